What follows belongs to an exercise in optimizing a design on an open flow for small area; a production flow would make more cautious choices.
RTL that was checked went through simulation tests only; none was proved equivalent to the original.
Order is by start time. A run may have started before the one above it ended, and the first run may already hold edits.
The series may have gaps, and a smaller design here may also do less where the tests do not look.
The RTL of runs 4 and 19 was laid out without a check of its function.

===== design/flow/design.v =====
module P2SUM(input [15:0] r0, input [15:0] r1, input [15:0] r2, input [15:0] r3,
             input [3:0] c, output [15:0] y);
wire z1, z2;
assign z1 = r0[0] ^ c[0] ^ r1[0];
assign z2 = (r0[0] & c[0]) | (r0[0] & r1[0]) | (c[0] & r1[0]);
wire z3, z4;
assign z3 = c[1] ^ r2[0] ^ c[2];
assign z4 = (c[1] & r2[0]) | (c[1] & c[2]) | (r2[0] & c[2]);
wire z5, z6;
assign z5 = r0[1] ^ r1[1] ^ r2[1];
assign z6 = (r0[1] & r1[1]) | (r0[1] & r2[1]) | (r1[1] & r2[1]);
wire z7, z8;
assign z7 = r0[2] ^ r1[2];
assign z8 = r0[2] & r1[2];
wire z9, z10;
assign z9 = r0[3] ^ r1[3];
assign z10 = r0[3] & r1[3];
wire z11, z12;
assign z11 = r0[4] ^ r1[4];
assign z12 = r0[4] & r1[4];
wire z13, z14;
assign z13 = r0[5] ^ r1[5];
assign z14 = r0[5] & r1[5];
wire z15, z16;
assign z15 = r0[6] ^ r1[6];
assign z16 = r0[6] & r1[6];
wire z17, z18;
assign z17 = r0[7] ^ r1[7];
assign z18 = r0[7] & r1[7];
wire z19, z20;
assign z19 = r0[8] ^ r1[8];
assign z20 = r0[8] & r1[8];
wire z21, z22;
assign z21 = r0[9] ^ r1[9];
assign z22 = r0[9] & r1[9];
wire z23, z24;
assign z23 = r0[10] ^ r1[10];
assign z24 = r0[10] & r1[10];
wire z25, z26;
assign z25 = r0[11] ^ r1[11];
assign z26 = r0[11] & r1[11];
wire z27, z28;
assign z27 = r0[12] ^ r1[12];
assign z28 = r0[12] & r1[12];
wire z29, z30;
assign z29 = r0[13] ^ r1[13];
assign z30 = r0[13] & r1[13];
wire z31, z32;
assign z31 = r0[14] ^ r1[14];
assign z32 = r0[14] & r1[14];
wire z33, z34;
assign z33 = r0[15] ^ r1[15];
assign z34 = r0[15] & r1[15];
wire z35, z36;
assign z35 = r3[0] ^ c[3];
assign z36 = r3[0] & c[3];
wire z37, z38;
assign z37 = r3[1] ^ z2 ^ z4;
assign z38 = (r3[1] & z2) | (r3[1] & z4) | (z2 & z4);
wire z39, z40;
assign z39 = r2[2] ^ r3[2] ^ z6;
assign z40 = (r2[2] & r3[2]) | (r2[2] & z6) | (r3[2] & z6);
wire z41, z42;
assign z41 = r2[3] ^ r3[3] ^ z8;
assign z42 = (r2[3] & r3[3]) | (r2[3] & z8) | (r3[3] & z8);
wire z43, z44;
assign z43 = r2[4] ^ r3[4] ^ z10;
assign z44 = (r2[4] & r3[4]) | (r2[4] & z10) | (r3[4] & z10);
wire z45, z46;
assign z45 = r2[5] ^ r3[5] ^ z12;
assign z46 = (r2[5] & r3[5]) | (r2[5] & z12) | (r3[5] & z12);
wire z47, z48;
assign z47 = r2[6] ^ r3[6] ^ z14;
assign z48 = (r2[6] & r3[6]) | (r2[6] & z14) | (r3[6] & z14);
wire z49, z50;
assign z49 = r2[7] ^ r3[7] ^ z16;
assign z50 = (r2[7] & r3[7]) | (r2[7] & z16) | (r3[7] & z16);
wire z51, z52;
assign z51 = r2[8] ^ r3[8] ^ z18;
assign z52 = (r2[8] & r3[8]) | (r2[8] & z18) | (r3[8] & z18);
wire z53, z54;
assign z53 = r2[9] ^ r3[9] ^ z20;
assign z54 = (r2[9] & r3[9]) | (r2[9] & z20) | (r3[9] & z20);
wire z55, z56;
assign z55 = r2[10] ^ r3[10] ^ z22;
assign z56 = (r2[10] & r3[10]) | (r2[10] & z22) | (r3[10] & z22);
wire z57, z58;
assign z57 = r2[11] ^ r3[11] ^ z24;
assign z58 = (r2[11] & r3[11]) | (r2[11] & z24) | (r3[11] & z24);
wire z59, z60;
assign z59 = r2[12] ^ r3[12] ^ z26;
assign z60 = (r2[12] & r3[12]) | (r2[12] & z26) | (r3[12] & z26);
wire z61, z62;
assign z61 = r2[13] ^ r3[13] ^ z28;
assign z62 = (r2[13] & r3[13]) | (r2[13] & z28) | (r3[13] & z28);
wire z63, z64;
assign z63 = r2[14] ^ r3[14] ^ z30;
assign z64 = (r2[14] & r3[14]) | (r2[14] & z30) | (r3[14] & z30);
wire z65, z66;
assign z65 = r2[15] ^ r3[15] ^ z32;
assign z66 = (r2[15] & r3[15]) | (r2[15] & z32) | (r3[15] & z32);
wire z67, z68;
assign z67 = z1 ^ z3;
assign z68 = z1 & z3;
wire z69, z70;
assign z69 = z5 ^ z36 ^ z37;
assign z70 = (z5 & z36) | (z5 & z37) | (z36 & z37);
wire z71, z72;
assign z71 = z7 ^ z38 ^ z39;
assign z72 = (z7 & z38) | (z7 & z39) | (z38 & z39);
wire z73, z74;
assign z73 = z9 ^ z40 ^ z41;
assign z74 = (z9 & z40) | (z9 & z41) | (z40 & z41);
wire z75, z76;
assign z75 = z11 ^ z42 ^ z43;
assign z76 = (z11 & z42) | (z11 & z43) | (z42 & z43);
wire z77, z78;
assign z77 = z13 ^ z44 ^ z45;
assign z78 = (z13 & z44) | (z13 & z45) | (z44 & z45);
wire z79, z80;
assign z79 = z15 ^ z46 ^ z47;
assign z80 = (z15 & z46) | (z15 & z47) | (z46 & z47);
wire z81, z82;
assign z81 = z17 ^ z48 ^ z49;
assign z82 = (z17 & z48) | (z17 & z49) | (z48 & z49);
wire z83, z84;
assign z83 = z19 ^ z50 ^ z51;
assign z84 = (z19 & z50) | (z19 & z51) | (z50 & z51);
wire z85, z86;
assign z85 = z21 ^ z52 ^ z53;
assign z86 = (z21 & z52) | (z21 & z53) | (z52 & z53);
wire z87, z88;
assign z87 = z23 ^ z54 ^ z55;
assign z88 = (z23 & z54) | (z23 & z55) | (z54 & z55);
wire z89, z90;
assign z89 = z25 ^ z56 ^ z57;
assign z90 = (z25 & z56) | (z25 & z57) | (z56 & z57);
wire z91, z92;
assign z91 = z27 ^ z58 ^ z59;
assign z92 = (z27 & z58) | (z27 & z59) | (z58 & z59);
wire z93, z94;
assign z93 = z29 ^ z60 ^ z61;
assign z94 = (z29 & z60) | (z29 & z61) | (z60 & z61);
wire z95, z96;
assign z95 = z31 ^ z62 ^ z63;
assign z96 = (z31 & z62) | (z31 & z63) | (z62 & z63);
wire z97, z98;
assign z97 = z33 ^ z64 ^ z65;
assign z98 = (z33 & z64) | (z33 & z65) | (z64 & z65);
wire z99, z100;
assign z99 = z35 ^ z67;
assign z100 = z35 & z67;
wire z101, z102;
assign z101 = z68 ^ z69 ^ z100;
assign z102 = (z68 & z69) | (z68 & z100) | (z69 & z100);
wire z103, z104;
assign z103 = z70 ^ z71 ^ z102;
assign z104 = (z70 & z71) | (z70 & z102) | (z71 & z102);
wire z105, z106;
assign z105 = z72 ^ z73 ^ z104;
assign z106 = (z72 & z73) | (z72 & z104) | (z73 & z104);
wire z107, z108;
assign z107 = z74 ^ z75 ^ z106;
assign z108 = (z74 & z75) | (z74 & z106) | (z75 & z106);
wire z109, z110;
assign z109 = z76 ^ z77 ^ z108;
assign z110 = (z76 & z77) | (z76 & z108) | (z77 & z108);
wire z111, z112;
assign z111 = z78 ^ z79 ^ z110;
assign z112 = (z78 & z79) | (z78 & z110) | (z79 & z110);
wire z113, z114;
assign z113 = z80 ^ z81 ^ z112;
assign z114 = (z80 & z81) | (z80 & z112) | (z81 & z112);
wire z115, z116;
assign z115 = z82 ^ z83 ^ z114;
assign z116 = (z82 & z83) | (z82 & z114) | (z83 & z114);
wire z117, z118;
assign z117 = z84 ^ z85 ^ z116;
assign z118 = (z84 & z85) | (z84 & z116) | (z85 & z116);
wire z119, z120;
assign z119 = z86 ^ z87 ^ z118;
assign z120 = (z86 & z87) | (z86 & z118) | (z87 & z118);
wire z121, z122;
assign z121 = z88 ^ z89 ^ z120;
assign z122 = (z88 & z89) | (z88 & z120) | (z89 & z120);
wire z123, z124;
assign z123 = z90 ^ z91 ^ z122;
assign z124 = (z90 & z91) | (z90 & z122) | (z91 & z122);
wire z125, z126;
assign z125 = z92 ^ z93 ^ z124;
assign z126 = (z92 & z93) | (z92 & z124) | (z93 & z124);
wire z127, z128;
assign z127 = z94 ^ z95 ^ z126;
assign z128 = (z94 & z95) | (z94 & z126) | (z95 & z126);
wire z129, z130;
assign z129 = z96 ^ z97 ^ z128;
assign z130 = (z96 & z97) | (z96 & z128) | (z97 & z128);
assign y[0] = z99;
assign y[1] = z101;
assign y[2] = z103;
assign y[3] = z105;
assign y[4] = z107;
assign y[5] = z109;
assign y[6] = z111;
assign y[7] = z113;
assign y[8] = z115;
assign y[9] = z117;
assign y[10] = z119;
assign y[11] = z121;
assign y[12] = z123;
assign y[13] = z125;
assign y[14] = z127;
assign y[15] = z129;
endmodule
module RCA #(parameter W = 16) (
    input  [W-1:0] a,
    input  [W-1:0] b,
    input          ci,
    output [W-1:0] y
);
wire [W:0] c;
assign c[0] = ci;
genvar i;
generate
    for (i = 0; i < W; i = i + 1) begin : bit_
        assign y[i]   = a[i] ^ b[i] ^ c[i];
        assign c[i+1] = (a[i] & b[i]) | (a[i] & c[i]) | (b[i] & c[i]);
    end
endgenerate
endmodule
module DPA(input [15:0] p, input [15:0] q, input n1, input n2,
           output [15:0] d1, output [15:0] d2);
wire [15:0] p1 = p ^ {16{n1}}, q1 = q ^ {16{n1}};
wire [15:0] p2 = p ^ {16{n2}}, q2 = q ^ {16{n2}};
wire x1, x2;
assign x1 = p1[14] ^ p1[9];
assign x2 = p1[14] & p1[9];
wire x3, x4;
assign x3 = ~p1[15] ^ p1[10] ^ ~p1[7];
assign x4 = (~p1[15] & p1[10]) | (~p1[15] & ~p1[7]) | (p1[10] & ~p1[7]);
wire x5, x6;
assign x5 = p1[10] ^ p1[5];
assign x6 = p1[10] & p1[5];
wire x7, x8;
assign x7 = p1[11] ^ p1[6] ^ ~p1[3];
assign x8 = (p1[11] & p1[6]) | (p1[11] & ~p1[3]) | (p1[6] & ~p1[3]);
wire x9, x10;
assign x9 = ~p1[1] ^ ~q1[10];
assign x10 = ~p1[1] & ~q1[10];
wire x11, x12;
assign x11 = p1[12] ^ p1[7] ^ ~p1[4];
assign x12 = (p1[12] & p1[7]) | (p1[12] & ~p1[4]) | (p1[7] & ~p1[4]);
wire x13, x14;
assign x13 = ~p1[2] ^ ~q1[11];
assign x14 = ~p1[2] & ~q1[11];
wire x15, x16;
assign x15 = p1[13] ^ p1[8] ^ ~p1[5];
assign x16 = (p1[13] & p1[8]) | (p1[13] & ~p1[5]) | (p1[8] & ~p1[5]);
wire x17, x18;
assign x17 = ~p1[3] ^ ~q1[12] ^ q1[6];
assign x18 = (~p1[3] & ~q1[12]) | (~p1[3] & q1[6]) | (~q1[12] & q1[6]);
wire x19, x20;
assign x19 = ~q1[2] ^ q1[0];
assign x20 = ~q1[2] & q1[0];
wire x21, x22;
assign x21 = ~p1[6] ^ ~p1[4] ^ p1[0];
assign x22 = (~p1[6] & ~p1[4]) | (~p1[6] & p1[0]) | (~p1[4] & p1[0]);
wire x23, x24;
assign x23 = n1 ^ ~q1[13] ^ q1[7];
assign x24 = (n1 & ~q1[13]) | (n1 & q1[7]) | (~q1[13] & q1[7]);
wire x25, x26;
assign x25 = ~q1[3] ^ q1[1] ^ x1;
assign x26 = (~q1[3] & q1[1]) | (~q1[3] & x1) | (q1[1] & x1);
wire x27, x28;
assign x27 = ~p1[5] ^ p1[1] ^ ~q1[14];
assign x28 = (~p1[5] & p1[1]) | (~p1[5] & ~q1[14]) | (p1[1] & ~q1[14]);
wire x29, x30;
assign x29 = q1[8] ^ ~q1[4] ^ q1[2];
assign x30 = (q1[8] & ~q1[4]) | (q1[8] & q1[2]) | (~q1[4] & q1[2]);
wire x31, x32;
assign x31 = 1'b1 ^ x2 ^ x3;
assign x32 = (1'b1 & x2) | (1'b1 & x3) | (x2 & x3);
wire x33, x34;
assign x33 = p1[11] ^ ~p1[8] ^ ~p1[6];
assign x34 = (p1[11] & ~p1[8]) | (p1[11] & ~p1[6]) | (~p1[8] & ~p1[6]);
wire x35, x36;
assign x35 = p1[2] ^ q1[15] ^ q1[9];
assign x36 = (p1[2] & q1[15]) | (p1[2] & q1[9]) | (q1[15] & q1[9]);
wire x37, x38;
assign x37 = ~q1[5] ^ q1[3] ^ x4;
assign x38 = (~q1[5] & q1[3]) | (~q1[5] & x4) | (q1[3] & x4);
wire x39, x40;
assign x39 = p1[12] ^ ~p1[9] ^ ~p1[7];
assign x40 = (p1[12] & ~p1[9]) | (p1[12] & ~p1[7]) | (~p1[9] & ~p1[7]);
wire x41, x42;
assign x41 = p1[3] ^ q1[10] ^ ~q1[6];
assign x42 = (p1[3] & q1[10]) | (p1[3] & ~q1[6]) | (q1[10] & ~q1[6]);
wire x43, x44;
assign x43 = q1[4] ^ 1'b1;
assign x44 = q1[4] & 1'b1;
wire x45, x46;
assign x45 = p1[13] ^ ~p1[10] ^ ~p1[8];
assign x46 = (p1[13] & ~p1[10]) | (p1[13] & ~p1[8]) | (~p1[10] & ~p1[8]);
wire x47, x48;
assign x47 = p1[4] ^ q1[11] ^ ~q1[7];
assign x48 = (p1[4] & q1[11]) | (p1[4] & ~q1[7]) | (q1[11] & ~q1[7]);
wire x49, x50;
assign x49 = q1[5] ^ 1'b1;
assign x50 = q1[5] & 1'b1;
wire x51, x52;
assign x51 = p1[14] ^ ~p1[11] ^ ~p1[9];
assign x52 = (p1[14] & ~p1[11]) | (p1[14] & ~p1[9]) | (~p1[11] & ~p1[9]);
wire x53, x54;
assign x53 = p1[5] ^ q1[12] ^ ~q1[8];
assign x54 = (p1[5] & q1[12]) | (p1[5] & ~q1[8]) | (q1[12] & ~q1[8]);
wire x55, x56;
assign x55 = q1[6] ^ 1'b1;
assign x56 = q1[6] & 1'b1;
wire x57, x58;
assign x57 = ~p1[15] ^ ~p1[12] ^ ~p1[10];
assign x58 = (~p1[15] & ~p1[12]) | (~p1[15] & ~p1[10]) | (~p1[12] & ~p1[10]);
wire x59, x60;
assign x59 = p1[6] ^ q1[13] ^ ~q1[9];
assign x60 = (p1[6] & q1[13]) | (p1[6] & ~q1[9]) | (q1[13] & ~q1[9]);
wire x61, x62;
assign x61 = ~p1[13] ^ ~p1[11] ^ p1[7];
assign x62 = (~p1[13] & ~p1[11]) | (~p1[13] & p1[7]) | (~p1[11] & p1[7]);
wire x63, x64;
assign x63 = q1[14] ^ ~q1[10];
assign x64 = q1[14] & ~q1[10];
wire x65, x66;
assign x65 = ~p1[14] ^ ~p1[12] ^ p1[8];
assign x66 = (~p1[14] & ~p1[12]) | (~p1[14] & p1[8]) | (~p1[12] & p1[8]);
wire x67, x68;
assign x67 = p1[7] ^ p1[2];
assign x68 = p1[7] & p1[2];
wire x69, x70;
assign x69 = p1[8] ^ p1[3] ^ ~p1[0];
assign x70 = (p1[8] & p1[3]) | (p1[8] & ~p1[0]) | (p1[3] & ~p1[0]);
wire x71, x72;
assign x71 = ~n1 ^ ~q1[7];
assign x72 = ~n1 & ~q1[7];
wire x73, x74;
assign x73 = p1[9] ^ p1[4] ^ ~p1[1];
assign x74 = (p1[9] & p1[4]) | (p1[9] & ~p1[1]) | (p1[4] & ~p1[1]);
wire x75, x76;
assign x75 = ~q1[8] ^ q1[2];
assign x76 = ~q1[8] & q1[2];
wire x77, x78;
assign x77 = ~p1[2] ^ ~p1[0] ^ ~n1;
assign x78 = (~p1[2] & ~p1[0]) | (~p1[2] & ~n1) | (~p1[0] & ~n1);
wire x79, x80;
assign x79 = ~q1[9] ^ q1[3] ^ x5;
assign x80 = (~q1[9] & q1[3]) | (~q1[9] & x5) | (q1[3] & x5);
wire x81, x82;
assign x81 = q1[4] ^ ~q1[0] ^ ~n1;
assign x82 = (q1[4] & ~q1[0]) | (q1[4] & ~n1) | (~q1[0] & ~n1);
wire x83, x84;
assign x83 = x6 ^ x7 ^ x9;
assign x84 = (x6 & x7) | (x6 & x9) | (x7 & x9);
wire x85, x86;
assign x85 = q1[5] ^ ~q1[1] ^ x8;
assign x86 = (q1[5] & ~q1[1]) | (q1[5] & x8) | (~q1[1] & x8);
wire x87, x88;
assign x87 = x10 ^ x11 ^ x13;
assign x88 = (x10 & x11) | (x10 & x13) | (x11 & x13);
wire x89, x90;
assign x89 = n1 ^ x12 ^ x14;
assign x90 = (n1 & x12) | (n1 & x14) | (x12 & x14);
wire x91, x92;
assign x91 = x15 ^ x17 ^ x19;
assign x92 = (x15 & x17) | (x15 & x19) | (x17 & x19);
wire x93, x94;
assign x93 = x16 ^ x18 ^ x20;
assign x94 = (x16 & x18) | (x16 & x20) | (x18 & x20);
wire x95, x96;
assign x95 = x21 ^ x23 ^ x25;
assign x96 = (x21 & x23) | (x21 & x25) | (x23 & x25);
wire x97, x98;
assign x97 = x22 ^ x24 ^ x26;
assign x98 = (x22 & x24) | (x22 & x26) | (x24 & x26);
wire x99, x100;
assign x99 = x27 ^ x29 ^ x31;
assign x100 = (x27 & x29) | (x27 & x31) | (x29 & x31);
wire x101, x102;
assign x101 = x28 ^ x30 ^ x32;
assign x102 = (x28 & x30) | (x28 & x32) | (x30 & x32);
wire x103, x104;
assign x103 = x33 ^ x35 ^ x37;
assign x104 = (x33 & x35) | (x33 & x37) | (x35 & x37);
wire x105, x106;
assign x105 = x34 ^ x36 ^ x38;
assign x106 = (x34 & x36) | (x34 & x38) | (x36 & x38);
wire x107, x108;
assign x107 = x39 ^ x41 ^ x43;
assign x108 = (x39 & x41) | (x39 & x43) | (x41 & x43);
wire x109, x110;
assign x109 = x40 ^ x42 ^ x44;
assign x110 = (x40 & x42) | (x40 & x44) | (x42 & x44);
wire x111, x112;
assign x111 = x45 ^ x47 ^ x49;
assign x112 = (x45 & x47) | (x45 & x49) | (x47 & x49);
wire x113, x114;
assign x113 = x46 ^ x48 ^ x50;
assign x114 = (x46 & x48) | (x46 & x50) | (x48 & x50);
wire x115, x116;
assign x115 = x51 ^ x53 ^ x55;
assign x116 = (x51 & x53) | (x51 & x55) | (x53 & x55);
wire x117, x118;
assign x117 = q1[7] ^ x52 ^ x54;
assign x118 = (q1[7] & x52) | (q1[7] & x54) | (x52 & x54);
wire x119, x120;
assign x119 = x56 ^ x57 ^ x59;
assign x120 = (x56 & x57) | (x56 & x59) | (x57 & x59);
wire x121, x122;
assign x121 = q1[8] ^ 1'b1 ^ x58;
assign x122 = (q1[8] & 1'b1) | (q1[8] & x58) | (1'b1 & x58);
wire x123, x124;
assign x123 = x60 ^ x61 ^ x63;
assign x124 = (x60 & x61) | (x60 & x63) | (x61 & x63);
wire x125, x126;
assign x125 = ~q1[15] ^ ~q1[11] ^ q1[9];
assign x126 = (~q1[15] & ~q1[11]) | (~q1[15] & q1[9]) | (~q1[11] & q1[9]);
wire x127, x128;
assign x127 = x62 ^ x64 ^ x65;
assign x128 = (x62 & x64) | (x62 & x65) | (x64 & x65);
wire x129, x130;
assign x129 = p1[15] ^ ~p1[13] ^ p1[9];
assign x130 = (p1[15] & ~p1[13]) | (p1[15] & p1[9]) | (~p1[13] & p1[9]);
wire x131, x132;
assign x131 = ~q1[12] ^ q1[10] ^ x66;
assign x132 = (~q1[12] & q1[10]) | (~q1[12] & x66) | (q1[10] & x66);
wire x133, x134;
assign x133 = ~p1[14] ^ p1[10] ^ ~q1[13];
assign x134 = (~p1[14] & p1[10]) | (~p1[14] & ~q1[13]) | (p1[10] & ~q1[13]);
wire x135, x136;
assign x135 = q1[11] ^ 1'b1;
assign x136 = q1[11] & 1'b1;
wire x137, x138;
assign x137 = p1[15] ^ p1[11] ^ ~q1[14];
assign x138 = (p1[15] & p1[11]) | (p1[15] & ~q1[14]) | (p1[11] & ~q1[14]);
wire x139, x140;
assign x139 = p1[5] ^ p1[0];
assign x140 = p1[5] & p1[0];
wire x141, x142;
assign x141 = p1[6] ^ p1[1];
assign x142 = p1[6] & p1[1];
wire x143, x144;
assign x143 = ~q1[6] ^ q1[0] ^ n1;
assign x144 = (~q1[6] & q1[0]) | (~q1[6] & n1) | (q1[0] & n1);
wire x145, x146;
assign x145 = q1[1] ^ x68 ^ x69;
assign x146 = (q1[1] & x68) | (q1[1] & x69) | (x68 & x69);
wire x147, x148;
assign x147 = x70 ^ x72 ^ x73;
assign x148 = (x70 & x72) | (x70 & x73) | (x72 & x73);
wire x149, x150;
assign x149 = x74 ^ x76 ^ x77;
assign x150 = (x74 & x76) | (x74 & x77) | (x76 & x77);
wire x151, x152;
assign x151 = x78 ^ x80 ^ x81;
assign x152 = (x78 & x80) | (x78 & x81) | (x80 & x81);
wire x153, x154;
assign x153 = x82 ^ x84 ^ x85;
assign x154 = (x82 & x84) | (x82 & x85) | (x84 & x85);
wire x155, x156;
assign x155 = x86 ^ x88 ^ x89;
assign x156 = (x86 & x88) | (x86 & x89) | (x88 & x89);
wire x157, x158;
assign x157 = x90 ^ x92 ^ x93;
assign x158 = (x90 & x92) | (x90 & x93) | (x92 & x93);
wire x159, x160;
assign x159 = x94 ^ x96 ^ x97;
assign x160 = (x94 & x96) | (x94 & x97) | (x96 & x97);
wire x161, x162;
assign x161 = x98 ^ x100 ^ x101;
assign x162 = (x98 & x100) | (x98 & x101) | (x100 & x101);
wire x163, x164;
assign x163 = x102 ^ x104 ^ x105;
assign x164 = (x102 & x104) | (x102 & x105) | (x104 & x105);
wire x165, x166;
assign x165 = x106 ^ x108 ^ x109;
assign x166 = (x106 & x108) | (x106 & x109) | (x108 & x109);
wire x167, x168;
assign x167 = x110 ^ x112 ^ x113;
assign x168 = (x110 & x112) | (x110 & x113) | (x112 & x113);
wire x169, x170;
assign x169 = x114 ^ x116 ^ x117;
assign x170 = (x114 & x116) | (x114 & x117) | (x116 & x117);
wire x171, x172;
assign x171 = x118 ^ x120 ^ x121;
assign x172 = (x118 & x120) | (x118 & x121) | (x120 & x121);
wire x173, x174;
assign x173 = x122 ^ x124 ^ x125;
assign x174 = (x122 & x124) | (x122 & x125) | (x124 & x125);
wire x175, x176;
assign x175 = x126 ^ x128 ^ x129;
assign x176 = (x126 & x128) | (x126 & x129) | (x128 & x129);
wire x177, x178;
assign x177 = x130 ^ x132 ^ x133;
assign x178 = (x130 & x132) | (x130 & x133) | (x132 & x133);
wire x179, x180;
assign x179 = q1[12] ^ x134 ^ x136;
assign x180 = (q1[12] & x134) | (q1[12] & x136) | (x134 & x136);
wire x181, x182;
assign x181 = p1[12] ^ q1[15] ^ q1[13];
assign x182 = (p1[12] & q1[15]) | (p1[12] & q1[13]) | (q1[15] & q1[13]);
wire x183, x184;
assign x183 = p1[13] ^ q1[14];
assign x184 = p1[13] & q1[14];
wire x185, x186;
assign x185 = p1[1] ^ ~q1[0];
assign x186 = p1[1] & ~q1[0];
wire x187, x188;
assign x187 = p1[2] ^ ~q1[1];
assign x188 = p1[2] & ~q1[1];
wire x189, x190;
assign x189 = p1[3] ^ ~q1[2];
assign x190 = p1[3] & ~q1[2];
wire x191, x192;
assign x191 = p1[4] ^ ~q1[3];
assign x192 = p1[4] & ~q1[3];
wire x193, x194;
assign x193 = n1 ^ ~q1[4] ^ x139;
assign x194 = (n1 & ~q1[4]) | (n1 & x139) | (~q1[4] & x139);
wire x195, x196;
assign x195 = ~q1[5] ^ x140 ^ x141;
assign x196 = (~q1[5] & x140) | (~q1[5] & x141) | (x140 & x141);
wire x197, x198;
assign x197 = x67 ^ x142 ^ x143;
assign x198 = (x67 & x142) | (x67 & x143) | (x142 & x143);
wire x199, x200;
assign x199 = x71 ^ x144 ^ x145;
assign x200 = (x71 & x144) | (x71 & x145) | (x144 & x145);
wire x201, x202;
assign x201 = x75 ^ x146 ^ x147;
assign x202 = (x75 & x146) | (x75 & x147) | (x146 & x147);
wire x203, x204;
assign x203 = x79 ^ x148 ^ x149;
assign x204 = (x79 & x148) | (x79 & x149) | (x148 & x149);
wire x205, x206;
assign x205 = x83 ^ x150 ^ x151;
assign x206 = (x83 & x150) | (x83 & x151) | (x150 & x151);
wire x207, x208;
assign x207 = x87 ^ x152 ^ x153;
assign x208 = (x87 & x152) | (x87 & x153) | (x152 & x153);
wire x209, x210;
assign x209 = x91 ^ x154 ^ x155;
assign x210 = (x91 & x154) | (x91 & x155) | (x154 & x155);
wire x211, x212;
assign x211 = x95 ^ x156 ^ x157;
assign x212 = (x95 & x156) | (x95 & x157) | (x156 & x157);
wire x213, x214;
assign x213 = x99 ^ x158 ^ x159;
assign x214 = (x99 & x158) | (x99 & x159) | (x158 & x159);
wire x215, x216;
assign x215 = x103 ^ x160 ^ x161;
assign x216 = (x103 & x160) | (x103 & x161) | (x160 & x161);
wire x217, x218;
assign x217 = x107 ^ x162 ^ x163;
assign x218 = (x107 & x162) | (x107 & x163) | (x162 & x163);
wire x219, x220;
assign x219 = x111 ^ x164 ^ x165;
assign x220 = (x111 & x164) | (x111 & x165) | (x164 & x165);
wire x221, x222;
assign x221 = x115 ^ x166 ^ x167;
assign x222 = (x115 & x166) | (x115 & x167) | (x166 & x167);
wire x223, x224;
assign x223 = x119 ^ x168 ^ x169;
assign x224 = (x119 & x168) | (x119 & x169) | (x168 & x169);
wire x225, x226;
assign x225 = x123 ^ x170 ^ x171;
assign x226 = (x123 & x170) | (x123 & x171) | (x170 & x171);
wire x227, x228;
assign x227 = x127 ^ x172 ^ x173;
assign x228 = (x127 & x172) | (x127 & x173) | (x172 & x173);
wire x229, x230;
assign x229 = x131 ^ x174 ^ x175;
assign x230 = (x131 & x174) | (x131 & x175) | (x174 & x175);
wire x231, x232;
assign x231 = x135 ^ x176 ^ x177;
assign x232 = (x135 & x176) | (x135 & x177) | (x176 & x177);
wire x233, x234;
assign x233 = x137 ^ x178 ^ x179;
assign x234 = (x137 & x178) | (x137 & x179) | (x178 & x179);
wire x235, x236;
assign x235 = x138 ^ x180 ^ x181;
assign x236 = (x138 & x180) | (x138 & x181) | (x180 & x181);
wire x237, x238;
assign x237 = 1'b1 ^ x182 ^ x183;
assign x238 = (1'b1 & x182) | (1'b1 & x183) | (x182 & x183);
wire x239, x240;
assign x239 = p1[14] ^ ~q1[15] ^ x184;
assign x240 = (p1[14] & ~q1[15]) | (p1[14] & x184) | (~q1[15] & x184);
wire x241, x242;
assign x241 = p1[0] ^ n1;
assign x242 = p1[0] & n1;
wire x243, x244;
assign x243 = ~n1 ^ x185 ^ x242;
assign x244 = (~n1 & x185) | (~n1 & x242) | (x185 & x242);
wire x245, x246;
assign x245 = x186 ^ x187 ^ x244;
assign x246 = (x186 & x187) | (x186 & x244) | (x187 & x244);
wire x247, x248;
assign x247 = x188 ^ x189 ^ x246;
assign x248 = (x188 & x189) | (x188 & x246) | (x189 & x246);
wire x249, x250;
assign x249 = x190 ^ x191 ^ x248;
assign x250 = (x190 & x191) | (x190 & x248) | (x191 & x248);
wire x251, x252;
assign x251 = x192 ^ x193 ^ x250;
assign x252 = (x192 & x193) | (x192 & x250) | (x193 & x250);
wire x253, x254;
assign x253 = x194 ^ x195 ^ x252;
assign x254 = (x194 & x195) | (x194 & x252) | (x195 & x252);
wire x255, x256;
assign x255 = x196 ^ x197 ^ x254;
assign x256 = (x196 & x197) | (x196 & x254) | (x197 & x254);
wire x257, x258;
assign x257 = x198 ^ x199 ^ x256;
assign x258 = (x198 & x199) | (x198 & x256) | (x199 & x256);
wire x259, x260;
assign x259 = x200 ^ x201 ^ x258;
assign x260 = (x200 & x201) | (x200 & x258) | (x201 & x258);
wire x261, x262;
assign x261 = x202 ^ x203 ^ x260;
assign x262 = (x202 & x203) | (x202 & x260) | (x203 & x260);
wire x263, x264;
assign x263 = x204 ^ x205 ^ x262;
assign x264 = (x204 & x205) | (x204 & x262) | (x205 & x262);
wire x265, x266;
assign x265 = x206 ^ x207 ^ x264;
assign x266 = (x206 & x207) | (x206 & x264) | (x207 & x264);
wire x267, x268;
assign x267 = x208 ^ x209 ^ x266;
assign x268 = (x208 & x209) | (x208 & x266) | (x209 & x266);
wire x269, x270;
assign x269 = x210 ^ x211 ^ x268;
assign x270 = (x210 & x211) | (x210 & x268) | (x211 & x268);
wire x271, x272;
assign x271 = x212 ^ x213 ^ x270;
assign x272 = (x212 & x213) | (x212 & x270) | (x213 & x270);
wire x273, x274;
assign x273 = x214 ^ x215 ^ x272;
assign x274 = (x214 & x215) | (x214 & x272) | (x215 & x272);
wire x275, x276;
assign x275 = x216 ^ x217 ^ x274;
assign x276 = (x216 & x217) | (x216 & x274) | (x217 & x274);
wire x277, x278;
assign x277 = x218 ^ x219 ^ x276;
assign x278 = (x218 & x219) | (x218 & x276) | (x219 & x276);
wire x279, x280;
assign x279 = x220 ^ x221 ^ x278;
assign x280 = (x220 & x221) | (x220 & x278) | (x221 & x278);
wire x281, x282;
assign x281 = x222 ^ x223 ^ x280;
assign x282 = (x222 & x223) | (x222 & x280) | (x223 & x280);
wire x283, x284;
assign x283 = x224 ^ x225 ^ x282;
assign x284 = (x224 & x225) | (x224 & x282) | (x225 & x282);
wire x285, x286;
assign x285 = x226 ^ x227 ^ x284;
assign x286 = (x226 & x227) | (x226 & x284) | (x227 & x284);
wire x287, x288;
assign x287 = x228 ^ x229 ^ x286;
assign x288 = (x228 & x229) | (x228 & x286) | (x229 & x286);
wire x289, x290;
assign x289 = x230 ^ x231 ^ x288;
assign x290 = (x230 & x231) | (x230 & x288) | (x231 & x288);
wire x291, x292;
assign x291 = x232 ^ x233 ^ x290;
assign x292 = (x232 & x233) | (x232 & x290) | (x233 & x290);
wire x293, x294;
assign x293 = x234 ^ x235 ^ x292;
assign x294 = (x234 & x235) | (x234 & x292) | (x235 & x292);
wire x295, x296;
assign x295 = x236 ^ x237 ^ x294;
assign x296 = (x236 & x237) | (x236 & x294) | (x237 & x294);
wire x297, x298;
assign x297 = x238 ^ x239 ^ x296;
assign x298 = (x238 & x239) | (x238 & x296) | (x239 & x296);
wire x299, x300;
assign x299 = ~p1[15] ^ x240 ^ x298;
assign x300 = (~p1[15] & x240) | (~p1[15] & x298) | (x240 & x298);
assign d1[0] = x269;
assign d1[1] = x271;
assign d1[2] = x273;
assign d1[3] = x275;
assign d1[4] = x277;
assign d1[5] = x279;
assign d1[6] = x281;
assign d1[7] = x283;
assign d1[8] = x285;
assign d1[9] = x287;
assign d1[10] = x289;
assign d1[11] = x291;
assign d1[12] = x293;
assign d1[13] = x295;
assign d1[14] = x297;
assign d1[15] = x299;
wire y1, y2;
assign y1 = q2[14] ^ q2[9];
assign y2 = q2[14] & q2[9];
wire y3, y4;
assign y3 = ~q2[15] ^ q2[10] ^ ~q2[7];
assign y4 = (~q2[15] & q2[10]) | (~q2[15] & ~q2[7]) | (q2[10] & ~q2[7]);
wire y5, y6;
assign y5 = q2[10] ^ q2[5];
assign y6 = q2[10] & q2[5];
wire y7, y8;
assign y7 = q2[11] ^ q2[6] ^ ~q2[3];
assign y8 = (q2[11] & q2[6]) | (q2[11] & ~q2[3]) | (q2[6] & ~q2[3]);
wire y9, y10;
assign y9 = ~q2[1] ^ p2[10];
assign y10 = ~q2[1] & p2[10];
wire y11, y12;
assign y11 = q2[12] ^ q2[7] ^ ~q2[4];
assign y12 = (q2[12] & q2[7]) | (q2[12] & ~q2[4]) | (q2[7] & ~q2[4]);
wire y13, y14;
assign y13 = ~q2[2] ^ p2[11];
assign y14 = ~q2[2] & p2[11];
wire y15, y16;
assign y15 = q2[13] ^ q2[8] ^ ~q2[5];
assign y16 = (q2[13] & q2[8]) | (q2[13] & ~q2[5]) | (q2[8] & ~q2[5]);
wire y17, y18;
assign y17 = ~q2[3] ^ p2[12] ^ ~p2[6];
assign y18 = (~q2[3] & p2[12]) | (~q2[3] & ~p2[6]) | (p2[12] & ~p2[6]);
wire y19, y20;
assign y19 = p2[2] ^ ~p2[0];
assign y20 = p2[2] & ~p2[0];
wire y21, y22;
assign y21 = ~q2[6] ^ ~q2[4] ^ q2[0];
assign y22 = (~q2[6] & ~q2[4]) | (~q2[6] & q2[0]) | (~q2[4] & q2[0]);
wire y23, y24;
assign y23 = n2 ^ p2[13] ^ ~p2[7];
assign y24 = (n2 & p2[13]) | (n2 & ~p2[7]) | (p2[13] & ~p2[7]);
wire y25, y26;
assign y25 = p2[3] ^ ~p2[1] ^ y1;
assign y26 = (p2[3] & ~p2[1]) | (p2[3] & y1) | (~p2[1] & y1);
wire y27, y28;
assign y27 = ~q2[5] ^ q2[1] ^ p2[14];
assign y28 = (~q2[5] & q2[1]) | (~q2[5] & p2[14]) | (q2[1] & p2[14]);
wire y29, y30;
assign y29 = ~p2[8] ^ p2[4] ^ ~p2[2];
assign y30 = (~p2[8] & p2[4]) | (~p2[8] & ~p2[2]) | (p2[4] & ~p2[2]);
wire y31, y32;
assign y31 = 1'b1 ^ y2 ^ y3;
assign y32 = (1'b1 & y2) | (1'b1 & y3) | (y2 & y3);
wire y33, y34;
assign y33 = q2[11] ^ ~q2[8] ^ ~q2[6];
assign y34 = (q2[11] & ~q2[8]) | (q2[11] & ~q2[6]) | (~q2[8] & ~q2[6]);
wire y35, y36;
assign y35 = q2[2] ^ ~p2[15] ^ ~p2[9];
assign y36 = (q2[2] & ~p2[15]) | (q2[2] & ~p2[9]) | (~p2[15] & ~p2[9]);
wire y37, y38;
assign y37 = p2[5] ^ ~p2[3] ^ y4;
assign y38 = (p2[5] & ~p2[3]) | (p2[5] & y4) | (~p2[3] & y4);
wire y39, y40;
assign y39 = q2[12] ^ ~q2[9] ^ ~q2[7];
assign y40 = (q2[12] & ~q2[9]) | (q2[12] & ~q2[7]) | (~q2[9] & ~q2[7]);
wire y41, y42;
assign y41 = q2[3] ^ ~p2[10] ^ p2[6];
assign y42 = (q2[3] & ~p2[10]) | (q2[3] & p2[6]) | (~p2[10] & p2[6]);
wire y43, y44;
assign y43 = ~p2[4] ^ 1'b1;
assign y44 = ~p2[4] & 1'b1;
wire y45, y46;
assign y45 = q2[13] ^ ~q2[10] ^ ~q2[8];
assign y46 = (q2[13] & ~q2[10]) | (q2[13] & ~q2[8]) | (~q2[10] & ~q2[8]);
wire y47, y48;
assign y47 = q2[4] ^ ~p2[11] ^ p2[7];
assign y48 = (q2[4] & ~p2[11]) | (q2[4] & p2[7]) | (~p2[11] & p2[7]);
wire y49, y50;
assign y49 = ~p2[5] ^ 1'b1;
assign y50 = ~p2[5] & 1'b1;
wire y51, y52;
assign y51 = q2[14] ^ ~q2[11] ^ ~q2[9];
assign y52 = (q2[14] & ~q2[11]) | (q2[14] & ~q2[9]) | (~q2[11] & ~q2[9]);
wire y53, y54;
assign y53 = q2[5] ^ ~p2[12] ^ p2[8];
assign y54 = (q2[5] & ~p2[12]) | (q2[5] & p2[8]) | (~p2[12] & p2[8]);
wire y55, y56;
assign y55 = ~p2[6] ^ 1'b1;
assign y56 = ~p2[6] & 1'b1;
wire y57, y58;
assign y57 = ~q2[15] ^ ~q2[12] ^ ~q2[10];
assign y58 = (~q2[15] & ~q2[12]) | (~q2[15] & ~q2[10]) | (~q2[12] & ~q2[10]);
wire y59, y60;
assign y59 = q2[6] ^ ~p2[13] ^ p2[9];
assign y60 = (q2[6] & ~p2[13]) | (q2[6] & p2[9]) | (~p2[13] & p2[9]);
wire y61, y62;
assign y61 = ~q2[13] ^ ~q2[11] ^ q2[7];
assign y62 = (~q2[13] & ~q2[11]) | (~q2[13] & q2[7]) | (~q2[11] & q2[7]);
wire y63, y64;
assign y63 = ~p2[14] ^ p2[10];
assign y64 = ~p2[14] & p2[10];
wire y65, y66;
assign y65 = ~q2[14] ^ ~q2[12] ^ q2[8];
assign y66 = (~q2[14] & ~q2[12]) | (~q2[14] & q2[8]) | (~q2[12] & q2[8]);
wire y67, y68;
assign y67 = q2[7] ^ q2[2];
assign y68 = q2[7] & q2[2];
wire y69, y70;
assign y69 = q2[8] ^ q2[3] ^ ~q2[0];
assign y70 = (q2[8] & q2[3]) | (q2[8] & ~q2[0]) | (q2[3] & ~q2[0]);
wire y71, y72;
assign y71 = ~n2 ^ p2[7];
assign y72 = ~n2 & p2[7];
wire y73, y74;
assign y73 = q2[9] ^ q2[4] ^ ~q2[1];
assign y74 = (q2[9] & q2[4]) | (q2[9] & ~q2[1]) | (q2[4] & ~q2[1]);
wire y75, y76;
assign y75 = p2[8] ^ ~p2[2];
assign y76 = p2[8] & ~p2[2];
wire y77, y78;
assign y77 = ~q2[2] ^ ~q2[0] ^ ~n2;
assign y78 = (~q2[2] & ~q2[0]) | (~q2[2] & ~n2) | (~q2[0] & ~n2);
wire y79, y80;
assign y79 = p2[9] ^ ~p2[3] ^ y5;
assign y80 = (p2[9] & ~p2[3]) | (p2[9] & y5) | (~p2[3] & y5);
wire y81, y82;
assign y81 = ~p2[4] ^ p2[0] ^ n2;
assign y82 = (~p2[4] & p2[0]) | (~p2[4] & n2) | (p2[0] & n2);
wire y83, y84;
assign y83 = y6 ^ y7 ^ y9;
assign y84 = (y6 & y7) | (y6 & y9) | (y7 & y9);
wire y85, y86;
assign y85 = ~p2[5] ^ p2[1] ^ y8;
assign y86 = (~p2[5] & p2[1]) | (~p2[5] & y8) | (p2[1] & y8);
wire y87, y88;
assign y87 = y10 ^ y11 ^ y13;
assign y88 = (y10 & y11) | (y10 & y13) | (y11 & y13);
wire y89, y90;
assign y89 = ~n2 ^ y12 ^ y14;
assign y90 = (~n2 & y12) | (~n2 & y14) | (y12 & y14);
wire y91, y92;
assign y91 = y15 ^ y17 ^ y19;
assign y92 = (y15 & y17) | (y15 & y19) | (y17 & y19);
wire y93, y94;
assign y93 = y16 ^ y18 ^ y20;
assign y94 = (y16 & y18) | (y16 & y20) | (y18 & y20);
wire y95, y96;
assign y95 = y21 ^ y23 ^ y25;
assign y96 = (y21 & y23) | (y21 & y25) | (y23 & y25);
wire y97, y98;
assign y97 = y22 ^ y24 ^ y26;
assign y98 = (y22 & y24) | (y22 & y26) | (y24 & y26);
wire y99, y100;
assign y99 = y27 ^ y29 ^ y31;
assign y100 = (y27 & y29) | (y27 & y31) | (y29 & y31);
wire y101, y102;
assign y101 = y28 ^ y30 ^ y32;
assign y102 = (y28 & y30) | (y28 & y32) | (y30 & y32);
wire y103, y104;
assign y103 = y33 ^ y35 ^ y37;
assign y104 = (y33 & y35) | (y33 & y37) | (y35 & y37);
wire y105, y106;
assign y105 = y34 ^ y36 ^ y38;
assign y106 = (y34 & y36) | (y34 & y38) | (y36 & y38);
wire y107, y108;
assign y107 = y39 ^ y41 ^ y43;
assign y108 = (y39 & y41) | (y39 & y43) | (y41 & y43);
wire y109, y110;
assign y109 = y40 ^ y42 ^ y44;
assign y110 = (y40 & y42) | (y40 & y44) | (y42 & y44);
wire y111, y112;
assign y111 = y45 ^ y47 ^ y49;
assign y112 = (y45 & y47) | (y45 & y49) | (y47 & y49);
wire y113, y114;
assign y113 = y46 ^ y48 ^ y50;
assign y114 = (y46 & y48) | (y46 & y50) | (y48 & y50);
wire y115, y116;
assign y115 = y51 ^ y53 ^ y55;
assign y116 = (y51 & y53) | (y51 & y55) | (y53 & y55);
wire y117, y118;
assign y117 = ~p2[7] ^ y52 ^ y54;
assign y118 = (~p2[7] & y52) | (~p2[7] & y54) | (y52 & y54);
wire y119, y120;
assign y119 = y56 ^ y57 ^ y59;
assign y120 = (y56 & y57) | (y56 & y59) | (y57 & y59);
wire y121, y122;
assign y121 = ~p2[8] ^ 1'b1 ^ y58;
assign y122 = (~p2[8] & 1'b1) | (~p2[8] & y58) | (1'b1 & y58);
wire y123, y124;
assign y123 = y60 ^ y61 ^ y63;
assign y124 = (y60 & y61) | (y60 & y63) | (y61 & y63);
wire y125, y126;
assign y125 = p2[15] ^ p2[11] ^ ~p2[9];
assign y126 = (p2[15] & p2[11]) | (p2[15] & ~p2[9]) | (p2[11] & ~p2[9]);
wire y127, y128;
assign y127 = y62 ^ y64 ^ y65;
assign y128 = (y62 & y64) | (y62 & y65) | (y64 & y65);
wire y129, y130;
assign y129 = q2[15] ^ ~q2[13] ^ q2[9];
assign y130 = (q2[15] & ~q2[13]) | (q2[15] & q2[9]) | (~q2[13] & q2[9]);
wire y131, y132;
assign y131 = p2[12] ^ ~p2[10] ^ y66;
assign y132 = (p2[12] & ~p2[10]) | (p2[12] & y66) | (~p2[10] & y66);
wire y133, y134;
assign y133 = ~q2[14] ^ q2[10] ^ p2[13];
assign y134 = (~q2[14] & q2[10]) | (~q2[14] & p2[13]) | (q2[10] & p2[13]);
wire y135, y136;
assign y135 = ~p2[11] ^ 1'b1;
assign y136 = ~p2[11] & 1'b1;
wire y137, y138;
assign y137 = q2[15] ^ q2[11] ^ p2[14];
assign y138 = (q2[15] & q2[11]) | (q2[15] & p2[14]) | (q2[11] & p2[14]);
wire y139, y140;
assign y139 = q2[5] ^ q2[0];
assign y140 = q2[5] & q2[0];
wire y141, y142;
assign y141 = q2[6] ^ q2[1];
assign y142 = q2[6] & q2[1];
wire y143, y144;
assign y143 = p2[6] ^ ~p2[0] ^ ~n2;
assign y144 = (p2[6] & ~p2[0]) | (p2[6] & ~n2) | (~p2[0] & ~n2);
wire y145, y146;
assign y145 = ~p2[1] ^ y68 ^ y69;
assign y146 = (~p2[1] & y68) | (~p2[1] & y69) | (y68 & y69);
wire y147, y148;
assign y147 = y70 ^ y72 ^ y73;
assign y148 = (y70 & y72) | (y70 & y73) | (y72 & y73);
wire y149, y150;
assign y149 = y74 ^ y76 ^ y77;
assign y150 = (y74 & y76) | (y74 & y77) | (y76 & y77);
wire y151, y152;
assign y151 = y78 ^ y80 ^ y81;
assign y152 = (y78 & y80) | (y78 & y81) | (y80 & y81);
wire y153, y154;
assign y153 = y82 ^ y84 ^ y85;
assign y154 = (y82 & y84) | (y82 & y85) | (y84 & y85);
wire y155, y156;
assign y155 = y86 ^ y88 ^ y89;
assign y156 = (y86 & y88) | (y86 & y89) | (y88 & y89);
wire y157, y158;
assign y157 = y90 ^ y92 ^ y93;
assign y158 = (y90 & y92) | (y90 & y93) | (y92 & y93);
wire y159, y160;
assign y159 = y94 ^ y96 ^ y97;
assign y160 = (y94 & y96) | (y94 & y97) | (y96 & y97);
wire y161, y162;
assign y161 = y98 ^ y100 ^ y101;
assign y162 = (y98 & y100) | (y98 & y101) | (y100 & y101);
wire y163, y164;
assign y163 = y102 ^ y104 ^ y105;
assign y164 = (y102 & y104) | (y102 & y105) | (y104 & y105);
wire y165, y166;
assign y165 = y106 ^ y108 ^ y109;
assign y166 = (y106 & y108) | (y106 & y109) | (y108 & y109);
wire y167, y168;
assign y167 = y110 ^ y112 ^ y113;
assign y168 = (y110 & y112) | (y110 & y113) | (y112 & y113);
wire y169, y170;
assign y169 = y114 ^ y116 ^ y117;
assign y170 = (y114 & y116) | (y114 & y117) | (y116 & y117);
wire y171, y172;
assign y171 = y118 ^ y120 ^ y121;
assign y172 = (y118 & y120) | (y118 & y121) | (y120 & y121);
wire y173, y174;
assign y173 = y122 ^ y124 ^ y125;
assign y174 = (y122 & y124) | (y122 & y125) | (y124 & y125);
wire y175, y176;
assign y175 = y126 ^ y128 ^ y129;
assign y176 = (y126 & y128) | (y126 & y129) | (y128 & y129);
wire y177, y178;
assign y177 = y130 ^ y132 ^ y133;
assign y178 = (y130 & y132) | (y130 & y133) | (y132 & y133);
wire y179, y180;
assign y179 = ~p2[12] ^ y134 ^ y136;
assign y180 = (~p2[12] & y134) | (~p2[12] & y136) | (y134 & y136);
wire y181, y182;
assign y181 = q2[12] ^ ~p2[15] ^ ~p2[13];
assign y182 = (q2[12] & ~p2[15]) | (q2[12] & ~p2[13]) | (~p2[15] & ~p2[13]);
wire y183, y184;
assign y183 = q2[13] ^ ~p2[14];
assign y184 = q2[13] & ~p2[14];
wire y185, y186;
assign y185 = q2[1] ^ p2[0];
assign y186 = q2[1] & p2[0];
wire y187, y188;
assign y187 = q2[2] ^ p2[1];
assign y188 = q2[2] & p2[1];
wire y189, y190;
assign y189 = q2[3] ^ p2[2];
assign y190 = q2[3] & p2[2];
wire y191, y192;
assign y191 = q2[4] ^ p2[3];
assign y192 = q2[4] & p2[3];
wire y193, y194;
assign y193 = n2 ^ p2[4] ^ y139;
assign y194 = (n2 & p2[4]) | (n2 & y139) | (p2[4] & y139);
wire y195, y196;
assign y195 = p2[5] ^ y140 ^ y141;
assign y196 = (p2[5] & y140) | (p2[5] & y141) | (y140 & y141);
wire y197, y198;
assign y197 = y67 ^ y142 ^ y143;
assign y198 = (y67 & y142) | (y67 & y143) | (y142 & y143);
wire y199, y200;
assign y199 = y71 ^ y144 ^ y145;
assign y200 = (y71 & y144) | (y71 & y145) | (y144 & y145);
wire y201, y202;
assign y201 = y75 ^ y146 ^ y147;
assign y202 = (y75 & y146) | (y75 & y147) | (y146 & y147);
wire y203, y204;
assign y203 = y79 ^ y148 ^ y149;
assign y204 = (y79 & y148) | (y79 & y149) | (y148 & y149);
wire y205, y206;
assign y205 = y83 ^ y150 ^ y151;
assign y206 = (y83 & y150) | (y83 & y151) | (y150 & y151);
wire y207, y208;
assign y207 = y87 ^ y152 ^ y153;
assign y208 = (y87 & y152) | (y87 & y153) | (y152 & y153);
wire y209, y210;
assign y209 = y91 ^ y154 ^ y155;
assign y210 = (y91 & y154) | (y91 & y155) | (y154 & y155);
wire y211, y212;
assign y211 = y95 ^ y156 ^ y157;
assign y212 = (y95 & y156) | (y95 & y157) | (y156 & y157);
wire y213, y214;
assign y213 = y99 ^ y158 ^ y159;
assign y214 = (y99 & y158) | (y99 & y159) | (y158 & y159);
wire y215, y216;
assign y215 = y103 ^ y160 ^ y161;
assign y216 = (y103 & y160) | (y103 & y161) | (y160 & y161);
wire y217, y218;
assign y217 = y107 ^ y162 ^ y163;
assign y218 = (y107 & y162) | (y107 & y163) | (y162 & y163);
wire y219, y220;
assign y219 = y111 ^ y164 ^ y165;
assign y220 = (y111 & y164) | (y111 & y165) | (y164 & y165);
wire y221, y222;
assign y221 = y115 ^ y166 ^ y167;
assign y222 = (y115 & y166) | (y115 & y167) | (y166 & y167);
wire y223, y224;
assign y223 = y119 ^ y168 ^ y169;
assign y224 = (y119 & y168) | (y119 & y169) | (y168 & y169);
wire y225, y226;
assign y225 = y123 ^ y170 ^ y171;
assign y226 = (y123 & y170) | (y123 & y171) | (y170 & y171);
wire y227, y228;
assign y227 = y127 ^ y172 ^ y173;
assign y228 = (y127 & y172) | (y127 & y173) | (y172 & y173);
wire y229, y230;
assign y229 = y131 ^ y174 ^ y175;
assign y230 = (y131 & y174) | (y131 & y175) | (y174 & y175);
wire y231, y232;
assign y231 = y135 ^ y176 ^ y177;
assign y232 = (y135 & y176) | (y135 & y177) | (y176 & y177);
wire y233, y234;
assign y233 = y137 ^ y178 ^ y179;
assign y234 = (y137 & y178) | (y137 & y179) | (y178 & y179);
wire y235, y236;
assign y235 = y138 ^ y180 ^ y181;
assign y236 = (y138 & y180) | (y138 & y181) | (y180 & y181);
wire y237, y238;
assign y237 = 1'b1 ^ y182 ^ y183;
assign y238 = (1'b1 & y182) | (1'b1 & y183) | (y182 & y183);
wire y239, y240;
assign y239 = q2[14] ^ p2[15] ^ y184;
assign y240 = (q2[14] & p2[15]) | (q2[14] & y184) | (p2[15] & y184);
wire y241, y242;
assign y241 = q2[0] ^ n2;
assign y242 = q2[0] & n2;
wire y243, y244;
assign y243 = n2 ^ y185 ^ y242;
assign y244 = (n2 & y185) | (n2 & y242) | (y185 & y242);
wire y245, y246;
assign y245 = y186 ^ y187 ^ y244;
assign y246 = (y186 & y187) | (y186 & y244) | (y187 & y244);
wire y247, y248;
assign y247 = y188 ^ y189 ^ y246;
assign y248 = (y188 & y189) | (y188 & y246) | (y189 & y246);
wire y249, y250;
assign y249 = y190 ^ y191 ^ y248;
assign y250 = (y190 & y191) | (y190 & y248) | (y191 & y248);
wire y251, y252;
assign y251 = y192 ^ y193 ^ y250;
assign y252 = (y192 & y193) | (y192 & y250) | (y193 & y250);
wire y253, y254;
assign y253 = y194 ^ y195 ^ y252;
assign y254 = (y194 & y195) | (y194 & y252) | (y195 & y252);
wire y255, y256;
assign y255 = y196 ^ y197 ^ y254;
assign y256 = (y196 & y197) | (y196 & y254) | (y197 & y254);
wire y257, y258;
assign y257 = y198 ^ y199 ^ y256;
assign y258 = (y198 & y199) | (y198 & y256) | (y199 & y256);
wire y259, y260;
assign y259 = y200 ^ y201 ^ y258;
assign y260 = (y200 & y201) | (y200 & y258) | (y201 & y258);
wire y261, y262;
assign y261 = y202 ^ y203 ^ y260;
assign y262 = (y202 & y203) | (y202 & y260) | (y203 & y260);
wire y263, y264;
assign y263 = y204 ^ y205 ^ y262;
assign y264 = (y204 & y205) | (y204 & y262) | (y205 & y262);
wire y265, y266;
assign y265 = y206 ^ y207 ^ y264;
assign y266 = (y206 & y207) | (y206 & y264) | (y207 & y264);
wire y267, y268;
assign y267 = y208 ^ y209 ^ y266;
assign y268 = (y208 & y209) | (y208 & y266) | (y209 & y266);
wire y269, y270;
assign y269 = y210 ^ y211 ^ y268;
assign y270 = (y210 & y211) | (y210 & y268) | (y211 & y268);
wire y271, y272;
assign y271 = y212 ^ y213 ^ y270;
assign y272 = (y212 & y213) | (y212 & y270) | (y213 & y270);
wire y273, y274;
assign y273 = y214 ^ y215 ^ y272;
assign y274 = (y214 & y215) | (y214 & y272) | (y215 & y272);
wire y275, y276;
assign y275 = y216 ^ y217 ^ y274;
assign y276 = (y216 & y217) | (y216 & y274) | (y217 & y274);
wire y277, y278;
assign y277 = y218 ^ y219 ^ y276;
assign y278 = (y218 & y219) | (y218 & y276) | (y219 & y276);
wire y279, y280;
assign y279 = y220 ^ y221 ^ y278;
assign y280 = (y220 & y221) | (y220 & y278) | (y221 & y278);
wire y281, y282;
assign y281 = y222 ^ y223 ^ y280;
assign y282 = (y222 & y223) | (y222 & y280) | (y223 & y280);
wire y283, y284;
assign y283 = y224 ^ y225 ^ y282;
assign y284 = (y224 & y225) | (y224 & y282) | (y225 & y282);
wire y285, y286;
assign y285 = y226 ^ y227 ^ y284;
assign y286 = (y226 & y227) | (y226 & y284) | (y227 & y284);
wire y287, y288;
assign y287 = y228 ^ y229 ^ y286;
assign y288 = (y228 & y229) | (y228 & y286) | (y229 & y286);
wire y289, y290;
assign y289 = y230 ^ y231 ^ y288;
assign y290 = (y230 & y231) | (y230 & y288) | (y231 & y288);
wire y291, y292;
assign y291 = y232 ^ y233 ^ y290;
assign y292 = (y232 & y233) | (y232 & y290) | (y233 & y290);
wire y293, y294;
assign y293 = y234 ^ y235 ^ y292;
assign y294 = (y234 & y235) | (y234 & y292) | (y235 & y292);
wire y295, y296;
assign y295 = y236 ^ y237 ^ y294;
assign y296 = (y236 & y237) | (y236 & y294) | (y237 & y294);
wire y297, y298;
assign y297 = y238 ^ y239 ^ y296;
assign y298 = (y238 & y239) | (y238 & y296) | (y239 & y296);
wire y299, y300;
assign y299 = ~q2[15] ^ y240 ^ y298;
assign y300 = (~q2[15] & y240) | (~q2[15] & y298) | (y240 & y298);
assign d2[0] = y269;
assign d2[1] = y271;
assign d2[2] = y273;
assign d2[3] = y275;
assign d2[4] = y277;
assign d2[5] = y279;
assign d2[6] = y281;
assign d2[7] = y283;
assign d2[8] = y285;
assign d2[9] = y287;
assign d2[10] = y289;
assign d2[11] = y291;
assign d2[12] = y293;
assign d2[13] = y295;
assign d2[14] = y297;
assign d2[15] = y299;
endmodule
module HMUL(input [16:0] w, input t, output [15:0] y);
wire h1, h2;
assign h1 = w[13] ^ w[7];
assign h2 = w[13] & w[7];
wire h3, h4;
assign h3 = w[14] ^ w[8];
assign h4 = w[14] & w[8];
wire h5, h6;
assign h5 = w[15] ^ w[9];
assign h6 = w[15] & w[9];
wire h7, h8;
assign h7 = ~w[16] ^ w[10] ^ w[8];
assign h8 = (~w[16] & w[10]) | (~w[16] & w[8]) | (w[10] & w[8]);
wire h9, h10;
assign h9 = w[11] ^ w[9];
assign h10 = w[11] & w[9];
wire h11, h12;
assign h11 = w[12] ^ w[10];
assign h12 = w[12] & w[10];
wire h13, h14;
assign h13 = w[13] ^ w[11];
assign h14 = w[13] & w[11];
wire h15, h16;
assign h15 = w[14] ^ w[12];
assign h16 = w[14] & w[12];
wire h17, h18;
assign h17 = w[15] ^ w[13];
assign h18 = w[15] & w[13];
wire h19, h20;
assign h19 = w[10] ^ w[4];
assign h20 = w[10] & w[4];
wire h21, h22;
assign h21 = w[11] ^ w[5] ^ w[3];
assign h22 = (w[11] & w[5]) | (w[11] & w[3]) | (w[5] & w[3]);
wire h23, h24;
assign h23 = w[1] ^ w[0];
assign h24 = w[1] & w[0];
wire h25, h26;
assign h25 = w[12] ^ w[6] ^ w[4];
assign h26 = (w[12] & w[6]) | (w[12] & w[4]) | (w[6] & w[4]);
wire h27, h28;
assign h27 = w[2] ^ w[1];
assign h28 = w[2] & w[1];
wire h29, h30;
assign h29 = w[5] ^ w[3] ^ w[2];
assign h30 = (w[5] & w[3]) | (w[5] & w[2]) | (w[3] & w[2]);
wire h31, h32;
assign h31 = w[0] ^ t ^ h1;
assign h32 = (w[0] & t) | (w[0] & h1) | (t & h1);
wire h33, h34;
assign h33 = w[6] ^ w[4] ^ w[3];
assign h34 = (w[6] & w[4]) | (w[6] & w[3]) | (w[4] & w[3]);
wire h35, h36;
assign h35 = w[1] ^ h2 ^ h3;
assign h36 = (w[1] & h2) | (w[1] & h3) | (h2 & h3);
wire h37, h38;
assign h37 = w[7] ^ w[5] ^ w[4];
assign h38 = (w[7] & w[5]) | (w[7] & w[4]) | (w[5] & w[4]);
wire h39, h40;
assign h39 = w[2] ^ h4 ^ h5;
assign h40 = (w[2] & h4) | (w[2] & h5) | (h4 & h5);
wire h41, h42;
assign h41 = w[6] ^ w[5] ^ w[3];
assign h42 = (w[6] & w[5]) | (w[6] & w[3]) | (w[5] & w[3]);
wire h43, h44;
assign h43 = 1'b1 ^ h6 ^ h7;
assign h44 = (1'b1 & h6) | (1'b1 & h7) | (h6 & h7);
wire h45, h46;
assign h45 = w[7] ^ w[6] ^ w[4];
assign h46 = (w[7] & w[6]) | (w[7] & w[4]) | (w[6] & w[4]);
wire h47, h48;
assign h47 = 1'b1 ^ h8 ^ h9;
assign h48 = (1'b1 & h8) | (1'b1 & h9) | (h8 & h9);
wire h49, h50;
assign h49 = w[8] ^ w[7] ^ w[5];
assign h50 = (w[8] & w[7]) | (w[8] & w[5]) | (w[7] & w[5]);
wire h51, h52;
assign h51 = 1'b1 ^ h10 ^ h11;
assign h52 = (1'b1 & h10) | (1'b1 & h11) | (h10 & h11);
wire h53, h54;
assign h53 = w[9] ^ w[8] ^ w[6];
assign h54 = (w[9] & w[8]) | (w[9] & w[6]) | (w[8] & w[6]);
wire h55, h56;
assign h55 = 1'b1 ^ h12 ^ h13;
assign h56 = (1'b1 & h12) | (1'b1 & h13) | (h12 & h13);
wire h57, h58;
assign h57 = w[10] ^ w[9] ^ w[7];
assign h58 = (w[10] & w[9]) | (w[10] & w[7]) | (w[9] & w[7]);
wire h59, h60;
assign h59 = 1'b1 ^ h14 ^ h15;
assign h60 = (1'b1 & h14) | (1'b1 & h15) | (h14 & h15);
wire h61, h62;
assign h61 = w[11] ^ w[10] ^ w[8];
assign h62 = (w[11] & w[10]) | (w[11] & w[8]) | (w[10] & w[8]);
wire h63, h64;
assign h63 = 1'b1 ^ h16 ^ h17;
assign h64 = (1'b1 & h16) | (1'b1 & h17) | (h16 & h17);
wire h65, h66;
assign h65 = ~w[16] ^ w[14] ^ w[12];
assign h66 = (~w[16] & w[14]) | (~w[16] & w[12]) | (w[14] & w[12]);
wire h67, h68;
assign h67 = w[11] ^ w[9] ^ h18;
assign h68 = (w[11] & w[9]) | (w[11] & h18) | (w[9] & h18);
wire h69, h70;
assign h69 = w[15] ^ w[13] ^ w[12];
assign h70 = (w[15] & w[13]) | (w[15] & w[12]) | (w[13] & w[12]);
wire h71, h72;
assign h71 = w[10] ^ 1'b1;
assign h72 = w[10] & 1'b1;
wire h73, h74;
assign h73 = ~w[16] ^ w[14] ^ w[13];
assign h74 = (~w[16] & w[14]) | (~w[16] & w[13]) | (w[14] & w[13]);
wire h75, h76;
assign h75 = w[15] ^ w[14];
assign h76 = w[15] & w[14];
wire h77, h78;
assign h77 = w[8] ^ w[2];
assign h78 = w[8] & w[2];
wire h79, h80;
assign h79 = w[9] ^ w[3];
assign h80 = w[9] & w[3];
wire h81, h82;
assign h81 = w[2] ^ w[0] ^ t;
assign h82 = (w[2] & w[0]) | (w[2] & t) | (w[0] & t);
wire h83, h84;
assign h83 = t ^ h20 ^ h21;
assign h84 = (t & h20) | (t & h21) | (h20 & h21);
wire h85, h86;
assign h85 = h22 ^ h24 ^ h25;
assign h86 = (h22 & h24) | (h22 & h25) | (h24 & h25);
wire h87, h88;
assign h87 = h26 ^ h28 ^ h29;
assign h88 = (h26 & h28) | (h26 & h29) | (h28 & h29);
wire h89, h90;
assign h89 = h30 ^ h32 ^ h33;
assign h90 = (h30 & h32) | (h30 & h33) | (h32 & h33);
wire h91, h92;
assign h91 = h34 ^ h36 ^ h37;
assign h92 = (h34 & h36) | (h34 & h37) | (h36 & h37);
wire h93, h94;
assign h93 = h38 ^ h40 ^ h41;
assign h94 = (h38 & h40) | (h38 & h41) | (h40 & h41);
wire h95, h96;
assign h95 = h42 ^ h44 ^ h45;
assign h96 = (h42 & h44) | (h42 & h45) | (h44 & h45);
wire h97, h98;
assign h97 = h46 ^ h48 ^ h49;
assign h98 = (h46 & h48) | (h46 & h49) | (h48 & h49);
wire h99, h100;
assign h99 = h50 ^ h52 ^ h53;
assign h100 = (h50 & h52) | (h50 & h53) | (h52 & h53);
wire h101, h102;
assign h101 = h54 ^ h56 ^ h57;
assign h102 = (h54 & h56) | (h54 & h57) | (h56 & h57);
wire h103, h104;
assign h103 = h58 ^ h60 ^ h61;
assign h104 = (h58 & h60) | (h58 & h61) | (h60 & h61);
wire h105, h106;
assign h105 = h62 ^ h64 ^ h65;
assign h106 = (h62 & h64) | (h62 & h65) | (h64 & h65);
wire h107, h108;
assign h107 = h66 ^ h68 ^ h69;
assign h108 = (h66 & h68) | (h66 & h69) | (h68 & h69);
wire h109, h110;
assign h109 = w[11] ^ h70 ^ h72;
assign h110 = (w[11] & h70) | (w[11] & h72) | (h70 & h72);
wire h111, h112;
assign h111 = w[12] ^ 1'b1 ^ h74;
assign h112 = (w[12] & 1'b1) | (w[12] & h74) | (1'b1 & h74);
wire h113, h114;
assign h113 = ~w[16] ^ w[15] ^ w[13];
assign h114 = (~w[16] & w[15]) | (~w[16] & w[13]) | (w[15] & w[13]);
wire h115, h116;
assign h115 = w[6] ^ w[0];
assign h116 = w[6] & w[0];
wire h117, h118;
assign h117 = w[7] ^ w[1];
assign h118 = w[7] & w[1];
wire h119, h120;
assign h119 = w[0] ^ t ^ h77;
assign h120 = (w[0] & t) | (w[0] & h77) | (t & h77);
wire h121, h122;
assign h121 = w[1] ^ h78 ^ h79;
assign h122 = (w[1] & h78) | (w[1] & h79) | (h78 & h79);
wire h123, h124;
assign h123 = h19 ^ h80 ^ h81;
assign h124 = (h19 & h80) | (h19 & h81) | (h80 & h81);
wire h125, h126;
assign h125 = h23 ^ h82 ^ h83;
assign h126 = (h23 & h82) | (h23 & h83) | (h82 & h83);
wire h127, h128;
assign h127 = h27 ^ h84 ^ h85;
assign h128 = (h27 & h84) | (h27 & h85) | (h84 & h85);
wire h129, h130;
assign h129 = h31 ^ h86 ^ h87;
assign h130 = (h31 & h86) | (h31 & h87) | (h86 & h87);
wire h131, h132;
assign h131 = h35 ^ h88 ^ h89;
assign h132 = (h35 & h88) | (h35 & h89) | (h88 & h89);
wire h133, h134;
assign h133 = h39 ^ h90 ^ h91;
assign h134 = (h39 & h90) | (h39 & h91) | (h90 & h91);
wire h135, h136;
assign h135 = h43 ^ h92 ^ h93;
assign h136 = (h43 & h92) | (h43 & h93) | (h92 & h93);
wire h137, h138;
assign h137 = h47 ^ h94 ^ h95;
assign h138 = (h47 & h94) | (h47 & h95) | (h94 & h95);
wire h139, h140;
assign h139 = h51 ^ h96 ^ h97;
assign h140 = (h51 & h96) | (h51 & h97) | (h96 & h97);
wire h141, h142;
assign h141 = h55 ^ h98 ^ h99;
assign h142 = (h55 & h98) | (h55 & h99) | (h98 & h99);
wire h143, h144;
assign h143 = h59 ^ h100 ^ h101;
assign h144 = (h59 & h100) | (h59 & h101) | (h100 & h101);
wire h145, h146;
assign h145 = h63 ^ h102 ^ h103;
assign h146 = (h63 & h102) | (h63 & h103) | (h102 & h103);
wire h147, h148;
assign h147 = h67 ^ h104 ^ h105;
assign h148 = (h67 & h104) | (h67 & h105) | (h104 & h105);
wire h149, h150;
assign h149 = h71 ^ h106 ^ h107;
assign h150 = (h71 & h106) | (h71 & h107) | (h106 & h107);
wire h151, h152;
assign h151 = h73 ^ h108 ^ h109;
assign h152 = (h73 & h108) | (h73 & h109) | (h108 & h109);
wire h153, h154;
assign h153 = h75 ^ h110 ^ h111;
assign h154 = (h75 & h110) | (h75 & h111) | (h110 & h111);
wire h155, h156;
assign h155 = h76 ^ h112 ^ h113;
assign h156 = (h76 & h112) | (h76 & h113) | (h112 & h113);
wire h157, h158;
assign h157 = ~w[16] ^ w[14] ^ h114;
assign h158 = (~w[16] & w[14]) | (~w[16] & h114) | (w[14] & h114);
wire h159, h160;
assign h159 = w[15] ^ 1'b1;
assign h160 = w[15] & 1'b1;
wire h161, h162;
assign h161 = w[0] ^ t;
assign h162 = w[0] & t;
wire h163, h164;
assign h163 = w[1] ^ h162;
assign h164 = w[1] & h162;
wire h165, h166;
assign h165 = w[2] ^ h164;
assign h166 = w[2] & h164;
wire h167, h168;
assign h167 = w[3] ^ h166;
assign h168 = w[3] & h166;
wire h169, h170;
assign h169 = w[4] ^ h168;
assign h170 = w[4] & h168;
wire h171, h172;
assign h171 = w[5] ^ h170;
assign h172 = w[5] & h170;
wire h173, h174;
assign h173 = t ^ h115 ^ h172;
assign h174 = (t & h115) | (t & h172) | (h115 & h172);
wire h175, h176;
assign h175 = h116 ^ h117 ^ h174;
assign h176 = (h116 & h117) | (h116 & h174) | (h117 & h174);
wire h177, h178;
assign h177 = h118 ^ h119 ^ h176;
assign h178 = (h118 & h119) | (h118 & h176) | (h119 & h176);
wire h179, h180;
assign h179 = h120 ^ h121 ^ h178;
assign h180 = (h120 & h121) | (h120 & h178) | (h121 & h178);
wire h181, h182;
assign h181 = h122 ^ h123 ^ h180;
assign h182 = (h122 & h123) | (h122 & h180) | (h123 & h180);
wire h183, h184;
assign h183 = h124 ^ h125 ^ h182;
assign h184 = (h124 & h125) | (h124 & h182) | (h125 & h182);
wire h185, h186;
assign h185 = h126 ^ h127 ^ h184;
assign h186 = (h126 & h127) | (h126 & h184) | (h127 & h184);
wire h187, h188;
assign h187 = h128 ^ h129 ^ h186;
assign h188 = (h128 & h129) | (h128 & h186) | (h129 & h186);
wire h189, h190;
assign h189 = h130 ^ h131 ^ h188;
assign h190 = (h130 & h131) | (h130 & h188) | (h131 & h188);
wire h191, h192;
assign h191 = h132 ^ h133 ^ h190;
assign h192 = (h132 & h133) | (h132 & h190) | (h133 & h190);
wire h193, h194;
assign h193 = h134 ^ h135 ^ h192;
assign h194 = (h134 & h135) | (h134 & h192) | (h135 & h192);
wire h195, h196;
assign h195 = h136 ^ h137 ^ h194;
assign h196 = (h136 & h137) | (h136 & h194) | (h137 & h194);
wire h197, h198;
assign h197 = h138 ^ h139 ^ h196;
assign h198 = (h138 & h139) | (h138 & h196) | (h139 & h196);
wire h199, h200;
assign h199 = h140 ^ h141 ^ h198;
assign h200 = (h140 & h141) | (h140 & h198) | (h141 & h198);
wire h201, h202;
assign h201 = h142 ^ h143 ^ h200;
assign h202 = (h142 & h143) | (h142 & h200) | (h143 & h200);
wire h203, h204;
assign h203 = h144 ^ h145 ^ h202;
assign h204 = (h144 & h145) | (h144 & h202) | (h145 & h202);
wire h205, h206;
assign h205 = h146 ^ h147 ^ h204;
assign h206 = (h146 & h147) | (h146 & h204) | (h147 & h204);
wire h207, h208;
assign h207 = h148 ^ h149 ^ h206;
assign h208 = (h148 & h149) | (h148 & h206) | (h149 & h206);
wire h209, h210;
assign h209 = h150 ^ h151 ^ h208;
assign h210 = (h150 & h151) | (h150 & h208) | (h151 & h208);
wire h211, h212;
assign h211 = h152 ^ h153 ^ h210;
assign h212 = (h152 & h153) | (h152 & h210) | (h153 & h210);
wire h213, h214;
assign h213 = h154 ^ h155 ^ h212;
assign h214 = (h154 & h155) | (h154 & h212) | (h155 & h212);
wire h215, h216;
assign h215 = h156 ^ h157 ^ h214;
assign h216 = (h156 & h157) | (h156 & h214) | (h157 & h214);
wire h217, h218;
assign h217 = h158 ^ h159 ^ h216;
assign h218 = (h158 & h159) | (h158 & h216) | (h159 & h216);
wire h219, h220;
assign h219 = ~w[16] ^ h160 ^ h218;
assign h220 = (~w[16] & h160) | (~w[16] & h218) | (h160 & h218);
assign y[0] = h189;
assign y[1] = h191;
assign y[2] = h193;
assign y[3] = h195;
assign y[4] = h197;
assign y[5] = h199;
assign y[6] = h201;
assign y[7] = h203;
assign y[8] = h205;
assign y[9] = h207;
assign y[10] = h209;
assign y[11] = h211;
assign y[12] = h213;
assign y[13] = h215;
assign y[14] = h217;
assign y[15] = h219;
endmodule
module FFT16_SEQUENTIAL(A, Y, CLK, START, DONE, RESET);
input  [31:0] A;
output [31:0] Y;
input         CLK;
input         START;
output        DONE;
input         RESET;
reg [5:0] STATE;
reg       LAST_START;
always @(posedge CLK) begin
    if (RESET) begin
        LAST_START <= 1'b0;
        STATE      <= 6'd0;
    end else begin
        LAST_START <= START;
        case (STATE)
            6'd0:    STATE <= (~LAST_START & START) ? 6'd1 : 6'd0;
            6'd33:   STATE <= 6'd0;
            default: STATE <= STATE + 6'd1;
        endcase
    end
end
assign DONE = (STATE == 6'd18);
reg  [31:0] T [0:3][0:3];
wire [3:0] k    = STATE[3:0];
wire       act  = (STATE[5:4] == 2'b00);
wire       init = act & (STATE[3:2] == 2'b00);
wire [1:0] n    = k[3:2];
wire [15:0] xr  = A[31:16] & {16{act}};
wire [15:0] xi  = A[15:0]  & {16{act}};
wire [31:0] tap [0:3];
genvar b;
generate
    for (b = 0; b < 4; b = b + 1) begin : ph1
        wire [1:0] br = k[1:0] - 2'd2 - b;
        wire [1:0] e  = n * br + ((k[1:0] == 2'd2 && br == 2'd2) ? 2'd1 : 2'd0);
        wire       nr = e[1] & act;
        wire       ni = (e[0] ^ e[1]) & act;
        wire [15:0] ar = e[0] ? xi : xr;
        wire [15:0] ai = e[0] ? xr : xi;
        wire [31:0] acc = init ? 32'd0 : T[0][b];
        wire [15:0] yr, yi;
        RCA #(16) ur (.a(acc[31:16]), .b(ar ^ {16{nr}}), .ci(nr), .y(yr));
        RCA #(16) ui (.a(acc[15:0]),  .b(ai ^ {16{ni}}), .ci(ni), .y(yi));
        assign tap[b] = {yr, yi};
    end
endgenerate
wire        a_p   = (STATE == 6'd15) | (STATE == 6'd17);
wire        a_q   = (STATE == 6'd14) | (STATE == 6'd16);
wire        a_sw  = a_q;
wire        a_n1  = (STATE == 6'd17);
wire        a_n2  = a_n1 ^ a_sw;
wire [31:0] a_in  = a_p ? T[2][0] : T[1][1];
wire [15:0] a_pp  = a_sw ? a_in[15:0]  : a_in[31:16];
wire [15:0] a_qq  = a_sw ? a_in[31:16] : a_in[15:0];
wire [15:0] a_d1, a_d2;
DPA u_dpa (.p(a_pp), .q(a_qq), .n1(a_n1), .n2(a_n2), .d1(a_d1), .d2(a_d2));
wire        h_r   = (STATE == 6'd15) | (STATE == 6'd16);
wire        h_s   = (STATE == 6'd19) | (STATE == 6'd20);
wire        h_t   = (STATE == 6'd16) | (STATE == 6'd20);
wire [31:0] h_in  = h_s ? T[2][3] : T[1][0];
wire [15:0] h_cr  = h_in[31:16];
wire [15:0] h_ci  = h_in[15:0];
wire [16:0] h_w1, h_w2;
wire [15:0] h_y1, h_y2;
wire [15:0] h_crx = h_cr ^ {16{h_t}};
wire [15:0] h_cix = h_ci ^ {16{h_t}};
RCA #(17) uw1 (.a({h_ci[15], h_ci}), .b({h_crx[15], h_crx}), .ci(h_t), .y(h_w1));
RCA #(17) uw2 (.a({h_cix[15], h_cix}), .b({~h_cr[15], ~h_cr}), .ci(1'b1), .y(h_w2));
HMUL u_h1 (.w(h_w1), .t(1'b0), .y(h_y1));
HMUL u_h2 (.w(h_w2), .t(h_t),  .y(h_y2));
integer i, j;
always @(posedge CLK) begin
    for (i = 0; i < 4; i = i + 1)
        for (j = 0; j < 4; j = j + 1)
            T[(i + 1) % 4][(j + 1) % 4] <= T[i][j];
    for (j = 0; j < 4; j = j + 1)
        T[1][(j + 1) % 4] <= tap[j];
    if (a_q) T[2][2] <= {a_d1, a_d2};
    if (a_p) T[3][1] <= {a_d1, a_d2};
    if (h_r) T[2][1] <= {h_y1, h_y2};
    if (h_s) T[3][0] <= {h_y1, h_y2};
end
wire [3:0]  kk = STATE[3:0] - 4'd2;
wire [1:0]  q  = kk[3:2];
wire [15:0] rr [0:3];
wire [15:0] ri [0:3];
wire [3:0]  cr, ci;
generate
    for (b = 0; b < 4; b = b + 1) begin : ph2
        wire [1:0] g = kk[1:0] + 2'd2 - b;
        wire [1:0] e = g * q;
        wire [31:0] s = T[b][0];
        assign cr[b] = e[1];
        assign ci[b] = e[0] ^ e[1];
        assign rr[b] = (e[0] ? s[15:0]  : s[31:16]) ^ {16{cr[b]}};
        assign ri[b] = (e[0] ? s[31:16] : s[15:0])  ^ {16{ci[b]}};
    end
endgenerate
wire [15:0] yr, yi;
P2SUM u_sr (.r0(rr[0]), .r1(rr[1]), .r2(rr[2]), .r3(rr[3]), .c(cr), .y(yr));
P2SUM u_si (.r0(ri[0]), .r1(ri[1]), .r2(ri[2]), .r3(ri[3]), .c(ci), .y(yi));
assign Y = {yr, yi};
endmodule

===== design/flow/run.sh =====
#!/bin/bash
# synth_recipe.tcl (not shown) runs the flow's synth.tcl, then flattens the netlist and writes it again
# the make line also repeats each setting of config.mk as NAME=value (left out here)
make -C /OpenROAD-flow-scripts/flow DESIGN_CONFIG=/design/flow/config.mk WORK_HOME=/design/flow/orfs CLKGATE_MAP_FILE= SYNTH_SCRIPT=/design/flow/synth_recipe.tcl finish

===== design/flow/config.mk =====
export PLATFORM = sky130hd
export DESIGN_NAME = FFT16_SEQUENTIAL
export DESIGN_NICKNAME = FFT16_SEQUENTIAL
export VERILOG_FILES = /design/flow/design.v
export SDC_FILE = /design/flow/constraint.sdc
export NUM_CORES = 4
export LEC_CHECK = 0
export CAP_MARGIN = 20
export CORE_MARGIN = 2
export CORE_UTILIZATION = 40
export SLEW_MARGIN = 20

===== design/flow/constraint.sdc =====
create_clock -name core_clock -period 14.0 [get_ports {CLK}]
set_input_delay 2.8000 -clock core_clock [delete_from_list [all_inputs] [get_ports {CLK}]]
set_output_delay 2.8000 -clock core_clock [all_outputs]
set_load 0.01 [all_outputs]

==> impl_metrics.yaml, run 1 <==
finish:
  fin_nets: 4387
  mostFrequentLayoutCells: "518 x nand2_1, 516 x dfxtp_1, 510 x fa_1"
  drive_gt1_share_pct: 10.7
  layout_commonest_cell: "nand2_1"
  final_instance_count_excl_fillers: 4981
  synthToLayoutAreaGrowth_pct: 11.9
clock_network:
  cts_max_level: 2
  clk_pin_slew_ps: 60
  tritoncts: "yes"
  clk_latency_ps: 590
  clock_buffers_created_by_tritoncts: 51
  root_buffer: "clkbuf_16"
  cts_max_path_buffers: 3
  clock_sink_count: 519
place:
  place_ws_ps: -302
  gp_congestion: 0.941
  dp_hpwl_um: 81800
  placement.io_buffers: 67
  place_inst: 4872
sta:
  setup_slack_after_layout_ps: 432
  max-slew-margin-rel_pct: 33.9
  max_freq_ghz: 0.0737
  totalNegativeSetupSlack_ps: 0
  finalHoldViolCount: 0
  timing.final.setup_violations: 0
  finalClockSkew_ps: 22.0
  shortest_clock_period_the_worst_path_allows_after_layout_ps: 13570
  timing.final.max_slew_violations: 0
  timing_worst_slew_pin_value_ps: 963
  post-route-period-util_pct: 96.9
grt:
  global_route.overflow_total: 0
  grt_start_max_net_pins: 84
  antenna_violations_before_repair: 5
  grt_use_total_pct: 21.7
  number_of_global_route_vias_before_repair: 24915
  grt_first_pass_wirelength_um: 156000
routing:
  drt_pass1_iterations: 5
  route.vias.total: 23595
  drc_errors: 0
  detail-route-antenna-nets: 0
  iter_0_drt_violations: 1361
  postRouteWirelength_um: 101000
  route.detailed.wl_per_inst_um: 20.4
  vias_per_cell: 4.74
setup_path:
  slowest_stage: "fa_1"
  critPathArrivalTime_ps: 14030
  critical_path.endpoint_type: "flop"
  critPathLaunchType: "flop"
  path_common_cell: "fa_2"
  critical_path_class: "flop to flop"
  cp_max_fo: 3
  worst_path_largest_cell_delay_ps: 520
  cp.required_ps: 14460
synthesis:
  synth-async-reset-ratio_pct: 0
  yosysUniqueCellTypes: 66
  synth.net_count: 4329
  netlist_area_um2: 37400
  ys_ff_latch: 519
  avgSynthCellArea_um2: 10.3
  synthCells: 3629
  synth_top_flop_cell: "dfxtp_1"
  yosysWarnings: 3
  synth-seq-area-share_pct: 27.8
  synth_enable_flop_cells: 0
floorplan:
  initial_core_util_pct: 40.2
  core_um2: 93000
  die_y_um: 310
  die-area_um2: 96100
  dieWidth_um: 310
  pin_count: 68
  std_cell_rows: 112
worst_hold_path:
  timing.hold.worst.class: "flop to flop"
outcome:
  result_of_the_run: "finished clean"
job:
  maxCapViolations: 0
[flip-flops by register name (all words and copies together), names as in the netlist]
register	flops
T	512
STATE	6
LAST_START	1
[through the flow]
| step | utilization (%) | instance area [µm²] | hold WS [ps] |
|---|---|---|---|
| after global routing | 45.0 | 41900 | 317 |
| after floorplan | - | 37600 | 310 |
| final | 45.0 | 41900 | 306 |
| after detailed placement | 42.9 | 39900 | 312 |
| after global placement | 42.9 | 39900 | 310 |
| after CTS | 44.8 | 41700 | 313 |
[logic make-up after synthesis]
| family | synth area share, % |
|---|---|
| buffers and inverters | 7.26 |
| adders and majority gates | 34.0 |
| xor gates and xnor gates | 11.4 |
| muxes | 8.02 |
| DFF | 27.8 |
| AOI/OAI and AO/OA | 4.07 |
| and+or+nand+nor | 7.46 |
[worst max-delay path, delay by kind of cell, from the launching register on]
family        cells  cell delay (ps)
simple gates      1              180
mux               3              800
flops             1              370
buf+inv           6              360
fa+ha+maj        34            11730
[per-layer routing]
metal / wire [µm] / track usage [%]
met2: 47800 / 35.8
met4: 3650 / 7.30
met1: 45800 / 29.6
met3: 4180 / 2.72
met5: 39 / 0
[what timing repair did]
action	in CTS	in global routing
setup endpoints to repair	10	14
setup buffers	4	12
pin swaps	5	9
gates resized for setup	19	38
hold buffers	0	0
[cell usage after synthesis (all sizes together) (3+ instances only)]
| library cell | number | area (µm²) |
|---|---|---|
| a211oi | 7 | 52.6 |
| a21oi | 95 | 479 |
| a221o | 4 | 40.0 |
| a221oi | 7 | 61.3 |
| a22oi | 3 | 22.5 |
| a31oi | 6 | 37.5 |
| a32oi | 3 | 26.3 |
| and2 | 3 | 18.8 |
| and3 | 3 | 18.8 |
| buf | 84 | 479 |
| clkbuf | 105 | 394 |
| dfxtp | 519 | 10400 |
| fa | 546 | 10900 |
| ha | 119 | 1490 |
| inv | 489 | 1840 |
| maj3 | 32 | 329 |
| mux2 | 84 | 946 |
| mux2i | 201 | 2030 |
| nand2 | 523 | 1980 |
| nand2b | 7 | 43.8 |
| nand3 | 10 | 50.1 |
| nand3b | 3 | 22.5 |
| nor2 | 111 | 417 |
| nor2b | 10 | 62.6 |
| nor3 | 13 | 65.1 |
| o211ai | 4 | 30.0 |
| o21ai | 100 | 500 |
| o221ai | 3 | 26.3 |
| o22ai | 11 | 68.8 |
| o31ai | 4 | 30.0 |
| or2 | 4 | 25.0 |
| xnor2 | 346 | 3040 |
| xor2 | 140 | 1230 |
[layout make-up]
cell class / instances / area (µm²)
fill: 8874 / 51200
multi-input combinational: 2430 / 24700
sequential: 519 / 10400
inverter: 491 / 1850
timing repair buffer: 194 / 1690
tap: 1254 / 1570
clock buffer: 74 / 1460
clock inverter: 17 / 185
antenna: 2 / 5.00
[path summary, 6_finish.rpt]
check                                         start                end  slack, ps  cells past startpoint
worst max-delay path            STATE[0]$_SDFF_PP0_  T[12][14]$_DFF_P_        430                     44
worst min-delay path                T[7][8]$_DFF_P_    T[8][8]$_DFF_P_        310                      0
worst max register to register  STATE[0]$_SDFF_PP0_  T[12][14]$_DFF_P_        430                     44
worst min register to register      T[7][8]$_DFF_P_    T[8][8]$_DFF_P_        310                      0
Power of run 1 is not shown: default switching activity piles up to over one toggle a cycle in this logic, so the estimate is an artifact.
==> inputs of run 2 (changes only) <==
--- a/design/flow/config.mk
+++ b/design/flow/config.mk
@@ -7,5 +7,7 @@
 export LEC_CHECK = 0
 export CAP_MARGIN = 20
 export CORE_MARGIN = 2
-export CORE_UTILIZATION = 40
+export CORE_UTILIZATION = 60
+export CTS_BUF_LIST = sky130_fd_sc_hd__clkbuf_2 sky130_fd_sc_hd__clkbuf_4
+export CTS_CLUSTER_SIZE = 20
 export SLEW_MARGIN = 20
==> impl_metrics.yaml, run 2 <==
outcome:
  result_of_the_run: "finished clean"
synthesis:
  yosysWarnings: 3
  synth_top_area_cell: "fa_1"
  synthMostInstantiatedCell: "fa_1"
  synthCells: 3629
  synth.top_cells.by_count: "546 x fa_1, 522 x nand2_1, 519 x dfxtp_1"
  synth_top_area_share_pct: 29.2
  yosys-top-cells-area: "fa_1 29%, dfxtp_1 28%, xnor2_1 8.1%, nand2_1 5.2%, mux2i_1 5.2%"
  synth_enable_flop_cells: 0
  synth-async-reset-ratio_pct: 0
  netlist_area_um2: 37400
  yosysUniqueCellTypes: 66
  synth.net_count: 4329
  synth-seq-area-share_pct: 27.8
  avgSynthCellArea_um2: 10.3
  ys_ff_latch: 519
  synth_top_flop_cell: "dfxtp_1"
clock_network:
  tritoncts: "yes"
  cts_max_level: 4
  root_buffer: "clkbuf_4"
  clk_pin_slew_ps: 60
  clock_buffers_created_by_tritoncts: 138
  clk_latency_ps: 1000
  clock_sink_count: 519
  cts_max_path_buffers: 3
setup_path:
  cp.required_ps: 14850
  path_common_cell: "fa_1"
  cp_max_fo: 5
  critPathArrivalTime_ps: 14560
  critical_path_class: "flop to flop"
  rrSetupSlack_ps: 290
  slowest_stage: "fa_1"
  critPathLaunchType: "flop"
  critical_path.endpoint_type: "flop"
  worst_path_largest_cell_delay_ps: 560
  worst_r2r_path_depth: 43
routing:
  vias_per_cell: 5.40
  detail-route-antenna-nets: 0
  route.vias.total: 25450
  route.detailed.wl_per_inst_um: 22.8
  postRouteWirelength_um: 108000
  iter_0_drt_violations: 1732
  drc_errors: 0
  drt_pass1_iterations: 6
floorplan:
  std_cell_rows: 91
  core_um2: 61700
  die_y_um: 254
  pin_count: 68
  dieWidth_um: 254
  die-area_um2: 64400
  initial_core_util_pct: 60.7
sta:
  max_freq_ghz: 0.0729
  timing.final.max_slew_violations: 0
  timing.final.setup_violations: 0
  timing_worst_slew_pin_value_ps: 991
  setup_slack_after_layout_ps: 287
  shortest_clock_period_the_worst_path_allows_after_layout_ps: 13710
  unrepaired_setup_endpoints_after_global_routing: "yes"
  finalClockSkew_ps: 89.3
  totalNegativeSetupSlack_ps: 0
  finalHoldViolCount: 0
  max-slew-margin-rel_pct: 32.1
  post-route-period-util_pct: 98.0
place:
  placement.io_buffers: 67
  dp_hpwl_um: 86300
  dpl-instance-area_um2: 39400
  place_ws_ps: -252
  gp_congestion: 0.967
finish:
  drive_gt1_share_pct: 13.6
  synthToLayoutAreaGrowth_pct: 10.9
  top_register: "T"
  layout_commonest_cell: "nand2_1"
  mostFrequentLayoutCells: "518 x nand2_1, 517 x fa_1, 516 x dfxtp_1"
  fin_nets: 4473
  finish.utilization_pct: 67.3
  max_reg_flops: 512
  final_design_area_no_fill_um2: 41500
  top_flop_regs: "T x512, STATE x6, LAST_START x1"
grt:
  number_of_global_route_vias_before_repair: 27347
  grt_use_total_pct: 34.8
  grt_start_max_net_pins: 77
  grt_first_pass_wirelength_um: 163000
  antenna_violations_before_repair: 2
  global_route.overflow_total: 0
job:
  maxCapViolations: 0
worst_hold_path:
  timing.hold.worst.class: "flop to flop"
  timing.hold.worst_path_depth: 0
[run 2: critical path: cells and delay by family (launching register included)]
| family | cells | cell delay (ps) |
|---|---|---|
| AND/OR/NAND/NOR | 2 | 580 |
| buffers and inverters | 6 | 560 |
| multiplexers | 2 | 440 |
| XOR/XNOR | 1 | 150 |
| adder cells (fa/ha/maj) | 32 | 11500 |
| flip-flops | 1 | 330 |
[run 2: cells by family (layout without fill, tap and decap cells)]
family,after synthesis,after routing,share of synthesized area [%]
AOI/OAI and AO/OA,264,264,4.07
adders and majority gates,697,697,34.0
xor gates and xnor gates,486,486,11.4
other,0,3,0
and+or+nand+nor,697,697,7.46
muxes,286,286,8.02
DFF,519,519,27.8
buffers and inverters,680,926,7.26
[run 2: layout make-up]
cell class / instances / area [µm²]
Sequential cell: 519 / 10400
Timing Repair Buffer: 193 / 1650
Inverter: 491 / 1860
Tap cell: 837 / 1050
Antenna cell: 3 / 7.51
Clock buffer: 191 / 1430
Clock inverter: 51 / 378
Multi-Input combinational cell: 2430 / 24700
Fill cell: 4892 / 20200
[run 2: worst paths after layout]
kind                                          start                end
worst max-delay path            STATE[4]$_SDFF_PP0_  T[12][14]$_DFF_P_
worst min-delay path                T[6][1]$_DFF_P_   T[11][1]$_DFF_P_
worst max register to register  STATE[4]$_SDFF_PP0_  T[12][14]$_DFF_P_
worst min register to register      T[6][1]$_DFF_P_   T[11][1]$_DFF_P_
[run 2: timing repair]
action                                  CTS  global route
setup buffers                             1             5
hold buffers                              0             0
hold endpoints to repair                  0             0
pin swaps                                 7            11
endpoints found under the setup margin   10            12
gates cloned                              0             1
gates resized for setup                  26            31
[run 2: layer usage]
metal | global-route usage, % | wire length, µm | vias to the layer above
li1 | - | - | 11520
met1 | 42.6 | 42100 | 12766
met2 | 58.5 | 53100 | 923
met3 | 6.73 | 6630 | 241
met4 | 18.3 | 5890 | 0
met5 | 0 | 0 | -
[run 2: metrics by stage]
step	hold slack, ps	std cells
global route	287	4715
CTS	264	4706
floorplan	310	3629
global placement	310	4463
detailed placement	312	4463
finish	264	4715
Power of run 2 is not shown: the default activity estimate is doubtful for this run.
==> inputs of run 3 (changes only) <==
--- a/design/flow/config.mk
+++ b/design/flow/config.mk
@@ -7,7 +7,6 @@
 export LEC_CHECK = 0
 export CAP_MARGIN = 20
 export CORE_MARGIN = 2
-export CORE_UTILIZATION = 60
-export CTS_BUF_LIST = sky130_fd_sc_hd__clkbuf_2 sky130_fd_sc_hd__clkbuf_4
-export CTS_CLUSTER_SIZE = 20
+export CORE_UTILIZATION = 40
+export CTS_BUF_LIST = sky130_fd_sc_hd__clkbuf_4 sky130_fd_sc_hd__clkbuf_8
 export SLEW_MARGIN = 20
==> impl_metrics.yaml, run 3 <==
outcome:
  result_of_the_run: "finished clean"
place:
  dpl-instance-area_um2: 39900
  dp_hpwl_um: 81800
  gp_congestion: 0.941
  placement.io_buffers: 67
floorplan:
  pin_count: 68
  initial_core_util_pct: 40.2
  dieWidth_um: 310
  die-area_um2: 96100
  std_cell_rows: 112
  core_um2: 93000
  die_y_um: 310
synthesis:
  ys_ff_latch: 519
  netlist_area_um2: 37400
  synth-async-reset-ratio_pct: 0
  yosys-top-cells-area: "fa_1 29%, dfxtp_1 28%, xnor2_1 8.1%, nand2_1 5.2%, mux2i_1 5.2%"
  avgSynthCellArea_um2: 10.3
  yosysUniqueCellTypes: 66
  yosysWarnings: 3
  synth_enable_flop_cells: 0
  synth.net_count: 4329
  synth_top_flop_cell: "dfxtp_1"
  synth.top_cells.by_count: "546 x fa_1, 522 x nand2_1, 519 x dfxtp_1"
  synth-seq-area-share_pct: 27.8
  synthCells: 3629
  synth_top_area_share_pct: 29.2
  synth_top_area_cell: "fa_1"
  synthMostInstantiatedCell: "fa_1"
sta:
  max_freq_ghz: 0.0735
  max-slew-margin-rel_pct: 33.2
  finalHoldViolCount: 0
  holdWs_ps: 300
  post-route-period-util_pct: 97.1
  totalNegativeSetupSlack_ps: 0
  timing_worst_slew_pin_value_ps: 1000
  timing.final.max_slew_violations: 0
  timing.final.setup_violations: 0
  shortest_clock_period_the_worst_path_allows_after_layout_ps: 13600
  finalClockSkew_ps: 38.7
finish:
  top_flop_regs: "T x512, STATE x6, LAST_START x1"
  mostFrequentLayoutCells: "518 x nand2_1, 516 x dfxtp_1, 511 x fa_1"
  synthToLayoutAreaGrowth_pct: 12.4
  layout_commonest_cell: "nand2_1"
  fill_cells: 8862
  max_reg_flops: 512
  final_design_area_no_fill_um2: 42100
  fin_nets: 4416
  finish.utilization_pct: 45.2
  top_register: "T"
  drive_gt1_share_pct: 12.2
clock_network:
  cts_max_path_buffers: 3
  clk_latency_ps: 690
  clk_pin_slew_ps: 70
  tritoncts: "yes"
  clock_sink_count: 519
  cts_max_level: 3
  root_buffer: "clkbuf_8"
  clock_buffers_created_by_tritoncts: 82
routing:
  postRouteWirelength_um: 102000
  route.vias.total: 23753
  met2WireLength_um: 48400
  iter_0_drt_violations: 1320
  drc_errors: 0
  wl_met3_um: 4570
  route.detailed.wl_per_inst_um: 20.2
  wl_met1_um: 45500
  drt_pass1_iterations: 5
  highest_layer: "met5"
  vias_per_cell: 4.72
  detail-route-antenna-nets: 0
worst_hold_path:
  timing.hold.worst.class: "flop to flop"
setup_path:
  critPathLaunchType: "flop"
  worst_path_largest_cell_delay_ps: 520
  cp_max_fo: 6
  critical_path.endpoint_type: "flop"
  path_common_cell: "fa_1"
  cp.required_ps: 14550
  slowest_stage: "fa_1"
  critPathArrivalTime_ps: 14150
  critical_path_class: "flop to flop"
grt:
  global_route.overflow_total: 0
  grt_first_pass_wirelength_um: 156000
  antenna_violations_before_repair: 8
  number_of_global_route_vias_before_repair: 25158
  grt_use_total_pct: 21.8
  grt_start_max_net_pins: 84
job:
  maxCapViolations: 0
## run 3: worst max-delay path, delay by kind of cell, from the launching register on
kind,cells,cell delay (ps)
flops,1,330
xor+xnor,1,90
buf+inv,6,460
simple gates,2,530
mux,2,520
fa+ha+maj,33,11550
## run 3: repair_timing
action,in CTS,in global routing
endpoints found under the hold margin,0,0
setup endpoints to repair,10,14
gates resized for setup,25,32
pin swaps,6,7
hold buffers,0,0
buffers inserted,4,10
## run 3: through the flow
stage,cells,setup WS (ps)
after floorplan,3629,2.74
after global placement,4872,-33.5
after detailed placement,4872,-302
after CTS,5020,4.69
after global routing,5032,-12.9
final,5032,402
## run 3: logic make-up after synthesis
group,synth area share (%)
adder cells (fa/ha/maj),34.0
AND/OR/NAND/NOR,7.46
buffers and inverters,7.26
flip-flops,27.8
XOR/XNOR,11.4
multiplexers,8.02
AO/OA/AOI/OAI,4.07
## run 3: layout make-up
class	count	area [µm²]	share of cell area, %
flip-flops and latches	519	10400	24.7
repair buffers	192	1660	3.94
well taps	1254	1570	3.73
diodes	2	5.00	0.0119
inverters	491	1850	4.40
multi-input cells	2430	24700	58.8
clock buffers	126	1620	3.84
clock inverters	18	260	0.618
## run 3: worst paths after layout
kind,slack (ps),cells past startpoint,to,from
setup / recovery,400,44,T[12][14]$_DFF_P_,STATE[4]$_SDFF_PP0_
hold / removal,300,0,T[8][17]$_DFF_P_,T[7][17]$_DFF_P_
setup reg to reg,400,44,T[12][14]$_DFF_P_,STATE[4]$_SDFF_PP0_
hold reg to reg,300,0,T[8][17]$_DFF_P_,T[7][17]$_DFF_P_
## run 3: per-layer routing
layer  vias up  GRT usage (%)
li1      11337              -
met1     11771           29.6
met2       508           36.0
met3       131           3.08
met4         6           7.10
met5         -              0
Power of run 3 is left out: the tool's default activity adds up to more than one toggle a clock period on the data nets, which glitch-free logic cannot reach.
==> inputs of run 4 (changes only) <==
--- a/design/flow/design.v
+++ b/design/flow/design.v
@@ -1541,33 +1541,32 @@
 wire       act  = (STATE[5:4] == 2'b00);
 wire       init = act & (STATE[3:2] == 2'b00);
 wire [1:0] n    = k[3:2];
-wire [15:0] xr  = A[31:16] & {16{act}};
-wire [15:0] xi  = A[15:0]  & {16{act}};
+wire       g0   = n[0] & k[0];
+wire [15:0] xh  = (g0 ? A[15:0]  : A[31:16]) & {16{act}};
+wire [15:0] xl  = (g0 ? A[31:16] : A[15:0])  & {16{act}};
 wire [31:0] tap [0:3];
 genvar b;
 generate
     for (b = 0; b < 4; b = b + 1) begin : ph1
         wire [1:0] br = k[1:0] - 2'd2 - b;
-        wire [1:0] e  = n * br + ((k[1:0] == 2'd2 && br == 2'd2) ? 2'd1 : 2'd0);
-        wire       nr = e[1] & act;
-        wire       ni = (e[0] ^ e[1]) & act;
-        wire [15:0] ar = e[0] ? xi : xr;
-        wire [15:0] ai = e[0] ? xr : xi;
+        wire [1:0] e  = n * br;
+        wire       f  = (b % 2 == 1) ? n[0] : 1'b0;
+        wire       sr = (f ? (e[0] ^ e[1]) : e[1]) & act;
+        wire       si = (f ? e[1] : (e[0] ^ e[1])) & act;
         wire [31:0] acc = init ? 32'd0 : T[0][b];
         wire [15:0] yr, yi;
-        RCA #(16) ur (.a(acc[31:16]), .b(ar ^ {16{nr}}), .ci(nr), .y(yr));
-        RCA #(16) ui (.a(acc[15:0]),  .b(ai ^ {16{ni}}), .ci(ni), .y(yi));
+        RCA #(16) ur (.a(acc[31:16]), .b(xh ^ {16{sr}}), .ci(sr), .y(yr));
+        RCA #(16) ui (.a(acc[15:0]),  .b(xl ^ {16{si}}), .ci(si), .y(yi));
         assign tap[b] = {yr, yi};
     end
 endgenerate
 wire        a_p   = (STATE == 6'd15) | (STATE == 6'd17);
 wire        a_q   = (STATE == 6'd14) | (STATE == 6'd16);
-wire        a_sw  = a_q;
 wire        a_n1  = (STATE == 6'd17);
-wire        a_n2  = a_n1 ^ a_sw;
+wire        a_n2  = a_n1 ^ a_q;
 wire [31:0] a_in  = a_p ? T[2][0] : T[1][1];
-wire [15:0] a_pp  = a_sw ? a_in[15:0]  : a_in[31:16];
-wire [15:0] a_qq  = a_sw ? a_in[31:16] : a_in[15:0];
+wire [15:0] a_pp  = a_in[31:16];
+wire [15:0] a_qq  = a_in[15:0];
 wire [15:0] a_d1, a_d2;
 DPA u_dpa (.p(a_pp), .q(a_qq), .n1(a_n1), .n2(a_n2), .d1(a_d1), .d2(a_d2));
 wire        h_r   = (STATE == 6'd15) | (STATE == 6'd16);
@@ -1584,32 +1583,48 @@
 RCA #(17) uw2 (.a({h_cix[15], h_cix}), .b({~h_cr[15], ~h_cr}), .ci(1'b1), .y(h_w2));
 HMUL u_h1 (.w(h_w1), .t(1'b0), .y(h_y1));
 HMUL u_h2 (.w(h_w2), .t(h_t),  .y(h_y2));
+function [31:0] hswap(input [31:0] v);
+    hswap = {v[15:0], v[31:16]};
+endfunction
 integer i, j;
 always @(posedge CLK) begin
     for (i = 0; i < 4; i = i + 1)
         for (j = 0; j < 4; j = j + 1)
             T[(i + 1) % 4][(j + 1) % 4] <= T[i][j];
-    for (j = 0; j < 4; j = j + 1)
-        T[1][(j + 1) % 4] <= tap[j];
-    if (a_q) T[2][2] <= {a_d1, a_d2};
-    if (a_p) T[3][1] <= {a_d1, a_d2};
-    if (h_r) T[2][1] <= {h_y1, h_y2};
-    if (h_s) T[3][0] <= {h_y1, h_y2};
+    T[1][1] <= hswap(tap[0]);
+    T[1][2] <= tap[1];
+    T[1][3] <= tap[2];
+    T[1][0] <= hswap(tap[3]);
+    T[2][2] <= a_q ? {a_d1, a_d2} : hswap(T[1][1]);
+    T[3][1] <= a_p ? {a_d1, a_d2} : T[2][0];
+    T[2][1] <= h_r ? {h_y1, h_y2} : T[1][0];
+    T[3][0] <= h_s ? {h_y1, h_y2} : hswap(T[2][3]);
 end
 wire [3:0]  kk = STATE[3:0] - 4'd2;
 wire [1:0]  q  = kk[3:2];
+reg  [1:0]  fr;
+always @(*) begin
+    case (kk)
+        4'd0:  fr = 2'b01;  4'd1:  fr = 2'b11;  4'd2:  fr = 2'b01;  4'd3:  fr = 2'b00;
+        4'd4:  fr = 2'b10;  4'd5:  fr = 2'b00;  4'd6:  fr = 2'b10;  4'd7:  fr = 2'b11;
+        4'd8:  fr = 2'b01;  4'd9:  fr = 2'b11;  4'd10: fr = 2'b01;  4'd11: fr = 2'b00;
+        4'd12: fr = 2'b10;  4'd13: fr = 2'b00;  4'd14: fr = 2'b10;  default: fr = 2'b11;
+    endcase
+end
 wire [15:0] rr [0:3];
 wire [15:0] ri [0:3];
 wire [3:0]  cr, ci;
 generate
     for (b = 0; b < 4; b = b + 1) begin : ph2
-        wire [1:0] g = kk[1:0] + 2'd2 - b;
-        wire [1:0] e = g * q;
+        wire [1:0] g  = kk[1:0] + 2'd2 - b;
+        wire [1:0] e  = g * q + ((kk[1:0] == 2'd2 && g == 2'd2) ? 2'd1 : 2'd0);
+        wire       f  = (b == 1) ? fr[0] : (b == 3) ? fr[1] : 1'b0;
+        wire       sw = e[0] ^ f;
         wire [31:0] s = T[b][0];
         assign cr[b] = e[1];
         assign ci[b] = e[0] ^ e[1];
-        assign rr[b] = (e[0] ? s[15:0]  : s[31:16]) ^ {16{cr[b]}};
-        assign ri[b] = (e[0] ? s[31:16] : s[15:0])  ^ {16{ci[b]}};
+        assign rr[b] = (sw ? s[15:0]  : s[31:16]) ^ {16{cr[b]}};
+        assign ri[b] = (sw ? s[31:16] : s[15:0])  ^ {16{ci[b]}};
     end
 endgenerate
 wire [15:0] yr, yi;
--- a/design/flow/config.mk
+++ b/design/flow/config.mk
@@ -8,5 +8,6 @@
 export CAP_MARGIN = 20
 export CORE_MARGIN = 2
 export CORE_UTILIZATION = 40
-export CTS_BUF_LIST = sky130_fd_sc_hd__clkbuf_4 sky130_fd_sc_hd__clkbuf_8
+export CTS_CLUSTER_DIAMETER = 80
+export CTS_CLUSTER_SIZE = 30
 export SLEW_MARGIN = 20
==> impl_metrics.yaml, run 4 <==
routing:
  postRouteWirelength_um: 94700
  iter_0_drt_violations: 1370
  vias_per_cell: 4.86
  wl_met1_um: 45400
  wl_met3_um: 3850
  route.vias.total: 22255
  drt_pass1_iterations: 7
  met2WireLength_um: 44000
  highest_layer: "met4"
  route.detailed.wl_per_inst_um: 20.7
  detail-route-antenna-nets: 0
  drc_errors: 0
worst_hold_path:
  hold-path-endpoint: "T[0][3]$_DFF_P_"
  timing.hold.worst.class: "flop to flop"
  worst_hold_startpoint: "T[15][3]$_DFF_P_"
  timing.hold.worst_path_depth: 0
finish:
  synthToLayoutAreaGrowth_pct: 9.04
  final_design_area_no_fill_um2: 40100
  n_antenna_cell: 0
  top_register: "T"
  layout_commonest_cell: "dfxtp_1"
  top_flop_regs: "T x512, STATE x6, LAST_START x1"
  drive_gt1_share_pct: 12.3
  max_reg_flops: 512
  mostFrequentLayoutCells: "517 x dfxtp_1, 498 x fa_1, 457 x inv_1"
  fill_cells: 8584
  fin_nets: 4084
job:
  maxCapViolations: 0
synthesis:
  yosysUniqueCellTypes: 75
  yosysWarnings: 3
  ys_ff_latch: 519
  synth_enable_flop_cells: 0
  synth.top_cells.by_count: "546 x fa_1, 519 x dfxtp_1, 463 x inv_1"
  netlist_area_um2: 36800
  synth.net_count: 4058
  synth_top_flop_cell: "dfxtp_1"
  synth_top_area_cell: "fa_1"
  synth_top_area_share_pct: 29.7
  synthMostInstantiatedCell: "fa_1"
  synthCells: 3353
  synth-seq-area-share_pct: 28.3
  yosys-top-cells-area: "fa_1 30%, dfxtp_1 28%, xnor2_1 8.0%, inv_1 4.7%, mux2i_1 4.5%"
  avgSynthCellArea_um2: 11.0
  synth-async-reset-ratio_pct: 0
setup_path:
  critPathArrivalTime_ps: 14130
  cp.required_ps: 14490
  critPathLaunchType: "flop"
  end_of_the_worst_register_to_register_path: "T[12][14]$_DFF_P_"
  r2r-start: "STATE[1]$_SDFF_PP0_"
  worst_r2r_path_depth: 48
  path_common_cell: "fa_2"
  cp_max_fo: 6
  slowest_stage: "fa_1"
  critical_path_class: "flop to flop"
  rrSetupSlack_ps: 360
  worst_path_largest_cell_delay_ps: 570
  critical_path.endpoint_type: "flop"
grt:
  grt_use_total_pct: 20.6
  number_of_global_route_vias_before_repair: 23539
  grt_first_pass_wirelength_um: 147000
  antenna_violations_before_repair: 3
  global_route.overflow_total: 0
  grt_start_max_net_pins: 77
clock_network:
  cts_max_path_buffers: 3
  clk_pin_slew_ps: 110
  clk_latency_ps: 590
  clock_buffers_created_by_tritoncts: 24
  cts_max_level: 1
  tritoncts: "yes"
  clock_sink_count: 519
  root_buffer: "clkbuf_16"
sta:
  unrepaired_setup_endpoints_after_global_routing: "yes"
  totalNegativeSetupSlack_ps: 0
  post-route-period-util_pct: 97.4
  finalHoldViolCount: 0
  max-slew-margin-rel_pct: 29.1
  finalClockSkew_ps: 33.6
  shortest_clock_period_the_worst_path_allows_after_layout_ps: 13640
  timing.final.setup_violations: 0
  timing_worst_slew_pin_value_ps: 1060
  max_freq_ghz: 0.0733
  timing.final.max_slew_violations: 0
floorplan:
  pin_count: 68
  die-area_um2: 94300
  die_y_um: 307
  initial_core_util_pct: 40.2
  core_um2: 91400
  dieWidth_um: 307
  std_cell_rows: 111
place:
  placement.io_buffers: 67
  gp_congestion: 0.924
  dpl-instance-area_um2: 38900
  dp_hpwl_um: 79100
outcome:
  result_of_the_run: "finished clean"
-- run 4: changes by cell type in the layout (fill, tap and decap cells not counted), sizes merged, moves of 17 or more --
cell	previous run	this run
clkbuf	126	29
buf	125	99
a21oi	95	65
o21ai	100	49
xor2	140	114
mux2	84	144
mux2i	201	180
nor2	111	94
nand2	523	358
-- run 4: cells by family after synthesis --
kind of cell             Yosys count  share of synthesized area, %
buffers and inverters            638                          7.05
flip-flops                       519                          28.3
AO/OA/AOI/OAI                    187                          3.13
XOR/XNOR                         452                          11.0
adder cells (fa/ha/maj)          701                          34.8
AND/OR/NAND/NOR                  532                          6.06
multiplexers                     324                          9.67
-- run 4: how the worst max path moves through the flow --
stage | slack, ps | endpoint | startpoint
finish | 360 | T[12][14]$_DFF_P_ | STATE[1]$_SDFF_PP0_
global route | -30 | T[9][31]$_DFF_P_ | STATE[1]$_SDFF_PP0_
CTS | -6 | T[9][30]$_DFF_P_ | STATE[1]$_SDFF_PP0_
detailed placement | -250 | T[9][14]$_DFF_P_ | STATE[1]$_SDFF_PP0_
global placement | 90 | T[9][30]$_DFF_P_ | STATE[1]$_SDFF_PP0_
floorplan | 2 | T[9][14]$_DFF_P_ | STATE[0]$_SDFF_PP0_
-- run 4: final cells by class --
class	instances	area [µm²]	share of cell area (%)
inverters	472	1770	4.42
clock inverters	10	141	0.353
flip-flops and latches	519	10400	25.9
well taps	1186	1480	3.70
clock buffers	28	647	1.61
repair buffers	166	1450	3.61
multi-input cells	2196	24200	60.4
-- run 4: metrics by stage --
step	setup slack, ps	hold WS (ps)	cells	util, %
after global placement	93.4	310	4524	42.6
after global routing	-32.6	315	4577	43.9
after detailed placement	-245	312	4524	42.6
final	363	319	4577	43.9
after floorplan	1.56	310	3353	-
after CTS	-5.73	324	4569	43.6
-- run 4: critical path: cells and delay by family (launching register included) --
kind / cells / cell delay (ps)
adder cells (fa/ha/maj): 33 / 10850
multiplexers: 3 / 880
buffers and inverters: 8 / 670
AND/OR/NAND/NOR: 3 / 470
flip-flops: 1 / 350
AO/OA/AOI/OAI: 1 / 330
-- run 4: routing by layer --
layer  vias to the layer above  global-route usage [%]
li1                      10362                       -
met1                     11330                    30.3
met2                       481                    33.7
met3                        82                    1.91
met4                         0                    2.88
met5                         -                       0
-- run 4: repair_timing --
item	CTS	global route
pin swaps	4	14
setup endpoints to repair	10	14
gates resized for setup	14	57
buffers inserted	7	8
hold buffers	0	0
Power of run 4 is left out for the same reason.
==> inputs of run 5 (changes only) <==
==> design/flow/design.v (replaced) <==
module FA3(input a, input b, input c, output s, output co);
assign s = a ^ b ^ c;
assign co = (a & b) | (a & c) | (b & c);
endmodule
module HA2(input a, input b, output s, output co);
assign s = a ^ b;
assign co = a & b;
endmodule
module FFT16_SEQUENTIAL(A, Y, CLK, START, DONE, RESET);
input  [31:0] A;
output [31:0] Y;
input         CLK;
input         START;
output        DONE;
input         RESET;
reg [5:0] STATE;
reg       LAST_START;
always @(posedge CLK) begin
    if (RESET) begin
        LAST_START <= 1'b0;
        STATE      <= 6'd0;
    end else begin
        LAST_START <= START;
        case (STATE)
            6'd0:    STATE <= (~LAST_START & START) ? 6'd1 : 6'd0;
            6'd33:   STATE <= 6'd0;
            default: STATE <= STATE + 6'd1;
        endcase
    end
end
assign DONE = (STATE == 6'd18);
reg  [31:0] T [0:3][0:3];
wire [3:0] k    = STATE[3:0];
wire       act  = (STATE[5:4] == 2'b00);
wire       init = act & (STATE[3:2] == 2'b00);
wire [1:0] n    = k[3:2];
wire       g0   = n[0] & k[0];
wire [15:0] xh  = (g0 ? A[15:0]  : A[31:16]) & {16{act}};
wire [15:0] xl  = (g0 ? A[31:16] : A[15:0])  & {16{act}};
wire [31:0] tap [0:3];
genvar b;
generate
    for (b = 0; b < 4; b = b + 1) begin : ph1
        wire [1:0] br = k[1:0] - 2'd2 - b;
        wire [1:0] e  = n * br;
        wire       f  = (b % 2 == 1) ? n[0] : 1'b0;
        wire       sr = (f ? (e[0] ^ e[1]) : e[1]) & act;
        wire       si = (f ? e[1] : (e[0] ^ e[1])) & act;
        wire [31:0] acc = init ? 32'd0 : T[0][b];
        wire [15:0] yr, yi;
        wire [15:0] br_ = xh ^ {16{sr}};
        wire [15:0] bi_ = xl ^ {16{si}};
        wire [16:0] cr_, ci_;
        assign cr_[0] = sr;
        assign ci_[0] = si;
        genvar t;
        for (t = 0; t < 16; t = t + 1) begin : fa_
            FA3 ur (.a(acc[16+t]), .b(br_[t]), .c(cr_[t]), .s(yr[t]), .co(cr_[t+1]));
            FA3 ui (.a(acc[t]),    .b(bi_[t]), .c(ci_[t]), .s(yi[t]), .co(ci_[t+1]));
        end
        assign tap[b] = {yr, yi};
    end
endgenerate
wire        a_p   = (STATE == 6'd15) | (STATE == 6'd17);
wire        a_q   = (STATE == 6'd14) | (STATE == 6'd16);
wire        a_n1  = (STATE == 6'd17);
wire        a_n2  = a_n1 ^ a_q;
wire [31:0] a_in  = a_p ? T[2][0] : T[1][1];
wire [15:0] a_pp  = a_in[31:16];
wire [15:0] a_qq  = a_in[15:0];
wire [15:0] a_d1, a_d2;
wire [15:0] a_p1 = a_pp ^ {16{a_n1}}, a_q1 = a_qq ^ {16{a_n1}};
wire [15:0] a_p2 = a_pp ^ {16{a_n2}}, a_q2 = a_qq ^ {16{a_n2}};
wire dpx1, dpx2;
HA2 dpx1_ha (.a(a_p1[14]), .b(a_p1[9]), .s(dpx1), .co(dpx2));
wire dpx3, dpx4;
FA3 dpx3_fa (.a(~a_p1[15]), .b(a_p1[10]), .c(~a_p1[7]), .s(dpx3), .co(dpx4));
wire dpx5, dpx6;
HA2 dpx5_ha (.a(a_p1[10]), .b(a_p1[5]), .s(dpx5), .co(dpx6));
wire dpx7, dpx8;
FA3 dpx7_fa (.a(a_p1[11]), .b(a_p1[6]), .c(~a_p1[3]), .s(dpx7), .co(dpx8));
wire dpx9, dpx10;
HA2 dpx9_ha (.a(~a_p1[1]), .b(~a_q1[10]), .s(dpx9), .co(dpx10));
wire dpx11, dpx12;
FA3 dpx11_fa (.a(a_p1[12]), .b(a_p1[7]), .c(~a_p1[4]), .s(dpx11), .co(dpx12));
wire dpx13, dpx14;
HA2 dpx13_ha (.a(~a_p1[2]), .b(~a_q1[11]), .s(dpx13), .co(dpx14));
wire dpx15, dpx16;
FA3 dpx15_fa (.a(a_p1[13]), .b(a_p1[8]), .c(~a_p1[5]), .s(dpx15), .co(dpx16));
wire dpx17, dpx18;
FA3 dpx17_fa (.a(~a_p1[3]), .b(~a_q1[12]), .c(a_q1[6]), .s(dpx17), .co(dpx18));
wire dpx19, dpx20;
HA2 dpx19_ha (.a(~a_q1[2]), .b(a_q1[0]), .s(dpx19), .co(dpx20));
wire dpx21, dpx22;
FA3 dpx21_fa (.a(~a_p1[6]), .b(~a_p1[4]), .c(a_p1[0]), .s(dpx21), .co(dpx22));
wire dpx23, dpx24;
FA3 dpx23_fa (.a(a_n1), .b(~a_q1[13]), .c(a_q1[7]), .s(dpx23), .co(dpx24));
wire dpx25, dpx26;
FA3 dpx25_fa (.a(~a_q1[3]), .b(a_q1[1]), .c(dpx1), .s(dpx25), .co(dpx26));
wire dpx27, dpx28;
FA3 dpx27_fa (.a(~a_p1[5]), .b(a_p1[1]), .c(~a_q1[14]), .s(dpx27), .co(dpx28));
wire dpx29, dpx30;
FA3 dpx29_fa (.a(a_q1[8]), .b(~a_q1[4]), .c(a_q1[2]), .s(dpx29), .co(dpx30));
wire dpx31, dpx32;
assign dpx31 = 1'b1 ^ dpx2 ^ dpx3;
assign dpx32 = (1'b1 & dpx2) | (1'b1 & dpx3) | (dpx2 & dpx3);
wire dpx33, dpx34;
FA3 dpx33_fa (.a(a_p1[11]), .b(~a_p1[8]), .c(~a_p1[6]), .s(dpx33), .co(dpx34));
wire dpx35, dpx36;
FA3 dpx35_fa (.a(a_p1[2]), .b(a_q1[15]), .c(a_q1[9]), .s(dpx35), .co(dpx36));
wire dpx37, dpx38;
FA3 dpx37_fa (.a(~a_q1[5]), .b(a_q1[3]), .c(dpx4), .s(dpx37), .co(dpx38));
wire dpx39, dpx40;
FA3 dpx39_fa (.a(a_p1[12]), .b(~a_p1[9]), .c(~a_p1[7]), .s(dpx39), .co(dpx40));
wire dpx41, dpx42;
FA3 dpx41_fa (.a(a_p1[3]), .b(a_q1[10]), .c(~a_q1[6]), .s(dpx41), .co(dpx42));
wire dpx43, dpx44;
assign dpx43 = a_q1[4] ^ 1'b1;
assign dpx44 = a_q1[4] & 1'b1;
wire dpx45, dpx46;
FA3 dpx45_fa (.a(a_p1[13]), .b(~a_p1[10]), .c(~a_p1[8]), .s(dpx45), .co(dpx46));
wire dpx47, dpx48;
FA3 dpx47_fa (.a(a_p1[4]), .b(a_q1[11]), .c(~a_q1[7]), .s(dpx47), .co(dpx48));
wire dpx49, dpx50;
assign dpx49 = a_q1[5] ^ 1'b1;
assign dpx50 = a_q1[5] & 1'b1;
wire dpx51, dpx52;
FA3 dpx51_fa (.a(a_p1[14]), .b(~a_p1[11]), .c(~a_p1[9]), .s(dpx51), .co(dpx52));
wire dpx53, dpx54;
FA3 dpx53_fa (.a(a_p1[5]), .b(a_q1[12]), .c(~a_q1[8]), .s(dpx53), .co(dpx54));
wire dpx55, dpx56;
assign dpx55 = a_q1[6] ^ 1'b1;
assign dpx56 = a_q1[6] & 1'b1;
wire dpx57, dpx58;
FA3 dpx57_fa (.a(~a_p1[15]), .b(~a_p1[12]), .c(~a_p1[10]), .s(dpx57), .co(dpx58));
wire dpx59, dpx60;
FA3 dpx59_fa (.a(a_p1[6]), .b(a_q1[13]), .c(~a_q1[9]), .s(dpx59), .co(dpx60));
wire dpx61, dpx62;
FA3 dpx61_fa (.a(~a_p1[13]), .b(~a_p1[11]), .c(a_p1[7]), .s(dpx61), .co(dpx62));
wire dpx63, dpx64;
HA2 dpx63_ha (.a(a_q1[14]), .b(~a_q1[10]), .s(dpx63), .co(dpx64));
wire dpx65, dpx66;
FA3 dpx65_fa (.a(~a_p1[14]), .b(~a_p1[12]), .c(a_p1[8]), .s(dpx65), .co(dpx66));
wire dpx67, dpx68;
HA2 dpx67_ha (.a(a_p1[7]), .b(a_p1[2]), .s(dpx67), .co(dpx68));
wire dpx69, dpx70;
FA3 dpx69_fa (.a(a_p1[8]), .b(a_p1[3]), .c(~a_p1[0]), .s(dpx69), .co(dpx70));
wire dpx71, dpx72;
HA2 dpx71_ha (.a(~a_n1), .b(~a_q1[7]), .s(dpx71), .co(dpx72));
wire dpx73, dpx74;
FA3 dpx73_fa (.a(a_p1[9]), .b(a_p1[4]), .c(~a_p1[1]), .s(dpx73), .co(dpx74));
wire dpx75, dpx76;
HA2 dpx75_ha (.a(~a_q1[8]), .b(a_q1[2]), .s(dpx75), .co(dpx76));
wire dpx77, dpx78;
FA3 dpx77_fa (.a(~a_p1[2]), .b(~a_p1[0]), .c(~a_n1), .s(dpx77), .co(dpx78));
wire dpx79, dpx80;
FA3 dpx79_fa (.a(~a_q1[9]), .b(a_q1[3]), .c(dpx5), .s(dpx79), .co(dpx80));
wire dpx81, dpx82;
FA3 dpx81_fa (.a(a_q1[4]), .b(~a_q1[0]), .c(~a_n1), .s(dpx81), .co(dpx82));
wire dpx83, dpx84;
FA3 dpx83_fa (.a(dpx6), .b(dpx7), .c(dpx9), .s(dpx83), .co(dpx84));
wire dpx85, dpx86;
FA3 dpx85_fa (.a(a_q1[5]), .b(~a_q1[1]), .c(dpx8), .s(dpx85), .co(dpx86));
wire dpx87, dpx88;
FA3 dpx87_fa (.a(dpx10), .b(dpx11), .c(dpx13), .s(dpx87), .co(dpx88));
wire dpx89, dpx90;
FA3 dpx89_fa (.a(a_n1), .b(dpx12), .c(dpx14), .s(dpx89), .co(dpx90));
wire dpx91, dpx92;
FA3 dpx91_fa (.a(dpx15), .b(dpx17), .c(dpx19), .s(dpx91), .co(dpx92));
wire dpx93, dpx94;
FA3 dpx93_fa (.a(dpx16), .b(dpx18), .c(dpx20), .s(dpx93), .co(dpx94));
wire dpx95, dpx96;
FA3 dpx95_fa (.a(dpx21), .b(dpx23), .c(dpx25), .s(dpx95), .co(dpx96));
wire dpx97, dpx98;
FA3 dpx97_fa (.a(dpx22), .b(dpx24), .c(dpx26), .s(dpx97), .co(dpx98));
wire dpx99, dpx100;
FA3 dpx99_fa (.a(dpx27), .b(dpx29), .c(dpx31), .s(dpx99), .co(dpx100));
wire dpx101, dpx102;
FA3 dpx101_fa (.a(dpx28), .b(dpx30), .c(dpx32), .s(dpx101), .co(dpx102));
wire dpx103, dpx104;
FA3 dpx103_fa (.a(dpx33), .b(dpx35), .c(dpx37), .s(dpx103), .co(dpx104));
wire dpx105, dpx106;
FA3 dpx105_fa (.a(dpx34), .b(dpx36), .c(dpx38), .s(dpx105), .co(dpx106));
wire dpx107, dpx108;
FA3 dpx107_fa (.a(dpx39), .b(dpx41), .c(dpx43), .s(dpx107), .co(dpx108));
wire dpx109, dpx110;
FA3 dpx109_fa (.a(dpx40), .b(dpx42), .c(dpx44), .s(dpx109), .co(dpx110));
wire dpx111, dpx112;
FA3 dpx111_fa (.a(dpx45), .b(dpx47), .c(dpx49), .s(dpx111), .co(dpx112));
wire dpx113, dpx114;
FA3 dpx113_fa (.a(dpx46), .b(dpx48), .c(dpx50), .s(dpx113), .co(dpx114));
wire dpx115, dpx116;
FA3 dpx115_fa (.a(dpx51), .b(dpx53), .c(dpx55), .s(dpx115), .co(dpx116));
wire dpx117, dpx118;
FA3 dpx117_fa (.a(a_q1[7]), .b(dpx52), .c(dpx54), .s(dpx117), .co(dpx118));
wire dpx119, dpx120;
FA3 dpx119_fa (.a(dpx56), .b(dpx57), .c(dpx59), .s(dpx119), .co(dpx120));
wire dpx121, dpx122;
assign dpx121 = a_q1[8] ^ 1'b1 ^ dpx58;
assign dpx122 = (a_q1[8] & 1'b1) | (a_q1[8] & dpx58) | (1'b1 & dpx58);
wire dpx123, dpx124;
FA3 dpx123_fa (.a(dpx60), .b(dpx61), .c(dpx63), .s(dpx123), .co(dpx124));
wire dpx125, dpx126;
FA3 dpx125_fa (.a(~a_q1[15]), .b(~a_q1[11]), .c(a_q1[9]), .s(dpx125), .co(dpx126));
wire dpx127, dpx128;
FA3 dpx127_fa (.a(dpx62), .b(dpx64), .c(dpx65), .s(dpx127), .co(dpx128));
wire dpx129, dpx130;
FA3 dpx129_fa (.a(a_p1[15]), .b(~a_p1[13]), .c(a_p1[9]), .s(dpx129), .co(dpx130));
wire dpx131, dpx132;
FA3 dpx131_fa (.a(~a_q1[12]), .b(a_q1[10]), .c(dpx66), .s(dpx131), .co(dpx132));
wire dpx133, dpx134;
FA3 dpx133_fa (.a(~a_p1[14]), .b(a_p1[10]), .c(~a_q1[13]), .s(dpx133), .co(dpx134));
wire dpx135, dpx136;
assign dpx135 = a_q1[11] ^ 1'b1;
assign dpx136 = a_q1[11] & 1'b1;
wire dpx137, dpx138;
FA3 dpx137_fa (.a(a_p1[15]), .b(a_p1[11]), .c(~a_q1[14]), .s(dpx137), .co(dpx138));
wire dpx139, dpx140;
HA2 dpx139_ha (.a(a_p1[5]), .b(a_p1[0]), .s(dpx139), .co(dpx140));
wire dpx141, dpx142;
HA2 dpx141_ha (.a(a_p1[6]), .b(a_p1[1]), .s(dpx141), .co(dpx142));
wire dpx143, dpx144;
FA3 dpx143_fa (.a(~a_q1[6]), .b(a_q1[0]), .c(a_n1), .s(dpx143), .co(dpx144));
wire dpx145, dpx146;
FA3 dpx145_fa (.a(a_q1[1]), .b(dpx68), .c(dpx69), .s(dpx145), .co(dpx146));
wire dpx147, dpx148;
FA3 dpx147_fa (.a(dpx70), .b(dpx72), .c(dpx73), .s(dpx147), .co(dpx148));
wire dpx149, dpx150;
FA3 dpx149_fa (.a(dpx74), .b(dpx76), .c(dpx77), .s(dpx149), .co(dpx150));
wire dpx151, dpx152;
FA3 dpx151_fa (.a(dpx78), .b(dpx80), .c(dpx81), .s(dpx151), .co(dpx152));
wire dpx153, dpx154;
FA3 dpx153_fa (.a(dpx82), .b(dpx84), .c(dpx85), .s(dpx153), .co(dpx154));
wire dpx155, dpx156;
FA3 dpx155_fa (.a(dpx86), .b(dpx88), .c(dpx89), .s(dpx155), .co(dpx156));
wire dpx157, dpx158;
FA3 dpx157_fa (.a(dpx90), .b(dpx92), .c(dpx93), .s(dpx157), .co(dpx158));
wire dpx159, dpx160;
FA3 dpx159_fa (.a(dpx94), .b(dpx96), .c(dpx97), .s(dpx159), .co(dpx160));
wire dpx161, dpx162;
FA3 dpx161_fa (.a(dpx98), .b(dpx100), .c(dpx101), .s(dpx161), .co(dpx162));
wire dpx163, dpx164;
FA3 dpx163_fa (.a(dpx102), .b(dpx104), .c(dpx105), .s(dpx163), .co(dpx164));
wire dpx165, dpx166;
FA3 dpx165_fa (.a(dpx106), .b(dpx108), .c(dpx109), .s(dpx165), .co(dpx166));
wire dpx167, dpx168;
FA3 dpx167_fa (.a(dpx110), .b(dpx112), .c(dpx113), .s(dpx167), .co(dpx168));
wire dpx169, dpx170;
FA3 dpx169_fa (.a(dpx114), .b(dpx116), .c(dpx117), .s(dpx169), .co(dpx170));
wire dpx171, dpx172;
FA3 dpx171_fa (.a(dpx118), .b(dpx120), .c(dpx121), .s(dpx171), .co(dpx172));
wire dpx173, dpx174;
FA3 dpx173_fa (.a(dpx122), .b(dpx124), .c(dpx125), .s(dpx173), .co(dpx174));
wire dpx175, dpx176;
FA3 dpx175_fa (.a(dpx126), .b(dpx128), .c(dpx129), .s(dpx175), .co(dpx176));
wire dpx177, dpx178;
FA3 dpx177_fa (.a(dpx130), .b(dpx132), .c(dpx133), .s(dpx177), .co(dpx178));
wire dpx179, dpx180;
FA3 dpx179_fa (.a(a_q1[12]), .b(dpx134), .c(dpx136), .s(dpx179), .co(dpx180));
wire dpx181, dpx182;
FA3 dpx181_fa (.a(a_p1[12]), .b(a_q1[15]), .c(a_q1[13]), .s(dpx181), .co(dpx182));
wire dpx183, dpx184;
HA2 dpx183_ha (.a(a_p1[13]), .b(a_q1[14]), .s(dpx183), .co(dpx184));
wire dpx185, dpx186;
HA2 dpx185_ha (.a(a_p1[1]), .b(~a_q1[0]), .s(dpx185), .co(dpx186));
wire dpx187, dpx188;
HA2 dpx187_ha (.a(a_p1[2]), .b(~a_q1[1]), .s(dpx187), .co(dpx188));
wire dpx189, dpx190;
HA2 dpx189_ha (.a(a_p1[3]), .b(~a_q1[2]), .s(dpx189), .co(dpx190));
wire dpx191, dpx192;
HA2 dpx191_ha (.a(a_p1[4]), .b(~a_q1[3]), .s(dpx191), .co(dpx192));
wire dpx193, dpx194;
FA3 dpx193_fa (.a(a_n1), .b(~a_q1[4]), .c(dpx139), .s(dpx193), .co(dpx194));
wire dpx195, dpx196;
FA3 dpx195_fa (.a(~a_q1[5]), .b(dpx140), .c(dpx141), .s(dpx195), .co(dpx196));
wire dpx197, dpx198;
FA3 dpx197_fa (.a(dpx67), .b(dpx142), .c(dpx143), .s(dpx197), .co(dpx198));
wire dpx199, dpx200;
FA3 dpx199_fa (.a(dpx71), .b(dpx144), .c(dpx145), .s(dpx199), .co(dpx200));
wire dpx201, dpx202;
FA3 dpx201_fa (.a(dpx75), .b(dpx146), .c(dpx147), .s(dpx201), .co(dpx202));
wire dpx203, dpx204;
FA3 dpx203_fa (.a(dpx79), .b(dpx148), .c(dpx149), .s(dpx203), .co(dpx204));
wire dpx205, dpx206;
FA3 dpx205_fa (.a(dpx83), .b(dpx150), .c(dpx151), .s(dpx205), .co(dpx206));
wire dpx207, dpx208;
FA3 dpx207_fa (.a(dpx87), .b(dpx152), .c(dpx153), .s(dpx207), .co(dpx208));
wire dpx209, dpx210;
FA3 dpx209_fa (.a(dpx91), .b(dpx154), .c(dpx155), .s(dpx209), .co(dpx210));
wire dpx211, dpx212;
FA3 dpx211_fa (.a(dpx95), .b(dpx156), .c(dpx157), .s(dpx211), .co(dpx212));
wire dpx213, dpx214;
FA3 dpx213_fa (.a(dpx99), .b(dpx158), .c(dpx159), .s(dpx213), .co(dpx214));
wire dpx215, dpx216;
FA3 dpx215_fa (.a(dpx103), .b(dpx160), .c(dpx161), .s(dpx215), .co(dpx216));
wire dpx217, dpx218;
FA3 dpx217_fa (.a(dpx107), .b(dpx162), .c(dpx163), .s(dpx217), .co(dpx218));
wire dpx219, dpx220;
FA3 dpx219_fa (.a(dpx111), .b(dpx164), .c(dpx165), .s(dpx219), .co(dpx220));
wire dpx221, dpx222;
FA3 dpx221_fa (.a(dpx115), .b(dpx166), .c(dpx167), .s(dpx221), .co(dpx222));
wire dpx223, dpx224;
FA3 dpx223_fa (.a(dpx119), .b(dpx168), .c(dpx169), .s(dpx223), .co(dpx224));
wire dpx225, dpx226;
FA3 dpx225_fa (.a(dpx123), .b(dpx170), .c(dpx171), .s(dpx225), .co(dpx226));
wire dpx227, dpx228;
FA3 dpx227_fa (.a(dpx127), .b(dpx172), .c(dpx173), .s(dpx227), .co(dpx228));
wire dpx229, dpx230;
FA3 dpx229_fa (.a(dpx131), .b(dpx174), .c(dpx175), .s(dpx229), .co(dpx230));
wire dpx231, dpx232;
FA3 dpx231_fa (.a(dpx135), .b(dpx176), .c(dpx177), .s(dpx231), .co(dpx232));
wire dpx233, dpx234;
FA3 dpx233_fa (.a(dpx137), .b(dpx178), .c(dpx179), .s(dpx233), .co(dpx234));
wire dpx235, dpx236;
FA3 dpx235_fa (.a(dpx138), .b(dpx180), .c(dpx181), .s(dpx235), .co(dpx236));
wire dpx237, dpx238;
assign dpx237 = 1'b1 ^ dpx182 ^ dpx183;
assign dpx238 = (1'b1 & dpx182) | (1'b1 & dpx183) | (dpx182 & dpx183);
wire dpx239, dpx240;
FA3 dpx239_fa (.a(a_p1[14]), .b(~a_q1[15]), .c(dpx184), .s(dpx239), .co(dpx240));
wire dpx241;
assign dpx241 = a_p1[0] & a_n1;
wire dpx242;
assign dpx242 = (~a_n1 & dpx185) | (~a_n1 & dpx241) | (dpx185 & dpx241);
wire dpx243;
assign dpx243 = (dpx186 & dpx187) | (dpx186 & dpx242) | (dpx187 & dpx242);
wire dpx244;
assign dpx244 = (dpx188 & dpx189) | (dpx188 & dpx243) | (dpx189 & dpx243);
wire dpx245;
assign dpx245 = (dpx190 & dpx191) | (dpx190 & dpx244) | (dpx191 & dpx244);
wire dpx246;
assign dpx246 = (dpx192 & dpx193) | (dpx192 & dpx245) | (dpx193 & dpx245);
wire dpx247;
assign dpx247 = (dpx194 & dpx195) | (dpx194 & dpx246) | (dpx195 & dpx246);
wire dpx248;
assign dpx248 = (dpx196 & dpx197) | (dpx196 & dpx247) | (dpx197 & dpx247);
wire dpx249;
assign dpx249 = (dpx198 & dpx199) | (dpx198 & dpx248) | (dpx199 & dpx248);
wire dpx250;
assign dpx250 = (dpx200 & dpx201) | (dpx200 & dpx249) | (dpx201 & dpx249);
wire dpx251;
assign dpx251 = (dpx202 & dpx203) | (dpx202 & dpx250) | (dpx203 & dpx250);
wire dpx252;
assign dpx252 = (dpx204 & dpx205) | (dpx204 & dpx251) | (dpx205 & dpx251);
wire dpx253;
assign dpx253 = (dpx206 & dpx207) | (dpx206 & dpx252) | (dpx207 & dpx252);
wire dpx254;
assign dpx254 = (dpx208 & dpx209) | (dpx208 & dpx253) | (dpx209 & dpx253);
wire dpx255, dpx256;
FA3 dpx255_fa (.a(dpx210), .b(dpx211), .c(dpx254), .s(dpx255), .co(dpx256));
wire dpx257, dpx258;
FA3 dpx257_fa (.a(dpx212), .b(dpx213), .c(dpx256), .s(dpx257), .co(dpx258));
wire dpx259, dpx260;
FA3 dpx259_fa (.a(dpx214), .b(dpx215), .c(dpx258), .s(dpx259), .co(dpx260));
wire dpx261, dpx262;
FA3 dpx261_fa (.a(dpx216), .b(dpx217), .c(dpx260), .s(dpx261), .co(dpx262));
wire dpx263, dpx264;
FA3 dpx263_fa (.a(dpx218), .b(dpx219), .c(dpx262), .s(dpx263), .co(dpx264));
wire dpx265, dpx266;
FA3 dpx265_fa (.a(dpx220), .b(dpx221), .c(dpx264), .s(dpx265), .co(dpx266));
wire dpx267, dpx268;
FA3 dpx267_fa (.a(dpx222), .b(dpx223), .c(dpx266), .s(dpx267), .co(dpx268));
wire dpx269, dpx270;
FA3 dpx269_fa (.a(dpx224), .b(dpx225), .c(dpx268), .s(dpx269), .co(dpx270));
wire dpx271, dpx272;
FA3 dpx271_fa (.a(dpx226), .b(dpx227), .c(dpx270), .s(dpx271), .co(dpx272));
wire dpx273, dpx274;
FA3 dpx273_fa (.a(dpx228), .b(dpx229), .c(dpx272), .s(dpx273), .co(dpx274));
wire dpx275, dpx276;
FA3 dpx275_fa (.a(dpx230), .b(dpx231), .c(dpx274), .s(dpx275), .co(dpx276));
wire dpx277, dpx278;
FA3 dpx277_fa (.a(dpx232), .b(dpx233), .c(dpx276), .s(dpx277), .co(dpx278));
wire dpx279, dpx280;
FA3 dpx279_fa (.a(dpx234), .b(dpx235), .c(dpx278), .s(dpx279), .co(dpx280));
wire dpx281, dpx282;
FA3 dpx281_fa (.a(dpx236), .b(dpx237), .c(dpx280), .s(dpx281), .co(dpx282));
wire dpx283, dpx284;
FA3 dpx283_fa (.a(dpx238), .b(dpx239), .c(dpx282), .s(dpx283), .co(dpx284));
wire dpx285, dpx286;
FA3 dpx285_fa (.a(~a_p1[15]), .b(dpx240), .c(dpx284), .s(dpx285), .co(dpx286));
assign a_d1[0] = dpx255;
assign a_d1[1] = dpx257;
assign a_d1[2] = dpx259;
assign a_d1[3] = dpx261;
assign a_d1[4] = dpx263;
assign a_d1[5] = dpx265;
assign a_d1[6] = dpx267;
assign a_d1[7] = dpx269;
assign a_d1[8] = dpx271;
assign a_d1[9] = dpx273;
assign a_d1[10] = dpx275;
assign a_d1[11] = dpx277;
assign a_d1[12] = dpx279;
assign a_d1[13] = dpx281;
assign a_d1[14] = dpx283;
assign a_d1[15] = dpx285;
wire dpy1, dpy2;
HA2 dpy1_ha (.a(a_q2[14]), .b(a_q2[9]), .s(dpy1), .co(dpy2));
wire dpy3, dpy4;
FA3 dpy3_fa (.a(~a_q2[15]), .b(a_q2[10]), .c(~a_q2[7]), .s(dpy3), .co(dpy4));
wire dpy5, dpy6;
HA2 dpy5_ha (.a(a_q2[10]), .b(a_q2[5]), .s(dpy5), .co(dpy6));
wire dpy7, dpy8;
FA3 dpy7_fa (.a(a_q2[11]), .b(a_q2[6]), .c(~a_q2[3]), .s(dpy7), .co(dpy8));
wire dpy9, dpy10;
HA2 dpy9_ha (.a(~a_q2[1]), .b(a_p2[10]), .s(dpy9), .co(dpy10));
wire dpy11, dpy12;
FA3 dpy11_fa (.a(a_q2[12]), .b(a_q2[7]), .c(~a_q2[4]), .s(dpy11), .co(dpy12));
wire dpy13, dpy14;
HA2 dpy13_ha (.a(~a_q2[2]), .b(a_p2[11]), .s(dpy13), .co(dpy14));
wire dpy15, dpy16;
FA3 dpy15_fa (.a(a_q2[13]), .b(a_q2[8]), .c(~a_q2[5]), .s(dpy15), .co(dpy16));
wire dpy17, dpy18;
FA3 dpy17_fa (.a(~a_q2[3]), .b(a_p2[12]), .c(~a_p2[6]), .s(dpy17), .co(dpy18));
wire dpy19, dpy20;
HA2 dpy19_ha (.a(a_p2[2]), .b(~a_p2[0]), .s(dpy19), .co(dpy20));
wire dpy21, dpy22;
FA3 dpy21_fa (.a(~a_q2[6]), .b(~a_q2[4]), .c(a_q2[0]), .s(dpy21), .co(dpy22));
wire dpy23, dpy24;
FA3 dpy23_fa (.a(a_n2), .b(a_p2[13]), .c(~a_p2[7]), .s(dpy23), .co(dpy24));
wire dpy25, dpy26;
FA3 dpy25_fa (.a(a_p2[3]), .b(~a_p2[1]), .c(dpy1), .s(dpy25), .co(dpy26));
wire dpy27, dpy28;
FA3 dpy27_fa (.a(~a_q2[5]), .b(a_q2[1]), .c(a_p2[14]), .s(dpy27), .co(dpy28));
wire dpy29, dpy30;
FA3 dpy29_fa (.a(~a_p2[8]), .b(a_p2[4]), .c(~a_p2[2]), .s(dpy29), .co(dpy30));
wire dpy31, dpy32;
assign dpy31 = 1'b1 ^ dpy2 ^ dpy3;
assign dpy32 = (1'b1 & dpy2) | (1'b1 & dpy3) | (dpy2 & dpy3);
wire dpy33, dpy34;
FA3 dpy33_fa (.a(a_q2[11]), .b(~a_q2[8]), .c(~a_q2[6]), .s(dpy33), .co(dpy34));
wire dpy35, dpy36;
FA3 dpy35_fa (.a(a_q2[2]), .b(~a_p2[15]), .c(~a_p2[9]), .s(dpy35), .co(dpy36));
wire dpy37, dpy38;
FA3 dpy37_fa (.a(a_p2[5]), .b(~a_p2[3]), .c(dpy4), .s(dpy37), .co(dpy38));
wire dpy39, dpy40;
FA3 dpy39_fa (.a(a_q2[12]), .b(~a_q2[9]), .c(~a_q2[7]), .s(dpy39), .co(dpy40));
wire dpy41, dpy42;
FA3 dpy41_fa (.a(a_q2[3]), .b(~a_p2[10]), .c(a_p2[6]), .s(dpy41), .co(dpy42));
wire dpy43, dpy44;
assign dpy43 = ~a_p2[4] ^ 1'b1;
assign dpy44 = ~a_p2[4] & 1'b1;
wire dpy45, dpy46;
FA3 dpy45_fa (.a(a_q2[13]), .b(~a_q2[10]), .c(~a_q2[8]), .s(dpy45), .co(dpy46));
wire dpy47, dpy48;
FA3 dpy47_fa (.a(a_q2[4]), .b(~a_p2[11]), .c(a_p2[7]), .s(dpy47), .co(dpy48));
wire dpy49, dpy50;
assign dpy49 = ~a_p2[5] ^ 1'b1;
assign dpy50 = ~a_p2[5] & 1'b1;
wire dpy51, dpy52;
FA3 dpy51_fa (.a(a_q2[14]), .b(~a_q2[11]), .c(~a_q2[9]), .s(dpy51), .co(dpy52));
wire dpy53, dpy54;
FA3 dpy53_fa (.a(a_q2[5]), .b(~a_p2[12]), .c(a_p2[8]), .s(dpy53), .co(dpy54));
wire dpy55, dpy56;
assign dpy55 = ~a_p2[6] ^ 1'b1;
assign dpy56 = ~a_p2[6] & 1'b1;
wire dpy57, dpy58;
FA3 dpy57_fa (.a(~a_q2[15]), .b(~a_q2[12]), .c(~a_q2[10]), .s(dpy57), .co(dpy58));
wire dpy59, dpy60;
FA3 dpy59_fa (.a(a_q2[6]), .b(~a_p2[13]), .c(a_p2[9]), .s(dpy59), .co(dpy60));
wire dpy61, dpy62;
FA3 dpy61_fa (.a(~a_q2[13]), .b(~a_q2[11]), .c(a_q2[7]), .s(dpy61), .co(dpy62));
wire dpy63, dpy64;
HA2 dpy63_ha (.a(~a_p2[14]), .b(a_p2[10]), .s(dpy63), .co(dpy64));
wire dpy65, dpy66;
FA3 dpy65_fa (.a(~a_q2[14]), .b(~a_q2[12]), .c(a_q2[8]), .s(dpy65), .co(dpy66));
wire dpy67, dpy68;
HA2 dpy67_ha (.a(a_q2[7]), .b(a_q2[2]), .s(dpy67), .co(dpy68));
wire dpy69, dpy70;
FA3 dpy69_fa (.a(a_q2[8]), .b(a_q2[3]), .c(~a_q2[0]), .s(dpy69), .co(dpy70));
wire dpy71, dpy72;
HA2 dpy71_ha (.a(~a_n2), .b(a_p2[7]), .s(dpy71), .co(dpy72));
wire dpy73, dpy74;
FA3 dpy73_fa (.a(a_q2[9]), .b(a_q2[4]), .c(~a_q2[1]), .s(dpy73), .co(dpy74));
wire dpy75, dpy76;
HA2 dpy75_ha (.a(a_p2[8]), .b(~a_p2[2]), .s(dpy75), .co(dpy76));
wire dpy77, dpy78;
FA3 dpy77_fa (.a(~a_q2[2]), .b(~a_q2[0]), .c(~a_n2), .s(dpy77), .co(dpy78));
wire dpy79, dpy80;
FA3 dpy79_fa (.a(a_p2[9]), .b(~a_p2[3]), .c(dpy5), .s(dpy79), .co(dpy80));
wire dpy81, dpy82;
FA3 dpy81_fa (.a(~a_p2[4]), .b(a_p2[0]), .c(a_n2), .s(dpy81), .co(dpy82));
wire dpy83, dpy84;
FA3 dpy83_fa (.a(dpy6), .b(dpy7), .c(dpy9), .s(dpy83), .co(dpy84));
wire dpy85, dpy86;
FA3 dpy85_fa (.a(~a_p2[5]), .b(a_p2[1]), .c(dpy8), .s(dpy85), .co(dpy86));
wire dpy87, dpy88;
FA3 dpy87_fa (.a(dpy10), .b(dpy11), .c(dpy13), .s(dpy87), .co(dpy88));
wire dpy89, dpy90;
FA3 dpy89_fa (.a(~a_n2), .b(dpy12), .c(dpy14), .s(dpy89), .co(dpy90));
wire dpy91, dpy92;
FA3 dpy91_fa (.a(dpy15), .b(dpy17), .c(dpy19), .s(dpy91), .co(dpy92));
wire dpy93, dpy94;
FA3 dpy93_fa (.a(dpy16), .b(dpy18), .c(dpy20), .s(dpy93), .co(dpy94));
wire dpy95, dpy96;
FA3 dpy95_fa (.a(dpy21), .b(dpy23), .c(dpy25), .s(dpy95), .co(dpy96));
wire dpy97, dpy98;
FA3 dpy97_fa (.a(dpy22), .b(dpy24), .c(dpy26), .s(dpy97), .co(dpy98));
wire dpy99, dpy100;
FA3 dpy99_fa (.a(dpy27), .b(dpy29), .c(dpy31), .s(dpy99), .co(dpy100));
wire dpy101, dpy102;
FA3 dpy101_fa (.a(dpy28), .b(dpy30), .c(dpy32), .s(dpy101), .co(dpy102));
wire dpy103, dpy104;
FA3 dpy103_fa (.a(dpy33), .b(dpy35), .c(dpy37), .s(dpy103), .co(dpy104));
wire dpy105, dpy106;
FA3 dpy105_fa (.a(dpy34), .b(dpy36), .c(dpy38), .s(dpy105), .co(dpy106));
wire dpy107, dpy108;
FA3 dpy107_fa (.a(dpy39), .b(dpy41), .c(dpy43), .s(dpy107), .co(dpy108));
wire dpy109, dpy110;
FA3 dpy109_fa (.a(dpy40), .b(dpy42), .c(dpy44), .s(dpy109), .co(dpy110));
wire dpy111, dpy112;
FA3 dpy111_fa (.a(dpy45), .b(dpy47), .c(dpy49), .s(dpy111), .co(dpy112));
wire dpy113, dpy114;
FA3 dpy113_fa (.a(dpy46), .b(dpy48), .c(dpy50), .s(dpy113), .co(dpy114));
wire dpy115, dpy116;
FA3 dpy115_fa (.a(dpy51), .b(dpy53), .c(dpy55), .s(dpy115), .co(dpy116));
wire dpy117, dpy118;
FA3 dpy117_fa (.a(~a_p2[7]), .b(dpy52), .c(dpy54), .s(dpy117), .co(dpy118));
wire dpy119, dpy120;
FA3 dpy119_fa (.a(dpy56), .b(dpy57), .c(dpy59), .s(dpy119), .co(dpy120));
wire dpy121, dpy122;
assign dpy121 = ~a_p2[8] ^ 1'b1 ^ dpy58;
assign dpy122 = (~a_p2[8] & 1'b1) | (~a_p2[8] & dpy58) | (1'b1 & dpy58);
wire dpy123, dpy124;
FA3 dpy123_fa (.a(dpy60), .b(dpy61), .c(dpy63), .s(dpy123), .co(dpy124));
wire dpy125, dpy126;
FA3 dpy125_fa (.a(a_p2[15]), .b(a_p2[11]), .c(~a_p2[9]), .s(dpy125), .co(dpy126));
wire dpy127, dpy128;
FA3 dpy127_fa (.a(dpy62), .b(dpy64), .c(dpy65), .s(dpy127), .co(dpy128));
wire dpy129, dpy130;
FA3 dpy129_fa (.a(a_q2[15]), .b(~a_q2[13]), .c(a_q2[9]), .s(dpy129), .co(dpy130));
wire dpy131, dpy132;
FA3 dpy131_fa (.a(a_p2[12]), .b(~a_p2[10]), .c(dpy66), .s(dpy131), .co(dpy132));
wire dpy133, dpy134;
FA3 dpy133_fa (.a(~a_q2[14]), .b(a_q2[10]), .c(a_p2[13]), .s(dpy133), .co(dpy134));
wire dpy135, dpy136;
assign dpy135 = ~a_p2[11] ^ 1'b1;
assign dpy136 = ~a_p2[11] & 1'b1;
wire dpy137, dpy138;
FA3 dpy137_fa (.a(a_q2[15]), .b(a_q2[11]), .c(a_p2[14]), .s(dpy137), .co(dpy138));
wire dpy139, dpy140;
HA2 dpy139_ha (.a(a_q2[5]), .b(a_q2[0]), .s(dpy139), .co(dpy140));
wire dpy141, dpy142;
HA2 dpy141_ha (.a(a_q2[6]), .b(a_q2[1]), .s(dpy141), .co(dpy142));
wire dpy143, dpy144;
FA3 dpy143_fa (.a(a_p2[6]), .b(~a_p2[0]), .c(~a_n2), .s(dpy143), .co(dpy144));
wire dpy145, dpy146;
FA3 dpy145_fa (.a(~a_p2[1]), .b(dpy68), .c(dpy69), .s(dpy145), .co(dpy146));
wire dpy147, dpy148;
FA3 dpy147_fa (.a(dpy70), .b(dpy72), .c(dpy73), .s(dpy147), .co(dpy148));
wire dpy149, dpy150;
FA3 dpy149_fa (.a(dpy74), .b(dpy76), .c(dpy77), .s(dpy149), .co(dpy150));
wire dpy151, dpy152;
FA3 dpy151_fa (.a(dpy78), .b(dpy80), .c(dpy81), .s(dpy151), .co(dpy152));
wire dpy153, dpy154;
FA3 dpy153_fa (.a(dpy82), .b(dpy84), .c(dpy85), .s(dpy153), .co(dpy154));
wire dpy155, dpy156;
FA3 dpy155_fa (.a(dpy86), .b(dpy88), .c(dpy89), .s(dpy155), .co(dpy156));
wire dpy157, dpy158;
FA3 dpy157_fa (.a(dpy90), .b(dpy92), .c(dpy93), .s(dpy157), .co(dpy158));
wire dpy159, dpy160;
FA3 dpy159_fa (.a(dpy94), .b(dpy96), .c(dpy97), .s(dpy159), .co(dpy160));
wire dpy161, dpy162;
FA3 dpy161_fa (.a(dpy98), .b(dpy100), .c(dpy101), .s(dpy161), .co(dpy162));
wire dpy163, dpy164;
FA3 dpy163_fa (.a(dpy102), .b(dpy104), .c(dpy105), .s(dpy163), .co(dpy164));
wire dpy165, dpy166;
FA3 dpy165_fa (.a(dpy106), .b(dpy108), .c(dpy109), .s(dpy165), .co(dpy166));
wire dpy167, dpy168;
FA3 dpy167_fa (.a(dpy110), .b(dpy112), .c(dpy113), .s(dpy167), .co(dpy168));
wire dpy169, dpy170;
FA3 dpy169_fa (.a(dpy114), .b(dpy116), .c(dpy117), .s(dpy169), .co(dpy170));
wire dpy171, dpy172;
FA3 dpy171_fa (.a(dpy118), .b(dpy120), .c(dpy121), .s(dpy171), .co(dpy172));
wire dpy173, dpy174;
FA3 dpy173_fa (.a(dpy122), .b(dpy124), .c(dpy125), .s(dpy173), .co(dpy174));
wire dpy175, dpy176;
FA3 dpy175_fa (.a(dpy126), .b(dpy128), .c(dpy129), .s(dpy175), .co(dpy176));
wire dpy177, dpy178;
FA3 dpy177_fa (.a(dpy130), .b(dpy132), .c(dpy133), .s(dpy177), .co(dpy178));
wire dpy179, dpy180;
FA3 dpy179_fa (.a(~a_p2[12]), .b(dpy134), .c(dpy136), .s(dpy179), .co(dpy180));
wire dpy181, dpy182;
FA3 dpy181_fa (.a(a_q2[12]), .b(~a_p2[15]), .c(~a_p2[13]), .s(dpy181), .co(dpy182));
wire dpy183, dpy184;
HA2 dpy183_ha (.a(a_q2[13]), .b(~a_p2[14]), .s(dpy183), .co(dpy184));
wire dpy185, dpy186;
HA2 dpy185_ha (.a(a_q2[1]), .b(a_p2[0]), .s(dpy185), .co(dpy186));
wire dpy187, dpy188;
HA2 dpy187_ha (.a(a_q2[2]), .b(a_p2[1]), .s(dpy187), .co(dpy188));
wire dpy189, dpy190;
HA2 dpy189_ha (.a(a_q2[3]), .b(a_p2[2]), .s(dpy189), .co(dpy190));
wire dpy191, dpy192;
HA2 dpy191_ha (.a(a_q2[4]), .b(a_p2[3]), .s(dpy191), .co(dpy192));
wire dpy193, dpy194;
FA3 dpy193_fa (.a(a_n2), .b(a_p2[4]), .c(dpy139), .s(dpy193), .co(dpy194));
wire dpy195, dpy196;
FA3 dpy195_fa (.a(a_p2[5]), .b(dpy140), .c(dpy141), .s(dpy195), .co(dpy196));
wire dpy197, dpy198;
FA3 dpy197_fa (.a(dpy67), .b(dpy142), .c(dpy143), .s(dpy197), .co(dpy198));
wire dpy199, dpy200;
FA3 dpy199_fa (.a(dpy71), .b(dpy144), .c(dpy145), .s(dpy199), .co(dpy200));
wire dpy201, dpy202;
FA3 dpy201_fa (.a(dpy75), .b(dpy146), .c(dpy147), .s(dpy201), .co(dpy202));
wire dpy203, dpy204;
FA3 dpy203_fa (.a(dpy79), .b(dpy148), .c(dpy149), .s(dpy203), .co(dpy204));
wire dpy205, dpy206;
FA3 dpy205_fa (.a(dpy83), .b(dpy150), .c(dpy151), .s(dpy205), .co(dpy206));
wire dpy207, dpy208;
FA3 dpy207_fa (.a(dpy87), .b(dpy152), .c(dpy153), .s(dpy207), .co(dpy208));
wire dpy209, dpy210;
FA3 dpy209_fa (.a(dpy91), .b(dpy154), .c(dpy155), .s(dpy209), .co(dpy210));
wire dpy211, dpy212;
FA3 dpy211_fa (.a(dpy95), .b(dpy156), .c(dpy157), .s(dpy211), .co(dpy212));
wire dpy213, dpy214;
FA3 dpy213_fa (.a(dpy99), .b(dpy158), .c(dpy159), .s(dpy213), .co(dpy214));
wire dpy215, dpy216;
FA3 dpy215_fa (.a(dpy103), .b(dpy160), .c(dpy161), .s(dpy215), .co(dpy216));
wire dpy217, dpy218;
FA3 dpy217_fa (.a(dpy107), .b(dpy162), .c(dpy163), .s(dpy217), .co(dpy218));
wire dpy219, dpy220;
FA3 dpy219_fa (.a(dpy111), .b(dpy164), .c(dpy165), .s(dpy219), .co(dpy220));
wire dpy221, dpy222;
FA3 dpy221_fa (.a(dpy115), .b(dpy166), .c(dpy167), .s(dpy221), .co(dpy222));
wire dpy223, dpy224;
FA3 dpy223_fa (.a(dpy119), .b(dpy168), .c(dpy169), .s(dpy223), .co(dpy224));
wire dpy225, dpy226;
FA3 dpy225_fa (.a(dpy123), .b(dpy170), .c(dpy171), .s(dpy225), .co(dpy226));
wire dpy227, dpy228;
FA3 dpy227_fa (.a(dpy127), .b(dpy172), .c(dpy173), .s(dpy227), .co(dpy228));
wire dpy229, dpy230;
FA3 dpy229_fa (.a(dpy131), .b(dpy174), .c(dpy175), .s(dpy229), .co(dpy230));
wire dpy231, dpy232;
FA3 dpy231_fa (.a(dpy135), .b(dpy176), .c(dpy177), .s(dpy231), .co(dpy232));
wire dpy233, dpy234;
FA3 dpy233_fa (.a(dpy137), .b(dpy178), .c(dpy179), .s(dpy233), .co(dpy234));
wire dpy235, dpy236;
FA3 dpy235_fa (.a(dpy138), .b(dpy180), .c(dpy181), .s(dpy235), .co(dpy236));
wire dpy237, dpy238;
assign dpy237 = 1'b1 ^ dpy182 ^ dpy183;
assign dpy238 = (1'b1 & dpy182) | (1'b1 & dpy183) | (dpy182 & dpy183);
wire dpy239, dpy240;
FA3 dpy239_fa (.a(a_q2[14]), .b(a_p2[15]), .c(dpy184), .s(dpy239), .co(dpy240));
wire dpy241;
assign dpy241 = a_q2[0] & a_n2;
wire dpy242;
assign dpy242 = (a_n2 & dpy185) | (a_n2 & dpy241) | (dpy185 & dpy241);
wire dpy243;
assign dpy243 = (dpy186 & dpy187) | (dpy186 & dpy242) | (dpy187 & dpy242);
wire dpy244;
assign dpy244 = (dpy188 & dpy189) | (dpy188 & dpy243) | (dpy189 & dpy243);
wire dpy245;
assign dpy245 = (dpy190 & dpy191) | (dpy190 & dpy244) | (dpy191 & dpy244);
wire dpy246;
assign dpy246 = (dpy192 & dpy193) | (dpy192 & dpy245) | (dpy193 & dpy245);
wire dpy247;
assign dpy247 = (dpy194 & dpy195) | (dpy194 & dpy246) | (dpy195 & dpy246);
wire dpy248;
assign dpy248 = (dpy196 & dpy197) | (dpy196 & dpy247) | (dpy197 & dpy247);
wire dpy249;
assign dpy249 = (dpy198 & dpy199) | (dpy198 & dpy248) | (dpy199 & dpy248);
wire dpy250;
assign dpy250 = (dpy200 & dpy201) | (dpy200 & dpy249) | (dpy201 & dpy249);
wire dpy251;
assign dpy251 = (dpy202 & dpy203) | (dpy202 & dpy250) | (dpy203 & dpy250);
wire dpy252;
assign dpy252 = (dpy204 & dpy205) | (dpy204 & dpy251) | (dpy205 & dpy251);
wire dpy253;
assign dpy253 = (dpy206 & dpy207) | (dpy206 & dpy252) | (dpy207 & dpy252);
wire dpy254;
assign dpy254 = (dpy208 & dpy209) | (dpy208 & dpy253) | (dpy209 & dpy253);
wire dpy255, dpy256;
FA3 dpy255_fa (.a(dpy210), .b(dpy211), .c(dpy254), .s(dpy255), .co(dpy256));
wire dpy257, dpy258;
FA3 dpy257_fa (.a(dpy212), .b(dpy213), .c(dpy256), .s(dpy257), .co(dpy258));
wire dpy259, dpy260;
FA3 dpy259_fa (.a(dpy214), .b(dpy215), .c(dpy258), .s(dpy259), .co(dpy260));
wire dpy261, dpy262;
FA3 dpy261_fa (.a(dpy216), .b(dpy217), .c(dpy260), .s(dpy261), .co(dpy262));
wire dpy263, dpy264;
FA3 dpy263_fa (.a(dpy218), .b(dpy219), .c(dpy262), .s(dpy263), .co(dpy264));
wire dpy265, dpy266;
FA3 dpy265_fa (.a(dpy220), .b(dpy221), .c(dpy264), .s(dpy265), .co(dpy266));
wire dpy267, dpy268;
FA3 dpy267_fa (.a(dpy222), .b(dpy223), .c(dpy266), .s(dpy267), .co(dpy268));
wire dpy269, dpy270;
FA3 dpy269_fa (.a(dpy224), .b(dpy225), .c(dpy268), .s(dpy269), .co(dpy270));
wire dpy271, dpy272;
FA3 dpy271_fa (.a(dpy226), .b(dpy227), .c(dpy270), .s(dpy271), .co(dpy272));
wire dpy273, dpy274;
FA3 dpy273_fa (.a(dpy228), .b(dpy229), .c(dpy272), .s(dpy273), .co(dpy274));
wire dpy275, dpy276;
FA3 dpy275_fa (.a(dpy230), .b(dpy231), .c(dpy274), .s(dpy275), .co(dpy276));
wire dpy277, dpy278;
FA3 dpy277_fa (.a(dpy232), .b(dpy233), .c(dpy276), .s(dpy277), .co(dpy278));
wire dpy279, dpy280;
FA3 dpy279_fa (.a(dpy234), .b(dpy235), .c(dpy278), .s(dpy279), .co(dpy280));
wire dpy281, dpy282;
FA3 dpy281_fa (.a(dpy236), .b(dpy237), .c(dpy280), .s(dpy281), .co(dpy282));
wire dpy283, dpy284;
FA3 dpy283_fa (.a(dpy238), .b(dpy239), .c(dpy282), .s(dpy283), .co(dpy284));
wire dpy285, dpy286;
FA3 dpy285_fa (.a(~a_q2[15]), .b(dpy240), .c(dpy284), .s(dpy285), .co(dpy286));
assign a_d2[0] = dpy255;
assign a_d2[1] = dpy257;
assign a_d2[2] = dpy259;
assign a_d2[3] = dpy261;
assign a_d2[4] = dpy263;
assign a_d2[5] = dpy265;
assign a_d2[6] = dpy267;
assign a_d2[7] = dpy269;
assign a_d2[8] = dpy271;
assign a_d2[9] = dpy273;
assign a_d2[10] = dpy275;
assign a_d2[11] = dpy277;
assign a_d2[12] = dpy279;
assign a_d2[13] = dpy281;
assign a_d2[14] = dpy283;
assign a_d2[15] = dpy285;
wire        h_r   = (STATE == 6'd15) | (STATE == 6'd16);
wire        h_s   = (STATE == 6'd19) | (STATE == 6'd20);
wire        h_t   = (STATE == 6'd16) | (STATE == 6'd20);
wire [31:0] h_in  = h_s ? T[2][3] : T[1][0];
wire [15:0] h_cr  = h_in[31:16];
wire [15:0] h_ci  = h_in[15:0];
wire [16:0] h_w1, h_w2;
wire [15:0] h_y1, h_y2;
wire [15:0] h_crx = h_cr ^ {16{h_t}};
wire [15:0] h_cix = h_ci ^ {16{h_t}};
wire [16:0] h_a1 = {h_ci[15], h_ci},   h_b1 = {h_crx[15], h_crx};
wire [16:0] h_a2 = {h_cix[15], h_cix}, h_b2 = {~h_cr[15], ~h_cr};
wire [17:0] h_c1, h_c2;
assign h_c1[0] = h_t;
assign h_c2[0] = 1'b1;
genvar u;
generate
    for (u = 0; u < 17; u = u + 1) begin : hw_
        FA3 u1 (.a(h_a1[u]), .b(h_b1[u]), .c(h_c1[u]), .s(h_w1[u]), .co(h_c1[u+1]));
        FA3 u2 (.a(h_a2[u]), .b(h_b2[u]), .c(h_c2[u]), .s(h_w2[u]), .co(h_c2[u+1]));
    end
endgenerate
wire hma1, hma2;
HA2 hma1_ha (.a(~h_w1[16]), .b(h_w1[10]), .s(hma1), .co(hma2));
wire hma3, hma4;
HA2 hma3_ha (.a(h_w1[11]), .b(h_w1[9]), .s(hma3), .co(hma4));
wire hma5, hma6;
HA2 hma5_ha (.a(h_w1[12]), .b(h_w1[10]), .s(hma5), .co(hma6));
wire hma7, hma8;
HA2 hma7_ha (.a(h_w1[13]), .b(h_w1[11]), .s(hma7), .co(hma8));
wire hma9, hma10;
HA2 hma9_ha (.a(h_w1[14]), .b(h_w1[12]), .s(hma9), .co(hma10));
wire hma11, hma12;
HA2 hma11_ha (.a(h_w1[15]), .b(h_w1[13]), .s(hma11), .co(hma12));
wire hma13, hma14;
HA2 hma13_ha (.a(h_w1[11]), .b(h_w1[5]), .s(hma13), .co(hma14));
wire hma15, hma16;
FA3 hma15_fa (.a(h_w1[12]), .b(h_w1[6]), .c(h_w1[4]), .s(hma15), .co(hma16));
wire hma17, hma18;
FA3 hma17_fa (.a(h_w1[13]), .b(h_w1[7]), .c(h_w1[5]), .s(hma17), .co(hma18));
wire hma19, hma20;
HA2 hma19_ha (.a(h_w1[3]), .b(h_w1[2]), .s(hma19), .co(hma20));
wire hma21, hma22;
FA3 hma21_fa (.a(h_w1[14]), .b(h_w1[8]), .c(h_w1[6]), .s(hma21), .co(hma22));
wire hma23, hma24;
FA3 hma23_fa (.a(h_w1[4]), .b(h_w1[3]), .c(h_w1[1]), .s(hma23), .co(hma24));
wire hma25, hma26;
FA3 hma25_fa (.a(h_w1[15]), .b(h_w1[9]), .c(h_w1[7]), .s(hma25), .co(hma26));
wire hma27, hma28;
FA3 hma27_fa (.a(h_w1[5]), .b(h_w1[4]), .c(h_w1[2]), .s(hma27), .co(hma28));
wire hma29, hma30;
FA3 hma29_fa (.a(h_w1[8]), .b(h_w1[6]), .c(h_w1[5]), .s(hma29), .co(hma30));
wire hma31, hma32;
assign hma31 = h_w1[3] ^ 1'b1 ^ hma1;
assign hma32 = (h_w1[3] & 1'b1) | (h_w1[3] & hma1) | (1'b1 & hma1);
wire hma33, hma34;
FA3 hma33_fa (.a(h_w1[7]), .b(h_w1[6]), .c(h_w1[4]), .s(hma33), .co(hma34));
wire hma35, hma36;
assign hma35 = 1'b1 ^ hma2 ^ hma3;
assign hma36 = (1'b1 & hma2) | (1'b1 & hma3) | (hma2 & hma3);
wire hma37, hma38;
FA3 hma37_fa (.a(h_w1[8]), .b(h_w1[7]), .c(h_w1[5]), .s(hma37), .co(hma38));
wire hma39, hma40;
assign hma39 = 1'b1 ^ hma4 ^ hma5;
assign hma40 = (1'b1 & hma4) | (1'b1 & hma5) | (hma4 & hma5);
wire hma41, hma42;
FA3 hma41_fa (.a(h_w1[9]), .b(h_w1[8]), .c(h_w1[6]), .s(hma41), .co(hma42));
wire hma43, hma44;
assign hma43 = 1'b1 ^ hma6 ^ hma7;
assign hma44 = (1'b1 & hma6) | (1'b1 & hma7) | (hma6 & hma7);
wire hma45, hma46;
FA3 hma45_fa (.a(h_w1[10]), .b(h_w1[9]), .c(h_w1[7]), .s(hma45), .co(hma46));
wire hma47, hma48;
assign hma47 = 1'b1 ^ hma8 ^ hma9;
assign hma48 = (1'b1 & hma8) | (1'b1 & hma9) | (hma8 & hma9);
wire hma49, hma50;
FA3 hma49_fa (.a(h_w1[11]), .b(h_w1[10]), .c(h_w1[8]), .s(hma49), .co(hma50));
wire hma51, hma52;
assign hma51 = 1'b1 ^ hma10 ^ hma11;
assign hma52 = (1'b1 & hma10) | (1'b1 & hma11) | (hma10 & hma11);
wire hma53, hma54;
FA3 hma53_fa (.a(~h_w1[16]), .b(h_w1[14]), .c(h_w1[12]), .s(hma53), .co(hma54));
wire hma55, hma56;
FA3 hma55_fa (.a(h_w1[11]), .b(h_w1[9]), .c(hma12), .s(hma55), .co(hma56));
wire hma57, hma58;
FA3 hma57_fa (.a(h_w1[15]), .b(h_w1[13]), .c(h_w1[12]), .s(hma57), .co(hma58));
wire hma59, hma60;
assign hma59 = h_w1[10] ^ 1'b1;
assign hma60 = h_w1[10] & 1'b1;
wire hma61, hma62;
FA3 hma61_fa (.a(~h_w1[16]), .b(h_w1[14]), .c(h_w1[13]), .s(hma61), .co(hma62));
wire hma63, hma64;
HA2 hma63_ha (.a(h_w1[15]), .b(h_w1[14]), .s(hma63), .co(hma64));
wire hma65, hma66;
HA2 hma65_ha (.a(h_w1[10]), .b(h_w1[4]), .s(hma65), .co(hma66));
wire hma67, hma68;
FA3 hma67_fa (.a(h_w1[3]), .b(h_w1[1]), .c(h_w1[0]), .s(hma67), .co(hma68));
wire hma69, hma70;
FA3 hma69_fa (.a(h_w1[2]), .b(h_w1[1]), .c(hma14), .s(hma69), .co(hma70));
wire hma71, hma72;
FA3 hma71_fa (.a(h_w1[0]), .b(hma16), .c(hma17), .s(hma71), .co(hma72));
wire hma73, hma74;
FA3 hma73_fa (.a(hma18), .b(hma20), .c(hma21), .s(hma73), .co(hma74));
wire hma75, hma76;
FA3 hma75_fa (.a(hma22), .b(hma24), .c(hma25), .s(hma75), .co(hma76));
wire hma77, hma78;
FA3 hma77_fa (.a(hma26), .b(hma28), .c(hma29), .s(hma77), .co(hma78));
wire hma79, hma80;
FA3 hma79_fa (.a(hma30), .b(hma32), .c(hma33), .s(hma79), .co(hma80));
wire hma81, hma82;
FA3 hma81_fa (.a(hma34), .b(hma36), .c(hma37), .s(hma81), .co(hma82));
wire hma83, hma84;
FA3 hma83_fa (.a(hma38), .b(hma40), .c(hma41), .s(hma83), .co(hma84));
wire hma85, hma86;
FA3 hma85_fa (.a(hma42), .b(hma44), .c(hma45), .s(hma85), .co(hma86));
wire hma87, hma88;
FA3 hma87_fa (.a(hma46), .b(hma48), .c(hma49), .s(hma87), .co(hma88));
wire hma89, hma90;
FA3 hma89_fa (.a(hma50), .b(hma52), .c(hma53), .s(hma89), .co(hma90));
wire hma91, hma92;
FA3 hma91_fa (.a(hma54), .b(hma56), .c(hma57), .s(hma91), .co(hma92));
wire hma93, hma94;
FA3 hma93_fa (.a(h_w1[11]), .b(hma58), .c(hma60), .s(hma93), .co(hma94));
wire hma95, hma96;
assign hma95 = h_w1[12] ^ 1'b1 ^ hma62;
assign hma96 = (h_w1[12] & 1'b1) | (h_w1[12] & hma62) | (1'b1 & hma62);
wire hma97, hma98;
FA3 hma97_fa (.a(~h_w1[16]), .b(h_w1[15]), .c(h_w1[13]), .s(hma97), .co(hma98));
wire hma99, hma100;
HA2 hma99_ha (.a(h_w1[8]), .b(h_w1[2]), .s(hma99), .co(hma100));
wire hma101, hma102;
FA3 hma101_fa (.a(h_w1[9]), .b(h_w1[3]), .c(h_w1[1]), .s(hma101), .co(hma102));
wire hma103, hma104;
FA3 hma103_fa (.a(h_w1[2]), .b(h_w1[0]), .c(hma65), .s(hma103), .co(hma104));
wire hma105, hma106;
FA3 hma105_fa (.a(hma13), .b(hma66), .c(hma67), .s(hma105), .co(hma106));
wire hma107, hma108;
FA3 hma107_fa (.a(hma15), .b(hma68), .c(hma69), .s(hma107), .co(hma108));
wire hma109, hma110;
FA3 hma109_fa (.a(hma19), .b(hma70), .c(hma71), .s(hma109), .co(hma110));
wire hma111, hma112;
FA3 hma111_fa (.a(hma23), .b(hma72), .c(hma73), .s(hma111), .co(hma112));
wire hma113, hma114;
FA3 hma113_fa (.a(hma27), .b(hma74), .c(hma75), .s(hma113), .co(hma114));
wire hma115, hma116;
FA3 hma115_fa (.a(hma31), .b(hma76), .c(hma77), .s(hma115), .co(hma116));
wire hma117, hma118;
FA3 hma117_fa (.a(hma35), .b(hma78), .c(hma79), .s(hma117), .co(hma118));
wire hma119, hma120;
FA3 hma119_fa (.a(hma39), .b(hma80), .c(hma81), .s(hma119), .co(hma120));
wire hma121, hma122;
FA3 hma121_fa (.a(hma43), .b(hma82), .c(hma83), .s(hma121), .co(hma122));
wire hma123, hma124;
FA3 hma123_fa (.a(hma47), .b(hma84), .c(hma85), .s(hma123), .co(hma124));
wire hma125, hma126;
FA3 hma125_fa (.a(hma51), .b(hma86), .c(hma87), .s(hma125), .co(hma126));
wire hma127, hma128;
FA3 hma127_fa (.a(hma55), .b(hma88), .c(hma89), .s(hma127), .co(hma128));
wire hma129, hma130;
FA3 hma129_fa (.a(hma59), .b(hma90), .c(hma91), .s(hma129), .co(hma130));
wire hma131, hma132;
FA3 hma131_fa (.a(hma61), .b(hma92), .c(hma93), .s(hma131), .co(hma132));
wire hma133, hma134;
FA3 hma133_fa (.a(hma63), .b(hma94), .c(hma95), .s(hma133), .co(hma134));
wire hma135, hma136;
FA3 hma135_fa (.a(hma64), .b(hma96), .c(hma97), .s(hma135), .co(hma136));
wire hma137, hma138;
FA3 hma137_fa (.a(~h_w1[16]), .b(h_w1[14]), .c(hma98), .s(hma137), .co(hma138));
wire hma139, hma140;
assign hma139 = h_w1[15] ^ 1'b1;
assign hma140 = h_w1[15] & 1'b1;
wire hma141;
assign hma141 = h_w1[6] & h_w1[0];
wire hma142;
assign hma142 = (h_w1[7] & h_w1[1]) | (h_w1[7] & hma141) | (h_w1[1] & hma141);
wire hma143;
assign hma143 = (h_w1[0] & hma99) | (h_w1[0] & hma142) | (hma99 & hma142);
wire hma144;
assign hma144 = (hma100 & hma101) | (hma100 & hma143) | (hma101 & hma143);
wire hma145;
assign hma145 = (hma102 & hma103) | (hma102 & hma144) | (hma103 & hma144);
wire hma146;
assign hma146 = (hma104 & hma105) | (hma104 & hma145) | (hma105 & hma145);
wire hma147;
assign hma147 = (hma106 & hma107) | (hma106 & hma146) | (hma107 & hma146);
wire hma148;
assign hma148 = (hma108 & hma109) | (hma108 & hma147) | (hma109 & hma147);
wire hma149, hma150;
FA3 hma149_fa (.a(hma110), .b(hma111), .c(hma148), .s(hma149), .co(hma150));
wire hma151, hma152;
FA3 hma151_fa (.a(hma112), .b(hma113), .c(hma150), .s(hma151), .co(hma152));
wire hma153, hma154;
FA3 hma153_fa (.a(hma114), .b(hma115), .c(hma152), .s(hma153), .co(hma154));
wire hma155, hma156;
FA3 hma155_fa (.a(hma116), .b(hma117), .c(hma154), .s(hma155), .co(hma156));
wire hma157, hma158;
FA3 hma157_fa (.a(hma118), .b(hma119), .c(hma156), .s(hma157), .co(hma158));
wire hma159, hma160;
FA3 hma159_fa (.a(hma120), .b(hma121), .c(hma158), .s(hma159), .co(hma160));
wire hma161, hma162;
FA3 hma161_fa (.a(hma122), .b(hma123), .c(hma160), .s(hma161), .co(hma162));
wire hma163, hma164;
FA3 hma163_fa (.a(hma124), .b(hma125), .c(hma162), .s(hma163), .co(hma164));
wire hma165, hma166;
FA3 hma165_fa (.a(hma126), .b(hma127), .c(hma164), .s(hma165), .co(hma166));
wire hma167, hma168;
FA3 hma167_fa (.a(hma128), .b(hma129), .c(hma166), .s(hma167), .co(hma168));
wire hma169, hma170;
FA3 hma169_fa (.a(hma130), .b(hma131), .c(hma168), .s(hma169), .co(hma170));
wire hma171, hma172;
FA3 hma171_fa (.a(hma132), .b(hma133), .c(hma170), .s(hma171), .co(hma172));
wire hma173, hma174;
FA3 hma173_fa (.a(hma134), .b(hma135), .c(hma172), .s(hma173), .co(hma174));
wire hma175, hma176;
FA3 hma175_fa (.a(hma136), .b(hma137), .c(hma174), .s(hma175), .co(hma176));
wire hma177, hma178;
FA3 hma177_fa (.a(hma138), .b(hma139), .c(hma176), .s(hma177), .co(hma178));
wire hma179, hma180;
FA3 hma179_fa (.a(~h_w1[16]), .b(hma140), .c(hma178), .s(hma179), .co(hma180));
assign h_y1[0] = hma149;
assign h_y1[1] = hma151;
assign h_y1[2] = hma153;
assign h_y1[3] = hma155;
assign h_y1[4] = hma157;
assign h_y1[5] = hma159;
assign h_y1[6] = hma161;
assign h_y1[7] = hma163;
assign h_y1[8] = hma165;
assign h_y1[9] = hma167;
assign h_y1[10] = hma169;
assign h_y1[11] = hma171;
assign h_y1[12] = hma173;
assign h_y1[13] = hma175;
assign h_y1[14] = hma177;
assign h_y1[15] = hma179;
wire hmb1, hmb2;
HA2 hmb1_ha (.a(h_w2[13]), .b(h_w2[7]), .s(hmb1), .co(hmb2));
wire hmb3, hmb4;
HA2 hmb3_ha (.a(h_w2[14]), .b(h_w2[8]), .s(hmb3), .co(hmb4));
wire hmb5, hmb6;
HA2 hmb5_ha (.a(h_w2[15]), .b(h_w2[9]), .s(hmb5), .co(hmb6));
wire hmb7, hmb8;
FA3 hmb7_fa (.a(~h_w2[16]), .b(h_w2[10]), .c(h_w2[8]), .s(hmb7), .co(hmb8));
wire hmb9, hmb10;
HA2 hmb9_ha (.a(h_w2[11]), .b(h_w2[9]), .s(hmb9), .co(hmb10));
wire hmb11, hmb12;
HA2 hmb11_ha (.a(h_w2[12]), .b(h_w2[10]), .s(hmb11), .co(hmb12));
wire hmb13, hmb14;
HA2 hmb13_ha (.a(h_w2[13]), .b(h_w2[11]), .s(hmb13), .co(hmb14));
wire hmb15, hmb16;
HA2 hmb15_ha (.a(h_w2[14]), .b(h_w2[12]), .s(hmb15), .co(hmb16));
wire hmb17, hmb18;
HA2 hmb17_ha (.a(h_w2[15]), .b(h_w2[13]), .s(hmb17), .co(hmb18));
wire hmb19, hmb20;
HA2 hmb19_ha (.a(h_w2[10]), .b(h_w2[4]), .s(hmb19), .co(hmb20));
wire hmb21, hmb22;
FA3 hmb21_fa (.a(h_w2[11]), .b(h_w2[5]), .c(h_w2[3]), .s(hmb21), .co(hmb22));
wire hmb23, hmb24;
HA2 hmb23_ha (.a(h_w2[1]), .b(h_w2[0]), .s(hmb23), .co(hmb24));
wire hmb25, hmb26;
FA3 hmb25_fa (.a(h_w2[12]), .b(h_w2[6]), .c(h_w2[4]), .s(hmb25), .co(hmb26));
wire hmb27, hmb28;
HA2 hmb27_ha (.a(h_w2[2]), .b(h_w2[1]), .s(hmb27), .co(hmb28));
wire hmb29, hmb30;
FA3 hmb29_fa (.a(h_w2[5]), .b(h_w2[3]), .c(h_w2[2]), .s(hmb29), .co(hmb30));
wire hmb31, hmb32;
FA3 hmb31_fa (.a(h_w2[0]), .b(h_t), .c(hmb1), .s(hmb31), .co(hmb32));
wire hmb33, hmb34;
FA3 hmb33_fa (.a(h_w2[6]), .b(h_w2[4]), .c(h_w2[3]), .s(hmb33), .co(hmb34));
wire hmb35, hmb36;
FA3 hmb35_fa (.a(h_w2[1]), .b(hmb2), .c(hmb3), .s(hmb35), .co(hmb36));
wire hmb37, hmb38;
FA3 hmb37_fa (.a(h_w2[7]), .b(h_w2[5]), .c(h_w2[4]), .s(hmb37), .co(hmb38));
wire hmb39, hmb40;
FA3 hmb39_fa (.a(h_w2[2]), .b(hmb4), .c(hmb5), .s(hmb39), .co(hmb40));
wire hmb41, hmb42;
FA3 hmb41_fa (.a(h_w2[6]), .b(h_w2[5]), .c(h_w2[3]), .s(hmb41), .co(hmb42));
wire hmb43, hmb44;
assign hmb43 = 1'b1 ^ hmb6 ^ hmb7;
assign hmb44 = (1'b1 & hmb6) | (1'b1 & hmb7) | (hmb6 & hmb7);
wire hmb45, hmb46;
FA3 hmb45_fa (.a(h_w2[7]), .b(h_w2[6]), .c(h_w2[4]), .s(hmb45), .co(hmb46));
wire hmb47, hmb48;
assign hmb47 = 1'b1 ^ hmb8 ^ hmb9;
assign hmb48 = (1'b1 & hmb8) | (1'b1 & hmb9) | (hmb8 & hmb9);
wire hmb49, hmb50;
FA3 hmb49_fa (.a(h_w2[8]), .b(h_w2[7]), .c(h_w2[5]), .s(hmb49), .co(hmb50));
wire hmb51, hmb52;
assign hmb51 = 1'b1 ^ hmb10 ^ hmb11;
assign hmb52 = (1'b1 & hmb10) | (1'b1 & hmb11) | (hmb10 & hmb11);
wire hmb53, hmb54;
FA3 hmb53_fa (.a(h_w2[9]), .b(h_w2[8]), .c(h_w2[6]), .s(hmb53), .co(hmb54));
wire hmb55, hmb56;
assign hmb55 = 1'b1 ^ hmb12 ^ hmb13;
assign hmb56 = (1'b1 & hmb12) | (1'b1 & hmb13) | (hmb12 & hmb13);
wire hmb57, hmb58;
FA3 hmb57_fa (.a(h_w2[10]), .b(h_w2[9]), .c(h_w2[7]), .s(hmb57), .co(hmb58));
wire hmb59, hmb60;
assign hmb59 = 1'b1 ^ hmb14 ^ hmb15;
assign hmb60 = (1'b1 & hmb14) | (1'b1 & hmb15) | (hmb14 & hmb15);
wire hmb61, hmb62;
FA3 hmb61_fa (.a(h_w2[11]), .b(h_w2[10]), .c(h_w2[8]), .s(hmb61), .co(hmb62));
wire hmb63, hmb64;
assign hmb63 = 1'b1 ^ hmb16 ^ hmb17;
assign hmb64 = (1'b1 & hmb16) | (1'b1 & hmb17) | (hmb16 & hmb17);
wire hmb65, hmb66;
FA3 hmb65_fa (.a(~h_w2[16]), .b(h_w2[14]), .c(h_w2[12]), .s(hmb65), .co(hmb66));
wire hmb67, hmb68;
FA3 hmb67_fa (.a(h_w2[11]), .b(h_w2[9]), .c(hmb18), .s(hmb67), .co(hmb68));
wire hmb69, hmb70;
FA3 hmb69_fa (.a(h_w2[15]), .b(h_w2[13]), .c(h_w2[12]), .s(hmb69), .co(hmb70));
wire hmb71, hmb72;
assign hmb71 = h_w2[10] ^ 1'b1;
assign hmb72 = h_w2[10] & 1'b1;
wire hmb73, hmb74;
FA3 hmb73_fa (.a(~h_w2[16]), .b(h_w2[14]), .c(h_w2[13]), .s(hmb73), .co(hmb74));
wire hmb75, hmb76;
HA2 hmb75_ha (.a(h_w2[15]), .b(h_w2[14]), .s(hmb75), .co(hmb76));
wire hmb77, hmb78;
HA2 hmb77_ha (.a(h_w2[8]), .b(h_w2[2]), .s(hmb77), .co(hmb78));
wire hmb79, hmb80;
HA2 hmb79_ha (.a(h_w2[9]), .b(h_w2[3]), .s(hmb79), .co(hmb80));
wire hmb81, hmb82;
FA3 hmb81_fa (.a(h_w2[2]), .b(h_w2[0]), .c(h_t), .s(hmb81), .co(hmb82));
wire hmb83, hmb84;
FA3 hmb83_fa (.a(h_t), .b(hmb20), .c(hmb21), .s(hmb83), .co(hmb84));
wire hmb85, hmb86;
FA3 hmb85_fa (.a(hmb22), .b(hmb24), .c(hmb25), .s(hmb85), .co(hmb86));
wire hmb87, hmb88;
FA3 hmb87_fa (.a(hmb26), .b(hmb28), .c(hmb29), .s(hmb87), .co(hmb88));
wire hmb89, hmb90;
FA3 hmb89_fa (.a(hmb30), .b(hmb32), .c(hmb33), .s(hmb89), .co(hmb90));
wire hmb91, hmb92;
FA3 hmb91_fa (.a(hmb34), .b(hmb36), .c(hmb37), .s(hmb91), .co(hmb92));
wire hmb93, hmb94;
FA3 hmb93_fa (.a(hmb38), .b(hmb40), .c(hmb41), .s(hmb93), .co(hmb94));
wire hmb95, hmb96;
FA3 hmb95_fa (.a(hmb42), .b(hmb44), .c(hmb45), .s(hmb95), .co(hmb96));
wire hmb97, hmb98;
FA3 hmb97_fa (.a(hmb46), .b(hmb48), .c(hmb49), .s(hmb97), .co(hmb98));
wire hmb99, hmb100;
FA3 hmb99_fa (.a(hmb50), .b(hmb52), .c(hmb53), .s(hmb99), .co(hmb100));
wire hmb101, hmb102;
FA3 hmb101_fa (.a(hmb54), .b(hmb56), .c(hmb57), .s(hmb101), .co(hmb102));
wire hmb103, hmb104;
FA3 hmb103_fa (.a(hmb58), .b(hmb60), .c(hmb61), .s(hmb103), .co(hmb104));
wire hmb105, hmb106;
FA3 hmb105_fa (.a(hmb62), .b(hmb64), .c(hmb65), .s(hmb105), .co(hmb106));
wire hmb107, hmb108;
FA3 hmb107_fa (.a(hmb66), .b(hmb68), .c(hmb69), .s(hmb107), .co(hmb108));
wire hmb109, hmb110;
FA3 hmb109_fa (.a(h_w2[11]), .b(hmb70), .c(hmb72), .s(hmb109), .co(hmb110));
wire hmb111, hmb112;
assign hmb111 = h_w2[12] ^ 1'b1 ^ hmb74;
assign hmb112 = (h_w2[12] & 1'b1) | (h_w2[12] & hmb74) | (1'b1 & hmb74);
wire hmb113, hmb114;
FA3 hmb113_fa (.a(~h_w2[16]), .b(h_w2[15]), .c(h_w2[13]), .s(hmb113), .co(hmb114));
wire hmb115, hmb116;
HA2 hmb115_ha (.a(h_w2[6]), .b(h_w2[0]), .s(hmb115), .co(hmb116));
wire hmb117, hmb118;
HA2 hmb117_ha (.a(h_w2[7]), .b(h_w2[1]), .s(hmb117), .co(hmb118));
wire hmb119, hmb120;
FA3 hmb119_fa (.a(h_w2[0]), .b(h_t), .c(hmb77), .s(hmb119), .co(hmb120));
wire hmb121, hmb122;
FA3 hmb121_fa (.a(h_w2[1]), .b(hmb78), .c(hmb79), .s(hmb121), .co(hmb122));
wire hmb123, hmb124;
FA3 hmb123_fa (.a(hmb19), .b(hmb80), .c(hmb81), .s(hmb123), .co(hmb124));
wire hmb125, hmb126;
FA3 hmb125_fa (.a(hmb23), .b(hmb82), .c(hmb83), .s(hmb125), .co(hmb126));
wire hmb127, hmb128;
FA3 hmb127_fa (.a(hmb27), .b(hmb84), .c(hmb85), .s(hmb127), .co(hmb128));
wire hmb129, hmb130;
FA3 hmb129_fa (.a(hmb31), .b(hmb86), .c(hmb87), .s(hmb129), .co(hmb130));
wire hmb131, hmb132;
FA3 hmb131_fa (.a(hmb35), .b(hmb88), .c(hmb89), .s(hmb131), .co(hmb132));
wire hmb133, hmb134;
FA3 hmb133_fa (.a(hmb39), .b(hmb90), .c(hmb91), .s(hmb133), .co(hmb134));
wire hmb135, hmb136;
FA3 hmb135_fa (.a(hmb43), .b(hmb92), .c(hmb93), .s(hmb135), .co(hmb136));
wire hmb137, hmb138;
FA3 hmb137_fa (.a(hmb47), .b(hmb94), .c(hmb95), .s(hmb137), .co(hmb138));
wire hmb139, hmb140;
FA3 hmb139_fa (.a(hmb51), .b(hmb96), .c(hmb97), .s(hmb139), .co(hmb140));
wire hmb141, hmb142;
FA3 hmb141_fa (.a(hmb55), .b(hmb98), .c(hmb99), .s(hmb141), .co(hmb142));
wire hmb143, hmb144;
FA3 hmb143_fa (.a(hmb59), .b(hmb100), .c(hmb101), .s(hmb143), .co(hmb144));
wire hmb145, hmb146;
FA3 hmb145_fa (.a(hmb63), .b(hmb102), .c(hmb103), .s(hmb145), .co(hmb146));
wire hmb147, hmb148;
FA3 hmb147_fa (.a(hmb67), .b(hmb104), .c(hmb105), .s(hmb147), .co(hmb148));
wire hmb149, hmb150;
FA3 hmb149_fa (.a(hmb71), .b(hmb106), .c(hmb107), .s(hmb149), .co(hmb150));
wire hmb151, hmb152;
FA3 hmb151_fa (.a(hmb73), .b(hmb108), .c(hmb109), .s(hmb151), .co(hmb152));
wire hmb153, hmb154;
FA3 hmb153_fa (.a(hmb75), .b(hmb110), .c(hmb111), .s(hmb153), .co(hmb154));
wire hmb155, hmb156;
FA3 hmb155_fa (.a(hmb76), .b(hmb112), .c(hmb113), .s(hmb155), .co(hmb156));
wire hmb157, hmb158;
FA3 hmb157_fa (.a(~h_w2[16]), .b(h_w2[14]), .c(hmb114), .s(hmb157), .co(hmb158));
wire hmb159, hmb160;
assign hmb159 = h_w2[15] ^ 1'b1;
assign hmb160 = h_w2[15] & 1'b1;
wire hmb161;
assign hmb161 = h_w2[0] & h_t;
wire hmb162;
assign hmb162 = h_w2[1] & hmb161;
wire hmb163;
assign hmb163 = h_w2[2] & hmb162;
wire hmb164;
assign hmb164 = h_w2[3] & hmb163;
wire hmb165;
assign hmb165 = h_w2[4] & hmb164;
wire hmb166;
assign hmb166 = h_w2[5] & hmb165;
wire hmb167;
assign hmb167 = (h_t & hmb115) | (h_t & hmb166) | (hmb115 & hmb166);
wire hmb168;
assign hmb168 = (hmb116 & hmb117) | (hmb116 & hmb167) | (hmb117 & hmb167);
wire hmb169;
assign hmb169 = (hmb118 & hmb119) | (hmb118 & hmb168) | (hmb119 & hmb168);
wire hmb170;
assign hmb170 = (hmb120 & hmb121) | (hmb120 & hmb169) | (hmb121 & hmb169);
wire hmb171;
assign hmb171 = (hmb122 & hmb123) | (hmb122 & hmb170) | (hmb123 & hmb170);
wire hmb172;
assign hmb172 = (hmb124 & hmb125) | (hmb124 & hmb171) | (hmb125 & hmb171);
wire hmb173;
assign hmb173 = (hmb126 & hmb127) | (hmb126 & hmb172) | (hmb127 & hmb172);
wire hmb174;
assign hmb174 = (hmb128 & hmb129) | (hmb128 & hmb173) | (hmb129 & hmb173);
wire hmb175, hmb176;
FA3 hmb175_fa (.a(hmb130), .b(hmb131), .c(hmb174), .s(hmb175), .co(hmb176));
wire hmb177, hmb178;
FA3 hmb177_fa (.a(hmb132), .b(hmb133), .c(hmb176), .s(hmb177), .co(hmb178));
wire hmb179, hmb180;
FA3 hmb179_fa (.a(hmb134), .b(hmb135), .c(hmb178), .s(hmb179), .co(hmb180));
wire hmb181, hmb182;
FA3 hmb181_fa (.a(hmb136), .b(hmb137), .c(hmb180), .s(hmb181), .co(hmb182));
wire hmb183, hmb184;
FA3 hmb183_fa (.a(hmb138), .b(hmb139), .c(hmb182), .s(hmb183), .co(hmb184));
wire hmb185, hmb186;
FA3 hmb185_fa (.a(hmb140), .b(hmb141), .c(hmb184), .s(hmb185), .co(hmb186));
wire hmb187, hmb188;
FA3 hmb187_fa (.a(hmb142), .b(hmb143), .c(hmb186), .s(hmb187), .co(hmb188));
wire hmb189, hmb190;
FA3 hmb189_fa (.a(hmb144), .b(hmb145), .c(hmb188), .s(hmb189), .co(hmb190));
wire hmb191, hmb192;
FA3 hmb191_fa (.a(hmb146), .b(hmb147), .c(hmb190), .s(hmb191), .co(hmb192));
wire hmb193, hmb194;
FA3 hmb193_fa (.a(hmb148), .b(hmb149), .c(hmb192), .s(hmb193), .co(hmb194));
wire hmb195, hmb196;
FA3 hmb195_fa (.a(hmb150), .b(hmb151), .c(hmb194), .s(hmb195), .co(hmb196));
wire hmb197, hmb198;
FA3 hmb197_fa (.a(hmb152), .b(hmb153), .c(hmb196), .s(hmb197), .co(hmb198));
wire hmb199, hmb200;
FA3 hmb199_fa (.a(hmb154), .b(hmb155), .c(hmb198), .s(hmb199), .co(hmb200));
wire hmb201, hmb202;
FA3 hmb201_fa (.a(hmb156), .b(hmb157), .c(hmb200), .s(hmb201), .co(hmb202));
wire hmb203, hmb204;
FA3 hmb203_fa (.a(hmb158), .b(hmb159), .c(hmb202), .s(hmb203), .co(hmb204));
wire hmb205, hmb206;
FA3 hmb205_fa (.a(~h_w2[16]), .b(hmb160), .c(hmb204), .s(hmb205), .co(hmb206));
assign h_y2[0] = hmb175;
assign h_y2[1] = hmb177;
assign h_y2[2] = hmb179;
assign h_y2[3] = hmb181;
assign h_y2[4] = hmb183;
assign h_y2[5] = hmb185;
assign h_y2[6] = hmb187;
assign h_y2[7] = hmb189;
assign h_y2[8] = hmb191;
assign h_y2[9] = hmb193;
assign h_y2[10] = hmb195;
assign h_y2[11] = hmb197;
assign h_y2[12] = hmb199;
assign h_y2[13] = hmb201;
assign h_y2[14] = hmb203;
assign h_y2[15] = hmb205;
function [31:0] hswap(input [31:0] v);
    hswap = {v[15:0], v[31:16]};
endfunction
integer i, j;
always @(posedge CLK) begin
    for (i = 0; i < 4; i = i + 1)
        for (j = 0; j < 4; j = j + 1)
            T[(i + 1) % 4][(j + 1) % 4] <= T[i][j];
    T[1][1] <= hswap(tap[0]);
    T[1][2] <= tap[1];
    T[1][3] <= tap[2];
    T[1][0] <= hswap(tap[3]);
    T[2][2] <= a_q ? {a_d1, a_d2} : hswap(T[1][1]);
    T[3][1] <= a_p ? {a_d1, a_d2} : T[2][0];
    T[2][1] <= h_r ? {h_y1, h_y2} : T[1][0];
    T[3][0] <= h_s ? {h_y1, h_y2} : hswap(T[2][3]);
end
wire [3:0]  kk = STATE[3:0] - 4'd2;
wire [1:0]  q  = kk[3:2];
reg  [1:0]  fr;
always @(*) begin
    case (kk)
        4'd0:  fr = 2'b01;  4'd1:  fr = 2'b11;  4'd2:  fr = 2'b01;  4'd3:  fr = 2'b00;
        4'd4:  fr = 2'b10;  4'd5:  fr = 2'b00;  4'd6:  fr = 2'b10;  4'd7:  fr = 2'b11;
        4'd8:  fr = 2'b01;  4'd9:  fr = 2'b11;  4'd10: fr = 2'b01;  4'd11: fr = 2'b00;
        4'd12: fr = 2'b10;  4'd13: fr = 2'b00;  4'd14: fr = 2'b10;  default: fr = 2'b11;
    endcase
end
wire [15:0] rr0, rr1, rr2, rr3, ri0, ri1, ri2, ri3;
wire [15:0] rr [0:3];
wire [15:0] ri [0:3];
assign rr0 = rr[0]; assign rr1 = rr[1]; assign rr2 = rr[2]; assign rr3 = rr[3];
assign ri0 = ri[0]; assign ri1 = ri[1]; assign ri2 = ri[2]; assign ri3 = ri[3];
wire [3:0]  cr, ci;
generate
    for (b = 0; b < 4; b = b + 1) begin : ph2
        wire [1:0] g  = kk[1:0] + 2'd2 - b;
        wire [1:0] e  = g * q + ((kk[1:0] == 2'd2 && g == 2'd2) ? 2'd1 : 2'd0);
        wire       f  = (b == 1) ? fr[0] : (b == 3) ? fr[1] : 1'b0;
        wire       sw = e[0] ^ f;
        wire [31:0] s = T[b][0];
        assign cr[b] = e[1];
        assign ci[b] = e[0] ^ e[1];
        assign rr[b] = (sw ? s[15:0]  : s[31:16]) ^ {16{cr[b]}};
        assign ri[b] = (sw ? s[31:16] : s[15:0])  ^ {16{ci[b]}};
    end
endgenerate
wire [15:0] yr, yi;
wire psr1, psr2;
FA3 psr1_fa (.a(rr0[0]), .b(cr[0]), .c(rr1[0]), .s(psr1), .co(psr2));
wire psr3, psr4;
FA3 psr3_fa (.a(cr[1]), .b(rr2[0]), .c(cr[2]), .s(psr3), .co(psr4));
wire psr5, psr6;
FA3 psr5_fa (.a(rr0[1]), .b(rr1[1]), .c(rr2[1]), .s(psr5), .co(psr6));
wire psr7, psr8;
HA2 psr7_ha (.a(rr0[2]), .b(rr1[2]), .s(psr7), .co(psr8));
wire psr9, psr10;
HA2 psr9_ha (.a(rr0[3]), .b(rr1[3]), .s(psr9), .co(psr10));
wire psr11, psr12;
HA2 psr11_ha (.a(rr0[4]), .b(rr1[4]), .s(psr11), .co(psr12));
wire psr13, psr14;
HA2 psr13_ha (.a(rr0[5]), .b(rr1[5]), .s(psr13), .co(psr14));
wire psr15, psr16;
HA2 psr15_ha (.a(rr0[6]), .b(rr1[6]), .s(psr15), .co(psr16));
wire psr17, psr18;
HA2 psr17_ha (.a(rr0[7]), .b(rr1[7]), .s(psr17), .co(psr18));
wire psr19, psr20;
HA2 psr19_ha (.a(rr0[8]), .b(rr1[8]), .s(psr19), .co(psr20));
wire psr21, psr22;
HA2 psr21_ha (.a(rr0[9]), .b(rr1[9]), .s(psr21), .co(psr22));
wire psr23, psr24;
HA2 psr23_ha (.a(rr0[10]), .b(rr1[10]), .s(psr23), .co(psr24));
wire psr25, psr26;
HA2 psr25_ha (.a(rr0[11]), .b(rr1[11]), .s(psr25), .co(psr26));
wire psr27, psr28;
HA2 psr27_ha (.a(rr0[12]), .b(rr1[12]), .s(psr27), .co(psr28));
wire psr29, psr30;
HA2 psr29_ha (.a(rr0[13]), .b(rr1[13]), .s(psr29), .co(psr30));
wire psr31, psr32;
HA2 psr31_ha (.a(rr0[14]), .b(rr1[14]), .s(psr31), .co(psr32));
wire psr33, psr34;
HA2 psr33_ha (.a(rr0[15]), .b(rr1[15]), .s(psr33), .co(psr34));
wire psr35, psr36;
HA2 psr35_ha (.a(rr3[0]), .b(cr[3]), .s(psr35), .co(psr36));
wire psr37, psr38;
FA3 psr37_fa (.a(rr3[1]), .b(psr2), .c(psr4), .s(psr37), .co(psr38));
wire psr39, psr40;
FA3 psr39_fa (.a(rr2[2]), .b(rr3[2]), .c(psr6), .s(psr39), .co(psr40));
wire psr41, psr42;
FA3 psr41_fa (.a(rr2[3]), .b(rr3[3]), .c(psr8), .s(psr41), .co(psr42));
wire psr43, psr44;
FA3 psr43_fa (.a(rr2[4]), .b(rr3[4]), .c(psr10), .s(psr43), .co(psr44));
wire psr45, psr46;
FA3 psr45_fa (.a(rr2[5]), .b(rr3[5]), .c(psr12), .s(psr45), .co(psr46));
wire psr47, psr48;
FA3 psr47_fa (.a(rr2[6]), .b(rr3[6]), .c(psr14), .s(psr47), .co(psr48));
wire psr49, psr50;
FA3 psr49_fa (.a(rr2[7]), .b(rr3[7]), .c(psr16), .s(psr49), .co(psr50));
wire psr51, psr52;
FA3 psr51_fa (.a(rr2[8]), .b(rr3[8]), .c(psr18), .s(psr51), .co(psr52));
wire psr53, psr54;
FA3 psr53_fa (.a(rr2[9]), .b(rr3[9]), .c(psr20), .s(psr53), .co(psr54));
wire psr55, psr56;
FA3 psr55_fa (.a(rr2[10]), .b(rr3[10]), .c(psr22), .s(psr55), .co(psr56));
wire psr57, psr58;
FA3 psr57_fa (.a(rr2[11]), .b(rr3[11]), .c(psr24), .s(psr57), .co(psr58));
wire psr59, psr60;
FA3 psr59_fa (.a(rr2[12]), .b(rr3[12]), .c(psr26), .s(psr59), .co(psr60));
wire psr61, psr62;
FA3 psr61_fa (.a(rr2[13]), .b(rr3[13]), .c(psr28), .s(psr61), .co(psr62));
wire psr63, psr64;
FA3 psr63_fa (.a(rr2[14]), .b(rr3[14]), .c(psr30), .s(psr63), .co(psr64));
wire psr65, psr66;
FA3 psr65_fa (.a(rr2[15]), .b(rr3[15]), .c(psr32), .s(psr65), .co(psr66));
wire psr67, psr68;
HA2 psr67_ha (.a(psr1), .b(psr3), .s(psr67), .co(psr68));
wire psr69, psr70;
FA3 psr69_fa (.a(psr5), .b(psr36), .c(psr37), .s(psr69), .co(psr70));
wire psr71, psr72;
FA3 psr71_fa (.a(psr7), .b(psr38), .c(psr39), .s(psr71), .co(psr72));
wire psr73, psr74;
FA3 psr73_fa (.a(psr9), .b(psr40), .c(psr41), .s(psr73), .co(psr74));
wire psr75, psr76;
FA3 psr75_fa (.a(psr11), .b(psr42), .c(psr43), .s(psr75), .co(psr76));
wire psr77, psr78;
FA3 psr77_fa (.a(psr13), .b(psr44), .c(psr45), .s(psr77), .co(psr78));
wire psr79, psr80;
FA3 psr79_fa (.a(psr15), .b(psr46), .c(psr47), .s(psr79), .co(psr80));
wire psr81, psr82;
FA3 psr81_fa (.a(psr17), .b(psr48), .c(psr49), .s(psr81), .co(psr82));
wire psr83, psr84;
FA3 psr83_fa (.a(psr19), .b(psr50), .c(psr51), .s(psr83), .co(psr84));
wire psr85, psr86;
FA3 psr85_fa (.a(psr21), .b(psr52), .c(psr53), .s(psr85), .co(psr86));
wire psr87, psr88;
FA3 psr87_fa (.a(psr23), .b(psr54), .c(psr55), .s(psr87), .co(psr88));
wire psr89, psr90;
FA3 psr89_fa (.a(psr25), .b(psr56), .c(psr57), .s(psr89), .co(psr90));
wire psr91, psr92;
FA3 psr91_fa (.a(psr27), .b(psr58), .c(psr59), .s(psr91), .co(psr92));
wire psr93, psr94;
FA3 psr93_fa (.a(psr29), .b(psr60), .c(psr61), .s(psr93), .co(psr94));
wire psr95, psr96;
FA3 psr95_fa (.a(psr31), .b(psr62), .c(psr63), .s(psr95), .co(psr96));
wire psr97, psr98;
FA3 psr97_fa (.a(psr33), .b(psr64), .c(psr65), .s(psr97), .co(psr98));
wire psr99, psr100;
HA2 psr99_ha (.a(psr35), .b(psr67), .s(psr99), .co(psr100));
wire psr101, psr102;
FA3 psr101_fa (.a(psr68), .b(psr69), .c(psr100), .s(psr101), .co(psr102));
wire psr103, psr104;
FA3 psr103_fa (.a(psr70), .b(psr71), .c(psr102), .s(psr103), .co(psr104));
wire psr105, psr106;
FA3 psr105_fa (.a(psr72), .b(psr73), .c(psr104), .s(psr105), .co(psr106));
wire psr107, psr108;
FA3 psr107_fa (.a(psr74), .b(psr75), .c(psr106), .s(psr107), .co(psr108));
wire psr109, psr110;
FA3 psr109_fa (.a(psr76), .b(psr77), .c(psr108), .s(psr109), .co(psr110));
wire psr111, psr112;
FA3 psr111_fa (.a(psr78), .b(psr79), .c(psr110), .s(psr111), .co(psr112));
wire psr113, psr114;
FA3 psr113_fa (.a(psr80), .b(psr81), .c(psr112), .s(psr113), .co(psr114));
wire psr115, psr116;
FA3 psr115_fa (.a(psr82), .b(psr83), .c(psr114), .s(psr115), .co(psr116));
wire psr117, psr118;
FA3 psr117_fa (.a(psr84), .b(psr85), .c(psr116), .s(psr117), .co(psr118));
wire psr119, psr120;
FA3 psr119_fa (.a(psr86), .b(psr87), .c(psr118), .s(psr119), .co(psr120));
wire psr121, psr122;
FA3 psr121_fa (.a(psr88), .b(psr89), .c(psr120), .s(psr121), .co(psr122));
wire psr123, psr124;
FA3 psr123_fa (.a(psr90), .b(psr91), .c(psr122), .s(psr123), .co(psr124));
wire psr125, psr126;
FA3 psr125_fa (.a(psr92), .b(psr93), .c(psr124), .s(psr125), .co(psr126));
wire psr127, psr128;
FA3 psr127_fa (.a(psr94), .b(psr95), .c(psr126), .s(psr127), .co(psr128));
wire psr129, psr130;
FA3 psr129_fa (.a(psr96), .b(psr97), .c(psr128), .s(psr129), .co(psr130));
assign yr[0] = psr99;
assign yr[1] = psr101;
assign yr[2] = psr103;
assign yr[3] = psr105;
assign yr[4] = psr107;
assign yr[5] = psr109;
assign yr[6] = psr111;
assign yr[7] = psr113;
assign yr[8] = psr115;
assign yr[9] = psr117;
assign yr[10] = psr119;
assign yr[11] = psr121;
assign yr[12] = psr123;
assign yr[13] = psr125;
assign yr[14] = psr127;
assign yr[15] = psr129;
wire psi1, psi2;
FA3 psi1_fa (.a(ri0[0]), .b(ci[0]), .c(ri1[0]), .s(psi1), .co(psi2));
wire psi3, psi4;
FA3 psi3_fa (.a(ci[1]), .b(ri2[0]), .c(ci[2]), .s(psi3), .co(psi4));
wire psi5, psi6;
FA3 psi5_fa (.a(ri0[1]), .b(ri1[1]), .c(ri2[1]), .s(psi5), .co(psi6));
wire psi7, psi8;
HA2 psi7_ha (.a(ri0[2]), .b(ri1[2]), .s(psi7), .co(psi8));
wire psi9, psi10;
HA2 psi9_ha (.a(ri0[3]), .b(ri1[3]), .s(psi9), .co(psi10));
wire psi11, psi12;
HA2 psi11_ha (.a(ri0[4]), .b(ri1[4]), .s(psi11), .co(psi12));
wire psi13, psi14;
HA2 psi13_ha (.a(ri0[5]), .b(ri1[5]), .s(psi13), .co(psi14));
wire psi15, psi16;
HA2 psi15_ha (.a(ri0[6]), .b(ri1[6]), .s(psi15), .co(psi16));
wire psi17, psi18;
HA2 psi17_ha (.a(ri0[7]), .b(ri1[7]), .s(psi17), .co(psi18));
wire psi19, psi20;
HA2 psi19_ha (.a(ri0[8]), .b(ri1[8]), .s(psi19), .co(psi20));
wire psi21, psi22;
HA2 psi21_ha (.a(ri0[9]), .b(ri1[9]), .s(psi21), .co(psi22));
wire psi23, psi24;
HA2 psi23_ha (.a(ri0[10]), .b(ri1[10]), .s(psi23), .co(psi24));
wire psi25, psi26;
HA2 psi25_ha (.a(ri0[11]), .b(ri1[11]), .s(psi25), .co(psi26));
wire psi27, psi28;
HA2 psi27_ha (.a(ri0[12]), .b(ri1[12]), .s(psi27), .co(psi28));
wire psi29, psi30;
HA2 psi29_ha (.a(ri0[13]), .b(ri1[13]), .s(psi29), .co(psi30));
wire psi31, psi32;
HA2 psi31_ha (.a(ri0[14]), .b(ri1[14]), .s(psi31), .co(psi32));
wire psi33, psi34;
HA2 psi33_ha (.a(ri0[15]), .b(ri1[15]), .s(psi33), .co(psi34));
wire psi35, psi36;
HA2 psi35_ha (.a(ri3[0]), .b(ci[3]), .s(psi35), .co(psi36));
wire psi37, psi38;
FA3 psi37_fa (.a(ri3[1]), .b(psi2), .c(psi4), .s(psi37), .co(psi38));
wire psi39, psi40;
FA3 psi39_fa (.a(ri2[2]), .b(ri3[2]), .c(psi6), .s(psi39), .co(psi40));
wire psi41, psi42;
FA3 psi41_fa (.a(ri2[3]), .b(ri3[3]), .c(psi8), .s(psi41), .co(psi42));
wire psi43, psi44;
FA3 psi43_fa (.a(ri2[4]), .b(ri3[4]), .c(psi10), .s(psi43), .co(psi44));
wire psi45, psi46;
FA3 psi45_fa (.a(ri2[5]), .b(ri3[5]), .c(psi12), .s(psi45), .co(psi46));
wire psi47, psi48;
FA3 psi47_fa (.a(ri2[6]), .b(ri3[6]), .c(psi14), .s(psi47), .co(psi48));
wire psi49, psi50;
FA3 psi49_fa (.a(ri2[7]), .b(ri3[7]), .c(psi16), .s(psi49), .co(psi50));
wire psi51, psi52;
FA3 psi51_fa (.a(ri2[8]), .b(ri3[8]), .c(psi18), .s(psi51), .co(psi52));
wire psi53, psi54;
FA3 psi53_fa (.a(ri2[9]), .b(ri3[9]), .c(psi20), .s(psi53), .co(psi54));
wire psi55, psi56;
FA3 psi55_fa (.a(ri2[10]), .b(ri3[10]), .c(psi22), .s(psi55), .co(psi56));
wire psi57, psi58;
FA3 psi57_fa (.a(ri2[11]), .b(ri3[11]), .c(psi24), .s(psi57), .co(psi58));
wire psi59, psi60;
FA3 psi59_fa (.a(ri2[12]), .b(ri3[12]), .c(psi26), .s(psi59), .co(psi60));
wire psi61, psi62;
FA3 psi61_fa (.a(ri2[13]), .b(ri3[13]), .c(psi28), .s(psi61), .co(psi62));
wire psi63, psi64;
FA3 psi63_fa (.a(ri2[14]), .b(ri3[14]), .c(psi30), .s(psi63), .co(psi64));
wire psi65, psi66;
FA3 psi65_fa (.a(ri2[15]), .b(ri3[15]), .c(psi32), .s(psi65), .co(psi66));
wire psi67, psi68;
HA2 psi67_ha (.a(psi1), .b(psi3), .s(psi67), .co(psi68));
wire psi69, psi70;
FA3 psi69_fa (.a(psi5), .b(psi36), .c(psi37), .s(psi69), .co(psi70));
wire psi71, psi72;
FA3 psi71_fa (.a(psi7), .b(psi38), .c(psi39), .s(psi71), .co(psi72));
wire psi73, psi74;
FA3 psi73_fa (.a(psi9), .b(psi40), .c(psi41), .s(psi73), .co(psi74));
wire psi75, psi76;
FA3 psi75_fa (.a(psi11), .b(psi42), .c(psi43), .s(psi75), .co(psi76));
wire psi77, psi78;
FA3 psi77_fa (.a(psi13), .b(psi44), .c(psi45), .s(psi77), .co(psi78));
wire psi79, psi80;
FA3 psi79_fa (.a(psi15), .b(psi46), .c(psi47), .s(psi79), .co(psi80));
wire psi81, psi82;
FA3 psi81_fa (.a(psi17), .b(psi48), .c(psi49), .s(psi81), .co(psi82));
wire psi83, psi84;
FA3 psi83_fa (.a(psi19), .b(psi50), .c(psi51), .s(psi83), .co(psi84));
wire psi85, psi86;
FA3 psi85_fa (.a(psi21), .b(psi52), .c(psi53), .s(psi85), .co(psi86));
wire psi87, psi88;
FA3 psi87_fa (.a(psi23), .b(psi54), .c(psi55), .s(psi87), .co(psi88));
wire psi89, psi90;
FA3 psi89_fa (.a(psi25), .b(psi56), .c(psi57), .s(psi89), .co(psi90));
wire psi91, psi92;
FA3 psi91_fa (.a(psi27), .b(psi58), .c(psi59), .s(psi91), .co(psi92));
wire psi93, psi94;
FA3 psi93_fa (.a(psi29), .b(psi60), .c(psi61), .s(psi93), .co(psi94));
wire psi95, psi96;
FA3 psi95_fa (.a(psi31), .b(psi62), .c(psi63), .s(psi95), .co(psi96));
wire psi97, psi98;
FA3 psi97_fa (.a(psi33), .b(psi64), .c(psi65), .s(psi97), .co(psi98));
wire psi99, psi100;
HA2 psi99_ha (.a(psi35), .b(psi67), .s(psi99), .co(psi100));
wire psi101, psi102;
FA3 psi101_fa (.a(psi68), .b(psi69), .c(psi100), .s(psi101), .co(psi102));
wire psi103, psi104;
FA3 psi103_fa (.a(psi70), .b(psi71), .c(psi102), .s(psi103), .co(psi104));
wire psi105, psi106;
FA3 psi105_fa (.a(psi72), .b(psi73), .c(psi104), .s(psi105), .co(psi106));
wire psi107, psi108;
FA3 psi107_fa (.a(psi74), .b(psi75), .c(psi106), .s(psi107), .co(psi108));
wire psi109, psi110;
FA3 psi109_fa (.a(psi76), .b(psi77), .c(psi108), .s(psi109), .co(psi110));
wire psi111, psi112;
FA3 psi111_fa (.a(psi78), .b(psi79), .c(psi110), .s(psi111), .co(psi112));
wire psi113, psi114;
FA3 psi113_fa (.a(psi80), .b(psi81), .c(psi112), .s(psi113), .co(psi114));
wire psi115, psi116;
FA3 psi115_fa (.a(psi82), .b(psi83), .c(psi114), .s(psi115), .co(psi116));
wire psi117, psi118;
FA3 psi117_fa (.a(psi84), .b(psi85), .c(psi116), .s(psi117), .co(psi118));
wire psi119, psi120;
FA3 psi119_fa (.a(psi86), .b(psi87), .c(psi118), .s(psi119), .co(psi120));
wire psi121, psi122;
FA3 psi121_fa (.a(psi88), .b(psi89), .c(psi120), .s(psi121), .co(psi122));
wire psi123, psi124;
FA3 psi123_fa (.a(psi90), .b(psi91), .c(psi122), .s(psi123), .co(psi124));
wire psi125, psi126;
FA3 psi125_fa (.a(psi92), .b(psi93), .c(psi124), .s(psi125), .co(psi126));
wire psi127, psi128;
FA3 psi127_fa (.a(psi94), .b(psi95), .c(psi126), .s(psi127), .co(psi128));
wire psi129, psi130;
FA3 psi129_fa (.a(psi96), .b(psi97), .c(psi128), .s(psi129), .co(psi130));
assign yi[0] = psi99;
assign yi[1] = psi101;
assign yi[2] = psi103;
assign yi[3] = psi105;
assign yi[4] = psi107;
assign yi[5] = psi109;
assign yi[6] = psi111;
assign yi[7] = psi113;
assign yi[8] = psi115;
assign yi[9] = psi117;
assign yi[10] = psi119;
assign yi[11] = psi121;
assign yi[12] = psi123;
assign yi[13] = psi125;
assign yi[14] = psi127;
assign yi[15] = psi129;
assign Y = {yr, yi};
endmodule
--- a/design/flow/config.mk
+++ b/design/flow/config.mk
@@ -11,3 +11,4 @@
 export CTS_CLUSTER_DIAMETER = 80
 export CTS_CLUSTER_SIZE = 30
 export SLEW_MARGIN = 20
+export SYNTH_HIERARCHICAL = 1
==> impl_metrics.yaml, run 5 <==
outcome:
  result_of_the_run: "finished with violations"
  checkFailReasons: "setup timing"
grt:
  antenna_violations_before_repair: 0
  number_of_global_route_vias_before_repair: 22340
  grt_start_max_net_pins: 66
  grt_use_total_pct: 20.6
  global_route.overflow_total: 0
  grt_first_pass_wirelength_um: 139000
synthesis:
  yosysUniqueCellTypes: 66
  synth-seq-area-share_pct: 29.7
  netlist_area_um2: 35000
  synth_top_area_share_pct: 35.5
  ys_ff_latch: 519
  synth_enable_flop_cells: 0
  yosysWarnings: 8
  synthMostInstantiatedCell: "fa_1"
  synth.top_cells.by_count: "621 x fa_1, 519 x dfxtp_1, 176 x nand2_1"
  synth.net_count: 3557
  yosys-top-cells-area: "fa_1 36%, dfxtp_1 30%, mux2_2 4.7%, ha_1 4.5%, xnor2_1 4.2%"
  avgSynthCellArea_um2: 12.6
  synthCells: 2775
  synth_top_area_cell: "fa_1"
  synth-async-reset-ratio_pct: 0
  synth_top_flop_cell: "dfxtp_1"
finish:
  layout_commonest_cell: "fa_1"
  fin_nets: 3625
  multi_input_comb_area_um2: 23600
  n_antenna_cell: 0
  mostFrequentLayoutCells: "560 x fa_1, 517 x dfxtp_1, 175 x nand2_1"
  top_register: "T"
  synthToLayoutAreaGrowth_pct: 9.88
  max_reg_flops: 512
  drive_gt1_share_pct: 13.7
  fill_cells: 7970
  sequential_cell_area_um2: 10400
  final_instance_count_excl_fillers: 4010
  top_flop_regs: "T x512, STATE x6, LAST_START x1"
sta:
  max-slew-margin-rel_pct: 28.0
  timing.final.setup_violations: 8
  timing_worst_slew_pin_value_ps: 1080
  unrepaired_setup_endpoints_after_global_routing: "yes"
  max_freq_ghz: 0.0686
  timing.final.max_slew_violations: 0
  shortest_clock_period_the_worst_path_allows_after_layout_ps: 14580
  finalHoldViolCount: 0
  setup_slack_after_layout_ps: -585
  post-route-period-util_pct: 104
  finalClockSkew_ps: 20.9
floorplan:
  core_um2: 86800
  die_y_um: 300
  dieWidth_um: 300
  initial_core_util_pct: 40.3
  pin_count: 68
  std_cell_rows: 108
  die-area_um2: 89800
clock_network:
  clk_latency_ps: 580
  clk_pin_slew_ps: 110
  cts_max_path_buffers: 3
  tritoncts: "yes"
  clock_sink_count: 519
  cts_max_level: 1
  clock_buffers_created_by_tritoncts: 25
  root_buffer: "clkbuf_16"
routing:
  route.vias.total: 19553
  iter_0_drt_violations: 1094
  route.detailed.wl_per_inst_um: 22.3
  drc_errors: 0
  drt_pass1_iterations: 5
  postRouteWirelength_um: 89400
  vias_per_cell: 4.88
  detail-route-antenna-nets: 0
setup_path:
  r2r-start: "STATE[0]$_SDFF_PP0_"
  cp_max_fo: 3
  critPathLaunchType: "flop"
  cp.required_ps: 14480
  slowest_stage: "fa_2"
  timing.critical_path.from: "STATE[0]$_SDFF_PP0_"
  critical_path_class: "flop to flop"
  critPathArrivalTime_ps: 15060
  path_common_cell: "fa_2"
  worst_path_largest_cell_delay_ps: 560
  critical_path.endpoint_type: "flop"
job:
  maxCapViolations: 0
place:
  place_inst: 3963
  gp_congestion: 0.956
  dp_hpwl_um: 75300
  placement.io_buffers: 67
worst_hold_path:
  timing.hold.worst.class: "flop to flop"
  worst_hold_startpoint: "T[15][6]$_DFF_P_"
run 5: what timing repair did:
item | in CTS | in global routing
hold endpoints to repair | 0 | 0
hold buffers | 0 | 0
endpoints found under the setup margin | 12 | 14
pin swaps | 10 | 2
buffers inserted | 6 | 3
gates resized for setup | 12 | 15
run 5: per-stage QoR:
| stage | util (%) | setup slack, ps | hold slack (ps) | area [µm²] | TNS, ps |
|---|---|---|---|---|---|
| 6_report | 44.3 | -585 | 317 | 38400 | -2700 |
| 5_1_grt | 44.3 | -906 | 317 | 38400 | -5830 |
| 4_1_cts | 44.2 | -646 | 317 | 38400 | -3070 |
| 3_5_place_dp | 43.2 | -732 | 312 | 37500 | -4240 |
| 2_1_floorplan | - | -572 | 310 | 35200 | -2550 |
| 3_3_place_gp | 43.2 | -571 | 310 | 37500 | -3100 |
run 5: cell type report:
| type | instances | area share, % |
|---|---|---|
| Multi-Input combinational cell | 1951 | 61.4 |
| Inverter | 168 | 1.67 |
| Timing Repair Buffer | 178 | 3.96 |
| Sequential cell | 519 | 27.0 |
| Clock buffer | 27 | 1.65 |
| Clock inverter | 12 | 0.472 |
| Tap cell | 1155 | 3.76 |
run 5: critical path: cells and delay by family (launching register included):
family,cells,cell delay [ps]
multiplexers,3,650
buffers and inverters,3,330
flip-flops,1,400
adder cells (fa/ha/maj),35,12870
XOR/XNOR,1,160
AND/OR/NAND/NOR,1,80
run 5: per-layer routing:
metal	vias to the layer above	GRT usage [%]	wire (µm)
met5	-	0	0
met4	0	4.74	2100
met3	87	1.14	2120
met2	306	36.0	44700
met1	10222	28.2	40500
li1	8938	-	-
run 5: per-module statistics from Yosys, one instance, submodules excluded:
module / area (µm²) / times used / cells inside
FA3: 20.0 / 621 / 1
FFT16_SEQUENTIAL: 21400 / 1 / 2061
HA2: 12.5 / 93 / 1
run 5: worst paths after layout:
| check | end | slack [ps] | cells past startpoint |
|---|---|---|---|
| max | T[12][31]$_DFF_P_ | -580 | 43 |
| min | T[0][6]$_DFF_P_ | 320 | 0 |
| max reg2reg | T[12][31]$_DFF_P_ | -580 | 43 |
| min reg2reg | T[0][6]$_DFF_P_ | 320 | 0 |
run 5: logic make-up after synthesis:
logic type | after synthesis | share of synthesized area, %
adders and majority gates | 752 | 40.2
buffers and inverters | 305 | 3.87
other | 1 | 0.0107
and+or+nand+nor | 368 | 5.20
xor gates and xnor gates | 335 | 8.65
DFF | 519 | 29.7
muxes | 292 | 8.87
AOI/OAI and AO/OA | 203 | 3.51
Power of run 5 is left out for the same reason.
## Run 6: large edit since run 5, in outline
design/flow/design.v: 1541 -> 1519 lines; modules unchanged: 2
  FFT16_SEQUENTIAL: edited, 1533 -> 1511 lines, shown in part
==> module FFT16_SEQUENTIAL, changes in run 6, first 42 of 1139 lines <==
@@ -727,156 +727,219 @@
 genvar u;
 generate
     for (u = 0; u < 17; u = u + 1) begin : hw_
-        FA3 u1 (.a(h_a1[u]), .b(h_b1[u]), .c(h_c1[u]), .s(h_w1[u]), .co(h_c1[u+1]));
-        FA3 u2 (.a(h_a2[u]), .b(h_b2[u]), .c(h_c2[u]), .s(h_w2[u]), .co(h_c2[u+1]));
+        assign h_w1[u]   = h_a1[u] ^ h_b1[u] ^ h_c1[u];
+        assign h_c1[u+1] = (h_a1[u] & h_b1[u]) | (h_a1[u] & h_c1[u]) | (h_b1[u] & h_c1[u]);
+        assign h_w2[u]   = h_a2[u] ^ h_b2[u] ^ h_c2[u];
+        assign h_c2[u+1] = (h_a2[u] & h_b2[u]) | (h_a2[u] & h_c2[u]) | (h_b2[u] & h_c2[u]);
     end
 endgenerate
 wire hma1, hma2;
-HA2 hma1_ha (.a(~h_w1[16]), .b(h_w1[10]), .s(hma1), .co(hma2));
+assign hma1 = ~h_w1[16] ^ h_w1[10];
+assign hma2 = ~h_w1[16] & h_w1[10];
 wire hma3, hma4;
-HA2 hma3_ha (.a(h_w1[11]), .b(h_w1[9]), .s(hma3), .co(hma4));
+assign hma3 = h_w1[11] ^ h_w1[9];
+assign hma4 = h_w1[11] & h_w1[9];
 wire hma5, hma6;
-HA2 hma5_ha (.a(h_w1[12]), .b(h_w1[10]), .s(hma5), .co(hma6));
+assign hma5 = h_w1[12] ^ h_w1[10];
+assign hma6 = h_w1[12] & h_w1[10];
 wire hma7, hma8;
-HA2 hma7_ha (.a(h_w1[13]), .b(h_w1[11]), .s(hma7), .co(hma8));
+assign hma7 = h_w1[13] ^ h_w1[11];
+assign hma8 = h_w1[13] & h_w1[11];
 wire hma9, hma10;
-HA2 hma9_ha (.a(h_w1[14]), .b(h_w1[12]), .s(hma9), .co(hma10));
+assign hma9 = h_w1[14] ^ h_w1[12];
+assign hma10 = h_w1[14] & h_w1[12];
 wire hma11, hma12;
-HA2 hma11_ha (.a(h_w1[15]), .b(h_w1[13]), .s(hma11), .co(hma12));
+assign hma11 = h_w1[15] ^ h_w1[13];
+assign hma12 = h_w1[15] & h_w1[13];
 wire hma13, hma14;
-HA2 hma13_ha (.a(h_w1[11]), .b(h_w1[5]), .s(hma13), .co(hma14));
+assign hma13 = h_w1[11] ^ h_w1[5];
+assign hma14 = h_w1[11] & h_w1[5];
 wire hma15, hma16;
-FA3 hma15_fa (.a(h_w1[12]), .b(h_w1[6]), .c(h_w1[4]), .s(hma15), .co(hma16));
==> impl_metrics.yaml, run 6 <==
grt:
  grt_first_pass_wirelength_um: 140000
  number_of_global_route_vias_before_repair: 22526
  global_route.overflow_total: 0
  antenna_violations_before_repair: 2
  grt_use_total_pct: 20.9
  grt_start_max_net_pins: 81
synthesis:
  yosys-top-cells-area: "fa_1 36%, dfxtp_1 30%, xnor2_1 5.4%, mux2_2 4.6%, mux2i_1 4.4%"
  synth.net_count: 3577
  synth_enable_flop_cells: 0
  avgSynthCellArea_um2: 12.2
  ys_ff_latch: 519
  yosysWarnings: 8
  synth_top_area_cell: "fa_1"
  synth_top_flop_cell: "dfxtp_1"
  synth_top_area_share_pct: 35.6
  netlist_area_um2: 34600
  yosysUniqueCellTypes: 68
  synthMostInstantiatedCell: "fa_1"
  synth.top_cells.by_count: "616 x fa_1, 519 x dfxtp_1, 264 x inv_1"
  synth-async-reset-ratio_pct: 0
  synth-seq-area-share_pct: 30.0
  synthCells: 2828
clock_network:
  cts_hold_buffers: 0
  cts_max_path_buffers: 3
  root_buffer: "clkbuf_16"
  clk_pin_slew_ps: 110
  tritoncts: "yes"
  cts_max_level: 1
  clock_buffers_created_by_tritoncts: 25
  clock_sink_count: 519
  clk_latency_ps: 580
routing:
  drt_pass1_iterations: 5
  iter_0_drt_violations: 994
  vias_per_cell: 4.86
  postRouteWirelength_um: 90900
  detail-route-antenna-nets: 0
  route.vias.total: 19837
  route.detailed.wl_per_inst_um: 22.3
  drc_errors: 0
sta:
  max_freq_ghz: 0.0727
  setup_slack_after_layout_ps: 252
  unrepaired_setup_endpoints_after_global_routing: "yes"
  timing.final.max_slew_violations: 0
  shortest_clock_period_the_worst_path_allows_after_layout_ps: 13750
  finalClockSkew_ps: 37.1
  finalHoldViolCount: 0
  max-slew-margin-rel_pct: 27.5
  timing_worst_slew_pin_value_ps: 1080
  post-route-period-util_pct: 98.2
  timing.final.setup_violations: 0
finish:
  drive_gt1_share_pct: 14.4
  top_register: "T"
  top_flop_regs: "T x512, STATE x6, LAST_START x1"
  synthToLayoutAreaGrowth_pct: 11.0
  fill_cells: 7885
  final_instance_count_excl_fillers: 4081
  final_design_area_no_fill_um2: 38400
  max_reg_flops: 512
  mostFrequentLayoutCells: "557 x fa_1, 515 x dfxtp_1, 244 x inv_1"
  layout_commonest_cell: "fa_1"
  fin_nets: 3672
setup_path:
  worst_path_largest_cell_delay_ps: 550
  critical_path.endpoint_type: "flop"
  critPathTopFamily: "adder cells"
  critPathArrivalTime_ps: 14220
  worst_r2r_path_depth: 51
  slowest_stage: "fa_2"
  cp.required_ps: 14470
  critPathLaunchType: "flop"
  path_common_cell: "fa_2"
  cp_max_fo: 6
  critical_path_depth: 51
  critical_path_class: "flop to flop"
  worstPathBufferInverterCount: 13
place:
  place_inst: 4023
  gp_congestion: 0.936
  dpl-instance-area_um2: 37200
  place_ws_ps: -446
  placement.io_buffers: 67
  dp_hpwl_um: 76600
floorplan:
  std_cell_rows: 107
  dieWidth_um: 298
  die-area_um2: 88900
  die_y_um: 298
  core_um2: 85400
  pin_count: 68
  initial_core_util_pct: 40.5
outcome:
  result_of_the_run: "finished clean"
worst_hold_path:
  timing.hold.worst.class: "flop to flop"
  timing.hold.worst_path_depth: 0
job:
  maxCapViolations: 0
run 6: changes by cell type after synthesis, moves of 6 or more:
cell,delta
a211oi_1,-26
a21oi_1,-16
buf_4,-35
ha_1,-28
inv_1,+99
nand2_1,+22
nor2_1,+21
nor2b_1,-9
o211ai_1,+17
o21ai_0,+6
xnor2_1,+45
xor2_1,-39
run 6: path summary, 6_finish.rpt:
path                       startpoint          endpoint  slack (ps)
setup / recovery  STATE[1]$_SDFF_PP0_  T[9][14]$_DFF_P_         250
hold / removal      T[13][19]$_DFF_P_  T[2][19]$_DFF_P_         320
setup reg to reg  STATE[1]$_SDFF_PP0_  T[9][14]$_DFF_P_         250
hold reg to reg     T[13][19]$_DFF_P_  T[2][19]$_DFF_P_         320
run 6: Yosys stat by module, one instance, submodules excluded:
| module | cells | flops+latches | cell area [µm²] | copies in the design |
|---|---|---|---|---|
| FFT16_SEQUENTIAL | 2346 | 519 | 25200 | 1 |
| FA3 | 1 | 0 | 20.0 | 450 |
| HA2 | 1 | 0 | 12.5 | 32 |
run 6: cell families (layout without fill, tap and decap cells):
kind of cell	after synthesis	count (layout)	share of synthesized area, %
muxes	294	294	9.01
DFF	519	519	30.0
xor gates and xnor gates	338	338	8.68
and+or+nand+nor	407	407	5.59
buffers and inverters	370	478	4.21
other	0	1	0
AOI/OAI and AO/OA	179	179	3.12
adders and majority gates	721	721	39.4
run 6: cell type report:
class / instances / area [µm²] / share of cell area (%)
repair buffers: 171 / 1510 / 3.93
clock buffers: 27 / 643 / 1.67
flip-flops and latches: 519 / 10400 / 27.1
diodes: 1 / 2.50 / 0.00651
inverters: 267 / 1000 / 2.62
well taps: 1144 / 1430 / 3.73
clock inverters: 13 / 190 / 0.495
multi-input cells: 1939 / 23200 / 60.5
run 6: routing by layer:
metal	track usage [%]	part of all wire (%)	vias to the layer above
met5	0	0	-
met4	4.52	2.2	0
met3	1.60	2.9	95
met2	37.4	51	345
met1	27.7	44	10368
li1	-	-	9029
run 6: repair_timing:
| action | CTS | global route |
|---|---|---|
| pin swaps | 62 | 44 |
| setup buffers | 9 | 8 |
| endpoints found under the setup margin | 10 | 14 |
| endpoints found under the hold margin | 0 | 0 |
| gates resized for setup | 25 | 35 |
run 6: per-stage QoR:
stage                     util (%)  hold WS, ps  setup TNS [ps]
after floorplan                  -          310               0
after CTS                     44.8          326            -398
after detailed placement      43.6          312           -3350
after global routing          45.0          331            -743
after global placement        43.6          310           -1360
final                         45.0          321               0
Power of run 6 is left out for the same reason.
==> inputs of run 7 (changes only) <==
--- a/design/flow/config.mk
+++ b/design/flow/config.mk
@@ -5,10 +5,11 @@
 export SDC_FILE = /design/flow/constraint.sdc
 export NUM_CORES = 4
 export LEC_CHECK = 0
-export CAP_MARGIN = 20
+export CAP_MARGIN = 0
 export CORE_MARGIN = 2
 export CORE_UTILIZATION = 40
 export CTS_CLUSTER_DIAMETER = 80
 export CTS_CLUSTER_SIZE = 30
-export SLEW_MARGIN = 20
+export GPL_TIMING_DRIVEN = 0
+export SLEW_MARGIN = 0
 export SYNTH_HIERARCHICAL = 1
==> impl_metrics.yaml, run 7 <==
grt:
  grt_first_pass_wirelength_um: 152000
  grt_start_max_net_pins: 32
  global_route.overflow_total: 0
  antenna_violations_before_repair: 2
  number_of_global_route_vias_before_repair: 23313
  grt_use_total_pct: 23.3
sta:
  finalHoldViolCount: 0
  timing.final.max_slew_violations: 0
  timing.final.setup_violations: 8
  max-slew-margin-rel_pct: 11.6
  timing_worst_slew_pin_value_ps: 1310
  totalNegativeSetupSlack_ps: -937
  max_freq_ghz: 0.0708
  finalClockSkew_ps: 21.8
  setup_slack_after_layout_ps: -130
  post-route-period-util_pct: 101
  shortest_clock_period_the_worst_path_allows_after_layout_ps: 14130
  unrepaired_setup_endpoints_after_global_routing: "yes"
synthesis:
  synth.top_cells.by_count: "616 x fa_1, 519 x dfxtp_1, 264 x inv_1"
  synth-seq-area-share_pct: 30.0
  avgSynthCellArea_um2: 12.2
  synth-async-reset-ratio_pct: 0
  synth_top_area_share_pct: 35.6
  netlist_area_um2: 34600
  synthMostInstantiatedCell: "fa_1"
  ys_ff_latch: 519
  synth_top_flop_cell: "dfxtp_1"
  synth_top_area_cell: "fa_1"
  synth.net_count: 3577
  yosysUniqueCellTypes: 68
  yosysWarnings: 8
  yosys-top-cells-area: "fa_1 36%, dfxtp_1 30%, xnor2_1 5.4%, mux2_2 4.6%, mux2i_1 4.4%"
  synthCells: 2828
  synth_enable_flop_cells: 0
clock_network:
  clock_buffers_created_by_tritoncts: 23
  clock_sink_count: 519
  cts_max_path_buffers: 3
  clk_pin_slew_ps: 110
  tritoncts: "yes"
  cts_max_level: 1
  root_buffer: "clkbuf_16"
  clk_latency_ps: 580
finish:
  top_register: "T"
  mostFrequentLayoutCells: "551 x fa_1, 514 x dfxtp_1, 244 x inv_1"
  layout_commonest_cell: "fa_1"
  fin_nets: 3723
  final_design_area_no_fill_um2: 38600
  top_flop_regs: "T x512, STATE x6, LAST_START x1"
  fill_cells: 7850
  finish.utilization_pct: 45.1
  synthToLayoutAreaGrowth_pct: 11.4
  drive_gt1_share_pct: 14.2
  max_reg_flops: 512
setup_path:
  critPathLaunchType: "flop"
  path_common_cell: "fa_2"
  slowest_stage: "fa_1"
  cp_max_fo: 4
  critPathTopFamily: "adder cells"
  worst_path_largest_cell_delay_ps: 470
  critical_path.endpoint_type: "flop"
  end_of_the_worst_register_to_register_path: "T[12][31]$_DFF_P_"
  rrSetupSlack_ps: -130
  r2r-start: "STATE[1]$_SDFF_PP0_"
  critPathArrivalTime_ps: 14560
  worstPathBufferInverterCount: 12
  critical_path_class: "flop to flop"
  worst_r2r_path_depth: 54
  cp.required_ps: 14430
floorplan:
  pin_count: 68
  dieWidth_um: 298
  core_um2: 85400
  die_y_um: 298
  die-area_um2: 88900
  initial_core_util_pct: 40.5
  std_cell_rows: 107
routing:
  drc_errors: 0
  iter_0_drt_violations: 1039
  route.detailed.wl_per_inst_um: 24.7
  vias_per_cell: 4.96
  postRouteWirelength_um: 102000
  route.vias.total: 20468
  detail-route-antenna-nets: 0
  drt_pass1_iterations: 7
place:
  dp_hpwl_um: 84900
  placement.io_buffers: 67
  dpl-instance-area_um2: 37000
  gp_congestion: 0.971
worst_hold_path:
  hold-path-endpoint: "T[8][7]$_DFF_P_"
  timing.hold.worst.class: "flop to flop"
  timing.hold.worst_path_depth: 0
  worst_hold_startpoint: "T[7][7]$_DFF_P_"
job:
  maxCapViolations: 0
outcome:
  result_of_the_run: "finished with violations"
  checkFailReasons: "setup timing"
==> run 7: modules after synthesis (local to each module, per instance) <==
| module | area [µm²] | times used | flip-flops and latches | cells inside |
|---|---|---|---|---|
| FA3 | 20.0 | 450 | 0 | 1 |
| FFT16_SEQUENTIAL | 25200 | 1 | 519 | 2346 |
| HA2 | 12.5 | 32 | 0 | 1 |
==> run 7: timing repair <==
action,CTS,global route
pin swaps,78,50
hold buffers,0,0
buffers inserted,51,9
setup endpoints to repair,28,21
resized for setup,104,35
==> run 7: worst max path at each step <==
stage,start,endpoint,slack (ps),cells after the start
after floorplan,STATE[3]$_SDFF_PP0_,T[9][14]$_DFF_P_,9,51
after global placement,STATE[0]$_SDFF_PP0_,T[9][31]$_DFF_P_,-1550,54
after detailed placement,STATE[0]$_SDFF_PP0_,T[9][31]$_DFF_P_,-1650,54
after CTS,STATE[3]$_SDFF_PP0_,T[9][30]$_DFF_P_,-780,52
after global routing,STATE[0]$_SDFF_PP0_,T[9][31]$_DFF_P_,-480,53
final,STATE[1]$_SDFF_PP0_,T[12][31]$_DFF_P_,-130,54
==> run 7: layout make-up <==
class	count	area [µm²]	area share (%)
multi-input combinational	1939	23300	60.3
sequential	519	10400	27.0
tap	1144	1430	3.71
timing repair buffer	127	1150	2.98
inverter	267	1030	2.68
clock buffer	25	593	1.54
buffer	97	544	1.41
clock inverter	8	136	0.354
antenna	1	2.50	0.00649
==> run 7: kinds of logic (layout without fill, tap and decap cells) <==
logic type,Yosys count,in the layout,synth area share [%]
AND/OR/NAND/NOR,407,407,5.59
flip-flops,519,519,30.0
other,0,1,0
adder cells (fa/ha/maj),721,721,39.4
XOR/XNOR,338,338,8.68
buffers and inverters,370,524,4.21
AO/OA/AOI/OAI,179,179,3.12
multiplexers,294,294,9.01
==> run 7: per-layer routing <==
metal / part of all wire [%] / up-vias / wire (µm) / global-route usage, %
li1: - / 9130 / - / -
met1: 41 / 10708 / 41600 / 29.1
met2: 51 / 477 / 52200 / 41.8
met3: 3.3 / 151 / 3340 / 1.89
met4: 4.6 / 2 / 4690 / 9.18
met5: 0.013 / - / 13 / 0
==> run 7: metrics by stage <==
stage / setup slack, ps / cells / hold WS, ps
final: -130 / 4127 / 326
after floorplan: 8.66 / 2828 / 310
after detailed placement: -1650 / 4039 / 312
after CTS: -783 / 4120 / 326
after global placement: -1550 / 4039 / 310
after global routing: -478 / 4126 / 324
Power of run 7 is left out for the same reason.
==> inputs of run 8 (changes only) <==
--- a/design/flow/config.mk
+++ b/design/flow/config.mk
@@ -10,6 +10,5 @@
 export CORE_UTILIZATION = 40
 export CTS_CLUSTER_DIAMETER = 80
 export CTS_CLUSTER_SIZE = 30
-export GPL_TIMING_DRIVEN = 0
 export SLEW_MARGIN = 0
 export SYNTH_HIERARCHICAL = 1
==> impl_metrics.yaml, run 8 <==
clock_network:
  clock_sink_count: 519
  cts_max_path_buffers: 3
  cts_hold_buffers: 0
  clk_latency_ps: 580
  tritoncts: "yes"
  clk_pin_slew_ps: 110
  clock_buffers_created_by_tritoncts: 25
  root_buffer: "clkbuf_16"
  cts_max_level: 1
finish:
  synthToLayoutAreaGrowth_pct: 11.0
  top_flop_regs: "T x512, STATE x6, LAST_START x1"
  mostFrequentLayoutCells: "557 x fa_1, 515 x dfxtp_1, 244 x inv_1"
  top_register: "T"
  fill_cells: 7885
  drive_gt1_share_pct: 14.4
  final_design_area_no_fill_um2: 38400
  max_reg_flops: 512
  fin_nets: 3672
  sequential_cell_area_um2: 10400
  multi_input_comb_area_um2: 23200
  layout_commonest_cell: "fa_1"
setup_path:
  cp.required_ps: 14470
  timing.critical_path.from: "STATE[1]$_SDFF_PP0_"
  rrSetupSlack_ps: 250
  critical_path_depth: 51
  cp_max_fo: 6
  worst_path_largest_cell_delay_ps: 550
  critPathLaunchType: "flop"
  r2r-start: "STATE[1]$_SDFF_PP0_"
  critPathArrivalTime_ps: 14220
  critPathTopFamily: "adder cells"
  critical_path.endpoint_type: "flop"
  critical_path_class: "flop to flop"
  worstPathBufferInverterCount: 13
  path_common_cell: "fa_2"
  slowest_stage: "fa_2"
  worst_r2r_path_depth: 51
routing:
  detail-route-antenna-nets: 0
  iter_0_drt_violations: 994
  route.vias.total: 19837
  postRouteWirelength_um: 90900
  vias_per_cell: 4.86
  drt_pass1_iterations: 5
  route.detailed.wl_per_inst_um: 22.3
  drc_errors: 0
sta:
  timing_worst_slew_pin_value_ps: 1080
  timing.final.setup_violations: 0
  finalHoldViolCount: 0
  finalClockSkew_ps: 37.1
  unrepaired_setup_endpoints_after_global_routing: "yes"
  shortest_clock_period_the_worst_path_allows_after_layout_ps: 13750
  timing.final.max_slew_violations: 0
  setup_slack_after_layout_ps: 252
  max_freq_ghz: 0.0727
  max-slew-margin-rel_pct: 27.5
  post-route-period-util_pct: 98.2
synthesis:
  synthCells: 2828
  yosys-top-cells-area: "fa_1 36%, dfxtp_1 30%, xnor2_1 5.4%, mux2_2 4.6%, mux2i_1 4.4%"
  synth.net_count: 3577
  synth_top_area_cell: "fa_1"
  synthMostInstantiatedCell: "fa_1"
  netlist_area_um2: 34600
  synth.top_cells.by_count: "616 x fa_1, 519 x dfxtp_1, 264 x inv_1"
  synth_xor_area_share_pct: 8.68
  synth-async-reset-ratio_pct: 0
  synth_top_family_by_area: "adder cells"
  synth_top_area_share_pct: 35.6
  ys_ff_latch: 519
  yosysWarnings: 8
  synth_enable_flop_cells: 0
  synth_top_flop_cell: "dfxtp_1"
  synth_compound_area_share_pct: 3.12
  post_synth_and_or_nand_nor_area_fraction_pct: 5.59
  synth_adder_area_share_pct: 39.4
  synth-seq-area-share_pct: 30.0
  post_synth_mux_area_share_pct: 9.01
  yosysUniqueCellTypes: 68
  avgSynthCellArea_um2: 12.2
place:
  placement.io_buffers: 67
  dpl-instance-area_um2: 37200
  gp_congestion: 0.936
  place_ws_ps: -446
  dp_hpwl_um: 76600
floorplan:
  die-area_um2: 88900
  die_y_um: 298
  dieWidth_um: 298
  core_um2: 85400
  std_cell_rows: 107
  initial_core_util_pct: 40.5
  pin_count: 68
grt:
  grt_use_total_pct: 20.9
  antenna_violations_before_repair: 2
  global_route.overflow_total: 0
  number_of_global_route_vias_before_repair: 22526
  grt_first_pass_wirelength_um: 140000
  grt_start_max_net_pins: 81
outcome:
  result_of_the_run: "finished clean"
worst_hold_path:
  timing.hold.worst_path_depth: 0
  worst_hold_startpoint: "T[13][19]$_DFF_P_"
  timing.hold.worst.class: "flop to flop"
job:
  maxCapViolations: 0
-- run 8: changes by cell type in the layout (fill, tap and decap cells not counted), sizes merged, moves of 2 or more --
cell and change:
clkbuf -43, buf -8, inv +7, clkdlybuf4s50 +2
clkinvlp -2
-- run 8: cells by family after synthesis --
kind of cell / Yosys count
fa+ha+maj: 721
flops: 519
simple gates: 407
buf+inv: 370
xor+xnor: 338
mux: 294
compound gates: 179
-- run 8: final timing paths --
| check | to |
|---|---|
| max | T[9][14]$_DFF_P_ |
| min | T[2][19]$_DFF_P_ |
| max reg2reg | T[9][14]$_DFF_P_ |
| min reg2reg | T[2][19]$_DFF_P_ |
-- run 8: worst reg2reg max path, delay by kind of cell, from the launching register on --
kind,cells,cell delay (ps)
xor gates and xnor gates,1,140
and+or+nand+nor,1,70
buffers and inverters,13,1000
adders and majority gates,33,11480
DFF,1,370
muxes,3,590
-- run 8: final cells by class --
cell class                 count  share of cell area, %
multi-input combinational   1939                   60.5
tap                         1144                   3.73
timing repair buffer         171                   3.93
sequential                   519                   27.1
antenna                        1                0.00651
clock buffer                  27                   1.67
inverter                     267                   2.62
clock inverter                13                  0.495
-- run 8: per-stage QoR --
stage	setup TNS, ps	std cells	hold WS [ps]	utilization [%]
global placement	-1360	4023	310	43.6
detailed placement	-3350	4023	312	43.6
global route	-743	4080	331	45.0
finish	0	4081	321	45.0
CTS	-398	4072	326	44.8
floorplan	0	2828	310	-
-- run 8: modules after synthesis (local to each module, per instance) --
| module | cells | times used |
|---|---|---|
| FFT16_SEQUENTIAL | 2346 | 1 |
| FA3 | 1 | 450 |
| HA2 | 1 | 32 |
-- run 8: timing repair --
item / CTS / global route
pin swaps: 62 / 44
resized for setup: 25 / 35
setup endpoints to repair: 10 / 14
setup buffers: 9 / 8
-- run 8: routing by layer --
layer	vias to the layer above	global-route usage (%)	wire length (µm)
met5	-	0	0
met4	0	4.52	2030
met3	95	1.60	2670
met2	345	37.4	46400
met1	10368	27.7	39800
li1	9029	-	-
Power of run 8 is left out for the same reason.
==> inputs of run 9 (changes only) <==
==> design/flow/config.mk (replaced) <==
export PLATFORM = sky130hd
export DESIGN_NAME = FFT16_SEQUENTIAL
export DESIGN_NICKNAME = FFT16_SEQUENTIAL
export VERILOG_FILES = /design/flow/design.v
export SDC_FILE = /design/flow/constraint.sdc
export NUM_CORES = 4
export LEC_CHECK = 0
export CAP_MARGIN = 20
export CORE_MARGIN = 2
export CORE_UTILIZATION = 40
export CTS_CLUSTER_DIAMETER = 80
export CTS_CLUSTER_SIZE = 34
export SLEW_MARGIN = 20
export SYNTH_HIERARCHICAL = 1
==> impl_metrics.yaml, run 9 <==
outcome:
  result_of_the_run: "finished clean"
synthesis:
  synth_top_area_cell: "fa_1"
  post_synth_mux_area_share_pct: 9.01
  synth_xor_area_share_pct: 8.68
  synth_top_area_share_pct: 35.6
  synth-async-reset-ratio_pct: 0
  synth_adder_area_share_pct: 39.4
  avgSynthCellArea_um2: 12.2
  synth_enable_flop_cells: 0
  yosysWarnings: 8
  synth_top_family_by_area: "adder cells"
  ys_ff_latch: 519
  netlist_area_um2: 34600
  synth_compound_area_share_pct: 3.12
  synth-seq-area-share_pct: 30.0
  post_synth_and_or_nand_nor_area_fraction_pct: 5.59
  yosys-top-cells-area: "fa_1 36%, dfxtp_1 30%, xnor2_1 5.4%, mux2_2 4.6%, mux2i_1 4.4%"
  synthCells: 2828
  synth.top_cells.by_count: "616 x fa_1, 519 x dfxtp_1, 264 x inv_1"
  synthMostInstantiatedCell: "fa_1"
  synth_top_flop_cell: "dfxtp_1"
  synth.net_count: 3577
  yosysUniqueCellTypes: 68
clock_network:
  clk_latency_ps: 590
  clock_sink_count: 519
  root_buffer: "clkbuf_16"
  cts_max_level: 1
  cts_max_path_buffers: 3
  cts_hold_buffers: 0
  clock_buffers_created_by_tritoncts: 24
  clk_pin_slew_ps: 120
  tritoncts: "yes"
grt:
  global_route.overflow_total: 0
  groute.layer.met1.usage_pct: 27.8
  gr-usage-met2_pct: 37.5
  grt_use_total_pct: 20.9
  global_route.usage.met3_pct: 1.52
  grt_first_pass_wirelength_um: 140000
  busiest_layer: "met2"
  number_of_global_route_vias_before_repair: 22515
  antenna_violations_before_repair: 2
  grt_start_max_net_pins: 81
finish:
  layout_commonest_cell: "fa_1"
  fill_cells: 7873
  max_reg_flops: 512
  fin_nets: 3675
  top_register: "T"
  multi_input_comb_area_um2: 23200
  final_design_area_no_fill_um2: 38500
  mostFrequentLayoutCells: "558 x fa_1, 515 x dfxtp_1, 249 x inv_1"
  sequential_cell_area_um2: 10400
  synthToLayoutAreaGrowth_pct: 11.1
  drive_gt1_share_pct: 14.3
  top_flop_regs: "T x512, STATE x6, LAST_START x1"
sta:
  unrepaired_setup_endpoints_after_global_routing: "yes"
  finalHoldViolCount: 0
  timing.final.setup_violations: 0
  finalClockSkew_ps: 38.0
  max-slew-margin-rel_pct: 29.4
  shortest_clock_period_the_worst_path_allows_after_layout_ps: 13870
  timing_worst_slew_pin_value_ps: 1060
  max_freq_ghz: 0.0721
  timing.final.max_slew_violations: 0
  post-route-period-util_pct: 99.1
floorplan:
  die-area_um2: 88900
  die_y_um: 298
  initial_core_util_pct: 40.5
  std_cell_rows: 107
  pin_count: 68
  core_um2: 85400
  dieWidth_um: 298
place:
  dpl-instance-area_um2: 37200
  gp_congestion: 0.936
  placement.io_buffers: 67
  dp_hpwl_um: 76600
setup_path:
  cp_max_fo: 6
  worst_r2r_path_depth: 50
  critical_path.endpoint_type: "flop"
  timing.critical_path.from: "STATE[4]$_SDFF_PP0_"
  critPathArrivalTime_ps: 14360
  critical_path_class: "flop to flop"
  end_of_the_worst_register_to_register_path: "T[9][14]$_DFF_P_"
  r2r-start: "STATE[4]$_SDFF_PP0_"
  path_common_cell: "fa_2"
  crit_path_end: "T[9][14]$_DFF_P_"
  worst_path_largest_cell_delay_ps: 570
  cp.required_ps: 14490
  rrSetupSlack_ps: 130
  critPathLaunchType: "flop"
  slowest_stage: "fa_2"
routing:
  postRouteWirelength_um: 91100
  route.vias.total: 19860
  detail-route-antenna-nets: 0
  drc_errors: 0
  vias_per_cell: 4.86
  route.detailed.wl_per_inst_um: 22.3
  iter_0_drt_violations: 942
  drt_pass1_iterations: 5
job:
  maxCapViolations: 0
worst_hold_path:
  timing.hold.worst.class: "flop to flop"
==> run 9: changes by cell type in the layout (fill, tap and decap cells not counted), moves of 2 or more <==
cell       change
buf_4          +3
clkinv_16      +2
inv_1          +5
inv_12         +3
inv_2          -5
inv_6          -4
inv_8          -2
==> run 9: worst min path at each step <==
stage                                  from               end  cells after the start
after floorplan            T[15][0]$_DFF_P_   T[0][0]$_DFF_P_                      0
after global placement    T[14][25]$_DFF_P_  T[3][25]$_DFF_P_                      0
after detailed placement   T[14][4]$_DFF_P_   T[3][4]$_DFF_P_                      0
after CTS                 T[14][16]$_DFF_P_  T[3][16]$_DFF_P_                      0
after global routing        T[6][0]$_DFF_P_  T[11][0]$_DFF_P_                      0
final                     T[14][16]$_DFF_P_  T[3][16]$_DFF_P_                      0
==> run 9: metrics by stage <==
| step | cells | hold WS (ps) | util (%) | TNS, ps | setup slack, ps |
|---|---|---|---|---|---|
| after global placement | 4023 | 310 | 43.6 | -1360 | -180 |
| after global routing | 4083 | 320 | 45.0 | -1050 | -161 |
| after CTS | 4073 | 316 | 44.8 | -644 | -200 |
| after detailed placement | 4023 | 312 | 43.6 | -3350 | -446 |
| after floorplan | 2828 | 310 | - | 0 | 8.66 |
| final | 4085 | 317 | 45.0 | 0 | 132 |
==> run 9: final cells by class <==
| cell class | count | area share [%] |
|---|---|---|
| inverter | 267 | 2.61 |
| antenna | 2 | 0.0130 |
| multi-input combinational | 1939 | 60.4 |
| sequential | 519 | 27.0 |
| tap | 1144 | 3.72 |
| clock inverter | 12 | 0.563 |
| timing repair buffer | 175 | 4.00 |
| clock buffer | 27 | 1.67 |
==> run 9: critical path: cells and delay by family (launching register included) <==
family	cells	cell delay (ps)
muxes	2	520
adders and majority gates	31	11020
xor gates and xnor gates	1	110
and+or+nand+nor	4	890
buffers and inverters	11	760
DFF	1	330
AOI/OAI and AO/OA	1	80
==> run 9: cells by family after synthesis <==
family                     Yosys count
AOI/OAI and AO/OA                  179
xor gates and xnor gates           338
adders and majority gates          721
buffers and inverters              370
DFF                                519
muxes                              294
and+or+nand+nor                    407
==> run 9: what timing repair did <==
item	in CTS	in global routing
gates resized for setup	22	36
endpoints found under the setup margin	10	14
pin swaps	54	63
setup buffers	11	11
==> run 9: per-module statistics from Yosys, one instance, submodules excluded <==
module / cells / flip-flops and latches / area [µm²]
FFT16_SEQUENTIAL: 2346 / 519 / 25200
FA3: 1 / 0 / 20.0
HA2: 1 / 0 / 12.5
==> run 9: routing by layer <==
layer  part of all wire, %  vias to the layer above
li1                      -                     9042
met1                    44                    10394
met2                    51                      336
met3                   2.6                       88
met4                   1.9                        0
met5                     0                        -
Power of run 9 is left out for the same reason.
==> inputs of run 10 (changes only) <==
--- a/design/flow/design.v
+++ b/design/flow/design.v
@@ -742,221 +742,160 @@
     end
 endgenerate
 wire hma1, hma2;
-assign hma1 = ~h_w1[16] ^ h_w1[10];
-assign hma2 = ~h_w1[16] & h_w1[10];
+HA2 hma1_ha (.a(h_w1[3]), .b(h_w1[5]), .s(hma1), .co(hma2));
 wire hma3, hma4;
-assign hma3 = h_w1[11] ^ h_w1[9];
-assign hma4 = h_w1[11] & h_w1[9];
+HA2 hma3_ha (.a(h_w1[4]), .b(h_w1[6]), .s(hma3), .co(hma4));
 wire hma5, hma6;
-assign hma5 = h_w1[12] ^ h_w1[10];
-assign hma6 = h_w1[12] & h_w1[10];
+HA2 hma5_ha (.a(h_w1[5]), .b(h_w1[7]), .s(hma5), .co(hma6));
 wire hma7, hma8;
-assign hma7 = h_w1[13] ^ h_w1[11];
-assign hma8 = h_w1[13] & h_w1[11];
+HA2 hma7_ha (.a(h_w1[6]), .b(h_w1[8]), .s(hma7), .co(hma8));
 wire hma9, hma10;
-assign hma9 = h_w1[14] ^ h_w1[12];
-assign hma10 = h_w1[14] & h_w1[12];
+HA2 hma9_ha (.a(h_w1[7]), .b(h_w1[9]), .s(hma9), .co(hma10));
 wire hma11, hma12;
-assign hma11 = h_w1[15] ^ h_w1[13];
-assign hma12 = h_w1[15] & h_w1[13];
+HA2 hma11_ha (.a(h_w1[8]), .b(h_w1[10]), .s(hma11), .co(hma12));
 wire hma13, hma14;
-assign hma13 = h_w1[11] ^ h_w1[5];
-assign hma14 = h_w1[11] & h_w1[5];
+HA2 hma13_ha (.a(h_w1[0]), .b(h_w1[1]), .s(hma13), .co(hma14));
 wire hma15, hma16;
-assign hma15 = h_w1[12] ^ h_w1[6] ^ h_w1[4];
-assign hma16 = (h_w1[12] & h_w1[6]) | (h_w1[12] & h_w1[4]) | (h_w1[6] & h_w1[4]);
+FA3 hma15_fa (.a(h_w1[1]), .b(h_w1[2]), .c(h_w1[4]), .s(hma15), .co(hma16));
 wire hma17, hma18;
-assign hma17 = h_w1[13] ^ h_w1[7] ^ h_w1[5];
-assign hma18 = (h_w1[13] & h_w1[7]) | (h_w1[13] & h_w1[5]) | (h_w1[7] & h_w1[5]);
+FA3 hma17_fa (.a(h_w1[0]), .b(h_w1[2]), .c(h_w1[3]), .s(hma17), .co(hma18));
 wire hma19, hma20;
-assign hma19 = h_w1[3] ^ h_w1[2];
-assign hma20 = h_w1[3] & h_w1[2];
+HA2 hma19_ha (.a(h_w1[5]), .b(h_w1[7]), .s(hma19), .co(hma20));
 wire hma21, hma22;
-assign hma21 = h_w1[14] ^ h_w1[8] ^ h_w1[6];
-assign hma22 = (h_w1[14] & h_w1[8]) | (h_w1[14] & h_w1[6]) | (h_w1[8] & h_w1[6]);
+FA3 hma21_fa (.a(h_w1[1]), .b(h_w1[3]), .c(h_w1[4]), .s(hma21), .co(hma22));
 wire hma23, hma24;
-assign hma23 = h_w1[4] ^ h_w1[3] ^ h_w1[1];
-assign hma24 = (h_w1[4] & h_w1[3]) | (h_w1[4] & h_w1[1]) | (h_w1[3] & h_w1[1]);
+FA3 hma23_fa (.a(h_w1[6]), .b(h_w1[8]), .c(h_w1[14]), .s(hma23), .co(hma24));
 wire hma25, hma26;
-assign hma25 = h_w1[15] ^ h_w1[9] ^ h_w1[7];
-assign hma26 = (h_w1[15] & h_w1[9]) | (h_w1[15] & h_w1[7]) | (h_w1[9] & h_w1[7]);
+FA3 hma25_fa (.a(h_w1[2]), .b(h_w1[4]), .c(h_w1[5]), .s(hma25), .co(hma26));
 wire hma27, hma28;
-assign hma27 = h_w1[5] ^ h_w1[4] ^ h_w1[2];
-assign hma28 = (h_w1[5] & h_w1[4]) | (h_w1[5] & h_w1[2]) | (h_w1[4] & h_w1[2]);
+FA3 hma27_fa (.a(h_w1[7]), .b(h_w1[9]), .c(h_w1[15]), .s(hma27), .co(hma28));
 wire hma29, hma30;
-assign hma29 = h_w1[8] ^ h_w1[6] ^ h_w1[5];
-assign hma30 = (h_w1[8] & h_w1[6]) | (h_w1[8] & h_w1[5]) | (h_w1[6] & h_w1[5]);
+FA3 hma29_fa (.a(hma1), .b(h_w1[6]), .c(h_w1[8]), .s(hma29), .co(hma30));
 wire hma31, hma32;
-assign hma31 = h_w1[3] ^ 1'b1 ^ hma1;
-assign hma32 = (h_w1[3] & 1'b1) | (h_w1[3] & hma1) | (1'b1 & hma1);
+assign hma31 = h_w1[10] ^ ~h_w1[16] ^ 1'b1;
+assign hma32 = (h_w1[10] & ~h_w1[16]) | (h_w1[10] & 1'b1) | (~h_w1[16] & 1'b1);
 wire hma33, hma34;
-assign hma33 = h_w1[7] ^ h_w1[6] ^ h_w1[4];
-assign hma34 = (h_w1[7] & h_w1[6]) | (h_w1[7] & h_w1[4]) | (h_w1[6] & h_w1[4]);
+FA3 hma33_fa (.a(hma2), .b(hma3), .c(h_w1[7]), .s(hma33), .co(hma34));
 wire hma35, hma36;
-assign hma35 = 1'b1 ^ hma2 ^ hma3;
-assign hma36 = (1'b1 & hma2) | (1'b1 & hma3) | (hma2 & hma3);
+assign hma35 = h_w1[9] ^ h_w1[11] ^ 1'b1;
+assign hma36 = (h_w1[9] & h_w1[11]) | (h_w1[9] & 1'b1) | (h_w1[11] & 1'b1);
 wire hma37, hma38;
-assign hma37 = h_w1[8] ^ h_w1[7] ^ h_w1[5];
-assign hma38 = (h_w1[8] & h_w1[7]) | (h_w1[8] & h_w1[5]) | (h_w1[7] & h_w1[5]);
+FA3 hma37_fa (.a(hma4), .b(hma5), .c(h_w1[8]), .s(hma37), .co(hma38));
 wire hma39, hma40;
-assign hma39 = 1'b1 ^ hma4 ^ hma5;
-assign hma40 = (1'b1 & hma4) | (1'b1 & hma5) | (hma4 & hma5);
+assign hma39 = h_w1[10] ^ h_w1[12] ^ 1'b1;
+assign hma40 = (h_w1[10] & h_w1[12]) | (h_w1[10] & 1'b1) | (h_w1[12] & 1'b1);
 wire hma41, hma42;
-assign hma41 = h_w1[9] ^ h_w1[8] ^ h_w1[6];
-assign hma42 = (h_w1[9] & h_w1[8]) | (h_w1[9] & h_w1[6]) | (h_w1[8] & h_w1[6]);
+FA3 hma41_fa (.a(hma6), .b(hma7), .c(h_w1[9]), .s(hma41), .co(hma42));
 wire hma43, hma44;
-assign hma43 = 1'b1 ^ hma6 ^ hma7;
-assign hma44 = (1'b1 & hma6) | (1'b1 & hma7) | (hma6 & hma7);
+assign hma43 = h_w1[11] ^ h_w1[13] ^ 1'b1;
+assign hma44 = (h_w1[11] & h_w1[13]) | (h_w1[11] & 1'b1) | (h_w1[13] & 1'b1);
 wire hma45, hma46;
-assign hma45 = h_w1[10] ^ h_w1[9] ^ h_w1[7];
-assign hma46 = (h_w1[10] & h_w1[9]) | (h_w1[10] & h_w1[7]) | (h_w1[9] & h_w1[7]);
+FA3 hma45_fa (.a(hma8), .b(hma9), .c(h_w1[10]), .s(hma45), .co(hma46));
 wire hma47, hma48;
-assign hma47 = 1'b1 ^ hma8 ^ hma9;
-assign hma48 = (1'b1 & hma8) | (1'b1 & hma9) | (hma8 & hma9);
+assign hma47 = h_w1[12] ^ h_w1[14] ^ 1'b1;
+assign hma48 = (h_w1[12] & h_w1[14]) | (h_w1[12] & 1'b1) | (h_w1[14] & 1'b1);
 wire hma49, hma50;
-assign hma49 = h_w1[11] ^ h_w1[10] ^ h_w1[8];
-assign hma50 = (h_w1[11] & h_w1[10]) | (h_w1[11] & h_w1[8]) | (h_w1[10] & h_w1[8]);
+FA3 hma49_fa (.a(hma10), .b(hma11), .c(h_w1[11]), .s(hma49), .co(hma50));
 wire hma51, hma52;
-assign hma51 = 1'b1 ^ hma10 ^ hma11;
-assign hma52 = (1'b1 & hma10) | (1'b1 & hma11) | (hma10 & hma11);
+assign hma51 = h_w1[13] ^ h_w1[15] ^ 1'b1;
+assign hma52 = (h_w1[13] & h_w1[15]) | (h_w1[13] & 1'b1) | (h_w1[15] & 1'b1);
 wire hma53, hma54;
-assign hma53 = ~h_w1[16] ^ h_w1[14] ^ h_w1[12];
-assign hma54 = (~h_w1[16] & h_w1[14]) | (~h_w1[16] & h_w1[12]) | (h_w1[14] & h_w1[12]);
+FA3 hma53_fa (.a(h_w1[9]), .b(hma12), .c(h_w1[11]), .s(hma53), .co(hma54));
 wire hma55, hma56;
-assign hma55 = h_w1[11] ^ h_w1[9] ^ hma12;
-assign hma56 = (h_w1[11] & h_w1[9]) | (h_w1[11] & hma12) | (h_w1[9] & hma12);
+FA3 hma55_fa (.a(h_w1[12]), .b(h_w1[14]), .c(~h_w1[16]), .s(hma55), .co(hma56));
 wire hma57, hma58;
-assign hma57 = h_w1[15] ^ h_w1[13] ^ h_w1[12];
-assign hma58 = (h_w1[15] & h_w1[13]) | (h_w1[15] & h_w1[12]) | (h_w1[13] & h_w1[12]);
+FA3 hma57_fa (.a(h_w1[10]), .b(h_w1[12]), .c(h_w1[13]), .s(hma57), .co(hma58));
 wire hma59, hma60;
-assign hma59 = h_w1[10] ^ 1'b1;
-assign hma60 = h_w1[10] & 1'b1;
+assign hma59 = h_w1[15] ^ 1'b1;
+assign hma60 = h_w1[15] & 1'b1;
 wire hma61, hma62;
-assign hma61 = ~h_w1[16] ^ h_w1[14] ^ h_w1[13];
-assign hma62 = (~h_w1[16] & h_w1[14]) | (~h_w1[16] & h_w1[13]) | (h_w1[14] & h_w1[13]);
+FA3 hma61_fa (.a(h_w1[11]), .b(h_w1[13]), .c(h_w1[14]), .s(hma61), .co(hma62));
 wire hma63, hma64;
-assign hma63 = h_w1[15] ^ h_w1[14];
-assign hma64 = h_w1[15] & h_w1[14];
+HA2 hma63_ha (.a(h_w1[12]), .b(h_w1[14]), .s(hma63), .co(hma64));
 wire hma65, hma66;
-assign hma65 = h_w1[10] ^ h_w1[4];
-assign hma66 = h_w1[10] & h_w1[4];
+HA2 hma65_ha (.a(h_w1[0]), .b(h_w1[2]), .s(hma65), .co(hma66));
 wire hma67, hma68;
-assign hma67 = h_w1[3] ^ h_w1[1] ^ h_w1[0];
-assign hma68 = (h_w1[3] & h_w1[1]) | (h_w1[3] & h_w1[0]) | (h_w1[1] & h_w1[0]);
+FA3 hma67_fa (.a(hma13), .b(h_w1[3]), .c(h_w1[5]), .s(hma67), .co(hma68));
 wire hma69, hma70;
-assign hma69 = h_w1[2] ^ h_w1[1] ^ hma14;
-assign hma70 = (h_w1[2] & h_w1[1]) | (h_w1[2] & hma14) | (h_w1[1] & hma14);
+FA3 hma69_fa (.a(hma14), .b(hma15), .c(h_w1[6]), .s(hma69), .co(hma70));
 wire hma71, hma72;
-assign hma71 = h_w1[0] ^ hma16 ^ hma17;
-assign hma72 = (h_w1[0] & hma16) | (h_w1[0] & hma17) | (hma16 & hma17);
+FA3 hma71_fa (.a(hma17), .b(hma16), .c(hma19), .s(hma71), .co(hma72));
 wire hma73, hma74;
-assign hma73 = hma18 ^ hma20 ^ hma21;
-assign hma74 = (hma18 & hma20) | (hma18 & hma21) | (hma20 & hma21);
+FA3 hma73_fa (.a(hma18), .b(hma21), .c(hma20), .s(hma73), .co(hma74));
 wire hma75, hma76;
-assign hma75 = hma22 ^ hma24 ^ hma25;
-assign hma76 = (hma22 & hma24) | (hma22 & hma25) | (hma24 & hma25);
+FA3 hma75_fa (.a(hma22), .b(hma25), .c(hma24), .s(hma75), .co(hma76));
 wire hma77, hma78;
-assign hma77 = hma26 ^ hma28 ^ hma29;
-assign hma78 = (hma26 & hma28) | (hma26 & hma29) | (hma28 & hma29);
+FA3 hma77_fa (.a(hma26), .b(hma29), .c(hma28), .s(hma77), .co(hma78));
 wire hma79, hma80;
-assign hma79 = hma30 ^ hma32 ^ hma33;
-assign hma80 = (hma30 & hma32) | (hma30 & hma33) | (hma32 & hma33);
+FA3 hma79_fa (.a(hma33), .b(hma30), .c(hma32), .s(hma79), .co(hma80));
 wire hma81, hma82;
-assign hma81 = hma34 ^ hma36 ^ hma37;
-assign hma82 = (hma34 & hma36) | (hma34 & hma37) | (hma36 & hma37);
+FA3 hma81_fa (.a(hma34), .b(hma37), .c(hma36), .s(hma81), .co(hma82));
 wire hma83, hma84;
-assign hma83 = hma38 ^ hma40 ^ hma41;
-assign hma84 = (hma38 & hma40) | (hma38 & hma41) | (hma40 & hma41);
+FA3 hma83_fa (.a(hma38), .b(hma41), .c(hma40), .s(hma83), .co(hma84));
 wire hma85, hma86;
-assign hma85 = hma42 ^ hma44 ^ hma45;
-assign hma86 = (hma42 & hma44) | (hma42 & hma45) | (hma44 & hma45);
+FA3 hma85_fa (.a(hma42), .b(hma45), .c(hma44), .s(hma85), .co(hma86));
 wire hma87, hma88;
-assign hma87 = hma46 ^ hma48 ^ hma49;
-assign hma88 = (hma46 & hma48) | (hma46 & hma49) | (hma48 & hma49);
+FA3 hma87_fa (.a(hma46), .b(hma49), .c(hma48), .s(hma87), .co(hma88));
 wire hma89, hma90;
-assign hma89 = hma50 ^ hma52 ^ hma53;
-assign hma90 = (hma50 & hma52) | (hma50 & hma53) | (hma52 & hma53);
+FA3 hma89_fa (.a(hma50), .b(hma53), .c(hma55), .s(hma89), .co(hma90));
 wire hma91, hma92;
-assign hma91 = hma54 ^ hma56 ^ hma57;
-assign hma92 = (hma54 & hma56) | (hma54 & hma57) | (hma56 & hma57);
+FA3 hma91_fa (.a(hma54), .b(hma57), .c(hma56), .s(hma91), .co(hma92));
 wire hma93, hma94;
-assign hma93 = h_w1[11] ^ hma58 ^ hma60;
-assign hma94 = (h_w1[11] & hma58) | (h_w1[11] & hma60) | (hma58 & hma60);
+FA3 hma93_fa (.a(hma58), .b(hma61), .c(~h_w1[16]), .s(hma93), .co(hma94));
 wire hma95, hma96;
-assign hma95 = h_w1[12] ^ 1'b1 ^ hma62;
-assign hma96 = (h_w1[12] & 1'b1) | (h_w1[12] & hma62) | (1'b1 & hma62);
+FA3 hma95_fa (.a(hma63), .b(h_w1[15]), .c(hma62), .s(hma95), .co(hma96));
 wire hma97, hma98;
-assign hma97 = ~h_w1[16] ^ h_w1[15] ^ h_w1[13];
-assign hma98 = (~h_w1[16] & h_w1[15]) | (~h_w1[16] & h_w1[13]) | (h_w1[15] & h_w1[13]);
+FA3 hma97_fa (.a(h_w1[13]), .b(hma64), .c(h_w1[15]), .s(hma97), .co(hma98));
 wire hma99, hma100;
-assign hma99 = h_w1[8] ^ h_w1[2];
-assign hma100 = h_w1[8] & h_w1[2];
+HA2 hma99_ha (.a(h_w1[0]), .b(h_w1[2]), .s(hma99), .co(hma100));
 wire hma101, hma102;
-assign hma101 = h_w1[9] ^ h_w1[3] ^ h_w1[1];
-assign hma102 = (h_w1[9] & h_w1[3]) | (h_w1[9] & h_w1[1]) | (h_w1[3] & h_w1[1]);
+FA3 hma101_fa (.a(h_w1[1]), .b(h_w1[3]), .c(h_w1[9]), .s(hma101), .co(hma102));
 wire hma103, hma104;
-assign hma103 = h_w1[2] ^ h_w1[0] ^ hma65;
-assign hma104 = (h_w1[2] & h_w1[0]) | (h_w1[2] & hma65) | (h_w1[0] & hma65);
+FA3 hma103_fa (.a(hma65), .b(h_w1[4]), .c(h_w1[10]), .s(hma103), .co(hma104));
 wire hma105, hma106;
-assign hma105 = hma13 ^ hma66 ^ hma67;
-assign hma106 = (hma13 & hma66) | (hma13 & hma67) | (hma66 & hma67);
+FA3 hma105_fa (.a(hma66), .b(hma67), .c(h_w1[11]), .s(hma105), .co(hma106));
 wire hma107, hma108;
-assign hma107 = hma15 ^ hma68 ^ hma69;
-assign hma108 = (hma15 & hma68) | (hma15 & hma69) | (hma68 & hma69);
+FA3 hma107_fa (.a(hma68), .b(hma69), .c(h_w1[12]), .s(hma107), .co(hma108));
 wire hma109, hma110;
-assign hma109 = hma19 ^ hma70 ^ hma71;
-assign hma110 = (hma19 & hma70) | (hma19 & hma71) | (hma70 & hma71);
+FA3 hma109_fa (.a(hma70), .b(hma71), .c(h_w1[13]), .s(hma109), .co(hma110));
 wire hma111, hma112;
-assign hma111 = hma23 ^ hma72 ^ hma73;
-assign hma112 = (hma23 & hma72) | (hma23 & hma73) | (hma72 & hma73);
+FA3 hma111_fa (.a(hma72), .b(hma73), .c(hma23), .s(hma111), .co(hma112));
 wire hma113, hma114;
-assign hma113 = hma27 ^ hma74 ^ hma75;
-assign hma114 = (hma27 & hma74) | (hma27 & hma75) | (hma74 & hma75);
+FA3 hma113_fa (.a(hma74), .b(hma27), .c(hma75), .s(hma113), .co(hma114));
 wire hma115, hma116;
-assign hma115 = hma31 ^ hma76 ^ hma77;
-assign hma116 = (hma31 & hma76) | (hma31 & hma77) | (hma76 & hma77);
+FA3 hma115_fa (.a(hma76), .b(hma77), .c(hma31), .s(hma115), .co(hma116));
 wire hma117, hma118;
-assign hma117 = hma35 ^ hma78 ^ hma79;
-assign hma118 = (hma35 & hma78) | (hma35 & hma79) | (hma78 & hma79);
+FA3 hma117_fa (.a(hma78), .b(hma35), .c(hma79), .s(hma117), .co(hma118));
 wire hma119, hma120;
-assign hma119 = hma39 ^ hma80 ^ hma81;
-assign hma120 = (hma39 & hma80) | (hma39 & hma81) | (hma80 & hma81);
+FA3 hma119_fa (.a(hma39), .b(hma80), .c(hma81), .s(hma119), .co(hma120));
 wire hma121, hma122;
-assign hma121 = hma43 ^ hma82 ^ hma83;
-assign hma122 = (hma43 & hma82) | (hma43 & hma83) | (hma82 & hma83);
+FA3 hma121_fa (.a(hma43), .b(hma82), .c(hma83), .s(hma121), .co(hma122));
 wire hma123, hma124;
-assign hma123 = hma47 ^ hma84 ^ hma85;
-assign hma124 = (hma47 & hma84) | (hma47 & hma85) | (hma84 & hma85);
+FA3 hma123_fa (.a(hma47), .b(hma84), .c(hma85), .s(hma123), .co(hma124));
 wire hma125, hma126;
-assign hma125 = hma51 ^ hma86 ^ hma87;
-assign hma126 = (hma51 & hma86) | (hma51 & hma87) | (hma86 & hma87);
+FA3 hma125_fa (.a(hma51), .b(hma86), .c(hma87), .s(hma125), .co(hma126));
 wire hma127, hma128;
-assign hma127 = hma55 ^ hma88 ^ hma89;
-assign hma128 = (hma55 & hma88) | (hma55 & hma89) | (hma88 & hma89);
+FA3 hma127_fa (.a(hma89), .b(hma52), .c(hma88), .s(hma127), .co(hma128));
 wire hma129, hma130;
-assign hma129 = hma59 ^ hma90 ^ hma91;
-assign hma130 = (hma59 & hma90) | (hma59 & hma91) | (hma90 & hma91);
+FA3 hma129_fa (.a(hma90), .b(hma91), .c(hma59), .s(hma129), .co(hma130));
 wire hma131, hma132;
-assign hma131 = hma61 ^ hma92 ^ hma93;
-assign hma132 = (hma61 & hma92) | (hma61 & hma93) | (hma92 & hma93);
+FA3 hma131_fa (.a(hma93), .b(hma92), .c(hma60), .s(hma131), .co(hma132));
 wire hma133, hma134;
-assign hma133 = hma63 ^ hma94 ^ hma95;
-assign hma134 = (hma63 & hma94) | (hma63 & hma95) | (hma94 & hma95);
+assign hma133 = hma95 ^ hma94 ^ 1'b1;
+assign hma134 = (hma95 & hma94) | (hma95 & 1'b1) | (hma94 & 1'b1);
 wire hma135, hma136;
-assign hma135 = hma64 ^ hma96 ^ hma97;
-assign hma136 = (hma64 & hma96) | (hma64 & hma97) | (hma96 & hma97);
+FA3 hma135_fa (.a(~h_w1[16]), .b(hma97), .c(hma96), .s(hma135), .co(hma136));
 wire hma137, hma138;
-assign hma137 = ~h_w1[16] ^ h_w1[14] ^ hma98;
-assign hma138 = (~h_w1[16] & h_w1[14]) | (~h_w1[16] & hma98) | (h_w1[14] & hma98);
+FA3 hma137_fa (.a(h_w1[14]), .b(~h_w1[16]), .c(hma98), .s(hma137), .co(hma138));
 wire hma139, hma140;
 assign hma139 = h_w1[15] ^ 1'b1;
 assign hma140 = h_w1[15] & 1'b1;
 wire hma141;
-assign hma141 = h_w1[6] & h_w1[0];
+assign hma141 = h_w1[0] & h_w1[6];
 wire hma142;
-assign hma142 = (h_w1[7] & h_w1[1]) | (h_w1[7] & hma141) | (h_w1[1] & hma141);
+assign hma142 = (h_w1[1] & h_w1[7]) | (h_w1[1] & hma141) | (h_w1[7] & hma141);
 wire hma143;
-assign hma143 = (h_w1[0] & hma99) | (h_w1[0] & hma142) | (hma99 & hma142);
+assign hma143 = (h_w1[8] & hma99) | (h_w1[8] & hma142) | (hma99 & hma142);
 wire hma144;
 assign hma144 = (hma100 & hma101) | (hma100 & hma143) | (hma101 & hma143);
 wire hma145;
@@ -968,53 +907,37 @@
 wire hma148;
 assign hma148 = (hma108 & hma109) | (hma108 & hma147) | (hma109 & hma147);
 wire hma149, hma150;
-assign hma149 = hma110 ^ hma111 ^ hma148;
-assign hma150 = (hma110 & hma111) | (hma110 & hma148) | (hma111 & hma148);
+FA3 hma149_fa (.a(hma110), .b(hma111), .c(hma148), .s(hma149), .co(hma150));
 wire hma151, hma152;
-assign hma151 = hma112 ^ hma113 ^ hma150;
-assign hma152 = (hma112 & hma113) | (hma112 & hma150) | (hma113 & hma150);
+FA3 hma151_fa (.a(hma112), .b(hma113), .c(hma150), .s(hma151), .co(hma152));
 wire hma153, hma154;
-assign hma153 = hma114 ^ hma115 ^ hma152;
-assign hma154 = (hma114 & hma115) | (hma114 & hma152) | (hma115 & hma152);
+FA3 hma153_fa (.a(hma114), .b(hma115), .c(hma152), .s(hma153), .co(hma154));
 wire hma155, hma156;
-assign hma155 = hma116 ^ hma117 ^ hma154;
-assign hma156 = (hma116 & hma117) | (hma116 & hma154) | (hma117 & hma154);
+FA3 hma155_fa (.a(hma116), .b(hma117), .c(hma154), .s(hma155), .co(hma156));
 wire hma157, hma158;
-assign hma157 = hma118 ^ hma119 ^ hma156;
-assign hma158 = (hma118 & hma119) | (hma118 & hma156) | (hma119 & hma156);
+FA3 hma157_fa (.a(hma118), .b(hma119), .c(hma156), .s(hma157), .co(hma158));
 wire hma159, hma160;
-assign hma159 = hma120 ^ hma121 ^ hma158;
-assign hma160 = (hma120 & hma121) | (hma120 & hma158) | (hma121 & hma158);
+FA3 hma159_fa (.a(hma120), .b(hma121), .c(hma158), .s(hma159), .co(hma160));
 wire hma161, hma162;
-assign hma161 = hma122 ^ hma123 ^ hma160;
-assign hma162 = (hma122 & hma123) | (hma122 & hma160) | (hma123 & hma160);
+FA3 hma161_fa (.a(hma122), .b(hma123), .c(hma160), .s(hma161), .co(hma162));
 wire hma163, hma164;
-assign hma163 = hma124 ^ hma125 ^ hma162;
-assign hma164 = (hma124 & hma125) | (hma124 & hma162) | (hma125 & hma162);
+FA3 hma163_fa (.a(hma124), .b(hma125), .c(hma162), .s(hma163), .co(hma164));
 wire hma165, hma166;
-assign hma165 = hma126 ^ hma127 ^ hma164;
-assign hma166 = (hma126 & hma127) | (hma126 & hma164) | (hma127 & hma164);
+FA3 hma165_fa (.a(hma126), .b(hma127), .c(hma164), .s(hma165), .co(hma166));
 wire hma167, hma168;
-assign hma167 = hma128 ^ hma129 ^ hma166;
-assign hma168 = (hma128 & hma129) | (hma128 & hma166) | (hma129 & hma166);
+FA3 hma167_fa (.a(hma128), .b(hma129), .c(hma166), .s(hma167), .co(hma168));
 wire hma169, hma170;
-assign hma169 = hma130 ^ hma131 ^ hma168;
-assign hma170 = (hma130 & hma131) | (hma130 & hma168) | (hma131 & hma168);
+FA3 hma169_fa (.a(hma130), .b(hma131), .c(hma168), .s(hma169), .co(hma170));
 wire hma171, hma172;
-assign hma171 = hma132 ^ hma133 ^ hma170;
-assign hma172 = (hma132 & hma133) | (hma132 & hma170) | (hma133 & hma170);
+FA3 hma171_fa (.a(hma132), .b(hma133), .c(hma170), .s(hma171), .co(hma172));
 wire hma173, hma174;
-assign hma173 = hma134 ^ hma135 ^ hma172;
-assign hma174 = (hma134 & hma135) | (hma134 & hma172) | (hma135 & hma172);
+FA3 hma173_fa (.a(hma134), .b(hma135), .c(hma172), .s(hma173), .co(hma174));
 wire hma175, hma176;
-assign hma175 = hma136 ^ hma137 ^ hma174;
-assign hma176 = (hma136 & hma137) | (hma136 & hma174) | (hma137 & hma174);
+FA3 hma175_fa (.a(hma136), .b(hma137), .c(hma174), .s(hma175), .co(hma176));
 wire hma177, hma178;
-assign hma177 = hma138 ^ hma139 ^ hma176;
-assign hma178 = (hma138 & hma139) | (hma138 & hma176) | (hma139 & hma176);
+FA3 hma177_fa (.a(hma138), .b(hma139), .c(hma176), .s(hma177), .co(hma178));
 wire hma179, hma180;
-assign hma179 = ~h_w1[16] ^ hma140 ^ hma178;
-assign hma180 = (~h_w1[16] & hma140) | (~h_w1[16] & hma178) | (hma140 & hma178);
+FA3 hma179_fa (.a(~h_w1[16]), .b(hma140), .c(hma178), .s(hma179), .co(hma180));
 assign h_y1[0] = hma149;
 assign h_y1[1] = hma151;
 assign h_y1[2] = hma153;
@@ -1032,247 +955,176 @@
 assign h_y1[14] = hma177;
 assign h_y1[15] = hma179;
 wire hmb1, hmb2;
-assign hmb1 = h_w2[13] ^ h_w2[7];
-assign hmb2 = h_w2[13] & h_w2[7];
+HA2 hmb1_ha (.a(h_t), .b(h_w2[0]), .s(hmb1), .co(hmb2));
 wire hmb3, hmb4;
-assign hmb3 = h_w2[14] ^ h_w2[8];
-assign hmb4 = h_w2[14] & h_w2[8];
+HA2 hmb3_ha (.a(h_w2[1]), .b(h_w2[3]), .s(hmb3), .co(hmb4));
 wire hmb5, hmb6;
-assign hmb5 = h_w2[15] ^ h_w2[9];
-assign hmb6 = h_w2[15] & h_w2[9];
+HA2 hmb5_ha (.a(h_w2[2]), .b(h_w2[4]), .s(hmb5), .co(hmb6));
 wire hmb7, hmb8;
-assign hmb7 = ~h_w2[16] ^ h_w2[10] ^ h_w2[8];
-assign hmb8 = (~h_w2[16] & h_w2[10]) | (~h_w2[16] & h_w2[8]) | (h_w2[10] & h_w2[8]);
+FA3 hmb7_fa (.a(h_w2[3]), .b(h_w2[5]), .c(h_w2[6]), .s(hmb7), .co(hmb8));
 wire hmb9, hmb10;
-assign hmb9 = h_w2[11] ^ h_w2[9];
-assign hmb10 = h_w2[11] & h_w2[9];
+HA2 hmb9_ha (.a(h_w2[4]), .b(h_w2[6]), .s(hmb9), .co(hmb10));
 wire hmb11, hmb12;
-assign hmb11 = h_w2[12] ^ h_w2[10];
-assign hmb12 = h_w2[12] & h_w2[10];
+HA2 hmb11_ha (.a(h_w2[5]), .b(h_w2[7]), .s(hmb11), .co(hmb12));
 wire hmb13, hmb14;
-assign hmb13 = h_w2[13] ^ h_w2[11];
-assign hmb14 = h_w2[13] & h_w2[11];
+HA2 hmb13_ha (.a(h_w2[6]), .b(h_w2[8]), .s(hmb13), .co(hmb14));
 wire hmb15, hmb16;
-assign hmb15 = h_w2[14] ^ h_w2[12];
-assign hmb16 = h_w2[14] & h_w2[12];
+HA2 hmb15_ha (.a(h_w2[7]), .b(h_w2[9]), .s(hmb15), .co(hmb16));
 wire hmb17, hmb18;
-assign hmb17 = h_w2[15] ^ h_w2[13];
-assign hmb18 = h_w2[15] & h_w2[13];
+HA2 hmb17_ha (.a(h_w2[8]), .b(h_w2[10]), .s(hmb17), .co(hmb18));
 wire hmb19, hmb20;
-assign hmb19 = h_w2[10] ^ h_w2[4];
-assign hmb20 = h_w2[10] & h_w2[4];
+HA2 hmb19_ha (.a(h_t), .b(h_w2[0]), .s(hmb19), .co(hmb20));
 wire hmb21, hmb22;
-assign hmb21 = h_w2[11] ^ h_w2[5] ^ h_w2[3];
-assign hmb22 = (h_w2[11] & h_w2[5]) | (h_w2[11] & h_w2[3]) | (h_w2[5] & h_w2[3]);
+FA3 hmb21_fa (.a(h_t), .b(h_w2[0]), .c(h_w2[1]), .s(hmb21), .co(hmb22));
 wire hmb23, hmb24;
-assign hmb23 = h_w2[1] ^ h_w2[0];
-assign hmb24 = h_w2[1] & h_w2[0];
+HA2 hmb23_ha (.a(h_w2[3]), .b(h_w2[5]), .s(hmb23), .co(hmb24));
 wire hmb25, hmb26;
-assign hmb25 = h_w2[12] ^ h_w2[6] ^ h_w2[4];
-assign hmb26 = (h_w2[12] & h_w2[6]) | (h_w2[12] & h_w2[4]) | (h_w2[6] & h_w2[4]);
+FA3 hmb25_fa (.a(h_w2[1]), .b(h_w2[2]), .c(h_w2[4]), .s(hmb25), .co(hmb26));
 wire hmb27, hmb28;
-assign hmb27 = h_w2[2] ^ h_w2[1];
-assign hmb28 = h_w2[2] & h_w2[1];
+HA2 hmb27_ha (.a(h_w2[6]), .b(h_w2[12]), .s(hmb27), .co(hmb28));
 wire hmb29, hmb30;
-assign hmb29 = h_w2[5] ^ h_w2[3] ^ h_w2[2];
-assign hmb30 = (h_w2[5] & h_w2[3]) | (h_w2[5] & h_w2[2]) | (h_w2[3] & h_w2[2]);
+FA3 hmb29_fa (.a(hmb1), .b(h_w2[2]), .c(h_w2[3]), .s(hmb29), .co(hmb30));
 wire hmb31, hmb32;
-assign hmb31 = h_w2[0] ^ h_t ^ hmb1;
-assign hmb32 = (h_w2[0] & h_t) | (h_w2[0] & hmb1) | (h_t & hmb1);
+FA3 hmb31_fa (.a(h_w2[5]), .b(h_w2[7]), .c(h_w2[13]), .s(hmb31), .co(hmb32));
 wire hmb33, hmb34;
-assign hmb33 = h_w2[6] ^ h_w2[4] ^ h_w2[3];
-assign hmb34 = (h_w2[6] & h_w2[4]) | (h_w2[6] & h_w2[3]) | (h_w2[4] & h_w2[3]);
+FA3 hmb33_fa (.a(hmb2), .b(hmb3), .c(h_w2[4]), .s(hmb33), .co(hmb34));
 wire hmb35, hmb36;
-assign hmb35 = h_w2[1] ^ hmb2 ^ hmb3;
-assign hmb36 = (h_w2[1] & hmb2) | (h_w2[1] & hmb3) | (hmb2 & hmb3);
+FA3 hmb35_fa (.a(h_w2[6]), .b(h_w2[8]), .c(h_w2[14]), .s(hmb35), .co(hmb36));
 wire hmb37, hmb38;
-assign hmb37 = h_w2[7] ^ h_w2[5] ^ h_w2[4];
-assign hmb38 = (h_w2[7] & h_w2[5]) | (h_w2[7] & h_w2[4]) | (h_w2[5] & h_w2[4]);
+FA3 hmb37_fa (.a(hmb4), .b(hmb5), .c(h_w2[5]), .s(hmb37), .co(hmb38));
 wire hmb39, hmb40;
-assign hmb39 = h_w2[2] ^ hmb4 ^ hmb5;
-assign hmb40 = (h_w2[2] & hmb4) | (h_w2[2] & hmb5) | (hmb4 & hmb5);
+FA3 hmb39_fa (.a(h_w2[7]), .b(h_w2[9]), .c(h_w2[15]), .s(hmb39), .co(hmb40));
 wire hmb41, hmb42;
-assign hmb41 = h_w2[6] ^ h_w2[5] ^ h_w2[3];
-assign hmb42 = (h_w2[6] & h_w2[5]) | (h_w2[6] & h_w2[3]) | (h_w2[5] & h_w2[3]);
+FA3 hmb41_fa (.a(hmb6), .b(hmb7), .c(h_w2[8]), .s(hmb41), .co(hmb42));
 wire hmb43, hmb44;
-assign hmb43 = 1'b1 ^ hmb6 ^ hmb7;
-assign hmb44 = (1'b1 & hmb6) | (1'b1 & hmb7) | (hmb6 & hmb7);
+assign hmb43 = h_w2[10] ^ ~h_w2[16] ^ 1'b1;
+assign hmb44 = (h_w2[10] & ~h_w2[16]) | (h_w2[10] & 1'b1) | (~h_w2[16] & 1'b1);
 wire hmb45, hmb46;
-assign hmb45 = h_w2[7] ^ h_w2[6] ^ h_w2[4];
-assign hmb46 = (h_w2[7] & h_w2[6]) | (h_w2[7] & h_w2[4]) | (h_w2[6] & h_w2[4]);
+FA3 hmb45_fa (.a(hmb9), .b(h_w2[7]), .c(hmb8), .s(hmb45), .co(hmb46));
 wire hmb47, hmb48;
-assign hmb47 = 1'b1 ^ hmb8 ^ hmb9;
-assign hmb48 = (1'b1 & hmb8) | (1'b1 & hmb9) | (hmb8 & hmb9);
+assign hmb47 = h_w2[9] ^ h_w2[11] ^ 1'b1;
+assign hmb48 = (h_w2[9] & h_w2[11]) | (h_w2[9] & 1'b1) | (h_w2[11] & 1'b1);
 wire hmb49, hmb50;
-assign hmb49 = h_w2[8] ^ h_w2[7] ^ h_w2[5];
-assign hmb50 = (h_w2[8] & h_w2[7]) | (h_w2[8] & h_w2[5]) | (h_w2[7] & h_w2[5]);
+FA3 hmb49_fa (.a(hmb10), .b(hmb11), .c(h_w2[8]), .s(hmb49), .co(hmb50));
 wire hmb51, hmb52;
-assign hmb51 = 1'b1 ^ hmb10 ^ hmb11;
-assign hmb52 = (1'b1 & hmb10) | (1'b1 & hmb11) | (hmb10 & hmb11);
+assign hmb51 = h_w2[10] ^ h_w2[12] ^ 1'b1;
+assign hmb52 = (h_w2[10] & h_w2[12]) | (h_w2[10] & 1'b1) | (h_w2[12] & 1'b1);
 wire hmb53, hmb54;
-assign hmb53 = h_w2[9] ^ h_w2[8] ^ h_w2[6];
-assign hmb54 = (h_w2[9] & h_w2[8]) | (h_w2[9] & h_w2[6]) | (h_w2[8] & h_w2[6]);
+FA3 hmb53_fa (.a(hmb12), .b(hmb13), .c(h_w2[9]), .s(hmb53), .co(hmb54));
 wire hmb55, hmb56;
-assign hmb55 = 1'b1 ^ hmb12 ^ hmb13;
-assign hmb56 = (1'b1 & hmb12) | (1'b1 & hmb13) | (hmb12 & hmb13);
+assign hmb55 = h_w2[11] ^ h_w2[13] ^ 1'b1;
+assign hmb56 = (h_w2[11] & h_w2[13]) | (h_w2[11] & 1'b1) | (h_w2[13] & 1'b1);
 wire hmb57, hmb58;
-assign hmb57 = h_w2[10] ^ h_w2[9] ^ h_w2[7];
-assign hmb58 = (h_w2[10] & h_w2[9]) | (h_w2[10] & h_w2[7]) | (h_w2[9] & h_w2[7]);
+FA3 hmb57_fa (.a(hmb14), .b(hmb15), .c(h_w2[10]), .s(hmb57), .co(hmb58));
 wire hmb59, hmb60;
-assign hmb59 = 1'b1 ^ hmb14 ^ hmb15;
-assign hmb60 = (1'b1 & hmb14) | (1'b1 & hmb15) | (hmb14 & hmb15);
+assign hmb59 = h_w2[12] ^ h_w2[14] ^ 1'b1;
+assign hmb60 = (h_w2[12] & h_w2[14]) | (h_w2[12] & 1'b1) | (h_w2[14] & 1'b1);
 wire hmb61, hmb62;
-assign hmb61 = h_w2[11] ^ h_w2[10] ^ h_w2[8];
-assign hmb62 = (h_w2[11] & h_w2[10]) | (h_w2[11] & h_w2[8]) | (h_w2[10] & h_w2[8]);
+FA3 hmb61_fa (.a(hmb16), .b(hmb17), .c(h_w2[11]), .s(hmb61), .co(hmb62));
 wire hmb63, hmb64;
-assign hmb63 = 1'b1 ^ hmb16 ^ hmb17;
-assign hmb64 = (1'b1 & hmb16) | (1'b1 & hmb17) | (hmb16 & hmb17);
+assign hmb63 = h_w2[13] ^ h_w2[15] ^ 1'b1;
+assign hmb64 = (h_w2[13] & h_w2[15]) | (h_w2[13] & 1'b1) | (h_w2[15] & 1'b1);
 wire hmb65, hmb66;
-assign hmb65 = ~h_w2[16] ^ h_w2[14] ^ h_w2[12];
-assign hmb66 = (~h_w2[16] & h_w2[14]) | (~h_w2[16] & h_w2[12]) | (h_w2[14] & h_w2[12]);
+FA3 hmb65_fa (.a(h_w2[9]), .b(hmb18), .c(h_w2[11]), .s(hmb65), .co(hmb66));
 wire hmb67, hmb68;
-assign hmb67 = h_w2[11] ^ h_w2[9] ^ hmb18;
-assign hmb68 = (h_w2[11] & h_w2[9]) | (h_w2[11] & hmb18) | (h_w2[9] & hmb18);
+FA3 hmb67_fa (.a(h_w2[12]), .b(h_w2[14]), .c(~h_w2[16]), .s(hmb67), .co(hmb68));
 wire hmb69, hmb70;
-assign hmb69 = h_w2[15] ^ h_w2[13] ^ h_w2[12];
-assign hmb70 = (h_w2[15] & h_w2[13]) | (h_w2[15] & h_w2[12]) | (h_w2[13] & h_w2[12]);
+FA3 hmb69_fa (.a(h_w2[10]), .b(h_w2[12]), .c(h_w2[13]), .s(hmb69), .co(hmb70));
 wire hmb71, hmb72;
-assign hmb71 = h_w2[10] ^ 1'b1;
-assign hmb72 = h_w2[10] & 1'b1;
+assign hmb71 = h_w2[15] ^ 1'b1;
+assign hmb72 = h_w2[15] & 1'b1;
 wire hmb73, hmb74;
-assign hmb73 = ~h_w2[16] ^ h_w2[14] ^ h_w2[13];
-assign hmb74 = (~h_w2[16] & h_w2[14]) | (~h_w2[16] & h_w2[13]) | (h_w2[14] & h_w2[13]);
+FA3 hmb73_fa (.a(h_w2[11]), .b(h_w2[13]), .c(h_w2[14]), .s(hmb73), .co(hmb74));
 wire hmb75, hmb76;
-assign hmb75 = h_w2[15] ^ h_w2[14];
-assign hmb76 = h_w2[15] & h_w2[14];
+HA2 hmb75_ha (.a(h_w2[12]), .b(h_w2[14]), .s(hmb75), .co(hmb76));
 wire hmb77, hmb78;
-assign hmb77 = h_w2[8] ^ h_w2[2];
-assign hmb78 = h_w2[8] & h_w2[2];
+HA2 hmb77_ha (.a(h_t), .b(h_w2[0]), .s(hmb77), .co(hmb78));
 wire hmb79, hmb80;
-assign hmb79 = h_w2[9] ^ h_w2[3];
-assign hmb80 = h_w2[9] & h_w2[3];
+HA2 hmb79_ha (.a(h_w2[1]), .b(h_w2[3]), .s(hmb79), .co(hmb80));
 wire hmb81, hmb82;
-assign hmb81 = h_w2[2] ^ h_w2[0] ^ h_t;
-assign hmb82 = (h_w2[2] & h_w2[0]) | (h_w2[2] & h_t) | (h_w2[0] & h_t);
+FA3 hmb81_fa (.a(hmb19), .b(h_w2[2]), .c(h_w2[4]), .s(hmb81), .co(hmb82));
 wire hmb83, hmb84;
-assign hmb83 = h_t ^ hmb20 ^ hmb21;
-assign hmb84 = (h_t & hmb20) | (h_t & hmb21) | (hmb20 & hmb21);
+FA3 hmb83_fa (.a(hmb20), .b(hmb21), .c(hmb23), .s(hmb83), .co(hmb84));
 wire hmb85, hmb86;
-assign hmb85 = hmb22 ^ hmb24 ^ hmb25;
-assign hmb86 = (hmb22 & hmb24) | (hmb22 & hmb25) | (hmb24 & hmb25);
+FA3 hmb85_fa (.a(hmb22), .b(hmb25), .c(hmb24), .s(hmb85), .co(hmb86));
 wire hmb87, hmb88;
-assign hmb87 = hmb26 ^ hmb28 ^ hmb29;
-assign hmb88 = (hmb26 & hmb28) | (hmb26 & hmb29) | (hmb28 & hmb29);
+FA3 hmb87_fa (.a(hmb29), .b(hmb26), .c(hmb28), .s(hmb87), .co(hmb88));
 wire hmb89, hmb90;
-assign hmb89 = hmb30 ^ hmb32 ^ hmb33;
-assign hmb90 = (hmb30 & hmb32) | (hmb30 & hmb33) | (hmb32 & hmb33);
+FA3 hmb89_fa (.a(hmb30), .b(hmb33), .c(hmb32), .s(hmb89), .co(hmb90));
 wire hmb91, hmb92;
-assign hmb91 = hmb34 ^ hmb36 ^ hmb37;
-assign hmb92 = (hmb34 & hmb36) | (hmb34 & hmb37) | (hmb36 & hmb37);
+FA3 hmb91_fa (.a(hmb34), .b(hmb37), .c(hmb36), .s(hmb91), .co(hmb92));
 wire hmb93, hmb94;
-assign hmb93 = hmb38 ^ hmb40 ^ hmb41;
-assign hmb94 = (hmb38 & hmb40) | (hmb38 & hmb41) | (hmb40 & hmb41);
+FA3 hmb93_fa (.a(hmb38), .b(hmb41), .c(hmb40), .s(hmb93), .co(hmb94));
 wire hmb95, hmb96;
-assign hmb95 = hmb42 ^ hmb44 ^ hmb45;
-assign hmb96 = (hmb42 & hmb44) | (hmb42 & hmb45) | (hmb44 & hmb45);
+FA3 hmb95_fa (.a(hmb45), .b(hmb42), .c(hmb44), .s(hmb95), .co(hmb96));
 wire hmb97, hmb98;
-assign hmb97 = hmb46 ^ hmb48 ^ hmb49;
-assign hmb98 = (hmb46 & hmb48) | (hmb46 & hmb49) | (hmb48 & hmb49);
+FA3 hmb97_fa (.a(hmb46), .b(hmb49), .c(hmb48), .s(hmb97), .co(hmb98));
 wire hmb99, hmb100;
-assign hmb99 = hmb50 ^ hmb52 ^ hmb53;
-assign hmb100 = (hmb50 & hmb52) | (hmb50 & hmb53) | (hmb52 & hmb53);
+FA3 hmb99_fa (.a(hmb50), .b(hmb53), .c(hmb52), .s(hmb99), .co(hmb100));
 wire hmb101, hmb102;
-assign hmb101 = hmb54 ^ hmb56 ^ hmb57;
-assign hmb102 = (hmb54 & hmb56) | (hmb54 & hmb57) | (hmb56 & hmb57);
+FA3 hmb101_fa (.a(hmb54), .b(hmb57), .c(hmb56), .s(hmb101), .co(hmb102));
 wire hmb103, hmb104;
-assign hmb103 = hmb58 ^ hmb60 ^ hmb61;
-assign hmb104 = (hmb58 & hmb60) | (hmb58 & hmb61) | (hmb60 & hmb61);
+FA3 hmb103_fa (.a(hmb58), .b(hmb61), .c(hmb60), .s(hmb103), .co(hmb104));
 wire hmb105, hmb106;
-assign hmb105 = hmb62 ^ hmb64 ^ hmb65;
-assign hmb106 = (hmb62 & hmb64) | (hmb62 & hmb65) | (hmb64 & hmb65);
+FA3 hmb105_fa (.a(hmb62), .b(hmb65), .c(hmb67), .s(hmb105), .co(hmb106));
 wire hmb107, hmb108;
-assign hmb107 = hmb66 ^ hmb68 ^ hmb69;
-assign hmb108 = (hmb66 & hmb68) | (hmb66 & hmb69) | (hmb68 & hmb69);
+FA3 hmb107_fa (.a(hmb66), .b(hmb69), .c(hmb68), .s(hmb107), .co(hmb108));
 wire hmb109, hmb110;
-assign hmb109 = h_w2[11] ^ hmb70 ^ hmb72;
-assign hmb110 = (h_w2[11] & hmb70) | (h_w2[11] & hmb72) | (hmb70 & hmb72);
+FA3 hmb109_fa (.a(hmb70), .b(hmb73), .c(~h_w2[16]), .s(hmb109), .co(hmb110));
 wire hmb111, hmb112;
-assign hmb111 = h_w2[12] ^ 1'b1 ^ hmb74;
-assign hmb112 = (h_w2[12] & 1'b1) | (h_w2[12] & hmb74) | (1'b1 & hmb74);
+FA3 hmb111_fa (.a(hmb75), .b(h_w2[15]), .c(hmb74), .s(hmb111), .co(hmb112));
 wire hmb113, hmb114;
-assign hmb113 = ~h_w2[16] ^ h_w2[15] ^ h_w2[13];
-assign hmb114 = (~h_w2[16] & h_w2[15]) | (~h_w2[16] & h_w2[13]) | (h_w2[15] & h_w2[13]);
+FA3 hmb113_fa (.a(h_w2[13]), .b(hmb76), .c(h_w2[15]), .s(hmb113), .co(hmb114));
 wire hmb115, hmb116;
-assign hmb115 = h_w2[6] ^ h_w2[0];
-assign hmb116 = h_w2[6] & h_w2[0];
+HA2 hmb115_ha (.a(h_t), .b(h_w2[0]), .s(hmb115), .co(hmb116));
 wire hmb117, hmb118;
-assign hmb117 = h_w2[7] ^ h_w2[1];
-assign hmb118 = h_w2[7] & h_w2[1];
+HA2 hmb117_ha (.a(h_w2[1]), .b(h_w2[7]), .s(hmb117), .co(hmb118));
 wire hmb119, hmb120;
-assign hmb119 = h_w2[0] ^ h_t ^ hmb77;
-assign hmb120 = (h_w2[0] & h_t) | (h_w2[0] & hmb77) | (h_t & hmb77);
+FA3 hmb119_fa (.a(hmb77), .b(h_w2[2]), .c(h_w2[8]), .s(hmb119), .co(hmb120));
 wire hmb121, hmb122;
-assign hmb121 = h_w2[1] ^ hmb78 ^ hmb79;
-assign hmb122 = (h_w2[1] & hmb78) | (h_w2[1] & hmb79) | (hmb78 & hmb79);
+FA3 hmb121_fa (.a(hmb78), .b(hmb79), .c(h_w2[9]), .s(hmb121), .co(hmb122));
 wire hmb123, hmb124;
-assign hmb123 = hmb19 ^ hmb80 ^ hmb81;
-assign hmb124 = (hmb19 & hmb80) | (hmb19 & hmb81) | (hmb80 & hmb81);
+FA3 hmb123_fa (.a(hmb80), .b(hmb81), .c(h_w2[10]), .s(hmb123), .co(hmb124));
 wire hmb125, hmb126;
-assign hmb125 = hmb23 ^ hmb82 ^ hmb83;
-assign hmb126 = (hmb23 & hmb82) | (hmb23 & hmb83) | (hmb82 & hmb83);
+FA3 hmb125_fa (.a(hmb82), .b(hmb83), .c(h_w2[11]), .s(hmb125), .co(hmb126));
 wire hmb127, hmb128;
-assign hmb127 = hmb27 ^ hmb84 ^ hmb85;
-assign hmb128 = (hmb27 & hmb84) | (hmb27 & hmb85) | (hmb84 & hmb85);
+FA3 hmb127_fa (.a(hmb84), .b(hmb85), .c(hmb27), .s(hmb127), .co(hmb128));
 wire hmb129, hmb130;
-assign hmb129 = hmb31 ^ hmb86 ^ hmb87;
-assign hmb130 = (hmb31 & hmb86) | (hmb31 & hmb87) | (hmb86 & hmb87);
+FA3 hmb129_fa (.a(hmb86), .b(hmb87), .c(hmb31), .s(hmb129), .co(hmb130));
 wire hmb131, hmb132;
-assign hmb131 = hmb35 ^ hmb88 ^ hmb89;
-assign hmb132 = (hmb35 & hmb88) | (hmb35 & hmb89) | (hmb88 & hmb89);
+FA3 hmb131_fa (.a(hmb88), .b(hmb35), .c(hmb89), .s(hmb131), .co(hmb132));
 wire hmb133, hmb134;
-assign hmb133 = hmb39 ^ hmb90 ^ hmb91;
-assign hmb134 = (hmb39 & hmb90) | (hmb39 & hmb91) | (hmb90 & hmb91);
+FA3 hmb133_fa (.a(hmb90), .b(hmb39), .c(hmb91), .s(hmb133), .co(hmb134));
 wire hmb135, hmb136;
-assign hmb135 = hmb43 ^ hmb92 ^ hmb93;
-assign hmb136 = (hmb43 & hmb92) | (hmb43 & hmb93) | (hmb92 & hmb93);
+FA3 hmb135_fa (.a(hmb92), .b(hmb93), .c(hmb43), .s(hmb135), .co(hmb136));
 wire hmb137, hmb138;
-assign hmb137 = hmb47 ^ hmb94 ^ hmb95;
-assign hmb138 = (hmb47 & hmb94) | (hmb47 & hmb95) | (hmb94 & hmb95);
+FA3 hmb137_fa (.a(hmb94), .b(hmb47), .c(hmb95), .s(hmb137), .co(hmb138));
 wire hmb139, hmb140;
-assign hmb139 = hmb51 ^ hmb96 ^ hmb97;
-assign hmb140 = (hmb51 & hmb96) | (hmb51 & hmb97) | (hmb96 & hmb97);
+FA3 hmb139_fa (.a(hmb51), .b(hmb96), .c(hmb97), .s(hmb139), .co(hmb140));
 wire hmb141, hmb142;
-assign hmb141 = hmb55 ^ hmb98 ^ hmb99;
-assign hmb142 = (hmb55 & hmb98) | (hmb55 & hmb99) | (hmb98 & hmb99);
+FA3 hmb141_fa (.a(hmb55), .b(hmb98), .c(hmb99), .s(hmb141), .co(hmb142));
 wire hmb143, hmb144;
-assign hmb143 = hmb59 ^ hmb100 ^ hmb101;
-assign hmb144 = (hmb59 & hmb100) | (hmb59 & hmb101) | (hmb100 & hmb101);
+FA3 hmb143_fa (.a(hmb59), .b(hmb100), .c(hmb101), .s(hmb143), .co(hmb144));
 wire hmb145, hmb146;
-assign hmb145 = hmb63 ^ hmb102 ^ hmb103;
-assign hmb146 = (hmb63 & hmb102) | (hmb63 & hmb103) | (hmb102 & hmb103);
+FA3 hmb145_fa (.a(hmb63), .b(hmb102), .c(hmb103), .s(hmb145), .co(hmb146));
 wire hmb147, hmb148;
-assign hmb147 = hmb67 ^ hmb104 ^ hmb105;
-assign hmb148 = (hmb67 & hmb104) | (hmb67 & hmb105) | (hmb104 & hmb105);
+FA3 hmb147_fa (.a(hmb105), .b(hmb64), .c(hmb104), .s(hmb147), .co(hmb148));
 wire hmb149, hmb150;
-assign hmb149 = hmb71 ^ hmb106 ^ hmb107;
-assign hmb150 = (hmb71 & hmb106) | (hmb71 & hmb107) | (hmb106 & hmb107);
+FA3 hmb149_fa (.a(hmb106), .b(hmb107), .c(hmb71), .s(hmb149), .co(hmb150));
 wire hmb151, hmb152;
-assign hmb151 = hmb73 ^ hmb108 ^ hmb109;
-assign hmb152 = (hmb73 & hmb108) | (hmb73 & hmb109) | (hmb108 & hmb109);
+FA3 hmb151_fa (.a(hmb109), .b(hmb108), .c(hmb72), .s(hmb151), .co(hmb152));
 wire hmb153, hmb154;
-assign hmb153 = hmb75 ^ hmb110 ^ hmb111;
-assign hmb154 = (hmb75 & hmb110) | (hmb75 & hmb111) | (hmb110 & hmb111);
+assign hmb153 = hmb111 ^ hmb110 ^ 1'b1;
+assign hmb154 = (hmb111 & hmb110) | (hmb111 & 1'b1) | (hmb110 & 1'b1);
 wire hmb155, hmb156;
-assign hmb155 = hmb76 ^ hmb112 ^ hmb113;
-assign hmb156 = (hmb76 & hmb112) | (hmb76 & hmb113) | (hmb112 & hmb113);
+FA3 hmb155_fa (.a(~h_w2[16]), .b(hmb113), .c(hmb112), .s(hmb155), .co(hmb156));
 wire hmb157, hmb158;
-assign hmb157 = ~h_w2[16] ^ h_w2[14] ^ hmb114;
-assign hmb158 = (~h_w2[16] & h_w2[14]) | (~h_w2[16] & hmb114) | (h_w2[14] & hmb114);
+FA3 hmb157_fa (.a(h_w2[14]), .b(~h_w2[16]), .c(hmb114), .s(hmb157), .co(hmb158));
 wire hmb159, hmb160;
 assign hmb159 = h_w2[15] ^ 1'b1;
 assign hmb160 = h_w2[15] & 1'b1;
 wire hmb161;
-assign hmb161 = h_w2[0] & h_t;
+assign hmb161 = h_t & h_w2[0];
 wire hmb162;
 assign hmb162 = h_w2[1] & hmb161;
 wire hmb163;
@@ -1284,7 +1136,7 @@
 wire hmb166;
 assign hmb166 = h_w2[5] & hmb165;
 wire hmb167;
-assign hmb167 = (h_t & hmb115) | (h_t & hmb166) | (hmb115 & hmb166);
+assign hmb167 = (h_w2[6] & hmb115) | (h_w2[6] & hmb166) | (hmb115 & hmb166);
 wire hmb168;
 assign hmb168 = (hmb116 & hmb117) | (hmb116 & hmb167) | (hmb117 & hmb167);
 wire hmb169;
@@ -1300,53 +1152,37 @@
 wire hmb174;
 assign hmb174 = (hmb128 & hmb129) | (hmb128 & hmb173) | (hmb129 & hmb173);
 wire hmb175, hmb176;
-assign hmb175 = hmb130 ^ hmb131 ^ hmb174;
-assign hmb176 = (hmb130 & hmb131) | (hmb130 & hmb174) | (hmb131 & hmb174);
+FA3 hmb175_fa (.a(hmb130), .b(hmb131), .c(hmb174), .s(hmb175), .co(hmb176));
 wire hmb177, hmb178;
-assign hmb177 = hmb132 ^ hmb133 ^ hmb176;
-assign hmb178 = (hmb132 & hmb133) | (hmb132 & hmb176) | (hmb133 & hmb176);
+FA3 hmb177_fa (.a(hmb132), .b(hmb133), .c(hmb176), .s(hmb177), .co(hmb178));
 wire hmb179, hmb180;
-assign hmb179 = hmb134 ^ hmb135 ^ hmb178;
-assign hmb180 = (hmb134 & hmb135) | (hmb134 & hmb178) | (hmb135 & hmb178);
+FA3 hmb179_fa (.a(hmb134), .b(hmb135), .c(hmb178), .s(hmb179), .co(hmb180));
 wire hmb181, hmb182;
-assign hmb181 = hmb136 ^ hmb137 ^ hmb180;
-assign hmb182 = (hmb136 & hmb137) | (hmb136 & hmb180) | (hmb137 & hmb180);
+FA3 hmb181_fa (.a(hmb136), .b(hmb137), .c(hmb180), .s(hmb181), .co(hmb182));
 wire hmb183, hmb184;
-assign hmb183 = hmb138 ^ hmb139 ^ hmb182;
-assign hmb184 = (hmb138 & hmb139) | (hmb138 & hmb182) | (hmb139 & hmb182);
+FA3 hmb183_fa (.a(hmb138), .b(hmb139), .c(hmb182), .s(hmb183), .co(hmb184));
 wire hmb185, hmb186;
-assign hmb185 = hmb140 ^ hmb141 ^ hmb184;
-assign hmb186 = (hmb140 & hmb141) | (hmb140 & hmb184) | (hmb141 & hmb184);
+FA3 hmb185_fa (.a(hmb140), .b(hmb141), .c(hmb184), .s(hmb185), .co(hmb186));
 wire hmb187, hmb188;
-assign hmb187 = hmb142 ^ hmb143 ^ hmb186;
-assign hmb188 = (hmb142 & hmb143) | (hmb142 & hmb186) | (hmb143 & hmb186);
+FA3 hmb187_fa (.a(hmb142), .b(hmb143), .c(hmb186), .s(hmb187), .co(hmb188));
 wire hmb189, hmb190;
-assign hmb189 = hmb144 ^ hmb145 ^ hmb188;
-assign hmb190 = (hmb144 & hmb145) | (hmb144 & hmb188) | (hmb145 & hmb188);
+FA3 hmb189_fa (.a(hmb144), .b(hmb145), .c(hmb188), .s(hmb189), .co(hmb190));
 wire hmb191, hmb192;
-assign hmb191 = hmb146 ^ hmb147 ^ hmb190;
-assign hmb192 = (hmb146 & hmb147) | (hmb146 & hmb190) | (hmb147 & hmb190);
+FA3 hmb191_fa (.a(hmb146), .b(hmb147), .c(hmb190), .s(hmb191), .co(hmb192));
 wire hmb193, hmb194;
-assign hmb193 = hmb148 ^ hmb149 ^ hmb192;
-assign hmb194 = (hmb148 & hmb149) | (hmb148 & hmb192) | (hmb149 & hmb192);
+FA3 hmb193_fa (.a(hmb148), .b(hmb149), .c(hmb192), .s(hmb193), .co(hmb194));
 wire hmb195, hmb196;
-assign hmb195 = hmb150 ^ hmb151 ^ hmb194;
-assign hmb196 = (hmb150 & hmb151) | (hmb150 & hmb194) | (hmb151 & hmb194);
+FA3 hmb195_fa (.a(hmb150), .b(hmb151), .c(hmb194), .s(hmb195), .co(hmb196));
 wire hmb197, hmb198;
-assign hmb197 = hmb152 ^ hmb153 ^ hmb196;
-assign hmb198 = (hmb152 & hmb153) | (hmb152 & hmb196) | (hmb153 & hmb196);
+FA3 hmb197_fa (.a(hmb152), .b(hmb153), .c(hmb196), .s(hmb197), .co(hmb198));
 wire hmb199, hmb200;
-assign hmb199 = hmb154 ^ hmb155 ^ hmb198;
-assign hmb200 = (hmb154 & hmb155) | (hmb154 & hmb198) | (hmb155 & hmb198);
+FA3 hmb199_fa (.a(hmb154), .b(hmb155), .c(hmb198), .s(hmb199), .co(hmb200));
 wire hmb201, hmb202;
-assign hmb201 = hmb156 ^ hmb157 ^ hmb200;
-assign hmb202 = (hmb156 & hmb157) | (hmb156 & hmb200) | (hmb157 & hmb200);
+FA3 hmb201_fa (.a(hmb156), .b(hmb157), .c(hmb200), .s(hmb201), .co(hmb202));
 wire hmb203, hmb204;
-assign hmb203 = hmb158 ^ hmb159 ^ hmb202;
-assign hmb204 = (hmb158 & hmb159) | (hmb158 & hmb202) | (hmb159 & hmb202);
+FA3 hmb203_fa (.a(hmb158), .b(hmb159), .c(hmb202), .s(hmb203), .co(hmb204));
 wire hmb205, hmb206;
-assign hmb205 = ~h_w2[16] ^ hmb160 ^ hmb204;
-assign hmb206 = (~h_w2[16] & hmb160) | (~h_w2[16] & hmb204) | (hmb160 & hmb204);
+FA3 hmb205_fa (.a(~h_w2[16]), .b(hmb160), .c(hmb204), .s(hmb205), .co(hmb206));
 assign h_y2[0] = hmb175;
 assign h_y2[1] = hmb177;
 assign h_y2[2] = hmb179;
--- a/design/flow/config.mk
+++ b/design/flow/config.mk
@@ -9,6 +9,6 @@
 export CORE_MARGIN = 2
 export CORE_UTILIZATION = 40
 export CTS_CLUSTER_DIAMETER = 80
-export CTS_CLUSTER_SIZE = 34
+export CTS_CLUSTER_SIZE = 30
 export SLEW_MARGIN = 20
 export SYNTH_HIERARCHICAL = 1
==> impl_metrics.yaml, run 10 <==
sta:
  unrepaired_setup_endpoints_after_global_routing: "yes"
  max_freq_ghz: 0.0721
  timing.final.setup_violations: 0
  setup_slack_after_layout_ps: 130
  finalHoldViolCount: 0
  holdWs_ps: 316
  timing.final.max_slew_violations: 0
  shortest_clock_period_the_worst_path_allows_after_layout_ps: 13870
  max-slew-margin-rel_pct: 38.7
  timing_worst_slew_pin_value_ps: 912
  finalClockSkew_ps: 24.5
  post-route-period-util_pct: 99.1
setup_path:
  slowest_stage: "fa_1"
  critical_path_class: "flop to flop"
  path_common_cell: "fa_2"
  cp.required_ps: 14460
  critPathLaunchType: "flop"
  worst_path_largest_cell_delay_ps: 530
  critical_path.endpoint_type: "flop"
  timing.critical_path.from: "STATE[1]$_SDFF_PP0_"
  critPathArrivalTime_ps: 14330
  cp_max_fo: 5
  r2r-start: "STATE[1]$_SDFF_PP0_"
routing:
  route.vias.total: 18422
  postRouteWirelength_um: 85900
  drc_errors: 0
  drt_pass1_iterations: 5
  vias_per_cell: 4.81
  iter_0_drt_violations: 777
  detail-route-antenna-nets: 0
  route.detailed.wl_per_inst_um: 22.4
synthesis:
  netlist_area_um2: 34000
  synth.top_cells.by_count: "617 x fa_1, 519 x dfxtp_1, 267 x xnor2_1"
  synth_top_flop_cell: "dfxtp_1"
  synth.net_count: 3332
  synth-seq-area-share_pct: 30.6
  ys_ff_latch: 519
  synthMostInstantiatedCell: "fa_1"
  yosysUniqueCellTypes: 58
  synth_top_area_cell: "fa_1"
  synthCells: 2586
  avgSynthCellArea_um2: 13.1
  synth_enable_flop_cells: 0
  synth_top_area_share_pct: 36.4
  synth-async-reset-ratio_pct: 0
  yosys-top-cells-area: "fa_1 36%, dfxtp_1 31%, xnor2_1 6.9%, mux2_2 5.7%, mux2i_1 4.4%"
  yosysWarnings: 8
grt:
  grt_start_max_net_pins: 66
  number_of_global_route_vias_before_repair: 20918
  grt_first_pass_wirelength_um: 132000
  global_route.overflow_total: 0
  grt_use_total_pct: 20.5
  antenna_violations_before_repair: 1
finish:
  top_flop_regs: "T x512, STATE x6, LAST_START x1"
  top_register: "T"
  max_reg_flops: 512
  layout_commonest_cell: "fa_1"
  synthToLayoutAreaGrowth_pct: 10.8
  final_design_area_no_fill_um2: 37600
  drive_gt1_share_pct: 16.0
  mostFrequentLayoutCells: "557 x fa_1, 516 x dfxtp_1, 263 x xnor2_1"
  fin_nets: 3430
clock_network:
  clk_latency_ps: 580
  cts_max_path_buffers: 3
  cts_max_level: 1
  tritoncts: "yes"
  clk_pin_slew_ps: 110
  clock_buffers_created_by_tritoncts: 24
  clock_sink_count: 519
  root_buffer: "clkbuf_16"
job:
  maxCapViolations: 0
place:
  place_ws_ps: -227
  dp_hpwl_um: 72500
  placement.io_buffers: 67
  gp_congestion: 0.889
  dpl-instance-area_um2: 36500
worst_hold_path:
  worst_hold_startpoint: "T[7][29]$_DFF_P_"
  timing.hold.worst.class: "flop to flop"
floorplan:
  dieWidth_um: 295
  initial_core_util_pct: 40.5
  core_um2: 83800
  std_cell_rows: 106
  pin_count: 68
  die_y_um: 295
  die-area_um2: 87300
outcome:
  result_of_the_run: "finished clean"
-- run 10: changes by cell type in the layout (fill, tap and decap cells not counted), sizes merged, moves of 5 or more --
cell,before,now
xnor2,215,269
buf,108,100
o21ai,74,28
nor2b,122,132
inv,271,171
mux2,142,176
xor2,123,103
o2bb2ai,5,0
nand2,198,72
o211ai,20,2
-- run 10: layout make-up --
cell class / instances / area [µm²]
fill: 7665 / 46200
antenna: 1 / 2.50
tap: 1134 / 1420
clock inverter: 10 / 170
multi-input combinational: 1804 / 22900
clock buffer: 26 / 639
timing repair buffer: 167 / 1460
sequential: 519 / 10400
inverter: 168 / 636
-- run 10: worst max-delay path: cells and delay by family, from the launching register on --
kind,cells,cell delay [ps]
fa+ha+maj,33,11500
buf+inv,8,680
mux,3,730
flops,1,380
simple gates,1,310
xor+xnor,1,150
-- run 10: worst paths after layout --
path / end / slack [ps] / depth (start not counted)
min reg2reg: T[8][29]$_DFF_P_ / 320 / 0
min: T[8][29]$_DFF_P_ / 320 / 0
max reg2reg: T[12][15]$_DFF_P_ / 130 / 46
max: T[12][15]$_DFF_P_ / 130 / 46
-- run 10: layer usage --
layer | vias up | GRT usage [%] | share of wire (%)
met1 | 9719 | 27.6 | 44
met2 | 256 | 35.2 | 50
met3 | 86 | 2.16 | 3.2
met5 | - | 0 | 0
li1 | 8361 | - | -
met4 | 0 | 5.29 | 2.7
-- run 10: cells by family after synthesis --
| family | share of synthesized area [%] |
|---|---|
| adder cells (fa/ha/maj) | 39.9 |
| flip-flops | 30.6 |
| XOR/XNOR | 9.75 |
| multiplexers | 10.3 |
| AND/OR/NAND/NOR | 4.45 |
| buffers and inverters | 3.16 |
| AO/OA/AOI/OAI | 1.89 |
-- run 10: timing repair --
item | CTS | global route
resized for setup | 14 | 44
hold buffers | 0 | 0
setup buffers | 4 | 18
hold endpoints to repair | 0 | 0
endpoints found under the setup margin | 5 | 6
pin swaps | 11 | 21
-- run 10: metrics by stage --
stage | instances | TNS, ps | utilization (%)
global placement | 3770 | 0 | 43.5
detailed placement | 3770 | -896 | 43.5
floorplan | 2586 | 0 | -
finish | 3829 | 0 | 44.9
CTS | 3810 | 0 | 44.6
global route | 3828 | -1100 | 44.9
-- run 10: per-module statistics from Yosys (local to each module, per instance) --
module | area, µm² | times used | cells
FA3 | 20.0 | 587 | 1
FFT16_SEQUENTIAL | 21500 | 1 | 1940
HA2 | 12.5 | 59 | 1
Power of run 10 is left out for the same reason.
==> inputs of run 11 (changes only) <==
--- a/design/flow/config.mk
+++ b/design/flow/config.mk
@@ -10,5 +10,6 @@
 export CORE_UTILIZATION = 40
 export CTS_CLUSTER_DIAMETER = 80
 export CTS_CLUSTER_SIZE = 30
+export SETUP_SLACK_MARGIN = 0.2
 export SLEW_MARGIN = 20
 export SYNTH_HIERARCHICAL = 1
==> impl_metrics.yaml, run 11 <==
outcome:
  result_of_the_run: "finished clean"
finish:
  top_flop_regs: "T x512, STATE x6, LAST_START x1"
  layout_commonest_cell: "fa_1"
  max_reg_flops: 512
  synthToLayoutAreaGrowth_pct: 10.3
  multi_input_comb_area_um2: 22900
  mostFrequentLayoutCells: "558 x fa_1, 516 x dfxtp_1, 260 x xnor2_1"
  sequential_cell_area_um2: 10400
  fill_cells: 7621
  n_antenna_cell: 0
  fin_nets: 3416
  drive_gt1_share_pct: 15.3
  top_register: "T"
setup_path:
  r2r-start: "STATE[0]$_SDFF_PP0_"
  cp_max_fo: 4
  critical_path.endpoint_type: "flop"
  end_of_the_worst_register_to_register_path: "T[9][15]$_DFF_P_"
  critPathLaunchType: "flop"
  timing.critical_path.from: "STATE[0]$_SDFF_PP0_"
  worst_path_largest_cell_delay_ps: 510
  path_common_cell: "fa_2"
  rrSetupSlack_ps: 400
  cp.required_ps: 14460
  worst_r2r_path_depth: 49
  critPathArrivalTime_ps: 14060
  slowest_stage: "fa_1"
  critical_path_class: "flop to flop"
clock_network:
  clock_buffers_created_by_tritoncts: 23
  clk_pin_slew_ps: 110
  cts_hold_buffers: 0
  root_buffer: "clkbuf_16"
  cts_max_path_buffers: 3
  clk_latency_ps: 570
  cts_max_level: 1
  clock_sink_count: 519
  tritoncts: "yes"
place:
  gp_congestion: 0.894
  placement.io_buffers: 67
  dp_hpwl_um: 72500
synthesis:
  synth.net_count: 3332
  synth_top_area_cell: "fa_1"
  yosysWarnings: 8
  avgSynthCellArea_um2: 13.1
  synthCells: 2586
  synth.top_cells.by_count: "617 x fa_1, 519 x dfxtp_1, 267 x xnor2_1"
  synth-seq-area-share_pct: 30.6
  yosys-top-cells-area: "fa_1 36%, dfxtp_1 31%, xnor2_1 6.9%, mux2_2 5.7%, mux2i_1 4.4%"
  synthMostInstantiatedCell: "fa_1"
  synth_top_flop_cell: "dfxtp_1"
  netlist_area_um2: 34000
  synth_top_area_share_pct: 36.4
  ys_ff_latch: 519
  yosysUniqueCellTypes: 58
  synth-async-reset-ratio_pct: 0
  synth_enable_flop_cells: 0
grt:
  global_route.overflow_total: 0
  grt_start_max_net_pins: 66
  grt_first_pass_wirelength_um: 133000
  number_of_global_route_vias_before_repair: 21095
  antenna_violations_before_repair: 0
  grt_use_total_pct: 20.5
sta:
  unrepaired_setup_endpoints_after_global_routing: "yes"
  holdWs_ps: 299
  post-route-period-util_pct: 97.1
  timing_worst_slew_pin_value_ps: 1060
  max-slew-margin-rel_pct: 29.1
  timing.final.max_slew_violations: 0
  shortest_clock_period_the_worst_path_allows_after_layout_ps: 13600
  max_freq_ghz: 0.0735
  finalClockSkew_ps: 32.1
  finalHoldViolCount: 0
  timing.final.setup_violations: 0
floorplan:
  std_cell_rows: 106
  die_y_um: 295
  pin_count: 68
  core_um2: 83800
  initial_core_util_pct: 40.5
  die-area_um2: 87300
  dieWidth_um: 295
routing:
  drc_errors: 0
  iter_0_drt_violations: 886
  drt_pass1_iterations: 5
  route.vias.total: 18380
  route.detailed.wl_per_inst_um: 22.5
  detail-route-antenna-nets: 0
  vias_per_cell: 4.82
  postRouteWirelength_um: 85800
job:
  maxCapViolations: 0
worst_hold_path:
  hold-path-endpoint: "T[0][6]$_DFF_P_"
  worst_hold_startpoint: "T[15][6]$_DFF_P_"
  timing.hold.worst.class: "flop to flop"
  timing.hold.worst_path_depth: 0
[run 11: cell counts after synthesis]
Identical to the previous run, type by type.
[run 11: layer usage]
layer	GRT usage, %	vias up	wire (µm)
li1	-	8315	-
met1	28.2	9766	38800
met2	35.7	227	43300
met3	1.50	72	1990
met4	4.35	0	1720
met5	0	-	0
[run 11: final cells by class]
type / count / area share [%]
Sequential cell: 519 / 27.8
Timing Repair Buffer: 154 / 3.65
Inverter: 168 / 1.70
Clock inverter: 8 / 0.327
Clock buffer: 24 / 1.57
Multi-Input combinational cell: 1804 / 61.2
Tap cell: 1134 / 3.79
[run 11: worst max-delay path: cells and delay by family, from the launching register on]
family / cells / cell delay [ps]
XOR/XNOR: 1 / 140
AND/OR/NAND/NOR: 1 / 200
multiplexers: 3 / 600
adder cells (fa/ha/maj): 34 / 11390
flip-flops: 1 / 390
buffers and inverters: 10 / 780
[run 11: worst max path at each step]
stage,endpoint
global placement,T[9][15]$_DFF_P_
detailed placement,T[9][15]$_DFF_P_
global route,T[9][15]$_DFF_P_
floorplan,T[12][15]$_DFF_P_
CTS,T[9][15]$_DFF_P_
finish,T[9][15]$_DFF_P_
[run 11: per-module statistics from Yosys, one instance, submodules excluded]
module            copies in the design  cell area [µm²]  flip-flops and latches
FA3                                587             20.0                       0
HA2                                 59             12.5                       0
FFT16_SEQUENTIAL                     1            21500                     519
[run 11: stage by stage]
step | instance area [µm²] | instances | setup TNS (ps) | util, % | setup WS [ps]
finish | 37500 | 3811 | 0 | 44.7 | 402
global route | 37500 | 3811 | 0 | 44.7 | 22.9
CTS | 37200 | 3802 | 0 | 44.4 | 194
detailed placement | 36500 | 3764 | -413 | 43.5 | -121
global placement | 36500 | 3764 | 0 | 43.5 | 113
floorplan | 34200 | 2586 | 0 | - | 224
[run 11: logic make-up (layout without fill, tap and decap cells)]
| group | Yosys count | in the layout | synth area share, % |
|---|---|---|---|
| AOI/OAI and AO/OA | 107 | 107 | 1.89 |
| and+or+nand+nor | 285 | 285 | 4.45 |
| xor gates and xnor gates | 372 | 372 | 9.75 |
| adders and majority gates | 714 | 714 | 39.9 |
| muxes | 326 | 326 | 10.3 |
| buffers and inverters | 263 | 354 | 3.16 |
| DFF | 519 | 519 | 30.6 |
[run 11: repair_timing]
item	CTS	global route
gates resized for setup	12	36
gates cloned	0	0
pin swaps	3	25
setup buffers	6	9
endpoints found under the hold margin	0	0
setup endpoints to repair	6	8
Power of run 11 is left out for the same reason.
==> inputs of run 12 (changes only) <==
--- a/design/flow/config.mk
+++ b/design/flow/config.mk
@@ -10,6 +10,6 @@
 export CORE_UTILIZATION = 40
 export CTS_CLUSTER_DIAMETER = 80
 export CTS_CLUSTER_SIZE = 30
-export SETUP_SLACK_MARGIN = 0.2
+export SETUP_SLACK_MARGIN = 0.4
 export SLEW_MARGIN = 20
 export SYNTH_HIERARCHICAL = 1
==> impl_metrics.yaml, run 12 <==
outcome:
  result_of_the_run: "finished clean"
finish:
  fill_cells: 7656
  top_flop_regs: "T x512, STATE x6, LAST_START x1"
  top_register: "T"
  synthToLayoutAreaGrowth_pct: 11.0
  mostFrequentLayoutCells: "553 x fa_1, 516 x dfxtp_1, 260 x xnor2_1"
  layout_commonest_cell: "fa_1"
  drive_gt1_share_pct: 15.9
  max_reg_flops: 512
  fin_nets: 3421
synthesis:
  synth-seq-area-share_pct: 30.6
  synth-async-reset-ratio_pct: 0
  yosysUniqueCellTypes: 58
  synthMostInstantiatedCell: "fa_1"
  netlist_area_um2: 34000
  yosysWarnings: 8
  synth_enable_flop_cells: 0
  synthCells: 2586
  synth.top_cells.by_count: "617 x fa_1, 519 x dfxtp_1, 267 x xnor2_1"
  synth_top_area_share_pct: 36.4
  yosys-top-cells-area: "fa_1 36%, dfxtp_1 31%, xnor2_1 6.9%, mux2_2 5.7%, mux2i_1 4.4%"
  synth.net_count: 3332
  ys_ff_latch: 519
  synth_top_area_cell: "fa_1"
  avgSynthCellArea_um2: 13.1
  synth_top_flop_cell: "dfxtp_1"
sta:
  shortest_clock_period_the_worst_path_allows_after_layout_ps: 13610
  unrepaired_setup_endpoints_after_global_routing: "yes"
  max-slew-margin-rel_pct: 35.3
  finalHoldViolCount: 0
  post-route-period-util_pct: 97.2
  setup_slack_after_layout_ps: 393
  holdWs_ps: 314
  timing.final.max_slew_violations: 0
  timing.final.setup_violations: 0
  max_freq_ghz: 0.0735
  timing_worst_slew_pin_value_ps: 964
  finalClockSkew_ps: 28.8
routing:
  vias_per_cell: 4.82
  iter_0_drt_violations: 877
  drt_pass1_iterations: 5
  drc_errors: 0
  postRouteWirelength_um: 86200
  route.detailed.wl_per_inst_um: 22.6
  route.vias.total: 18429
  detail-route-antenna-nets: 0
clock_network:
  root_buffer: "clkbuf_16"
  cts_max_level: 1
  clock_buffers_created_by_tritoncts: 25
  cts_hold_buffers: 0
  cts_max_path_buffers: 3
  tritoncts: "yes"
  clk_latency_ps: 590
  clk_pin_slew_ps: 110
  clock_sink_count: 519
grt:
  global_route.overflow_total: 0
  grt_use_total_pct: 20.6
  antenna_violations_before_repair: 0
  grt_first_pass_wirelength_um: 133000
  number_of_global_route_vias_before_repair: 21197
  grt_start_max_net_pins: 66
setup_path:
  critical_path_class: "flop to flop"
  cp.required_ps: 14470
  worst_path_largest_cell_delay_ps: 620
  critPathArrivalTime_ps: 14080
  cp_max_fo: 5
  path_common_cell: "fa_2"
  critPathLaunchType: "flop"
  critical_path.endpoint_type: "flop"
  slowest_stage: "fa_2"
floorplan:
  std_cell_rows: 106
  initial_core_util_pct: 40.5
  dieWidth_um: 295
  pin_count: 68
  die_y_um: 295
  die-area_um2: 87300
  core_um2: 83800
place:
  dp_hpwl_um: 72600
  place_ws_ps: -119
  placement.io_buffers: 67
  gp_congestion: 0.924
worst_hold_path:
  timing.hold.worst.class: "flop to flop"
job:
  maxCapViolations: 0
## run 12: cell count changes in the layout (fill, tap and decap cells not counted), moves of 2 or more
cell       change
buf_12         +2
clkbuf_16      +3
clkinv_16      +2
fa_1           -5
fa_2           +5
nor2_2         +2
nor2_4         -2
## run 12: cell families after synthesis
group                      synth area share (%)
adders and majority gates                  39.9
DFF                                        30.6
xor gates and xnor gates                   9.75
muxes                                      10.3
and+or+nand+nor                            4.45
buffers and inverters                      3.16
AOI/OAI and AO/OA                          1.89
## run 12: layout make-up
cell class | count | area [µm²] | share of cell area [%]
flip-flops and latches | 519 | 10400 | 27.6
multi-input cells | 1804 | 23000 | 60.9
diodes | 1 | 2.50 | 0.00664
clock buffers | 28 | 657 | 1.74
repair buffers | 157 | 1430 | 3.79
well taps | 1134 | 1420 | 3.76
inverters | 168 | 641 | 1.70
clock inverters | 10 | 173 | 0.458
## run 12: modules after synthesis, one instance, submodules excluded
module,flip-flops and latches,area [µm²]
FA3,0,20.0
FFT16_SEQUENTIAL,519,21500
HA2,0,12.5
## run 12: worst paths after layout
path                  startpoint               end  slack [ps]  cells past startpoint
min             T[10][8]$_DFF_P_  T[15][8]$_DFF_P_         310                      0
min reg2reg     T[10][8]$_DFF_P_  T[15][8]$_DFF_P_         310                      0
max reg2reg  STATE[0]$_SDFF_PP0_  T[9][15]$_DFF_P_         390                     46
max          STATE[0]$_SDFF_PP0_  T[9][15]$_DFF_P_         390                     46
## run 12: worst max-delay path, delay by kind of cell (launching register included)
kind | cells | cell delay (ps)
xor+xnor | 1 | 150
fa+ha+maj | 34 | 11530
buf+inv | 7 | 540
flops | 1 | 390
mux | 3 | 590
simple gates | 1 | 280
## run 12: repair_timing
action | in CTS | in global routing
setup buffers | 12 | 6
pin swaps | 10 | 7
endpoints found under the setup margin | 11 | 8
gates resized for setup | 26 | 23
cloned | 0 | 1
endpoints found under the hold margin | 0 | 0
## run 12: layer usage
metal,up-vias,global-route usage [%],share of wire [%]
li1,8338,-,-
met5,-,0,0
met3,84,1.59,2.3
met1,9769,28.5,45
met4,0,5.06,2.5
met2,238,35.2,50
## run 12: stage by stage
stage                     setup TNS (ps)  cell area [µm²]  std cells  utilization, %
final                                  0            37700       3821            45.0
after CTS                              0            37500       3813            44.7
after global placement                 0            36500       3763            43.5
after detailed placement            -236            36500       3763            43.5
after floorplan                        0            34200       2586               -
after global routing                   0            37700       3820            45.0
Power of run 12 is left out for the same reason.
==> inputs of run 13 (changes only) <==
--- a/design/flow/config.mk
+++ b/design/flow/config.mk
@@ -10,6 +10,6 @@
 export CORE_UTILIZATION = 40
 export CTS_CLUSTER_DIAMETER = 80
 export CTS_CLUSTER_SIZE = 30
-export SETUP_SLACK_MARGIN = 0.4
+export SETUP_SLACK_MARGIN = 0.1
 export SLEW_MARGIN = 20
 export SYNTH_HIERARCHICAL = 1
==> impl_metrics.yaml, run 13 <==
clock_network:
  root_buffer: "clkbuf_16"
  clk_pin_slew_ps: 110
  clk_latency_ps: 580
  clock_buffers_created_by_tritoncts: 23
  cts_max_path_buffers: 3
  cts_hold_buffers: 0
  tritoncts: "yes"
  clock_sink_count: 519
  cts_max_level: 1
routing:
  detail-route-antenna-nets: 0
  iter_0_drt_violations: 771
  vias_per_cell: 4.81
  drc_errors: 0
  route.vias.total: 18287
  drt_pass1_iterations: 5
  postRouteWirelength_um: 85600
  route.detailed.wl_per_inst_um: 22.5
synthesis:
  synth_top_area_share_pct: 36.4
  synth_enable_flop_cells: 0
  synthMostInstantiatedCell: "fa_1"
  yosysUniqueCellTypes: 58
  netlist_area_um2: 34000
  synth-async-reset-ratio_pct: 0
  synth-seq-area-share_pct: 30.6
  synth.net_count: 3332
  yosys-top-cells-area: "fa_1 36%, dfxtp_1 31%, xnor2_1 6.9%, mux2_2 5.7%, mux2i_1 4.4%"
  synth_top_flop_cell: "dfxtp_1"
  synth_top_area_cell: "fa_1"
  synth.top_cells.by_count: "617 x fa_1, 519 x dfxtp_1, 267 x xnor2_1"
  synthCells: 2586
  avgSynthCellArea_um2: 13.1
  yosysWarnings: 8
  ys_ff_latch: 519
worst_hold_path:
  timing.hold.worst.class: "flop to flop"
  timing.hold.worst_path_depth: 0
  hold-path-endpoint: "T[15][11]$_DFF_P_"
  worst_hold_startpoint: "T[10][11]$_DFF_P_"
grt:
  grt_use_total_pct: 20.4
  global_route.overflow_total: 0
  number_of_global_route_vias_before_repair: 21107
  grt_first_pass_wirelength_um: 132000
  antenna_violations_before_repair: 0
  grt_start_max_net_pins: 66
sta:
  timing.final.setup_violations: 0
  timing.final.max_slew_violations: 0
  timing_worst_slew_pin_value_ps: 1080
  finalClockSkew_ps: 17.6
  setup_slack_after_layout_ps: 206
  max-slew-margin-rel_pct: 27.6
  post-route-period-util_pct: 98.5
  max_freq_ghz: 0.0725
  shortest_clock_period_the_worst_path_allows_after_layout_ps: 13790
  unrepaired_setup_endpoints_after_global_routing: "yes"
  finalHoldViolCount: 0
place:
  place_ws_ps: -175
  placement.io_buffers: 67
  gp_congestion: 0.909
  dpl-instance-area_um2: 36400
  dp_hpwl_um: 71700
finish:
  finish.utilization_pct: 44.6
  synthToLayoutAreaGrowth_pct: 10.1
  layout_commonest_cell: "fa_1"
  mostFrequentLayoutCells: "557 x fa_1, 517 x dfxtp_1, 263 x xnor2_1"
  max_reg_flops: 512
  fin_nets: 3408
  n_antenna_cell: 0
  final_design_area_no_fill_um2: 37400
  top_flop_regs: "T x512, STATE x6, LAST_START x1"
  fill_cells: 7659
  top_register: "T"
  drive_gt1_share_pct: 15.2
setup_path:
  critical_path.endpoint_type: "flop"
  critPathArrivalTime_ps: 14260
  critPathTopFamily: "adder cells"
  slowest_stage: "fa_1"
  cp_max_fo: 5
  critical_path_depth: 49
  rrSetupSlack_ps: 210
  worst_path_largest_cell_delay_ps: 490
  path_common_cell: "fa_2"
  critical_path_class: "flop to flop"
  end_of_the_worst_register_to_register_path: "T[12][15]$_DFF_P_"
  r2r-start: "STATE[1]$_SDFF_PP0_"
  timing.critical_path.from: "STATE[1]$_SDFF_PP0_"
  worstPathBufferInverterCount: 10
  worst_r2r_path_depth: 49
  critPathLaunchType: "flop"
  cp.required_ps: 14460
outcome:
  result_of_the_run: "finished clean"
floorplan:
  pin_count: 68
  std_cell_rows: 106
  core_um2: 83800
  dieWidth_um: 295
  initial_core_util_pct: 40.5
  die_y_um: 295
  die-area_um2: 87300
job:
  maxCapViolations: 0
==> run 13: cell counts after synthesis <==
No cell type changed its count.
==> run 13: stage by stage <==
step	hold WS, ps	setup TNS [ps]	std cells
finish	328	0	3804
global placement	310	0	3758
detailed placement	312	-429	3758
global route	327	-583	3804
floorplan	310	0	2586
CTS	325	0	3796
==> run 13: how the worst max path moves through the flow <==
stage / to / slack, ps
global route: T[12][15]$_DFF_P_ / -200
detailed placement: T[9][15]$_DFF_P_ / -180
CTS: Y[15] / 100
finish: T[12][15]$_DFF_P_ / 210
floorplan: T[12][15]$_DFF_P_ / 100
global placement: T[9][15]$_DFF_P_ / 70
==> run 13: modules after synthesis, one instance, submodules excluded <==
module	cells	times used	flip-flops and latches
FA3	1	587	0
FFT16_SEQUENTIAL	1940	1	519
HA2	1	59	0
==> run 13: cell families (layout without fill, tap and decap cells) <==
group | count (synthesis) | after routing | synth area share (%)
compound gates | 107 | 107 | 1.89
xor+xnor | 372 | 373 | 9.75
fa+ha+maj | 714 | 714 | 39.9
buf+inv | 263 | 346 | 3.16
flops | 519 | 519 | 30.6
mux | 326 | 326 | 10.3
simple gates | 285 | 285 | 4.45
==> run 13: worst register-to-register path, delay by kind of cell (launching register included) <==
kind	cells	cell delay (ps)
buffers and inverters	10	840
muxes	3	610
DFF	1	370
adders and majority gates	34	11510
and+or+nand+nor	1	240
xor gates and xnor gates	1	140
==> run 13: cell type report <==
type / count / area (µm²) / area share (%)
timing repair buffer: 145 / 1310 / 3.49
multi-input combinational: 1805 / 22900 / 61.3
clock inverter: 9 / 119 / 0.318
sequential: 519 / 10400 / 27.8
clock buffer: 24 / 589 / 1.58
inverter: 168 / 633 / 1.69
tap: 1134 / 1420 / 3.79
==> run 13: repair_timing <==
| item | in CTS | in global routing |
|---|---|---|
| pin swaps | 12 | 19 |
| gates cloned | 1 | 0 |
| resized for setup | 18 | 25 |
| endpoints found under the setup margin | 6 | 6 |
| buffers inserted | 4 | 8 |
| hold endpoints to repair | 0 | 0 |
==> run 13: layer usage <==
metal | global-route usage, % | share of wire, % | up-vias
li1 | - | - | 8296
met1 | 27.5 | 44 | 9576
met2 | 34.4 | 48 | 291
met3 | 2.01 | 3.0 | 124
met4 | 7.52 | 4.2 | 0
met5 | 0 | 0 | -
Power of run 13 is left out for the same reason.
==> inputs of run 14 (changes only) <==
--- a/design/flow/config.mk
+++ b/design/flow/config.mk
@@ -10,6 +10,7 @@
 export CORE_UTILIZATION = 40
 export CTS_CLUSTER_DIAMETER = 80
 export CTS_CLUSTER_SIZE = 30
-export SETUP_SLACK_MARGIN = 0.1
+export PLACE_DENSITY = 0.7
+export SETUP_SLACK_MARGIN = 0.2
 export SLEW_MARGIN = 20
 export SYNTH_HIERARCHICAL = 1
==> impl_metrics.yaml, run 14 <==
outcome:
  result_of_the_run: "finished clean"
setup_path:
  worst_path_largest_cell_delay_ps: 560
  path_common_cell: "fa_2"
  critical_path_class: "flop to flop"
  cp_max_fo: 4
  slowest_stage: "fa_2"
  cp.required_ps: 14480
  critPathArrivalTime_ps: 14070
  rrSetupSlack_ps: 410
  critical_path.endpoint_type: "flop"
  critPathLaunchType: "flop"
synthesis:
  ys_ff_latch: 519
  synth_enable_flop_cells: 0
  yosys-top-cells-area: "fa_1 36%, dfxtp_1 31%, xnor2_1 6.9%, mux2_2 5.7%, mux2i_1 4.4%"
  synthCells: 2586
  yosysUniqueCellTypes: 58
  synth_top_flop_cell: "dfxtp_1"
  synth-async-reset-ratio_pct: 0
  synth.top_cells.by_count: "617 x fa_1, 519 x dfxtp_1, 267 x xnor2_1"
  netlist_area_um2: 34000
  synth_top_area_cell: "fa_1"
  avgSynthCellArea_um2: 13.1
  yosysWarnings: 8
  synthMostInstantiatedCell: "fa_1"
  synth-seq-area-share_pct: 30.6
  synth_top_area_share_pct: 36.4
  synth.net_count: 3332
routing:
  drc_errors: 0
  route.vias.total: 18263
  detail-route-antenna-nets: 0
  iter_0_drt_violations: 957
  route.detailed.wl_per_inst_um: 21.3
  postRouteWirelength_um: 81200
  drt_pass1_iterations: 5
  vias_per_cell: 4.79
sta:
  totalNegativeSetupSlack_ps: 0
  post-route-period-util_pct: 97.1
  max_freq_ghz: 0.0736
  unrepaired_setup_endpoints_after_global_routing: "yes"
  finalClockSkew_ps: 31.8
  timing.final.max_slew_violations: 0
  shortest_clock_period_the_worst_path_allows_after_layout_ps: 13590
  timing_worst_slew_pin_value_ps: 1020
  max-slew-margin-rel_pct: 32.0
  timing.final.setup_violations: 0
  finalHoldViolCount: 0
place:
  gp_congestion: 0.921
  dp_hpwl_um: 67400
  placement.io_buffers: 67
floorplan:
  die_y_um: 295
  core_um2: 83800
  pin_count: 68
  initial_core_util_pct: 40.5
  dieWidth_um: 295
  die-area_um2: 87300
  std_cell_rows: 106
grt:
  antenna_violations_before_repair: 3
  grt_use_total_pct: 19.3
  grt_start_max_net_pins: 66
  number_of_global_route_vias_before_repair: 20590
  grt_first_pass_wirelength_um: 126000
  global_route.overflow_total: 0
finish:
  max_reg_flops: 512
  layout_commonest_cell: "fa_1"
  synthToLayoutAreaGrowth_pct: 10.5
  drive_gt1_share_pct: 15.1
  fin_nets: 3416
  top_flop_regs: "T x512, STATE x6, LAST_START x1"
  fill_cells: 7685
  n_antenna_cell: 0
  multi_input_comb_area_um2: 22900
  top_register: "T"
  mostFrequentLayoutCells: "560 x fa_1, 517 x dfxtp_1, 263 x xnor2_1"
  sequential_cell_area_um2: 10400
clock_network:
  cts_hold_buffers: 0
  root_buffer: "clkbuf_16"
  clock_sink_count: 519
  cts_max_level: 1
  clock_buffers_created_by_tritoncts: 25
  tritoncts: "yes"
  clk_pin_slew_ps: 110
  cts_max_path_buffers: 3
  clk_latency_ps: 590
worst_hold_path:
  timing.hold.worst.class: "flop to flop"
job:
  maxCapViolations: 0
[run 14: cell counts after synthesis]
No cell type changed its count.
[run 14: metrics by stage]
stage	instance area, µm²	setup WS, ps	util, %	hold slack, ps	instances
4_1_cts	37300	182	44.5	301	3799
2_1_floorplan	34200	224	-	310	2586
3_3_place_gp	36400	179	43.5	310	3758
3_5_place_dp	36400	7.35	43.5	312	3758
5_1_grt	37500	15.6	44.8	297	3811
6_report	37500	410	44.8	298	3811
[run 14: Yosys stat by module, one instance, submodules excluded]
module	flip-flops and latches	copies in the design
FFT16_SEQUENTIAL	519	1
HA2	0	59
FA3	0	587
[run 14: final timing paths]
kind,startpoint,end,cells past startpoint
worst min-delay path,T[15][6]$_DFF_P_,T[0][6]$_DFF_P_,0
worst min register to register,T[15][6]$_DFF_P_,T[0][6]$_DFF_P_,0
worst max register to register,STATE[0]$_SDFF_PP0_,T[12][15]$_DFF_P_,47
worst max-delay path,STATE[0]$_SDFF_PP0_,T[12][15]$_DFF_P_,47
[run 14: logic make-up (layout without fill, tap and decap cells)]
group | count (synthesis) | in the layout | share of synthesized area [%]
fa+ha+maj | 714 | 714 | 39.9
flops | 519 | 519 | 30.6
xor+xnor | 372 | 373 | 9.75
mux | 326 | 326 | 10.3
simple gates | 285 | 285 | 4.45
buf+inv | 263 | 353 | 3.16
compound gates | 107 | 107 | 1.89
[run 14: layout make-up]
class | instances | share of cell area (%)
well taps | 1134 | 3.78
flip-flops and latches | 519 | 27.7
inverters | 168 | 1.69
clock buffers | 26 | 1.68
clock inverters | 8 | 0.457
multi-input cells | 1805 | 61.1
repair buffers | 151 | 3.64
[run 14: critical path, delay by kind of cell, from the launching register on]
family	cells	cell delay (ps)
flops	1	380
simple gates	1	270
xor+xnor	1	150
mux	3	620
buf+inv	8	620
fa+ha+maj	34	11460
[run 14: metal layers]
metal | GRT usage [%] | up-vias | part of all wire (%)
met3 | 1.90 | 92 | 3.5
met5 | 0 | - | 0.016
li1 | - | 8311 | -
met1 | 27.1 | 9540 | 46
met4 | 5.52 | 2 | 3.1
met2 | 32.0 | 318 | 48
[run 14: what timing repair did]
item	4_1_cts	5_1_grt
setup buffers	6	12
pin swaps	4	13
setup endpoints to repair	6	8
gates resized for setup	8	26
gates cloned	1	0
Power of run 14 is left out for the same reason.
==> inputs of run 15 (changes only) <==
--- a/design/flow/config.mk
+++ b/design/flow/config.mk
@@ -8,9 +8,9 @@
 export CAP_MARGIN = 20
 export CORE_MARGIN = 2
 export CORE_UTILIZATION = 40
+export CTS_BUF_LIST = sky130_fd_sc_hd__clkbuf_8 sky130_fd_sc_hd__clkbuf_16
 export CTS_CLUSTER_DIAMETER = 80
 export CTS_CLUSTER_SIZE = 30
-export PLACE_DENSITY = 0.7
 export SETUP_SLACK_MARGIN = 0.2
 export SLEW_MARGIN = 20
 export SYNTH_HIERARCHICAL = 1
==> impl_metrics.yaml, run 15 <==
synthesis:
  synth.net_count: 3332
  synthMostInstantiatedCell: "fa_1"
  synth_top_area_share_pct: 36.4
  yosysUniqueCellTypes: 58
  synth-async-reset-ratio_pct: 0
  avgSynthCellArea_um2: 13.1
  yosysWarnings: 8
  synth-seq-area-share_pct: 30.6
  synthCells: 2586
  synth_top_flop_cell: "dfxtp_1"
  synth.top_cells.by_count: "617 x fa_1, 519 x dfxtp_1, 267 x xnor2_1"
  synth_enable_flop_cells: 0
  ys_ff_latch: 519
  yosys-top-cells-area: "fa_1 36%, dfxtp_1 31%, xnor2_1 6.9%, mux2_2 5.7%, mux2i_1 4.4%"
  synth_top_area_cell: "fa_1"
  netlist_area_um2: 34000
place:
  place_ws_ps: -121
  dp_hpwl_um: 72500
  gp_congestion: 0.894
  placement.io_buffers: 67
sta:
  setup_slack_after_layout_ps: 402
  timing_worst_slew_pin_value_ps: 1060
  finalClockSkew_ps: 32.1
  max_freq_ghz: 0.0735
  timing.final.setup_violations: 0
  unrepaired_setup_endpoints_after_global_routing: "yes"
  timing.final.max_slew_violations: 0
  max-slew-margin-rel_pct: 29.1
  shortest_clock_period_the_worst_path_allows_after_layout_ps: 13600
  post-route-period-util_pct: 97.1
  finalHoldViolCount: 0
  totalNegativeSetupSlack_ps: 0
routing:
  vias_per_cell: 4.82
  detail-route-antenna-nets: 0
  route.vias.total: 18380
  iter_0_drt_violations: 886
  drt_pass1_iterations: 5
  postRouteWirelength_um: 85800
  route.detailed.wl_per_inst_um: 22.5
  drc_errors: 0
floorplan:
  initial_core_util_pct: 40.5
  die_y_um: 295
  core_um2: 83800
  dieWidth_um: 295
  pin_count: 68
  std_cell_rows: 106
  die-area_um2: 87300
setup_path:
  slowest_stage: "fa_1"
  critPathArrivalTime_ps: 14060
  rrSetupSlack_ps: 400
  crit_path_end: "T[9][15]$_DFF_P_"
  cp.required_ps: 14460
  critPathLaunchType: "flop"
  worst_r2r_path_depth: 49
  worstPathBufferInverterCount: 10
  worst_path_largest_cell_delay_ps: 510
  end_of_the_worst_register_to_register_path: "T[9][15]$_DFF_P_"
  critical_path_class: "flop to flop"
  cp_max_fo: 4
  r2r-start: "STATE[0]$_SDFF_PP0_"
  critical_path_depth: 49
  timing.critical_path.from: "STATE[0]$_SDFF_PP0_"
  critical_path.endpoint_type: "flop"
  path_common_cell: "fa_2"
  critPathTopFamily: "adder cells"
finish:
  layout_commonest_cell: "fa_1"
  drive_gt1_share_pct: 15.3
  synthToLayoutAreaGrowth_pct: 10.3
  multi_input_comb_area_um2: 22900
  sequential_cell_area_um2: 10400
  mostFrequentLayoutCells: "558 x fa_1, 516 x dfxtp_1, 260 x xnor2_1"
  top_register: "T"
  fin_nets: 3416
  n_antenna_cell: 0
  top_flop_regs: "T x512, STATE x6, LAST_START x1"
  fill_cells: 7621
  max_reg_flops: 512
clock_network:
  cts_max_level: 1
  clk_latency_ps: 570
  cts_max_path_buffers: 3
  root_buffer: "clkbuf_16"
  clock_buffers_created_by_tritoncts: 23
  clock_sink_count: 519
  clk_pin_slew_ps: 110
  tritoncts: "yes"
grt:
  global_route.overflow_total: 0
  grt_use_total_pct: 20.5
  grt_start_max_net_pins: 66
  grt_first_pass_wirelength_um: 133000
  number_of_global_route_vias_before_repair: 21095
  antenna_violations_before_repair: 0
job:
  maxCapViolations: 0
outcome:
  result_of_the_run: "finished clean"
worst_hold_path:
  worst_hold_startpoint: "T[15][6]$_DFF_P_"
  timing.hold.worst.class: "flop to flop"
[run 15: cell counts after synthesis]
Identical to the previous run, type by type.
[run 15: per-stage QoR]
stage / utilization, % / cells / instance area, µm² / hold WS, ps
after floorplan: - / 2586 / 34200 / 310
after global placement: 43.5 / 3764 / 36500 / 310
after detailed placement: 43.5 / 3764 / 36500 / 312
after CTS: 44.4 / 3802 / 37200 / 298
after global routing: 44.7 / 3811 / 37500 / 290
final: 44.7 / 3811 / 37500 / 299
[run 15: modules after synthesis, one instance, submodules excluded]
module / flip-flops and latches / copies in the design
FA3: 0 / 587
FFT16_SEQUENTIAL: 519 / 1
HA2: 0 / 59
[run 15: cell families (layout without fill, tap and decap cells)]
family | after synthesis | in the layout | synth area share [%]
compound gates | 107 | 107 | 1.89
xor+xnor | 372 | 372 | 9.75
fa+ha+maj | 714 | 714 | 39.9
buf+inv | 263 | 354 | 3.16
flops | 519 | 519 | 30.6
mux | 326 | 326 | 10.3
simple gates | 285 | 285 | 4.45
[run 15: repair_timing]
action,4_1_cts,5_1_grt
setup buffers,6,9
hold buffers,0,0
endpoints found under the setup margin,6,8
endpoints found under the hold margin,0,0
resized for setup,12,36
pin swaps,3,25
gates cloned,0,0
[run 15: worst min-delay path by stage]
stage | endpoint | slack, ps | cells past startpoint
floorplan | T[0][0]$_DFF_P_ | 310 | 0
global placement | T[8][8]$_DFF_P_ | 310 | 0
detailed placement | T[3][21]$_DFF_P_ | 310 | 0
CTS | T[0][6]$_DFF_P_ | 300 | 0
global route | T[2][23]$_DFF_P_ | 290 | 0
finish | T[0][6]$_DFF_P_ | 300 | 0
[run 15: area by class of cell]
type,count,area share (%)
inverters,168,1.70
repair buffers,154,3.65
well taps,1134,3.79
clock inverters,8,0.327
clock buffers,24,1.57
flip-flops and latches,519,27.8
multi-input cells,1804,61.2
[run 15: routing by layer]
layer / up-vias / share of wire [%] / GRT usage [%]
met5: - / 0 / 0
met4: 0 / 2.0 / 4.35
met1: 9766 / 45 / 28.2
met3: 72 / 2.3 / 1.50
li1: 8315 / - / -
met2: 227 / 50 / 35.7
[run 15: worst reg2reg max path, delay by kind of cell (launching register included)]
kind / cells / cell delay (ps)
and+or+nand+nor: 1 / 200
buffers and inverters: 10 / 790
adders and majority gates: 34 / 11400
xor gates and xnor gates: 1 / 140
muxes: 3 / 600
DFF: 1 / 390
Power of run 15 is left out for the same reason.
==> inputs of run 16 (changes only) <==
--- a/design/flow/config.mk
+++ b/design/flow/config.mk
@@ -8,9 +8,9 @@
 export CAP_MARGIN = 20
 export CORE_MARGIN = 2
 export CORE_UTILIZATION = 40
-export CTS_BUF_LIST = sky130_fd_sc_hd__clkbuf_8 sky130_fd_sc_hd__clkbuf_16
-export CTS_CLUSTER_DIAMETER = 80
-export CTS_CLUSTER_SIZE = 30
+export CTS_BUF_LIST = sky130_fd_sc_hd__clkbuf_8
+export CTS_CLUSTER_DIAMETER = 60
+export CTS_CLUSTER_SIZE = 20
 export SETUP_SLACK_MARGIN = 0.2
 export SLEW_MARGIN = 20
 export SYNTH_HIERARCHICAL = 1
==> impl_metrics.yaml, run 16 <==
routing:
  vias_per_cell: 4.80
  drt_pass1_iterations: 5
  iter_0_drt_violations: 923
  detail-route-antenna-nets: 0
  route.detailed.wl_per_inst_um: 22.5
  route.vias.total: 18383
  postRouteWirelength_um: 86100
  drc_errors: 0
floorplan:
  initial_core_util_pct: 40.5
  pin_count: 68
  core_um2: 83800
  die-area_um2: 87300
  dieWidth_um: 295
  std_cell_rows: 106
  die_y_um: 295
sta:
  post-route-period-util_pct: 97.1
  max-slew-margin-rel_pct: 29.4
  timing.final.setup_violations: 0
  timing.final.max_slew_violations: 0
  timing_worst_slew_pin_value_ps: 1060
  max_freq_ghz: 0.0736
  finalHoldViolCount: 0
  unrepaired_setup_endpoints_after_global_routing: "yes"
  finalClockSkew_ps: 44.5
  setup_slack_after_layout_ps: 404
  shortest_clock_period_the_worst_path_allows_after_layout_ps: 13600
clock_network:
  root_buffer: "clkbuf_8"
  clock_buffers_created_by_tritoncts: 37
  clock_sink_count: 519
  cts_max_level: 2
  clk_pin_slew_ps: 120
  tritoncts: "yes"
  cts_max_path_buffers: 3
  clk_latency_ps: 630
place:
  placement.io_buffers: 67
  place_ws_ps: -121
  gp_congestion: 0.894
  dp_hpwl_um: 72500
grt:
  antenna_violations_before_repair: 2
  grt_use_total_pct: 20.7
  grt_first_pass_wirelength_um: 133000
  number_of_global_route_vias_before_repair: 21162
  grt_start_max_net_pins: 66
  global_route.overflow_total: 0
setup_path:
  slowest_stage: "fa_1"
  timing.critical_path.from: "STATE[0]$_SDFF_PP0_"
  cp_max_fo: 6
  critical_path_class: "flop to flop"
  r2r-start: "STATE[0]$_SDFF_PP0_"
  cp.required_ps: 14520
  path_common_cell: "fa_2"
  worst_path_largest_cell_delay_ps: 510
  critPathLaunchType: "flop"
  critical_path.endpoint_type: "flop"
  critPathArrivalTime_ps: 14120
outcome:
  result_of_the_run: "finished clean"
synthesis:
  yosysUniqueCellTypes: 58
  ys_ff_latch: 519
  synthCells: 2586
  avgSynthCellArea_um2: 13.1
  synth_top_area_share_pct: 36.4
  synthMostInstantiatedCell: "fa_1"
  netlist_area_um2: 34000
  synth-async-reset-ratio_pct: 0
  yosys-top-cells-area: "fa_1 36%, dfxtp_1 31%, xnor2_1 6.9%, mux2_2 5.7%, mux2i_1 4.4%"
  synth_enable_flop_cells: 0
  synth_top_area_cell: "fa_1"
  synth.net_count: 3332
  synth_top_flop_cell: "dfxtp_1"
  yosysWarnings: 8
  synth.top_cells.by_count: "617 x fa_1, 519 x dfxtp_1, 267 x xnor2_1"
  synth-seq-area-share_pct: 30.6
finish:
  multi_input_comb_area_um2: 22900
  drive_gt1_share_pct: 15.9
  top_register: "T"
  max_reg_flops: 512
  top_flop_regs: "T x512, STATE x6, LAST_START x1"
  layout_commonest_cell: "fa_1"
  fill_cells: 7623
  sequential_cell_area_um2: 10400
  mostFrequentLayoutCells: "556 x fa_1, 516 x dfxtp_1, 260 x xnor2_1"
  fin_nets: 3425
  synthToLayoutAreaGrowth_pct: 10.3
worst_hold_path:
  worst_hold_startpoint: "T[13][19]$_DFF_P_"
  timing.hold.worst.class: "flop to flop"
job:
  maxCapViolations: 0
-- run 16: Yosys stat by module, one instance, submodules excluded --
| module | copies in the design | flip-flops and latches | cell area, µm² |
|---|---|---|---|
| FFT16_SEQUENTIAL | 1 | 519 | 21500 |
| FA3 | 587 | 0 | 20.0 |
| HA2 | 59 | 0 | 12.5 |
-- run 16: cell families (layout without fill, tap and decap cells) --
group / after synthesis / in the layout / share of synthesized area, %
adder cells (fa/ha/maj): 714 / 714 / 39.9
flip-flops: 519 / 519 / 30.6
XOR/XNOR: 372 / 372 / 9.75
multiplexers: 326 / 326 / 10.3
AND/OR/NAND/NOR: 285 / 285 / 4.45
buffers and inverters: 263 / 373 / 3.16
AO/OA/AOI/OAI: 107 / 107 / 1.89
other: 0 / 1 / 0
-- run 16: layer usage --
layer / vias to the layer above / track usage (%) / share of wire (%)
met2: 310 / 34.8 / 49
met5: - / 0 / 0
met1: 9632 / 28.0 / 45
li1: 8330 / - / -
met3: 111 / 2.32 / 3.0
met4: 0 / 6.48 / 3.2
-- run 16: path summary, 6_finish.rpt --
check,endpoint,slack (ps),depth (start not counted)
max,T[9][15]$_DFF_P_,400,49
min,T[2][19]$_DFF_P_,310,0
max reg2reg,T[9][15]$_DFF_P_,400,49
min reg2reg,T[2][19]$_DFF_P_,310,0
-- run 16: worst max-delay path, delay by kind of cell (launching register included) --
kind / cells / cell delay [ps]
xor+xnor: 1 / 140
fa+ha+maj: 34 / 11360
buf+inv: 10 / 780
flops: 1 / 390
mux: 3 / 600
simple gates: 1 / 200
-- run 16: layout make-up --
class,instances,share of cell area (%)
inverter,168,1.69
sequential,519,27.8
multi-input combinational,1804,61.2
clock buffer,41,1.51
antenna,1,0.00668
tap,1134,3.79
timing repair buffer,149,3.61
clock inverter,15,0.414
-- run 16: what timing repair did --
item                       CTS  global route
setup endpoints to repair    6             8
pin swaps                    4            22
gates cloned                 0             0
gates resized for setup     16            35
hold buffers                 0             0
setup buffers                4             6
-- run 16: per-stage QoR --
step	hold slack, ps	instances	setup TNS (ps)	utilization (%)	instance area, µm²
floorplan	310	2586	0	-	34200
global placement	310	3764	0	43.5	36500
detailed placement	312	3764	-413	43.5	36500
CTS	306	3824	0	44.5	37300
global route	302	3831	0	44.7	37500
finish	308	3831	0	44.7	37500
Power of run 16 is left out for the same reason.
==> inputs of run 17 (changes only) <==
==> design/flow/config.mk (replaced) <==
export PLATFORM = sky130hd
export DESIGN_NAME = FFT16_SEQUENTIAL
export DESIGN_NICKNAME = FFT16_SEQUENTIAL
export VERILOG_FILES = /design/flow/design.v
export SDC_FILE = /design/flow/constraint.sdc
export NUM_CORES = 4
export LEC_CHECK = 0
export CAP_MARGIN = 20
export CORE_MARGIN = 2
export CORE_UTILIZATION = 30
export CTS_CLUSTER_DIAMETER = 80
export CTS_CLUSTER_SIZE = 30
export SETUP_SLACK_MARGIN = 0.2
export SLEW_MARGIN = 20
export SYNTH_HIERARCHICAL = 1
==> impl_metrics.yaml, run 17 <==
clock_network:
  cts_hold_buffers: 0
  cts_max_level: 1
  clk_pin_slew_ps: 110
  clk_latency_ps: 630
  root_buffer: "clkbuf_16"
  cts_max_path_buffers: 3
  clock_sink_count: 519
  tritoncts: "yes"
  clock_buffers_created_by_tritoncts: 28
grt:
  antenna_violations_before_repair: 3
  grt_use_total_pct: 15.2
  global_route.overflow_total: 0
  number_of_global_route_vias_before_repair: 20258
  grt_first_pass_wirelength_um: 132000
  grt_start_max_net_pins: 66
routing:
  vias_per_cell: 4.37
  route.detailed.wl_per_inst_um: 20.7
  route.vias.total: 18270
  drt_pass1_iterations: 5
  detail-route-antenna-nets: 0
  postRouteWirelength_um: 86400
  iter_0_drt_violations: 1001
  drc_errors: 0
synthesis:
  yosys-top-cells-area: "fa_1 36%, dfxtp_1 31%, xnor2_1 6.9%, mux2_2 5.7%, mux2i_1 4.4%"
  yosysWarnings: 8
  synthCells: 2586
  synth_top_area_share_pct: 36.4
  synth_top_flop_cell: "dfxtp_1"
  yosysUniqueCellTypes: 58
  synth.net_count: 3332
  synthMostInstantiatedCell: "fa_1"
  synth-async-reset-ratio_pct: 0
  ys_ff_latch: 519
  synth_top_area_cell: "fa_1"
  synth-seq-area-share_pct: 30.6
  synth_enable_flop_cells: 0
  netlist_area_um2: 34000
  synth.top_cells.by_count: "617 x fa_1, 519 x dfxtp_1, 267 x xnor2_1"
  avgSynthCellArea_um2: 13.1
setup_path:
  critPathTopFamily: "adder cells"
  worst_path_largest_cell_delay_ps: 610
  worstPathBufferInverterCount: 7
  path_common_cell: "fa_2"
  critPathArrivalTime_ps: 14180
  critical_path_class: "flop to flop"
  critPathLaunchType: "flop"
  cp_max_fo: 6
  cp.required_ps: 14520
  critical_path.endpoint_type: "flop"
  slowest_stage: "fa_2"
finish:
  top_register: "T"
  synthToLayoutAreaGrowth_pct: 12.4
  fin_nets: 3410
  top_flop_regs: "T x512, STATE x6, LAST_START x1"
  drive_gt1_share_pct: 15.5
  n_antenna_cell: 0
  mostFrequentLayoutCells: "552 x fa_1, 517 x dfxtp_1, 263 x xnor2_1"
  final_design_area_no_fill_um2: 38200
  max_reg_flops: 512
  layout_commonest_cell: "fa_1"
  fill_cells: 11014
sta:
  max_freq_ghz: 0.0732
  timing.final.setup_violations: 0
  timing_worst_slew_pin_value_ps: 1080
  finalClockSkew_ps: 46.7
  post-route-period-util_pct: 97.6
  setup_slack_after_layout_ps: 333
  holdWs_ps: 309
  unrepaired_setup_endpoints_after_global_routing: "yes"
  totalNegativeSetupSlack_ps: 0
  shortest_clock_period_the_worst_path_allows_after_layout_ps: 13670
  timing.final.max_slew_violations: 0
  finalHoldViolCount: 0
  max-slew-margin-rel_pct: 28.0
floorplan:
  die_y_um: 341
  dieWidth_um: 341
  core_um2: 112000
  std_cell_rows: 123
  die-area_um2: 116000
  pin_count: 68
  initial_core_util_pct: 30.2
place:
  place_ws_ps: 22.2
  dp_hpwl_um: 71800
  placement.io_buffers: 67
  gp_congestion: 0.885
  dpl-instance-area_um2: 36900
job:
  maxCapViolations: 0
outcome:
  result_of_the_run: "finished clean"
worst_hold_path:
  timing.hold.worst.class: "flop to flop"
[run 17: cell counts after synthesis]
Identical to the previous run, type by type.
[run 17: layout make-up]
| type | count | area (µm²) | area share, % |
|---|---|---|---|
| Inverter | 168 | 633 | 1.66 |
| Tap cell | 1500 | 1880 | 4.91 |
| Clock inverter | 16 | 317 | 0.829 |
| Sequential cell | 519 | 10400 | 27.2 |
| Multi-Input combinational cell | 1805 | 22900 | 60.1 |
| Clock buffer | 30 | 708 | 1.85 |
| Timing Repair Buffer | 142 | 1320 | 3.46 |
[run 17: Yosys stat by module (local to each module, per instance)]
module | area, µm² | cells inside | copies in the design | flops+latches
FA3 | 20.0 | 1 | 587 | 0
FFT16_SEQUENTIAL | 21500 | 1940 | 1 | 519
HA2 | 12.5 | 1 | 59 | 0
[run 17: metrics by stage]
step | instances | util [%]
2_1_floorplan | 2586 | -
3_3_place_gp | 4120 | 32.8
4_1_cts | 4174 | 33.9
5_1_grt | 4180 | 34.0
6_report | 4180 | 34.0
3_5_place_dp | 4120 | 32.8
[run 17: worst register-to-register path, delay by kind of cell (launching register included)]
family                   cells  cell delay (ps)
AO/OA/AOI/OAI                1               60
AND/OR/NAND/NOR              2              420
adder cells (fa/ha/maj)     33            11470
buffers and inverters        7              560
multiplexers                 3              670
flip-flops                   1              380
[run 17: logic make-up after synthesis]
group,after synthesis,share of synthesized area (%)
AOI/OAI and AO/OA,107,1.89
xor gates and xnor gates,372,9.75
adders and majority gates,714,39.9
buffers and inverters,263,3.16
DFF,519,30.6
muxes,326,10.3
and+or+nand+nor,285,4.45
[run 17: layer usage]
| metal | wire [µm] | global-route usage, % | vias to the layer above |
|---|---|---|---|
| met5 | 0 | 0 | - |
| met3 | 3820 | 1.99 | 77 |
| met4 | 1840 | 3.17 | 0 |
| met2 | 39400 | 24.2 | 346 |
| met1 | 41300 | 22.1 | 9527 |
| li1 | - | - | 8320 |
[run 17: worst paths after layout]
| kind | startpoint | end | slack, ps | depth (start not counted) |
|---|---|---|---|---|
| worst min-delay path | T[6][19]$_DFF_P_ | T[11][19]$_DFF_P_ | 310 | 0 |
| worst max register to register | STATE[0]$_SDFF_PP0_ | T[9][31]$_DFF_P_ | 330 | 46 |
| worst min register to register | T[6][19]$_DFF_P_ | T[11][19]$_DFF_P_ | 310 | 0 |
| worst max-delay path | STATE[0]$_SDFF_PP0_ | T[9][31]$_DFF_P_ | 330 | 46 |
[run 17: repair_timing]
item | CTS | global route
buffers inserted | 7 | 6
setup endpoints to repair | 7 | 7
pin swaps | 4 | 39
gates cloned | 1 | 0
gates resized for setup | 16 | 35
Power of run 17 is left out for the same reason.
==> inputs of run 18 (changes only) <==
--- a/design/flow/config.mk
+++ b/design/flow/config.mk
@@ -7,7 +7,7 @@
 export LEC_CHECK = 0
 export CAP_MARGIN = 20
 export CORE_MARGIN = 2
-export CORE_UTILIZATION = 30
+export CORE_UTILIZATION = 50
 export CTS_CLUSTER_DIAMETER = 80
 export CTS_CLUSTER_SIZE = 30
 export SETUP_SLACK_MARGIN = 0.2
==> impl_metrics.yaml, run 18 <==
outcome:
  result_of_the_run: "finished clean"
synthesis:
  yosysWarnings: 8
  synth.net_count: 3332
  yosysUniqueCellTypes: 58
  synthMostInstantiatedCell: "fa_1"
  netlist_area_um2: 34000
  synth-seq-area-share_pct: 30.6
  ys_ff_latch: 519
  synth_top_flop_cell: "dfxtp_1"
  synth-async-reset-ratio_pct: 0
  synthCells: 2586
  synth_top_area_cell: "fa_1"
  synth_enable_flop_cells: 0
  avgSynthCellArea_um2: 13.1
  synth_top_area_share_pct: 36.4
  yosys-top-cells-area: "fa_1 36%, dfxtp_1 31%, xnor2_1 6.9%, mux2_2 5.7%, mux2i_1 4.4%"
  synth.top_cells.by_count: "617 x fa_1, 519 x dfxtp_1, 267 x xnor2_1"
finish:
  synthToLayoutAreaGrowth_pct: 9.86
  final_instance_count_excl_fillers: 3545
  top_register: "T"
  top_flop_regs: "T x512, STATE x6, LAST_START x1"
  drive_gt1_share_pct: 15.3
  max_reg_flops: 512
  fin_nets: 3403
  n_antenna_cell: 0
  mostFrequentLayoutCells: "556 x fa_1, 517 x dfxtp_1, 258 x xnor2_1"
  layout_commonest_cell: "fa_1"
floorplan:
  die_y_um: 265
  die-area_um2: 70000
  initial_core_util_pct: 50.6
  dieWidth_um: 265
  pin_count: 68
  std_cell_rows: 95
  core_um2: 67200
setup_path:
  cp_max_fo: 14
  critical_path_depth: 28
  critPathArrivalTime_ps: 10950
  critical_path.endpoint_type: "output pin"
  cp.required_ps: 11200
  critPathTopFamily: "adder cells"
  worst_path_largest_cell_delay_ps: 540
  worst_r2r_path_depth: 48
  path_common_cell: "fa_1"
  slowest_stage: "clkdlybuf4s50_1"
  critPathLaunchType: "flop"
  critical_path_class: "flop to output pin"
  worstPathBufferInverterCount: 4
clock_network:
  clock_buffers_created_by_tritoncts: 27
  cts_max_path_buffers: 3
  cts_max_level: 1
  root_buffer: "clkbuf_16"
  clk_pin_slew_ps: 110
  clk_latency_ps: 610
  clock_sink_count: 519
  tritoncts: "yes"
routing:
  vias_per_cell: 5.18
  iter_0_drt_violations: 850
  route.detailed.wl_per_inst_um: 23.9
  drc_errors: 0
  detail-route-antenna-nets: 0
  postRouteWirelength_um: 84800
  route.vias.total: 18380
  drt_pass1_iterations: 5
sta:
  timing.final.max_slew_violations: 0
  timing_worst_slew_pin_value_ps: 1120
  finalHoldViolCount: 0
  post-route-period-util_pct: 98.2
  max-slew-margin-rel_pct: 25.0
  finalClockSkew_ps: 32.7
  shortest_clock_period_the_worst_path_allows_after_layout_ps: 13750
  max_freq_ghz: 0.0727
  timing.final.setup_violations: 0
  unrepaired_setup_endpoints_after_global_routing: "yes"
  holdWs_ps: 315
grt:
  global_route.overflow_total: 0
  number_of_global_route_vias_before_repair: 20726
  grt_first_pass_wirelength_um: 130000
  grt_use_total_pct: 25.1
  antenna_violations_before_repair: 0
  grt_start_max_net_pins: 66
place:
  dp_hpwl_um: 70600
  gp_congestion: 0.912
  placement.io_buffers: 67
  place_inst: 3485
worst_hold_path:
  timing.hold.worst.class: "flop to flop"
  timing.hold.worst_path_depth: 0
job:
  maxCapViolations: 0
## run 18: cell counts after synthesis
No cell type changed its count.
## run 18: repair_timing
item	in CTS	in global routing
cloned	0	1
gates resized for setup	8	44
setup buffers	5	10
pin swaps	5	18
setup endpoints to repair	6	8
hold buffers	0	0
## run 18: cells by family (layout without fill, tap and decap cells)
family | Yosys count | count (layout) | synth area share (%)
compound gates | 107 | 107 | 1.89
xor+xnor | 372 | 372 | 9.75
fa+ha+maj | 714 | 714 | 39.9
buf+inv | 263 | 349 | 3.16
flops | 519 | 519 | 30.6
mux | 326 | 326 | 10.3
simple gates | 285 | 285 | 4.45
## run 18: layout make-up
class	count	area, µm²
Timing Repair Buffer	137	1290
Inverter	168	633
Tap cell	873	1090
Clock inverter	16	274
Sequential cell	519	10400
Fill cell	5468	29800
Clock buffer	28	679
Multi-Input combinational cell	1804	23000
## run 18: modules after synthesis, one instance, submodules excluded
module,flip-flops and latches,cells,times used
FA3,0,1,587
HA2,0,1,59
FFT16_SEQUENTIAL,519,1940,1
## run 18: final timing paths
kind	to	slack, ps	from
worst min-delay path	T[3][22]$_DFF_P_	320	T[14][22]$_DFF_P_
worst max register to register	T[12][15]$_DFF_P_	320	STATE[0]$_SDFF_PP0_
worst min register to register	T[3][22]$_DFF_P_	320	T[14][22]$_DFF_P_
worst max-delay path	Y[31]	250	STATE[2]$_SDFF_PP0_
## run 18: metal layers
metal  global-route usage [%]  up-vias  routed length, µm
met5                        0        -                  0
met4                     8.31        0               3170
met3                     2.42      119               2610
met2                     41.6      310              41100
met1                     35.0     9644              37900
li1                         -     8307                  -
## run 18: metrics by stage
stage / setup WS, ps / setup TNS [ps] / area, µm² / util [%]
after global placement: 225 / 0 / 36000 / 53.7
after global routing: -61.0 / -164 / 37300 / 55.6
after CTS: 176 / 0 / 37100 / 55.2
after detailed placement: 40.4 / 0 / 36000 / 53.7
after floorplan: 224 / 0 / 34200 / -
final: 250 / 0 / 37300 / 55.6
## run 18: worst register-to-register path: cells and delay by family, from the launching register on
| family | cells | cell delay [ps] |
|---|---|---|
| adders and majority gates | 34 | 11420 |
| buffers and inverters | 9 | 690 |
| muxes | 3 | 620 |
| DFF | 1 | 380 |
| and+or+nand+nor | 1 | 330 |
| xor gates and xnor gates | 1 | 130 |
Power of run 18 is left out for the same reason.
==> inputs of run 19 (changes only) <==
--- a/design/flow/design.v
+++ b/design/flow/design.v
@@ -48,11 +48,22 @@
         wire       si = (f ? e[1] : (e[0] ^ e[1])) & act;
         wire [31:0] acc = init ? 32'd0 : T[0][b];
         wire [15:0] yr, yi;
-        wire [15:0] br_ = xh ^ {16{sr}};
-        wire [15:0] bi_ = xl ^ {16{si}};
+        wire [15:0] br_, bi_;
+        wire        sr_, si_;
+        if (b == 0 || b == 3) begin : own
+            assign br_ = xh ^ {16{sr}};
+            assign bi_ = xl ^ {16{si}};
+            assign sr_ = sr;
+            assign si_ = si;
+        end else begin : shared
+            assign br_ = ph1[(b + 2) % 4].br_;
+            assign bi_ = ph1[(b + 2) % 4].bi_;
+            assign sr_ = ph1[(b + 2) % 4].sr_;
+            assign si_ = ph1[(b + 2) % 4].si_;
+        end
         wire [16:0] cr_, ci_;
-        assign cr_[0] = sr;
-        assign ci_[0] = si;
+        assign cr_[0] = sr_;
+        assign ci_[0] = si_;
         genvar t;
         for (t = 0; t < 16; t = t + 1) begin : fa_
             FA3 ur (.a(acc[16+t]), .b(br_[t]), .c(cr_[t]), .s(yr[t]), .co(cr_[t+1]));
@@ -65,12 +76,14 @@
 wire        a_q   = (STATE == 6'd14) | (STATE == 6'd16);
 wire        a_n1  = (STATE == 6'd17);
 wire        a_n2  = a_n1 ^ a_q;
+wire        a_x1  = a_n1 ^ a_p;
+wire        a_x2  = a_n2 ^ a_p;
 wire [31:0] a_in  = a_p ? T[2][0] : T[1][1];
 wire [15:0] a_pp  = a_in[31:16];
 wire [15:0] a_qq  = a_in[15:0];
 wire [15:0] a_d1, a_d2;
-wire [15:0] a_p1 = a_pp ^ {16{a_n1}}, a_q1 = a_qq ^ {16{a_n1}};
-wire [15:0] a_p2 = a_pp ^ {16{a_n2}}, a_q2 = a_qq ^ {16{a_n2}};
+wire [15:0] a_p1 = a_pp ^ {16{a_x1}}, a_q1 = a_qq ^ {16{a_x1}};
+wire [15:0] a_p2 = a_pp ^ {16{a_x2}}, a_q2 = a_qq ^ {16{a_x2}};
 wire dpx1, dpx2;
 HA2 dpx1_ha (.a(a_p1[14]), .b(a_p1[9]), .s(dpx1), .co(dpx2));
 wire dpx3, dpx4;
@@ -1212,9 +1225,9 @@
     T[1][3] <= tap[2];
     T[1][0] <= hswap(tap[3]);
     T[2][2] <= a_q ? {a_d1, a_d2} : hswap(T[1][1]);
-    T[3][1] <= a_p ? {a_d1, a_d2} : T[2][0];
+    T[3][1] <= ~(a_p ? {a_d1, a_d2} : T[2][0]);
     T[2][1] <= h_r ? {h_y1, h_y2} : T[1][0];
-    T[3][0] <= h_s ? {h_y1, h_y2} : hswap(T[2][3]);
+    T[3][0] <= ~(h_s ? {h_y1, h_y2} : hswap(T[2][3]));
 end
 wire [3:0]  kk = STATE[3:0] - 4'd2;
 wire [1:0]  q  = kk[3:2];
@@ -1227,6 +1240,15 @@
         4'd12: fr = 2'b10;  4'd13: fr = 2'b00;  4'd14: fr = 2'b10;  default: fr = 2'b11;
     endcase
 end
+reg  [1:0]  iv;
+always @(*) begin
+    case (kk)
+        4'd0: iv = 2'b00;  4'd1: iv = 2'b11;  4'd2: iv = 2'b10;  4'd3: iv = 2'b11;
+        4'd4: iv = 2'b11;  4'd5: iv = 2'b00;  4'd6: iv = 2'b01;  4'd7: iv = 2'b00;
+        4'd8: iv = 2'b00;  4'd9: iv = 2'b11;  4'd10: iv = 2'b10;  4'd11: iv = 2'b11;
+        4'd12: iv = 2'b11;  4'd13: iv = 2'b00;  4'd14: iv = 2'b01;  default: iv = 2'b00;
+    endcase
+end
 wire [15:0] rr0, rr1, rr2, rr3, ri0, ri1, ri2, ri3;
 wire [15:0] rr [0:3];
 wire [15:0] ri [0:3];
@@ -1242,8 +1264,9 @@
         wire [31:0] s = T[b][0];
         assign cr[b] = e[1];
         assign ci[b] = e[0] ^ e[1];
-        assign rr[b] = (sw ? s[15:0]  : s[31:16]) ^ {16{cr[b]}};
-        assign ri[b] = (sw ? s[31:16] : s[15:0])  ^ {16{ci[b]}};
+        wire       v  = (b == 2) ? iv[0] : (b == 3) ? iv[1] : 1'b0;
+        assign rr[b] = (sw ? s[15:0]  : s[31:16]) ^ {16{cr[b] ^ v}};
+        assign ri[b] = (sw ? s[31:16] : s[15:0])  ^ {16{ci[b] ^ v}};
     end
 endgenerate
 wire [15:0] yr, yi;
--- a/design/flow/config.mk
+++ b/design/flow/config.mk
@@ -7,7 +7,7 @@
 export LEC_CHECK = 0
 export CAP_MARGIN = 20
 export CORE_MARGIN = 2
-export CORE_UTILIZATION = 50
+export CORE_UTILIZATION = 40
 export CTS_CLUSTER_DIAMETER = 80
 export CTS_CLUSTER_SIZE = 30
 export SETUP_SLACK_MARGIN = 0.2
==> impl_metrics.yaml, run 19 <==
place:
  dpl-instance-area_um2: 36600
  place_inst: 3861
  place_ws_ps: -13.7
  dp_hpwl_um: 73200
  placement.io_buffers: 67
  gp_congestion: 0.912
setup_path:
  end_of_the_worst_register_to_register_path: "T[9][31]$_DFF_P_"
  critPathArrivalTime_ps: 13960
  cp_max_fo: 5
  rrSetupSlack_ps: 520
  path_common_cell: "fa_2"
  worst_r2r_path_depth: 45
  critPathLaunchType: "flop"
  slowest_stage: "fa_1"
  cp.required_ps: 14480
  critical_path_class: "flop to flop"
  worst_path_largest_cell_delay_ps: 500
  critical_path.endpoint_type: "flop"
  r2r-start: "STATE[1]$_SDFF_PP0_"
floorplan:
  initial_core_util_pct: 40.5
  dieWidth_um: 296
  die_y_um: 296
  die-area_um2: 87300
  core_um2: 84000
  pin_count: 68
  std_cell_rows: 106
synthesis:
  yosys-top-cells-area: "fa_1 36%, dfxtp_1 31%, mux2i_1 6.7%, xnor2_1 5.2%, ha_1 3.4%"
  synth.net_count: 3427
  yosysWarnings: 8
  synth_top_area_share_pct: 36.3
  synth-async-reset-ratio_pct: 0
  synthCells: 2682
  synthMostInstantiatedCell: "fa_1"
  synth.top_cells.by_count: "617 x fa_1, 519 x dfxtp_1, 226 x mux2i_1"
  synth_top_flop_cell: "dfxtp_1"
  synth-seq-area-share_pct: 30.6
  avgSynthCellArea_um2: 12.7
  netlist_area_um2: 34000
  synth_top_area_cell: "fa_1"
  yosysUniqueCellTypes: 67
  synth_enable_flop_cells: 0
  ys_ff_latch: 519
finish:
  layout_commonest_cell: "fa_1"
  max_reg_flops: 512
  drive_gt1_share_pct: 12.6
  mostFrequentLayoutCells: "556 x fa_1, 516 x dfxtp_1, 222 x mux2i_1"
  final_design_area_no_fill_um2: 37700
  top_register: "T"
  fill_cells: 7682
  synthToLayoutAreaGrowth_pct: 10.9
  top_flop_regs: "T x512, STATE x6, LAST_START x1"
  n_antenna_cell: 0
  fin_nets: 3517
  final_instance_count_excl_fillers: 3917
sta:
  unrepaired_setup_endpoints_after_global_routing: "yes"
  max_freq_ghz: 0.0742
  finalClockSkew_ps: 36.3
  post-route-period-util_pct: 96.3
  timing.final.setup_violations: 0
  setup_slack_after_layout_ps: 523
  timing_worst_slew_pin_value_ps: 1070
  holdWs_ps: 323
  max-slew-margin-rel_pct: 27.7
  shortest_clock_period_the_worst_path_allows_after_layout_ps: 13480
  finalHoldViolCount: 0
  timing.final.max_slew_violations: 0
clock_network:
  clk_latency_ps: 590
  clock_buffers_created_by_tritoncts: 24
  clk_pin_slew_ps: 120
  cts_max_level: 1
  tritoncts: "yes"
  clock_sink_count: 519
  cts_max_path_buffers: 3
  root_buffer: "clkbuf_16"
  cts_hold_buffers: 0
worst_hold_path:
  hold-path-endpoint: "T[8][22]$_DFF_P_"
  worst_hold_startpoint: "T[7][22]$_DFF_P_"
  timing.hold.worst_path_depth: 0
  timing.hold.worst.class: "flop to flop"
grt:
  global_route.overflow_total: 0
  antenna_violations_before_repair: 4
  grt_first_pass_wirelength_um: 135000
  number_of_global_route_vias_before_repair: 22207
  grt_use_total_pct: 20.7
  grt_start_max_net_pins: 69
routing:
  drc_errors: 0
  route.vias.total: 19687
  route.detailed.wl_per_inst_um: 22.3
  vias_per_cell: 5.03
  iter_0_drt_violations: 914
  postRouteWirelength_um: 87200
  detail-route-antenna-nets: 0
  drt_pass1_iterations: 5
job:
  maxCapViolations: 0
outcome:
  result_of_the_run: "finished clean"
-- run 19: changes by cell type after synthesis, sizes merged, moves of 33 or more --
cell,change
o211ai,+33
mux2,-98
a21oi,+43
nor2,+47
xnor2,-62
o21ai,+50
mux2i,+76
-- run 19: worst max path at each step --
stage | startpoint | to | slack, ps | depth (start not counted)
after global placement | STATE[1]$_SDFF_PP0_ | T[9][31]$_DFF_P_ | 180 | 45
after CTS | STATE[2]$_SDFF_PP0_ | Y[15] | 180 | 28
after global routing | STATE[0]$_SDFF_PP0_ | T[9][31]$_DFF_P_ | 100 | 45
after detailed placement | STATE[1]$_SDFF_PP0_ | T[9][31]$_DFF_P_ | -10 | 45
final | STATE[1]$_SDFF_PP0_ | T[9][31]$_DFF_P_ | 520 | 45
after floorplan | STATE[0]$_SDFF_PP0_ | T[9][15]$_DFF_P_ | 220 | 47
-- run 19: final cells by class --
class                   count  area [µm²]  area share (%)
multi-input cells        1896       23000            60.9
inverters                 159         599            1.59
clock inverters            10         165           0.438
well taps                1134        1420            3.76
repair buffers            172        1520            4.03
clock buffers              27         643            1.71
flip-flops and latches    519       10400            27.6
-- run 19: repair_timing --
item                       in CTS  in global routing
gates cloned                    0                  0
setup buffers                  12                  7
setup endpoints to repair       8                 10
gates resized for setup        15                 35
pin swaps                      11                 28
-- run 19: per-module statistics from Yosys (local to each module, per instance) --
module / flops+latches / area (µm²) / times used / cells
FA3: 0 / 20.0 / 587 / 1
FFT16_SEQUENTIAL: 519 / 21500 / 1 / 2036
HA2: 0 / 12.5 / 59 / 1
-- run 19: logic make-up (layout without fill, tap and decap cells) --
family	after synthesis	count (layout)	share of synthesized area, %
fa+ha+maj	715	715	39.9
buf+inv	267	368	3.21
compound gates	246	246	4.37
flops	519	519	30.6
simple gates	351	351	5.25
mux	304	304	9.24
xor+xnor	280	280	7.48
-- run 19: per-stage QoR --
stage | TNS (ps) | util (%)
final | 0 | 44.9
after global routing | 0 | 44.9
after CTS | 0 | 44.7
after detailed placement | -13.7 | 43.6
after global placement | 0 | 43.6
after floorplan | 0 | -
-- run 19: critical path: cells and delay by family (launching register included) --
family	cells	cell delay, ps
multiplexers	3	660
adder cells (fa/ha/maj)	33	11270
AND/OR/NAND/NOR	2	450
flip-flops	1	370
AO/OA/AOI/OAI	1	60
buffers and inverters	6	540
-- run 19: per-layer routing --
layer / up-vias / GRT usage [%] / wire, µm
met5: - / 0 / 0
met1: 10354 / 30.5 / 41300
met2: 443 / 32.6 / 39700
met4: 0 / 3.90 / 1730
li1: 8804 / - / -
met3: 86 / 3.21 / 4500
Power of run 19 is left out for the same reason.
==> inputs of run 20 (changes only) <==
==> design/flow/design.v: back to that of run 10 <==
==> design/flow/flow/run.sh (new file) <==
#!/bin/bash
# Own flow: the standard layout (standard synthesis, floorplan, placement,
# CTS, routing) with one change: the buffers that placement puts on the input
# and output ports are sky130_fd_sc_hd__buf_1 cells. Every port is still buffered.
set -euo pipefail
cd "$(dirname "$0")/.."
export BUFFER_PORTS_ARGS="-buffer_cell sky130_fd_sc_hd__buf_1"
bash standard.sh > standard_flow.log 2>&1
==> design/flow/standard.sh (new file) <==
#!/bin/bash
# synth_recipe.tcl (not shown) runs the flow's synth.tcl, then flattens the netlist and writes it again
# the make line also repeats each setting of config.mk as NAME=value (left out here)
make -C /OpenROAD-flow-scripts/flow DESIGN_CONFIG=/design/flow/config.mk WORK_HOME=/design/flow/orfs CLKGATE_MAP_FILE= SYNTH_SCRIPT=/design/flow/synth_recipe.tcl "${@:-finish}"
removed: design/flow/run.sh
==> impl_metrics.yaml, run 20 <==
outcome:
  result_of_the_run: "finished clean"
worst_hold_path:
  timing.hold.worst.class: "flop to flop"
routing:
  detail-route-antenna-nets: 0
  drt_pass1_iterations: 5
  postRouteWirelength_um: 85700
  iter_0_drt_violations: 846
  drc_errors: 0
  vias_per_cell: 4.77
  route.vias.total: 18154
  route.detailed.wl_per_inst_um: 22.5
synthesis:
  yosysUniqueCellTypes: 58
  synth-seq-area-share_pct: 30.6
  ys_ff_latch: 519
  netlist_area_um2: 34000
  synthCells: 2586
  synthMostInstantiatedCell: "fa_1"
  synth_enable_flop_cells: 0
  synth.top_cells.by_count: "617 x fa_1, 519 x dfxtp_1, 267 x xnor2_1"
  synth_top_flop_cell: "dfxtp_1"
  synth.net_count: 3332
  yosys-top-cells-area: "fa_1 36%, dfxtp_1 31%, xnor2_1 6.9%, mux2_2 5.7%, mux2i_1 4.4%"
  avgSynthCellArea_um2: 13.1
  synth_top_area_cell: "fa_1"
  yosysWarnings: 8
  synth-async-reset-ratio_pct: 0
  synth_top_area_share_pct: 36.4
finish:
  top_flop_regs: "T x512, STATE x6, LAST_START x1"
  drive_gt1_share_pct: 15.0
  layout_commonest_cell: "fa_1"
  finish.utilization_pct: 44.2
  top_register: "T"
  final_instance_count_excl_fillers: 3809
  mostFrequentLayoutCells: "560 x fa_1, 517 x dfxtp_1, 262 x xnor2_1"
  synthToLayoutAreaGrowth_pct: 8.94
  max_reg_flops: 512
  fill_cells: 7736
  fin_nets: 3410
setup_path:
  critPathTopFamily: "adder cells"
  critPathArrivalTime_ps: 14100
  worst_path_largest_cell_delay_ps: 580
  cp_max_fo: 4
  rrSetupSlack_ps: 380
  slowest_stage: "fa_1"
  end_of_the_worst_register_to_register_path: "T[12][15]$_DFF_P_"
  r2r-start: "STATE[0]$_SDFF_PP0_"
  worst_r2r_path_depth: 48
  critical_path.endpoint_type: "flop"
  critical_path_depth: 48
  cp.required_ps: 14480
  critPathLaunchType: "flop"
  crit_path_end: "T[12][15]$_DFF_P_"
  critical_path_class: "flop to flop"
  worstPathBufferInverterCount: 10
  timing.critical_path.from: "STATE[0]$_SDFF_PP0_"
  path_common_cell: "fa_2"
sta:
  holdWs_ps: 319
  post-route-period-util_pct: 97.3
  finalHoldViolCount: 0
  timing.final.max_slew_violations: 0
  finalClockSkew_ps: 29.6
  max_freq_ghz: 0.0734
  unrepaired_setup_endpoints_after_global_routing: "yes"
  max-slew-margin-rel_pct: 27.2
  shortest_clock_period_the_worst_path_allows_after_layout_ps: 13620
  timing_worst_slew_pin_value_ps: 1090
  timing.final.setup_violations: 0
floorplan:
  initial_core_util_pct: 40.5
  die-area_um2: 87300
  core_um2: 83800
  std_cell_rows: 106
  dieWidth_um: 295
  die_y_um: 295
  pin_count: 68
job:
  maxCapViolations: 0
clock_network:
  clk_pin_slew_ps: 110
  clk_latency_ps: 590
  tritoncts: "yes"
  clock_buffers_created_by_tritoncts: 24
  cts_max_path_buffers: 3
  cts_max_level: 1
  clock_sink_count: 519
  root_buffer: "clkbuf_16"
  cts_hold_buffers: 0
place:
  place_inst: 3761
  dp_hpwl_um: 72200
  gp_congestion: 0.907
  placement.io_buffers: 67
grt:
  grt_use_total_pct: 20.5
  grt_first_pass_wirelength_um: 132000
  global_route.overflow_total: 0
  antenna_violations_before_repair: 0
  number_of_global_route_vias_before_repair: 20885
  grt_start_max_net_pins: 66
==> run 20: cell types whose count changed after synthesis, sizes merged, moves of 43 or more <==
cell and delta:
o21ai -50, xnor2 +62, mux2 +98, nor2 -47
a21oi -43, mux2i -76
==> run 20: cell families (layout without fill, tap and decap cells) <==
kind of cell | Yosys count | count (layout) | share of synthesized area [%]
DFF | 519 | 519 | 30.6
muxes | 326 | 326 | 10.3
and+or+nand+nor | 285 | 285 | 4.45
adders and majority gates | 714 | 714 | 39.9
other | 0 | 1 | 0
buffers and inverters | 263 | 351 | 3.16
xor gates and xnor gates | 372 | 372 | 9.75
AOI/OAI and AO/OA | 107 | 107 | 1.89
==> run 20: layout make-up <==
type / instances / area (µm²) / share of cell area [%]
Tap cell: 1134 / 1420 / 3.83
Timing Repair Buffer: 147 / 897 / 2.42
Clock inverter: 10 / 135 / 0.365
Clock buffer: 26 / 639 / 1.73
Sequential cell: 519 / 10400 / 28.1
Multi-Input combinational cell: 1804 / 22900 / 61.8
Antenna cell: 1 / 2.50 / 0.00676
Inverter: 168 / 633 / 1.71
==> run 20: worst min path at each step <==
stage                           startpoint                to  cells after the start
final                     T[7][19]$_DFF_P_  T[8][19]$_DFF_P_                      0
after detailed placement  T[15][6]$_DFF_P_   T[0][6]$_DFF_P_                      0
after floorplan           T[15][0]$_DFF_P_   T[0][0]$_DFF_P_                      0
after global placement    T[7][26]$_DFF_P_  T[8][26]$_DFF_P_                      0
after CTS                 T[7][29]$_DFF_P_  T[8][29]$_DFF_P_                      0
after global routing      T[7][19]$_DFF_P_  T[8][19]$_DFF_P_                      0
==> run 20: worst reg2reg max path, delay by kind of cell (launching register included) <==
family | cells | cell delay [ps]
buffers and inverters | 10 | 770
AND/OR/NAND/NOR | 1 | 310
multiplexers | 3 | 680
adder cells (fa/ha/maj) | 34 | 11360
flip-flops | 1 | 380
==> run 20: metrics by stage <==
step / setup TNS [ps] / worst slack, ps / cell area (µm²)
2_1_floorplan: 0 / 224 / 34200
5_1_grt: -7.92 / -5.50 / 37000
6_report: 0 / 382 / 37000
4_1_cts: 0 / 221 / 36900
3_3_place_gp: 0 / 100 / 36000
3_5_place_dp: -51.9 / -22.8 / 36000
==> run 20: layer usage <==
layer,track usage [%],vias up,part of all wire (%)
li1,-,8312,-
met1,27.5,9587,45
met2,36.1,190,51
met3,1.68,65,2.1
met4,4.28,0,2.1
met5,0,-,0
==> run 20: timing repair <==
action	CTS	global route
resized for setup	8	19
pin swaps	3	19
buffers inserted	5	6
setup endpoints to repair	5	6
==> run 20: modules after synthesis, one instance, submodules excluded <==
module | flops+latches | cells inside
FFT16_SEQUENTIAL | 519 | 1940
FA3 | 0 | 1
HA2 | 0 | 1
Power of run 20 is left out for the same reason.
==> inputs of run 21 (changes only) <==
--- a/design/flow/flow/run.sh
+++ b/design/flow/flow/run.sh
@@ -5,4 +5,5 @@
 set -euo pipefail
 cd "$(dirname "$0")/.."
 export BUFFER_PORTS_ARGS="-buffer_cell sky130_fd_sc_hd__buf_1"
+export SETUP_REPAIR_SEQUENCE="unbuffer,sizedown,sizeup,swap"
 bash standard.sh > standard_flow.log 2>&1
==> impl_metrics.yaml, run 21 <==
setup_path:
  critPathTopFamily: "adder cells"
  critical_path.endpoint_type: "flop"
  end_of_the_worst_register_to_register_path: "T[12][15]$_DFF_P_"
  worst_r2r_path_depth: 48
  cp.required_ps: 14480
  path_common_cell: "fa_2"
  slowest_stage: "fa_1"
  worst_path_largest_cell_delay_ps: 580
  critPathArrivalTime_ps: 14100
  critPathLaunchType: "flop"
  r2r-start: "STATE[0]$_SDFF_PP0_"
  rrSetupSlack_ps: 380
  critical_path_class: "flop to flop"
  cp_max_fo: 4
  worstPathBufferInverterCount: 10
clock_network:
  clk_pin_slew_ps: 110
  clock_sink_count: 519
  cts_max_path_buffers: 3
  tritoncts: "yes"
  root_buffer: "clkbuf_16"
  clock_buffers_created_by_tritoncts: 24
  cts_max_level: 1
  cts_hold_buffers: 0
  clk_latency_ps: 590
synthesis:
  synthCells: 2586
  yosys-top-cells-area: "fa_1 36%, dfxtp_1 31%, xnor2_1 6.9%, mux2_2 5.7%, mux2i_1 4.4%"
  synth_top_area_share_pct: 36.4
  synth_enable_flop_cells: 0
  avgSynthCellArea_um2: 13.1
  yosysWarnings: 8
  synthMostInstantiatedCell: "fa_1"
  synth-async-reset-ratio_pct: 0
  synth_top_area_cell: "fa_1"
  synth-seq-area-share_pct: 30.6
  synth_top_flop_cell: "dfxtp_1"
  netlist_area_um2: 34000
  yosysUniqueCellTypes: 58
  synth.top_cells.by_count: "617 x fa_1, 519 x dfxtp_1, 267 x xnor2_1"
  synth.net_count: 3332
  ys_ff_latch: 519
floorplan:
  pin_count: 68
  initial_core_util_pct: 40.5
  core_um2: 83800
  dieWidth_um: 295
  die-area_um2: 87300
  std_cell_rows: 106
  die_y_um: 295
worst_hold_path:
  timing.hold.worst.class: "flop to flop"
  timing.hold.worst_path_depth: 0
  hold-path-endpoint: "T[8][19]$_DFF_P_"
  worst_hold_startpoint: "T[7][19]$_DFF_P_"
routing:
  detail-route-antenna-nets: 0
  drc_errors: 0
  route.vias.total: 18154
  drt_pass1_iterations: 5
  iter_0_drt_violations: 846
  vias_per_cell: 4.77
  route.detailed.wl_per_inst_um: 22.5
  postRouteWirelength_um: 85700
sta:
  max_freq_ghz: 0.0734
  holdWs_ps: 319
  finalClockSkew_ps: 29.6
  post-route-period-util_pct: 97.3
  timing.final.setup_violations: 0
  finalHoldViolCount: 0
  max-slew-margin-rel_pct: 27.2
  shortest_clock_period_the_worst_path_allows_after_layout_ps: 13620
  timing.final.max_slew_violations: 0
  timing_worst_slew_pin_value_ps: 1090
  unrepaired_setup_endpoints_after_global_routing: "yes"
finish:
  layout_commonest_cell: "fa_1"
  final_design_area_no_fill_um2: 37000
  synthToLayoutAreaGrowth_pct: 8.94
  top_flop_regs: "T x512, STATE x6, LAST_START x1"
  top_register: "T"
  max_reg_flops: 512
  mostFrequentLayoutCells: "560 x fa_1, 517 x dfxtp_1, 262 x xnor2_1"
  drive_gt1_share_pct: 15.0
  final_instance_count_excl_fillers: 3809
  fin_nets: 3410
  finish.utilization_pct: 44.2
place:
  dpl-instance-area_um2: 36000
  dp_hpwl_um: 72200
  place_inst: 3761
  placement.io_buffers: 67
  gp_congestion: 0.907
grt:
  grt_start_max_net_pins: 66
  global_route.overflow_total: 0
  antenna_violations_before_repair: 0
  grt_use_total_pct: 20.5
  grt_first_pass_wirelength_um: 132000
  number_of_global_route_vias_before_repair: 20885
job:
  maxCapViolations: 0
outcome:
  result_of_the_run: "finished clean"
[run 21: worst max-delay path by stage]
stage / startpoint / endpoint / slack (ps) / depth (start not counted)
floorplan: STATE[0]$_SDFF_PP0_ / T[12][15]$_DFF_P_ / 220 / 51
global placement: STATE[0]$_SDFF_PP0_ / T[9][31]$_DFF_P_ / 100 / 44
detailed placement: STATE[0]$_SDFF_PP0_ / T[12][31]$_DFF_P_ / -20 / 44
CTS: STATE[1]$_SDFF_PP0_ / T[12][31]$_DFF_P_ / 220 / 45
global route: STATE[0]$_SDFF_PP0_ / T[12][15]$_DFF_P_ / -6 / 48
finish: STATE[0]$_SDFF_PP0_ / T[12][15]$_DFF_P_ / 380 / 48
[run 21: layer usage]
metal  share of wire, %  vias up  track usage [%]
li1                   -     8312                -
met1                 45     9587             27.5
met2                 51      190             36.1
met3                2.1       65             1.68
met4                2.1        0             4.28
met5                  0        -                0
[run 21: repair_timing]
action / CTS / global route
hold endpoints to repair: 0 / 0
gates cloned: 0 / 0
resized for setup: 8 / 19
endpoints found under the setup margin: 5 / 6
setup buffers: 5 / 6
pin swaps: 3 / 19
[run 21: final cells by class]
class / instances / area [µm²]
multi-input combinational: 1804 / 22900
antenna: 1 / 2.50
clock buffer: 26 / 639
tap: 1134 / 1420
clock inverter: 10 / 135
fill: 7736 / 46800
timing repair buffer: 147 / 897
inverter: 168 / 633
sequential: 519 / 10400
[run 21: modules after synthesis, one instance, submodules excluded]
module,copies in the design,cell area [µm²],cells inside
FFT16_SEQUENTIAL,1,21500,1940
FA3,587,20.0,1
HA2,59,12.5,1
[run 21: worst register-to-register path, delay by kind of cell (launching register included)]
family	cells	cell delay, ps
DFF	1	380
buffers and inverters	10	770
muxes	3	680
adders and majority gates	34	11360
and+or+nand+nor	1	310
[run 21: cell families (layout without fill, tap and decap cells)]
| logic type | Yosys count | in the layout | synth area share (%) |
|---|---|---|---|
| AND/OR/NAND/NOR | 285 | 285 | 4.45 |
| AO/OA/AOI/OAI | 107 | 107 | 1.89 |
| flip-flops | 519 | 519 | 30.6 |
| adder cells (fa/ha/maj) | 714 | 714 | 39.9 |
| buffers and inverters | 263 | 351 | 3.16 |
| other | 0 | 1 | 0 |
| XOR/XNOR | 372 | 372 | 9.75 |
| multiplexers | 326 | 326 | 10.3 |
[run 21: through the flow]
| step | setup TNS (ps) | setup slack (ps) |
|---|---|---|
| after floorplan | 0 | 224 |
| after global placement | 0 | 100 |
| after detailed placement | -51.9 | -22.8 |
| after CTS | 0 | 221 |
| after global routing | -7.92 | -5.50 |
| final | 0 | 382 |
Power of run 21 is left out for the same reason.
==> inputs of run 22 (changes only) <==
==> design/flow/flow/run.sh (replaced) <==
#!/bin/bash
set -euo pipefail
cd "$(dirname "$0")/.."
export BUFFER_PORTS_ARGS="-buffer_cell sky130_fd_sc_hd__buf_1"
bash standard.sh synth > standard_synth.log 2>&1
export DONT_USE_CELLS="sky130_fd_sc_hd__buf_4 sky130_fd_sc_hd__buf_6 sky130_fd_sc_hd__buf_8 sky130_fd_sc_hd__buf_12 sky130_fd_sc_hd__buf_16"
bash standard.sh > standard_flow.log 2>&1
==> impl_metrics.yaml, run 22 <==
clock_network:
  cts_max_level: 1
  root_buffer: "clkbuf_16"
  cts_max_path_buffers: 3
  clk_pin_slew_ps: 110
  tritoncts: "yes"
  clk_latency_ps: 590
  clock_buffers_created_by_tritoncts: 24
  clock_sink_count: 519
synthesis:
  ys_ff_latch: 519
  netlist_area_um2: 34000
  synth.top_cells.by_count: "617 x fa_1, 519 x dfxtp_1, 267 x xnor2_1"
  synth.net_count: 3332
  synth_compound_area_share_pct: 1.89
  yosysUniqueCellTypes: 58
  yosysWarnings: 8
  synth-seq-area-share_pct: 30.6
  synth_xor_area_share_pct: 9.75
  yosys-top-cells-area: "fa_1 36%, dfxtp_1 31%, xnor2_1 6.9%, mux2_2 5.7%, mux2i_1 4.4%"
  synth_top_family_by_area: "adder cells"
  synth_top_area_share_pct: 36.4
  synth_adder_area_share_pct: 39.9
  synth_enable_flop_cells: 0
  synth-async-reset-ratio_pct: 0
  post_synth_and_or_nand_nor_area_fraction_pct: 4.45
  avgSynthCellArea_um2: 13.1
  synth_top_area_cell: "fa_1"
  synth_top_flop_cell: "dfxtp_1"
  synthMostInstantiatedCell: "fa_1"
  synthCells: 2586
  post_synth_mux_area_share_pct: 10.3
finish:
  sequential_cell_area_um2: 10400
  top_register: "T"
  multi_input_comb_area_um2: 22900
  top_flop_regs: "T x512, STATE x6, LAST_START x1"
  drive_gt1_share_pct: 15.0
  fin_nets: 3410
  fill_cells: 7736
  max_reg_flops: 512
  mostFrequentLayoutCells: "560 x fa_1, 517 x dfxtp_1, 262 x xnor2_1"
  layout_commonest_cell: "fa_1"
  synthToLayoutAreaGrowth_pct: 8.94
floorplan:
  std_cell_rows: 106
  initial_core_util_pct: 40.5
  die-area_um2: 87300
  pin_count: 68
  dieWidth_um: 295
  die_y_um: 295
  core_um2: 83800
setup_path:
  crit_path_end: "T[12][15]$_DFF_P_"
  critPathTopFamily: "adder cells"
  worstPathBufferInverterCount: 10
  worst_r2r_path_depth: 48
  critPathLaunchType: "flop"
  r2r-start: "STATE[0]$_SDFF_PP0_"
  timing.critical_path.from: "STATE[0]$_SDFF_PP0_"
  critical_path.endpoint_type: "flop"
  slowest_stage: "fa_1"
  cp.required_ps: 14480
  rrSetupSlack_ps: 380
  critical_path_class: "flop to flop"
  end_of_the_worst_register_to_register_path: "T[12][15]$_DFF_P_"
  cp_max_fo: 4
  critPathArrivalTime_ps: 14100
  critical_path_depth: 48
  path_common_cell: "fa_2"
  worst_path_largest_cell_delay_ps: 580
routing:
  drc_errors: 0
  detail-route-antenna-nets: 0
  iter_0_drt_violations: 846
  drt_pass1_iterations: 5
  route.detailed.wl_per_inst_um: 22.5
  postRouteWirelength_um: 85700
  vias_per_cell: 4.77
  route.vias.total: 18154
worst_hold_path:
  worst_hold_startpoint: "T[7][19]$_DFF_P_"
  timing.hold.worst.class: "flop to flop"
sta:
  shortest_clock_period_the_worst_path_allows_after_layout_ps: 13620
  max-slew-margin-rel_pct: 27.2
  timing.final.max_slew_violations: 0
  unrepaired_setup_endpoints_after_global_routing: "yes"
  timing_worst_slew_pin_value_ps: 1090
  post-route-period-util_pct: 97.3
  timing.final.setup_violations: 0
  finalHoldViolCount: 0
  holdWs_ps: 319
  max_freq_ghz: 0.0734
  finalClockSkew_ps: 29.6
grt:
  grt_first_pass_wirelength_um: 132000
  global_route.overflow_total: 0
  antenna_violations_before_repair: 0
  grt_use_total_pct: 20.5
  number_of_global_route_vias_before_repair: 20885
  grt_start_max_net_pins: 66
place:
  placement.io_buffers: 67
  gp_congestion: 0.907
  dp_hpwl_um: 72200
outcome:
  result_of_the_run: "finished clean"
job:
  maxCapViolations: 0
[run 22: cell counts after synthesis]
Identical to the previous run, type by type.
[run 22: final cells by class]
cell class                 count  share of cell area (%)
antenna                        1                 0.00676
clock buffer                  26                    1.73
clock inverter                10                   0.365
inverter                     168                    1.71
multi-input combinational   1804                    61.8
sequential                   519                    28.1
tap                         1134                    3.83
timing repair buffer         147                    2.42
[run 22: logic make-up after synthesis]
kind of cell | count (synthesis)
compound gates | 107
simple gates | 285
buf+inv | 263
flops | 519
fa+ha+maj | 714
mux | 326
xor+xnor | 372
[run 22: repair_timing]
action,4_1_cts,5_1_grt
cloned,0,0
hold buffers,0,0
gates resized for setup,8,19
setup buffers,5,6
pin swaps,3,19
setup endpoints to repair,5,6
[run 22: metrics by stage]
step           cells  TNS [ps]  utilization, %  setup slack (ps)  cell area [µm²]
2_1_floorplan   2586         0               -               224            34200
3_3_place_gp    3761         0            43.0               100            36000
3_5_place_dp    3761     -51.9            43.0             -22.8            36000
4_1_cts         3802         0            44.0               221            36900
5_1_grt         3808     -7.92            44.1             -5.50            37000
6_report        3809         0            44.2               382            37000
[run 22: modules after synthesis (local to each module, per instance)]
module	flops+latches	cell area [µm²]
FFT16_SEQUENTIAL	519	21500
HA2	0	12.5
FA3	0	20.0
[run 22: worst min-delay path by stage]
| stage | endpoint | slack, ps | cells after the start |
|---|---|---|---|
| floorplan | T[0][0]$_DFF_P_ | 310 | 0 |
| global placement | T[8][26]$_DFF_P_ | 310 | 0 |
| detailed placement | T[0][6]$_DFF_P_ | 310 | 0 |
| CTS | T[8][29]$_DFF_P_ | 320 | 0 |
| global route | T[8][19]$_DFF_P_ | 320 | 0 |
| finish | T[8][19]$_DFF_P_ | 320 | 0 |
[run 22: layer usage]
metal  track usage [%]  part of all wire, %  vias up
li1                  -                    -     8312
met1              27.5                   45     9587
met2              36.1                   51      190
met3              1.68                  2.1       65
met4              4.28                  2.1        0
met5                 0                    0        -
Power of run 22 is left out for the same reason.

afterwards: timing with drivers on the ports:
In the flow no input, the clock included, has a driving cell. The finished layouts below were timed again as built, in two steps.
Step 1 sets driving cells, clkbuf_16 on the clock port and buf_2 on the other inputs (assumed; they add their load-dependent delay and slew).
Step 2 adds t to the input delays and takes it off the output delays; t is the mean of the earliest and latest rising clock arrival at the registers after step 1. Input paths then give back, and output paths get back, about the clock's delay inside the block.
a / b / c = ideal / step 1 / step 2; a / b = the first two.
run | t (ns) | setup WS [ns] | hold slack, ns | worst setup path at the end | pins driven straight from the clock port
run 1 | 0.641 | 0.432 / 0.390 / 0.432 | 0.306 / 0.306 / 0.306 | register to register | 1
run 2 | 1.025 | 0.287 / 0.265 / 0.287 | 0.264 / 0.264 / 0.264 | register to register | 1
run 3 | 0.727 | 0.402 / 0.402 / 0.402 | 0.300 / 0.300 / 0.300 | register to register | 1
run 4 | 0.641 | 0.363 / 0.362 / 0.363 | 0.319 / 0.319 / 0.319 | register to register | 1
run 5 | 0.635 | -0.585 / -0.585 / -0.585 | 0.317 / 0.317 / 0.317 | register to register | 1
run 6 | 0.631 | 0.252 / 0.252 / 0.252 | 0.321 / 0.321 / 0.321 | register to register | 1
run 7 | 0.631 | -0.130 / -0.130 / -0.130 | 0.326 / 0.326 / 0.326 | register to register | 1
run 8 | 0.631 | 0.252 / 0.252 / 0.252 | 0.321 / 0.321 / 0.321 | register to register | 1
run 9 | 0.635 | 0.132 / 0.132 / 0.132 | 0.317 / 0.317 / 0.317 | register to register | 1
run 10 | 0.625 | 0.130 / 0.130 / 0.130 | 0.316 / 0.316 / 0.316 | register to register | 1
run 11 | 0.618 | 0.402 / 0.402 / 0.402 | 0.299 / 0.299 / 0.299 | register to register | 1
run 12 | 0.637 | 0.393 / 0.393 / 0.393 | 0.314 / 0.314 / 0.314 | register to register | 1
run 13 | 0.626 | 0.206 / 0.186 / 0.206 | 0.328 / 0.328 / 0.328 | register to register | 1
run 14 | 0.632 | 0.410 / 0.410 / 0.410 | 0.298 / 0.298 / 0.298 | register to register | 1
run 15 | 0.618 | 0.402 / 0.402 / 0.402 | 0.299 / 0.299 / 0.299 | register to register | 1
run 16 | 0.668 | 0.404 / 0.404 / 0.404 | 0.308 / 0.308 / 0.308 | register to register | 1
run 17 | 0.670 | 0.333 / 0.270 / 0.333 | 0.309 / 0.309 / 0.309 | register to register | 1
run 18 | 0.651 | 0.250 / 0.191 / 0.324 | 0.315 / 0.315 / 0.315 | register to register | 1
run 19 | 0.639 | 0.523 / 0.523 / 0.523 | 0.323 / 0.323 / 0.323 | register to register | 1
run 20 | 0.636 | 0.382 / 0.382 / 0.382 | 0.319 / 0.319 / 0.319 | register to register | 1
run 21 | 0.636 | 0.382 / 0.382 / 0.382 | 0.319 / 0.319 / 0.319 | register to register | 1
run 22 | 0.636 | 0.382 / 0.382 / 0.382 | 0.319 / 0.319 / 0.319 | register to register | 1
